Background: an optimization exercise with open tools, aiming at small area, a short achievable clock period and few clock cycles per item. Do not read the settings as production practice. At most, simulation tests tie the RTL to the original design; equivalence was not proved. Runs are listed by start time; runs that overlapped did not see each other's results, and the first one shown may already differ from the original design. Not every run is shown, and edits may drop behaviour that the tests do not exercise. For runs 4 to 6 and 13, only the layout was checked, not whether the RTL still works.

$ cat flow/design.v
	module but64
(
input [63:0] Y0,Y1,Y2,Y3,
input [2:0] state,           
input [63:0] TF1,TF2,TF3,  
input clk,                   
input nrst,                    
output reg[63:0]  X0,X1,X2,X3 ,
input  enable,
output reg fft_available
);
reg enabled1;reg enabled2;reg enabled3;
wire [63:0] O1,O2,O3;         
reg  [63:0] Y0d1,Y0d2,Y0d3;
 booth64_cpx _m1(Y1,TF1,O1,clk);
     booth64_cpx _m2(Y2,TF2,O2,clk);
      booth64_cpx _m3(Y3,TF3,O3,clk);
wire signed[31:0]Y0R,Y0I,Y1R,Y1I,Y2R,Y2I,Y3R,Y3I;
assign Y0R=Y0d3[63:32];assign Y0I=Y0d3[31:0];assign Y1R=Y1[63:32];assign Y1I=Y1[31:0];
assign Y2R=Y2[63:32];assign Y2I=Y2[31:0];assign Y3R=Y3[63:32];assign Y3I=Y3[31:0];
wire signed[31:0] O1R,O2R,O3R,O1I,O2I,O3I;     
wire signed[23:0] O1RR,O2RR,O3RR,O1II,O2II,O3II;
assign O1RR=O1[63:40];assign O1II=O1[31:8];assign O2RR=O2[63:40];assign O2II=O2[31:8];assign O3RR=O3[63:40];assign O3II=O3[31:8];
assign O1R=O1RR;assign O1I=O1II;assign O2R=O2RR;assign O2I=O2II;assign O3R=O3RR;assign O3I=O3II;
wire signed[31:0] U0R,U1R,U0I,U1I;
assign U0R=Y0R+O2R; 
assign U0I=Y0I+O2I;
assign U1R=Y0R-O2R; 
assign U1I=Y0I-O2I;
wire signed[31:0] V0R,V1R,V0I,V1I;
assign V0R=O1R+O3R; 
assign V0I=O1I+O3I;
assign V1R=O1R-O3R; 
assign V1I=O1I-O3I;
wire signed[31:0] Z0R,Z1R,Z2R,Z3R,Z0I,Z1I,Z2I,Z3I;
assign Z0R=U0R+V0R;assign Z0I=U0I+V0I; 
assign Z1R=U1R+V1I;assign Z1I=U1I-V1R; 
assign Z2R=U0R-V0R;assign Z2I=U0I-V0I; 
assign Z3R=U1R-V1I;assign Z3I=U1I+V1R; 
always@(posedge clk or negedge nrst)begin
 if(!nrst)
  begin
  X0<=64'b0;X1<=64'b0;X2<=64'b0;X3<=64'b0;
  fft_available<=1'b0;
  enabled1<=1'b0;
  enabled2<=1'b0;
  enabled3<=1'b0;
  Y0d1<=64'b0;
  Y0d2<=64'b0;
  Y0d3<=64'b0;
  end
 else if(enable||enabled1||enabled2||enabled3)begin
  Y0d1<=Y0;
  Y0d2<=Y0d1;
  Y0d3<=Y0d2;
  X0<={Z0R,Z0I};
  X1<={Z1R,Z1I};
  X2<={Z2R,Z2I};
  X3<={Z3R,Z3I};
  enabled1<=enable;
  enabled2<=enabled1;
  enabled3<=enabled2;
  fft_available<=enabled3;
  end
     else begin
   enabled1<=enable;
      enabled2<=enabled1;
	  enabled3<=enabled2;
      fft_available<=enabled3;
        X0<=64'b0;
  X1<=64'b0;
  X2<=64'b0;
  X3<=64'b0;
 end
end
endmodule 
module booth64_cpx(
input signed [63:0]mult1,mult2, 
output reg signed [63:0]result, 
input clk
);  
wire signed [31:0]a,b,c,d;
assign a=mult1[63:32];
assign b=mult1[31:0];
assign c=mult2[63:32];
assign d=mult2[31:0];
wire signed [31:0]tmp_A,tmp_B,tmp_C;      
wire signed [31:0]prod_A,prod_B,prod_C; 
wire signed [31:0]result_high,result_low;
assign tmp_A=a+b;
assign tmp_B=c+d;
assign tmp_C=b-a;
booth64 _A(tmp_A,c,clk,prod_A);
booth64 _B(tmp_B,b,clk,prod_B);
booth64 _C(tmp_C,d,clk,prod_C);
assign result_high=prod_A-prod_B;
assign result_low=prod_B-prod_C;
always@(*)
begin
result<={result_high,result_low};
end
endmodule 
module booth64(
input signed  [31:0] mult1,mult2,
input clk,
output reg signed [31:0] part_prod
);
reg signed[31:0] part_prodA,part_prodB,part_prodC,part_prodD,part_prodE,part_prodF,part_prodG,part_prodH;
reg signed[31:0] part_prod1,part_prod2;
reg signed[32:0] part_A1,part_A2,part_A3,part_A4,part_A5,part_A6,part_A7,part_A8; 
reg signed[32:0] part_A9,part_AA,part_AB,part_AC,part_AD,part_AE,part_AF,part_A0; 
wire signed a0,a1,a2,a3,a4,a5,a6,a7,a8,a9,aa,ab,ac,ad,ae,af;
assign a0=part_A1[32];
assign a1=part_A2[32];
assign a2=part_A3[32];
assign a3=part_A4[32];
assign a4=part_A5[32];
assign a5=part_A6[32];
assign a6=part_A7[32];
assign a7=part_A8[32];
assign a8=part_A9[32];
assign a9=part_AA[32];
assign aa=part_AB[32];
assign ab=part_AC[32];
assign ac=part_AD[32];
assign ad=part_AE[32];
assign ae=part_AF[32];
assign af=part_A0[32];
always@(posedge clk)
begin        
part_prodA<=part_A1[31:0]+
          {part_A2[29:0],2'sb0};
part_prodE<={part_A3[27:0],4'sb0}+
          {part_A4[25:0],6'sb0};
part_prodB<={part_A5[23:0],8'sb0}+
          {part_A6[21:0],10'sb0};
part_prodF<={part_A7[19:0],12'sb0}+
          {part_A8[17:0],14'sb0};
part_prodC<={part_A9[15:0],16'sb0}+
          {part_AA[13:0],18'sb0};
part_prodG<={part_AB[11:0],20'sb0}+
          {part_AC[9:0],22'sb0};
part_prodD<={part_AD[7:0],24'sb0}+
          {part_AE[5:0],26'sb0};
part_prodH<={part_AF[3:0],28'sb0}+
          {part_A0[1:0],30'sb0};
part_prod1<=part_prodA+part_prodB+part_prodC+part_prodD;
part_prod2<=part_prodE+part_prodF+part_prodG+part_prodH;
part_prod<=part_prod1+part_prod2;
end
always@(*)
begin
case(mult1[1:0])
  2'b00:part_A1=33'b0;
  2'b01:part_A1={mult2[31],mult2};
  2'b10:part_A1=-{mult2,1'b0};
  2'b11:part_A1=-{mult2[31],mult2};
  default:part_A1=33'b0;
endcase
case(mult1[3:1])
  3'b000:part_A2= 33'b0;
  3'b001:part_A2= {mult2[31],mult2};
  3'b010:part_A2= {mult2[31],mult2};
  3'b011:part_A2= {mult2,1'b0};
  3'b100:part_A2=-{mult2,1'b0};
  3'b101:part_A2=-{mult2[31],mult2};
  3'b110:part_A2=-{mult2[31],mult2};
  3'b111:part_A2= 33'b0;
default:part_A2= 33'b0;
endcase
case(mult1[5:3])
  3'b000:part_A3= 33'b0;
  3'b001:part_A3= {mult2[31],mult2};
  3'b010:part_A3= {mult2[31],mult2};
  3'b011:part_A3= {mult2,1'b0};
  3'b100:part_A3=-{mult2,1'b0};
  3'b101:part_A3=-{mult2[31],mult2};
  3'b110:part_A3=-{mult2[31],mult2};
  3'b111:part_A3= 33'b0;
default:part_A3= 33'b0;
endcase
case(mult1[7:5])
  3'b000:part_A4= 33'b0;
  3'b001:part_A4= {mult2[31],mult2};
  3'b010:part_A4= {mult2[31],mult2};
  3'b011:part_A4= {mult2,1'b0};
  3'b100:part_A4=-{mult2,1'b0};
  3'b101:part_A4=-{mult2[31],mult2};
  3'b110:part_A4=-{mult2[31],mult2};
  3'b111:part_A4= 33'b0;
default:part_A4= 33'b0;
endcase
case(mult1[9:7])
  3'b000:part_A5= 33'b0;
  3'b001:part_A5= {mult2[31],mult2};
  3'b010:part_A5= {mult2[31],mult2};
  3'b011:part_A5= {mult2,1'b0};
  3'b100:part_A5=-{mult2,1'b0};
  3'b101:part_A5=-{mult2[31],mult2};
  3'b110:part_A5=-{mult2[31],mult2};
  3'b111:part_A5= 33'b0;
default:part_A5= 33'b0;
endcase
case(mult1[11:9])
  3'b000:part_A6= 33'b0;
  3'b001:part_A6= {mult2[31],mult2};
  3'b010:part_A6= {mult2[31],mult2};
  3'b011:part_A6= {mult2,1'b0};
  3'b100:part_A6=-{mult2,1'b0};
  3'b101:part_A6=-{mult2[31],mult2};
  3'b110:part_A6=-{mult2[31],mult2};
  3'b111:part_A6= 33'b0;
default:part_A6= 33'b0;
endcase
case(mult1[13:11])
  3'b000:part_A7= 33'b0;
  3'b001:part_A7= {mult2[31],mult2};
  3'b010:part_A7= {mult2[31],mult2};
  3'b011:part_A7= {mult2,1'b0};
  3'b100:part_A7=-{mult2,1'b0};
  3'b101:part_A7=-{mult2[31],mult2};
  3'b110:part_A7=-{mult2[31],mult2};
  3'b111:part_A7= 33'b0;
default:part_A7= 33'b0;
endcase
case(mult1[15:13])
  3'b000:part_A8= 33'b0;
  3'b001:part_A8= {mult2[31],mult2};
  3'b010:part_A8= {mult2[31],mult2};
  3'b011:part_A8= {mult2,1'b0};
  3'b100:part_A8=-{mult2,1'b0};
  3'b101:part_A8=-{mult2[31],mult2};
  3'b110:part_A8=-{mult2[31],mult2};
  3'b111:part_A8= 33'b0;
default:part_A8= 33'b0;
endcase
case(mult1[17:15])
  3'b000:part_A9= 33'b0;
  3'b001:part_A9= {mult2[31],mult2};
  3'b010:part_A9= {mult2[31],mult2};
  3'b011:part_A9= {mult2,1'b0};
  3'b100:part_A9=-{mult2,1'b0};
  3'b101:part_A9=-{mult2[31],mult2};
  3'b110:part_A9=-{mult2[31],mult2};
  3'b111:part_A9= 33'b0;
default:part_A9= 33'b0;
endcase
case(mult1[19:17])
  3'b000:part_AA= 33'b0;
  3'b001:part_AA= {mult2[31],mult2};
  3'b010:part_AA= {mult2[31],mult2};
  3'b011:part_AA= {mult2,1'b0};
  3'b100:part_AA=-{mult2,1'b0};
  3'b101:part_AA=-{mult2[31],mult2};
  3'b110:part_AA=-{mult2[31],mult2};
  3'b111:part_AA= 33'b0;
default:part_AA= 33'b0;
endcase
case(mult1[21:19])
  3'b000:part_AB= 33'b0;
  3'b001:part_AB= {mult2[31],mult2};
  3'b010:part_AB= {mult2[31],mult2};
  3'b011:part_AB= {mult2,1'b0};
  3'b100:part_AB=-{mult2,1'b0};
  3'b101:part_AB=-{mult2[31],mult2};
  3'b110:part_AB=-{mult2[31],mult2};
  3'b111:part_AB= 33'b0;
default:part_AB= 33'b0;
endcase
case(mult1[23:21])
  3'b000:part_AC= 33'b0;
  3'b001:part_AC= {mult2[31],mult2};
  3'b010:part_AC= {mult2[31],mult2};
  3'b011:part_AC= {mult2,1'b0};
  3'b100:part_AC=-{mult2,1'b0};
  3'b101:part_AC=-{mult2[31],mult2};
  3'b110:part_AC=-{mult2[31],mult2};
  3'b111:part_AC= 33'b0;
default:part_AC= 33'b0;
endcase
case(mult1[25:23])
  3'b000:part_AD= 33'b0;
  3'b001:part_AD= {mult2[31],mult2};
  3'b010:part_AD= {mult2[31],mult2};
  3'b011:part_AD= {mult2,1'b0};
  3'b100:part_AD=-{mult2,1'b0};
  3'b101:part_AD=-{mult2[31],mult2};
  3'b110:part_AD=-{mult2[31],mult2};
  3'b111:part_AD= 33'b0;
default:part_AD= 33'b0;
endcase
case(mult1[27:25])
  3'b000:part_AE= 33'b0;
  3'b001:part_AE= {mult2[31],mult2};
  3'b010:part_AE= {mult2[31],mult2};
  3'b011:part_AE= {mult2,1'b0};
  3'b100:part_AE=-{mult2,1'b0};
  3'b101:part_AE=-{mult2[31],mult2};
  3'b110:part_AE=-{mult2[31],mult2};
  3'b111:part_AE= 33'b0;
default:part_AE= 33'b0;
endcase
case(mult1[29:27])
  3'b000:part_AF= 33'b0;
  3'b001:part_AF= {mult2[31],mult2};
  3'b010:part_AF= {mult2[31],mult2};
  3'b011:part_AF= {mult2,1'b0};
  3'b100:part_AF=-{mult2,1'b0};
  3'b101:part_AF=-{mult2[31],mult2};
  3'b110:part_AF=-{mult2[31],mult2};
  3'b111:part_AF= 33'b0;
default:part_AF= 33'b0;
endcase
case(mult1[31:29])
  3'b000:part_A0= 33'b0;
3'b001:part_A0= {mult2[31],mult2};
3'b010:part_A0= {mult2[31],mult2};
3'b011:part_A0= {mult2,1'b0};
3'b100:part_A0=-{mult2,1'b0};
3'b101:part_A0=-{mult2[31],mult2};
3'b110:part_A0=-{mult2[31],mult2};
3'b111:part_A0= 33'b0;
default:part_A0= 33'b0;
endcase
end
endmodule 
module tf1(
input clka,
input ena,
input [7:0] addra,
output reg [63:0] douta
);
always @(posedge clka)
begin
if(ena)
case(addra)
8'd0: douta <= 64'h0000010000000000;
8'd1: douta <= 64'h00000100fffffffe;
8'd2: douta <= 64'h00000100fffffffd;
8'd3: douta <= 64'h00000100fffffffb;
8'd4: douta <= 64'h00000100fffffffa;
8'd5: douta <= 64'h00000100fffffff8;
8'd6: douta <= 64'h00000100fffffff7;
8'd7: douta <= 64'h00000100fffffff5;
8'd8: douta <= 64'h00000100fffffff3;
8'd9: douta <= 64'h00000100fffffff2;
8'd10: douta <= 64'h00000100fffffff0;
8'd11: douta <= 64'h000000ffffffffef;
8'd12: douta <= 64'h000000ffffffffed;
8'd13: douta <= 64'h000000ffffffffec;
8'd14: douta <= 64'h000000ffffffffea;
8'd15: douta <= 64'h000000ffffffffe8;
8'd16: douta <= 64'h000000ffffffffe7;
8'd17: douta <= 64'h000000ffffffffe5;
8'd18: douta <= 64'h000000feffffffe4;
8'd19: douta <= 64'h000000feffffffe2;
8'd20: douta <= 64'h000000feffffffe1;
8'd21: douta <= 64'h000000feffffffdf;
8'd22: douta <= 64'h000000feffffffde;
8'd23: douta <= 64'h000000fdffffffdc;
8'd24: douta <= 64'h000000fdffffffda;
8'd25: douta <= 64'h000000fdffffffd9;
8'd26: douta <= 64'h000000fdffffffd7;
8'd27: douta <= 64'h000000fcffffffd6;
8'd28: douta <= 64'h000000fcffffffd4;
8'd29: douta <= 64'h000000fcffffffd3;
8'd30: douta <= 64'h000000fcffffffd1;
8'd31: douta <= 64'h000000fbffffffd0;
8'd32: douta <= 64'h000000fbffffffce;
8'd33: douta <= 64'h000000fbffffffcd;
8'd34: douta <= 64'h000000faffffffcb;
8'd35: douta <= 64'h000000faffffffc9;
8'd36: douta <= 64'h000000faffffffc8;
8'd37: douta <= 64'h000000f9ffffffc6;
8'd38: douta <= 64'h000000f9ffffffc5;
8'd39: douta <= 64'h000000f9ffffffc3;
8'd40: douta <= 64'h000000f8ffffffc2;
8'd41: douta <= 64'h000000f8ffffffc0;
8'd42: douta <= 64'h000000f8ffffffbf;
8'd43: douta <= 64'h000000f7ffffffbd;
8'd44: douta <= 64'h000000f7ffffffbc;
8'd45: douta <= 64'h000000f6ffffffba;
8'd46: douta <= 64'h000000f6ffffffb9;
8'd47: douta <= 64'h000000f5ffffffb7;
8'd48: douta <= 64'h000000f5ffffffb6;
8'd49: douta <= 64'h000000f5ffffffb4;
8'd50: douta <= 64'h000000f4ffffffb3;
8'd51: douta <= 64'h000000f4ffffffb1;
8'd52: douta <= 64'h000000f3ffffffb0;
8'd53: douta <= 64'h000000f3ffffffae;
8'd54: douta <= 64'h000000f2ffffffad;
8'd55: douta <= 64'h000000f2ffffffab;
8'd56: douta <= 64'h000000f1ffffffaa;
8'd57: douta <= 64'h000000f1ffffffa8;
8'd58: douta <= 64'h000000f0ffffffa7;
8'd59: douta <= 64'h000000efffffffa5;
8'd60: douta <= 64'h000000efffffffa4;
8'd61: douta <= 64'h000000eeffffffa2;
8'd62: douta <= 64'h000000eeffffffa1;
8'd63: douta <= 64'h000000edffffff9f;
8'd64: douta <= 64'h000000edffffff9e;
8'd65: douta <= 64'h000000ecffffff9d;
8'd66: douta <= 64'h000000ebffffff9b;
8'd67: douta <= 64'h000000ebffffff9a;
8'd68: douta <= 64'h000000eaffffff98;
8'd69: douta <= 64'h000000e9ffffff97;
8'd70: douta <= 64'h000000e9ffffff95;
8'd71: douta <= 64'h000000e8ffffff94;
8'd72: douta <= 64'h000000e7ffffff93;
8'd73: douta <= 64'h000000e7ffffff91;
8'd74: douta <= 64'h000000e6ffffff90;
8'd75: douta <= 64'h000000e5ffffff8e;
8'd76: douta <= 64'h000000e5ffffff8d;
8'd77: douta <= 64'h000000e4ffffff8b;
8'd78: douta <= 64'h000000e3ffffff8a;
8'd79: douta <= 64'h000000e3ffffff89;
8'd80: douta <= 64'h000000e2ffffff87;
8'd81: douta <= 64'h000000e1ffffff86;
8'd82: douta <= 64'h000000e0ffffff85;
8'd83: douta <= 64'h000000e0ffffff83;
8'd84: douta <= 64'h000000dfffffff82;
8'd85: douta <= 64'h000000deffffff80;
8'd86: douta <= 64'h000000ddffffff7f;
8'd87: douta <= 64'h000000dcffffff7e;
8'd88: douta <= 64'h000000dcffffff7c;
8'd89: douta <= 64'h000000dbffffff7b;
8'd90: douta <= 64'h000000daffffff7a;
8'd91: douta <= 64'h000000d9ffffff78;
8'd92: douta <= 64'h000000d8ffffff77;
8'd93: douta <= 64'h000000d7ffffff76;
8'd94: douta <= 64'h000000d7ffffff74;
8'd95: douta <= 64'h000000d6ffffff73;
8'd96: douta <= 64'h000000d5ffffff72;
8'd97: douta <= 64'h000000d4ffffff70;
8'd98: douta <= 64'h000000d3ffffff6f;
8'd99: douta <= 64'h000000d2ffffff6e;
8'd100: douta <= 64'h000000d1ffffff6d;
8'd101: douta <= 64'h000000d0ffffff6b;
8'd102: douta <= 64'h000000cfffffff6a;
8'd103: douta <= 64'h000000cfffffff69;
8'd104: douta <= 64'h000000ceffffff68;
8'd105: douta <= 64'h000000cdffffff66;
8'd106: douta <= 64'h000000ccffffff65;
8'd107: douta <= 64'h000000cbffffff64;
8'd108: douta <= 64'h000000caffffff63;
8'd109: douta <= 64'h000000c9ffffff61;
8'd110: douta <= 64'h000000c8ffffff60;
8'd111: douta <= 64'h000000c7ffffff5f;
8'd112: douta <= 64'h000000c6ffffff5e;
8'd113: douta <= 64'h000000c5ffffff5c;
8'd114: douta <= 64'h000000c4ffffff5b;
8'd115: douta <= 64'h000000c3ffffff5a;
8'd116: douta <= 64'h000000c2ffffff59;
8'd117: douta <= 64'h000000c1ffffff58;
8'd118: douta <= 64'h000000c0ffffff56;
8'd119: douta <= 64'h000000bfffffff55;
8'd120: douta <= 64'h000000beffffff54;
8'd121: douta <= 64'h000000bdffffff53;
8'd122: douta <= 64'h000000bcffffff52;
8'd123: douta <= 64'h000000baffffff51;
8'd124: douta <= 64'h000000b9ffffff4f;
8'd125: douta <= 64'h000000b8ffffff4e;
8'd126: douta <= 64'h000000b7ffffff4d;
8'd127: douta <= 64'h000000b6ffffff4c;
8'd128: douta <= 64'h000000b5ffffff4b;
8'd129: douta <= 64'h000000b4ffffff4a;
8'd130: douta <= 64'h000000b3ffffff49;
8'd131: douta <= 64'h000000b2ffffff48;
8'd132: douta <= 64'h000000b1ffffff47;
8'd133: douta <= 64'h000000afffffff46;
8'd134: douta <= 64'h000000aeffffff44;
8'd135: douta <= 64'h000000adffffff43;
8'd136: douta <= 64'h000000acffffff42;
8'd137: douta <= 64'h000000abffffff41;
8'd138: douta <= 64'h000000aaffffff40;
8'd139: douta <= 64'h000000a8ffffff3f;
8'd140: douta <= 64'h000000a7ffffff3e;
8'd141: douta <= 64'h000000a6ffffff3d;
8'd142: douta <= 64'h000000a5ffffff3c;
8'd143: douta <= 64'h000000a4ffffff3b;
8'd144: douta <= 64'h000000a2ffffff3a;
8'd145: douta <= 64'h000000a1ffffff39;
8'd146: douta <= 64'h000000a0ffffff38;
8'd147: douta <= 64'h0000009fffffff37;
8'd148: douta <= 64'h0000009dffffff36;
8'd149: douta <= 64'h0000009cffffff35;
8'd150: douta <= 64'h0000009bffffff34;
8'd151: douta <= 64'h0000009affffff33;
8'd152: douta <= 64'h00000098ffffff32;
8'd153: douta <= 64'h00000097ffffff31;
8'd154: douta <= 64'h00000096ffffff31;
8'd155: douta <= 64'h00000095ffffff30;
8'd156: douta <= 64'h00000093ffffff2f;
8'd157: douta <= 64'h00000092ffffff2e;
8'd158: douta <= 64'h00000091ffffff2d;
8'd159: douta <= 64'h00000090ffffff2c;
8'd160: douta <= 64'h0000008effffff2b;
8'd161: douta <= 64'h0000008dffffff2a;
8'd162: douta <= 64'h0000008cffffff29;
8'd163: douta <= 64'h0000008affffff29;
8'd164: douta <= 64'h00000089ffffff28;
8'd165: douta <= 64'h00000088ffffff27;
8'd166: douta <= 64'h00000086ffffff26;
8'd167: douta <= 64'h00000085ffffff25;
8'd168: douta <= 64'h00000084ffffff24;
8'd169: douta <= 64'h00000082ffffff24;
8'd170: douta <= 64'h00000081ffffff23;
8'd171: douta <= 64'h00000080ffffff22;
8'd172: douta <= 64'h0000007effffff21;
8'd173: douta <= 64'h0000007dffffff20;
8'd174: douta <= 64'h0000007bffffff20;
8'd175: douta <= 64'h0000007affffff1f;
8'd176: douta <= 64'h00000079ffffff1e;
8'd177: douta <= 64'h00000077ffffff1d;
8'd178: douta <= 64'h00000076ffffff1d;
8'd179: douta <= 64'h00000075ffffff1c;
8'd180: douta <= 64'h00000073ffffff1b;
8'd181: douta <= 64'h00000072ffffff1b;
8'd182: douta <= 64'h00000070ffffff1a;
8'd183: douta <= 64'h0000006fffffff19;
8'd184: douta <= 64'h0000006dffffff19;
8'd185: douta <= 64'h0000006cffffff18;
8'd186: douta <= 64'h0000006bffffff17;
8'd187: douta <= 64'h00000069ffffff17;
8'd188: douta <= 64'h00000068ffffff16;
8'd189: douta <= 64'h00000066ffffff15;
8'd190: douta <= 64'h00000065ffffff15;
8'd191: douta <= 64'h00000063ffffff14;
8'd192: douta <= 64'h00000062ffffff13;
8'd193: douta <= 64'h00000061ffffff13;
8'd194: douta <= 64'h0000005fffffff12;
8'd195: douta <= 64'h0000005effffff12;
8'd196: douta <= 64'h0000005cffffff11;
8'd197: douta <= 64'h0000005bffffff11;
8'd198: douta <= 64'h00000059ffffff10;
8'd199: douta <= 64'h00000058ffffff0f;
8'd200: douta <= 64'h00000056ffffff0f;
8'd201: douta <= 64'h00000055ffffff0e;
8'd202: douta <= 64'h00000053ffffff0e;
8'd203: douta <= 64'h00000052ffffff0d;
8'd204: douta <= 64'h00000050ffffff0d;
8'd205: douta <= 64'h0000004fffffff0c;
8'd206: douta <= 64'h0000004dffffff0c;
8'd207: douta <= 64'h0000004cffffff0b;
8'd208: douta <= 64'h0000004affffff0b;
8'd209: douta <= 64'h00000049ffffff0b;
8'd210: douta <= 64'h00000047ffffff0a;
8'd211: douta <= 64'h00000046ffffff0a;
8'd212: douta <= 64'h00000044ffffff09;
8'd213: douta <= 64'h00000043ffffff09;
8'd214: douta <= 64'h00000041ffffff08;
8'd215: douta <= 64'h00000040ffffff08;
8'd216: douta <= 64'h0000003effffff08;
8'd217: douta <= 64'h0000003dffffff07;
8'd218: douta <= 64'h0000003bffffff07;
8'd219: douta <= 64'h0000003affffff07;
8'd220: douta <= 64'h00000038ffffff06;
8'd221: douta <= 64'h00000037ffffff06;
8'd222: douta <= 64'h00000035ffffff06;
8'd223: douta <= 64'h00000033ffffff05;
8'd224: douta <= 64'h00000032ffffff05;
8'd225: douta <= 64'h00000030ffffff05;
8'd226: douta <= 64'h0000002fffffff04;
8'd227: douta <= 64'h0000002dffffff04;
8'd228: douta <= 64'h0000002cffffff04;
8'd229: douta <= 64'h0000002affffff04;
8'd230: douta <= 64'h00000029ffffff03;
8'd231: douta <= 64'h00000027ffffff03;
8'd232: douta <= 64'h00000026ffffff03;
8'd233: douta <= 64'h00000024ffffff03;
8'd234: douta <= 64'h00000022ffffff02;
8'd235: douta <= 64'h00000021ffffff02;
8'd236: douta <= 64'h0000001fffffff02;
8'd237: douta <= 64'h0000001effffff02;
8'd238: douta <= 64'h0000001cffffff02;
8'd239: douta <= 64'h0000001bffffff01;
8'd240: douta <= 64'h00000019ffffff01;
8'd241: douta <= 64'h00000018ffffff01;
8'd242: douta <= 64'h00000016ffffff01;
8'd243: douta <= 64'h00000014ffffff01;
8'd244: douta <= 64'h00000013ffffff01;
8'd245: douta <= 64'h00000011ffffff01;
8'd246: douta <= 64'h00000010ffffff00;
8'd247: douta <= 64'h0000000effffff00;
8'd248: douta <= 64'h0000000dffffff00;
8'd249: douta <= 64'h0000000bffffff00;
8'd250: douta <= 64'h00000009ffffff00;
8'd251: douta <= 64'h00000008ffffff00;
8'd252: douta <= 64'h00000006ffffff00;
8'd253: douta <= 64'h00000005ffffff00;
8'd254: douta <= 64'h00000003ffffff00;
8'd255: douta <= 64'h00000002ffffff00;
default: douta <= 64'h0;
endcase
end
endmodule
module tf2(
input clka,
input ena,
input [7:0] addra,
output reg [63:0] douta
);
always @(posedge clka)
begin
if(ena)
case(addra)
8'd0: douta <= 64'h0000010000000000;
8'd1: douta <= 64'h00000100fffffffd;
8'd2: douta <= 64'h00000100fffffffa;
8'd3: douta <= 64'h00000100fffffff7;
8'd4: douta <= 64'h00000100fffffff3;
8'd5: douta <= 64'h00000100fffffff0;
8'd6: douta <= 64'h000000ffffffffed;
8'd7: douta <= 64'h000000ffffffffea;
8'd8: douta <= 64'h000000ffffffffe7;
8'd9: douta <= 64'h000000feffffffe4;
8'd10: douta <= 64'h000000feffffffe1;
8'd11: douta <= 64'h000000feffffffde;
8'd12: douta <= 64'h000000fdffffffda;
8'd13: douta <= 64'h000000fdffffffd7;
8'd14: douta <= 64'h000000fcffffffd4;
8'd15: douta <= 64'h000000fcffffffd1;
8'd16: douta <= 64'h000000fbffffffce;
8'd17: douta <= 64'h000000faffffffcb;
8'd18: douta <= 64'h000000faffffffc8;
8'd19: douta <= 64'h000000f9ffffffc5;
8'd20: douta <= 64'h000000f8ffffffc2;
8'd21: douta <= 64'h000000f8ffffffbf;
8'd22: douta <= 64'h000000f7ffffffbc;
8'd23: douta <= 64'h000000f6ffffffb9;
8'd24: douta <= 64'h000000f5ffffffb6;
8'd25: douta <= 64'h000000f4ffffffb3;
8'd26: douta <= 64'h000000f3ffffffb0;
8'd27: douta <= 64'h000000f2ffffffad;
8'd28: douta <= 64'h000000f1ffffffaa;
8'd29: douta <= 64'h000000f0ffffffa7;
8'd30: douta <= 64'h000000efffffffa4;
8'd31: douta <= 64'h000000eeffffffa1;
8'd32: douta <= 64'h000000edffffff9e;
8'd33: douta <= 64'h000000ebffffff9b;
8'd34: douta <= 64'h000000eaffffff98;
8'd35: douta <= 64'h000000e9ffffff95;
8'd36: douta <= 64'h000000e7ffffff93;
8'd37: douta <= 64'h000000e6ffffff90;
8'd38: douta <= 64'h000000e5ffffff8d;
8'd39: douta <= 64'h000000e3ffffff8a;
8'd40: douta <= 64'h000000e2ffffff87;
8'd41: douta <= 64'h000000e0ffffff85;
8'd42: douta <= 64'h000000dfffffff82;
8'd43: douta <= 64'h000000ddffffff7f;
8'd44: douta <= 64'h000000dcffffff7c;
8'd45: douta <= 64'h000000daffffff7a;
8'd46: douta <= 64'h000000d8ffffff77;
8'd47: douta <= 64'h000000d7ffffff74;
8'd48: douta <= 64'h000000d5ffffff72;
8'd49: douta <= 64'h000000d3ffffff6f;
8'd50: douta <= 64'h000000d1ffffff6d;
8'd51: douta <= 64'h000000cfffffff6a;
8'd52: douta <= 64'h000000ceffffff68;
8'd53: douta <= 64'h000000ccffffff65;
8'd54: douta <= 64'h000000caffffff63;
8'd55: douta <= 64'h000000c8ffffff60;
8'd56: douta <= 64'h000000c6ffffff5e;
8'd57: douta <= 64'h000000c4ffffff5b;
8'd58: douta <= 64'h000000c2ffffff59;
8'd59: douta <= 64'h000000c0ffffff56;
8'd60: douta <= 64'h000000beffffff54;
8'd61: douta <= 64'h000000bcffffff52;
8'd62: douta <= 64'h000000b9ffffff4f;
8'd63: douta <= 64'h000000b7ffffff4d;
8'd64: douta <= 64'h000000b5ffffff4b;
8'd65: douta <= 64'h000000b3ffffff49;
8'd66: douta <= 64'h000000b1ffffff47;
8'd67: douta <= 64'h000000aeffffff44;
8'd68: douta <= 64'h000000acffffff42;
8'd69: douta <= 64'h000000aaffffff40;
8'd70: douta <= 64'h000000a7ffffff3e;
8'd71: douta <= 64'h000000a5ffffff3c;
8'd72: douta <= 64'h000000a2ffffff3a;
8'd73: douta <= 64'h000000a0ffffff38;
8'd74: douta <= 64'h0000009dffffff36;
8'd75: douta <= 64'h0000009bffffff34;
8'd76: douta <= 64'h00000098ffffff32;
8'd77: douta <= 64'h00000096ffffff31;
8'd78: douta <= 64'h00000093ffffff2f;
8'd79: douta <= 64'h00000091ffffff2d;
8'd80: douta <= 64'h0000008effffff2b;
8'd81: douta <= 64'h0000008cffffff29;
8'd82: douta <= 64'h00000089ffffff28;
8'd83: douta <= 64'h00000086ffffff26;
8'd84: douta <= 64'h00000084ffffff24;
8'd85: douta <= 64'h00000081ffffff23;
8'd86: douta <= 64'h0000007effffff21;
8'd87: douta <= 64'h0000007bffffff20;
8'd88: douta <= 64'h00000079ffffff1e;
8'd89: douta <= 64'h00000076ffffff1d;
8'd90: douta <= 64'h00000073ffffff1b;
8'd91: douta <= 64'h00000070ffffff1a;
8'd92: douta <= 64'h0000006dffffff19;
8'd93: douta <= 64'h0000006bffffff17;
8'd94: douta <= 64'h00000068ffffff16;
8'd95: douta <= 64'h00000065ffffff15;
8'd96: douta <= 64'h00000062ffffff13;
8'd97: douta <= 64'h0000005fffffff12;
8'd98: douta <= 64'h0000005cffffff11;
8'd99: douta <= 64'h00000059ffffff10;
8'd100: douta <= 64'h00000056ffffff0f;
8'd101: douta <= 64'h00000053ffffff0e;
8'd102: douta <= 64'h00000050ffffff0d;
8'd103: douta <= 64'h0000004dffffff0c;
8'd104: douta <= 64'h0000004affffff0b;
8'd105: douta <= 64'h00000047ffffff0a;
8'd106: douta <= 64'h00000044ffffff09;
8'd107: douta <= 64'h00000041ffffff08;
8'd108: douta <= 64'h0000003effffff08;
8'd109: douta <= 64'h0000003bffffff07;
8'd110: douta <= 64'h00000038ffffff06;
8'd111: douta <= 64'h00000035ffffff06;
8'd112: douta <= 64'h00000032ffffff05;
8'd113: douta <= 64'h0000002fffffff04;
8'd114: douta <= 64'h0000002cffffff04;
8'd115: douta <= 64'h00000029ffffff03;
8'd116: douta <= 64'h00000026ffffff03;
8'd117: douta <= 64'h00000022ffffff02;
8'd118: douta <= 64'h0000001fffffff02;
8'd119: douta <= 64'h0000001cffffff02;
8'd120: douta <= 64'h00000019ffffff01;
8'd121: douta <= 64'h00000016ffffff01;
8'd122: douta <= 64'h00000013ffffff01;
8'd123: douta <= 64'h00000010ffffff00;
8'd124: douta <= 64'h0000000dffffff00;
8'd125: douta <= 64'h00000009ffffff00;
8'd126: douta <= 64'h00000006ffffff00;
8'd127: douta <= 64'h00000003ffffff00;
8'd128: douta <= 64'h00000000ffffff00;
8'd129: douta <= 64'hfffffffdffffff00;
8'd130: douta <= 64'hfffffffaffffff00;
8'd131: douta <= 64'hfffffff7ffffff00;
8'd132: douta <= 64'hfffffff3ffffff00;
8'd133: douta <= 64'hfffffff0ffffff00;
8'd134: douta <= 64'hffffffedffffff01;
8'd135: douta <= 64'hffffffeaffffff01;
8'd136: douta <= 64'hffffffe7ffffff01;
8'd137: douta <= 64'hffffffe4ffffff02;
8'd138: douta <= 64'hffffffe1ffffff02;
8'd139: douta <= 64'hffffffdeffffff02;
8'd140: douta <= 64'hffffffdaffffff03;
8'd141: douta <= 64'hffffffd7ffffff03;
8'd142: douta <= 64'hffffffd4ffffff04;
8'd143: douta <= 64'hffffffd1ffffff04;
8'd144: douta <= 64'hffffffceffffff05;
8'd145: douta <= 64'hffffffcbffffff06;
8'd146: douta <= 64'hffffffc8ffffff06;
8'd147: douta <= 64'hffffffc5ffffff07;
8'd148: douta <= 64'hffffffc2ffffff08;
8'd149: douta <= 64'hffffffbfffffff08;
8'd150: douta <= 64'hffffffbcffffff09;
8'd151: douta <= 64'hffffffb9ffffff0a;
8'd152: douta <= 64'hffffffb6ffffff0b;
8'd153: douta <= 64'hffffffb3ffffff0c;
8'd154: douta <= 64'hffffffb0ffffff0d;
8'd155: douta <= 64'hffffffadffffff0e;
8'd156: douta <= 64'hffffffaaffffff0f;
8'd157: douta <= 64'hffffffa7ffffff10;
8'd158: douta <= 64'hffffffa4ffffff11;
8'd159: douta <= 64'hffffffa1ffffff12;
8'd160: douta <= 64'hffffff9effffff13;
8'd161: douta <= 64'hffffff9bffffff15;
8'd162: douta <= 64'hffffff98ffffff16;
8'd163: douta <= 64'hffffff95ffffff17;
8'd164: douta <= 64'hffffff93ffffff19;
8'd165: douta <= 64'hffffff90ffffff1a;
8'd166: douta <= 64'hffffff8dffffff1b;
8'd167: douta <= 64'hffffff8affffff1d;
8'd168: douta <= 64'hffffff87ffffff1e;
8'd169: douta <= 64'hffffff85ffffff20;
8'd170: douta <= 64'hffffff82ffffff21;
8'd171: douta <= 64'hffffff7fffffff23;
8'd172: douta <= 64'hffffff7cffffff24;
8'd173: douta <= 64'hffffff7affffff26;
8'd174: douta <= 64'hffffff77ffffff28;
8'd175: douta <= 64'hffffff74ffffff29;
8'd176: douta <= 64'hffffff72ffffff2b;
8'd177: douta <= 64'hffffff6fffffff2d;
8'd178: douta <= 64'hffffff6dffffff2f;
8'd179: douta <= 64'hffffff6affffff31;
8'd180: douta <= 64'hffffff68ffffff32;
8'd181: douta <= 64'hffffff65ffffff34;
8'd182: douta <= 64'hffffff63ffffff36;
8'd183: douta <= 64'hffffff60ffffff38;
8'd184: douta <= 64'hffffff5effffff3a;
8'd185: douta <= 64'hffffff5bffffff3c;
8'd186: douta <= 64'hffffff59ffffff3e;
8'd187: douta <= 64'hffffff56ffffff40;
8'd188: douta <= 64'hffffff54ffffff42;
8'd189: douta <= 64'hffffff52ffffff44;
8'd190: douta <= 64'hffffff4fffffff47;
8'd191: douta <= 64'hffffff4dffffff49;
8'd192: douta <= 64'hffffff4bffffff4b;
8'd193: douta <= 64'hffffff49ffffff4d;
8'd194: douta <= 64'hffffff47ffffff4f;
8'd195: douta <= 64'hffffff44ffffff52;
8'd196: douta <= 64'hffffff42ffffff54;
8'd197: douta <= 64'hffffff40ffffff56;
8'd198: douta <= 64'hffffff3effffff59;
8'd199: douta <= 64'hffffff3cffffff5b;
8'd200: douta <= 64'hffffff3affffff5e;
8'd201: douta <= 64'hffffff38ffffff60;
8'd202: douta <= 64'hffffff36ffffff63;
8'd203: douta <= 64'hffffff34ffffff65;
8'd204: douta <= 64'hffffff32ffffff68;
8'd205: douta <= 64'hffffff31ffffff6a;
8'd206: douta <= 64'hffffff2fffffff6d;
8'd207: douta <= 64'hffffff2dffffff6f;
8'd208: douta <= 64'hffffff2bffffff72;
8'd209: douta <= 64'hffffff29ffffff74;
8'd210: douta <= 64'hffffff28ffffff77;
8'd211: douta <= 64'hffffff26ffffff7a;
8'd212: douta <= 64'hffffff24ffffff7c;
8'd213: douta <= 64'hffffff23ffffff7f;
8'd214: douta <= 64'hffffff21ffffff82;
8'd215: douta <= 64'hffffff20ffffff85;
8'd216: douta <= 64'hffffff1effffff87;
8'd217: douta <= 64'hffffff1dffffff8a;
8'd218: douta <= 64'hffffff1bffffff8d;
8'd219: douta <= 64'hffffff1affffff90;
8'd220: douta <= 64'hffffff19ffffff93;
8'd221: douta <= 64'hffffff17ffffff95;
8'd222: douta <= 64'hffffff16ffffff98;
8'd223: douta <= 64'hffffff15ffffff9b;
8'd224: douta <= 64'hffffff13ffffff9e;
8'd225: douta <= 64'hffffff12ffffffa1;
8'd226: douta <= 64'hffffff11ffffffa4;
8'd227: douta <= 64'hffffff10ffffffa7;
8'd228: douta <= 64'hffffff0fffffffaa;
8'd229: douta <= 64'hffffff0effffffad;
8'd230: douta <= 64'hffffff0dffffffb0;
8'd231: douta <= 64'hffffff0cffffffb3;
8'd232: douta <= 64'hffffff0bffffffb6;
8'd233: douta <= 64'hffffff0affffffb9;
8'd234: douta <= 64'hffffff09ffffffbc;
8'd235: douta <= 64'hffffff08ffffffbf;
8'd236: douta <= 64'hffffff08ffffffc2;
8'd237: douta <= 64'hffffff07ffffffc5;
8'd238: douta <= 64'hffffff06ffffffc8;
8'd239: douta <= 64'hffffff06ffffffcb;
8'd240: douta <= 64'hffffff05ffffffce;
8'd241: douta <= 64'hffffff04ffffffd1;
8'd242: douta <= 64'hffffff04ffffffd4;
8'd243: douta <= 64'hffffff03ffffffd7;
8'd244: douta <= 64'hffffff03ffffffda;
8'd245: douta <= 64'hffffff02ffffffde;
8'd246: douta <= 64'hffffff02ffffffe1;
8'd247: douta <= 64'hffffff02ffffffe4;
8'd248: douta <= 64'hffffff01ffffffe7;
8'd249: douta <= 64'hffffff01ffffffea;
8'd250: douta <= 64'hffffff01ffffffed;
8'd251: douta <= 64'hffffff00fffffff0;
8'd252: douta <= 64'hffffff00fffffff3;
8'd253: douta <= 64'hffffff00fffffff7;
8'd254: douta <= 64'hffffff00fffffffa;
8'd255: douta <= 64'hffffff00fffffffd;
default: douta <= 64'h0;
endcase
end
endmodule
module tf3(
input clka,
input ena,
input [7:0] addra,
output reg [63:0] douta
);
always @(posedge clka)
begin
if(ena)
case(addra)
8'd0: douta <= 64'h0000010000000000;
8'd1: douta <= 64'h00000100fffffffb;
8'd2: douta <= 64'h00000100fffffff7;
8'd3: douta <= 64'h00000100fffffff2;
8'd4: douta <= 64'h000000ffffffffed;
8'd5: douta <= 64'h000000ffffffffe8;
8'd6: douta <= 64'h000000feffffffe4;
8'd7: douta <= 64'h000000feffffffdf;
8'd8: douta <= 64'h000000fdffffffda;
8'd9: douta <= 64'h000000fcffffffd6;
8'd10: douta <= 64'h000000fcffffffd1;
8'd11: douta <= 64'h000000fbffffffcd;
8'd12: douta <= 64'h000000faffffffc8;
8'd13: douta <= 64'h000000f9ffffffc3;
8'd14: douta <= 64'h000000f8ffffffbf;
8'd15: douta <= 64'h000000f6ffffffba;
8'd16: douta <= 64'h000000f5ffffffb6;
8'd17: douta <= 64'h000000f4ffffffb1;
8'd18: douta <= 64'h000000f2ffffffad;
8'd19: douta <= 64'h000000f1ffffffa8;
8'd20: douta <= 64'h000000efffffffa4;
8'd21: douta <= 64'h000000edffffff9f;
8'd22: douta <= 64'h000000ebffffff9b;
8'd23: douta <= 64'h000000e9ffffff97;
8'd24: douta <= 64'h000000e7ffffff93;
8'd25: douta <= 64'h000000e5ffffff8e;
8'd26: douta <= 64'h000000e3ffffff8a;
8'd27: douta <= 64'h000000e1ffffff86;
8'd28: douta <= 64'h000000dfffffff82;
8'd29: douta <= 64'h000000dcffffff7e;
8'd30: douta <= 64'h000000daffffff7a;
8'd31: douta <= 64'h000000d7ffffff76;
8'd32: douta <= 64'h000000d5ffffff72;
8'd33: douta <= 64'h000000d2ffffff6e;
8'd34: douta <= 64'h000000cfffffff6a;
8'd35: douta <= 64'h000000cdffffff66;
8'd36: douta <= 64'h000000caffffff63;
8'd37: douta <= 64'h000000c7ffffff5f;
8'd38: douta <= 64'h000000c4ffffff5b;
8'd39: douta <= 64'h000000c1ffffff58;
8'd40: douta <= 64'h000000beffffff54;
8'd41: douta <= 64'h000000baffffff51;
8'd42: douta <= 64'h000000b7ffffff4d;
8'd43: douta <= 64'h000000b4ffffff4a;
8'd44: douta <= 64'h000000b1ffffff47;
8'd45: douta <= 64'h000000adffffff43;
8'd46: douta <= 64'h000000aaffffff40;
8'd47: douta <= 64'h000000a6ffffff3d;
8'd48: douta <= 64'h000000a2ffffff3a;
8'd49: douta <= 64'h0000009fffffff37;
8'd50: douta <= 64'h0000009bffffff34;
8'd51: douta <= 64'h00000097ffffff31;
8'd52: douta <= 64'h00000093ffffff2f;
8'd53: douta <= 64'h00000090ffffff2c;
8'd54: douta <= 64'h0000008cffffff29;
8'd55: douta <= 64'h00000088ffffff27;
8'd56: douta <= 64'h00000084ffffff24;
8'd57: douta <= 64'h00000080ffffff22;
8'd58: douta <= 64'h0000007bffffff20;
8'd59: douta <= 64'h00000077ffffff1d;
8'd60: douta <= 64'h00000073ffffff1b;
8'd61: douta <= 64'h0000006fffffff19;
8'd62: douta <= 64'h0000006bffffff17;
8'd63: douta <= 64'h00000066ffffff15;
8'd64: douta <= 64'h00000062ffffff13;
8'd65: douta <= 64'h0000005effffff12;
8'd66: douta <= 64'h00000059ffffff10;
8'd67: douta <= 64'h00000055ffffff0e;
8'd68: douta <= 64'h00000050ffffff0d;
8'd69: douta <= 64'h0000004cffffff0b;
8'd70: douta <= 64'h00000047ffffff0a;
8'd71: douta <= 64'h00000043ffffff09;
8'd72: douta <= 64'h0000003effffff08;
8'd73: douta <= 64'h0000003affffff07;
8'd74: douta <= 64'h00000035ffffff06;
8'd75: douta <= 64'h00000030ffffff05;
8'd76: douta <= 64'h0000002cffffff04;
8'd77: douta <= 64'h00000027ffffff03;
8'd78: douta <= 64'h00000022ffffff02;
8'd79: douta <= 64'h0000001effffff02;
8'd80: douta <= 64'h00000019ffffff01;
8'd81: douta <= 64'h00000014ffffff01;
8'd82: douta <= 64'h00000010ffffff00;
8'd83: douta <= 64'h0000000bffffff00;
8'd84: douta <= 64'h00000006ffffff00;
8'd85: douta <= 64'h00000002ffffff00;
8'd86: douta <= 64'hfffffffdffffff00;
8'd87: douta <= 64'hfffffff8ffffff00;
8'd88: douta <= 64'hfffffff3ffffff00;
8'd89: douta <= 64'hffffffefffffff01;
8'd90: douta <= 64'hffffffeaffffff01;
8'd91: douta <= 64'hffffffe5ffffff01;
8'd92: douta <= 64'hffffffe1ffffff02;
8'd93: douta <= 64'hffffffdcffffff03;
8'd94: douta <= 64'hffffffd7ffffff03;
8'd95: douta <= 64'hffffffd3ffffff04;
8'd96: douta <= 64'hffffffceffffff05;
8'd97: douta <= 64'hffffffc9ffffff06;
8'd98: douta <= 64'hffffffc5ffffff07;
8'd99: douta <= 64'hffffffc0ffffff08;
8'd100: douta <= 64'hffffffbcffffff09;
8'd101: douta <= 64'hffffffb7ffffff0b;
8'd102: douta <= 64'hffffffb3ffffff0c;
8'd103: douta <= 64'hffffffaeffffff0d;
8'd104: douta <= 64'hffffffaaffffff0f;
8'd105: douta <= 64'hffffffa5ffffff11;
8'd106: douta <= 64'hffffffa1ffffff12;
8'd107: douta <= 64'hffffff9dffffff14;
8'd108: douta <= 64'hffffff98ffffff16;
8'd109: douta <= 64'hffffff94ffffff18;
8'd110: douta <= 64'hffffff90ffffff1a;
8'd111: douta <= 64'hffffff8bffffff1c;
8'd112: douta <= 64'hffffff87ffffff1e;
8'd113: douta <= 64'hffffff83ffffff20;
8'd114: douta <= 64'hffffff7fffffff23;
8'd115: douta <= 64'hffffff7bffffff25;
8'd116: douta <= 64'hffffff77ffffff28;
8'd117: douta <= 64'hffffff73ffffff2a;
8'd118: douta <= 64'hffffff6fffffff2d;
8'd119: douta <= 64'hffffff6bffffff30;
8'd120: douta <= 64'hffffff68ffffff32;
8'd121: douta <= 64'hffffff64ffffff35;
8'd122: douta <= 64'hffffff60ffffff38;
8'd123: douta <= 64'hffffff5cffffff3b;
8'd124: douta <= 64'hffffff59ffffff3e;
8'd125: douta <= 64'hffffff55ffffff41;
8'd126: douta <= 64'hffffff52ffffff44;
8'd127: douta <= 64'hffffff4effffff48;
8'd128: douta <= 64'hffffff4bffffff4b;
8'd129: douta <= 64'hffffff48ffffff4e;
8'd130: douta <= 64'hffffff44ffffff52;
8'd131: douta <= 64'hffffff41ffffff55;
8'd132: douta <= 64'hffffff3effffff59;
8'd133: douta <= 64'hffffff3bffffff5c;
8'd134: douta <= 64'hffffff38ffffff60;
8'd135: douta <= 64'hffffff35ffffff64;
8'd136: douta <= 64'hffffff32ffffff68;
8'd137: douta <= 64'hffffff30ffffff6b;
8'd138: douta <= 64'hffffff2dffffff6f;
8'd139: douta <= 64'hffffff2affffff73;
8'd140: douta <= 64'hffffff28ffffff77;
8'd141: douta <= 64'hffffff25ffffff7b;
8'd142: douta <= 64'hffffff23ffffff7f;
8'd143: douta <= 64'hffffff20ffffff83;
8'd144: douta <= 64'hffffff1effffff87;
8'd145: douta <= 64'hffffff1cffffff8b;
8'd146: douta <= 64'hffffff1affffff90;
8'd147: douta <= 64'hffffff18ffffff94;
8'd148: douta <= 64'hffffff16ffffff98;
8'd149: douta <= 64'hffffff14ffffff9d;
8'd150: douta <= 64'hffffff12ffffffa1;
8'd151: douta <= 64'hffffff11ffffffa5;
8'd152: douta <= 64'hffffff0fffffffaa;
8'd153: douta <= 64'hffffff0dffffffae;
8'd154: douta <= 64'hffffff0cffffffb3;
8'd155: douta <= 64'hffffff0bffffffb7;
8'd156: douta <= 64'hffffff09ffffffbc;
8'd157: douta <= 64'hffffff08ffffffc0;
8'd158: douta <= 64'hffffff07ffffffc5;
8'd159: douta <= 64'hffffff06ffffffc9;
8'd160: douta <= 64'hffffff05ffffffce;
8'd161: douta <= 64'hffffff04ffffffd3;
8'd162: douta <= 64'hffffff03ffffffd7;
8'd163: douta <= 64'hffffff03ffffffdc;
8'd164: douta <= 64'hffffff02ffffffe1;
8'd165: douta <= 64'hffffff01ffffffe5;
8'd166: douta <= 64'hffffff01ffffffea;
8'd167: douta <= 64'hffffff01ffffffef;
8'd168: douta <= 64'hffffff00fffffff3;
8'd169: douta <= 64'hffffff00fffffff8;
8'd170: douta <= 64'hffffff00fffffffd;
8'd171: douta <= 64'hffffff0000000002;
8'd172: douta <= 64'hffffff0000000006;
8'd173: douta <= 64'hffffff000000000b;
8'd174: douta <= 64'hffffff0000000010;
8'd175: douta <= 64'hffffff0100000014;
8'd176: douta <= 64'hffffff0100000019;
8'd177: douta <= 64'hffffff020000001e;
8'd178: douta <= 64'hffffff0200000022;
8'd179: douta <= 64'hffffff0300000027;
8'd180: douta <= 64'hffffff040000002c;
8'd181: douta <= 64'hffffff0500000030;
8'd182: douta <= 64'hffffff0600000035;
8'd183: douta <= 64'hffffff070000003a;
8'd184: douta <= 64'hffffff080000003e;
8'd185: douta <= 64'hffffff0900000043;
8'd186: douta <= 64'hffffff0a00000047;
8'd187: douta <= 64'hffffff0b0000004c;
8'd188: douta <= 64'hffffff0d00000050;
8'd189: douta <= 64'hffffff0e00000055;
8'd190: douta <= 64'hffffff1000000059;
8'd191: douta <= 64'hffffff120000005e;
8'd192: douta <= 64'hffffff1300000062;
8'd193: douta <= 64'hffffff1500000066;
8'd194: douta <= 64'hffffff170000006b;
8'd195: douta <= 64'hffffff190000006f;
8'd196: douta <= 64'hffffff1b00000073;
8'd197: douta <= 64'hffffff1d00000077;
8'd198: douta <= 64'hffffff200000007b;
8'd199: douta <= 64'hffffff2200000080;
8'd200: douta <= 64'hffffff2400000084;
8'd201: douta <= 64'hffffff2700000088;
8'd202: douta <= 64'hffffff290000008c;
8'd203: douta <= 64'hffffff2c00000090;
8'd204: douta <= 64'hffffff2f00000093;
8'd205: douta <= 64'hffffff3100000097;
8'd206: douta <= 64'hffffff340000009b;
8'd207: douta <= 64'hffffff370000009f;
8'd208: douta <= 64'hffffff3a000000a2;
8'd209: douta <= 64'hffffff3d000000a6;
8'd210: douta <= 64'hffffff40000000aa;
8'd211: douta <= 64'hffffff43000000ad;
8'd212: douta <= 64'hffffff47000000b1;
8'd213: douta <= 64'hffffff4a000000b4;
8'd214: douta <= 64'hffffff4d000000b7;
8'd215: douta <= 64'hffffff51000000ba;
8'd216: douta <= 64'hffffff54000000be;
8'd217: douta <= 64'hffffff58000000c1;
8'd218: douta <= 64'hffffff5b000000c4;
8'd219: douta <= 64'hffffff5f000000c7;
8'd220: douta <= 64'hffffff63000000ca;
8'd221: douta <= 64'hffffff66000000cd;
8'd222: douta <= 64'hffffff6a000000cf;
8'd223: douta <= 64'hffffff6e000000d2;
8'd224: douta <= 64'hffffff72000000d5;
8'd225: douta <= 64'hffffff76000000d7;
8'd226: douta <= 64'hffffff7a000000da;
8'd227: douta <= 64'hffffff7e000000dc;
8'd228: douta <= 64'hffffff82000000df;
8'd229: douta <= 64'hffffff86000000e1;
8'd230: douta <= 64'hffffff8a000000e3;
8'd231: douta <= 64'hffffff8e000000e5;
8'd232: douta <= 64'hffffff93000000e7;
8'd233: douta <= 64'hffffff97000000e9;
8'd234: douta <= 64'hffffff9b000000eb;
8'd235: douta <= 64'hffffff9f000000ed;
8'd236: douta <= 64'hffffffa4000000ef;
8'd237: douta <= 64'hffffffa8000000f1;
8'd238: douta <= 64'hffffffad000000f2;
8'd239: douta <= 64'hffffffb1000000f4;
8'd240: douta <= 64'hffffffb6000000f5;
8'd241: douta <= 64'hffffffba000000f6;
8'd242: douta <= 64'hffffffbf000000f8;
8'd243: douta <= 64'hffffffc3000000f9;
8'd244: douta <= 64'hffffffc8000000fa;
8'd245: douta <= 64'hffffffcd000000fb;
8'd246: douta <= 64'hffffffd1000000fc;
8'd247: douta <= 64'hffffffd6000000fc;
8'd248: douta <= 64'hffffffda000000fd;
8'd249: douta <= 64'hffffffdf000000fe;
8'd250: douta <= 64'hffffffe4000000fe;
8'd251: douta <= 64'hffffffe8000000ff;
8'd252: douta <= 64'hffffffed000000ff;
8'd253: douta <= 64'hfffffff200000100;
8'd254: douta <= 64'hfffffff700000100;
8'd255: douta <= 64'hfffffffb00000100;
default: douta <= 64'h0;
endcase
end
endmodule
module fft
(
input clk,
input nrst,
input data_ok, 
input [63:0] serialin,
output wire in_ready, 
output wire [31:0] serialout_RE,
output wire [31:0] serialout_IM,
output reg [9:0] out_cnt,
output out_avail, 
output reg ram00en,ram01en,ram02en,ram03en,ram10en,ram11en,ram12en,ram13en,
output reg ram00we,ram01we,ram02we,ram03we,ram10we,ram11we,ram12we,ram13we,
output reg [7:0]addr00,addr01,addr02,addr03,addr10,addr11,addr12,addr13,
output reg [63:0]ram00_wdata,ram01_wdata,ram02_wdata,ram03_wdata,ram10_wdata,ram11_wdata,ram12_wdata,ram13_wdata,
input [63:0]ram00_rdata,ram01_rdata,ram02_rdata,ram03_rdata,ram10_rdata,ram11_rdata,ram12_rdata,ram13_rdata
);
wire enable=1'b1; 
localparam IDLE=3'b0;
localparam CT0=3'b1;
localparam CT1=3'd2;
localparam CT2=3'd3;
localparam CT3=3'd4;
localparam CT4=3'd5;
localparam OUT=3'd6;
reg [63:0] serialout;
reg out_delayen;
reg out_available;
assign serialout_RE=serialout[63:32];
assign serialout_IM=serialout[31:0];
assign out_avail=out_available|out_delayen;
assign in_ready=(state==IDLE)&&!input_ok;
reg input_ok;    
reg out_ok;   
reg out_do;         
reg buten;  
(* fsm_encoding = "none" *) reg [2:0] state; 
reg [63:0] buf_wdata0;      
reg [7:0]  buf_waddr0;     
reg [63:0] buf_0[2:0];     
reg [1:0]  buf_cnt0;     
reg        buf_full0;     
reg           buf_we0;
reg [63:0] buf_wdata1;
reg [7:0]  buf_waddr1;
reg [63:0] buf_1[2:0];
reg [1:0]  buf_cnt1;
reg        buf_full1;
reg           buf_we1;
reg [63:0] buf_wdata2;
reg [7:0]  buf_waddr2;
reg [63:0] buf_2[2:0];
reg [1:0]  buf_cnt2;
reg        buf_full2;
reg           buf_we2;
reg [63:0] buf_wdata3;
reg [7:0]  buf_waddr3;
reg [63:0] buf_3[2:0];
reg [1:0]  buf_cnt3;
reg        buf_full3;
reg           buf_we3;
wire        buf_clear;
assign        buf_clear=(!buf_full0)&&(!buf_full1)&&(!buf_full2)&&(!buf_full3);
reg ram0we;             
reg [7:0]  ram0_waddr;  
reg [7:0]  ram0_raddr;  
reg [63:0] ram0_wdata;  
wire[63:0] ram0_rdata;  
reg ram1we;    
reg [7:0]  ram1_waddr;
reg [7:0]  ram1_raddr;
reg [63:0] ram1_wdata;
wire[63:0] ram1_rdata; 
reg ram2we;    
reg [7:0]  ram2_waddr;
reg [7:0]  ram2_raddr;
reg [63:0] ram2_wdata;
wire[63:0] ram2_rdata;
reg ram3we;    
reg [7:0]  ram3_waddr;
reg [7:0]  ram3_raddr;
reg [63:0] ram3_wdata;
wire[63:0] ram3_rdata;
reg [7:0]rom_addr;
wire [63:0]TF1,TF2,TF3;
reg  [63:0]Y0,Y1,Y2,Y3;
wire [63:0] X0,X1,X2,X3;
wire fft_available; 
reg [7:0] cnt;    
reg [7:0] cntd1;  
reg [7:0] cntd2;  
reg [7:0] cntd3;  
reg [7:0] cntd4;  
reg [7:0] cntd5; 
reg [9:0] outcnt; 
reg [9:0] outcntd1; 
reg [9:0] outcntd2; 
reg [9:0] incnt; 
always@(posedge clk or negedge nrst)begin
if(!nrst)
begin
ram0_waddr<=8'b0;ram1_waddr<=8'b0;ram2_waddr<=8'b0;ram3_waddr<=8'b0;
ram0we<=1'b0;ram1we<=1'b0;ram2we<=1'b0;ram3we<=1'b0;
incnt<=10'b0;
input_ok<=1'b0;
end
else begin 
case(state)
IDLE:
begin
if(data_ok&&!input_ok&&enable)
begin
incnt<=incnt+1;
ram0_waddr<=incnt[7:0];ram1_waddr<=incnt[7:0];ram2_waddr<=incnt[7:0];ram3_waddr<=incnt[7:0];
case(incnt[9:8])
2'b00:begin ram0we<=1'b1;ram1we<=1'b0;ram2we<=1'b0;ram3we<=1'b0;ram0_wdata<=serialin; end
2'b01:begin ram0we<=1'b0;ram1we<=1'b1;ram2we<=1'b0;ram3we<=1'b0;ram1_wdata<=serialin; end
2'b10:begin ram0we<=1'b0;ram1we<=1'b0;ram2we<=1'b1;ram3we<=1'b0;ram2_wdata<=serialin; end
2'b11:begin ram0we<=1'b0;ram1we<=1'b0;ram2we<=1'b0;ram3we<=1'b1;ram3_wdata<=serialin; end
default:begin ram0we<=1'b0;ram1we<=1'b0;ram2we<=1'b0;ram3we<=1'b0; end
endcase
if(incnt==10'd1023)
begin
input_ok<=1'b1;         
end
else input_ok<=1'b0;
end
end
CT0:
begin
ram0we<=fft_available;ram1we<=ram0we;ram2we<=ram1we;ram3we<=ram2we;    
ram0_waddr<={cntd2[1:0],cntd2[7:2]};ram1_waddr<=ram0_waddr;ram2_waddr<=ram1_waddr;
end
CT1,CT2,CT3: 
begin
ram0we<=fft_available;ram1we<=ram0we;ram2we<=ram1we;ram3we<=ram2we;  
ram0_waddr<={cntd5[1:0],cntd5[7:2]};ram1_waddr<=ram0_waddr;ram2_waddr<=ram1_waddr;
end
OUT: 
begin
ram0we<=1'b0;ram1we<=1'b0;ram2we<=1'b0;ram3we<=1'b0;
input_ok<=1'b0;
end
endcase
end
end
always@(*)
begin
rom_addr=8'b0;
begin
case(state)
IDLE:
begin
end
CT0:
begin
rom_addr=8'b0;
end
CT1:
begin
rom_addr={cnt[7:6],6'b0};
end
CT2:
begin
rom_addr={cnt[7:4],4'b0};
end
CT3:
begin
rom_addr={cnt[7:2],2'b0};
end
CT4:
begin
rom_addr=cnt;
end
default:
begin
rom_addr=8'b0;
end
endcase 
end
end
always@(posedge clk or negedge nrst)
begin
if(!nrst)
begin
out_cnt<=10'b0;
outcnt<=10'b0;
outcntd1<=10'b0;
outcntd2<=10'b0;
out_available<=1'b0;
out_delayen<=1'b0;
out_do<=1'b0;
ram0_raddr<=8'b0;ram1_raddr<=8'b0;ram2_raddr<=8'b0;ram3_raddr<=8'b0;
end
else 
case(state)
OUT:
begin
if(!out_do)
begin
if(out_ok==1)
begin
out_do<=1'b1;
ram0_raddr<=8'b0;ram1_raddr<=8'b0;ram2_raddr<=8'b0;ram3_raddr<=8'b0;
end
else 
begin
ram0_raddr<=8'b0;ram1_raddr<=8'b0;ram2_raddr<=8'b0;ram3_raddr<=8'b0;
end
end
else if(out_do)
begin
outcnt<=outcnt+1'b1;
ram0_raddr<=outcnt[7:0];ram1_raddr<=outcnt[7:0];ram2_raddr<=outcnt[7:0];ram3_raddr<=outcnt[7:0];
if(outcnt==10'd1023)
begin
outcnt<=10'b0;
out_do<=1'b0;
end
end
outcntd1<=outcnt;
outcntd2<=outcntd1;
out_delayen<=out_available;
out_cnt<=outcntd1;
if(outcntd1==10'b1)
begin out_available<=1'b1; end
else if(outcntd2==10'd1023)
begin out_available<=1'b0; end
case(outcntd2[9:8])
2'b00:begin serialout<=ram10_rdata; end
2'b01:begin serialout<=ram11_rdata; end
2'b10:begin serialout<=ram12_rdata; end
2'b11:begin serialout<=ram13_rdata; end
default:serialout<=64'b0;
endcase
end
endcase
end
always@(posedge clk or negedge nrst)
begin
if(!nrst)
begin
state<=IDLE;
out_ok<=1'b0;
cnt<=0;
cntd1<=0;
cntd2<=0;
cntd3<=0;
cntd4<=0;
cntd5<=0;
end
else case(state)
IDLE: 
begin
if(enable&&input_ok&&(incnt==10'b0))
begin
cnt<=0;
state<=CT0;
end
else begin
cnt<=8'b0;
cntd1<=8'b0;
cntd2<=8'b0;
cntd3<=8'b0;
cntd4<=8'b0;
cntd5<=8'b0;
buten<=1'b0;
end
end
CT0:
begin
if(cnt==8'b0&&cntd5==8'b0)
begin
buten<=1'b1;
end
if(cntd1==8'd255)
begin
buten<=1'b0;
end
if(cntd5==8'd255)
begin
cnt<=8'd0;
cntd1<=8'd0;
cntd2<=8'd0;
cntd3<=8'd0;
cntd4<=8'b0;
if(buf_clear&&(!ram13we))
begin
state<=CT1;
cntd5<=8'd0;
end
end
else 
begin
cnt<=cnt+1'b1;
cntd1<=cnt;
cntd2<=cntd1;
cntd3<=cntd2;
cntd4<=cntd3;
cntd5<=cntd4;
end
end
CT1:    
begin
if(cnt==8'b0&&cntd5==8'b0)
begin
buten<=1'b1;
end
if(cntd1==8'd255)
begin
buten<=1'b0;
end
if(cntd5==8'd255)
begin
cnt<=8'd0;
cntd1<=8'd0;
cntd2<=8'd0;
cntd3<=8'd0;
cntd4<=8'd0;
if(buf_clear&&(!ram13we))
begin
state<=CT2;
cntd5<=8'd0;
end
end
else 
begin
cnt<=cnt+1'b1;
cntd1<=cnt;
cntd2<=cntd1;
cntd3<=cntd2;
cntd4<=cntd3;
cntd5<=cntd4;
end
end
CT2:    
begin
if(cnt==8'b0&&cntd5==8'b0)
begin
buten<=1'b1;
end
if(cntd1==8'd255)
begin
buten<=1'b0;
end
if(cntd5==8'd255)
begin
cnt<=8'd0;
cntd1<=8'd0;
cntd2<=8'd0;
cntd3<=8'd0;
cntd4<=8'd0;
if(buf_clear&&(!ram13we))
begin
state<=CT3;
cntd5<=8'd0;
end
end
else 
begin
cnt<=cnt+1'b1;
cntd1<=cnt;
cntd2<=cntd1;
cntd3<=cntd2;
cntd4<=cntd3;
cntd5<=cntd4;
end
end
CT3:    
begin
if(cnt==8'b0&&cntd5==8'b0)
begin
buten<=1'b1;
end
if(cntd1==8'd255)
begin
buten<=1'b0;
end
if(cntd5==8'd255)
begin
cnt<=8'd0;
cntd1<=8'd0;
cntd2<=8'b0;
cntd3<=8'b0;
cntd4<=8'b0;
if(buf_clear&&(!ram13we))
begin
state<=CT4;
cntd5<=8'd0;
end
end
else 
begin
cnt<=cnt+1'b1;
cntd1<=cnt;
cntd2<=cntd1;
cntd3<=cntd2;
cntd4<=cntd3;
cntd5<=cntd4;
end
end
CT4:    
begin
if(cnt==8'b0&&cntd5==8'b0)
begin
buten<=1'b1;
end
if(cntd1==8'd255)
begin
buten<=1'b0;
end
if(cntd5==8'd255)
begin
cnt<=8'd0;
cntd1<=8'd0;
cntd2<=8'b0;
cntd3<=8'b0;
cntd4<=8'b0;
if(buf_clear&&!fft_available)
begin
state<=OUT;
out_ok<=1'b1;
end
end
else 
begin
cnt<=cnt+1'b1;
cntd1<=cnt;
cntd2<=cntd1;
cntd3<=cntd2;
cntd4<=cntd3;
cntd5<=cntd4;
end
end
OUT:
begin
out_ok<=1'b0;
if(!out_ok&&!out_do&&!out_available&&!out_delayen) 
state<=IDLE;
end
endcase
end  
always@(posedge clk or negedge nrst)
begin
if(!nrst)
begin
buf_wdata0<=64'b0;
buf_waddr0<=8'b0;
buf_0[0]<=64'b0;
buf_0[1]<=64'b0;
buf_0[2]<=64'b0;
buf_cnt0<=2'b0;
buf_full0<=1'b0;
buf_we0<=1'b0;
buf_wdata1<=64'b0;
buf_waddr1<=8'b0;
buf_1[0]<=64'b0;
buf_1[1]<=64'b0;
buf_1[2]<=64'b0;
buf_cnt1<=2'b0;
buf_full1<=1'b0;
buf_we1<=1'b0;
buf_wdata2<=64'b0;
buf_waddr2<=8'b0;
buf_2[0]<=64'b0;
buf_2[1]<=64'b0;
buf_2[2]<=64'b0;
buf_cnt2<=2'b0;
buf_full2<=1'b0;
buf_we2<=1'b0;
buf_wdata3<=64'b0;
buf_waddr3<=8'b0;
buf_3[0]<=64'b0;
buf_3[1]<=64'b0;
buf_3[2]<=64'b0;
buf_cnt3<=2'b0;
buf_full3<=1'b0;
buf_we3<=1'b0;
end
else 
begin 
if(buf_full0) 
begin
case(state)
CT0:
begin
buf_wdata0<=buf_0[buf_cnt0];
buf_waddr0<={cntd5[1:0],cntd5[7:2]};
buf_we0<=1'b1;
if(buf_cnt0==2'd2)
begin
buf_cnt0<=2'b0;
buf_full0<=1'b0;
end
else buf_cnt0<=buf_cnt0+1'b1;
end
CT1,CT2,CT3: 
begin
buf_wdata0<=buf_0[buf_cnt0];
buf_waddr0<={cntd5[1:0],cntd5[7:2]};
buf_we0<=1'b1;
if(buf_cnt0==2'd2)
begin
buf_cnt0<=2'b0;
buf_full0<=1'b0;
end
else buf_cnt0<=buf_cnt0+1'b1;
end
default:
begin
buf_wdata0<=64'b0;
buf_waddr0<=8'b0;
buf_we0<=1'b0;
buf_cnt0<=2'b0;
buf_full0<=1'b0;
end
endcase
end
else 
begin
case(state)
CT0:if(cntd5[1:0]==2'b0&&fft_available)
begin
buf_wdata0<=X0;
buf_waddr0<={cntd5[1:0],cntd5[7:2]};
buf_we0<=1'b1;
buf_0[0]<=X1;
buf_0[1]<=X2;
buf_0[2]<=X3;
buf_full0<=1'b1;
end
CT1,CT2,CT3:if(cntd5[1:0]==2'b0&&fft_available)
begin
buf_wdata0<=X0;
buf_waddr0<={cntd5[1:0],cntd5[7:2]};
buf_we0<=1'b1;
buf_0[0]<=X1;
buf_0[1]<=X2;
buf_0[2]<=X3;
buf_full0<=1'b1;
end
default:
begin
buf_wdata0<=64'b0;
buf_waddr0<=8'b0;
buf_we0<=1'b0;
buf_0[0]<=64'b0;
buf_0[1]<=64'b0;
buf_0[2]<=64'b0;
buf_full0<=1'b0;
end
endcase
end    
if(buf_full1) 
begin
case(state)
CT0:
begin
buf_wdata1<=buf_1[buf_cnt1];
buf_waddr1<=buf_waddr0;
buf_we1<=1'b1;
if(buf_cnt1==2'd2)
begin
buf_cnt1<=2'b0;
buf_full1<=1'b0;
end
else buf_cnt1<=buf_cnt1+1'b1;
end
CT1,CT2,CT3:
begin
buf_wdata1<=buf_1[buf_cnt1];
buf_waddr1<=buf_waddr0;
buf_we1<=1'b1;
if(buf_cnt1==2'd2)
begin
buf_cnt1<=2'b0;
buf_full1<=1'b0;
end
else buf_cnt1<=buf_cnt1+1'b1;
end
default:
begin
buf_wdata1<=64'b0;
buf_waddr1<=8'b0;
buf_we1<=1'b0;
buf_cnt1<=2'b0;
buf_full1<=1'b0;
end
endcase
end
else begin
case(state)
CT0:if(cntd5[1:0]==2'b1&&fft_available)
begin
buf_wdata1<=X0;
buf_waddr1<=buf_waddr0;
buf_we1<=1'b1;
buf_1[0]<=X1;
buf_1[1]<=X2;
buf_1[2]<=X3;
buf_full1<=1'b1;
end
CT1,CT2,CT3:
begin
if(cntd5[1:0]==2'b1&&fft_available)
begin
buf_wdata1<=X0;
buf_waddr1<=buf_waddr0;
buf_we1<=1'b1;
buf_1[0]<=X1;
buf_1[1]<=X2;
buf_1[2]<=X3;
buf_full1<=1'b1;
end
end
default:
begin
buf_wdata1<=64'b0;
buf_waddr1<=8'b0;
buf_we1<=1'b0;
buf_1[0]<=64'b0;
buf_1[1]<=64'b0;
buf_1[2]<=64'b0;
buf_full1<=1'b0;
end
endcase
end    
if(buf_full2) 
begin
case(state)
CT0:
begin
buf_wdata2<=buf_2[buf_cnt2];
buf_waddr2<=buf_waddr1;
buf_we2<=1'b1;
if(buf_cnt2==2'd2)
begin
buf_cnt2<=2'b0;
buf_full2<=1'b0;
end
else buf_cnt2<=buf_cnt2+1'b1;
end
CT1,CT2,CT3:
begin
buf_wdata2<=buf_2[buf_cnt2];
buf_waddr2<=buf_waddr1;
buf_we2<=1'b1;
if(buf_cnt2==2'd2)
begin
buf_cnt2<=2'b0;
buf_full2<=1'b0;
end
else buf_cnt2<=buf_cnt2+1'b1;
end
default:
begin
        buf_wdata2<=64'b0;
        buf_waddr2<=8'b0;
        buf_we2<=1'b0;
        buf_cnt2<=2'b0;
        buf_full2<=1'b0;
end
endcase
end
else 
begin
case(state)
CT0:if(cntd5[1:0]==2'b10&&fft_available)
begin
buf_wdata2<=X0;
buf_waddr2<=buf_waddr1;
buf_we2<=1'b1;
buf_2[0]<=X1;
buf_2[1]<=X2;
buf_2[2]<=X3;
buf_full2<=1'b1;
end
CT1,CT2,CT3:if(cntd5[1:0]==2'b10&&fft_available)
begin
buf_wdata2<=X0;
buf_waddr2<=buf_waddr1;
buf_we2<=1'b1;
buf_2[0]<=X1;
buf_2[1]<=X2;
buf_2[2]<=X3;
buf_full2<=1'b1;
end
default:
begin
buf_wdata2<=64'b0;
buf_waddr2<=8'b0;
buf_we2<=1'b0;
buf_2[0]<=64'b0;
buf_2[1]<=64'b0;
buf_2[2]<=64'b0;
buf_full2<=1'b0;
end
endcase
end    
if(buf_full3) 
begin
case(state)
CT0:
begin
buf_wdata3<=buf_3[buf_cnt3];
buf_waddr3<=buf_waddr2;
buf_we3<=1'b1;
if(buf_cnt3==2'd2)
begin
buf_cnt3<=2'b0;
buf_full3<=1'b0;
end
else buf_cnt3<=buf_cnt3+1'b1;
end
CT1,CT2,CT3:
begin
buf_wdata3<=buf_3[buf_cnt3];
buf_waddr3<=buf_waddr2;
buf_we3<=1'b1;
if(buf_cnt3==2'd2)
begin
buf_cnt3<=2'b0;
buf_full3<=1'b0;
end
else buf_cnt3<=buf_cnt3+1'b1;
end
default:
begin
buf_wdata3<=64'b0;
buf_waddr3<=64'b0;
buf_we3<=1'b0;
buf_cnt3<=2'b0;
buf_full3<=1'b0;
end
endcase
end
else 
begin
case(state)
CT0:if(cntd5[1:0]==2'd3&&fft_available)
begin
buf_wdata3<=X0;
buf_waddr3<=buf_waddr2;
buf_we3<=1'b1;
buf_3[0]<=X1;
buf_3[1]<=X2;
buf_3[2]<=X3;
buf_full3<=1'b1;
end
CT1,CT2,CT3:if(cntd5[1:0]==2'd3&&fft_available)
begin
buf_wdata3<=X0;
buf_waddr3<=buf_waddr2;
buf_we3<=1'b1;
buf_3[0]<=X1;
buf_3[1]<=X2;
buf_3[2]<=X3;
buf_full3<=1'b1;
end
default:
begin
buf_wdata3<=64'b0;
buf_waddr3<=64'b0;
buf_we3<=1'b0;
buf_3[0]<=64'b0;
buf_3[1]<=64'b0;
buf_3[2]<=64'b0;
buf_full3<=1'b0;
end
endcase
end    
end
end
always@(*)
begin
ram00en=1'b0;ram01en=1'b0;ram02en=1'b0;ram03en=1'b0;ram10en=1'b0;ram11en=1'b0;ram12en=1'b0;ram13en=1'b0;
ram00we=1'b0;ram01we=1'b0;ram02we=1'b0;ram03we=1'b0;ram10we=1'b0;ram11we=1'b0;ram12we=1'b0;ram13we=1'b0;
addr00=8'b0;addr01=8'b0;addr02=8'b0;addr03=8'b0;addr10=8'b0;addr11=8'b0;addr12=8'b0;addr13=8'b0;
ram00_wdata=64'b0;ram01_wdata=64'b0;ram02_wdata=64'b0;ram03_wdata=64'b0;ram10_wdata=64'b0;ram11_wdata=64'b0;ram12_wdata=64'b0;ram13_wdata=64'b0;
case(state)
IDLE:
begin
ram00en=1'b1;ram01en=1'b1;ram02en=1'b1;ram03en=1'b1;ram10en=1'b0;ram11en=1'b0;ram12en=1'b0;ram13en=1'b0;
ram00we=ram0we; ram01we=ram1we; ram02we=ram2we; ram03we=ram3we;ram10we=0;ram11we=0;ram12we=0;ram13we=0;
addr00=ram0_waddr; addr01=ram1_waddr; addr02=ram2_waddr; addr03=ram3_waddr;
ram00_wdata=ram0_wdata; ram01_wdata=ram1_wdata; ram02_wdata=ram2_wdata; ram03_wdata=ram3_wdata;
end
CT0:
begin
ram00en=1'b1;ram01en=1'b1;ram02en=1'b1;ram03en=1'b1;ram10en=1'b1;ram11en=1'b1;ram12en=1'b1;ram13en=1'b1;
ram00we=1'b0;ram01we=1'b0;ram02we=1'b0;ram03we=1'b0;ram10we=ram0we;ram11we=ram1we;ram12we=ram2we;ram13we=ram3we;
addr00={cnt[1:0],cnt[7:2]};addr01={cnt[1:0],cnt[7:2]};addr02={cnt[1:0],cnt[7:2]};addr03={cnt[1:0],cnt[7:2]};addr10=buf_waddr0;addr11=buf_waddr1;addr12=buf_waddr2;addr13=buf_waddr3;
ram10_wdata=buf_wdata0;ram11_wdata=buf_wdata1;ram12_wdata=buf_wdata2;ram13_wdata=buf_wdata3;
end
CT1:
begin
ram00en=1'b1;ram01en=1'b1;ram02en=1'b1;ram03en=1'b1;ram10en=1'b1;ram11en=1'b1;ram12en=1'b1;ram13en=1'b1;
ram00we=ram0we;ram01we=ram1we;ram02we=ram2we;ram03we=ram3we;ram10we=1'b0;ram11we=1'b0;ram12we=1'b0;ram13we=1'b0;
addr00=buf_waddr0;addr01=buf_waddr1;addr02=buf_waddr2;addr03=buf_waddr3;addr10={cnt[7:6],cnt[1:0],cnt[5:2]};addr11=addr10;addr12=addr11;addr13=addr12;
ram00_wdata=buf_wdata0;ram01_wdata=buf_wdata1;ram02_wdata=buf_wdata2;ram03_wdata=buf_wdata3;
end
CT2:
begin
ram00en=1'b1;ram01en=1'b1;ram02en=1'b1;ram03en=1'b1;ram10en=1'b1;ram11en=1'b1;ram12en=1'b1;ram13en=1'b1;
ram00we=1'b0;ram01we=1'b0;ram02we=1'b0;ram03we=1'b0;ram10we=ram0we;ram11we=ram1we;ram12we=ram2we;ram13we=ram3we;
addr00={cnt[7:4],cnt[1:0],cnt[3:2]};addr01=addr00;addr02=addr00;addr03=addr00;addr10=buf_waddr0;addr11=buf_waddr1;addr12=buf_waddr2;addr13=buf_waddr3;
ram10_wdata=buf_wdata0;ram11_wdata=buf_wdata1;ram12_wdata=buf_wdata2;ram13_wdata=buf_wdata3;
end
CT3:
begin
ram00en=1'b1;ram01en=1'b1;ram02en=1'b1;ram03en=1'b1;ram10en=1'b1;ram11en=1'b1;ram12en=1'b1;ram13en=1'b1;
ram00we=ram0we;ram01we=ram1we;ram02we=ram2we;ram03we=ram3we;ram10we=1'b0;ram11we=1'b0;ram12we=1'b0;ram13we=1'b0;
addr00=buf_waddr0;addr01=buf_waddr1;addr02=buf_waddr2;addr03=buf_waddr3;addr10=cnt;addr11=addr10;addr12=addr11;addr13=addr12;
ram00_wdata=buf_wdata0;ram01_wdata=buf_wdata1;ram02_wdata=buf_wdata2;ram03_wdata=buf_wdata3;
end
CT4:
begin
ram00en=1'b1;ram01en=1'b1;ram02en=1'b1;ram03en=1'b1;ram10en=1'b1;ram11en=1'b1;ram12en=1'b1;ram13en=1'b1;
ram00we=1'b0;ram01we=1'b0;ram02we=1'b0;ram03we=1'b0;ram10we=fft_available;ram11we=ram10we;ram12we=ram10we;ram13we=ram10we;
addr00=cnt;addr01=addr00;addr02=addr00;addr03=addr00;addr10=cntd5;addr11=addr10;addr12=addr10;addr13=addr10;
ram10_wdata=X0;ram11_wdata=X1;ram12_wdata=X2;ram13_wdata=X3;
end                
OUT:
begin
ram00en=1'b0;ram01en=1'b0;ram02en=1'b0;ram03en=1'b0;ram10en=1'b1;ram11en=1'b1;ram12en=1'b1;ram13en=1'b1;
ram00we=0; ram01we=0; ram02we=0; ram03we=0;
ram10we=0; ram11we=0; ram12we=0; ram13we=0;
addr10=ram0_raddr; addr11=ram1_raddr; addr12=ram2_raddr; addr13=ram3_raddr; 
end
endcase 
end
tf1 _tf1(clk,1'b1,rom_addr,TF1);
tf2 _tf2(clk,1'b1,rom_addr,TF2);
tf3 _tf3(clk,1'b1,rom_addr,TF3);  
always@(*)
begin
Y0=64'b0;Y1=64'b0;Y2=64'b0;Y3=64'b0;
case(state)
IDLE:
begin
end
CT0,CT2,CT4:
begin
Y0=ram00_rdata;Y1=ram01_rdata;Y2=ram02_rdata;Y3=ram03_rdata;  
end
CT1,CT3:
begin
Y0=ram10_rdata;Y1=ram11_rdata;Y2=ram12_rdata;Y3=ram13_rdata;  
end
default:
begin
Y0=64'b0;Y1=64'b0;Y2=64'b0;Y3=64'b0;
end
endcase
end
but64 _but
(
Y0,Y1,Y2,Y3,
state,           
TF1,TF2,TF3,  
clk,                   
nrst,                    
X0,X1,X2,X3,
buten,
fft_available
);
endmodule 
$ cat flow/run.sh
#!/bin/bash
# synth_recipe.tcl (not shown) runs the flow's synth.tcl, then flattens the netlist and writes it again
# the make line also repeats each setting of config.mk as NAME=value (left out here)
make -C /OpenROAD-flow-scripts/flow DESIGN_CONFIG=/design/flow/config.mk WORK_HOME=/design/flow/orfs CLKGATE_MAP_FILE= SYNTH_SCRIPT=/design/flow/synth_recipe.tcl finish
$ cat flow/config.mk
export PLATFORM = sky130hd
export DESIGN_NAME = fft
export DESIGN_NICKNAME = fft
export VERILOG_FILES = /design/flow/design.v
export SDC_FILE = /design/flow/constraint.sdc
export NUM_CORES = 8
export LEC_CHECK = 0
export CAP_MARGIN = 20
export CORE_MARGIN = 2
export CORE_UTILIZATION = 40
export SLEW_MARGIN = 20
export SYNTH_MEMORY_MAX_BITS = 65536
$ cat flow/constraint.sdc
create_clock -name core_clock -period 12.0 [get_ports {clk}]
set_input_delay 2.4000 -clock core_clock [delete_from_list [all_inputs] [get_ports {clk}]]
set_output_delay 2.4000 -clock core_clock [all_outputs]
set_load 0.01 [all_outputs]
==> run notes, run 1 <==
Post-CTS Hold Fix Bufs - 0
RSZ-0062 raised after global routing - false
H-tree levels - 5
startpoint types - flip-flop
Post-DP Area - 356000 sq um
Tot GR Track Use - 42.4%
vias in the first global route - 303014
status - no timing/DRC/antenna violations
Filler cells - 80326
per-cell routed wire length - 35.4 microns
r2r endpoint - _but.X0[62]
io pins - 1247
Post-Layout Inst Area - 373000 sq um
Initial DRC Count - 45359
hpwl dp - 1460000 microns
clk slew on worst S/H paths - 0.06 ns
worst skew pair latency - 1.22 ns
Worst setup EP type - flip-flop
Port-buffer cells - 1246
TNS Setup - 0 ns
r2r startpoint - _but._m1._B.part_prod[4]
slowest cell delay on critical path - 0.97 ns
layout cells sized above 1 - 7.42%
FF/Latch Area - 94600 sq um
TritonCTS clock tree - built
via/cell ratio - 6.41
Max FO, Critical Path - 9
Residual DRC - 0
Mapped Cells - 39863
area grow syn2layout - 14.1%
fin. max-slew vios - 0
period utilization - 90.2%
Crit path required time - 13.07 ns
CP arrival - 11.89 ns
post-CTS setup buffers - 0
Max Clock Freq - 0.0924 GHz
DR vias - 332083
Total Die Area - 825000 sq um
Max-slew headroom - 5.59%
clock sinks - 4149
most common cell after layout, fill and taps aside - a21oi_1
number of buffers created by CTS - 471
Period minus WS final - 10.82 ns
Mapped Nets - 43912
critical path type - flip-flop to flip-flop
FF-to-FF path depth - 33
post-synth cell types - 123
Die X - 908 microns
# nets final - 44313
Initial Utilization - 40.1%
Pre-Repair DR Iteration Count - 13
Mean Syn Cell Area - 8.20 sq um
largest net degree at the start of global routing - 159
gr ovfl total - 0
most frequent cells in the layout - a21oi_1 (4084), nor2_1 (3972), ha_1 (2991), o21ai_0 (2919), nand2_1 (2895)
Synth top area share - 13.3%
top area cells in the synthesized netlist - dfxtp_1 (13%), dfrtp_1 (13%), ha_1 (12%)
crit path to - _but.X0[62]
initial antenna violation count - 345
DIE HEIGHT - 908 microns
Max-cap violations - 0
Setup-failing EPs final - 0
Worst Skew - 0.174 ns
register area share after synthesis - 28.9%
Synth Cell Area - 327000 sq um
total wire length - 1840000 microns
first-pass GRT wire length - 2490000 microns
Multi-input gate area - 218000 sq um
Synth Flop Type - dfxtp_1
number of synthesized flops with an enable pin - 321
Placeable Area - 816000 sq um
FFs w/ async S/R, synth - 39.7%
antenna-violating nets left - 0
Yosys top cell by area - dfxtp_1
synth warn - 11
hold_ws - 0.313 ns
Worst Tran Pin Value - 1.39 ns
worst hold path type - flip-flop to flip-flop
Routability Congestion - 1.06
post_cts resized - 0
Placement Rows - 332
Clock Tree Root - clkbuf_16
crit path from - _but._m1._B.part_prod[4]
#FFs+latches synth - 4149
CP max stage cell - a221oi_1
Final Hold Viols - 0
Reg2Reg Setup Slack - 1.18 ns
CTS max path bufs - 4
[how the worst min path moves through the flow]
stage                                    startpoint                   endpoint  slack (ns)  cells after the start
final                     _but._m2._B.part_prodE[7]  _but._m2._B.part_prod2[7]        0.31                      0
after global placement    _but._m3._A.part_prod1[0]   _but._m3._A.part_prod[0]        0.31                      0
after floorplan           _but._m1._A.part_prodA[0]  _but._m1._A.part_prod1[0]        0.31                      0
after global routing      _but._m2._B.part_prodE[6]  _but._m2._B.part_prod2[6]        0.30                      0
after CTS                 _but._m2._B.part_prodE[6]  _but._m2._B.part_prod2[6]        0.30                      0
after detailed placement  _but._m3._C.part_prodA[2]  _but._m3._C.part_prod1[2]        0.31                      0
[final cells by class]
| type | count | share of cell area (%) |
|---|---|---|
| flip-flops and latches | 4149 | 25.3 |
| inverters | 1684 | 1.70 |
| clock buffers | 670 | 3.68 |
| clock inverters | 213 | 0.764 |
| well taps | 10855 | 3.64 |
| diodes | 313 | 0.210 |
| multi-input cells | 31249 | 58.3 |
| repair buffers | 2709 | 6.39 |
[cells in the mapped netlist, types with 321 or more instances]
library cell / n
a22oi_1: 639
xor2_1: 489
o21ai_0: 2927
clkbuf_1: 2455
a21o_1: 555
a221oi_1: 558
dfxtp_1: 2180
inv_1: 1627
a21oi_1: 4091
nor2_1: 4011
nand2b_1: 358
nand3_1: 637
o22ai_1: 752
xnor2_1: 2233
nor3_1: 825
o211ai_1: 342
ha_1: 3017
edfxtp_1: 321
nor2b_1: 391
fa_1: 453
nand2_1: 2904
a211oi_1: 505
a22o_1: 1372
o21bai_1: 602
dfrtp_1: 1648
[metrics by stage]
step	util [%]	setup WS, ns	instances
global placement	43.6	0.414	50629
finish	45.7	1.18	51842
CTS	45.6	1.54	51521
floorplan	-	2.61	39863
detailed placement	43.6	0.808	50638
global route	45.7	0.776	51709
[critical path, delay by kind of cell (launching register included)]
family	cells	cell delay (ns)
AO/OA/AOI/OAI	16	5.46
AND/OR/NAND/NOR	10	2.92
adder cells (fa/ha/maj)	3	1.04
XOR/XNOR	2	0.89
flip-flops	1	0.34
buffers and inverters	2	0.13
[cell families (layout without fill, tap and decap cells)]
| logic type | count (synthesis) | count (layout) | synth area share [%] |
|---|---|---|---|
| xor+xnor | 2733 | 2733 | 7.35 |
| compound gates | 14369 | 14369 | 28.6 |
| fa+ha+maj | 3547 | 3547 | 14.6 |
| other cells | 0 | 313 | 0 |
| mux | 431 | 431 | 1.59 |
| simple gates | 10169 | 10169 | 13.8 |
| buf+inv | 4465 | 5276 | 5.20 |
| flops | 4149 | 4149 | 28.9 |
[routing by layer]
layer	up-vias	share of wire (%)	wire length (microns)	track usage (%)
met4	128	9.0	165000	31.5
li1	145657	-	-	-
met1	162755	40	737000	55.1
met3	3880	11	199000	12.0
met5	-	0.057	1040	0.0578
met2	19663	40	734000	59.5
Testbench counts, summed over its fixed seeds: cycles 108,088, items 32.
Power of run 1 is not shown: the default activity estimate is doubtful for this run.
==> run 2, diff against run 1 <==
==> flow/design.v (replaced) <==
module bmul_rows(input [31:0] x, input [14:0] dg, output [159:0] rows, output [31:0] negs);
genvar i;
generate for (i=0;i<5;i=i+1) begin : g
  wire one = dg[3*i], two = dg[3*i+1], neg = dg[3*i+2];
  wire [31:0] sel = ({32{one}} & x) | ({32{two}} & {x[30:0],1'b0});
  wire [31:0] sh = (sel ^ {32{neg}}) << (2*i);
  assign rows[32*i+31:32*i] = sh;
end endgenerate
assign negs = {23'b0, dg[14], 1'b0, dg[11], 1'b0, dg[8], 1'b0, dg[5], 1'b0, dg[2]};
endmodule
module cmul(input clk, input [63:0] y, input [29:0] tw, output reg [63:0] o);
wire [31:0] a = y[63:32], b = y[31:0];
wire [14:0] dc = tw[29:15], dd = tw[14:0];
wire [14:0] dnd;
booth_neg nd(.a(dd), .n(1'b1), .y(dnd));
wire [159:0] ac, bnd, ad, bc;
wire [31:0] nac, nbnd, nad, nbc;
bmul_rows m0(.x(a), .dg(dc),  .rows(ac),  .negs(nac));
bmul_rows m1(.x(b), .dg(dnd), .rows(bnd), .negs(nbnd));
bmul_rows m2(.x(a), .dg(dd),  .rows(ad),  .negs(nad));
bmul_rows m3(.x(b), .dg(dc),  .rows(bc),  .negs(nbc));
wire [31:0] re = ac[31:0] + ac[63:32] + ac[95:64] + ac[127:96] + ac[159:128]
               + bnd[31:0] + bnd[63:32] + bnd[95:64] + bnd[127:96] + bnd[159:128]
               + nac + nbnd;
wire [31:0] im = ad[31:0] + ad[63:32] + ad[95:64] + ad[127:96] + ad[159:128]
               + bc[31:0] + bc[63:32] + bc[95:64] + bc[127:96] + bc[159:128]
               + nad + nbc;
always @(posedge clk) o <= {{8{re[31]}}, re[31:8], {8{im[31]}}, im[31:8]};
endmodule
module bfly(input [63:0] y0, o1, o2, o3, output [63:0] z0, z1, z2, z3);
wire [31:0] y0r = y0[63:32], y0i = y0[31:0];
wire [31:0] o1r = o1[63:32], o1i = o1[31:0], o2r = o2[63:32], o2i = o2[31:0], o3r = o3[63:32], o3i = o3[31:0];
wire [31:0] u0r = y0r + o2r, u0i = y0i + o2i, u1r = y0r - o2r, u1i = y0i - o2i;
wire [31:0] v0r = o1r + o3r, v0i = o1i + o3i, v1r = o1r - o3r, v1i = o1i - o3i;
assign z0 = {u0r + v0r, u0i + v0i};
assign z1 = {u1r + v1i, u1i - v1r};
assign z2 = {u0r - v0r, u0i - v0i};
assign z3 = {u1r - v1i, u1i + v1r};
endmodule
module tw_oct(input [7:0] r, output reg [29:0] q);  
always @(*) begin
  case (r)
  8'd0: q = 30'h08000000;
  8'd1: q = 30'h0800000e;
  8'd2: q = 30'h0800000d;
  8'd3: q = 30'h08000009;
  8'd4: q = 30'h08000016;
  8'd5: q = 30'h08000070;
  8'd6: q = 30'h08000071;
  8'd7: q = 30'h0800006d;
  8'd8: q = 30'h08000069;
  8'd9: q = 30'h08000046;
  8'd10: q = 30'h08000040;
  8'd11: q = 30'h08028041;
  8'd12: q = 30'h0802804d;
  8'd13: q = 30'h08028048;
  8'd14: q = 30'h08028056;
  8'd15: q = 30'h080280b0;
  8'd16: q = 30'h080280b1;
  8'd17: q = 30'h080280ad;
  8'd18: q = 30'h080300a8;
  8'd19: q = 30'h08030086;
  8'd20: q = 30'h08030085;
  8'd21: q = 30'h08030381;
  8'd22: q = 30'h0803038e;
  8'd23: q = 30'h08148388;
  8'd24: q = 30'h08148396;
  8'd25: q = 30'h08148395;
  8'd26: q = 30'h08148371;
  8'd27: q = 30'h0814036e;
  8'd28: q = 30'h08140368;
  8'd29: q = 30'h08140369;
  8'd30: q = 30'h08140345;
  8'd31: q = 30'h08168340;
  8'd32: q = 30'h0816834e;
  8'd33: q = 30'h0816834d;
  8'd34: q = 30'h08170349;
  8'd35: q = 30'h08170355;
  8'd36: q = 30'h08170230;
  8'd37: q = 30'h0818822e;
  8'd38: q = 30'h0818822d;
  8'd39: q = 30'h08188229;
  8'd40: q = 30'h08180206;
  8'd41: q = 30'h08180200;
  8'd42: q = 30'h08180201;
  8'd43: q = 30'h08aa820d;
  8'd44: q = 30'h08aa8208;
  8'd45: q = 30'h08ab0216;
  8'd46: q = 30'h08ab0215;
  8'd47: q = 30'h08a48271;
  8'd48: q = 30'h08a4826e;
  8'd49: q = 30'h08a48268;
  8'd50: q = 30'h08a40269;
  8'd51: q = 30'h08a40245;
  8'd52: q = 30'h08a68240;
  8'd53: q = 30'h08a6824e;
  8'd54: q = 30'h08a7024d;
  8'd55: q = 30'h08a70249;
  8'd56: q = 30'h08a08256;
  8'd57: q = 30'h08a082b0;
  8'd58: q = 30'h08a002b1;
  8'd59: q = 30'h08a282ad;
  8'd60: q = 30'h08a282a8;
  8'd61: q = 30'h08a30286;
  8'd62: q = 30'h08a30285;
  8'd63: q = 30'h08b48581;
  8'd64: q = 30'h08b4858e;
  8'd65: q = 30'h08b4058d;
  8'd66: q = 30'h08b68589;
  8'd67: q = 30'h08b68596;
  8'd68: q = 30'h08b70570;
  8'd69: q = 30'h08b88571;
  8'd70: q = 30'h08b8856d;
  8'd71: q = 30'h08b80568;
  8'd72: q = 30'h08ca8569;
  8'd73: q = 30'h08ca8545;
  8'd74: q = 30'h08cb0540;
  8'd75: q = 30'h08c4854e;
  8'd76: q = 30'h08c4854d;
  8'd77: q = 30'h08c40549;
  8'd78: q = 30'h08c68556;
  8'd79: q = 30'h08c68555;
  8'd80: q = 30'h08c70431;
  8'd81: q = 30'h08c0842e;
  8'd82: q = 30'h08c0042d;
  8'd83: q = 30'h08c00429;
  8'd84: q = 30'h0d428406;
  8'd85: q = 30'h0d431c00;
  8'd86: q = 30'h0d549c01;
  8'd87: q = 30'h0d541c0e;
  8'd88: q = 30'h0d541c08;
  8'd89: q = 30'h0d569c09;
  8'd90: q = 30'h0d571c16;
  8'd91: q = 30'h0d589c70;
  8'd92: q = 30'h0d581c71;
  8'd93: q = 30'h0d2a9c6e;
  8'd94: q = 30'h0d2a9c68;
  8'd95: q = 30'h0d2b1c69;
  8'd96: q = 30'h0d249c46;
  8'd97: q = 30'h0d241c40;
  8'd98: q = 30'h0d269c41;
  8'd99: q = 30'h0d271c4e;
  8'd100: q = 30'h0d209c4d;
  8'd101: q = 30'h0d201c49;
  8'd102: q = 30'h0d229c56;
  8'd103: q = 30'h0d229c55;
  8'd104: q = 30'h0d231cb0;
  8'd105: q = 30'h0d349cae;
  8'd106: q = 30'h0d341cad;
  8'd107: q = 30'h0d369ca8;
  8'd108: q = 30'h0d371ca9;
  8'd109: q = 30'h0d389c85;
  8'd110: q = 30'h0d381b80;
  8'd111: q = 30'h0d0a9b81;
  8'd112: q = 30'h0d0b1b8e;
  8'd113: q = 30'h0d049b88;
  8'd114: q = 30'h0d041b89;
  8'd115: q = 30'h0d069b96;
  8'd116: q = 30'h0d071b95;
  8'd117: q = 30'h0d009b70;
  8'd118: q = 30'h0d001b6e;
  8'd119: q = 30'h0d029b6d;
  8'd120: q = 30'h0d031b68;
  8'd121: q = 30'h0d149b69;
  8'd122: q = 30'h0d141b46;
  8'd123: q = 30'h0d171b45;
  8'd124: q = 30'h0d189b41;
  8'd125: q = 30'h0d181b4e;
  8'd126: q = 30'h0daa9b4d;
  8'd127: q = 30'h0dab1b48;
  8'd128: q = 30'h0da49b49;
  default: q = 30'h0;
  endcase
end
endmodule
module booth_neg(input [14:0] a, input n, output [14:0] y);
genvar i;
generate for (i=0;i<5;i=i+1) begin : g
  assign y[3*i+1:3*i] = a[3*i+1:3*i];
  assign y[3*i+2] = a[3*i+2] ^ (n & (a[3*i] | a[3*i+1]));
end endgenerate
endmodule
module tw_gen(input [9:0] e, output [29:0] tw);
wire [2:0] o = e[9:7];
wire [7:0] r = o[0] ? (8'd128 - {1'b0,e[6:0]}) : {1'b0,e[6:0]};
wire [29:0] q;
tw_oct t(.r(r), .q(q));
wire swap = o[0] ^ o[1];
wire negc = o[2] ^ o[1];
wire negd = ~o[2];
wire [14:0] c0 = swap ? q[14:0] : q[29:15];
wire [14:0] d0 = swap ? q[29:15] : q[14:0];
booth_neg nc(.a(c0), .n(negc), .y(tw[29:15]));
booth_neg nd(.a(d0), .n(negd), .y(tw[14:0]));
endmodule
module fft
(
input clk,
input nrst,
input data_ok,
input [63:0] serialin,
output wire in_ready,
output wire [31:0] serialout_RE,
output wire [31:0] serialout_IM,
output reg [9:0] out_cnt,
output reg out_avail,
output wire ram00en,ram01en,ram02en,ram03en,ram10en,ram11en,ram12en,ram13en,
output wire ram00we,ram01we,ram02we,ram03we,ram10we,ram11we,ram12we,ram13we,
output wire [7:0]addr00,addr01,addr02,addr03,addr10,addr11,addr12,addr13,
output wire [63:0]ram00_wdata,ram01_wdata,ram02_wdata,ram03_wdata,ram10_wdata,ram11_wdata,ram12_wdata,ram13_wdata,
input [63:0]ram00_rdata,ram01_rdata,ram02_rdata,ram03_rdata,ram10_rdata,ram11_rdata,ram12_rdata,ram13_rdata
);
localparam D0 = 8;           
localparam C_IDLE = 2'd0, C_PEND = 2'd1, C_RUN = 2'd2;
localparam O_IDLE = 2'd0, O_PEND = 2'd1, O_RUN = 2'd2;
reg        in_act;           
reg  [9:0] in_cnt;           
reg        Qi;               
reg        in_ready_r;
reg [63:0] in_reg;           
reg  [1:0] cst;              
reg  [2:0] cs;
reg  [7:0] cb;
reg  [2:0] cgap;
reg        cbub;
reg        Qc;
reg  [1:0] ost;              
reg  [9:0] ocnt;
reg  [1:0] ogap;
reg p1v, p2v, p3v, p4v;
reg [2:0] p1s, p2s, p3s, p4s;
reg [7:0] p1b, p2b, p3b, p4b;
reg p1q, p2q, p3q, p4q;
reg o1v, o2v;
reg [9:0] o1k, o2k;
reg [7:0] men, mwe;
reg [7:0] maddr [0:7];
reg [3:0] rsel, rsel_d;      
reg [63:0] X0, X1, X2, X3;
reg [63:0] Y0, Y1, Y2, Y3;
reg [29:0] TW1, TW2, TW3;
wire [63:0] O1, O2, O3;
reg [63:0] serialout;
assign in_ready = in_ready_r;
assign serialout_RE = serialout[63:32];
assign serialout_IM = serialout[31:0];
wire take = data_ok & in_ready_r;
function rside(input [2:0] s, input q, input [1:0] p);
  rside = (p == 2'd0 || p == 2'd3) ? (s[0] ? q : ~q) : s[0];
endfunction
wire s4busy   = (cst == C_RUN && cs == 3'd4) || ost == O_PEND;
wire obusy12  = (cst == C_RUN && cs == 3'd4) || ost == O_PEND || (ost == O_RUN && ocnt < 10'd768);
wire start_in = !in_act && (cst == C_IDLE || (cst == C_RUN && cs == 3'd4 && cb >= D0));
reg        in_act_n, Qi_n, handover;
reg  [9:0] in_cnt_n;
reg        in_ready_n;
always @(*) begin
  in_act_n = in_act; in_cnt_n = in_cnt; Qi_n = Qi; handover = 1'b0;
  if (take) begin
    in_cnt_n = in_cnt + 10'd1;
    if (in_cnt == 10'd1023) begin in_act_n = 1'b0; handover = 1'b1; Qi_n = ~Qi; end
  end
  if (start_in) in_act_n = 1'b1;
  case (in_cnt_n[9:8])
    2'd0: in_ready_n = in_act_n;
    2'd1, 2'd2: in_ready_n = in_act_n && !s4busy;
    default: in_ready_n = in_act_n && !obusy12 && !(take && in_cnt[9:8] == 2'd2);  
  endcase
end
reg  [1:0] cst_n; reg [2:0] cs_n; reg [7:0] cb_n; reg [2:0] cgap_n; reg cbub_n, Qc_n, issc, s4last;
always @(*) begin
  cst_n = cst; cs_n = cs; cb_n = cb; cgap_n = cgap; cbub_n = 1'b0; Qc_n = Qc; issc = 1'b0; s4last = 1'b0;
  case (cst)
    C_PEND: if (cgap != 3'd0) cgap_n = cgap - 3'd1;
            else if (ost == O_IDLE) begin cst_n = C_RUN; cs_n = 3'd1; cb_n = 8'd0; end
    C_RUN:  if (cgap != 3'd0) cgap_n = cgap - 3'd1;
            else if (!cbub) begin
              issc = 1'b1; cb_n = cb + 8'd1;
              if (cb[5:0] == 6'd63 && cb != 8'd255) cbub_n = 1'b1;
              if (cb == 8'd255) begin
                if (cs == 3'd4) begin cst_n = C_IDLE; s4last = 1'b1; end
                else begin cs_n = cs + 3'd1; cgap_n = 3'd4; end
              end
            end
    default: ;
  endcase
  if (handover) begin cst_n = C_PEND; cgap_n = 3'd2; Qc_n = Qi; end
end
reg [1:0] ost_n; reg [9:0] ocnt_n; reg [1:0] ogap_n; reg oiss;
always @(*) begin
  ost_n = ost; ocnt_n = ocnt; ogap_n = ogap; oiss = 1'b0;
  case (ost)
    O_PEND: if (ogap != 2'd0) ogap_n = ogap - 2'd1; else begin ost_n = O_RUN; ocnt_n = 10'd256; end
    O_RUN:  begin oiss = 1'b1; ocnt_n = ocnt + 10'd1; if (ocnt == 10'd1023) ost_n = O_IDLE; end
    default: ;
  endcase
  if (s4last) begin ost_n = O_PEND; ogap_n = 2'd3; end
end
wire       iss0  = in_ready_n && in_cnt_n[9:8] == 2'd3;
wire       iss_v = issc | iss0;
wire [2:0] iss_s = issc ? cs : 3'd0;
wire [7:0] iss_b = issc ? cb : in_cnt_n[7:0];
wire       iss_q = issc ? Qc : Qi;
wire [1:0] iss_r = (iss_s == 3'd0) ? 2'd0 : iss_b[7:6];
wire [1:0] p1r   = (p1s == 3'd0) ? 2'd0 : p1b[7:6];
wire [1:0] p2r   = (p2s == 3'd0) ? 2'd0 : p2b[7:6];
wire [1:0] p3r   = (p3s == 3'd0) ? 2'd0 : p3b[7:6];
reg [1:0] w4;
always @(*) case (p4s)
  3'd0: w4 = p4b[7:6]; 3'd1: w4 = p4b[5:4]; 3'd2: w4 = p4b[3:2]; 3'd3: w4 = p4b[1:0]; default: w4 = 2'd0;
endcase
function [7:0] waddr(input [2:0] s, input [7:0] b, input [1:0] j);
  case (s)
    3'd0: waddr = {j, b[5:0]};
    3'd1: waddr = {j, b[7:6], b[3:0]};
    3'd2: waddr = {j, b[7:4], b[1:0]};
    3'd3: waddr = {j, b[7:2]};
    default: waddr = b;
  endcase
endfunction
reg [7:0] men_n, mwe_n;
reg [7:0] maddr_n [0:7];
reg [3:0] rsel_n;
integer k, p;
always @(*) begin
  men_n = 8'd0; mwe_n = 8'd0; rsel_n = rsel;
  for (k = 0; k < 8; k = k + 1) maddr_n[k] = 8'd0;
  if (iss_v) for (k = 1; k < 4; k = k + 1) if (iss_s != 3'd0 || k != 3) begin
    p = (k + iss_r) & 3;
    men_n[{rside(iss_s, iss_q, p[1:0]), p[1:0]}] = 1'b1;
    maddr_n[{rside(iss_s, iss_q, p[1:0]), p[1:0]}] = iss_b;
    rsel_n[p] = rside(iss_s, iss_q, p[1:0]);
  end
  if (p1v) begin
    men_n[{rside(p1s, p1q, p1r), p1r}] = 1'b1;
    maddr_n[{rside(p1s, p1q, p1r), p1r}] = p1b;
    rsel_n[p1r] = rside(p1s, p1q, p1r);
  end
  if (p4v) for (k = 0; k < 4; k = k + 1) if (p4s != 3'd4 || k != 0) begin
    men_n[{~rside(p4s, p4q, k[1:0]), k[1:0]}] = 1'b1;
    mwe_n[{~rside(p4s, p4q, k[1:0]), k[1:0]}] = 1'b1;
    maddr_n[{~rside(p4s, p4q, k[1:0]), k[1:0]}] = waddr(p4s, p4b, k[1:0] - w4);
  end
  if (take && in_cnt[9:8] != 2'd3) begin
    men_n[{in_cnt[9:8] == 2'd0 ? ~Qi : 1'b0, in_cnt[9:8]}] = 1'b1;
    mwe_n[{in_cnt[9:8] == 2'd0 ? ~Qi : 1'b0, in_cnt[9:8]}] = 1'b1;
    maddr_n[{in_cnt[9:8] == 2'd0 ? ~Qi : 1'b0, in_cnt[9:8]}] = in_cnt[7:0];
  end
  if (oiss) begin
    men_n[{ocnt[9:8] == 2'd3 ? Qc : 1'b1, ocnt[9:8]}] = 1'b1;
    maddr_n[{ocnt[9:8] == 2'd3 ? Qc : 1'b1, ocnt[9:8]}] = ocnt[7:0];
    rsel_n[ocnt[9:8]] = (ocnt[9:8] == 2'd3) ? Qc : 1'b1;
  end
end
always @(posedge clk or negedge nrst) begin
  if (!nrst) begin
    in_act <= 1'b0; in_cnt <= 10'd0; Qi <= 1'b1; in_ready_r <= 1'b0;
    cst <= C_IDLE; cs <= 3'd0; cb <= 8'd0; cgap <= 3'd0; cbub <= 1'b0; Qc <= 1'b0;
    ost <= O_IDLE; ocnt <= 10'd0; ogap <= 2'd0;
    p1v <= 1'b0; p2v <= 1'b0; p3v <= 1'b0; p4v <= 1'b0;
    o1v <= 1'b0; o2v <= 1'b0;
    men <= 8'd0; mwe <= 8'd0;
    out_avail <= 1'b0;
  end else begin
    in_act <= in_act_n; in_cnt <= in_cnt_n; Qi <= Qi_n; in_ready_r <= in_ready_n;
    cst <= cst_n; cs <= cs_n; cb <= cb_n; cgap <= cgap_n; cbub <= cbub_n; Qc <= Qc_n;
    ost <= ost_n; ocnt <= ocnt_n; ogap <= ogap_n;
    p1v <= iss_v;
    p2v <= p1v && (p1s != 3'd0 || take);
    p3v <= p2v; p4v <= p3v;
    o1v <= oiss; o2v <= o1v;
    men <= men_n; mwe <= mwe_n;
    out_avail <= (p4v && p4s == 3'd4) || o2v;
  end
end
integer m;
always @(posedge clk) begin
  in_reg <= serialin;
  p1s <= iss_s; p1b <= iss_b; p1q <= iss_q;
  p2s <= p1s; p2b <= p1b; p2q <= p1q;
  p3s <= p2s; p3b <= p2b; p3q <= p2q;
  p4s <= p3s; p4b <= p3b; p4q <= p3q;
  o1k <= ocnt; o2k <= o1k;
  for (m = 0; m < 8; m = m + 1) maddr[m] <= maddr_n[m];
  rsel <= rsel_n; rsel_d <= rsel;
end
wire [63:0] rdp0 = rsel_d[0] ? ram10_rdata : ram00_rdata;
wire [63:0] rdp1 = rsel_d[1] ? ram11_rdata : ram01_rdata;
wire [63:0] rdp2 = rsel_d[2] ? ram12_rdata : ram02_rdata;
wire [63:0] rdp3 = rsel_d[3] ? ram13_rdata : ram03_rdata;
function [63:0] pick(input [1:0] i, input [63:0] a0, a1, a2, a3);
  case (i) 2'd0: pick = a0; 2'd1: pick = a1; 2'd2: pick = a2; default: pick = a3; endcase
endfunction
reg [7:0] idx2;
always @(*) case (p2s)
  3'd1: idx2 = {p2b[7:6], 6'd0};
  3'd2: idx2 = {p2b[7:4], 4'd0};
  3'd3: idx2 = {p2b[7:2], 2'd0};
  3'd4: idx2 = p2b;
  default: idx2 = 8'd0;
endcase
wire [9:0] e1 = {2'd0, idx2}, e2 = {1'b0, idx2, 1'b0}, e3 = e1 + e2;
wire [29:0] tw1, tw2, tw3;
tw_gen g1(.e(e1), .tw(tw1));
tw_gen g2(.e(e2), .tw(tw2));
tw_gen g3(.e(e3), .tw(tw3));
always @(posedge clk) begin
  Y1 <= pick(p2r + 2'd1, rdp0, rdp1, rdp2, rdp3);
  Y2 <= pick(p2r + 2'd2, rdp0, rdp1, rdp2, rdp3);
  Y3 <= (p2s == 3'd0) ? in_reg : pick(p2r + 2'd3, rdp0, rdp1, rdp2, rdp3);
  Y0 <= pick(p3r, rdp0, rdp1, rdp2, rdp3);
  TW1 <= tw1; TW2 <= tw2; TW3 <= tw3;
end
cmul c1(.clk(clk), .y(Y1), .tw(TW1), .o(O1));
cmul c2(.clk(clk), .y(Y2), .tw(TW2), .o(O2));
cmul c3(.clk(clk), .y(Y3), .tw(TW3), .o(O3));
wire [63:0] Z0, Z1, Z2, Z3;
bfly bf(.y0(Y0), .o1(O1), .o2(O2), .o3(O3), .z0(Z0), .z1(Z1), .z2(Z2), .z3(Z3));
wire tk0 = take && in_cnt[9:8] == 2'd0;
wire tk1 = take && in_cnt[9:8] == 2'd1;
wire tk2 = take && in_cnt[9:8] == 2'd2;
always @(posedge clk) begin
  X0 <= tk0 ? serialin : pick(2'd0 - w4, Z0, Z1, Z2, Z3);
  X1 <= tk1 ? serialin : pick(2'd1 - w4, Z0, Z1, Z2, Z3);
  X2 <= tk2 ? serialin : pick(2'd2 - w4, Z0, Z1, Z2, Z3);
  X3 <= pick(2'd3 - w4, Z0, Z1, Z2, Z3);
  if (o2v) begin
    serialout <= pick(o2k[9:8], rdp0, rdp1, rdp2, rdp3);
    out_cnt <= o2k + 10'd1;
  end else begin
    serialout <= Z0;
    out_cnt <= {2'd0, p4b} + 10'd1;
  end
end
assign {ram13en,ram12en,ram11en,ram10en,ram03en,ram02en,ram01en,ram00en} = men;
assign {ram13we,ram12we,ram11we,ram10we,ram03we,ram02we,ram01we,ram00we} = mwe;
assign addr00 = maddr[0]; assign addr01 = maddr[1]; assign addr02 = maddr[2]; assign addr03 = maddr[3];
assign addr10 = maddr[4]; assign addr11 = maddr[5]; assign addr12 = maddr[6]; assign addr13 = maddr[7];
assign ram00_wdata = X0; assign ram10_wdata = X0;
assign ram01_wdata = X1; assign ram11_wdata = X1;
assign ram02_wdata = X2; assign ram12_wdata = X2;
assign ram03_wdata = X3; assign ram13_wdata = X3;
endmodule
==> run 2 against run 1 <==
Synthesized area fell by 53%. Sequential cell count is 3066 lower. Critical path depth shrank 11. Final cell count shrank 54%. Hold slack improved by 0.011 ns.
==> run notes, run 2 <==
initial antenna violation count - 168
Post-Layout Inst Area - 173000 sq um
post_cts resized - 0
register area share after synthesis - 14.4%
status - no timing/DRC/antenna violations
period utilization - 69.0%
Worst Tran Pin Value - 1.37 ns
Post-DP Area - 168000 sq um
#FFs+latches synth - 1083
# nets final - 21476
total wire length - 797000 microns
CTS max path bufs - 4
Port-buffer cells - 1246
top area cells in the synthesized netlist - fa_1 (17%), dfxtp_1 (13%), xnor2_1 (11%)
clk slew on worst S/H paths - 0.07 ns
Clock Tree Root - clkbuf_16
H-tree levels - 4
Pre-Repair DR Iteration Count - 9
post-CTS setup buffers - 0
clock sinks - 1083
most frequent cell after synthesis - xnor2_1
fin util - 45.7%
layout cells sized above 1 - 6.85%
hpwl dp - 625000 microns
Routability Congestion - 1.10
Mapped Nets - 21507
io pins - 1247
DIE HEIGHT - 622 microns
largest net degree at the start of global routing - 163
worst hold path type - flip-flop to flip-flop
Mean Syn Cell Area - 8.17 sq um
Max Clock Freq - 0.121 GHz
Multi-input gate area - 116000 sq um
Tot GR Track Use - 39.4%
post-synth cell types - 106
Synth top area share - 16.9%
Hold Path Origin - p3b[1]
Crit path required time - 12.78 ns
Reg2Reg Setup Slack - 3.72 ns
Initial Utilization - 40.2%
most frequent cells in the layout - xnor2_1 (1890), inv_1 (1751), a22oi_1 (1380), a21oi_1 (1308), fa_1 (1285)
critical path type - flip-flop to flip-flop
antenna-violating nets left - 0
Die X - 622 microns
Max-cap violations - 0
gr ovfl total - 0
Filler cells - 37455
Total Die Area - 386000 sq um
Synth Flop Type - dfxtp_1
Worst Skew - 0.0855 ns
Initial DRC Count - 21273
RSZ-0062 raised after global routing - false
worst skew pair latency - 0.95 ns
Final Hold Viols - 0
first-pass GRT wire length - 1100000 microns
TritonCTS clock tree - built
FF-to-FF path depth - 22
number of synthesized flops with an enable pin - 0
Worst setup EP type - flip-flop
Yosys top cell by area - fa_1
final worst slack - 3.72 ns
Hold Crit Depth - 0
Synth Cell Area - 153000 sq um
r2r endpoint - c1.o[19]
TNS Setup - 0 ns
fin. max-slew vios - 0
vias in the first global route - 139080
most common cell after layout, fill and taps aside - xnor2_1
CP arrival - 9.06 ns
commonest cells in the synthesized netlist - xnor2_1 (1911), inv_1 (1753), a22oi_1 (1380)
startpoint types - flip-flop
r2r startpoint - TW1[26]
Hold Path End - p4b[1]
pre-CTS WS - 3.79 ns
Max-slew headroom - 8.89%
Mapped Cells - 18683
DR vias - 148785
per-cell routed wire length - 33.2 microns
number of buffers created by CTS - 146
synth warn - 5
area grow syn2layout - 13.5%
Residual DRC - 0
FF/Latch Area - 22200 sq um
Setup-failing EPs final - 0
Placeable Area - 379000 sq um
crit path from - TW1[26]
Placement Rows - 226
Max FO, Critical Path - 23
FFs w/ async S/R, synth - 6.28%
Post-CTS Hold Fix Bufs - 0
via/cell ratio - 6.20
Period minus WS final - 8.28 ns
-- run 2: cell types whose count changed in the layout (fill, tap and decap cells not counted), moves of 934 or more --
cell / delta
dfrtp_1: -1571
nand2_1: -1684
a22o_1: -1345
buf_4: -934
dfxtp_1: -1234
o21ai_0: -2456
nor2_1: -2722
a21oi_1: -2776
ha_1: -2041
-- run 2: worst max-delay path by stage --
stage,endpoint,cells after the start
after floorplan,c2.o[53],27
after global placement,c1.o[19],22
after detailed placement,c1.o[20],22
after CTS,c1.o[19],22
after global routing,c1.o[19],22
final,c1.o[19],22
-- run 2: per-layer routing --
metal	global-route usage [%]	up-vias	wire (microns)
met5	0	-	656
met4	29.3	102	72300
met3	13.7	2201	99100
met2	59.1	10139	337000
met1	46.6	72298	288000
li1	-	64045	-
-- run 2: per-stage QoR --
stage	std cells	hold WS [ns]
2_1_floorplan	18683	0.310
3_3_place_gp	23516	0.311
3_5_place_dp	23516	0.312
4_1_cts	23769	0.322
5_1_grt	23945	0.331
6_report	23994	0.324
-- run 2: area by class of cell --
cell class	instances	area share, %
multi-input cells	13897	67.2
flip-flops and latches	1083	12.8
repair buffers	1738	9.34
inverters	1786	3.87
well taps	5016	3.62
clock buffers	182	2.31
clock inverters	71	0.585
diodes	221	0.319
-- run 2: cells by family after synthesis --
logic type,count (synthesis),synth area share (%)
XOR/XNOR,2249,12.9
multiplexers,550,4.28
flip-flops,1083,14.4
AND/OR/NAND/NOR,3743,11.0
adder cells (fa/ha/maj),2245,24.7
buffers and inverters,3703,9.80
AO/OA/AOI/OAI,5110,22.8
-- run 2: critical path: stages, from the launching register on --
cell and delay [ns]:
dfxtp_1 0.31, buf_4 0.43, clkinv_1 0.54, buf_4 0.44
xnor2_1 0.21, fa_1 0.37, inv_1 0.09, fa_1 0.41
fa_1 0.57, fa_1 0.43, fa_1 0.45, ha_1 0.31
nand4_1 0.10, o31ai_1 0.54, a21boi_0 0.40, a21oi_1 0.56
a211oi_1 0.32, o31ai_1 0.76, and2_1 0.26, o21a_1 0.16
o21a_1 0.16, o22ai_1 0.10, xnor2_1 0.12
Testbench counts for the RTL of run 2, summed over its fixed seeds: cycles 66,632, items 32.
Power of run 2 is not shown: the default activity estimate is doubtful for this run.
==> run 3: too many edits to list; what changed since run 2 <==
flow/design.v: 443 -> 2123 lines; modules unchanged: 3
  cmul: edited, 19 -> 9 lines
  bfly: edited, 10 -> 8 lines
  cm_pp: new, 1690 lines, shown in part
  fft: edited, 248 -> 260 lines
  removed: bmul_rows
==> module cmul as of run 3 <==
module cmul(input clk, input [63:0] y, input [29:0] tw, output reg [63:0] o);
wire [31:0] re_s, re_c, im_s, im_c;
cm_pp pp(.y(y), .tw(tw), .re_s(re_s), .re_c(re_c), .im_s(im_s), .im_c(im_c));
reg [31:0] rs, rc, is, ic;
always @(posedge clk) begin rs <= re_s; rc <= re_c; is <= im_s; ic <= im_c; end
wire [31:0] re = rs + rc;
wire [31:0] im = is + ic;
always @(posedge clk) o <= {{8{re[31]}}, re[31:8], {8{im[31]}}, im[31:8]};
endmodule
==> module bfly as of run 3 <==
module bfly(input [63:0] y0, o1, o2, o3, output [63:0] z0, z1, z2, z3);
wire [31:0] yr = y0[63:32], yi = y0[31:0];
wire [31:0] ar = o1[63:32], ai = o1[31:0], br = o2[63:32], bi = o2[31:0], cr = o3[63:32], ci = o3[31:0];
assign z0 = {yr + ar + br + cr, yi + ai + bi + ci};
assign z1 = {yr + ai - br - ci, yi - ar - bi + cr};
assign z2 = {yr - ar + br - cr, yi - ai + bi - ci};
assign z3 = {yr - ai - br + ci, yi + ar - bi - cr};
endmodule
==> module cm_pp as of run 3, first 33 of 1690 lines <==
module cm_pp(input [63:0] y, input [29:0] tw, output [31:0] re_s, re_c, im_s, im_c);
wire [31:0] a = y[63:32], b = y[31:0];
wire [14:0] dc = tw[29:15], dd = tw[14:0];
wire [14:0] dnd;
booth_neg nd(.a(dd), .n(1'b1), .y(dnd));
wire pp1 = dc[2] ^ (dc[0] & a[0]);
wire pp2 = dc[2] ^ ((dc[0] & a[1]) | (dc[1] & a[0]));
wire pp3 = dc[2] ^ ((dc[0] & a[2]) | (dc[1] & a[1]));
wire pp4 = dc[2] ^ ((dc[0] & a[3]) | (dc[1] & a[2]));
wire pp5 = dc[2] ^ ((dc[0] & a[4]) | (dc[1] & a[3]));
wire pp6 = dc[2] ^ ((dc[0] & a[5]) | (dc[1] & a[4]));
wire pp7 = dc[2] ^ ((dc[0] & a[6]) | (dc[1] & a[5]));
wire pp8 = dc[2] ^ ((dc[0] & a[7]) | (dc[1] & a[6]));
wire pp9 = dc[2] ^ ((dc[0] & a[8]) | (dc[1] & a[7]));
wire pp10 = dc[2] ^ ((dc[0] & a[9]) | (dc[1] & a[8]));
wire pp11 = dc[2] ^ ((dc[0] & a[10]) | (dc[1] & a[9]));
wire pp12 = dc[2] ^ ((dc[0] & a[11]) | (dc[1] & a[10]));
wire pp13 = dc[2] ^ ((dc[0] & a[12]) | (dc[1] & a[11]));
wire pp14 = dc[2] ^ ((dc[0] & a[13]) | (dc[1] & a[12]));
wire pp15 = dc[2] ^ ((dc[0] & a[14]) | (dc[1] & a[13]));
wire pp16 = dc[2] ^ ((dc[0] & a[15]) | (dc[1] & a[14]));
wire pp17 = dc[2] ^ ((dc[0] & a[16]) | (dc[1] & a[15]));
wire pp18 = dc[2] ^ ((dc[0] & a[17]) | (dc[1] & a[16]));
wire pp19 = dc[2] ^ ((dc[0] & a[18]) | (dc[1] & a[17]));
wire pp20 = dc[2] ^ ((dc[0] & a[19]) | (dc[1] & a[18]));
wire pp21 = dc[2] ^ ((dc[0] & a[20]) | (dc[1] & a[19]));
wire pp22 = dc[2] ^ ((dc[0] & a[21]) | (dc[1] & a[20]));
wire pp23 = dc[2] ^ ((dc[0] & a[22]) | (dc[1] & a[21]));
wire pp24 = dc[2] ^ ((dc[0] & a[23]) | (dc[1] & a[22]));
wire pp25 = dc[2] ^ ((dc[0] & a[24]) | (dc[1] & a[23]));
wire pp26 = dc[2] ^ ((dc[0] & a[25]) | (dc[1] & a[24]));
wire pp27 = dc[2] ^ ((dc[0] & a[26]) | (dc[1] & a[25]));
wire pp28 = dc[2] ^ ((dc[0] & a[27]) | (dc[1] & a[26]));
==> module fft as of run 3 <==
module fft
(
input clk,
input nrst,
input data_ok,
input [63:0] serialin,
output wire in_ready,
output wire [31:0] serialout_RE,
output wire [31:0] serialout_IM,
output reg [9:0] out_cnt,
output reg out_avail,
output wire ram00en,ram01en,ram02en,ram03en,ram10en,ram11en,ram12en,ram13en,
output wire ram00we,ram01we,ram02we,ram03we,ram10we,ram11we,ram12we,ram13we,
output wire [7:0]addr00,addr01,addr02,addr03,addr10,addr11,addr12,addr13,
output wire [63:0]ram00_wdata,ram01_wdata,ram02_wdata,ram03_wdata,ram10_wdata,ram11_wdata,ram12_wdata,ram13_wdata,
input [63:0]ram00_rdata,ram01_rdata,ram02_rdata,ram03_rdata,ram10_rdata,ram11_rdata,ram12_rdata,ram13_rdata
);
localparam D0 = 10;           
localparam C_IDLE = 2'd0, C_PEND = 2'd1, C_RUN = 2'd2;
localparam O_IDLE = 2'd0, O_PEND = 2'd1, O_RUN = 2'd2;
reg        in_act;           
reg  [9:0] in_cnt;           
reg        Qi;               
reg        in_ready_r;
reg [63:0] in_reg;           
reg  [1:0] cst;              
reg  [2:0] cs;
reg  [7:0] cb;
reg  [2:0] cgap;
reg        cbub;
reg        Qc;
reg  [1:0] ost;              
reg  [9:0] ocnt;
reg  [2:0] ogap;
reg p1v, p2v, p3v, p4v, p5v;
reg [2:0] p1s, p2s, p3s, p4s, p5s;
reg [7:0] p1b, p2b, p3b, p4b, p5b;
reg p1q, p2q, p3q, p4q, p5q;
reg o1v, o2v;
reg [9:0] o1k, o2k;
reg [7:0] men, mwe;
reg [7:0] maddr [0:7];
reg [3:0] rsel, rsel_d;      
reg [63:0] X0, X1, X2, X3;
reg [63:0] Y0, Y1, Y2, Y3;
reg [29:0] TW1, TW2, TW3;
wire [63:0] O1, O2, O3;
reg [63:0] serialout;
assign in_ready = in_ready_r;
assign serialout_RE = serialout[63:32];
assign serialout_IM = serialout[31:0];
wire take = data_ok & in_ready_r;
function rside(input [2:0] s, input q, input [1:0] p);
  rside = (p == 2'd0 || p == 2'd3) ? (s[0] ? q : ~q) : s[0];
endfunction
wire s4busy   = (cst == C_RUN && cs == 3'd4) || ost == O_PEND;
wire obusy12  = (cst == C_RUN && cs == 3'd4) || ost == O_PEND || (ost == O_RUN && ocnt < 10'd768);
wire start_in = !in_act && (cst == C_IDLE || (cst == C_RUN && cs == 3'd4 && cb >= D0));
wire [9:0] in_inc = in_cnt + 10'd1;
wire in_last = (in_cnt == 10'd1023);
wire act_nt = in_act | start_in;        
wire act_t  = ~in_last;                 
function rdy(input act, input [1:0] q, input blk);
  case (q)
    2'd0: rdy = act;
    2'd1, 2'd2: rdy = act && !s4busy;
    default: rdy = act && !obusy12 && !blk;
  endcase
endfunction
wire rdy_nt = rdy(act_nt, in_cnt[9:8], 1'b0);
wire rdy_t  = rdy(act_t, in_inc[9:8], in_cnt[9:8] == 2'd2);    
wire s0_nt  = rdy_nt && in_cnt[9:8] == 2'd3;
wire s0_t   = rdy_t && in_inc[9:8] == 2'd3;
wire handover = take & in_last;
wire [9:0] in_cnt_n   = take ? in_inc : in_cnt;
wire       in_act_n   = take ? act_t : act_nt;
wire       in_ready_n = take ? rdy_t : rdy_nt;
wire       Qi_n       = handover ? ~Qi : Qi;
wire       q3  = in_act && in_cnt[9:8] == 2'd3;
wire       s0rd_en   = q3 && (in_ready_r ? (take && !in_last) : 1'b1);
wire [7:0] s0rd_addr = in_ready_r ? in_inc[7:0] : in_cnt[7:0];
reg  [1:0] cst_n; reg [2:0] cs_n; reg [7:0] cb_n; reg [2:0] cgap_n; reg Qc_n, issc, s4last;
always @(*) begin
  cst_n = cst; cs_n = cs; cb_n = cb; cgap_n = cgap; Qc_n = Qc; issc = 1'b0; s4last = 1'b0;
  case (cst)
    C_PEND: if (cgap != 3'd0) cgap_n = cgap - 3'd1;
            else if (ost == O_IDLE) begin cst_n = C_RUN; cs_n = 3'd1; cb_n = 8'd0; end
    C_RUN:  if (cgap != 3'd0) cgap_n = cgap - 3'd1;
            else begin
              issc = 1'b1; cb_n = cb + 8'd1;
              if (cb[5:0] == 6'd63) cgap_n = 3'd2;           
              if (cb == 8'd255) begin
                if (cs == 3'd4) begin cst_n = C_IDLE; s4last = 1'b1; end
                else begin cs_n = cs + 3'd1; cgap_n = 3'd5; end
              end
            end
    default: ;
  endcase
end
wire [1:0] cst_nn = handover ? C_PEND : cst_n;
wire [2:0] cgap_nn = handover ? 3'd3 : cgap_n;
wire       Qc_nn = handover ? Qi : Qc_n;
reg [1:0] ost_n; reg [9:0] ocnt_n; reg [2:0] ogap_n; reg oiss;
always @(*) begin
  ost_n = ost; ocnt_n = ocnt; ogap_n = ogap; oiss = 1'b0;
  case (ost)
    O_PEND: if (ogap != 3'd0) ogap_n = ogap - 3'd1; else begin ost_n = O_RUN; ocnt_n = 10'd256; end
    O_RUN:  begin oiss = 1'b1; ocnt_n = ocnt + 10'd1; if (ocnt == 10'd1023) ost_n = O_IDLE; end
    default: ;
  endcase
  if (s4last) begin ost_n = O_PEND; ogap_n = 3'd4; end
end
wire       p1v_n = issc | (take ? s0_t : s0_nt);
wire [2:0] iss_s = issc ? cs : 3'd0;
wire [7:0] iss_b = issc ? cb : in_cnt_n[7:0];
wire       iss_q = issc ? Qc : Qi;
wire [1:0] iss_r = issc ? cb[7:6] : 2'd0;
wire [1:0] p2r   = (p2s == 3'd0) ? 2'd0 : p2b[7:6];
wire [1:0] p4r   = (p4s == 3'd0) ? 2'd0 : p4b[7:6];
reg [1:0] w5;
always @(*) case (p5s)
  3'd0: w5 = p5b[7:6]; 3'd1: w5 = p5b[5:4]; 3'd2: w5 = p5b[3:2]; 3'd3: w5 = p5b[1:0]; default: w5 = 2'd0;
endcase
function [7:0] waddr(input [2:0] s, input [7:0] b, input [1:0] j);
  case (s)
    3'd0: waddr = {j, b[5:0]};
    3'd1: waddr = {j, b[7:6], b[3:0]};
    3'd2: waddr = {j, b[7:4], b[1:0]};
    3'd3: waddr = {j, b[7:2]};
    default: waddr = b;
  endcase
endfunction
reg [7:0] men_n, mwe_n;
reg [7:0] maddr_n [0:7];
reg [3:0] rsel_n;
integer k, p;
always @(*) begin
  men_n = 8'd0; mwe_n = 8'd0; rsel_n = rsel;
  for (k = 0; k < 8; k = k + 1) maddr_n[k] = 8'd0;
  if (issc) for (k = 1; k < 4; k = k + 1) begin
    p = (k + iss_r) & 3;
    men_n[{rside(iss_s, iss_q, p[1:0]), p[1:0]}] = 1'b1;
    maddr_n[{rside(iss_s, iss_q, p[1:0]), p[1:0]}] = iss_b;
    rsel_n[p] = rside(iss_s, iss_q, p[1:0]);
  end
  if (s0rd_en) begin
    men_n[1] = 1'b1; maddr_n[1] = s0rd_addr; rsel_n[1] = 1'b0;
    men_n[2] = 1'b1; maddr_n[2] = s0rd_addr; rsel_n[2] = 1'b0;
  end
  if (p2v) begin
    men_n[{rside(p2s, p2q, p2r), p2r}] = 1'b1;
    maddr_n[{rside(p2s, p2q, p2r), p2r}] = p2b;
    rsel_n[p2r] = rside(p2s, p2q, p2r);
  end
  if (p5v) for (k = 0; k < 4; k = k + 1) if (p5s != 3'd4 || k != 0) begin
    men_n[{~rside(p5s, p5q, k[1:0]), k[1:0]}] = 1'b1;
    mwe_n[{~rside(p5s, p5q, k[1:0]), k[1:0]}] = 1'b1;
    maddr_n[{~rside(p5s, p5q, k[1:0]), k[1:0]}] = waddr(p5s, p5b, k[1:0] - w5);
  end
  if (take && in_cnt[9:8] != 2'd3) begin
    men_n[{in_cnt[9:8] == 2'd0 ? ~Qi : 1'b0, in_cnt[9:8]}] = 1'b1;
    mwe_n[{in_cnt[9:8] == 2'd0 ? ~Qi : 1'b0, in_cnt[9:8]}] = 1'b1;
    maddr_n[{in_cnt[9:8] == 2'd0 ? ~Qi : 1'b0, in_cnt[9:8]}] = in_cnt[7:0];
  end
  if (oiss) begin
    men_n[{ocnt[9:8] == 2'd3 ? Qc : 1'b1, ocnt[9:8]}] = 1'b1;
    maddr_n[{ocnt[9:8] == 2'd3 ? Qc : 1'b1, ocnt[9:8]}] = ocnt[7:0];
    rsel_n[ocnt[9:8]] = (ocnt[9:8] == 2'd3) ? Qc : 1'b1;
  end
end
always @(posedge clk or negedge nrst) begin
  if (!nrst) begin
    in_act <= 1'b0; in_cnt <= 10'd0; Qi <= 1'b1; in_ready_r <= 1'b0;
    cst <= C_IDLE; cs <= 3'd0; cb <= 8'd0; cgap <= 3'd0; Qc <= 1'b0;
    ost <= O_IDLE; ocnt <= 10'd0; ogap <= 3'd0;
    p1v <= 1'b0; p2v <= 1'b0; p3v <= 1'b0; p4v <= 1'b0; p5v <= 1'b0;
    o1v <= 1'b0; o2v <= 1'b0;
    men <= 8'd0; mwe <= 8'd0;
    out_avail <= 1'b0;
  end else begin
    in_act <= in_act_n; in_cnt <= in_cnt_n; Qi <= Qi_n; in_ready_r <= in_ready_n;
    cst <= cst_nn; cs <= cs_n; cb <= cb_n; cgap <= cgap_nn; Qc <= Qc_nn;
    ost <= ost_n; ocnt <= ocnt_n; ogap <= ogap_n;
    p1v <= p1v_n;
    p2v <= p1v && (p1s != 3'd0 || take);
    p3v <= p2v; p4v <= p3v; p5v <= p4v;
    o1v <= oiss; o2v <= o1v;
    men <= men_n; mwe <= mwe_n;
    out_avail <= (p5v && p5s == 3'd4) || o2v;
  end
end
integer m;
always @(posedge clk) begin
  in_reg <= serialin;
  p1s <= iss_s; p1b <= iss_b; p1q <= iss_q;
  p2s <= p1s; p2b <= p1b; p2q <= p1q;
  p3s <= p2s; p3b <= p2b; p3q <= p2q;
  p4s <= p3s; p4b <= p3b; p4q <= p3q;
  p5s <= p4s; p5b <= p4b; p5q <= p4q;
  o1k <= ocnt; o2k <= o1k;
  for (m = 0; m < 8; m = m + 1) maddr[m] <= maddr_n[m];
  rsel <= rsel_n; rsel_d <= rsel;
end
wire [63:0] rdp0 = rsel_d[0] ? ram10_rdata : ram00_rdata;
wire [63:0] rdp1 = rsel_d[1] ? ram11_rdata : ram01_rdata;
wire [63:0] rdp2 = rsel_d[2] ? ram12_rdata : ram02_rdata;
wire [63:0] rdp3 = rsel_d[3] ? ram13_rdata : ram03_rdata;
function [63:0] pick(input [1:0] i, input [63:0] a0, a1, a2, a3);
  case (i) 2'd0: pick = a0; 2'd1: pick = a1; 2'd2: pick = a2; default: pick = a3; endcase
endfunction
reg [7:0] idx2;
always @(*) case (p2s)
  3'd1: idx2 = {p2b[7:6], 6'd0};
  3'd2: idx2 = {p2b[7:4], 4'd0};
  3'd3: idx2 = {p2b[7:2], 2'd0};
  3'd4: idx2 = p2b;
  default: idx2 = 8'd0;
endcase
wire [9:0] e1 = {2'd0, idx2}, e2 = {1'b0, idx2, 1'b0}, e3 = e1 + e2;
wire [29:0] tw1, tw2, tw3;
tw_gen g1(.e(e1), .tw(tw1));
tw_gen g2(.e(e2), .tw(tw2));
tw_gen g3(.e(e3), .tw(tw3));
always @(posedge clk) begin
  Y1 <= pick(p2r + 2'd1, rdp0, rdp1, rdp2, rdp3);
  Y2 <= pick(p2r + 2'd2, rdp0, rdp1, rdp2, rdp3);
  Y3 <= (p2s == 3'd0) ? in_reg : pick(p2r + 2'd3, rdp0, rdp1, rdp2, rdp3);
  Y0 <= pick(p4r, rdp0, rdp1, rdp2, rdp3);
  TW1 <= tw1; TW2 <= tw2; TW3 <= tw3;
end
cmul c1(.clk(clk), .y(Y1), .tw(TW1), .o(O1));
cmul c2(.clk(clk), .y(Y2), .tw(TW2), .o(O2));
cmul c3(.clk(clk), .y(Y3), .tw(TW3), .o(O3));
wire [63:0] Z0, Z1, Z2, Z3;
bfly bf(.y0(Y0), .o1(O1), .o2(O2), .o3(O3), .z0(Z0), .z1(Z1), .z2(Z2), .z3(Z3));
wire tk0 = take && in_cnt[9:8] == 2'd0;
wire tk1 = take && in_cnt[9:8] == 2'd1;
wire tk2 = take && in_cnt[9:8] == 2'd2;
always @(posedge clk) begin
  X0 <= tk0 ? serialin : pick(2'd0 - w5, Z0, Z1, Z2, Z3);
  X1 <= tk1 ? serialin : pick(2'd1 - w5, Z0, Z1, Z2, Z3);
  X2 <= tk2 ? serialin : pick(2'd2 - w5, Z0, Z1, Z2, Z3);
  X3 <= pick(2'd3 - w5, Z0, Z1, Z2, Z3);
  if (o2v) begin
    serialout <= pick(o2k[9:8], rdp0, rdp1, rdp2, rdp3);
    out_cnt <= o2k + 10'd1;
  end else begin
    serialout <= Z0;
    out_cnt <= {2'd0, p5b} + 10'd1;
  end
end
assign {ram13en,ram12en,ram11en,ram10en,ram03en,ram02en,ram01en,ram00en} = men;
assign {ram13we,ram12we,ram11we,ram10we,ram03we,ram02we,ram01we,ram00we} = mwe;
assign addr00 = maddr[0]; assign addr01 = maddr[1]; assign addr02 = maddr[2]; assign addr03 = maddr[3];
assign addr10 = maddr[4]; assign addr11 = maddr[5]; assign addr12 = maddr[6]; assign addr13 = maddr[7];
assign ram00_wdata = X0; assign ram10_wdata = X0;
assign ram01_wdata = X1; assign ram11_wdata = X1;
assign ram02_wdata = X2; assign ram12_wdata = X2;
assign ram03_wdata = X3; assign ram13_wdata = X3;
endmodule
==> run 3 against run 2 <==
The layout now fails its checks (capacitance limit, slew limit). Synthesized area up 2.7%. Fmax rose by 18%. Final cell count down 2.9%. Count of clock-buffer cells in the layout rose by 59. Global-route usage decreased by 0.22 points. Core utilization rose by 0.21 points. Die area up 2.7%. Critical path depth decreased by 2.
==> run notes, run 3 <==
largest net degree at the start of global routing - 118
clock sinks - 1480
TNS Setup - 0 ns
number of buffers created by CTS - 184
Mapped Nets - 20581
status - complete, but fails checks
DIE HEIGHT - 630 microns
Synth top area share - 22.0%
most frequent cell after synthesis - fa_1
crit path cell chain - or3_4 -> nand3_1 -> buf_4 -> inv_1 -> ha_1 -> buf_4 -> inv_4 -> or4_4 -> o211ai_4 -> xnor2_4 -> buf_4 -> inv_2 -> ha_1 -> a2111oi_0 -> a2111oi_0 -> a211o_1 -> a32o_1 -> mux2_2 -> o21ai_2 -> xnor2_1
Die X - 630 microns
CTS max path bufs - 4
Mean Syn Cell Area - 8.94 sq um
layout cells sized above 1 - 6.85%
CP arrival - 7.83 ns
Synth Flop Type - dfxtp_1
initial antenna violation count - 274
Worst setup EP type - flip-flop
TritonCTS clock tree - built
number of synthesized flops with an enable pin - 0
met2 routed WL - 334000 microns
area grow syn2layout - 14.0%
final worst slack - 5.01 ns
Placeable Area - 390000 sq um
worst hold path type - flip-flop to flip-flop
slowest cell delay on critical path - 0.68 ns
Mapped Cells - 17535
FFs w/ async S/R, synth - 4.66%
via/cell ratio - 6.28
commonest cells in the synthesized netlist - fa_1 (1726), nand2_1 (1514), inv_1 (1435)
# nets final - 20580
startpoint types - flip-flop
most frequent cells in the layout - fa_1 (1726), nand2_1 (1510), inv_1 (1432), a22oi_1 (1378), dfxtp_1 (1324)
fin. max-slew vios - 13
Max-cap violations - 1
Worst Skew - 0.0875 ns
Synth Cell Area - 157000 sq um
Max-slew headroom - -0.510%
CP max stage cell - or3_4
first-pass GRT wire length - 1110000 microns
per-cell routed wire length - 34.7 microns
worst skew pair latency - 1.00 ns
post-synth cell types - 110
post_cts resized - 0
Crit path required time - 12.84 ns
Yosys top cell by area - fa_1
gr ovfl total - 0
Post-CTS Hold Fix Bufs - 0
Routability Congestion - 1.06
clk slew on worst S/H paths - 0.06 ns
H-tree levels - 4
Met1 Routed Length - 295000 microns
Period minus WS final - 6.99 ns
io pins - 1247
Residual DRC - 0
Clock Tree Root - clkbuf_16
Pre-Repair DR Iteration Count - 14
DR vias - 146401
Total Die Area - 397000 sq um
top area cells in the synthesized netlist - fa_1 (22%), dfxtp_1 (18%), a22oi_1 (6.6%)
Max Clock Freq - 0.143 GHz
Final Hold Viols - 0
Setup-failing EPs final - 0
Post-Layout Inst Area - 179000 sq um
register area share after synthesis - 19.1%
Worst Tran Pin Value - 1.50 ns
Max FO, Critical Path - 66
Placement Rows - 229
routed wl met3 - 116000 microns
post-CTS setup buffers - 0
layout check faults - capacitance limit, slew limit
critical path type - flip-flop to flip-flop
synth warn - 5
total wire length - 809000 microns
vias in the first global route - 137527
hpwl dp - 621000 microns
most common cell after layout, fill and taps aside - fa_1
#FFs+latches synth - 1480
period utilization - 58.3%
pre-CTS WS - 5.13 ns
RSZ-0062 raised after global routing - false
Port-buffer cells - 1246
Worst path most repeated cell - buf_4
Tot GR Track Use - 39.2%
Post-DP Area - 171000 sq um
Max Used Layer - met5
antenna-violating nets left - 0
Initial DRC Count - 22799
Initial Utilization - 40.2%
run 3: cell type report:
type,instances,area (sq um)
repair buffers,1592,15100
flip-flops and latches,1480,30200
inverters,1447,5440
fillers,38038,211000
well taps,5197,6500
clock inverters,96,1050
multi-input cells,12829,114000
clock buffers,241,5190
diodes,414,1040
run 3: layer usage:
| layer | vias to the layer above | global-route usage, % |
|---|---|---|
| met5 | - | 0 |
| met4 | 128 | 25.6 |
| met3 | 2168 | 16.7 |
| met2 | 10822 | 56.3 |
| met1 | 72871 | 47.8 |
| li1 | 60412 | - |
run 3: stage by stage:
stage	util (%)	std cells	hold WS (ns)
finish	45.9	23296	0.325
global route	45.8	23132	0.329
CTS	45.6	22879	0.324
detailed placement	44.0	22542	0.312
global placement	44.0	22541	0.310
floorplan	-	17535	0.310
run 3: worst paths after layout:
kind                         from  depth (start not counted)  slack (ns)      to
max reg2reg                p2s[0]                         20        5.01  TW3[2]
max                        p2s[0]                         20        5.01  TW3[2]
min                           p3q                          0        0.32     p4q
max in group asynchronous    nrst                          2        9.82     o2v
min reg2reg                   p3q                          0        0.32     p4q
min in group asynchronous    nrst                          2        1.61  men[4]
run 3: cells by family (layout without fill, tap and decap cells):
logic type | Yosys count | after routing | share of synthesized area, %
multiplexers | 609 | 609 | 4.12
XOR/XNOR | 2073 | 2073 | 11.6
adder cells (fa/ha/maj) | 2467 | 2467 | 28.0
buffers and inverters | 3226 | 3376 | 8.41
AO/OA/AOI/OAI | 4487 | 4487 | 20.1
other | 0 | 414 | 0
AND/OR/NAND/NOR | 3193 | 3193 | 8.67
flip-flops | 1480 | 1480 | 19.1
run 3: critical path, delay by kind of cell, from the launching register on:
kind	cells	cell delay, ns
compound gates	6	1.64
xor+xnor	2	0.28
fa+ha+maj	2	0.73
buf+inv	6	2.01
flops	1	0.38
mux	1	0.30
simple gates	3	1.47
Testbench counts for the RTL of run 3, summed over its fixed seeds: cycles 67,152, items 32.
Power of run 3 is not shown: the default activity estimate is doubtful for this run.
==> run 4, diff against run 3 <==
--- a/flow/design.v
+++ b/flow/design.v
@@ -1890,6 +1890,7 @@
 reg  [2:0] cs;
 reg  [7:0] cb;
 reg  [2:0] cgap;
+reg        go;               
 reg        cbub;
 reg        Qc;
 reg  [1:0] ost;              
@@ -1948,7 +1949,7 @@
   case (cst)
     C_PEND: if (cgap != 3'd0) cgap_n = cgap - 3'd1;
             else if (ost == O_IDLE) begin cst_n = C_RUN; cs_n = 3'd1; cb_n = 8'd0; end
-    C_RUN:  if (cgap != 3'd0) cgap_n = cgap - 3'd1;
+    C_RUN:  if (!go) begin if (cgap != 3'd0) cgap_n = cgap - 3'd1; end
             else begin
               issc = 1'b1; cb_n = cb + 8'd1;
               if (cb[5:0] == 6'd63) cgap_n = 3'd2;           
@@ -1963,6 +1964,7 @@
 wire [1:0] cst_nn = handover ? C_PEND : cst_n;
 wire [2:0] cgap_nn = handover ? 3'd3 : cgap_n;
 wire       Qc_nn = handover ? Qi : Qc_n;
+wire       go_n = (cst_n == C_RUN) && (cgap_n == 3'd0);    
 reg [1:0] ost_n; reg [9:0] ocnt_n; reg [2:0] ogap_n; reg oiss;
 always @(*) begin
   ost_n = ost; ocnt_n = ocnt; ogap_n = ogap; oiss = 1'b0;
@@ -2000,6 +2002,8 @@
 always @(*) begin
   men_n = 8'd0; mwe_n = 8'd0; rsel_n = rsel;
   for (k = 0; k < 8; k = k + 1) maddr_n[k] = 8'd0;
+  if (in_cnt[9:8] != 2'd3) maddr_n[{in_cnt[9:8] == 2'd0 ? ~Qi : 1'b0, in_cnt[9:8]}] = in_cnt[7:0];
+  else begin maddr_n[1] = s0rd_addr; maddr_n[2] = s0rd_addr; end
   if (issc) for (k = 1; k < 4; k = k + 1) begin
     p = (k + iss_r) & 3;
     men_n[{rside(iss_s, iss_q, p[1:0]), p[1:0]}] = 1'b1;
@@ -2007,8 +2011,8 @@
     rsel_n[p] = rside(iss_s, iss_q, p[1:0]);
   end
   if (s0rd_en) begin
-    men_n[1] = 1'b1; maddr_n[1] = s0rd_addr; rsel_n[1] = 1'b0;
-    men_n[2] = 1'b1; maddr_n[2] = s0rd_addr; rsel_n[2] = 1'b0;
+    men_n[1] = 1'b1; rsel_n[1] = 1'b0;
+    men_n[2] = 1'b1; rsel_n[2] = 1'b0;
   end
   if (p2v) begin
     men_n[{rside(p2s, p2q, p2r), p2r}] = 1'b1;
@@ -2023,7 +2027,6 @@
   if (take && in_cnt[9:8] != 2'd3) begin
     men_n[{in_cnt[9:8] == 2'd0 ? ~Qi : 1'b0, in_cnt[9:8]}] = 1'b1;
     mwe_n[{in_cnt[9:8] == 2'd0 ? ~Qi : 1'b0, in_cnt[9:8]}] = 1'b1;
-    maddr_n[{in_cnt[9:8] == 2'd0 ? ~Qi : 1'b0, in_cnt[9:8]}] = in_cnt[7:0];
   end
   if (oiss) begin
     men_n[{ocnt[9:8] == 2'd3 ? Qc : 1'b1, ocnt[9:8]}] = 1'b1;
@@ -2034,7 +2037,7 @@
 always @(posedge clk or negedge nrst) begin
   if (!nrst) begin
     in_act <= 1'b0; in_cnt <= 10'd0; Qi <= 1'b1; in_ready_r <= 1'b0;
-    cst <= C_IDLE; cs <= 3'd0; cb <= 8'd0; cgap <= 3'd0; Qc <= 1'b0;
+    cst <= C_IDLE; cs <= 3'd0; cb <= 8'd0; cgap <= 3'd0; Qc <= 1'b0; go <= 1'b0;
     ost <= O_IDLE; ocnt <= 10'd0; ogap <= 3'd0;
     p1v <= 1'b0; p2v <= 1'b0; p3v <= 1'b0; p4v <= 1'b0; p5v <= 1'b0;
     o1v <= 1'b0; o2v <= 1'b0;
@@ -2042,7 +2045,7 @@
     out_avail <= 1'b0;
   end else begin
     in_act <= in_act_n; in_cnt <= in_cnt_n; Qi <= Qi_n; in_ready_r <= in_ready_n;
-    cst <= cst_nn; cs <= cs_n; cb <= cb_n; cgap <= cgap_nn; Qc <= Qc_nn;
+    cst <= cst_nn; cs <= cs_n; cb <= cb_n; cgap <= cgap_nn; Qc <= Qc_nn; go <= go_n;
     ost <= ost_n; ocnt <= ocnt_n; ogap <= ogap_n;
     p1v <= p1v_n;
     p2v <= p1v && (p1s != 3'd0 || take);
@@ -2071,15 +2074,18 @@
 function [63:0] pick(input [1:0] i, input [63:0] a0, a1, a2, a3);
   case (i) 2'd0: pick = a0; 2'd1: pick = a1; 2'd2: pick = a2; default: pick = a3; endcase
 endfunction
-reg [7:0] idx2;
-always @(*) case (p2s)
-  3'd1: idx2 = {p2b[7:6], 6'd0};
-  3'd2: idx2 = {p2b[7:4], 4'd0};
-  3'd3: idx2 = {p2b[7:2], 2'd0};
-  3'd4: idx2 = p2b;
-  default: idx2 = 8'd0;
+reg [7:0] idx1;
+always @(*) case (p1s)
+  3'd1: idx1 = {p1b[7:6], 6'd0};
+  3'd2: idx1 = {p1b[7:4], 4'd0};
+  3'd3: idx1 = {p1b[7:2], 2'd0};
+  3'd4: idx1 = p1b;
+  default: idx1 = 8'd0;
 endcase
-wire [9:0] e1 = {2'd0, idx2}, e2 = {1'b0, idx2, 1'b0}, e3 = e1 + e2;
+reg [9:0] e1, e2, e3;
+always @(posedge clk) begin
+  e1 <= {2'd0, idx1}; e2 <= {1'b0, idx1, 1'b0}; e3 <= {2'd0, idx1} + {1'b0, idx1, 1'b0};
+end
 wire [29:0] tw1, tw2, tw3;
 tw_gen g1(.e(e1), .tw(tw1));
 tw_gen g2(.e(e2), .tw(tw2));
==> flow/flow/run.sh (new file) <==
#!/bin/bash
set -euo pipefail
MARGIN=${FLOW_SETUP_MARGIN:-8.0}
bash standard.sh SETUP_SLACK_MARGIN=$MARGIN finish > make_finish.log 2>&1
==> flow/standard.sh (new file) <==
#!/bin/bash
# synth_recipe.tcl (not shown) runs the flow's synth.tcl, then flattens the netlist and writes it again
# the make line also repeats each setting of config.mk as NAME=value (left out here)
make -C /OpenROAD-flow-scripts/flow DESIGN_CONFIG=/design/flow/config.mk WORK_HOME=/design/flow/orfs CLKGATE_MAP_FILE= SYNTH_SCRIPT=/design/flow/synth_recipe.tcl "${@:-finish}"
removed: flow/run.sh
==> run 4 against run 3 <==
Now clean on timing, DRC and antenna. Synthesized area up 2.5%. Register-to-register slack better by 2.1 ns. Routed wire length up 11%. Clock skew up 0.019 ns. Critical path type unchanged.
==> run notes, run 4 <==
status - no timing/DRC/antenna violations
register area share after synthesis - 18.9%
Filler cells - 37138
#FFs+latches synth - 1498
antenna-violating nets left - 0
mux share of post-synthesis cell area - 4.34%
number of synthesized flops with an enable pin - 0
first-pass GRT wire length - 1200000 microns
per-cell routed wire length - 36.4 microns
RSZ-0062 raised after global routing - true
Die X - 638 microns
Routability Congestion - 1.08
Yosys top cell by area - fa_1
Synth Cell Area - 161000 sq um
hpwl dp - 651000 microns
Residual DRC - 0
DIE HEIGHT - 638 microns
TritonCTS clock tree - built
FFs w/ async S/R, synth - 4.67%
worst hold path type - flip-flop to flip-flop
Placement Rows - 232
synth warn - 5
most common cell after layout, fill and taps aside - inv_1
most frequent cell after synthesis - inv_1
FF/Latch Area - 31500 sq um
period utilization - 40.4%
Mapped Cells - 18242
TNS Setup - 0 ns
Crit path required time - 12.82 ns
most frequent cells in the layout - inv_1 (1776), fa_1 (1683), a22oi_1 (1324), nand2_1 (1301), xor2_1 (1027)
Port-buffer cells - 1246
Max Clock Freq - 0.206 GHz
gr ovfl total - 0
Synth top area share - 21.5%
dpl cells - 23305
Max-cap violations - 0
layout cells sized above 1 - 20.6%
Final Hold Viols - 0
largest family of logic cells by synthesized area - adder cells
io pins - 1247
Initial DRC Count - 24141
CTS max path bufs - 4
clock sinks - 1498
Pre-Repair DR Iteration Count - 15
Post-CTS Hold Fix Bufs - 0
post-synth cell types - 110
fin. max-slew vios - 0
initial antenna violation count - 303
Compound-Gate Fraction of Synth Area - 20.1%
Post-Synth Adder-Cell Area - 27.2%
Initial Utilization - 40.2%
largest net degree at the start of global routing - 88
DR vias - 157789
via/cell ratio - 6.38
Setup-failing EPs final - 0
Mapped Nets - 21284
Synth Area in Simple Gates - 8.78%
critical path type - flip-flop to flip-flop
Tot GR Track Use - 41.7%
area grow syn2layout - 24.2%
Placeable Area - 400000 sq um
total wire length - 900000 microns
vias in the first global route - 147253
top area cells in the synthesized netlist - fa_1 (22%), dfxtp_1 (18%), a22oi_1 (6.4%)
Max-slew headroom - 4.65%
Period minus WS final - 4.85 ns
number of buffers created by CTS - 187
worst skew pair latency - 1.03 ns
Post-Layout Inst Area - 200000 sq um
# nets final - 21977
fin util - 49.9%
Mean Syn Cell Area - 8.81 sq um
Worst setup EP type - flip-flop
Clock Tree Root - clkbuf_16
clk slew on worst S/H paths - 0.06 ns
Max FO, Critical Path - 6
xor-xnor portion of the synthesized cell area - 11.4%
post-route insts no fill - 24738
Multi-input gate area - 123000 sq um
H-tree levels - 4
CP arrival - 5.67 ns
Post-DP Area - 176000 sq um
Total Die Area - 407000 sq um
Worst Skew - 0.107 ns
startpoint types - flip-flop
Synth Flop Type - dfxtp_1
Worst Tran Pin Value - 1.43 ns
commonest cells in the synthesized netlist - inv_1 (1889), fa_1 (1726), dfxtp_1 (1428)
[run 4: cell count changes after synthesis, moves of 40 or more]
cell      delta
inv_1      +454
nand2_1    -160
nor2_1      +86
a21oi_1     +80
a221oi_1    -70
o211ai_1    -56
a211oi_1    +40
[run 4: worst paths after layout]
check | from | endpoint | slack (ns) | depth (start not counted)
worst max-delay path | c3.o[45] | X0[62] | 7.15 | 14
worst min-delay path | o1k[1] | o2k[1] | 0.33 | 0
worst max register to register | c3.o[45] | X0[62] | 7.15 | 14
worst min register to register | o1k[1] | o2k[1] | 0.33 | 0
max in group asynchronous | nrst | o2v | 9.46 | 2
min in group asynchronous | nrst | mwe[1] | 1.22 | 1
[run 4: per-stage QoR]
stage	setup WS, ns	hold slack, ns
after floorplan	7.74	0.310
after global placement	6.17	0.311
after CTS	7.17	0.325
after detailed placement	6.17	0.312
after global routing	7.11	0.328
final	7.15	0.326
[run 4: logic make-up after synthesis]
| logic type | Yosys count |
|---|---|
| xor+xnor | 2086 |
| flops | 1498 |
| fa+ha+maj | 2463 |
| simple gates | 3241 |
| compound gates | 4614 |
| buf+inv | 3684 |
| mux | 656 |
[run 4: layer usage]
layer  GRT usage, %  up-vias  wire [microns]
li1               -    63743               -
met1           48.1    77520          309000
met2           58.1    12814          356000
met3           21.1     3584          142000
met4           32.9      128           92200
met5          0.638        -            1280
[run 4: area by class of cell]
type                    count  area share, %
diodes                    383          0.480
clock buffers             238           2.58
clock inverters           106          0.680
inverters                1900           3.63
multi-input cells       13065           61.8
flip-flops and latches   1498           15.8
well taps                5265           3.30
repair buffers           2280           11.7
repair inverters            3         0.0113
[run 4: critical path: stages (launching register included)]
cell	delay (ns)
dfxtp_2	0.35
fa_1	0.47
fa_1	0.56
inv_2	0.06
ha_4	0.24
a21o_1	0.21
a221oi_4	0.36
or4b_4	0.54
a311oi_4	0.58
o21bai_4	0.16
a221oi_4	0.30
xnor2_2	0.17
a221o_1	0.38
a221oi_2	0.17
a311oi_1	0.07
[run 4: repair_timing]
action | 4_1_cts | 5_1_grt
endpoints found under the setup margin | 1583 | 688
pin swaps | 325 | 394
gates resized for setup | 3768 | 865
buffers inserted | 377 | 287
gates cloned | 23 | 17
Power of run 4 is not shown: the default activity estimate is doubtful for this run.
==> run 5, diff against run 4 <==
--- a/flow/design.v
+++ b/flow/design.v
@@ -7,13 +7,18 @@
 wire [31:0] im = is + ic;
 always @(posedge clk) o <= {{8{re[31]}}, re[31:8], {8{im[31]}}, im[31:8]};
 endmodule
-module bfly(input [63:0] y0, o1, o2, o3, output [63:0] z0, z1, z2, z3);
-wire [31:0] yr = y0[63:32], yi = y0[31:0];
-wire [31:0] ar = o1[63:32], ai = o1[31:0], br = o2[63:32], bi = o2[31:0], cr = o3[63:32], ci = o3[31:0];
-assign z0 = {yr + ar + br + cr, yi + ai + bi + ci};
-assign z1 = {yr + ai - br - ci, yi - ar - bi + cr};
-assign z2 = {yr - ar + br - cr, yi - ai + bi - ci};
-assign z3 = {yr - ai - br + ci, yi + ar - bi - cr};
+module bfly(input clk, input [63:0] y0, o1, o2, o3, output [63:0] z0, z1, z2, z3);
+reg [31:0] u0r, u0i, u1r, u1i, v0r, v0i, v1r, v1i;
+always @(posedge clk) begin
+  u0r <= y0[63:32] + o2[63:32]; u0i <= y0[31:0] + o2[31:0];
+  u1r <= y0[63:32] - o2[63:32]; u1i <= y0[31:0] - o2[31:0];
+  v0r <= o1[63:32] + o3[63:32]; v0i <= o1[31:0] + o3[31:0];
+  v1r <= o1[63:32] - o3[63:32]; v1i <= o1[31:0] - o3[31:0];
+end
+assign z0 = {u0r + v0r, u0i + v0i};
+assign z1 = {u1r + v1i, u1i - v1r};
+assign z2 = {u0r - v0r, u0i - v0i};
+assign z3 = {u1r - v1i, u1i + v1r};
 endmodule
 module cm_pp(input [63:0] y, input [29:0] tw, output [31:0] re_s, re_c, im_s, im_c);
 wire [31:0] a = y[63:32], b = y[31:0];
@@ -1848,16 +1853,20 @@
   assign y[3*i+2] = a[3*i+2] ^ (n & (a[3*i] | a[3*i+1]));
 end endgenerate
 endmodule
-module tw_gen(input [9:0] e, output [29:0] tw);
+module tw_idx(input [9:0] e, output [10:0] q);
 wire [2:0] o = e[9:7];
 wire [7:0] r = o[0] ? (8'd128 - {1'b0,e[6:0]}) : {1'b0,e[6:0]};
-wire [29:0] q;
-tw_oct t(.r(r), .q(q));
+assign q = {o, r};
+endmodule
+module tw_gen(input [10:0] q, output [29:0] tw);
+wire [2:0] o = q[10:8];
+wire [29:0] t;
+tw_oct u(.r(q[7:0]), .q(t));
 wire swap = o[0] ^ o[1];
 wire negc = o[2] ^ o[1];
 wire negd = ~o[2];
-wire [14:0] c0 = swap ? q[14:0] : q[29:15];
-wire [14:0] d0 = swap ? q[29:15] : q[14:0];
+wire [14:0] c0 = swap ? t[14:0] : t[29:15];
+wire [14:0] d0 = swap ? t[29:15] : t[14:0];
 booth_neg nc(.a(c0), .n(negc), .y(tw[29:15]));
 booth_neg nd(.a(d0), .n(negd), .y(tw[14:0]));
 endmodule
@@ -1896,10 +1905,10 @@
 reg  [1:0] ost;              
 reg  [9:0] ocnt;
 reg  [2:0] ogap;
-reg p1v, p2v, p3v, p4v, p5v;
-reg [2:0] p1s, p2s, p3s, p4s, p5s;
-reg [7:0] p1b, p2b, p3b, p4b, p5b;
-reg p1q, p2q, p3q, p4q, p5q;
+reg p1v, p2v, p3v, p4v, p5v, p6v;
+reg [2:0] p1s, p2s, p3s, p4s, p5s, p6s;
+reg [7:0] p1b, p2b, p3b, p4b, p5b, p6b;
+reg p1q, p2q, p3q, p4q, p5q, p6q;
 reg o1v, o2v;
 reg [9:0] o1k, o2k;
 reg [7:0] men, mwe;
@@ -1955,14 +1964,14 @@
               if (cb[5:0] == 6'd63) cgap_n = 3'd2;           
               if (cb == 8'd255) begin
                 if (cs == 3'd4) begin cst_n = C_IDLE; s4last = 1'b1; end
-                else begin cs_n = cs + 3'd1; cgap_n = 3'd5; end
+                else begin cs_n = cs + 3'd1; cgap_n = 3'd6; end
               end
             end
     default: ;
   endcase
 end
 wire [1:0] cst_nn = handover ? C_PEND : cst_n;
-wire [2:0] cgap_nn = handover ? 3'd3 : cgap_n;
+wire [2:0] cgap_nn = handover ? 3'd4 : cgap_n;
 wire       Qc_nn = handover ? Qi : Qc_n;
 wire       go_n = (cst_n == C_RUN) && (cgap_n == 3'd0);    
 reg [1:0] ost_n; reg [9:0] ocnt_n; reg [2:0] ogap_n; reg oiss;
@@ -1973,7 +1982,7 @@
     O_RUN:  begin oiss = 1'b1; ocnt_n = ocnt + 10'd1; if (ocnt == 10'd1023) ost_n = O_IDLE; end
     default: ;
   endcase
-  if (s4last) begin ost_n = O_PEND; ogap_n = 3'd4; end
+  if (s4last) begin ost_n = O_PEND; ogap_n = 3'd5; end
 end
 wire       p1v_n = issc | (take ? s0_t : s0_nt);
 wire [2:0] iss_s = issc ? cs : 3'd0;
@@ -1983,8 +1992,8 @@
 wire [1:0] p2r   = (p2s == 3'd0) ? 2'd0 : p2b[7:6];
 wire [1:0] p4r   = (p4s == 3'd0) ? 2'd0 : p4b[7:6];
 reg [1:0] w5;
-always @(*) case (p5s)
-  3'd0: w5 = p5b[7:6]; 3'd1: w5 = p5b[5:4]; 3'd2: w5 = p5b[3:2]; 3'd3: w5 = p5b[1:0]; default: w5 = 2'd0;
+always @(*) case (p6s)
+  3'd0: w5 = p6b[7:6]; 3'd1: w5 = p6b[5:4]; 3'd2: w5 = p6b[3:2]; 3'd3: w5 = p6b[1:0]; default: w5 = 2'd0;
 endcase
 function [7:0] waddr(input [2:0] s, input [7:0] b, input [1:0] j);
   case (s)
@@ -2019,10 +2028,10 @@
     maddr_n[{rside(p2s, p2q, p2r), p2r}] = p2b;
     rsel_n[p2r] = rside(p2s, p2q, p2r);
   end
-  if (p5v) for (k = 0; k < 4; k = k + 1) if (p5s != 3'd4 || k != 0) begin
-    men_n[{~rside(p5s, p5q, k[1:0]), k[1:0]}] = 1'b1;
-    mwe_n[{~rside(p5s, p5q, k[1:0]), k[1:0]}] = 1'b1;
-    maddr_n[{~rside(p5s, p5q, k[1:0]), k[1:0]}] = waddr(p5s, p5b, k[1:0] - w5);
+  if (p6v) for (k = 0; k < 4; k = k + 1) if (p6s != 3'd4 || k != 0) begin
+    men_n[{~rside(p6s, p6q, k[1:0]), k[1:0]}] = 1'b1;
+    mwe_n[{~rside(p6s, p6q, k[1:0]), k[1:0]}] = 1'b1;
+    maddr_n[{~rside(p6s, p6q, k[1:0]), k[1:0]}] = waddr(p6s, p6b, k[1:0] - w5);
   end
   if (take && in_cnt[9:8] != 2'd3) begin
     men_n[{in_cnt[9:8] == 2'd0 ? ~Qi : 1'b0, in_cnt[9:8]}] = 1'b1;
@@ -2039,7 +2048,7 @@
     in_act <= 1'b0; in_cnt <= 10'd0; Qi <= 1'b1; in_ready_r <= 1'b0;
     cst <= C_IDLE; cs <= 3'd0; cb <= 8'd0; cgap <= 3'd0; Qc <= 1'b0; go <= 1'b0;
     ost <= O_IDLE; ocnt <= 10'd0; ogap <= 3'd0;
-    p1v <= 1'b0; p2v <= 1'b0; p3v <= 1'b0; p4v <= 1'b0; p5v <= 1'b0;
+    p1v <= 1'b0; p2v <= 1'b0; p3v <= 1'b0; p4v <= 1'b0; p5v <= 1'b0; p6v <= 1'b0;
     o1v <= 1'b0; o2v <= 1'b0;
     men <= 8'd0; mwe <= 8'd0;
     out_avail <= 1'b0;
@@ -2049,10 +2058,10 @@
     ost <= ost_n; ocnt <= ocnt_n; ogap <= ogap_n;
     p1v <= p1v_n;
     p2v <= p1v && (p1s != 3'd0 || take);
-    p3v <= p2v; p4v <= p3v; p5v <= p4v;
+    p3v <= p2v; p4v <= p3v; p5v <= p4v; p6v <= p5v;
     o1v <= oiss; o2v <= o1v;
     men <= men_n; mwe <= mwe_n;
-    out_avail <= (p5v && p5s == 3'd4) || o2v;
+    out_avail <= (p6v && p6s == 3'd4) || o2v;
   end
 end
 integer m;
@@ -2063,6 +2072,7 @@
   p3s <= p2s; p3b <= p2b; p3q <= p2q;
   p4s <= p3s; p4b <= p3b; p4q <= p3q;
   p5s <= p4s; p5b <= p4b; p5q <= p4q;
+  p6s <= p5s; p6b <= p5b; p6q <= p5q;
   o1k <= ocnt; o2k <= o1k;
   for (m = 0; m < 8; m = m + 1) maddr[m] <= maddr_n[m];
   rsel <= rsel_n; rsel_d <= rsel;
@@ -2082,14 +2092,17 @@
   3'd4: idx1 = p1b;
   default: idx1 = 8'd0;
 endcase
-reg [9:0] e1, e2, e3;
-always @(posedge clk) begin
-  e1 <= {2'd0, idx1}; e2 <= {1'b0, idx1, 1'b0}; e3 <= {2'd0, idx1} + {1'b0, idx1, 1'b0};
-end
+wire [9:0] x1 = {2'd0, idx1}, x2 = {1'b0, idx1, 1'b0}, x3 = x1 + x2;
+wire [10:0] tq1, tq2, tq3;
+tw_idx i1(.e(x1), .q(tq1));
+tw_idx i2(.e(x2), .q(tq2));
+tw_idx i3(.e(x3), .q(tq3));
+reg [10:0] e1, e2, e3;
+always @(posedge clk) begin e1 <= tq1; e2 <= tq2; e3 <= tq3; end
 wire [29:0] tw1, tw2, tw3;
-tw_gen g1(.e(e1), .tw(tw1));
-tw_gen g2(.e(e2), .tw(tw2));
-tw_gen g3(.e(e3), .tw(tw3));
+tw_gen g1(.q(e1), .tw(tw1));
+tw_gen g2(.q(e2), .tw(tw2));
+tw_gen g3(.q(e3), .tw(tw3));
 always @(posedge clk) begin
   Y1 <= pick(p2r + 2'd1, rdp0, rdp1, rdp2, rdp3);
   Y2 <= pick(p2r + 2'd2, rdp0, rdp1, rdp2, rdp3);
@@ -2101,7 +2114,7 @@
 cmul c2(.clk(clk), .y(Y2), .tw(TW2), .o(O2));
 cmul c3(.clk(clk), .y(Y3), .tw(TW3), .o(O3));
 wire [63:0] Z0, Z1, Z2, Z3;
-bfly bf(.y0(Y0), .o1(O1), .o2(O2), .o3(O3), .z0(Z0), .z1(Z1), .z2(Z2), .z3(Z3));
+bfly bf(.clk(clk), .y0(Y0), .o1(O1), .o2(O2), .o3(O3), .z0(Z0), .z1(Z1), .z2(Z2), .z3(Z3));
 wire tk0 = take && in_cnt[9:8] == 2'd0;
 wire tk1 = take && in_cnt[9:8] == 2'd1;
 wire tk2 = take && in_cnt[9:8] == 2'd2;
@@ -2115,7 +2128,7 @@
     out_cnt <= o2k + 10'd1;
   end else begin
     serialout <= Z0;
-    out_cnt <= {2'd0, p5b} + 10'd1;
+    out_cnt <= {2'd0, p6b} + 10'd1;
   end
 end
 assign {ram13en,ram12en,ram11en,ram10en,ram03en,ram02en,ram01en,ram00en} = men;
--- a/flow/config.mk
+++ b/flow/config.mk
@@ -5,8 +5,8 @@
 export SDC_FILE = /design/flow/constraint.sdc
 export NUM_CORES = 8
 export LEC_CHECK = 0
-export CAP_MARGIN = 20
+export CAP_MARGIN = 35
 export CORE_MARGIN = 2
 export CORE_UTILIZATION = 40
-export SLEW_MARGIN = 20
+export SLEW_MARGIN = 35
 export SYNTH_MEMORY_MAX_BITS = 65536
==> run 5 against run 4 <==
Fmax grew 16%. First-iteration DRC count shrank 2.8%. Die area grew 1.9%. Critical path depth shrank 13. Critical path type is now flip-flop to primary output. Global-route usage grew 0.95 points. Synthesized cell count grew 4.7%. Non-clock buffer count shrank 274. Highest routed layer unchanged. Count of clock-buffer cells in the layout grew 43. Largest cell class unchanged. Still clean on timing, DRC and antenna. Register-to-register slack gained 0.69 ns. Sequential cell count grew 260. Final cell count grew 2.5%.
==> run notes, run 5 <==
status - no timing/DRC/antenna violations
Initial DRC Count - 23459
Routability Congestion - 1.06
synth warn - 6
RSZ-0062 raised after global routing - true
first-pass GRT wire length - 1240000 microns
number of synthesized flops with an enable pin - 0
Synth top area share - 20.6%
worst hold path type - flip-flop to flip-flop
via/cell ratio - 6.31
DIE HEIGHT - 644 microns
Clock Tree Root - clkbuf_16
Total Die Area - 415000 sq um
area grow syn2layout - 19.0%
layout cells sized above 1 - 14.8%
crit path buf inv count - 1
Residual DRC - 0
Pre-Repair DR Iteration Count - 14
Hold Path Origin - p3b[7]
clock sinks - 1758
largest net degree at the start of global routing - 137
register area share after synthesis - 21.7%
Worst Skew - 0.104 ns
Synth Cell Area - 164000 sq um
per-cell routed wire length - 36.9 microns
TNS Setup - 0 ns
startpoint types - flip-flop
gr ovfl total - 0
#FFs+latches synth - 1758
Tot GR Track Use - 42.7%
worst skew pair latency - 1.06 ns
hpwl dp - 683000 microns
Reg2Reg Setup Slack - 7.84 ns
total wire length - 935000 microns
critical path type - flip-flop to primary output
crit path cell chain - buf_6
vias in the first global route - 148381
Setup-failing EPs final - 0
most frequent cell after synthesis - dfxtp_1
Placeable Area - 409000 sq um
Filler cells - 39338
Mapped Nets - 21883
post-synth cell types - 96
delay-heaviest family, CP - flip-flops
Hold Path End - p4b[7]
H-tree levels - 4
Final Hold Viols - 0
commonest cells in the synthesized netlist - dfxtp_1 (1687), inv_1 (1660), nand2_1 (1469)
Mean Syn Cell Area - 8.58 sq um
CP max stage cell - dfxtp_4
Yosys top cell by area - dfxtp_1
number of buffers created by CTS - 216
Synth Flop Type - dfxtp_1
r2r startpoint - p2s[1]
Post-CTS Hold Fix Bufs - 0
Mapped Cells - 19093
clk slew on worst S/H paths - 0.06 ns
fin. max-slew vios - 0
fin util - 47.7%
initial antenna violation count - 266
Initial Utilization - 40.1%
slowest cell delay on critical path - 0.56 ns
Worst Tran Pin Value - 1.44 ns
# nets final - 22229
DR vias - 159821
Multi-input gate area - 117000 sq um
FF/Latch Area - 36800 sq um
CTS max path bufs - 4
Max FO, Critical Path - 2
Max Clock Freq - 0.240 GHz
r2r endpoint - Y3[5]
Crit path required time - 9.60 ns
CP arrival - 1.77 ns
io pins - 1247
Max-slew headroom - 3.06%
Max-cap violations - 0
Placement Rows - 235
FF-to-FF path depth - 10
top area cells in the synthesized netlist - dfxtp_1 (21%), fa_1 (15%), ha_1 (7.4%)
most common cell after layout, fill and taps aside - inv_1
Period minus WS final - 4.17 ns
Port-buffer cells - 1246
Worst setup EP type - primary output
antenna-violating nets left - 0
period utilization - 34.8%
most frequent cells in the layout - inv_1 (1652), nand2_1 (1456), a22oi_1 (1330), fa_1 (1233), dfxtp_1 (1226)
FFs w/ async S/R, synth - 4.04%
Die X - 644 microns
TritonCTS clock tree - built
Hold Crit Depth - 0
==> run 5: logic make-up after synthesis <==
logic type / synth area share, %
buffers and inverters: 8.76
muxes: 4.21
AOI/OAI and AO/OA: 20.6
and+or+nand+nor: 10.1
DFF: 21.7
xor gates and xnor gates: 12.0
adders and majority gates: 22.6
==> run 5: area by class of cell <==
type	instances	share of cell area (%)
Multi-Input combinational cell	13781	59.8
Sequential cell	1758	18.9
Timing Repair Buffer	2006	10.3
Tap cell	5451	3.50
Inverter	1676	3.25
Clock buffer	281	3.08
Clock inverter	114	0.822
Antenna cell	280	0.359
==> run 5: layer usage <==
layer / vias to the layer above / wire length, microns / GRT usage [%]
met2: 12421 / 369000 / 59.2
met5: - / 894 / 0.278
met4: 110 / 110000 / 40.7
li1: 65989 / - / -
met1: 77672 / 317000 / 47.7
met3: 3629 / 138000 / 19.8
==> run 5: timing repair <==
item / in CTS / in global routing
gates resized for setup: 3352 / 404
setup endpoints to repair: 1344 / 554
pin swaps: 36 / 94
cloned: 17 / 26
setup buffers: 149 / 160
==> run 5: how the worst max path moves through the flow <==
stage	from	cells past startpoint	slack [ns]	end
after floorplan	TW3[4]	16	7.93	c3.is[31]
after global placement	ram02_rdata[33]	5	6.20	Y0[33]
after detailed placement	data_ok	9	6.59	X0[18]
after CTS	TW3[25]	13	7.86	c3.rs[31]
after global routing	bf.v1i[1]	11	7.62	X1[59]
final	X2[23]	1	7.83	ram12_wdata[23]
==> run 5: worst reg2reg max path: stages (launching register included) <==
cell	delay, ns
dfxtp_1	0.51
or3_4	0.49
nand2_2	0.24
inv_1	0.23
ha_1	0.38
inv_4	0.31
buf_4	0.48
buf_4	0.45
o221ai_1	0.23
o21ai_0	0.48
a21oi_1	0.18
==> run 5: stage by stage <==
stage          std cells  area, sq um  setup WS, ns  hold slack, ns
3_5_place_dp       24318       179000          6.59           0.312
6_report           25347       195000          7.83           0.323
5_1_grt            25237       195000          7.62           0.329
3_3_place_gp       24306       179000          6.20           0.310
4_1_cts            24879       190000          7.86           0.324
2_1_floorplan      19093       164000          7.93           0.310
Power of run 5 is not shown: the default activity estimate is doubtful for this run.
==> run 6, diff against run 5 <==
==> flow/flow/run.sh (replaced) <==
#!/bin/bash
set -euo pipefail
MARGIN=${FLOW_SETUP_MARGIN:-8.0}
bash standard.sh SETUP_SLACK_MARGIN=$MARGIN "BUFFER_PORTS_ARGS=-buffer_cell sky130_fd_sc_hd__buf_1" finish > make_finish.log 2>&1
==> run 6 against run 5 <==
Still clean on timing, DRC and antenna. Count of clock-buffer cells in the layout down 13. Final cell count up 0.29%. Global-route usage decreased by 0.11 points. Critical path type unchanged.
==> run notes, run 6 <==
status - no timing/DRC/antenna violations
Worst Skew - 0.0988 ns
delay-heaviest family, CP - flip-flops
Crit path required time - 9.60 ns
Synth Flop Type - dfxtp_1
most frequent cells in the layout - inv_1 (1651), nand2_1 (1456), dfxtp_1 (1323), a22oi_1 (1308), fa_1 (1236)
gr ovfl total - 0
crit path to - ram13_wdata[32]
first-pass GRT wire length - 1230000 microns
io pins - 1247
Synth Cell Area - 164000 sq um
CP max stage cell - dfxtp_4
Max Clock Freq - 0.240 GHz
Pre-Repair DR Iteration Count - 12
Die X - 644 microns
most frequent cell after synthesis - dfxtp_1
Yosys top cell by area - dfxtp_1
CTS max path bufs - 4
Final Hold Viols - 0
Placement Rows - 235
antenna-violating nets left - 0
per-cell routed wire length - 36.7 microns
post-synth cell types - 96
Tot GR Track Use - 42.6%
pre-CTS WS - 6.94 ns
area grow syn2layout - 15.8%
slowest cell delay on critical path - 0.56 ns
Worst setup EP type - primary output
# nets final - 22203
crit path from - X3[32]
register area share after synthesis - 21.7%
Hold Path Origin - p4b[2]
via/cell ratio - 6.32
CP Depth - 1
largest net degree at the start of global routing - 144
Setup-failing EPs final - 0
FFs w/ async S/R, synth - 4.04%
Clock Tree Root - clkbuf_16
Synth top area share - 20.6%
Total Die Area - 415000 sq um
Period minus WS final - 4.17 ns
top area cells in the synthesized netlist - dfxtp_1 (21%), fa_1 (15%), ha_1 (7.4%)
Worst Tran Pin Value - 1.29 ns
H-tree levels - 4
worst skew pair latency - 1.05 ns
Residual DRC - 0
commonest cells in the synthesized netlist - dfxtp_1 (1687), inv_1 (1660), nand2_1 (1469)
#FFs+latches synth - 1758
number of synthesized flops with an enable pin - 0
hpwl dp - 676000 microns
period utilization - 34.7%
Max-slew headroom - 14.1%
Filler cells - 39869
Hold Crit Depth - 0
number of buffers created by CTS - 217
Initial Utilization - 40.1%
Placeable Area - 409000 sq um
worst hold path type - flip-flop to flip-flop
final worst slack - 7.83 ns
Initial DRC Count - 23847
Mapped Nets - 21883
TritonCTS clock tree - built
crit path buf inv count - 1
fin. max-slew vios - 0
r2r startpoint - p2s[1]
DIE HEIGHT - 644 microns
Mean Syn Cell Area - 8.58 sq um
initial antenna violation count - 286
Reg2Reg Setup Slack - 7.90 ns
DR vias - 160549
crit path cell chain - buf_6
startpoint types - flip-flop
Max FO, Critical Path - 2
Port-buffer cells - 1246
Mapped Cells - 19093
layout cells sized above 1 - 13.0%
RSZ-0062 raised after global routing - true
critical path type - flip-flop to primary output
CP arrival - 1.77 ns
Max-cap violations - 0
vias in the first global route - 148225
r2r endpoint - Y1[59]
clock sinks - 1758
total wire length - 934000 microns
FF-to-FF path depth - 7
Routability Congestion - 1.06
clk slew on worst S/H paths - 0.06 ns
most common cell after layout, fill and taps aside - inv_1
synth warn - 6
TNS Setup - 0 ns
[run 6: cell counts after synthesis]
No cell type changed its count.
[run 6: logic make-up (layout without fill, tap and decap cells)]
group / count (synthesis) / after routing / synth area share (%)
AOI/OAI and AO/OA: 4955 / 4955 / 20.6
and+or+nand+nor: 3766 / 3773 / 10.1
buffers and inverters: 3563 / 4058 / 8.76
xor gates and xnor gates: 2243 / 2243 / 12.0
adders and majority gates: 2211 / 2211 / 22.6
DFF: 1758 / 1758 / 21.7
muxes: 597 / 597 / 4.21
other: 0 / 375 / 0
[run 6: final cells by class]
| type | count | area, sq um | share of cell area, % |
|---|---|---|---|
| Multi-Input combinational cell | 13779 | 117000 | 61.5 |
| Sequential cell | 1758 | 36500 | 19.2 |
| Timing Repair Buffer | 1981 | 14900 | 7.85 |
| Tap cell | 5451 | 6820 | 3.59 |
| Inverter | 1676 | 6330 | 3.34 |
| Clock buffer | 268 | 6080 | 3.21 |
| Clock inverter | 133 | 1540 | 0.810 |
| Antenna cell | 375 | 938 | 0.495 |
[run 6: per-layer routing]
layer,global-route usage [%],wire length (microns),share of wire (%)
met1,47.5,317000,34
met2,58.9,367000,39
met3,20.4,138000,15
met4,40.2,112000,12
met5,0.185,969,0.10
[run 6: per-stage QoR]
| step | instance area, sq um | hold WS (ns) | instances | utilization, % |
|---|---|---|---|---|
| after detailed placement | 171000 | 0.312 | 24312 | 41.9 |
| after floorplan | 164000 | 0.310 | 19093 | - |
| after global routing | 189000 | 0.312 | 25283 | 46.3 |
| after global placement | 171000 | 0.309 | 24307 | 41.8 |
| final | 190000 | 0.318 | 25421 | 46.4 |
| after CTS | 185000 | 0.318 | 24878 | 45.2 |
[run 6: worst min-delay path by stage]
stage,to,slack (ns)
after detailed placement,p4b[2],0.31
after global placement,p4b[7],0.31
final,p5b[2],0.32
after global routing,p4q,0.31
after CTS,p5b[2],0.32
after floorplan,o2k[0],0.31
[run 6: repair_timing]
item	in CTS	in global routing
setup buffers	139	132
endpoints found under the setup margin	1140	500
pin swaps	45	131
gates resized for setup	1146	407
hold endpoints to repair	0	0
hold buffers	0	0
cloned	26	33
Power of run 6 is not shown: the default activity estimate is doubtful for this run.
==> run 7, diff against run 6 <==
--- a/flow/design.v
+++ b/flow/design.v
@@ -1991,10 +1991,12 @@
 wire [1:0] iss_r = issc ? cb[7:6] : 2'd0;
 wire [1:0] p2r   = (p2s == 3'd0) ? 2'd0 : p2b[7:6];
 wire [1:0] p4r   = (p4s == 3'd0) ? 2'd0 : p4b[7:6];
-reg [1:0] w5;
-always @(*) case (p6s)
-  3'd0: w5 = p6b[7:6]; 3'd1: w5 = p6b[5:4]; 3'd2: w5 = p6b[3:2]; 3'd3: w5 = p6b[1:0]; default: w5 = 2'd0;
-endcase
+function [1:0] wrot(input [2:0] s, input [7:0] b);
+  case (s) 3'd0: wrot = b[7:6]; 3'd1: wrot = b[5:4]; 3'd2: wrot = b[3:2]; 3'd3: wrot = b[1:0]; default: wrot = 2'd0; endcase
+endfunction
+wire [1:0] w5 = wrot(p6s, p6b);
+reg [3:0] wsel;
+always @(posedge clk) wsel <= 4'b0001 << wrot(p5s, p5b);
 function [7:0] waddr(input [2:0] s, input [7:0] b, input [1:0] j);
   case (s)
     3'd0: waddr = {j, b[5:0]};
@@ -2103,11 +2105,20 @@
 tw_gen g1(.q(e1), .tw(tw1));
 tw_gen g2(.q(e2), .tw(tw2));
 tw_gen g3(.q(e3), .tw(tw3));
+wire [1:0] p1r = (p1s == 3'd0) ? 2'd0 : p1b[7:6];
+wire [1:0] p3r = (p3s == 3'd0) ? 2'd0 : p3b[7:6];
+reg [3:0] ysel, y0sel; reg ys0;
+always @(posedge clk) begin
+  ysel <= 4'b0001 << p1r; ys0 <= (p1s == 3'd0); y0sel <= 4'b0001 << p3r;
+end
+function [63:0] pick1(input [3:0] s, input [63:0] a0, a1, a2, a3);
+  pick1 = ({64{s[0]}} & a0) | ({64{s[1]}} & a1) | ({64{s[2]}} & a2) | ({64{s[3]}} & a3);
+endfunction
 always @(posedge clk) begin
-  Y1 <= pick(p2r + 2'd1, rdp0, rdp1, rdp2, rdp3);
-  Y2 <= pick(p2r + 2'd2, rdp0, rdp1, rdp2, rdp3);
-  Y3 <= (p2s == 3'd0) ? in_reg : pick(p2r + 2'd3, rdp0, rdp1, rdp2, rdp3);
-  Y0 <= pick(p4r, rdp0, rdp1, rdp2, rdp3);
+  Y1 <= pick1(ysel, rdp1, rdp2, rdp3, rdp0);
+  Y2 <= pick1(ysel, rdp2, rdp3, rdp0, rdp1);
+  Y3 <= ys0 ? in_reg : pick1(ysel, rdp3, rdp0, rdp1, rdp2);
+  Y0 <= pick1(y0sel, rdp0, rdp1, rdp2, rdp3);
   TW1 <= tw1; TW2 <= tw2; TW3 <= tw3;
 end
 cmul c1(.clk(clk), .y(Y1), .tw(TW1), .o(O1));
@@ -2119,10 +2130,10 @@
 wire tk1 = take && in_cnt[9:8] == 2'd1;
 wire tk2 = take && in_cnt[9:8] == 2'd2;
 always @(posedge clk) begin
-  X0 <= tk0 ? serialin : pick(2'd0 - w5, Z0, Z1, Z2, Z3);
-  X1 <= tk1 ? serialin : pick(2'd1 - w5, Z0, Z1, Z2, Z3);
-  X2 <= tk2 ? serialin : pick(2'd2 - w5, Z0, Z1, Z2, Z3);
-  X3 <= pick(2'd3 - w5, Z0, Z1, Z2, Z3);
+  X0 <= tk0 ? serialin : pick1(wsel, Z0, Z3, Z2, Z1);
+  X1 <= tk1 ? serialin : pick1(wsel, Z1, Z0, Z3, Z2);
+  X2 <= tk2 ? serialin : pick1(wsel, Z2, Z1, Z0, Z3);
+  X3 <= pick1(wsel, Z3, Z2, Z1, Z0);
   if (o2v) begin
     serialout <= pick(o2k[9:8], rdp0, rdp1, rdp2, rdp3);
     out_cnt <= o2k + 10'd1;
==> run 7 against run 6 <==
Hold slack improved by 0.0068 ns. Count of clock-buffer cells in the layout increased by 31. Register-to-register slack improved by 0.06 ns. Core utilization decreased by 1.0 points. Via count decreased by 6.2%. First-iteration DRC count decreased by 11%. Fmax increased by 1.1%. Sequential share of layout area increased by 0.76 points. Critical path depth unchanged. Setup slack improved by 0.043 ns. Routed wire length decreased by 14%. Clock skew increased by 0.00060 ns. Highest routed layer unchanged.
==> run notes, run 7 <==
status - no timing/DRC/antenna violations
r2r startpoint - bf.v0r[2]
Tot GR Track Use - 36.9%
Max-slew headroom - 17.6%
Residual DRC - 0
Post-Synth Adder-Cell Area - 22.6%
met2 routed WL - 349000 microns
Setup-failing EPs final - 0
per-cell routed wire length - 32.8 microns
# nets final - 21606
clock sinks - 1771
routed wl met3 - 94300 microns
final worst slack - 7.88 ns
#FFs+latches synth - 1771
Max Clock Freq - 0.243 GHz
fin util - 45.4%
mux share of post-synthesis cell area - 4.12%
crit path buf inv count - 1
io pins - 1247
r2r endpoint - X1[57]
DR vias - 150559
DIE HEIGHT - 642 microns
largest net degree at the start of global routing - 143
Max FO, Critical Path - 2
H-tree levels - 4
slowest cell delay on critical path - 0.57 ns
Initial DRC Count - 21232
period utilization - 34.4%
commonest cells in the synthesized netlist - a22oi_1 (1943), dfxtp_1 (1700), inv_1 (1629)
CP max stage cell - dfxtp_4
clk slew on worst S/H paths - 0.06 ns
Routability Congestion - 1.04
Total Die Area - 412000 sq um
most common cell after layout, fill and taps aside - a22oi_1
total wire length - 808000 microns
xor-xnor portion of the synthesized cell area - 12.2%
Hold Path End - o2k[8]
antenna-violating nets left - 0
Met1 Routed Length - 289000 microns
RSZ-0062 raised after global routing - true
worst skew pair latency - 1.02 ns
CP arrival - 1.72 ns
Yosys top cell by area - dfxtp_1
via/cell ratio - 6.12
CTS max path bufs - 4
TritonCTS clock tree - built
Worst setup EP type - primary output
register area share after synthesis - 22.0%
Crit path required time - 9.60 ns
Reg2Reg Setup Slack - 7.96 ns
Synth Area in Simple Gates - 10.2%
pre-CTS WS - 6.83 ns
Max Used Layer - met5
Clock Tree Root - clkbuf_16
Placement Rows - 234
TNS Setup - 0 ns
Mapped Cells - 18731
first-pass GRT wire length - 1090000 microns
Period minus WS final - 4.12 ns
initial antenna violation count - 161
worst hold path type - flip-flop to flip-flop
area grow syn2layout - 13.2%
gr ovfl total - 0
most frequent cells in the layout - a22oi_1 (1930), inv_1 (1627), nand2_1 (1616), dfxtp_1 (1293), fa_1 (1241)
Synth Flop Type - dfxtp_1
hpwl dp - 595000 microns
crit path cell chain - buf_6
FFs w/ async S/R, synth - 4.01%
top area cells in the synthesized netlist - dfxtp_1 (21%), fa_1 (15%), a22oi_1 (9.0%)
layout cells sized above 1 - 12.2%
Synth Cell Area - 163000 sq um
delay-heaviest family, CP - flip-flops
Die X - 642 microns
post-synth cell types - 110
vias in the first global route - 140610
synth warn - 6
Mean Syn Cell Area - 8.68 sq um
FF-to-FF path depth - 12
Max-cap violations - 0
Hold Path Origin - o1k[8]
Compound-Gate Fraction of Synth Area - 20.2%
Mapped Nets - 21500
number of buffers created by CTS - 217
Worst Tran Pin Value - 1.24 ns
fin. max-slew vios - 0
most frequent cell after synthesis - a22oi_1
Placeable Area - 406000 sq um
number of synthesized flops with an enable pin - 0
largest family of logic cells by synthesized area - adder cells
Synth top area share - 20.9%
Pre-Repair DR Iteration Count - 13
Initial Utilization - 40.1%
Worst Skew - 0.0994 ns
Port-buffer cells - 1246
Final Hold Viols - 0
critical path type - flip-flop to primary output
startpoint types - flip-flop
Hold Crit Depth - 0
run 7: cells by family (layout without fill, tap and decap cells):
kind of cell / count (synthesis) / after routing
AO/OA/AOI/OAI: 4679 / 4679
XOR/XNOR: 2259 / 2259
adder cells (fa/ha/maj): 2190 / 2190
buffers and inverters: 3493 / 3772
flip-flops: 1771 / 1771
multiplexers: 528 / 528
other: 0 / 161
AND/OR/NAND/NOR: 3811 / 3820
run 7: how the worst max path moves through the flow:
stage / cells past startpoint / from / end
after global placement: 8 / data_ok / X1[26]
after CTS: 1 / X2[49] / ram12_wdata[49]
after floorplan: 16 / TW3[4] / c3.is[31]
final: 1 / X2[49] / ram12_wdata[49]
after global routing: 12 / bf.v1i[9] / X1[56]
after detailed placement: 15 / cst[0] / maddr[2][6]
run 7: area by class of cell:
type	instances	area [sq um]
Timing Repair Buffer	1722	11900
Tap cell	5428	6790
Antenna cell	161	403
Fill cell	39496	221000
Multi-Input combinational cell	13476	114000
Clock buffer	299	6320
Clock inverter	102	1430
Inverter	1649	6210
Sequential cell	1771	36800
run 7: stage by stage:
stage / instances / hold WS, ns / area (sq um)
6_report: 24608 / 0.325 / 184000
5_1_grt: 24570 / 0.328 / 184000
4_1_cts: 24293 / 0.326 / 181000
3_3_place_gp: 23795 / 0.310 / 168000
3_5_place_dp: 23797 / 0.312 / 169000
2_1_floorplan: 18731 / 0.310 / 163000
run 7: what timing repair did:
item / in CTS / in global routing
setup buffers: 77 / 132
cloned: 18 / 19
endpoints found under the hold margin: 0 / 0
gates resized for setup: 1130 / 196
hold buffers: 0 / 0
setup endpoints to repair: 901 / 342
pin swaps: 21 / 36
run 7: metal layers:
metal | vias to the layer above | track usage [%]
met5 | - | 0
met4 | 48 | 26.8
met3 | 2507 | 10.9
met2 | 10357 | 56.6
met1 | 73590 | 43.9
li1 | 64057 | -
run 7: worst register-to-register path, stage by stage, from the launching register on:
cell	delay, ns
dfxtp_1	0.33
inv_1	0.05
ha_2	0.43
inv_1	0.12
o221ai_1	0.28
a21oi_1	0.13
buf_4	0.18
a2111o_1	0.54
a211oi_2	0.39
o21ai_1	0.29
xnor2_2	0.68
a22oi_1	0.20
a21oi_1	0.34
Testbench counts for the RTL of run 7, summed over its fixed seeds: cycles 67,312, items 32.
Power of run 7 is not shown: the default activity estimate is doubtful for this run.
==> run 8, diff against run 7 <==
==> flow/flow/run.sh (replaced) <==
#!/bin/bash
set -euo pipefail
MARGIN=${FLOW_SETUP_MARGIN:-7.7}
bash standard.sh SETUP_SLACK_MARGIN=$MARGIN "BUFFER_PORTS_ARGS=-buffer_cell sky130_fd_sc_hd__buf_1" finish > make_finish.log 2>&1
==> run 8 against run 7 <==
Sequential cell count unchanged. Hold slack got worse by 0.0053 ns. Sequential share of layout area rose by 0.33 points. Routed wire length down 3.0%. Critical path depth up 10. Clock skew down 0.034 ns. Core utilization shrank 1.4 points. Critical path type is now flip-flop to flip-flop. Register-to-register slack worse by 0.28 ns. Design area shrank 3.1%. Die area did not move.
==> run notes, run 8 <==
status - no timing/DRC/antenna violations
r2r startpoint - c1.o[8]
Max FO, Critical Path - 7
Worst Tran Pin Value - 1.18 ns
Initial DRC Count - 18927
top area cells in the synthesized netlist - dfxtp_1 (21%), fa_1 (15%), a22oi_1 (9.0%)
FF-to-FF path depth - 11
H-tree levels - 4
TritonCTS clock tree - built
Worst Skew - 0.0649 ns
Mean Syn Cell Area - 8.68 sq um
Hold Path End - p5s[2]
most frequent cell after synthesis - a22oi_1
io pins - 1247
DIE HEIGHT - 642 microns
vias in the first global route - 139642
final worst slack - 7.68 ns
CTS max path bufs - 4
FFs w/ async S/R, synth - 4.01%
total wire length - 784000 microns
Placeable Area - 406000 sq um
clock sinks - 1771
Setup-failing EPs final - 0
Period minus WS final - 4.32 ns
Max-slew headroom - 21.2%
Max Clock Freq - 0.232 GHz
# nets final - 21388
hpwl dp - 599000 microns
most common cell after layout, fill and taps aside - a22oi_1
Reg2Reg Setup Slack - 7.68 ns
TNS Setup - 0 ns
Synth Cell Area - 163000 sq um
Port-buffer cells - 1246
number of buffers created by CTS - 218
initial antenna violation count - 190
Mapped Nets - 21500
worst skew pair latency - 1.01 ns
r2r endpoint - bf.v1i[27]
Initial Utilization - 40.1%
Residual DRC - 0
Die X - 642 microns
Synth top area share - 20.9%
pre-CTS WS - 7.00 ns
CP arrival - 5.18 ns
fin. max-slew vios - 0
Mapped Cells - 18731
fin util - 44.0%
gr ovfl total - 0
worst hold path type - flip-flop to flip-flop
startpoint types - flip-flop
per-cell routed wire length - 32.0 microns
Crit path required time - 12.86 ns
critical path type - flip-flop to flip-flop
Routability Congestion - 1.03
largest net degree at the start of global routing - 144
Yosys top cell by area - dfxtp_1
layout cells sized above 1 - 8.47%
Hold Path Origin - p4s[2]
Placement Rows - 234
RSZ-0062 raised after global routing - true
Post-CTS Hold Fix Bufs - 0
#FFs+latches synth - 1771
Hold Crit Depth - 0
Tot GR Track Use - 36.3%
most frequent cells in the layout - a22oi_1 (1943), inv_1 (1627), nand2_1 (1618), dfxtp_1 (1470), fa_1 (1246)
Synth Flop Type - dfxtp_1
Pre-Repair DR Iteration Count - 12
first-pass GRT wire length - 1080000 microns
Total Die Area - 412000 sq um
Final Hold Viols - 0
Clock Tree Root - clkbuf_16
Max-cap violations - 0
number of synthesized flops with an enable pin - 0
DR vias - 147772
clk slew on worst S/H paths - 0.07 ns
register area share after synthesis - 22.0%
synth warn - 6
area grow syn2layout - 9.65%
Worst setup EP type - flip-flop
via/cell ratio - 6.03
hold_ws - 0.319 ns
commonest cells in the synthesized netlist - a22oi_1 (1943), dfxtp_1 (1700), inv_1 (1629)
period utilization - 36.0%
post-synth cell types - 110
antenna-violating nets left - 0
-- run 8: cell counts after synthesis --
No cell type changed its count.
-- run 8: critical path, stage by stage (launching register included) --
cell,delay (ns)
dfxtp_1,0.59
ha_1,0.38
and3_1,0.27
nand3_1,0.11
a211o_1,0.41
a311oi_1,0.65
o21ai_0,0.33
a211o_1,0.37
a31oi_1,0.38
o21ai_0,0.28
nand2b_1,0.26
o21ai_0,0.14
-- run 8: area by class of cell --
cell class	instances	area (sq um)
Antenna cell	276	691
Clock buffer	282	6130
Clock inverter	123	1520
Fill cell	39884	227000
Inverter	1649	6200
Multi-Input combinational cell	13467	113000
Sequential cell	1771	36300
Tap cell	5428	6790
Timing Repair Buffer	1512	7390
-- run 8: metal layers --
layer  up-vias  global-route usage, %  wire [microns]
met5         -                      0             373
met4        58                   26.0           68200
met3      2092                   11.4           90100
met2      9460                   54.9          337000
met1     72438                   43.5          288000
li1      63724                      -               -
-- run 8: logic make-up after synthesis --
kind of cell | count (synthesis) | share of synthesized area, %
AOI/OAI and AO/OA | 4679 | 20.2
and+or+nand+nor | 3811 | 10.2
buffers and inverters | 3493 | 8.68
xor gates and xnor gates | 2259 | 12.2
adders and majority gates | 2190 | 22.6
DFF | 1771 | 22.0
muxes | 528 | 4.12
-- run 8: worst max-delay path by stage --
stage | start | endpoint | slack, ns | cells after the start
2_1_floorplan | TW3[4] | c3.is[31] | 7.79 | 16
3_3_place_gp | cst[0] | maddr[2][6] | 6.98 | 16
3_5_place_dp | cst[0] | maddr[2][6] | 7.00 | 16
4_1_cts | cst[0] | maddr[2][6] | 7.68 | 16
5_1_grt | cst[0] | maddr[2][6] | 7.60 | 16
6_report | c1.o[8] | bf.v1i[27] | 7.68 | 11
-- run 8: metrics by stage --
stage / instance area, sq um / std cells
after floorplan: 163000 / 18731
final: 178000 / 24508
after detailed placement: 169000 / 23809
after global routing: 178000 / 24449
after global placement: 168000 / 23807
after CTS: 177000 / 24220
-- run 8: what timing repair did --
item                                    4_1_cts  5_1_grt
endpoints found under the setup margin      393      210
resized for setup                           163      114
buffers inserted                              6        9
pin swaps                                     2        3
Power of run 8 is not shown: the default activity estimate is doubtful for this run.
==> run 9, diff against run 8 <==
==> flow/flow/run.sh (replaced) <==
#!/bin/bash
set -euo pipefail
MARGIN=${FLOW_SETUP_MARGIN:-8.0}
bash standard.sh SETUP_SLACK_MARGIN=$MARGIN "BUFFER_PORTS_ARGS=-buffer_cell sky130_fd_sc_hd__buf_1" finish > make_finish.log 2>&1
--- a/flow/config.mk
+++ b/flow/config.mk
@@ -7,6 +7,6 @@
 export LEC_CHECK = 0
 export CAP_MARGIN = 35
 export CORE_MARGIN = 2
-export CORE_UTILIZATION = 40
+export CORE_UTILIZATION = 55
 export SLEW_MARGIN = 35
 export SYNTH_MEMORY_MAX_BITS = 65536
==> run 9 against run 8 <==
Fmax increased by 4.2%. Highest routed layer unchanged. Largest cell class unchanged. Non-clock buffer count increased by 163. Design area increased by 1.1%. Final cell count decreased by 6.1%. Hold slack got worse by 0.0078 ns.
==> run notes, run 9 <==
status - no timing/DRC/antenna violations
worst hold path type - flip-flop to flip-flop
Max Clock Freq - 0.241 GHz
DR vias - 150950
Mean Syn Cell Area - 8.68 sq um
hpwl dp - 564000 microns
# nets final - 21550
Crit path required time - 12.77 ns
number of synthesized flops with an enable pin - 0
antenna-violating nets left - 0
Mapped Nets - 21500
Worst setup EP type - flip-flop
Synth Flop Type - dfxtp_1
Tot GR Track Use - 49.0%
H-tree levels - 4
number of buffers created by CTS - 208
RSZ-0062 raised after global routing - true
per-cell routed wire length - 33.5 microns
Placement Rows - 199
FF/Latch Area - 36600 sq um
Clock Tree Root - clkbuf_16
Worst Skew - 0.0527 ns
TNS Setup - 0 ns
area grow syn2layout - 10.8%
most frequent cell after synthesis - a22oi_1
first-pass GRT wire length - 1060000 microns
commonest cells in the synthesized netlist - a22oi_1 (1943), dfxtp_1 (1700), inv_1 (1629)
Max-slew headroom - 19.2%
Die X - 548 microns
TritonCTS clock tree - built
Period minus WS final - 4.15 ns
top area cells in the synthesized netlist - dfxtp_1 (21%), fa_1 (15%), a22oi_1 (9.0%)
period utilization - 34.6%
total wire length - 771000 microns
Synth top area share - 20.9%
Port-buffer cells - 1246
Total Die Area - 300000 sq um
Placeable Area - 294000 sq um
register area share after synthesis - 22.0%
Post-CTS Hold Fix Bufs - 0
Yosys top cell by area - dfxtp_1
clk slew on worst S/H paths - 0.07 ns
critical path type - flip-flop to flip-flop
CTS max path bufs - 4
vias in the first global route - 139338
worst skew pair latency - 0.94 ns
Initial DRC Count - 20513
FFs w/ async S/R, synth - 4.01%
layout cells sized above 1 - 10.9%
Max FO, Critical Path - 10
startpoint types - flip-flop
most common cell after layout, fill and taps aside - a22oi_1
Max-cap violations - 0
Synth Cell Area - 163000 sq um
DIE HEIGHT - 548 microns
Pre-Repair DR Iteration Count - 12
Routability Congestion - 1.06
Mapped Cells - 18731
most frequent cells in the layout - a22oi_1 (1928), inv_1 (1627), nand2_1 (1616), dfxtp_1 (1360), fa_1 (1242)
post-synth cell types - 110
io pins - 1247
fin. max-slew vios - 0
synth warn - 6
Worst Tran Pin Value - 1.21 ns
via/cell ratio - 6.56
Multi-input gate area - 115000 sq um
gr ovfl total - 0
initial antenna violation count - 170
clock sinks - 1771
Initial Utilization - 55.3%
Setup-failing EPs final - 0
largest net degree at the start of global routing - 137
CP arrival - 4.92 ns
Residual DRC - 0
Filler cells - 26042
Final Hold Viols - 0
#FFs+latches synth - 1771
run 9: cell counts after synthesis:
No cell type changed its count.
run 9: worst max-delay path: stages (launching register included):
cell and delay, ns:
dfxtp_1 0.33, inv_1 0.04, ha_1 0.48, or3_1 0.44, o31ai_1 0.83, and4_1 0.35
a221oi_4 0.11, xnor2_2 0.47, nor2_1 0.31, nor2_2 0.62
run 9: area by class of cell:
class,count,share of cell area (%)
Timing Repair Buffer,1675,5.75
Tap cell,3919,2.72
Clock inverter,106,0.782
Antenna cell,137,0.190
Multi-Input combinational cell,13476,63.5
Clock buffer,273,3.27
Sequential cell,1771,20.3
Inverter,1649,3.44
run 9: cells by family after synthesis:
group	share of synthesized area (%)
AOI/OAI and AO/OA	20.2
xor gates and xnor gates	12.2
adders and majority gates	22.6
buffers and inverters	8.68
DFF	22.0
muxes	4.12
and+or+nand+nor	10.2
run 9: per-stage QoR:
stage	setup slack (ns)	area (sq um)	utilization, %	instances	hold slack, ns
finish	7.85	180000	61.3	23006	0.312
global placement	6.86	166000	56.6	22283	0.309
CTS	7.89	177000	60.1	22714	0.314
detailed placement	6.81	167000	56.8	22285	0.312
global route	7.88	180000	61.2	22909	0.321
floorplan	7.93	163000	-	18731	0.310
run 9: what timing repair did:
action	CTS	global route
setup buffers	37	138
endpoints found under the setup margin	837	440
gates resized for setup	626	368
cloned	13	11
pin swaps	16	57
run 9: final timing paths:
check / from / end / slack [ns] / cells past startpoint
worst max register to register: bf.v0r[15] / serialout[53] / 7.85 / 9
max in group asynchronous: nrst / o2v / 9.80 / 2
worst min-delay path: p3b[0] / p4b[0] / 0.31 / 0
worst max-delay path: bf.v0r[15] / serialout[53] / 7.85 / 9
min in group asynchronous: nrst / men[3] / 1.60 / 2
worst min register to register: p3b[0] / p4b[0] / 0.31 / 0
run 9: layer usage:
| metal | share of wire, % | global-route usage (%) | up-vias |
|---|---|---|---|
| met2 | 41 | 70.1 | 10852 |
| met3 | 15 | 23.5 | 2887 |
| li1 | - | - | 63970 |
| met1 | 34 | 56.6 | 73133 |
| met4 | 9.8 | 36.4 | 108 |
| met5 | 0.11 | 0.665 | - |
Power of run 9 is not shown: the default activity estimate is doubtful for this run.
==> run 10, diff against run 9 <==
==> flow/flow/run.sh (replaced) <==
#!/bin/bash
set -euo pipefail
MARGIN=${FLOW_SETUP_MARGIN:-8.0}
bash standard.sh SETUP_SLACK_MARGIN=$MARGIN "BUFFER_PORTS_ARGS=-buffer_cell sky130_fd_sc_hd__buf_1" "CTS_ARGS=-sink_clustering_enable -repair_clock_nets -dont_use_dummy_load" finish > make_finish.log 2>&1
--- a/flow/config.mk
+++ b/flow/config.mk
@@ -7,6 +7,6 @@
 export LEC_CHECK = 0
 export CAP_MARGIN = 35
 export CORE_MARGIN = 2
-export CORE_UTILIZATION = 55
+export CORE_UTILIZATION = 40
 export SLEW_MARGIN = 35
 export SYNTH_MEMORY_MAX_BITS = 65536
==> run 10 against run 9 <==
Critical path depth is 8 lower. Core utilization is 16 points lower. Non-clock buffer count increased by 69. Sequential share of layout area is 0.11 points lower. Critical path type is now flip-flop to primary output. Largest cell class unchanged.
==> run notes, run 10 <==
Period minus WS final - 4.03 ns
Setup-failing EPs final - 0
antenna-violating nets left - 0
critical path type - flip-flop to primary output
Initial Utilization - 40.1%
io pins - 1247
DIE HEIGHT - 642 microns
first-pass GRT wire length - 1090000 microns
CP Depth - 1
most common cell after layout, fill and taps aside - a22oi_1
fin. max-slew vios - 0
Port-buffer cells - 1246
dpl cells - 23797
post-synth cell types - 110
CTS max path bufs - 4
TritonCTS clock tree - built
top area cells in the synthesized netlist - dfxtp_1 (21%), fa_1 (15%), a22oi_1 (9.0%)
Residual DRC - 0
Max-slew headroom - 11.7%
Initial DRC Count - 20383
Synth Flop Type - dfxtp_1
number of synthesized flops with an enable pin - 0
Worst Skew - 0.107 ns
crit path buf inv count - 1
routed wl met3 - 95300 microns
register area share after synthesis - 22.0%
commonest cells in the synthesized netlist - a22oi_1 (1943), dfxtp_1 (1700), inv_1 (1629)
Tot GR Track Use - 36.8%
#FFs+latches synth - 1771
worst skew pair latency - 0.99 ns
clk slew on worst S/H paths - 0.06 ns
initial antenna violation count - 156
synth warn - 6
post-route insts no fill - 24493
layout cells sized above 1 - 11.2%
period utilization - 33.5%
Max Clock Freq - 0.248 GHz
Post-Layout Inst Area - 182000 sq um
Max Used Layer - met5
Yosys top cell by area - dfxtp_1
Total Die Area - 412000 sq um
via/cell ratio - 6.12
gr ovfl total - 0
Synth Cell Area - 163000 sq um
Post-DP Area - 169000 sq um
Final Hold Viols - 0
vias in the first global route - 140089
Worst Tran Pin Value - 1.32 ns
delay-heaviest family, CP - flip-flops
Placeable Area - 406000 sq um
clock sinks - 1771
largest net degree at the start of global routing - 143
number of buffers created by CTS - 217
CP arrival - 1.63 ns
Mapped Cells - 18731
slowest cell delay on critical path - 0.53 ns
hpwl dp - 595000 microns
Max FO, Critical Path - 2
Met1 Routed Length - 287000 microns
Max-cap violations - 0
H-tree levels - 4
status - no timing/DRC/antenna violations
worst hold path type - flip-flop to flip-flop
Crit path required time - 9.60 ns
Hold Crit Depth - 0
Pre-Repair DR Iteration Count - 10
area grow syn2layout - 11.7%
FF-to-FF path depth - 11
TNS Setup - 0 ns
# nets final - 21628
hold_ws - 0.323 ns
met2 routed WL - 346000 microns
Mean Syn Cell Area - 8.68 sq um
most frequent cell after synthesis - a22oi_1
Worst setup EP type - primary output
Mapped Nets - 21500
CP max stage cell - dfxtp_4
Die X - 642 microns
total wire length - 806000 microns
DR vias - 150018
Clock Tree Root - clkbuf_16
crit path cell chain - buf_6
FFs w/ async S/R, synth - 4.01%
Synth top area share - 20.9%
startpoint types - flip-flop
Routability Congestion - 1.04
per-cell routed wire length - 32.9 microns
most frequent cells in the layout - a22oi_1 (1933), inv_1 (1627), nand2_1 (1617), dfxtp_1 (1323), fa_1 (1240)
RSZ-0062 raised after global routing - true
Placement Rows - 234
run 10: layer usage:
metal,GRT usage (%),vias to the layer above
met5,0,-
met2,56.2,10402
li1,-,63971
met3,11.1,2570
met4,26.8,42
met1,43.7,73033
run 10: layout make-up:
cell class              count  area, sq um
flip-flops and latches   1771        36700
diodes                    208          520
well taps                5428         6790
clock buffers             217         5430
repair buffers           1744        11900
fillers                 39742       224000
inverters                1649         6200
multi-input cells       13476       114000
run 10: cell families (layout without fill, tap and decap cells):
logic type               count (synthesis)  after routing  synth area share, %
adder cells (fa/ha/maj)               2190           2190                 22.6
buffers and inverters                 3493           3610                 8.68
multiplexers                           528            528                 4.12
AND/OR/NAND/NOR                       3811           3820                 10.2
XOR/XNOR                              2259           2259                 12.2
flip-flops                            1771           1771                 22.0
AO/OA/AOI/OAI                         4679           4679                 20.2
other                                    0            208                    0
run 10: worst paths after layout:
path / slack [ns] / to / start
max: 7.97 / ram12_wdata[42] / X2[42]
min: 0.32 / p5q / p4q
max reg2reg: 8.00 / c3.is[13] / TW3[1]
min reg2reg: 0.32 / p5q / p4q
max in group asynchronous: 9.75 / cgap[2] / nrst
min in group asynchronous: 1.30 / out_avail / nrst
run 10: what timing repair did:
item	4_1_cts	5_1_grt
gates resized for setup	975	204
buffers inserted	67	160
setup endpoints to repair	839	342
pin swaps	20	40
hold buffers	0	0
cloned	18	21
run 10: metrics by stage:
step                      setup slack [ns]  util [%]
final                                 7.97      44.8
after global routing                  7.94      44.8
after CTS                             7.92      43.9
after detailed placement              6.83      41.6
after global placement                6.83      41.5
after floorplan                       7.93         -
Power of run 10 is not shown: the default activity estimate is doubtful for this run.
==> run 11, diff against run 10 <==
==> flow/flow/run.sh (replaced) <==
#!/bin/bash
set -euo pipefail
MARGIN=${FLOW_SETUP_MARGIN:-8.0}
bash standard.sh SETUP_SLACK_MARGIN=$MARGIN "BUFFER_PORTS_ARGS=-buffer_cell sky130_fd_sc_hd__buf_1" "CTS_ARGS=-sink_clustering_enable -repair_clock_nets -dont_use_dummy_load -sink_clustering_size 30 -sink_clustering_max_diameter 100" finish > make_finish.log 2>&1
==> run 11 against run 10 <==
Hold slack improved by 0.00093 ns. Routed wire length fell by 0.63%. Sequential share of layout area rose by 0.33 points. Count of clock-buffer cells in the layout fell by 108. Critical path depth rose by 10. Fmax fell by 1.3%. Core utilization fell by 0.61 points. Via count fell by 0.45%. Synthesized cell count did not move. Critical path type is now flip-flop to flip-flop. Critical endpoint is now c3.o[31].
==> run notes, run 11 <==
status - no timing/DRC/antenna violations
period utilization - 34.0%
Residual DRC - 0
DIE HEIGHT - 642 microns
GR Layer Usage met1 - 43.5%
Post-CTS Hold Fix Bufs - 0
area grow syn2layout - 10.2%
crit path from - c3.ic[16]
Die X - 642 microns
vias in the first global route - 139061
# nets final - 21513
hpwl dp - 595000 microns
Port-buffer cells - 1246
clk slew on worst S/H paths - 0.11 ns
FFs w/ async S/R, synth - 4.01%
r2r startpoint - c3.ic[16]
register area share after synthesis - 22.0%
RSZ-0062 raised after global routing - true
Setup-failing EPs final - 0
H-tree levels - 3
Initial DRC Count - 20386
clock sinks - 1771
io pins - 1247
Synth top area share - 20.9%
largest family of logic cells by synthesized area - adder cells
final worst slack - 7.92 ns
Max-slew headroom - 19.3%
largest net degree at the start of global routing - 143
total wire length - 801000 microns
Initial Utilization - 40.1%
TNS Setup - 0 ns
GRT busiest layer - met2
mux share of post-synthesis cell area - 4.12%
initial antenna violation count - 160
first-pass GRT wire length - 1080000 microns
Placement Rows - 234
xor-xnor portion of the synthesized cell area - 12.2%
CTS max path bufs - 4
most frequent cell after synthesis - a22oi_1
pre-CTS WS - 6.83 ns
Placeable Area - 406000 sq um
worst skew pair latency - 1.00 ns
DR vias - 149344
Crit path required time - 12.82 ns
Worst setup EP type - flip-flop
TritonCTS clock tree - built
post-synth cell types - 110
Pre-Repair DR Iteration Count - 19
Clock Tree Root - clkbuf_16
worst hold path type - flip-flop to flip-flop
fin util - 44.2%
via/cell ratio - 6.13
Compound-Gate Fraction of Synth Area - 20.2%
Synth Cell Area - 163000 sq um
Worst Skew - 0.153 ns
synth warn - 6
Mean Syn Cell Area - 8.68 sq um
gr ovfl total - 0
Yosys top cell by area - dfxtp_1
most frequent cells in the layout - a22oi_1 (1927), inv_1 (1627), nand2_1 (1617), dfxtp_1 (1303), fa_1 (1240)
Max FO, Critical Path - 5
Total Die Area - 412000 sq um
Routability Congestion - 1.04
Hold Path Origin - p3b[1]
Synth Area in Simple Gates - 10.2%
antenna-violating nets left - 0
layout cells sized above 1 - 11.0%
most common cell after layout, fill and taps aside - a22oi_1
startpoint types - flip-flop
number of buffers created by CTS - 109
CP arrival - 4.90 ns
Worst Tran Pin Value - 1.21 ns
Final Hold Viols - 0
Period minus WS final - 4.08 ns
number of synthesized flops with an enable pin - 0
per-cell routed wire length - 32.8 microns
Tot GR Track Use - 36.6%
commonest cells in the synthesized netlist - a22oi_1 (1943), dfxtp_1 (1700), inv_1 (1629)
Max-cap violations - 0
met2 Track Usage GR - 56.1%
top area cells in the synthesized netlist - dfxtp_1 (21%), fa_1 (15%), a22oi_1 (9.0%)
hold_ws - 0.324 ns
Max Clock Freq - 0.245 GHz
Mapped Cells - 18731
critical path type - flip-flop to flip-flop
fin. max-slew vios - 0
Filler cells - 39907
Mapped Nets - 21500
Post-Synth Adder-Cell Area - 22.6%
Synth Flop Type - dfxtp_1
#FFs+latches synth - 1771
GR Layer Usage met3 - 11.2%
## run 11: cell counts after synthesis
No cell type changed its count.
## run 11: cells by family after synthesis
| family | Yosys count |
|---|---|
| AOI/OAI and AO/OA | 4679 |
| adders and majority gates | 2190 |
| xor gates and xnor gates | 2259 |
| DFF | 1771 |
| and+or+nand+nor | 3811 |
| muxes | 528 |
| buffers and inverters | 3493 |
## run 11: layout make-up
class | count | area, sq um | share of cell area [%]
antenna | 208 | 520 | 0.290
clock buffer | 109 | 2730 | 1.52
inverter | 1649 | 6200 | 3.46
multi-input combinational | 13477 | 114000 | 63.8
sequential | 1771 | 36800 | 20.5
tap | 5428 | 6790 | 3.79
timing repair buffer | 1736 | 11900 | 6.62
## run 11: per-stage QoR
stage / instance area [sq um] / instances
floorplan: 163000 / 18731
global route: 179000 / 24345
detailed placement: 169000 / 23797
global placement: 168000 / 23795
CTS: 176000 / 23992
finish: 179000 / 24378
## run 11: worst max-delay path: stages, from the launching register on
cell,delay [ns]
dfxtp_1,0.30
ha_1,0.35
a211oi_1,0.68
o21ai_1,0.41
a2111oi_1,0.39
buf_4,0.23
o21ai_1,0.32
o21bai_1,0.41
a31oi_1,0.26
a21o_1,0.27
a21oi_1,0.19
xnor2_1,0.13
## run 11: worst paths after layout
check	to	slack, ns	depth (start not counted)
max in group asynchronous	cb[7]	9.47	2
min reg2reg	p4b[1]	0.32	0
max reg2reg	c3.o[31]	7.92	11
min	p4b[1]	0.32	0
max	c3.o[31]	7.92	11
min in group asynchronous	men[7]	1.30	1
## run 11: what timing repair did
| action | 4_1_cts | 5_1_grt |
|---|---|---|
| gates cloned | 13 | 20 |
| setup buffers | 73 | 157 |
| pin swaps | 18 | 42 |
| resized for setup | 1110 | 210 |
| endpoints found under the setup margin | 893 | 335 |
## run 11: routing by layer
| metal | share of wire (%) | routed length, microns |
|---|---|---|
| met1 | 36 | 287000 |
| met2 | 43 | 346000 |
| met3 | 12 | 93500 |
| met4 | 9.2 | 73600 |
| met5 | 0.058 | 461 |
Power of run 11 is not shown: the default activity estimate is doubtful for this run.
==> run 12, diff against run 11 <==
==> flow/flow/run.sh (replaced) <==
#!/bin/bash
set -euo pipefail
MARGIN=${FLOW_SETUP_MARGIN:-8.3}
bash standard.sh SETUP_SLACK_MARGIN=$MARGIN "BUFFER_PORTS_ARGS=-buffer_cell sky130_fd_sc_hd__buf_1" finish > make_finish.log 2>&1
==> run 12 against run 11 <==
Setup slack got worse by 0.023 ns. Routed wire length is 6.7% higher. Fmax is 0.55% lower. Design area up 11%. Clock skew down 0.017 ns. Via count rose by 4.3%. Sequential cell count is the same.
==> run notes, run 12 <==
Post-CTS Hold Fix Bufs - 0
Worst Skew - 0.137 ns
Setup-failing EPs final - 0
most frequent cell after synthesis - a22oi_1
gr ovfl total - 0
number of synthesized flops with an enable pin - 0
crit path cell chain - buf_12 -> buf_6
Crit path required time - 9.60 ns
Worst setup EP type - primary output
synth warn - 6
fin. max-slew vios - 0
crit path buf inv count - 2
status - no timing/DRC/antenna violations
number of buffers created by CTS - 219
delay-heaviest family, CP - flip-flops
clock sinks - 1771
Max FO, Critical Path - 2
Synth top area share - 20.9%
Placement Rows - 234
Clock Tree Root - clkbuf_16
Synth Flop Type - dfxtp_1
per-cell routed wire length - 34.1 microns
Routability Congestion - 1.03
Total Die Area - 412000 sq um
CP arrival - 1.70 ns
first-pass GRT wire length - 1130000 microns
Worst Tran Pin Value - 1.08 ns
Port-buffer cells - 1246
TNS Setup - 0 ns
vias in the first global route - 145162
startpoint types - flip-flop
commonest cells in the synthesized netlist - a22oi_1 (1943), dfxtp_1 (1700), inv_1 (1629)
DIE HEIGHT - 642 microns
post-synth cell types - 110
io pins - 1247
antenna-violating nets left - 0
# nets final - 22001
layout cells sized above 1 - 21.4%
most common cell after layout, fill and taps aside - a22oi_1
worst skew pair latency - 1.04 ns
Max Clock Freq - 0.244 GHz
Yosys top cell by area - dfxtp_1
Residual DRC - 0
#FFs+latches synth - 1771
total wire length - 855000 microns
Mean Syn Cell Area - 8.68 sq um
CTS max path bufs - 4
FFs w/ async S/R, synth - 4.01%
initial antenna violation count - 167
Final Hold Viols - 0
clk slew on worst S/H paths - 0.07 ns
top area cells in the synthesized netlist - dfxtp_1 (21%), fa_1 (15%), a22oi_1 (9.0%)
Synth Cell Area - 163000 sq um
CP max stage cell - dfxtp_4
critical path type - flip-flop to primary output
Pre-Repair DR Iteration Count - 11
worst hold path type - flip-flop to flip-flop
Max-cap violations - 0
Mapped Nets - 21500
largest net degree at the start of global routing - 105
H-tree levels - 4
Initial Utilization - 40.1%
period utilization - 34.2%
most frequent cells in the layout - a22oi_1 (1657), inv_1 (1574), nand2_1 (1571), nor2_1 (1137), dfxtp_1 (1089)
RSZ-0062 raised after global routing - true
Period minus WS final - 4.10 ns
Placeable Area - 406000 sq um
Mapped Cells - 18731
TritonCTS clock tree - built
Max-slew headroom - 27.3%
area grow syn2layout - 22.2%
hpwl dp - 598000 microns
Filler cells - 37555
Tot GR Track Use - 38.5%
Die X - 642 microns
DR vias - 155793
via/cell ratio - 6.21
register area share after synthesis - 22.0%
Initial DRC Count - 21179
slowest cell delay on critical path - 0.38 ns
run 12: cell counts after synthesis:
Identical to the previous run, type by type.
run 12: final cells by class:
type / count / area (sq um) / area share (%)
Sequential cell: 1771 / 37500 / 18.9
Timing Repair inverter: 1 / 5.00 / 0.00252
Tap cell: 5428 / 6790 / 3.42
Inverter: 1649 / 6230 / 3.13
Clock buffer: 270 / 6060 / 3.05
Antenna cell: 238 / 596 / 0.300
Clock inverter: 140 / 1860 / 0.935
Timing Repair Buffer: 2113 / 21500 / 10.8
Multi-Input combinational cell: 13477 / 118000 / 59.5
run 12: stage by stage:
stage,utilization [%],instances,setup slack [ns],hold WS (ns),area [sq um]
after global routing,49.0,25012,7.90,0.330,199000
after CTS,46.9,24543,7.91,0.326,190000
after global placement,41.5,23803,7.25,0.310,168000
after detailed placement,41.6,23807,7.23,0.312,169000
final,49.0,25087,7.90,0.325,199000
after floorplan,-,18731,8.21,0.310,163000
run 12: worst register-to-register path: stages, from the launching register on:
cell and delay, ns:
dfxtp_4 0.37, buf_12 0.13, buf_16 0.16, buf_8 0.16, clkbuf_16 0.15, buf_12 0.12, or2_4 0.28, buf_12 0.17
buf_8 0.14, nand2_4 0.06, xnor2_2 0.06, ha_1 0.31, inv_2 0.05, fa_1 0.56, inv_2 0.05, fa_2 0.51
inv_1 0.05, fa_2 0.51, inv_1 0.03
run 12: path summary, 6_finish.rpt:
check	depth (start not counted)	slack, ns	start	end
worst max-delay path	2	7.90	X1[9]	ram11_wdata[9]
worst min-delay path	0	0.33	p3b[5]	p4b[5]
worst max register to register	18	8.02	TW3[7]	c3.rs[7]
worst min register to register	0	0.33	p3b[5]	p4b[5]
max in group asynchronous	2	9.85	nrst	o2v
min in group asynchronous	2	1.53	nrst	mwe[1]
run 12: logic make-up after synthesis:
logic type	Yosys count	synth area share (%)
AOI/OAI and AO/OA	4679	20.2
xor gates and xnor gates	2259	12.2
adders and majority gates	2190	22.6
buffers and inverters	3493	8.68
DFF	1771	22.0
muxes	528	4.12
and+or+nand+nor	3811	10.2
run 12: routing by layer:
layer  up-vias  share of wire (%)  track usage [%]
li1      64995                  -                -
met1     75582                 34             43.9
met2     11656                 43             58.6
met3      3508                 12             12.7
met4        52                 11             31.8
met5         -              0.044                0
run 12: what timing repair did:
action | in CTS | in global routing
setup buffers | 273 | 264
endpoints found under the setup margin | 1323 | 1215
pin swaps | 127 | 320
gates resized for setup | 2771 | 1049
cloned | 53 | 41
Power of run 12 is not shown: the default activity estimate is doubtful for this run.
==> run 13, diff against run 12 <==
--- a/flow/design.v
+++ b/flow/design.v
@@ -1,11 +1,17 @@
 module cmul(input clk, input [63:0] y, input [29:0] tw, output reg [63:0] o);
 wire [31:0] re_s, re_c, im_s, im_c;
-cm_pp pp(.y(y), .tw(tw), .re_s(re_s), .re_c(re_c), .im_s(im_s), .im_c(im_c));
-reg [31:0] rs, rc, is, ic;
-always @(posedge clk) begin rs <= re_s; rc <= re_c; is <= im_s; ic <= im_c; end
-wire [31:0] re = rs + rc;
-wire [31:0] im = is + ic;
-always @(posedge clk) o <= {{8{re[31]}}, re[31:8], {8{im[31]}}, im[31:8]};
+wire re_c6, im_c6;
+cm_pp pp(.y(y), .tw(tw), .re_s(re_s), .re_c(re_c), .im_s(im_s), .im_c(im_c), .re_c6(re_c6), .im_c6(im_c6));
+reg [25:0] rs, rc, is, ic;
+reg rk, ik;
+always @(posedge clk) begin
+  rs <= re_s[31:6]; rc <= re_c[31:6]; rk <= re_c6;
+  is <= im_s[31:6]; ic <= im_c[31:6]; ik <= im_c6;
+end
+wire [26:0] re1 = {rs, 1'b1} + {rc, rk};    
+wire [26:0] im1 = {is, 1'b1} + {ic, ik};
+wire [23:0] re = re1[26:3], im = im1[26:3];   
+always @(posedge clk) o <= {{8{re[23]}}, re, {8{im[23]}}, im};
 endmodule
 module bfly(input clk, input [63:0] y0, o1, o2, o3, output [63:0] z0, z1, z2, z3);
 reg [31:0] u0r, u0i, u1r, u1i, v0r, v0i, v1r, v1i;
@@ -20,7 +26,7 @@
 assign z2 = {u0r - v0r, u0i - v0i};
 assign z3 = {u1r - v1i, u1i + v1r};
 endmodule
-module cm_pp(input [63:0] y, input [29:0] tw, output [31:0] re_s, re_c, im_s, im_c);
+module cm_pp(input [63:0] y, input [29:0] tw, output [31:0] re_s, re_c, im_s, im_c, output re_c6, im_c6);
 wire [31:0] a = y[63:32], b = y[31:0];
 wire [14:0] dc = tw[29:15], dd = tw[14:0];
 wire [14:0] dnd;
@@ -1147,6 +1153,7 @@
 assign re_c[30] = c1054;
 assign re_s[31] = s1057;
 assign re_c[31] = c1056;
+wire [6:0] re_s_lo = re_s[5:0] + re_c[5:0];
 wire s1059 = pp287 ^ pp317;
 wire c1060 = pp287 & pp317;
 wire s1061 = pp289 ^ pp319 ^ pp347;
@@ -1709,6 +1716,9 @@
 assign im_c[30] = c1552;
 assign im_s[31] = s1555;
 assign im_c[31] = c1554;
+wire [6:0] im_s_lo = im_s[5:0] + im_c[5:0];
+assign re_c6 = re_s_lo[6];
+assign im_c6 = im_s_lo[6];
 endmodule
 module tw_oct(input [7:0] r, output reg [29:0] q);  
 always @(*) begin
@@ -1894,7 +1904,7 @@
 reg  [9:0] in_cnt;           
 reg        Qi;               
 reg        in_ready_r;
-reg [63:0] in_reg;           
+reg        rd_q3;
 reg  [1:0] cst;              
 reg  [2:0] cs;
 reg  [7:0] cb;
@@ -1910,6 +1920,7 @@
 reg [7:0] p1b, p2b, p3b, p4b, p5b, p6b;
 reg p1q, p2q, p3q, p4q, p5q, p6q;
 reg o1v, o2v;
+reg [3:0] osel;
 reg [9:0] o1k, o2k;
 reg [7:0] men, mwe;
 reg [7:0] maddr [0:7];
@@ -1933,25 +1944,24 @@
 wire in_last = (in_cnt == 10'd1023);
 wire act_nt = in_act | start_in;        
 wire act_t  = ~in_last;                 
-function rdy(input act, input [1:0] q, input blk);
+function rdy(input act, input [1:0] q, input ok3);
   case (q)
     2'd0: rdy = act;
     2'd1, 2'd2: rdy = act && !s4busy;
-    default: rdy = act && !obusy12 && !blk;
+    default: rdy = act && !obusy12 && ok3;
   endcase
 endfunction
-wire rdy_nt = rdy(act_nt, in_cnt[9:8], 1'b0);
-wire rdy_t  = rdy(act_t, in_inc[9:8], in_cnt[9:8] == 2'd2);    
-wire s0_nt  = rdy_nt && in_cnt[9:8] == 2'd3;
-wire s0_t   = rdy_t && in_inc[9:8] == 2'd3;
+wire rdy_nt = rdy(act_nt, in_cnt[9:8], rd_q3 && !in_ready_r);
+wire rdy_t  = rdy(act_t, in_inc[9:8], rd_q3);
 wire handover = take & in_last;
 wire [9:0] in_cnt_n   = take ? in_inc : in_cnt;
 wire       in_act_n   = take ? act_t : act_nt;
 wire       in_ready_n = take ? rdy_t : rdy_nt;
 wire       Qi_n       = handover ? ~Qi : Qi;
-wire       q3  = in_act && in_cnt[9:8] == 2'd3;
-wire       s0rd_en   = q3 && (in_ready_r ? (take && !in_last) : 1'b1);
-wire [7:0] s0rd_addr = in_ready_r ? in_inc[7:0] : in_cnt[7:0];
+wire       q3rd_n   = take ? (act_t && in_inc[9:8] == 2'd3 && in_cnt[9:8] != 2'd2)
+                           : (act_nt && in_cnt[9:8] == 2'd3);
+wire [9:0] in_inc2  = in_cnt + 10'd2;
+wire [7:0] q3addr_n = take ? (rdy_t ? in_inc2[7:0] : in_inc[7:0]) : (rdy_nt ? in_inc[7:0] : in_cnt[7:0]);
 reg  [1:0] cst_n; reg [2:0] cs_n; reg [7:0] cb_n; reg [2:0] cgap_n; reg Qc_n, issc, s4last;
 always @(*) begin
   cst_n = cst; cs_n = cs; cb_n = cb; cgap_n = cgap; Qc_n = Qc; issc = 1'b0; s4last = 1'b0;
@@ -1961,7 +1971,7 @@
     C_RUN:  if (!go) begin if (cgap != 3'd0) cgap_n = cgap - 3'd1; end
             else begin
               issc = 1'b1; cb_n = cb + 8'd1;
-              if (cb[5:0] == 6'd63) cgap_n = 3'd2;           
+              if (cs == 3'd4 ? (cb[5:0] == 6'd63) : (cb == 8'd127)) cgap_n = 3'd2;
               if (cb == 8'd255) begin
                 if (cs == 3'd4) begin cst_n = C_IDLE; s4last = 1'b1; end
                 else begin cs_n = cs + 3'd1; cgap_n = 3'd6; end
@@ -1984,11 +1994,12 @@
   endcase
   if (s4last) begin ost_n = O_PEND; ogap_n = 3'd5; end
 end
-wire       p1v_n = issc | (take ? s0_t : s0_nt);
+wire       p1v_n = issc | q3rd_n;
 wire [2:0] iss_s = issc ? cs : 3'd0;
-wire [7:0] iss_b = issc ? cb : in_cnt_n[7:0];
+wire [7:0] cbx = (cs == 3'd4) ? cb : {cb[7], cb[0], cb[6:1]};    
+wire [7:0] iss_b = issc ? cbx : q3addr_n;
 wire       iss_q = issc ? Qc : Qi;
-wire [1:0] iss_r = issc ? cb[7:6] : 2'd0;
+wire [1:0] iss_r = issc ? cbx[7:6] : 2'd0;
 wire [1:0] p2r   = (p2s == 3'd0) ? 2'd0 : p2b[7:6];
 wire [1:0] p4r   = (p4s == 3'd0) ? 2'd0 : p4b[7:6];
 function [1:0] wrot(input [2:0] s, input [7:0] b);
@@ -2014,14 +2025,14 @@
   men_n = 8'd0; mwe_n = 8'd0; rsel_n = rsel;
   for (k = 0; k < 8; k = k + 1) maddr_n[k] = 8'd0;
   if (in_cnt[9:8] != 2'd3) maddr_n[{in_cnt[9:8] == 2'd0 ? ~Qi : 1'b0, in_cnt[9:8]}] = in_cnt[7:0];
-  else begin maddr_n[1] = s0rd_addr; maddr_n[2] = s0rd_addr; end
+  else begin maddr_n[1] = q3addr_n; maddr_n[2] = q3addr_n; end
   if (issc) for (k = 1; k < 4; k = k + 1) begin
     p = (k + iss_r) & 3;
     men_n[{rside(iss_s, iss_q, p[1:0]), p[1:0]}] = 1'b1;
     maddr_n[{rside(iss_s, iss_q, p[1:0]), p[1:0]}] = iss_b;
     rsel_n[p] = rside(iss_s, iss_q, p[1:0]);
   end
-  if (s0rd_en) begin
+  if (q3rd_n) begin
     men_n[1] = 1'b1; rsel_n[1] = 1'b0;
     men_n[2] = 1'b1; rsel_n[2] = 1'b0;
   end
@@ -2047,7 +2058,7 @@
 end
 always @(posedge clk or negedge nrst) begin
   if (!nrst) begin
-    in_act <= 1'b0; in_cnt <= 10'd0; Qi <= 1'b1; in_ready_r <= 1'b0;
+    in_act <= 1'b0; in_cnt <= 10'd0; Qi <= 1'b1; in_ready_r <= 1'b0; rd_q3 <= 1'b0;
     cst <= C_IDLE; cs <= 3'd0; cb <= 8'd0; cgap <= 3'd0; Qc <= 1'b0; go <= 1'b0;
     ost <= O_IDLE; ocnt <= 10'd0; ogap <= 3'd0;
     p1v <= 1'b0; p2v <= 1'b0; p3v <= 1'b0; p4v <= 1'b0; p5v <= 1'b0; p6v <= 1'b0;
@@ -2055,12 +2066,13 @@
     men <= 8'd0; mwe <= 8'd0;
     out_avail <= 1'b0;
   end else begin
-    in_act <= in_act_n; in_cnt <= in_cnt_n; Qi <= Qi_n; in_ready_r <= in_ready_n;
+    in_act <= in_act_n; in_cnt <= in_cnt_n; Qi <= Qi_n; in_ready_r <= in_ready_n; rd_q3 <= q3rd_n;
     cst <= cst_nn; cs <= cs_n; cb <= cb_n; cgap <= cgap_nn; Qc <= Qc_nn; go <= go_n;
     ost <= ost_n; ocnt <= ocnt_n; ogap <= ogap_n;
     p1v <= p1v_n;
-    p2v <= p1v && (p1s != 3'd0 || take);
-    p3v <= p2v; p4v <= p3v; p5v <= p4v; p6v <= p5v;
+    p2v <= p1v && (p1s != 3'd0 || in_ready_n);
+    p3v <= p2v && (p2s != 3'd0 || take);
+    p4v <= p3v; p5v <= p4v; p6v <= p5v;
     o1v <= oiss; o2v <= o1v;
     men <= men_n; mwe <= mwe_n;
     out_avail <= (p6v && p6s == 3'd4) || o2v;
@@ -2068,7 +2080,6 @@
 end
 integer m;
 always @(posedge clk) begin
-  in_reg <= serialin;
   p1s <= iss_s; p1b <= iss_b; p1q <= iss_q;
   p2s <= p1s; p2b <= p1b; p2q <= p1q;
   p3s <= p2s; p3b <= p2b; p3q <= p2q;
@@ -2076,6 +2087,7 @@
   p5s <= p4s; p5b <= p4b; p5q <= p4q;
   p6s <= p5s; p6b <= p5b; p6q <= p5q;
   o1k <= ocnt; o2k <= o1k;
+  osel <= o1v ? (4'b0001 << o1k[9:8]) : 4'b0001;    
   for (m = 0; m < 8; m = m + 1) maddr[m] <= maddr_n[m];
   rsel <= rsel_n; rsel_d <= rsel;
 end
@@ -2117,7 +2129,7 @@
 always @(posedge clk) begin
   Y1 <= pick1(ysel, rdp1, rdp2, rdp3, rdp0);
   Y2 <= pick1(ysel, rdp2, rdp3, rdp0, rdp1);
-  Y3 <= ys0 ? in_reg : pick1(ysel, rdp3, rdp0, rdp1, rdp2);
+  Y3 <= ys0 ? serialin : pick1(ysel, rdp3, rdp0, rdp1, rdp2);
   Y0 <= pick1(y0sel, rdp0, rdp1, rdp2, rdp3);
   TW1 <= tw1; TW2 <= tw2; TW3 <= tw3;
 end
@@ -2134,13 +2146,8 @@
   X1 <= tk1 ? serialin : pick1(wsel, Z1, Z0, Z3, Z2);
   X2 <= tk2 ? serialin : pick1(wsel, Z2, Z1, Z0, Z3);
   X3 <= pick1(wsel, Z3, Z2, Z1, Z0);
-  if (o2v) begin
-    serialout <= pick(o2k[9:8], rdp0, rdp1, rdp2, rdp3);
-    out_cnt <= o2k + 10'd1;
-  end else begin
-    serialout <= Z0;
-    out_cnt <= {2'd0, p6b} + 10'd1;
-  end
+  serialout <= pick1(osel, Z0, rdp1, rdp2, rdp3);
+  out_cnt <= (o2v ? o2k : {2'd0, p6b}) + 10'd1;
 end
 assign {ram13en,ram12en,ram11en,ram10en,ram03en,ram02en,ram01en,ram00en} = men;
 assign {ram13we,ram12we,ram11we,ram10we,ram03we,ram02we,ram01we,ram00we} = mwe;
==> flow/flow/run.sh (replaced) <==
#!/bin/bash
set -euo pipefail
MARGIN=${FLOW_SETUP_MARGIN:-8.0}
bash standard.sh SETUP_SLACK_MARGIN=$MARGIN "BUFFER_PORTS_ARGS=-buffer_cell sky130_fd_sc_hd__buf_1" "PRE_IO_PLACEMENT_TCL=$(pwd)/flow/pins.tcl" "CTS_ARGS=-sink_clustering_enable -repair_clock_nets -dont_use_dummy_load -sink_clustering_size 25 -sink_clustering_max_diameter 70" finish > make_finish.log 2>&1
==> flow/flow/pins.tcl (new file) <==
# Keep the two memory-block ports of each bit side by side: each write-data bit
# comes from one register that feeds both blocks of its pair, and each read-data
# bit of a pair goes to one multiplexer.
set_io_pin_constraint -group -order -pin_names {ram00_wdata[0] ram10_wdata[0]}
set_io_pin_constraint -group -order -pin_names {ram00_rdata[0] ram10_rdata[0]}
set_io_pin_constraint -group -order -pin_names {ram00_wdata[1] ram10_wdata[1]}
set_io_pin_constraint -group -order -pin_names {ram00_rdata[1] ram10_rdata[1]}
set_io_pin_constraint -group -order -pin_names {ram00_wdata[2] ram10_wdata[2]}
set_io_pin_constraint -group -order -pin_names {ram00_rdata[2] ram10_rdata[2]}
set_io_pin_constraint -group -order -pin_names {ram00_wdata[3] ram10_wdata[3]}
set_io_pin_constraint -group -order -pin_names {ram00_rdata[3] ram10_rdata[3]}
set_io_pin_constraint -group -order -pin_names {ram00_wdata[4] ram10_wdata[4]}
set_io_pin_constraint -group -order -pin_names {ram00_rdata[4] ram10_rdata[4]}
set_io_pin_constraint -group -order -pin_names {ram00_wdata[5] ram10_wdata[5]}
set_io_pin_constraint -group -order -pin_names {ram00_rdata[5] ram10_rdata[5]}
set_io_pin_constraint -group -order -pin_names {ram00_wdata[6] ram10_wdata[6]}
set_io_pin_constraint -group -order -pin_names {ram00_rdata[6] ram10_rdata[6]}
set_io_pin_constraint -group -order -pin_names {ram00_wdata[7] ram10_wdata[7]}
set_io_pin_constraint -group -order -pin_names {ram00_rdata[7] ram10_rdata[7]}
set_io_pin_constraint -group -order -pin_names {ram00_wdata[8] ram10_wdata[8]}
set_io_pin_constraint -group -order -pin_names {ram00_rdata[8] ram10_rdata[8]}
set_io_pin_constraint -group -order -pin_names {ram00_wdata[9] ram10_wdata[9]}
set_io_pin_constraint -group -order -pin_names {ram00_rdata[9] ram10_rdata[9]}
set_io_pin_constraint -group -order -pin_names {ram00_wdata[10] ram10_wdata[10]}
set_io_pin_constraint -group -order -pin_names {ram00_rdata[10] ram10_rdata[10]}
set_io_pin_constraint -group -order -pin_names {ram00_wdata[11] ram10_wdata[11]}
set_io_pin_constraint -group -order -pin_names {ram00_rdata[11] ram10_rdata[11]}
set_io_pin_constraint -group -order -pin_names {ram00_wdata[12] ram10_wdata[12]}
set_io_pin_constraint -group -order -pin_names {ram00_rdata[12] ram10_rdata[12]}
set_io_pin_constraint -group -order -pin_names {ram00_wdata[13] ram10_wdata[13]}
set_io_pin_constraint -group -order -pin_names {ram00_rdata[13] ram10_rdata[13]}
set_io_pin_constraint -group -order -pin_names {ram00_wdata[14] ram10_wdata[14]}
set_io_pin_constraint -group -order -pin_names {ram00_rdata[14] ram10_rdata[14]}
set_io_pin_constraint -group -order -pin_names {ram00_wdata[15] ram10_wdata[15]}
set_io_pin_constraint -group -order -pin_names {ram00_rdata[15] ram10_rdata[15]}
set_io_pin_constraint -group -order -pin_names {ram00_wdata[16] ram10_wdata[16]}
set_io_pin_constraint -group -order -pin_names {ram00_rdata[16] ram10_rdata[16]}
set_io_pin_constraint -group -order -pin_names {ram00_wdata[17] ram10_wdata[17]}
set_io_pin_constraint -group -order -pin_names {ram00_rdata[17] ram10_rdata[17]}
set_io_pin_constraint -group -order -pin_names {ram00_wdata[18] ram10_wdata[18]}
set_io_pin_constraint -group -order -pin_names {ram00_rdata[18] ram10_rdata[18]}
set_io_pin_constraint -group -order -pin_names {ram00_wdata[19] ram10_wdata[19]}
set_io_pin_constraint -group -order -pin_names {ram00_rdata[19] ram10_rdata[19]}
set_io_pin_constraint -group -order -pin_names {ram00_wdata[20] ram10_wdata[20]}
set_io_pin_constraint -group -order -pin_names {ram00_rdata[20] ram10_rdata[20]}
set_io_pin_constraint -group -order -pin_names {ram00_wdata[21] ram10_wdata[21]}
set_io_pin_constraint -group -order -pin_names {ram00_rdata[21] ram10_rdata[21]}
set_io_pin_constraint -group -order -pin_names {ram00_wdata[22] ram10_wdata[22]}
set_io_pin_constraint -group -order -pin_names {ram00_rdata[22] ram10_rdata[22]}
set_io_pin_constraint -group -order -pin_names {ram00_wdata[23] ram10_wdata[23]}
set_io_pin_constraint -group -order -pin_names {ram00_rdata[23] ram10_rdata[23]}
set_io_pin_constraint -group -order -pin_names {ram00_wdata[24] ram10_wdata[24]}
set_io_pin_constraint -group -order -pin_names {ram00_rdata[24] ram10_rdata[24]}
set_io_pin_constraint -group -order -pin_names {ram00_wdata[25] ram10_wdata[25]}
set_io_pin_constraint -group -order -pin_names {ram00_rdata[25] ram10_rdata[25]}
set_io_pin_constraint -group -order -pin_names {ram00_wdata[26] ram10_wdata[26]}
set_io_pin_constraint -group -order -pin_names {ram00_rdata[26] ram10_rdata[26]}
set_io_pin_constraint -group -order -pin_names {ram00_wdata[27] ram10_wdata[27]}
set_io_pin_constraint -group -order -pin_names {ram00_rdata[27] ram10_rdata[27]}
set_io_pin_constraint -group -order -pin_names {ram00_wdata[28] ram10_wdata[28]}
set_io_pin_constraint -group -order -pin_names {ram00_rdata[28] ram10_rdata[28]}
set_io_pin_constraint -group -order -pin_names {ram00_wdata[29] ram10_wdata[29]}
set_io_pin_constraint -group -order -pin_names {ram00_rdata[29] ram10_rdata[29]}
set_io_pin_constraint -group -order -pin_names {ram00_wdata[30] ram10_wdata[30]}
set_io_pin_constraint -group -order -pin_names {ram00_rdata[30] ram10_rdata[30]}
set_io_pin_constraint -group -order -pin_names {ram00_wdata[31] ram10_wdata[31]}
set_io_pin_constraint -group -order -pin_names {ram00_rdata[31] ram10_rdata[31]}
set_io_pin_constraint -group -order -pin_names {ram00_wdata[32] ram10_wdata[32]}
set_io_pin_constraint -group -order -pin_names {ram00_rdata[32] ram10_rdata[32]}
set_io_pin_constraint -group -order -pin_names {ram00_wdata[33] ram10_wdata[33]}
set_io_pin_constraint -group -order -pin_names {ram00_rdata[33] ram10_rdata[33]}
set_io_pin_constraint -group -order -pin_names {ram00_wdata[34] ram10_wdata[34]}
set_io_pin_constraint -group -order -pin_names {ram00_rdata[34] ram10_rdata[34]}
set_io_pin_constraint -group -order -pin_names {ram00_wdata[35] ram10_wdata[35]}
set_io_pin_constraint -group -order -pin_names {ram00_rdata[35] ram10_rdata[35]}
set_io_pin_constraint -group -order -pin_names {ram00_wdata[36] ram10_wdata[36]}
set_io_pin_constraint -group -order -pin_names {ram00_rdata[36] ram10_rdata[36]}
set_io_pin_constraint -group -order -pin_names {ram00_wdata[37] ram10_wdata[37]}
set_io_pin_constraint -group -order -pin_names {ram00_rdata[37] ram10_rdata[37]}
set_io_pin_constraint -group -order -pin_names {ram00_wdata[38] ram10_wdata[38]}
set_io_pin_constraint -group -order -pin_names {ram00_rdata[38] ram10_rdata[38]}
set_io_pin_constraint -group -order -pin_names {ram00_wdata[39] ram10_wdata[39]}
set_io_pin_constraint -group -order -pin_names {ram00_rdata[39] ram10_rdata[39]}
set_io_pin_constraint -group -order -pin_names {ram00_wdata[40] ram10_wdata[40]}
set_io_pin_constraint -group -order -pin_names {ram00_rdata[40] ram10_rdata[40]}
set_io_pin_constraint -group -order -pin_names {ram00_wdata[41] ram10_wdata[41]}
set_io_pin_constraint -group -order -pin_names {ram00_rdata[41] ram10_rdata[41]}
set_io_pin_constraint -group -order -pin_names {ram00_wdata[42] ram10_wdata[42]}
set_io_pin_constraint -group -order -pin_names {ram00_rdata[42] ram10_rdata[42]}
set_io_pin_constraint -group -order -pin_names {ram00_wdata[43] ram10_wdata[43]}
set_io_pin_constraint -group -order -pin_names {ram00_rdata[43] ram10_rdata[43]}
set_io_pin_constraint -group -order -pin_names {ram00_wdata[44] ram10_wdata[44]}
set_io_pin_constraint -group -order -pin_names {ram00_rdata[44] ram10_rdata[44]}
set_io_pin_constraint -group -order -pin_names {ram00_wdata[45] ram10_wdata[45]}
set_io_pin_constraint -group -order -pin_names {ram00_rdata[45] ram10_rdata[45]}
set_io_pin_constraint -group -order -pin_names {ram00_wdata[46] ram10_wdata[46]}
set_io_pin_constraint -group -order -pin_names {ram00_rdata[46] ram10_rdata[46]}
set_io_pin_constraint -group -order -pin_names {ram00_wdata[47] ram10_wdata[47]}
set_io_pin_constraint -group -order -pin_names {ram00_rdata[47] ram10_rdata[47]}
set_io_pin_constraint -group -order -pin_names {ram00_wdata[48] ram10_wdata[48]}
set_io_pin_constraint -group -order -pin_names {ram00_rdata[48] ram10_rdata[48]}
set_io_pin_constraint -group -order -pin_names {ram00_wdata[49] ram10_wdata[49]}
set_io_pin_constraint -group -order -pin_names {ram00_rdata[49] ram10_rdata[49]}
set_io_pin_constraint -group -order -pin_names {ram00_wdata[50] ram10_wdata[50]}
set_io_pin_constraint -group -order -pin_names {ram00_rdata[50] ram10_rdata[50]}
set_io_pin_constraint -group -order -pin_names {ram00_wdata[51] ram10_wdata[51]}
set_io_pin_constraint -group -order -pin_names {ram00_rdata[51] ram10_rdata[51]}
set_io_pin_constraint -group -order -pin_names {ram00_wdata[52] ram10_wdata[52]}
set_io_pin_constraint -group -order -pin_names {ram00_rdata[52] ram10_rdata[52]}
set_io_pin_constraint -group -order -pin_names {ram00_wdata[53] ram10_wdata[53]}
set_io_pin_constraint -group -order -pin_names {ram00_rdata[53] ram10_rdata[53]}
set_io_pin_constraint -group -order -pin_names {ram00_wdata[54] ram10_wdata[54]}
set_io_pin_constraint -group -order -pin_names {ram00_rdata[54] ram10_rdata[54]}
set_io_pin_constraint -group -order -pin_names {ram00_wdata[55] ram10_wdata[55]}
set_io_pin_constraint -group -order -pin_names {ram00_rdata[55] ram10_rdata[55]}
set_io_pin_constraint -group -order -pin_names {ram00_wdata[56] ram10_wdata[56]}
set_io_pin_constraint -group -order -pin_names {ram00_rdata[56] ram10_rdata[56]}
set_io_pin_constraint -group -order -pin_names {ram00_wdata[57] ram10_wdata[57]}
set_io_pin_constraint -group -order -pin_names {ram00_rdata[57] ram10_rdata[57]}
set_io_pin_constraint -group -order -pin_names {ram00_wdata[58] ram10_wdata[58]}
set_io_pin_constraint -group -order -pin_names {ram00_rdata[58] ram10_rdata[58]}
set_io_pin_constraint -group -order -pin_names {ram00_wdata[59] ram10_wdata[59]}
set_io_pin_constraint -group -order -pin_names {ram00_rdata[59] ram10_rdata[59]}
set_io_pin_constraint -group -order -pin_names {ram00_wdata[60] ram10_wdata[60]}
set_io_pin_constraint -group -order -pin_names {ram00_rdata[60] ram10_rdata[60]}
set_io_pin_constraint -group -order -pin_names {ram00_wdata[61] ram10_wdata[61]}
set_io_pin_constraint -group -order -pin_names {ram00_rdata[61] ram10_rdata[61]}
set_io_pin_constraint -group -order -pin_names {ram00_wdata[62] ram10_wdata[62]}
set_io_pin_constraint -group -order -pin_names {ram00_rdata[62] ram10_rdata[62]}
set_io_pin_constraint -group -order -pin_names {ram00_wdata[63] ram10_wdata[63]}
set_io_pin_constraint -group -order -pin_names {ram00_rdata[63] ram10_rdata[63]}
set_io_pin_constraint -group -order -pin_names {ram01_wdata[0] ram11_wdata[0]}
set_io_pin_constraint -group -order -pin_names {ram01_rdata[0] ram11_rdata[0]}
set_io_pin_constraint -group -order -pin_names {ram01_wdata[1] ram11_wdata[1]}
set_io_pin_constraint -group -order -pin_names {ram01_rdata[1] ram11_rdata[1]}
set_io_pin_constraint -group -order -pin_names {ram01_wdata[2] ram11_wdata[2]}
set_io_pin_constraint -group -order -pin_names {ram01_rdata[2] ram11_rdata[2]}
set_io_pin_constraint -group -order -pin_names {ram01_wdata[3] ram11_wdata[3]}
set_io_pin_constraint -group -order -pin_names {ram01_rdata[3] ram11_rdata[3]}
set_io_pin_constraint -group -order -pin_names {ram01_wdata[4] ram11_wdata[4]}
set_io_pin_constraint -group -order -pin_names {ram01_rdata[4] ram11_rdata[4]}
set_io_pin_constraint -group -order -pin_names {ram01_wdata[5] ram11_wdata[5]}
set_io_pin_constraint -group -order -pin_names {ram01_rdata[5] ram11_rdata[5]}
set_io_pin_constraint -group -order -pin_names {ram01_wdata[6] ram11_wdata[6]}
set_io_pin_constraint -group -order -pin_names {ram01_rdata[6] ram11_rdata[6]}
set_io_pin_constraint -group -order -pin_names {ram01_wdata[7] ram11_wdata[7]}
set_io_pin_constraint -group -order -pin_names {ram01_rdata[7] ram11_rdata[7]}
set_io_pin_constraint -group -order -pin_names {ram01_wdata[8] ram11_wdata[8]}
set_io_pin_constraint -group -order -pin_names {ram01_rdata[8] ram11_rdata[8]}
set_io_pin_constraint -group -order -pin_names {ram01_wdata[9] ram11_wdata[9]}
set_io_pin_constraint -group -order -pin_names {ram01_rdata[9] ram11_rdata[9]}
set_io_pin_constraint -group -order -pin_names {ram01_wdata[10] ram11_wdata[10]}
set_io_pin_constraint -group -order -pin_names {ram01_rdata[10] ram11_rdata[10]}
set_io_pin_constraint -group -order -pin_names {ram01_wdata[11] ram11_wdata[11]}
set_io_pin_constraint -group -order -pin_names {ram01_rdata[11] ram11_rdata[11]}
set_io_pin_constraint -group -order -pin_names {ram01_wdata[12] ram11_wdata[12]}
set_io_pin_constraint -group -order -pin_names {ram01_rdata[12] ram11_rdata[12]}
set_io_pin_constraint -group -order -pin_names {ram01_wdata[13] ram11_wdata[13]}
set_io_pin_constraint -group -order -pin_names {ram01_rdata[13] ram11_rdata[13]}
set_io_pin_constraint -group -order -pin_names {ram01_wdata[14] ram11_wdata[14]}
set_io_pin_constraint -group -order -pin_names {ram01_rdata[14] ram11_rdata[14]}
set_io_pin_constraint -group -order -pin_names {ram01_wdata[15] ram11_wdata[15]}
set_io_pin_constraint -group -order -pin_names {ram01_rdata[15] ram11_rdata[15]}
set_io_pin_constraint -group -order -pin_names {ram01_wdata[16] ram11_wdata[16]}
set_io_pin_constraint -group -order -pin_names {ram01_rdata[16] ram11_rdata[16]}
set_io_pin_constraint -group -order -pin_names {ram01_wdata[17] ram11_wdata[17]}
set_io_pin_constraint -group -order -pin_names {ram01_rdata[17] ram11_rdata[17]}
set_io_pin_constraint -group -order -pin_names {ram01_wdata[18] ram11_wdata[18]}
set_io_pin_constraint -group -order -pin_names {ram01_rdata[18] ram11_rdata[18]}
set_io_pin_constraint -group -order -pin_names {ram01_wdata[19] ram11_wdata[19]}
set_io_pin_constraint -group -order -pin_names {ram01_rdata[19] ram11_rdata[19]}
set_io_pin_constraint -group -order -pin_names {ram01_wdata[20] ram11_wdata[20]}
set_io_pin_constraint -group -order -pin_names {ram01_rdata[20] ram11_rdata[20]}
set_io_pin_constraint -group -order -pin_names {ram01_wdata[21] ram11_wdata[21]}
set_io_pin_constraint -group -order -pin_names {ram01_rdata[21] ram11_rdata[21]}
set_io_pin_constraint -group -order -pin_names {ram01_wdata[22] ram11_wdata[22]}
set_io_pin_constraint -group -order -pin_names {ram01_rdata[22] ram11_rdata[22]}
set_io_pin_constraint -group -order -pin_names {ram01_wdata[23] ram11_wdata[23]}
set_io_pin_constraint -group -order -pin_names {ram01_rdata[23] ram11_rdata[23]}
set_io_pin_constraint -group -order -pin_names {ram01_wdata[24] ram11_wdata[24]}
set_io_pin_constraint -group -order -pin_names {ram01_rdata[24] ram11_rdata[24]}
set_io_pin_constraint -group -order -pin_names {ram01_wdata[25] ram11_wdata[25]}
set_io_pin_constraint -group -order -pin_names {ram01_rdata[25] ram11_rdata[25]}
set_io_pin_constraint -group -order -pin_names {ram01_wdata[26] ram11_wdata[26]}
set_io_pin_constraint -group -order -pin_names {ram01_rdata[26] ram11_rdata[26]}
set_io_pin_constraint -group -order -pin_names {ram01_wdata[27] ram11_wdata[27]}
set_io_pin_constraint -group -order -pin_names {ram01_rdata[27] ram11_rdata[27]}
set_io_pin_constraint -group -order -pin_names {ram01_wdata[28] ram11_wdata[28]}
set_io_pin_constraint -group -order -pin_names {ram01_rdata[28] ram11_rdata[28]}
set_io_pin_constraint -group -order -pin_names {ram01_wdata[29] ram11_wdata[29]}
set_io_pin_constraint -group -order -pin_names {ram01_rdata[29] ram11_rdata[29]}
set_io_pin_constraint -group -order -pin_names {ram01_wdata[30] ram11_wdata[30]}
set_io_pin_constraint -group -order -pin_names {ram01_rdata[30] ram11_rdata[30]}
set_io_pin_constraint -group -order -pin_names {ram01_wdata[31] ram11_wdata[31]}
set_io_pin_constraint -group -order -pin_names {ram01_rdata[31] ram11_rdata[31]}
set_io_pin_constraint -group -order -pin_names {ram01_wdata[32] ram11_wdata[32]}
set_io_pin_constraint -group -order -pin_names {ram01_rdata[32] ram11_rdata[32]}
set_io_pin_constraint -group -order -pin_names {ram01_wdata[33] ram11_wdata[33]}
set_io_pin_constraint -group -order -pin_names {ram01_rdata[33] ram11_rdata[33]}
set_io_pin_constraint -group -order -pin_names {ram01_wdata[34] ram11_wdata[34]}
set_io_pin_constraint -group -order -pin_names {ram01_rdata[34] ram11_rdata[34]}
set_io_pin_constraint -group -order -pin_names {ram01_wdata[35] ram11_wdata[35]}
set_io_pin_constraint -group -order -pin_names {ram01_rdata[35] ram11_rdata[35]}
set_io_pin_constraint -group -order -pin_names {ram01_wdata[36] ram11_wdata[36]}
set_io_pin_constraint -group -order -pin_names {ram01_rdata[36] ram11_rdata[36]}
set_io_pin_constraint -group -order -pin_names {ram01_wdata[37] ram11_wdata[37]}
set_io_pin_constraint -group -order -pin_names {ram01_rdata[37] ram11_rdata[37]}
set_io_pin_constraint -group -order -pin_names {ram01_wdata[38] ram11_wdata[38]}
set_io_pin_constraint -group -order -pin_names {ram01_rdata[38] ram11_rdata[38]}
set_io_pin_constraint -group -order -pin_names {ram01_wdata[39] ram11_wdata[39]}
set_io_pin_constraint -group -order -pin_names {ram01_rdata[39] ram11_rdata[39]}
set_io_pin_constraint -group -order -pin_names {ram01_wdata[40] ram11_wdata[40]}
set_io_pin_constraint -group -order -pin_names {ram01_rdata[40] ram11_rdata[40]}
set_io_pin_constraint -group -order -pin_names {ram01_wdata[41] ram11_wdata[41]}
set_io_pin_constraint -group -order -pin_names {ram01_rdata[41] ram11_rdata[41]}
set_io_pin_constraint -group -order -pin_names {ram01_wdata[42] ram11_wdata[42]}
set_io_pin_constraint -group -order -pin_names {ram01_rdata[42] ram11_rdata[42]}
set_io_pin_constraint -group -order -pin_names {ram01_wdata[43] ram11_wdata[43]}
set_io_pin_constraint -group -order -pin_names {ram01_rdata[43] ram11_rdata[43]}
set_io_pin_constraint -group -order -pin_names {ram01_wdata[44] ram11_wdata[44]}
set_io_pin_constraint -group -order -pin_names {ram01_rdata[44] ram11_rdata[44]}
set_io_pin_constraint -group -order -pin_names {ram01_wdata[45] ram11_wdata[45]}
set_io_pin_constraint -group -order -pin_names {ram01_rdata[45] ram11_rdata[45]}
set_io_pin_constraint -group -order -pin_names {ram01_wdata[46] ram11_wdata[46]}
set_io_pin_constraint -group -order -pin_names {ram01_rdata[46] ram11_rdata[46]}
set_io_pin_constraint -group -order -pin_names {ram01_wdata[47] ram11_wdata[47]}
set_io_pin_constraint -group -order -pin_names {ram01_rdata[47] ram11_rdata[47]}
set_io_pin_constraint -group -order -pin_names {ram01_wdata[48] ram11_wdata[48]}
set_io_pin_constraint -group -order -pin_names {ram01_rdata[48] ram11_rdata[48]}
set_io_pin_constraint -group -order -pin_names {ram01_wdata[49] ram11_wdata[49]}
set_io_pin_constraint -group -order -pin_names {ram01_rdata[49] ram11_rdata[49]}
set_io_pin_constraint -group -order -pin_names {ram01_wdata[50] ram11_wdata[50]}
set_io_pin_constraint -group -order -pin_names {ram01_rdata[50] ram11_rdata[50]}
set_io_pin_constraint -group -order -pin_names {ram01_wdata[51] ram11_wdata[51]}
set_io_pin_constraint -group -order -pin_names {ram01_rdata[51] ram11_rdata[51]}
set_io_pin_constraint -group -order -pin_names {ram01_wdata[52] ram11_wdata[52]}
set_io_pin_constraint -group -order -pin_names {ram01_rdata[52] ram11_rdata[52]}
set_io_pin_constraint -group -order -pin_names {ram01_wdata[53] ram11_wdata[53]}
set_io_pin_constraint -group -order -pin_names {ram01_rdata[53] ram11_rdata[53]}
set_io_pin_constraint -group -order -pin_names {ram01_wdata[54] ram11_wdata[54]}
set_io_pin_constraint -group -order -pin_names {ram01_rdata[54] ram11_rdata[54]}
set_io_pin_constraint -group -order -pin_names {ram01_wdata[55] ram11_wdata[55]}
set_io_pin_constraint -group -order -pin_names {ram01_rdata[55] ram11_rdata[55]}
set_io_pin_constraint -group -order -pin_names {ram01_wdata[56] ram11_wdata[56]}
set_io_pin_constraint -group -order -pin_names {ram01_rdata[56] ram11_rdata[56]}
set_io_pin_constraint -group -order -pin_names {ram01_wdata[57] ram11_wdata[57]}
set_io_pin_constraint -group -order -pin_names {ram01_rdata[57] ram11_rdata[57]}
set_io_pin_constraint -group -order -pin_names {ram01_wdata[58] ram11_wdata[58]}
set_io_pin_constraint -group -order -pin_names {ram01_rdata[58] ram11_rdata[58]}
set_io_pin_constraint -group -order -pin_names {ram01_wdata[59] ram11_wdata[59]}
set_io_pin_constraint -group -order -pin_names {ram01_rdata[59] ram11_rdata[59]}
set_io_pin_constraint -group -order -pin_names {ram01_wdata[60] ram11_wdata[60]}
set_io_pin_constraint -group -order -pin_names {ram01_rdata[60] ram11_rdata[60]}
set_io_pin_constraint -group -order -pin_names {ram01_wdata[61] ram11_wdata[61]}
set_io_pin_constraint -group -order -pin_names {ram01_rdata[61] ram11_rdata[61]}
set_io_pin_constraint -group -order -pin_names {ram01_wdata[62] ram11_wdata[62]}
set_io_pin_constraint -group -order -pin_names {ram01_rdata[62] ram11_rdata[62]}
set_io_pin_constraint -group -order -pin_names {ram01_wdata[63] ram11_wdata[63]}
set_io_pin_constraint -group -order -pin_names {ram01_rdata[63] ram11_rdata[63]}
set_io_pin_constraint -group -order -pin_names {ram02_wdata[0] ram12_wdata[0]}
set_io_pin_constraint -group -order -pin_names {ram02_rdata[0] ram12_rdata[0]}
set_io_pin_constraint -group -order -pin_names {ram02_wdata[1] ram12_wdata[1]}
set_io_pin_constraint -group -order -pin_names {ram02_rdata[1] ram12_rdata[1]}
set_io_pin_constraint -group -order -pin_names {ram02_wdata[2] ram12_wdata[2]}
set_io_pin_constraint -group -order -pin_names {ram02_rdata[2] ram12_rdata[2]}
set_io_pin_constraint -group -order -pin_names {ram02_wdata[3] ram12_wdata[3]}
set_io_pin_constraint -group -order -pin_names {ram02_rdata[3] ram12_rdata[3]}
set_io_pin_constraint -group -order -pin_names {ram02_wdata[4] ram12_wdata[4]}
set_io_pin_constraint -group -order -pin_names {ram02_rdata[4] ram12_rdata[4]}
set_io_pin_constraint -group -order -pin_names {ram02_wdata[5] ram12_wdata[5]}
set_io_pin_constraint -group -order -pin_names {ram02_rdata[5] ram12_rdata[5]}
set_io_pin_constraint -group -order -pin_names {ram02_wdata[6] ram12_wdata[6]}
set_io_pin_constraint -group -order -pin_names {ram02_rdata[6] ram12_rdata[6]}
set_io_pin_constraint -group -order -pin_names {ram02_wdata[7] ram12_wdata[7]}
set_io_pin_constraint -group -order -pin_names {ram02_rdata[7] ram12_rdata[7]}
set_io_pin_constraint -group -order -pin_names {ram02_wdata[8] ram12_wdata[8]}
set_io_pin_constraint -group -order -pin_names {ram02_rdata[8] ram12_rdata[8]}
set_io_pin_constraint -group -order -pin_names {ram02_wdata[9] ram12_wdata[9]}
set_io_pin_constraint -group -order -pin_names {ram02_rdata[9] ram12_rdata[9]}
set_io_pin_constraint -group -order -pin_names {ram02_wdata[10] ram12_wdata[10]}
set_io_pin_constraint -group -order -pin_names {ram02_rdata[10] ram12_rdata[10]}
set_io_pin_constraint -group -order -pin_names {ram02_wdata[11] ram12_wdata[11]}
set_io_pin_constraint -group -order -pin_names {ram02_rdata[11] ram12_rdata[11]}
set_io_pin_constraint -group -order -pin_names {ram02_wdata[12] ram12_wdata[12]}
set_io_pin_constraint -group -order -pin_names {ram02_rdata[12] ram12_rdata[12]}
set_io_pin_constraint -group -order -pin_names {ram02_wdata[13] ram12_wdata[13]}
set_io_pin_constraint -group -order -pin_names {ram02_rdata[13] ram12_rdata[13]}
set_io_pin_constraint -group -order -pin_names {ram02_wdata[14] ram12_wdata[14]}
set_io_pin_constraint -group -order -pin_names {ram02_rdata[14] ram12_rdata[14]}
set_io_pin_constraint -group -order -pin_names {ram02_wdata[15] ram12_wdata[15]}
set_io_pin_constraint -group -order -pin_names {ram02_rdata[15] ram12_rdata[15]}
set_io_pin_constraint -group -order -pin_names {ram02_wdata[16] ram12_wdata[16]}
set_io_pin_constraint -group -order -pin_names {ram02_rdata[16] ram12_rdata[16]}
set_io_pin_constraint -group -order -pin_names {ram02_wdata[17] ram12_wdata[17]}
set_io_pin_constraint -group -order -pin_names {ram02_rdata[17] ram12_rdata[17]}
set_io_pin_constraint -group -order -pin_names {ram02_wdata[18] ram12_wdata[18]}
set_io_pin_constraint -group -order -pin_names {ram02_rdata[18] ram12_rdata[18]}
set_io_pin_constraint -group -order -pin_names {ram02_wdata[19] ram12_wdata[19]}
set_io_pin_constraint -group -order -pin_names {ram02_rdata[19] ram12_rdata[19]}
set_io_pin_constraint -group -order -pin_names {ram02_wdata[20] ram12_wdata[20]}
set_io_pin_constraint -group -order -pin_names {ram02_rdata[20] ram12_rdata[20]}
set_io_pin_constraint -group -order -pin_names {ram02_wdata[21] ram12_wdata[21]}
set_io_pin_constraint -group -order -pin_names {ram02_rdata[21] ram12_rdata[21]}
set_io_pin_constraint -group -order -pin_names {ram02_wdata[22] ram12_wdata[22]}
set_io_pin_constraint -group -order -pin_names {ram02_rdata[22] ram12_rdata[22]}
set_io_pin_constraint -group -order -pin_names {ram02_wdata[23] ram12_wdata[23]}
set_io_pin_constraint -group -order -pin_names {ram02_rdata[23] ram12_rdata[23]}
set_io_pin_constraint -group -order -pin_names {ram02_wdata[24] ram12_wdata[24]}
set_io_pin_constraint -group -order -pin_names {ram02_rdata[24] ram12_rdata[24]}
set_io_pin_constraint -group -order -pin_names {ram02_wdata[25] ram12_wdata[25]}
set_io_pin_constraint -group -order -pin_names {ram02_rdata[25] ram12_rdata[25]}
set_io_pin_constraint -group -order -pin_names {ram02_wdata[26] ram12_wdata[26]}
set_io_pin_constraint -group -order -pin_names {ram02_rdata[26] ram12_rdata[26]}
set_io_pin_constraint -group -order -pin_names {ram02_wdata[27] ram12_wdata[27]}
set_io_pin_constraint -group -order -pin_names {ram02_rdata[27] ram12_rdata[27]}
set_io_pin_constraint -group -order -pin_names {ram02_wdata[28] ram12_wdata[28]}
set_io_pin_constraint -group -order -pin_names {ram02_rdata[28] ram12_rdata[28]}
set_io_pin_constraint -group -order -pin_names {ram02_wdata[29] ram12_wdata[29]}
set_io_pin_constraint -group -order -pin_names {ram02_rdata[29] ram12_rdata[29]}
set_io_pin_constraint -group -order -pin_names {ram02_wdata[30] ram12_wdata[30]}
set_io_pin_constraint -group -order -pin_names {ram02_rdata[30] ram12_rdata[30]}
set_io_pin_constraint -group -order -pin_names {ram02_wdata[31] ram12_wdata[31]}
set_io_pin_constraint -group -order -pin_names {ram02_rdata[31] ram12_rdata[31]}
set_io_pin_constraint -group -order -pin_names {ram02_wdata[32] ram12_wdata[32]}
set_io_pin_constraint -group -order -pin_names {ram02_rdata[32] ram12_rdata[32]}
set_io_pin_constraint -group -order -pin_names {ram02_wdata[33] ram12_wdata[33]}
set_io_pin_constraint -group -order -pin_names {ram02_rdata[33] ram12_rdata[33]}
set_io_pin_constraint -group -order -pin_names {ram02_wdata[34] ram12_wdata[34]}
set_io_pin_constraint -group -order -pin_names {ram02_rdata[34] ram12_rdata[34]}
set_io_pin_constraint -group -order -pin_names {ram02_wdata[35] ram12_wdata[35]}
set_io_pin_constraint -group -order -pin_names {ram02_rdata[35] ram12_rdata[35]}
set_io_pin_constraint -group -order -pin_names {ram02_wdata[36] ram12_wdata[36]}
set_io_pin_constraint -group -order -pin_names {ram02_rdata[36] ram12_rdata[36]}
set_io_pin_constraint -group -order -pin_names {ram02_wdata[37] ram12_wdata[37]}
set_io_pin_constraint -group -order -pin_names {ram02_rdata[37] ram12_rdata[37]}
set_io_pin_constraint -group -order -pin_names {ram02_wdata[38] ram12_wdata[38]}
set_io_pin_constraint -group -order -pin_names {ram02_rdata[38] ram12_rdata[38]}
set_io_pin_constraint -group -order -pin_names {ram02_wdata[39] ram12_wdata[39]}
set_io_pin_constraint -group -order -pin_names {ram02_rdata[39] ram12_rdata[39]}
set_io_pin_constraint -group -order -pin_names {ram02_wdata[40] ram12_wdata[40]}
set_io_pin_constraint -group -order -pin_names {ram02_rdata[40] ram12_rdata[40]}
set_io_pin_constraint -group -order -pin_names {ram02_wdata[41] ram12_wdata[41]}
set_io_pin_constraint -group -order -pin_names {ram02_rdata[41] ram12_rdata[41]}
set_io_pin_constraint -group -order -pin_names {ram02_wdata[42] ram12_wdata[42]}
set_io_pin_constraint -group -order -pin_names {ram02_rdata[42] ram12_rdata[42]}
set_io_pin_constraint -group -order -pin_names {ram02_wdata[43] ram12_wdata[43]}
set_io_pin_constraint -group -order -pin_names {ram02_rdata[43] ram12_rdata[43]}
set_io_pin_constraint -group -order -pin_names {ram02_wdata[44] ram12_wdata[44]}
set_io_pin_constraint -group -order -pin_names {ram02_rdata[44] ram12_rdata[44]}
set_io_pin_constraint -group -order -pin_names {ram02_wdata[45] ram12_wdata[45]}
set_io_pin_constraint -group -order -pin_names {ram02_rdata[45] ram12_rdata[45]}
set_io_pin_constraint -group -order -pin_names {ram02_wdata[46] ram12_wdata[46]}
set_io_pin_constraint -group -order -pin_names {ram02_rdata[46] ram12_rdata[46]}
set_io_pin_constraint -group -order -pin_names {ram02_wdata[47] ram12_wdata[47]}
set_io_pin_constraint -group -order -pin_names {ram02_rdata[47] ram12_rdata[47]}
set_io_pin_constraint -group -order -pin_names {ram02_wdata[48] ram12_wdata[48]}
set_io_pin_constraint -group -order -pin_names {ram02_rdata[48] ram12_rdata[48]}
set_io_pin_constraint -group -order -pin_names {ram02_wdata[49] ram12_wdata[49]}
set_io_pin_constraint -group -order -pin_names {ram02_rdata[49] ram12_rdata[49]}
set_io_pin_constraint -group -order -pin_names {ram02_wdata[50] ram12_wdata[50]}
set_io_pin_constraint -group -order -pin_names {ram02_rdata[50] ram12_rdata[50]}
set_io_pin_constraint -group -order -pin_names {ram02_wdata[51] ram12_wdata[51]}
set_io_pin_constraint -group -order -pin_names {ram02_rdata[51] ram12_rdata[51]}
set_io_pin_constraint -group -order -pin_names {ram02_wdata[52] ram12_wdata[52]}
set_io_pin_constraint -group -order -pin_names {ram02_rdata[52] ram12_rdata[52]}
set_io_pin_constraint -group -order -pin_names {ram02_wdata[53] ram12_wdata[53]}
set_io_pin_constraint -group -order -pin_names {ram02_rdata[53] ram12_rdata[53]}
set_io_pin_constraint -group -order -pin_names {ram02_wdata[54] ram12_wdata[54]}
set_io_pin_constraint -group -order -pin_names {ram02_rdata[54] ram12_rdata[54]}
set_io_pin_constraint -group -order -pin_names {ram02_wdata[55] ram12_wdata[55]}
set_io_pin_constraint -group -order -pin_names {ram02_rdata[55] ram12_rdata[55]}
set_io_pin_constraint -group -order -pin_names {ram02_wdata[56] ram12_wdata[56]}
set_io_pin_constraint -group -order -pin_names {ram02_rdata[56] ram12_rdata[56]}
set_io_pin_constraint -group -order -pin_names {ram02_wdata[57] ram12_wdata[57]}
set_io_pin_constraint -group -order -pin_names {ram02_rdata[57] ram12_rdata[57]}
set_io_pin_constraint -group -order -pin_names {ram02_wdata[58] ram12_wdata[58]}
set_io_pin_constraint -group -order -pin_names {ram02_rdata[58] ram12_rdata[58]}
set_io_pin_constraint -group -order -pin_names {ram02_wdata[59] ram12_wdata[59]}
set_io_pin_constraint -group -order -pin_names {ram02_rdata[59] ram12_rdata[59]}
set_io_pin_constraint -group -order -pin_names {ram02_wdata[60] ram12_wdata[60]}
set_io_pin_constraint -group -order -pin_names {ram02_rdata[60] ram12_rdata[60]}
set_io_pin_constraint -group -order -pin_names {ram02_wdata[61] ram12_wdata[61]}
set_io_pin_constraint -group -order -pin_names {ram02_rdata[61] ram12_rdata[61]}
set_io_pin_constraint -group -order -pin_names {ram02_wdata[62] ram12_wdata[62]}
set_io_pin_constraint -group -order -pin_names {ram02_rdata[62] ram12_rdata[62]}
set_io_pin_constraint -group -order -pin_names {ram02_wdata[63] ram12_wdata[63]}
set_io_pin_constraint -group -order -pin_names {ram02_rdata[63] ram12_rdata[63]}
set_io_pin_constraint -group -order -pin_names {ram03_wdata[0] ram13_wdata[0]}
set_io_pin_constraint -group -order -pin_names {ram03_rdata[0] ram13_rdata[0]}
set_io_pin_constraint -group -order -pin_names {ram03_wdata[1] ram13_wdata[1]}
set_io_pin_constraint -group -order -pin_names {ram03_rdata[1] ram13_rdata[1]}
set_io_pin_constraint -group -order -pin_names {ram03_wdata[2] ram13_wdata[2]}
set_io_pin_constraint -group -order -pin_names {ram03_rdata[2] ram13_rdata[2]}
set_io_pin_constraint -group -order -pin_names {ram03_wdata[3] ram13_wdata[3]}
set_io_pin_constraint -group -order -pin_names {ram03_rdata[3] ram13_rdata[3]}
set_io_pin_constraint -group -order -pin_names {ram03_wdata[4] ram13_wdata[4]}
set_io_pin_constraint -group -order -pin_names {ram03_rdata[4] ram13_rdata[4]}
set_io_pin_constraint -group -order -pin_names {ram03_wdata[5] ram13_wdata[5]}
set_io_pin_constraint -group -order -pin_names {ram03_rdata[5] ram13_rdata[5]}
set_io_pin_constraint -group -order -pin_names {ram03_wdata[6] ram13_wdata[6]}
set_io_pin_constraint -group -order -pin_names {ram03_rdata[6] ram13_rdata[6]}
set_io_pin_constraint -group -order -pin_names {ram03_wdata[7] ram13_wdata[7]}
set_io_pin_constraint -group -order -pin_names {ram03_rdata[7] ram13_rdata[7]}
set_io_pin_constraint -group -order -pin_names {ram03_wdata[8] ram13_wdata[8]}
set_io_pin_constraint -group -order -pin_names {ram03_rdata[8] ram13_rdata[8]}
set_io_pin_constraint -group -order -pin_names {ram03_wdata[9] ram13_wdata[9]}
set_io_pin_constraint -group -order -pin_names {ram03_rdata[9] ram13_rdata[9]}
set_io_pin_constraint -group -order -pin_names {ram03_wdata[10] ram13_wdata[10]}
set_io_pin_constraint -group -order -pin_names {ram03_rdata[10] ram13_rdata[10]}
set_io_pin_constraint -group -order -pin_names {ram03_wdata[11] ram13_wdata[11]}
set_io_pin_constraint -group -order -pin_names {ram03_rdata[11] ram13_rdata[11]}
set_io_pin_constraint -group -order -pin_names {ram03_wdata[12] ram13_wdata[12]}
set_io_pin_constraint -group -order -pin_names {ram03_rdata[12] ram13_rdata[12]}
set_io_pin_constraint -group -order -pin_names {ram03_wdata[13] ram13_wdata[13]}
set_io_pin_constraint -group -order -pin_names {ram03_rdata[13] ram13_rdata[13]}
set_io_pin_constraint -group -order -pin_names {ram03_wdata[14] ram13_wdata[14]}
set_io_pin_constraint -group -order -pin_names {ram03_rdata[14] ram13_rdata[14]}
set_io_pin_constraint -group -order -pin_names {ram03_wdata[15] ram13_wdata[15]}
set_io_pin_constraint -group -order -pin_names {ram03_rdata[15] ram13_rdata[15]}
set_io_pin_constraint -group -order -pin_names {ram03_wdata[16] ram13_wdata[16]}
set_io_pin_constraint -group -order -pin_names {ram03_rdata[16] ram13_rdata[16]}
set_io_pin_constraint -group -order -pin_names {ram03_wdata[17] ram13_wdata[17]}
set_io_pin_constraint -group -order -pin_names {ram03_rdata[17] ram13_rdata[17]}
set_io_pin_constraint -group -order -pin_names {ram03_wdata[18] ram13_wdata[18]}
set_io_pin_constraint -group -order -pin_names {ram03_rdata[18] ram13_rdata[18]}
set_io_pin_constraint -group -order -pin_names {ram03_wdata[19] ram13_wdata[19]}
set_io_pin_constraint -group -order -pin_names {ram03_rdata[19] ram13_rdata[19]}
set_io_pin_constraint -group -order -pin_names {ram03_wdata[20] ram13_wdata[20]}
set_io_pin_constraint -group -order -pin_names {ram03_rdata[20] ram13_rdata[20]}
set_io_pin_constraint -group -order -pin_names {ram03_wdata[21] ram13_wdata[21]}
set_io_pin_constraint -group -order -pin_names {ram03_rdata[21] ram13_rdata[21]}
set_io_pin_constraint -group -order -pin_names {ram03_wdata[22] ram13_wdata[22]}
set_io_pin_constraint -group -order -pin_names {ram03_rdata[22] ram13_rdata[22]}
set_io_pin_constraint -group -order -pin_names {ram03_wdata[23] ram13_wdata[23]}
set_io_pin_constraint -group -order -pin_names {ram03_rdata[23] ram13_rdata[23]}
set_io_pin_constraint -group -order -pin_names {ram03_wdata[24] ram13_wdata[24]}
set_io_pin_constraint -group -order -pin_names {ram03_rdata[24] ram13_rdata[24]}
set_io_pin_constraint -group -order -pin_names {ram03_wdata[25] ram13_wdata[25]}
set_io_pin_constraint -group -order -pin_names {ram03_rdata[25] ram13_rdata[25]}
set_io_pin_constraint -group -order -pin_names {ram03_wdata[26] ram13_wdata[26]}
set_io_pin_constraint -group -order -pin_names {ram03_rdata[26] ram13_rdata[26]}
set_io_pin_constraint -group -order -pin_names {ram03_wdata[27] ram13_wdata[27]}
set_io_pin_constraint -group -order -pin_names {ram03_rdata[27] ram13_rdata[27]}
set_io_pin_constraint -group -order -pin_names {ram03_wdata[28] ram13_wdata[28]}
set_io_pin_constraint -group -order -pin_names {ram03_rdata[28] ram13_rdata[28]}
set_io_pin_constraint -group -order -pin_names {ram03_wdata[29] ram13_wdata[29]}
set_io_pin_constraint -group -order -pin_names {ram03_rdata[29] ram13_rdata[29]}
set_io_pin_constraint -group -order -pin_names {ram03_wdata[30] ram13_wdata[30]}
set_io_pin_constraint -group -order -pin_names {ram03_rdata[30] ram13_rdata[30]}
set_io_pin_constraint -group -order -pin_names {ram03_wdata[31] ram13_wdata[31]}
set_io_pin_constraint -group -order -pin_names {ram03_rdata[31] ram13_rdata[31]}
set_io_pin_constraint -group -order -pin_names {ram03_wdata[32] ram13_wdata[32]}
set_io_pin_constraint -group -order -pin_names {ram03_rdata[32] ram13_rdata[32]}
set_io_pin_constraint -group -order -pin_names {ram03_wdata[33] ram13_wdata[33]}
set_io_pin_constraint -group -order -pin_names {ram03_rdata[33] ram13_rdata[33]}
set_io_pin_constraint -group -order -pin_names {ram03_wdata[34] ram13_wdata[34]}
set_io_pin_constraint -group -order -pin_names {ram03_rdata[34] ram13_rdata[34]}
set_io_pin_constraint -group -order -pin_names {ram03_wdata[35] ram13_wdata[35]}
set_io_pin_constraint -group -order -pin_names {ram03_rdata[35] ram13_rdata[35]}
set_io_pin_constraint -group -order -pin_names {ram03_wdata[36] ram13_wdata[36]}
set_io_pin_constraint -group -order -pin_names {ram03_rdata[36] ram13_rdata[36]}
set_io_pin_constraint -group -order -pin_names {ram03_wdata[37] ram13_wdata[37]}
set_io_pin_constraint -group -order -pin_names {ram03_rdata[37] ram13_rdata[37]}
set_io_pin_constraint -group -order -pin_names {ram03_wdata[38] ram13_wdata[38]}
set_io_pin_constraint -group -order -pin_names {ram03_rdata[38] ram13_rdata[38]}
set_io_pin_constraint -group -order -pin_names {ram03_wdata[39] ram13_wdata[39]}
set_io_pin_constraint -group -order -pin_names {ram03_rdata[39] ram13_rdata[39]}
set_io_pin_constraint -group -order -pin_names {ram03_wdata[40] ram13_wdata[40]}
set_io_pin_constraint -group -order -pin_names {ram03_rdata[40] ram13_rdata[40]}
set_io_pin_constraint -group -order -pin_names {ram03_wdata[41] ram13_wdata[41]}
set_io_pin_constraint -group -order -pin_names {ram03_rdata[41] ram13_rdata[41]}
set_io_pin_constraint -group -order -pin_names {ram03_wdata[42] ram13_wdata[42]}
set_io_pin_constraint -group -order -pin_names {ram03_rdata[42] ram13_rdata[42]}
set_io_pin_constraint -group -order -pin_names {ram03_wdata[43] ram13_wdata[43]}
set_io_pin_constraint -group -order -pin_names {ram03_rdata[43] ram13_rdata[43]}
set_io_pin_constraint -group -order -pin_names {ram03_wdata[44] ram13_wdata[44]}
set_io_pin_constraint -group -order -pin_names {ram03_rdata[44] ram13_rdata[44]}
set_io_pin_constraint -group -order -pin_names {ram03_wdata[45] ram13_wdata[45]}
set_io_pin_constraint -group -order -pin_names {ram03_rdata[45] ram13_rdata[45]}
set_io_pin_constraint -group -order -pin_names {ram03_wdata[46] ram13_wdata[46]}
set_io_pin_constraint -group -order -pin_names {ram03_rdata[46] ram13_rdata[46]}
set_io_pin_constraint -group -order -pin_names {ram03_wdata[47] ram13_wdata[47]}
set_io_pin_constraint -group -order -pin_names {ram03_rdata[47] ram13_rdata[47]}
set_io_pin_constraint -group -order -pin_names {ram03_wdata[48] ram13_wdata[48]}
set_io_pin_constraint -group -order -pin_names {ram03_rdata[48] ram13_rdata[48]}
set_io_pin_constraint -group -order -pin_names {ram03_wdata[49] ram13_wdata[49]}
set_io_pin_constraint -group -order -pin_names {ram03_rdata[49] ram13_rdata[49]}
set_io_pin_constraint -group -order -pin_names {ram03_wdata[50] ram13_wdata[50]}
set_io_pin_constraint -group -order -pin_names {ram03_rdata[50] ram13_rdata[50]}
set_io_pin_constraint -group -order -pin_names {ram03_wdata[51] ram13_wdata[51]}
set_io_pin_constraint -group -order -pin_names {ram03_rdata[51] ram13_rdata[51]}
set_io_pin_constraint -group -order -pin_names {ram03_wdata[52] ram13_wdata[52]}
set_io_pin_constraint -group -order -pin_names {ram03_rdata[52] ram13_rdata[52]}
set_io_pin_constraint -group -order -pin_names {ram03_wdata[53] ram13_wdata[53]}
set_io_pin_constraint -group -order -pin_names {ram03_rdata[53] ram13_rdata[53]}
set_io_pin_constraint -group -order -pin_names {ram03_wdata[54] ram13_wdata[54]}
set_io_pin_constraint -group -order -pin_names {ram03_rdata[54] ram13_rdata[54]}
set_io_pin_constraint -group -order -pin_names {ram03_wdata[55] ram13_wdata[55]}
set_io_pin_constraint -group -order -pin_names {ram03_rdata[55] ram13_rdata[55]}
set_io_pin_constraint -group -order -pin_names {ram03_wdata[56] ram13_wdata[56]}
set_io_pin_constraint -group -order -pin_names {ram03_rdata[56] ram13_rdata[56]}
set_io_pin_constraint -group -order -pin_names {ram03_wdata[57] ram13_wdata[57]}
set_io_pin_constraint -group -order -pin_names {ram03_rdata[57] ram13_rdata[57]}
set_io_pin_constraint -group -order -pin_names {ram03_wdata[58] ram13_wdata[58]}
set_io_pin_constraint -group -order -pin_names {ram03_rdata[58] ram13_rdata[58]}
set_io_pin_constraint -group -order -pin_names {ram03_wdata[59] ram13_wdata[59]}
set_io_pin_constraint -group -order -pin_names {ram03_rdata[59] ram13_rdata[59]}
set_io_pin_constraint -group -order -pin_names {ram03_wdata[60] ram13_wdata[60]}
set_io_pin_constraint -group -order -pin_names {ram03_rdata[60] ram13_rdata[60]}
set_io_pin_constraint -group -order -pin_names {ram03_wdata[61] ram13_wdata[61]}
set_io_pin_constraint -group -order -pin_names {ram03_rdata[61] ram13_rdata[61]}
set_io_pin_constraint -group -order -pin_names {ram03_wdata[62] ram13_wdata[62]}
set_io_pin_constraint -group -order -pin_names {ram03_rdata[62] ram13_rdata[62]}
set_io_pin_constraint -group -order -pin_names {ram03_wdata[63] ram13_wdata[63]}
set_io_pin_constraint -group -order -pin_names {ram03_rdata[63] ram13_rdata[63]}
--- a/flow/config.mk
+++ b/flow/config.mk
@@ -7,6 +7,7 @@
 export LEC_CHECK = 0
 export CAP_MARGIN = 35
 export CORE_MARGIN = 2
-export CORE_UTILIZATION = 40
+export CORE_UTILIZATION = 50
+export GPL_ROUTABILITY_DRIVEN = 0
 export SLEW_MARGIN = 35
 export SYNTH_MEMORY_MAX_BITS = 65536
==> run 13 against run 12 <==
Now fails the layout checks on antenna rules. Synthesized cell count decreased by 1.7%. Count of clock-buffer cells in the layout decreased by 113. Non-clock buffer count decreased by 317. Critical endpoint is now c3.is[2]. Design area decreased by 13%. Via count decreased by 5.8%. Final cell count decreased by 9.0%. Critical path type is now flip-flop to flip-flop. Core utilization increased by 6.1 points. Clock skew decreased by 0.028 ns. First-iteration DRC count decreased by 3.5%.
==> run notes, run 13 <==
Hold Path End - p4v
Synth Cell Area - 158000 sq um
Initial DRC Count - 20440
synth warn - 6
Worst Tran Pin Value - 1.13 ns
status - complete, but fails checks
io pins - 1247
most common cell after layout, fill and taps aside - a22oi_1
CP max stage cell - fa_1
most frequent cells in the layout - a22oi_1 (1948), inv_1 (1655), nand2_1 (1637), dfxtp_1 (1303)
fin util - 55.2%
Period minus WS final - 4.04 ns
Max-cap violations - 0
clock sinks - 1646
Worst path most repeated cell - fa_1
hpwl dp - 524000 microns
pre-CTS WS - 6.87 ns
# nets final - 21325
most frequent cell after synthesis - a22oi_1
critical path type - flip-flop to flip-flop
slowest cell delay on critical path - 0.54 ns
period utilization - 33.7%
first-pass GRT wire length - 988000 microns
Mean Syn Cell Area - 8.58 sq um
layout cells sized above 1 - 9.26%
Worst Skew - 0.109 ns
total wire length - 725000 microns
startpoint types - flip-flop
gr ovfl total - 0
register area share after synthesis - 21.1%
layout check faults - antenna rules
Worst setup EP type - flip-flop
Final Hold Viols - 0
H-tree levels - 4
Clock Tree Root - clkbuf_16
Placeable Area - 315000 sq um
met2 Track Usage GR - 61.5%
fin. max-slew vios - 0
Port-buffer cells - 1246
clk slew on worst S/H paths - 0.10 ns
commonest cells in the synthesized netlist - a22oi_1 (1967), inv_1 (1662), nand2_1 (1652)
via/cell ratio - 6.43
Max FO, Critical Path - 10
Reg2Reg Setup Slack - 7.96 ns
Hold Path Origin - p3v
top area cells in the synthesized netlist - dfxtp_1 (20%), fa_1 (16%), a22oi_1 (9.3%)
GRT busiest layer - met2
Setup-failing EPs final - 0
FF-to-FF path depth - 10
Mapped Cells - 18413
antenna-violating nets left - 1
worst skew pair latency - 0.94 ns
Die X - 566 microns
Max-slew headroom - 24.7%
Mapped Nets - 21190
Initial Utilization - 50.2%
Synth top area share - 19.9%
DIE HEIGHT - 566 microns
r2r startpoint - TW3[4]
Pre-Repair DR Iteration Count - 12
number of synthesized flops with an enable pin - 0
CP arrival - 4.77 ns
TritonCTS clock tree - built
worst hold path type - flip-flop to flip-flop
Hold Crit Depth - 0
GR Layer Usage met3 - 19.4%
#FFs+latches synth - 1646
number of buffers created by CTS - 157
area grow syn2layout - 9.85%
crit path cell chain - buf_4 -> clkbuf_16 -> a22oi_1 -> xor2_1 -> fa_1 -> fa_1 -> fa_1 -> inv_1 -> fa_1 -> fa_1
Yosys top cell by area - dfxtp_1
Synth Flop Type - dfxtp_1
Total Die Area - 321000 sq um
CTS max path bufs - 4
Tot GR Track Use - 42.4%
Residual DRC - 0
post-synth cell types - 100
r2r endpoint - c3.is[2]
per-cell routed wire length - 31.7 microns
GR Layer Usage met1 - 50.1%
TNS Setup - 0 ns
largest net degree at the start of global routing - 145
initial antenna violation count - 173
Max Clock Freq - 0.247 GHz
Placement Rows - 206
DR vias - 146798
RSZ-0062 raised after global routing - true
Crit path required time - 12.72 ns
vias in the first global route - 136215
FFs w/ async S/R, synth - 4.37%
final worst slack - 7.96 ns
==> run 13: cell count changes in the layout (fill, tap and decap cells not counted), sizes merged, moves of 29 or more <==
cell | before | now
nand2 | 1623 | 1652
xnor2 | 1149 | 1112
clkbuf | 320 | 187
diode | 238 | 135
a222oi | 112 | 186
buf | 2032 | 1753
mux4 | 77 | 9
o21bai | 126 | 90
dfxtp | 1700 | 1574
nor2 | 1155 | 1079
clkinv | 73 | 14
o221ai | 15 | 52
==> run 13: cell families (layout without fill, tap and decap cells) <==
| group | count (synthesis) | after routing | synth area share (%) |
|---|---|---|---|
| fa+ha+maj | 2198 | 2198 | 23.3 |
| flops | 1646 | 1646 | 21.1 |
| buf+inv | 3505 | 3634 | 8.96 |
| simple gates | 3686 | 3690 | 10.1 |
| mux | 449 | 449 | 3.20 |
| compound gates | 4682 | 4682 | 20.9 |
| other cells | 0 | 135 | 0 |
| xor+xnor | 2247 | 2247 | 12.5 |
==> run 13: stage by stage <==
step                      area (sq um)  hold slack (ns)  std cells
after CTS                       170000            0.302      22540
final                           174000            0.302      22841
after global routing            173000            0.298      22753
after detailed placement        163000            0.312      22255
after global placement          162000            0.310      22250
after floorplan                 158000            0.310      18413
==> run 13: layout make-up <==
cell class	count	area, sq um
Tap cell	4160	5200
Sequential cell	1646	33900
Antenna cell	135	338
Fill cell	28980	141000
Clock buffer	157	3930
Inverter	1680	6320
Multi-Input combinational cell	13266	112000
Timing Repair inverter	1	5.00
Timing Repair Buffer	1796	11500
==> run 13: what timing repair did <==
| action | in CTS | in global routing |
|---|---|---|
| gates resized for setup | 476 | 295 |
| gates cloned | 18 | 28 |
| buffers inserted | 110 | 132 |
| hold buffers | 0 | 0 |
| endpoints found under the setup margin | 621 | 322 |
| pin swaps | 37 | 83 |
==> run 13: worst max-delay path: cells and delay by family, from the launching register on <==
kind / cells / cell delay, ns
fa+ha+maj: 5 / 2.53
buf+inv: 3 / 0.54
flops: 1 / 0.46
xor+xnor: 1 / 0.20
compound gates: 1 / 0.10
==> run 13: per-layer routing <==
layer | vias to the layer above | share of wire [%] | routed length (microns)
li1 | 62871 | - | -
met1 | 70069 | 35 | 253000
met2 | 11159 | 41 | 298000
met3 | 2611 | 15 | 111000
met4 | 88 | 8.6 | 62200
met5 | - | 0.15 | 1080
==> run 13: worst max path at each step <==
stage | startpoint | end | slack, ns | cells after the start
after detailed placement | cst[0] | maddr[6][7] | 6.87 | 16
after global placement | cst[0] | maddr[6][6] | 6.84 | 16
final | TW3[4] | c3.is[2] | 7.96 | 10
after global routing | TW1[18] | c1.rk | 7.88 | 14
after CTS | TW1[18] | c1.rk | 7.89 | 14
after floorplan | TW2[2] | c2.is[25] | 8.00 | 14
Power of run 13 is not shown: the default activity estimate is doubtful for this run.

-- static timing again, ports no longer ideal --
Ports are ideal in the flow. The routed layouts listed here were re-timed in OpenROAD. Step 1 (the two cells are an assumption about what drives the block):
set clk [get_ports {clk}]
set_driving_cell -lib_cell sky130_fd_sc_hd__clkbuf_16 $clk
set_driving_cell -lib_cell sky130_fd_sc_hd__buf_2 [delete_from_list [all_inputs] $clk]
Step 2 adds t to the input delays and takes it off the output delays; t is the mean of the earliest and latest rising clock arrival at the registers after step 1. Input paths then give back, and output paths get back, about the clock's delay inside the block. Slacks: ideal / step 1 / step 2; pairs: ideal / step 1.
run	t, ns	setup WS [ns]	worst setup path at the end
run 1	1.291	1.178 / 1.178 / 0.426	input to register
run 2	1.028	3.722 / 3.722 / 3.722	register to register
run 3	1.056	5.009 / 5.009 / 5.009	register to register
run 4	1.097	7.153 / 7.153 / 6.560	input to register
run 5	1.130	7.826 / 7.700 / 6.885	input to register
run 6	1.126	7.834 / 7.710 / 7.143	input to register
run 7	1.088	7.878 / 7.752 / 7.167	input to register
run 8	1.099	7.680 / 7.567 / 7.092	input to register
run 9	1.034	7.853 / 7.783 / 7.167	input to register
run 10	1.061	7.974 / 7.856 / 7.192	input to register
run 11	1.044	7.923 / 7.840 / 7.203	input to register
run 12	1.093	7.900 / 7.778 / 7.414	input to register
run 13	0.986	7.957 / 7.914 / 7.155	input to register
For run 5, which loses most, drivers alone change the setup slack by -0.126 ns; drivers and shift together by -0.941 ns.
